This design comes from an exercise in tuning for small area on the open sky130 flow, not from production work.
In this exercise RTL edits were held to simulation tests only and were not proved equivalent to the original.
Order is by start time. A run may have started before the one above it ended, and the first run may already hold edits.
Some runs may be left out. An edit can pass the tests and still lose a function that they never use.
The clock cells of runs 7 to 13 and 15 to 29 come from the design's own scripts or RTL, not from TritonCTS.
The clock input has no modelled driver; a real chip could not lean on it and would need a root buffer or a full tree.
No activity file was given, so power comes from the tool's default toggle rates.

==> flow/design.v <==
module	square_object	(	
					input		logic	clk,
					input		logic	resetN,
					input 	logic signed	[10:0] pixelX, 
					input 	logic signed	[10:0] pixelY,
					input 	logic signed	[10:0] topLeftX,  
					input 	logic	signed [10:0] topLeftY,    
					output 	logic	[10:0] offsetX, 
					output 	logic	[10:0] offsetY,
					output	logic	drawingRequest,  
					output	logic	[7:0]	 RGBout  
);
parameter  int OBJECT_WIDTH_X = 100;
parameter  int OBJECT_HEIGHT_Y = 100;
parameter  logic [7:0] OBJECT_COLOR = 8'h03 ; 
localparam logic [7:0] TRANSPARENT_ENCODING = 8'hFF ; 
int rightX ;  
int bottomY ;
logic insideBracket ; 
assign rightX	= (topLeftX + OBJECT_WIDTH_X);
assign bottomY	= (topLeftY + OBJECT_HEIGHT_Y);
assign	insideBracket  = 	 ( (pixelX  >= topLeftX) &&  (pixelX < rightX)  
						   && (pixelY  >= topLeftY) &&  (pixelY < bottomY) )  ;  
always_ff@(posedge clk or negedge resetN)
begin
	if(!resetN) begin
		RGBout			<=	8'b0;
		drawingRequest	<=	1'b0;
	end
	else begin 
	      RGBout <= TRANSPARENT_ENCODING ;  
			drawingRequest <= 1'b0 ; 
			offsetX	<= 0;  
			offsetY	<= 0;  
		if (insideBracket)  
		begin 
			RGBout  <= OBJECT_COLOR ;	 
			drawingRequest <= 1'b1 ;
			offsetX	<= (pixelX - topLeftX);  
			offsetY	<= (pixelY - topLeftY);
		end 
	end
end 
endmodule 
module	player_move	(	
					input	logic clk,
					input logic resetN,
					input	logic startOfFrame,       	 
					input	logic up_direction_key,   	 
					input	logic down_direction_key,   
					input	logic left_direction_key,   
					input	logic right_direction_key,  
					input logic column_collision,     
					input logic [1:0] speed_level,	 
					input logic [3:0] HitEdgeCode,
					input logic game_on,
					output logic signed [10:0] topLeftX,  
					output logic signed [10:0] topLeftY   
);
parameter int INITIAL_X = 15;
parameter int INITIAL_Y = 48;
parameter int Speed_default = 64;
localparam int	FIXED_POINT_MULTIPLIER = 64;  
localparam int   OBJECT_WIDTH_X = 32;
localparam int   OBJECT_HIGHT_Y = 32;
localparam int	x_FRAME_LEFT	=	15 * FIXED_POINT_MULTIPLIER; 
localparam int	x_FRAME_RIGHT	=	(623 - OBJECT_WIDTH_X)* FIXED_POINT_MULTIPLIER; 
localparam int	y_FRAME_TOP		=	48 * FIXED_POINT_MULTIPLIER;
localparam int	y_FRAME_BOTTOM	=	(464 - OBJECT_HIGHT_Y ) * FIXED_POINT_MULTIPLIER;  
localparam logic [3:0] TOP =		 4'b0100; 
localparam logic [3:0] RIGHT =   4'b0010; 
localparam logic [3:0] LEFT =	 4'b1000; 
localparam logic [3:0] BOTTOM =  4'b0001; 
enum  logic [2:0] {IDLE_ST,         	 
						 MOVE_ST, 				 
						 START_OF_FRAME_ST, 	 
						 POSITION_CHANGE_ST,  
						 POSITION_LIMITS_ST   
						}  SM_Motion ;
int Xmove;		  
int Ymove;
int Xposition ;  
int Yposition ;
logic [7:0] Speed;
logic [7:0] speed_level_value;        
always_comb
	case (speed_level)
		2'd0: speed_level_value = 8'd64;
		2'd1: speed_level_value = 8'd96;
		2'd2: speed_level_value = 8'd128;
		default: speed_level_value = 8'd64;    
	endcase
logic [3:0] hit_reg_1;
logic [3:0] hit_reg_2;
logic move_flag_up;
logic move_flag_down;
logic move_flag_left;
logic move_flag_right;
logic hit_flag_1;
logic hit_flag_2;
always_ff @(posedge clk or negedge resetN)
begin : fsm_sync_proc
	if (resetN == 1'b0) begin 
		SM_Motion <= IDLE_ST; 
		Xposition <= 0; 
		Yposition <= 0;
		Xmove <= 0;
		Ymove <= 0;
		hit_reg_1 <= 4'b0;
		hit_reg_2 <= 4'b0;
		move_flag_down <= 0;
		move_flag_up <= 0;
		move_flag_left <= 0;
		move_flag_right <= 0;
		hit_flag_1 <= 0;
		hit_flag_2 <= 0;
		Speed <= Speed_default;
	end 	
	else begin
		case(SM_Motion)
			IDLE_ST: begin
				Xposition <= INITIAL_X*FIXED_POINT_MULTIPLIER; 
				Yposition <= INITIAL_Y*FIXED_POINT_MULTIPLIER; 
				if (game_on) 
					SM_Motion <= MOVE_ST ;
			end
			MOVE_ST:  begin      
				if (up_direction_key && move_flag_up == 0) begin
					Ymove <= - Speed;
					move_flag_up <= 1;
					end
				if (down_direction_key && move_flag_down == 0) begin
					Ymove <= Speed;
					move_flag_down <= 1;
					end
				if (left_direction_key && move_flag_left == 0) begin
					Xmove <= - Speed;
					move_flag_left <= 1;
					end
				if (right_direction_key && move_flag_right == 0) begin
					Xmove <= Speed;
					move_flag_right <= 1;
					end
				if (column_collision && hit_flag_1 == 0) begin  
					hit_reg_1 <= HitEdgeCode;
					hit_flag_1 <= 1;
				end
				if (column_collision && hit_flag_1 && !hit_flag_2 && HitEdgeCode != hit_reg_1 && HitEdgeCode != 0) begin  
					hit_reg_2 <= HitEdgeCode;
					hit_flag_2 <= 1;
				end
				if (startOfFrame) begin
					move_flag_down <= 0;
					move_flag_up <= 0;
					move_flag_left <= 0;
					move_flag_right <= 0;
					SM_Motion <= START_OF_FRAME_ST ; 
				end
		end 
			START_OF_FRAME_ST:  begin       
				case (hit_reg_1[3:0])   
					TOP + LEFT: 	 
					begin
						Xposition[10:0] <= 11'b01111000000;
						Yposition[10:0] <= 11'b10000000000;
					end
					TOP + RIGHT:	 
					begin
						Xposition[10:0] <= 11'b01111000000;
						Yposition[10:0] <= 11'b10000000000;
					end
					BOTTOM + LEFT:  
					begin
						Xposition[10:0] <= 11'b01111000000;
						Yposition[10:0] <= 11'b10000000000;
					end
					BOTTOM + LEFT:  
					begin
						Xposition[10:0] <= 11'b01111000000;
						Yposition[10:0] <= 11'b10000000000;
					end
					TOP:  			 
					begin
						Yposition[10:0] <= 11'b10000000000;
					end
					BOTTOM: 			 
					begin
						Yposition[10:0] <= 11'b10000000000;
					end
					RIGHT:   		 
					begin
						Xposition[10:0] <= 11'b01111000000;
					end
					LEFT:				 
					begin
						Xposition[10:0] <= 11'b01111000000;
					end
					default: ; 
			  endcase
			  case (hit_reg_2[3:0])   
					TOP + LEFT: 	 
					begin
						Xposition[10:0] <= 11'b01111000000;
						Yposition[10:0] <= 11'b10000000000;
					end
					TOP + RIGHT:	 
					begin
						Xposition[10:0] <= 11'b01111000000;
						Yposition[10:0] <= 11'b10000000000;
					end
					BOTTOM + LEFT:  
					begin
						Xposition[10:0] <= 11'b01111000000;
						Yposition[10:0] <= 11'b10000000000;
					end
					BOTTOM + LEFT:  
					begin
						Xposition[10:0] <= 11'b01111000000;
						Yposition[10:0] <= 11'b10000000000;
					end
					TOP:  			 
					begin
						Yposition[10:0] <= 11'b10000000000;
					end
					BOTTOM: 			 
					begin
						Yposition[10:0] <= 11'b10000000000;
					end
					RIGHT:   		 
					begin
						Xposition[10:0] <= 11'b01111000000;
					end
					LEFT:				 
					begin
						Xposition[10:0] <= 11'b01111000000;
					end
					default: ; 
			  endcase
			hit_reg_1 <= 4'b0;
			hit_flag_1 <= 0;
			hit_reg_2 <= 4'b0;
			hit_flag_2 <= 0;
			SM_Motion <= POSITION_CHANGE_ST ; 
		end 
			POSITION_CHANGE_ST : begin   
				Xposition <= Xposition + Xmove; 
				Yposition <= Yposition + Ymove;
				Xmove <= 0;
				Ymove <= 0;
				Speed <= speed_level_value;
				SM_Motion <= POSITION_LIMITS_ST ; 
			end
			POSITION_LIMITS_ST : begin   
		if (Xposition < x_FRAME_LEFT) 
						Xposition <= x_FRAME_LEFT ; 
		if (Xposition > x_FRAME_RIGHT)
						Xposition <= x_FRAME_RIGHT ; 
		if (Yposition < y_FRAME_TOP) 
						Yposition <= y_FRAME_TOP ; 
		if (Yposition > y_FRAME_BOTTOM) 
						Yposition <= y_FRAME_BOTTOM ; 
					if (!game_on)
						SM_Motion <= IDLE_ST;
					else
						SM_Motion <= MOVE_ST; 
			end
		endcase   
	end 
end  
assign topLeftX = Xposition / FIXED_POINT_MULTIPLIER ;    
assign topLeftY = Yposition / FIXED_POINT_MULTIPLIER ; 
endmodule	
module	player_hit_SM	(	
			input	logic	clk,
			input	logic	resetN,
			input	logic	player_hit,
			input logic turbo_pulse,
			output logic player_invert,
			output logic player_invulnerable
);
enum  logic [1:0] {IDLE_ST,         	 
						 INVERTED_ST, 			 
						 REGULAR_ST 			 
						}  SM_Player_Hit ;
logic [4:0] count;
always_ff@(posedge clk or negedge resetN)
begin
	if(!resetN)
	begin 
	count <=5'b0;
	SM_Player_Hit <= IDLE_ST;
	player_invert <= 0;
	player_invulnerable <= 0;
	end 
	else begin 
		case(SM_Player_Hit)
			IDLE_ST: begin
				if (player_hit) begin
					SM_Player_Hit <= INVERTED_ST;
					player_invert <= 1;
					player_invulnerable <= 1;
					end
			end
			INVERTED_ST:  begin 
			if (turbo_pulse) begin
				SM_Player_Hit <= REGULAR_ST;
				player_invert <= 0;
				end	
			end 
			REGULAR_ST:  begin 
				if (count == 10) begin				 
					SM_Player_Hit <= IDLE_ST;
					player_invert <= 0;
					player_invulnerable <= 0;
					count <= 0;
					end
				else if (turbo_pulse) begin		 
					SM_Player_Hit <= INVERTED_ST;
					player_invert <= 1;
					count <= count + 1;
					end	
			end
		endcase
	end 
end
endmodule
module	playerBitMap	(	
					input	logic	clk,
					input	logic	resetN,
					input logic	[10:0] offsetX, 
					input logic	[10:0] offsetY,
					input	logic	InsideRectangle,  
					input logic left_key,
					input logic right_key,
					input logic up_key,
					output	logic	drawingRequest,  
					output	logic	[7:0] RGBout,   
				   output   logic	[3:0] HitEdgeCode 
 ) ;
localparam  int OBJECT_NUMBER_OF_Y_BITS = 5;   
localparam  int OBJECT_NUMBER_OF_X_BITS = 5;   
localparam logic [7:0] TRANSPARENT_ENCODING = 8'h00; 
logic [0:2] [0:31] [0:31] [7:0] object_colors;
assign object_colors = {
	{{8'h00,8'h00,8'h00,8'h00,8'h00,8'h00,8'h00,8'h00,8'h00,8'h00,8'h00,8'h00,8'h00,8'h00,8'h00,8'h00,8'h00,8'h00,8'h00,8'h00,8'h00,8'h00,8'h00,8'h00,8'h00,8'h00,8'h00,8'h00,8'h00,8'h00,8'h00,8'h00},
	{8'h00,8'h00,8'h00,8'h00,8'h00,8'h00,8'h00,8'h00,8'h00,8'h00,8'h00,8'h00,8'h00,8'h00,8'h00,8'h00,8'h00,8'h00,8'h00,8'h00,8'h00,8'h00,8'h00,8'h00,8'h00,8'h00,8'h00,8'h00,8'h00,8'h00,8'h00,8'h00},
	{8'h00,8'h00,8'h00,8'h00,8'h00,8'h00,8'h00,8'h00,8'h00,8'h00,8'h00,8'h65,8'h65,8'h65,8'h65,8'h65,8'h65,8'h65,8'h65,8'h65,8'h65,8'h00,8'h00,8'h00,8'h00,8'h00,8'h00,8'h00,8'h00,8'h00,8'h00,8'h00},
	{8'h00,8'h00,8'h00,8'h00,8'h00,8'h00,8'h00,8'h00,8'h00,8'h00,8'h00,8'h65,8'h65,8'h65,8'h65,8'h65,8'h65,8'h65,8'h65,8'h65,8'h65,8'h00,8'h00,8'h00,8'h00,8'h00,8'h00,8'h00,8'h00,8'h00,8'h00,8'h00},
	{8'h00,8'h00,8'h00,8'h00,8'h00,8'h00,8'h00,8'h00,8'h00,8'h65,8'h65,8'had,8'hd1,8'hd1,8'hd1,8'hd1,8'hd1,8'hd1,8'hd1,8'hd1,8'had,8'h65,8'h65,8'h00,8'h00,8'h00,8'h00,8'h00,8'h00,8'h00,8'h00,8'h00},
	{8'h00,8'h00,8'h00,8'h00,8'h00,8'h00,8'h00,8'h00,8'h00,8'h65,8'h65,8'had,8'hd1,8'hd1,8'hd1,8'hd1,8'hd1,8'hd1,8'hd1,8'hd1,8'had,8'h65,8'h65,8'h00,8'h00,8'h00,8'h00,8'h00,8'h00,8'h00,8'h00,8'h00},
	{8'h00,8'h00,8'h00,8'h00,8'h65,8'h65,8'h65,8'h65,8'h65,8'h65,8'h65,8'had,8'hd1,8'hd1,8'hd1,8'hd1,8'hd1,8'hd1,8'hd1,8'hd1,8'had,8'h65,8'h65,8'h65,8'h65,8'h65,8'h65,8'h65,8'h00,8'h00,8'h00,8'h00},
	{8'h00,8'h00,8'h65,8'h65,8'had,8'hd1,8'hd1,8'hd1,8'hd1,8'h46,8'h46,8'h6d,8'h6d,8'h6d,8'h6d,8'h6d,8'h6d,8'h6d,8'h6d,8'h6d,8'h6d,8'h46,8'h46,8'hd1,8'hd1,8'hd1,8'hd1,8'had,8'h65,8'h65,8'h00,8'h00},
	{8'h00,8'h00,8'h65,8'h65,8'had,8'hd1,8'hd1,8'hd1,8'hd1,8'h46,8'h46,8'h6d,8'h6d,8'h6d,8'h6d,8'h6d,8'h6d,8'h6d,8'h6d,8'h6d,8'h6d,8'h46,8'h46,8'hd1,8'hd1,8'hd1,8'hd1,8'had,8'h65,8'h65,8'h00,8'h00},
	{8'h00,8'h00,8'h65,8'h65,8'had,8'had,8'had,8'hd1,8'hd1,8'hd1,8'hd1,8'hd1,8'hd1,8'hd1,8'hd1,8'hd1,8'hd1,8'hd1,8'hd1,8'hd1,8'hd1,8'hd1,8'hd1,8'hd1,8'hd1,8'had,8'had,8'had,8'h65,8'h65,8'h00,8'h00},
	{8'h00,8'h00,8'h65,8'h65,8'had,8'had,8'had,8'hd1,8'hd1,8'hd1,8'hd1,8'hd1,8'hd1,8'hd1,8'hd1,8'hd1,8'hd1,8'hd1,8'hd1,8'hd1,8'hd1,8'hd1,8'hd1,8'hd1,8'hd1,8'had,8'had,8'had,8'h65,8'h65,8'h00,8'h00},
	{8'h00,8'h00,8'h65,8'h65,8'had,8'had,8'had,8'had,8'had,8'h65,8'h65,8'h65,8'h65,8'h65,8'h65,8'h65,8'h65,8'h65,8'h65,8'h65,8'h65,8'h65,8'h65,8'had,8'had,8'had,8'had,8'had,8'h65,8'h65,8'h00,8'h00},
	{8'h00,8'h00,8'h65,8'h65,8'had,8'had,8'had,8'had,8'had,8'h65,8'h65,8'h65,8'h65,8'h65,8'h65,8'h65,8'h65,8'h65,8'h65,8'h65,8'h65,8'h65,8'h65,8'had,8'had,8'had,8'had,8'had,8'h65,8'h65,8'h00,8'h00},
	{8'h00,8'h00,8'h00,8'h00,8'h65,8'had,8'had,8'h65,8'h65,8'hd6,8'hd6,8'hfa,8'hfa,8'hfa,8'hfa,8'hfa,8'hfa,8'hfa,8'hfa,8'hfa,8'hfa,8'hd6,8'hd6,8'h65,8'h65,8'had,8'had,8'h65,8'h00,8'h00,8'h00,8'h00},
	{8'h00,8'h00,8'h00,8'h00,8'h65,8'had,8'had,8'h65,8'h65,8'hd6,8'hd6,8'hfa,8'hfa,8'hfa,8'hfa,8'hfa,8'hfa,8'hfa,8'hfa,8'hfa,8'hfa,8'hd6,8'hd6,8'h65,8'h65,8'had,8'had,8'h65,8'h00,8'h00,8'h00,8'h00},
	{8'h00,8'h00,8'h00,8'h00,8'h00,8'h65,8'h65,8'h65,8'h65,8'hd6,8'hd6,8'hfa,8'h6d,8'h6d,8'hfa,8'hfa,8'hfa,8'hfa,8'h6d,8'h6d,8'hfa,8'hd6,8'hd6,8'h65,8'h65,8'h65,8'h65,8'h00,8'h00,8'h00,8'h00,8'h00},
	{8'h00,8'h00,8'h00,8'h00,8'h00,8'h65,8'h65,8'h65,8'h65,8'hd6,8'hd6,8'hfa,8'h6d,8'h6d,8'hfa,8'hfa,8'hfa,8'hfa,8'h6d,8'h6d,8'hfa,8'hd6,8'hd6,8'h65,8'h65,8'h65,8'h65,8'h00,8'h00,8'h00,8'h00,8'h00},
	{8'h00,8'h00,8'h00,8'h00,8'h00,8'h00,8'h00,8'h65,8'h65,8'hd6,8'hd6,8'hfa,8'h46,8'h46,8'hfa,8'hfa,8'hfa,8'hfa,8'h46,8'h46,8'hfa,8'hd6,8'hd6,8'h65,8'h65,8'h00,8'h00,8'h00,8'h00,8'h00,8'h00,8'h00},
	{8'h00,8'h00,8'h00,8'h00,8'h00,8'h00,8'h00,8'h65,8'h65,8'hd6,8'hd6,8'hfa,8'h46,8'h46,8'hfa,8'hfa,8'hfa,8'hfa,8'h46,8'h46,8'hfa,8'hd6,8'hd6,8'h65,8'h65,8'h00,8'h00,8'h00,8'h00,8'h00,8'h00,8'h00},
	{8'h00,8'h00,8'h00,8'h00,8'h00,8'h00,8'h00,8'h00,8'h00,8'h65,8'h65,8'hd6,8'hfa,8'hfa,8'hfa,8'hfa,8'hfa,8'hfa,8'hfa,8'hfa,8'hd6,8'h65,8'h65,8'h00,8'h00,8'h00,8'h00,8'h00,8'h00,8'h00,8'h00,8'h00},
	{8'h00,8'h00,8'h00,8'h00,8'h00,8'h00,8'h00,8'h00,8'h00,8'h65,8'h65,8'hd6,8'hfa,8'hfa,8'hfa,8'hfa,8'hfa,8'hfa,8'hfa,8'hfa,8'hd6,8'h65,8'h65,8'h00,8'h00,8'h00,8'h00,8'h00,8'h00,8'h00,8'h00,8'h00},
	{8'h00,8'h00,8'h00,8'h00,8'h00,8'h00,8'h00,8'h00,8'h00,8'h65,8'h65,8'had,8'had,8'had,8'had,8'had,8'had,8'had,8'had,8'had,8'had,8'h65,8'h65,8'h00,8'h00,8'h00,8'h00,8'h00,8'h00,8'h00,8'h00,8'h00},
	{8'h00,8'h00,8'h00,8'h00,8'h00,8'h00,8'h00,8'h00,8'h00,8'h65,8'h65,8'had,8'had,8'had,8'had,8'had,8'had,8'had,8'had,8'had,8'had,8'h65,8'h65,8'h00,8'h00,8'h00,8'h00,8'h00,8'h00,8'h00,8'h00,8'h00},
	{8'h00,8'h00,8'h00,8'h00,8'h00,8'h00,8'h00,8'h65,8'h65,8'hc5,8'hc5,8'hed,8'hc5,8'hc5,8'hed,8'hed,8'hed,8'hed,8'hc5,8'hc5,8'hed,8'hc5,8'hc5,8'h65,8'h65,8'h00,8'h00,8'h00,8'h00,8'h00,8'h00,8'h00},
	{8'h00,8'h00,8'h00,8'h00,8'h00,8'h00,8'h00,8'hfa,8'hfa,8'had,8'had,8'had,8'hd1,8'hd1,8'hd1,8'hd1,8'hd1,8'hd1,8'hd1,8'hd1,8'had,8'had,8'had,8'hfa,8'hfa,8'h00,8'h00,8'h00,8'h00,8'h00,8'h00,8'h00},
	{8'h00,8'h00,8'h00,8'h00,8'h00,8'h00,8'h00,8'hfa,8'hfa,8'had,8'had,8'had,8'hd1,8'hd1,8'hd1,8'hd1,8'hd1,8'hd1,8'hd1,8'hd1,8'had,8'had,8'had,8'hfa,8'hfa,8'h00,8'h00,8'h00,8'h00,8'h00,8'h00,8'h00},
	{8'h00,8'h00,8'h00,8'h00,8'h00,8'h00,8'h00,8'h00,8'h00,8'h65,8'h65,8'had,8'had,8'had,8'h65,8'h65,8'h65,8'h65,8'had,8'had,8'had,8'h65,8'h65,8'h00,8'h00,8'h00,8'h00,8'h00,8'h00,8'h00,8'h00,8'h00},
	{8'h00,8'h00,8'h00,8'h00,8'h00,8'h00,8'h00,8'h00,8'h00,8'h65,8'h65,8'had,8'had,8'had,8'h65,8'h65,8'h65,8'h65,8'had,8'had,8'had,8'h65,8'h65,8'h00,8'h00,8'h00,8'h00,8'h00,8'h00,8'h00,8'h00,8'h00},
	{8'h00,8'h00,8'h00,8'h00,8'h00,8'h00,8'h00,8'hb6,8'hb6,8'hb6,8'hb6,8'h65,8'h65,8'h65,8'hb6,8'hb6,8'hb6,8'hb6,8'h65,8'h65,8'h65,8'hb6,8'hb6,8'hb6,8'hb6,8'h00,8'h00,8'h00,8'h00,8'h00,8'h00,8'h00},
	{8'h00,8'h00,8'h00,8'h00,8'h00,8'h00,8'h00,8'hb6,8'hb6,8'hb6,8'hb6,8'h65,8'h65,8'h65,8'hb6,8'hb6,8'hb6,8'hb6,8'h65,8'h65,8'h65,8'hb6,8'hb6,8'hb6,8'hb6,8'h00,8'h00,8'h00,8'h00,8'h00,8'h00,8'h00},
	{8'h00,8'h00,8'h00,8'h00,8'h00,8'h00,8'h00,8'h00,8'h00,8'hb6,8'hb6,8'hb6,8'hb6,8'hb6,8'hb6,8'hb6,8'hb6,8'hb6,8'hb6,8'hb6,8'hb6,8'hb6,8'hb6,8'h00,8'h00,8'h00,8'h00,8'h00,8'h00,8'h00,8'h00,8'h00},
	{8'h00,8'h00,8'h00,8'h00,8'h00,8'h00,8'h00,8'h00,8'h00,8'hb6,8'hb6,8'hb6,8'hb6,8'hb6,8'hb6,8'hb6,8'hb6,8'hb6,8'hb6,8'hb6,8'hb6,8'hb6,8'hb6,8'h00,8'h00,8'h00,8'h00,8'h00,8'h00,8'h00,8'h00,8'h00}},
	{{8'h00,8'h00,8'h00,8'h00,8'h00,8'h00,8'h00,8'h00,8'h00,8'h00,8'h00,8'h00,8'h00,8'h00,8'h00,8'h00,8'h00,8'h00,8'h00,8'h00,8'h00,8'h00,8'h00,8'h00,8'h00,8'h00,8'h00,8'h00,8'h00,8'h00,8'h00,8'h00},
	{8'h00,8'h00,8'h00,8'h00,8'h00,8'h00,8'h00,8'h00,8'h00,8'h00,8'h65,8'h65,8'h65,8'h65,8'h65,8'h65,8'h65,8'h65,8'h65,8'h65,8'h65,8'h65,8'h00,8'h00,8'h00,8'h00,8'h00,8'h00,8'h00,8'h00,8'h00,8'h00},
	{8'h00,8'h00,8'h00,8'h00,8'h00,8'h00,8'h00,8'h00,8'h00,8'h00,8'h65,8'h65,8'h65,8'h65,8'h65,8'h65,8'h65,8'h65,8'h65,8'h65,8'h65,8'h65,8'h00,8'h00,8'h00,8'h00,8'h00,8'h00,8'h00,8'h00,8'h00,8'h00},
	{8'h00,8'h00,8'h00,8'h00,8'h00,8'h00,8'h00,8'h00,8'h00,8'h65,8'hd1,8'hd1,8'hd1,8'hd1,8'hd1,8'hd1,8'hd1,8'hd1,8'hd1,8'hd1,8'hd1,8'hd1,8'h65,8'h00,8'h00,8'h00,8'h00,8'h00,8'h00,8'h00,8'h00,8'h00},
	{8'h00,8'h00,8'h00,8'h00,8'h00,8'h00,8'h00,8'h00,8'h00,8'h65,8'hd1,8'hd1,8'hd1,8'hd1,8'hd1,8'hd1,8'hd1,8'hd1,8'hd1,8'hd1,8'hd1,8'hd1,8'h65,8'h00,8'h00,8'h00,8'h00,8'h00,8'h00,8'h00,8'h00,8'h00},
	{8'h00,8'h00,8'h00,8'h65,8'h65,8'h65,8'h65,8'h65,8'h65,8'h6d,8'hd1,8'hd1,8'hd1,8'hd1,8'hd1,8'hd1,8'hd1,8'hd1,8'hd1,8'hd1,8'hd1,8'hd1,8'h6d,8'h65,8'h65,8'h65,8'h65,8'h65,8'h65,8'h00,8'h00,8'h00},
	{8'h00,8'h00,8'h00,8'h65,8'h65,8'h65,8'h65,8'h65,8'h65,8'h6d,8'hd1,8'hd1,8'hd1,8'hd1,8'hd1,8'hd1,8'hd1,8'hd1,8'hd1,8'hd1,8'hd1,8'hd1,8'h6d,8'h65,8'h65,8'h65,8'h65,8'h65,8'h65,8'h00,8'h00,8'h00},
	{8'h00,8'h65,8'h65,8'had,8'had,8'hd1,8'hd1,8'hd1,8'hd1,8'hd1,8'h6d,8'h6d,8'h6d,8'h6d,8'h6d,8'h6d,8'h6d,8'h6d,8'h6d,8'h6d,8'h6d,8'h6d,8'hd1,8'hd1,8'hd1,8'hd1,8'hd1,8'had,8'had,8'h65,8'h65,8'h00},
	{8'h00,8'h65,8'h65,8'had,8'had,8'hd1,8'hd1,8'hd1,8'hd1,8'hd1,8'h6d,8'h6d,8'h6d,8'h6d,8'h6d,8'h6d,8'h6d,8'h6d,8'h6d,8'h6d,8'h6d,8'h6d,8'hd1,8'hd1,8'hd1,8'hd1,8'hd1,8'had,8'had,8'h65,8'h65,8'h00},
	{8'h00,8'h65,8'h65,8'had,8'had,8'had,8'had,8'had,8'had,8'hd1,8'hd1,8'hd1,8'hd1,8'hd1,8'hd1,8'hd1,8'hd1,8'hd1,8'hd1,8'hd1,8'hd1,8'hd1,8'hd1,8'had,8'had,8'had,8'had,8'had,8'had,8'h65,8'h65,8'h00},
	{8'h00,8'h65,8'h65,8'had,8'had,8'had,8'had,8'had,8'had,8'hd1,8'hd1,8'hd1,8'hd1,8'hd1,8'hd1,8'hd1,8'hd1,8'hd1,8'hd1,8'hd1,8'hd1,8'hd1,8'hd1,8'had,8'had,8'had,8'had,8'had,8'had,8'h65,8'h65,8'h00},
	{8'h00,8'h00,8'h00,8'h65,8'h65,8'h65,8'h65,8'h65,8'h65,8'h65,8'h65,8'h65,8'h65,8'h65,8'h65,8'h65,8'h65,8'h65,8'h65,8'h65,8'h65,8'h65,8'h65,8'h65,8'h65,8'h65,8'h65,8'h65,8'h65,8'h00,8'h00,8'h00},
	{8'h00,8'h00,8'h00,8'h65,8'h65,8'h65,8'h65,8'h65,8'h65,8'h65,8'h65,8'h65,8'h65,8'h65,8'h65,8'h65,8'h65,8'h65,8'h65,8'h65,8'h65,8'h65,8'h65,8'h65,8'h65,8'h65,8'h65,8'h65,8'h65,8'h00,8'h00,8'h00},
	{8'h00,8'h00,8'h00,8'h00,8'h00,8'h00,8'h00,8'h00,8'h00,8'h65,8'hfa,8'hfa,8'hfa,8'hfa,8'hfa,8'hfa,8'hfa,8'hfa,8'hd6,8'hd6,8'hd6,8'hd6,8'h65,8'h00,8'h00,8'h00,8'h00,8'h00,8'h00,8'h00,8'h00,8'h00},
	{8'h00,8'h00,8'h00,8'h00,8'h00,8'h00,8'h00,8'h00,8'h00,8'h65,8'hfa,8'hfa,8'hfa,8'hfa,8'hfa,8'hfa,8'hfa,8'hfa,8'hd6,8'hd6,8'hd6,8'hd6,8'h65,8'h00,8'h00,8'h00,8'h00,8'h00,8'h00,8'h00,8'h00,8'h00},
	{8'h00,8'h00,8'h00,8'h00,8'h00,8'h00,8'h00,8'h00,8'h00,8'h65,8'hfa,8'hfa,8'h6d,8'h6d,8'hfa,8'hfa,8'hfa,8'hfa,8'hd6,8'hd6,8'hd6,8'hd6,8'h65,8'h00,8'h00,8'h00,8'h00,8'h00,8'h00,8'h00,8'h00,8'h00},
	{8'h00,8'h00,8'h00,8'h00,8'h00,8'h00,8'h00,8'h00,8'h00,8'h65,8'hfa,8'hfa,8'h6d,8'h6d,8'hfa,8'hfa,8'hfa,8'hfa,8'hd6,8'hd6,8'hd6,8'hd6,8'h65,8'h00,8'h00,8'h00,8'h00,8'h00,8'h00,8'h00,8'h00,8'h00},
	{8'h00,8'h00,8'h00,8'h00,8'h00,8'h00,8'h00,8'h00,8'h00,8'h65,8'hfa,8'hfa,8'h6d,8'h6d,8'hfa,8'hfa,8'hfa,8'hfa,8'hd6,8'hd6,8'hd6,8'hd6,8'h65,8'h00,8'h00,8'h00,8'h00,8'h00,8'h00,8'h00,8'h00,8'h00},
	{8'h00,8'h00,8'h00,8'h00,8'h00,8'h00,8'h00,8'h00,8'h00,8'h65,8'hfa,8'hfa,8'hfa,8'hfa,8'hfa,8'hfa,8'hd6,8'hd6,8'hd6,8'hd6,8'h65,8'h65,8'h00,8'h00,8'h00,8'h00,8'h00,8'h00,8'h00,8'h00,8'h00,8'h00},
	{8'h00,8'h00,8'h00,8'h00,8'h00,8'h00,8'h00,8'h00,8'h00,8'h65,8'hfa,8'hfa,8'hfa,8'hfa,8'hfa,8'hfa,8'hd6,8'hd6,8'hd6,8'hd6,8'h65,8'h65,8'h00,8'h00,8'h00,8'h00,8'h00,8'h00,8'h00,8'h00,8'h00,8'h00},
	{8'h00,8'h00,8'h00,8'h00,8'h00,8'h00,8'h00,8'h00,8'h00,8'h00,8'h65,8'h65,8'had,8'had,8'had,8'had,8'had,8'had,8'had,8'had,8'h65,8'h65,8'h00,8'h00,8'h00,8'h00,8'h00,8'h00,8'h00,8'h00,8'h00,8'h00},
	{8'h00,8'h00,8'h00,8'h00,8'h00,8'h00,8'h00,8'h00,8'h00,8'h00,8'h65,8'h65,8'had,8'had,8'had,8'had,8'had,8'had,8'had,8'had,8'h65,8'h65,8'h00,8'h00,8'h00,8'h00,8'h00,8'h00,8'h00,8'h00,8'h00,8'h00},
	{8'h00,8'h00,8'h00,8'h00,8'h00,8'h00,8'h00,8'h00,8'h00,8'h65,8'hed,8'hed,8'hc5,8'hc5,8'hed,8'hed,8'hed,8'hed,8'hc5,8'hc5,8'hed,8'hed,8'h65,8'h00,8'h00,8'h00,8'h00,8'h00,8'h00,8'h00,8'h00,8'h00},
	{8'h00,8'h00,8'h00,8'h00,8'h00,8'h00,8'h00,8'h00,8'h00,8'h65,8'hed,8'hed,8'hc5,8'hc5,8'hed,8'hed,8'hed,8'hed,8'hc5,8'hc5,8'hed,8'hed,8'h65,8'h00,8'h00,8'h00,8'h00,8'h00,8'h00,8'h00,8'h00,8'h00},
	{8'h00,8'h00,8'h00,8'h00,8'h00,8'h00,8'h00,8'h00,8'h00,8'h65,8'had,8'had,8'had,8'had,8'hfa,8'hfa,8'had,8'had,8'had,8'had,8'had,8'had,8'h65,8'h00,8'h00,8'h00,8'h00,8'h00,8'h00,8'h00,8'h00,8'h00},
	{8'h00,8'h00,8'h00,8'h00,8'h00,8'h00,8'h00,8'h00,8'h00,8'h65,8'had,8'had,8'had,8'had,8'hfa,8'hfa,8'had,8'had,8'had,8'had,8'had,8'had,8'h65,8'h00,8'h00,8'h00,8'h00,8'h00,8'h00,8'h00,8'h00,8'h00},
	{8'h00,8'h00,8'h00,8'h00,8'h00,8'h00,8'h00,8'h00,8'h00,8'h00,8'h65,8'h65,8'had,8'had,8'had,8'had,8'had,8'had,8'had,8'had,8'h65,8'h65,8'h00,8'h00,8'h00,8'h00,8'h00,8'h00,8'h00,8'h00,8'h00,8'h00},
	{8'h00,8'h00,8'h00,8'h00,8'h00,8'h00,8'h00,8'h00,8'h00,8'h00,8'h65,8'h65,8'had,8'had,8'had,8'had,8'had,8'had,8'had,8'had,8'h65,8'h65,8'h00,8'h00,8'h00,8'h00,8'h00,8'h00,8'h00,8'h00,8'h00,8'h00},
	{8'h00,8'h00,8'h00,8'h00,8'h00,8'h00,8'h00,8'h00,8'h00,8'hb6,8'hb6,8'hb6,8'h65,8'h65,8'h65,8'h65,8'h65,8'h65,8'h65,8'h65,8'hb6,8'hb6,8'hb6,8'h00,8'h00,8'h00,8'h00,8'h00,8'h00,8'h00,8'h00,8'h00},
	{8'h00,8'h00,8'h00,8'h00,8'h00,8'h00,8'h00,8'h00,8'h00,8'hb6,8'hb6,8'hb6,8'h65,8'h65,8'h65,8'h65,8'h65,8'h65,8'h65,8'h65,8'hb6,8'hb6,8'hb6,8'h00,8'h00,8'h00,8'h00,8'h00,8'h00,8'h00,8'h00,8'h00},
	{8'h00,8'h00,8'h00,8'h00,8'h00,8'h00,8'h00,8'h00,8'h00,8'h00,8'hb6,8'hb6,8'hb6,8'hb6,8'hb6,8'hb6,8'hb6,8'hb6,8'hb6,8'hb6,8'hb6,8'hb6,8'h00,8'h00,8'h00,8'h00,8'h00,8'h00,8'h00,8'h00,8'h00,8'h00},
	{8'h00,8'h00,8'h00,8'h00,8'h00,8'h00,8'h00,8'h00,8'h00,8'h00,8'hb6,8'hb6,8'hb6,8'hb6,8'hb6,8'hb6,8'hb6,8'hb6,8'hb6,8'hb6,8'hb6,8'hb6,8'h00,8'h00,8'h00,8'h00,8'h00,8'h00,8'h00,8'h00,8'h00,8'h00}},
	{{8'h00,8'h00,8'h00,8'h00,8'h00,8'h00,8'h00,8'h00,8'h00,8'h00,8'h00,8'h00,8'h00,8'h00,8'h00,8'h00,8'h00,8'h00,8'h00,8'h00,8'h00,8'h00,8'h00,8'h00,8'h00,8'h00,8'h00,8'h00,8'h00,8'h00,8'h00,8'h00},
	{8'h00,8'h00,8'h00,8'h00,8'h00,8'h00,8'h00,8'h00,8'h00,8'h00,8'h00,8'h65,8'h65,8'h65,8'h65,8'h65,8'h65,8'h65,8'h65,8'h65,8'h65,8'h65,8'h00,8'h00,8'h00,8'h00,8'h00,8'h00,8'h00,8'h00,8'h00,8'h00},
	{8'h00,8'h00,8'h00,8'h00,8'h00,8'h00,8'h00,8'h00,8'h00,8'h00,8'h00,8'h65,8'h65,8'h65,8'h65,8'h65,8'h65,8'h65,8'h65,8'h65,8'h65,8'h65,8'h00,8'h00,8'h00,8'h00,8'h00,8'h00,8'h00,8'h00,8'h00,8'h00},
	{8'h00,8'h00,8'h00,8'h00,8'h00,8'h00,8'h00,8'h00,8'h00,8'h65,8'h65,8'had,8'had,8'hd1,8'hd1,8'hd1,8'hd1,8'hd1,8'hd1,8'hd1,8'had,8'had,8'h65,8'h65,8'h00,8'h00,8'h00,8'h00,8'h00,8'h00,8'h00,8'h00},
	{8'h00,8'h00,8'h00,8'h00,8'h00,8'h00,8'h00,8'h00,8'h00,8'h65,8'h65,8'had,8'had,8'hd1,8'hd1,8'hd1,8'hd1,8'hd1,8'hd1,8'hd1,8'had,8'had,8'h65,8'h65,8'h00,8'h00,8'h00,8'h00,8'h00,8'h00,8'h00,8'h00},
	{8'h00,8'h00,8'h00,8'h65,8'h65,8'h65,8'h65,8'h65,8'h65,8'h65,8'h65,8'had,8'had,8'hd1,8'hd1,8'hd1,8'hd1,8'hd1,8'hd1,8'hd1,8'had,8'had,8'h65,8'h65,8'h65,8'h65,8'h65,8'h65,8'h65,8'h65,8'h00,8'h00},
	{8'h00,8'h00,8'h00,8'h65,8'h65,8'h65,8'h65,8'h65,8'h65,8'h65,8'h65,8'had,8'had,8'hd1,8'hd1,8'hd1,8'hd1,8'hd1,8'hd1,8'hd1,8'had,8'had,8'h65,8'h65,8'h65,8'h65,8'h65,8'h65,8'h65,8'h65,8'h00,8'h00},
	{8'h00,8'h65,8'h65,8'had,8'had,8'hd1,8'hd1,8'hd1,8'hd1,8'h6d,8'h6d,8'had,8'had,8'hd1,8'hd1,8'hd1,8'hd1,8'hd1,8'hd1,8'hd1,8'had,8'had,8'h6d,8'h6d,8'hd1,8'hd1,8'hd1,8'hd1,8'had,8'had,8'h65,8'h65},
	{8'h00,8'h65,8'h65,8'had,8'had,8'hd1,8'hd1,8'hd1,8'hd1,8'h6d,8'h6d,8'had,8'had,8'hd1,8'hd1,8'hd1,8'hd1,8'hd1,8'hd1,8'hd1,8'had,8'had,8'h6d,8'h6d,8'hd1,8'hd1,8'hd1,8'hd1,8'had,8'had,8'h65,8'h65},
	{8'h00,8'h65,8'h65,8'had,8'had,8'had,8'had,8'hd1,8'hd1,8'hd1,8'hd1,8'h6d,8'h6d,8'h6d,8'h6d,8'h6d,8'h6d,8'h6d,8'h6d,8'h6d,8'h6d,8'h6d,8'hd1,8'hd1,8'hd1,8'hd1,8'had,8'had,8'had,8'had,8'h65,8'h65},
	{8'h00,8'h65,8'h65,8'had,8'had,8'had,8'had,8'hd1,8'hd1,8'hd1,8'hd1,8'h6d,8'h6d,8'h6d,8'h6d,8'h6d,8'h6d,8'h6d,8'h6d,8'h6d,8'h6d,8'h6d,8'hd1,8'hd1,8'hd1,8'hd1,8'had,8'had,8'had,8'had,8'h65,8'h65},
	{8'h00,8'h65,8'h65,8'had,8'had,8'had,8'had,8'had,8'had,8'hd1,8'hd1,8'hd1,8'hd1,8'hd1,8'hd1,8'hd1,8'hd1,8'hd1,8'hd1,8'hd1,8'hd1,8'hd1,8'hd1,8'hd1,8'had,8'had,8'had,8'had,8'had,8'had,8'h65,8'h65},
	{8'h00,8'h65,8'h65,8'had,8'had,8'had,8'had,8'had,8'had,8'hd1,8'hd1,8'hd1,8'hd1,8'hd1,8'hd1,8'hd1,8'hd1,8'hd1,8'hd1,8'hd1,8'hd1,8'hd1,8'hd1,8'hd1,8'had,8'had,8'had,8'had,8'had,8'had,8'h65,8'h65},
	{8'h00,8'h00,8'h00,8'h65,8'h65,8'had,8'had,8'had,8'had,8'had,8'had,8'had,8'had,8'had,8'had,8'had,8'had,8'had,8'had,8'had,8'had,8'had,8'had,8'had,8'had,8'had,8'had,8'had,8'h65,8'h65,8'h00,8'h00},
	{8'h00,8'h00,8'h00,8'h65,8'h65,8'had,8'had,8'had,8'had,8'had,8'had,8'had,8'had,8'had,8'had,8'had,8'had,8'had,8'had,8'had,8'had,8'had,8'had,8'had,8'had,8'had,8'had,8'had,8'h65,8'h65,8'h00,8'h00},
	{8'h00,8'h00,8'h00,8'h00,8'h00,8'h65,8'h65,8'h65,8'h65,8'had,8'had,8'had,8'had,8'had,8'had,8'had,8'had,8'had,8'had,8'had,8'had,8'had,8'had,8'had,8'h65,8'h65,8'h65,8'h65,8'h00,8'h00,8'h00,8'h00},
	{8'h00,8'h00,8'h00,8'h00,8'h00,8'h65,8'h65,8'h65,8'h65,8'had,8'had,8'had,8'had,8'had,8'had,8'had,8'had,8'had,8'had,8'had,8'had,8'had,8'had,8'had,8'h65,8'h65,8'h65,8'h65,8'h00,8'h00,8'h00,8'h00},
	{8'h00,8'h00,8'h00,8'h00,8'h00,8'h00,8'h00,8'h65,8'h65,8'h65,8'h65,8'h65,8'h65,8'h65,8'h65,8'h65,8'h65,8'h65,8'h65,8'h65,8'h65,8'h65,8'h65,8'h65,8'h65,8'h65,8'h00,8'h00,8'h00,8'h00,8'h00,8'h00},
	{8'h00,8'h00,8'h00,8'h00,8'h00,8'h00,8'h00,8'h65,8'h65,8'h65,8'h65,8'h65,8'h65,8'h65,8'h65,8'h65,8'h65,8'h65,8'h65,8'h65,8'h65,8'h65,8'h65,8'h65,8'h65,8'h65,8'h00,8'h00,8'h00,8'h00,8'h00,8'h00},
	{8'h00,8'h00,8'h00,8'h00,8'h00,8'h00,8'h00,8'h00,8'h00,8'h65,8'h65,8'hd6,8'hd6,8'hd6,8'hd6,8'hd6,8'hd6,8'hd6,8'hd6,8'hd6,8'hd6,8'hd6,8'h65,8'h65,8'h00,8'h00,8'h00,8'h00,8'h00,8'h00,8'h00,8'h00},
	{8'h00,8'h00,8'h00,8'h00,8'h00,8'h00,8'h00,8'h00,8'h00,8'h65,8'h65,8'hd6,8'hd6,8'hd6,8'hd6,8'hd6,8'hd6,8'hd6,8'hd6,8'hd6,8'hd6,8'hd6,8'h65,8'h65,8'h00,8'h00,8'h00,8'h00,8'h00,8'h00,8'h00,8'h00},
	{8'h00,8'h00,8'h00,8'h00,8'h00,8'h00,8'h00,8'h00,8'h00,8'h65,8'h65,8'had,8'had,8'had,8'had,8'had,8'had,8'had,8'had,8'had,8'had,8'had,8'h65,8'h65,8'h00,8'h00,8'h00,8'h00,8'h00,8'h00,8'h00,8'h00},
	{8'h00,8'h00,8'h00,8'h00,8'h00,8'h00,8'h00,8'h65,8'h65,8'hc5,8'hc5,8'hed,8'hed,8'hed,8'hed,8'hed,8'hed,8'hed,8'hed,8'hed,8'hed,8'hed,8'hc5,8'hc5,8'h65,8'h65,8'h00,8'h00,8'h00,8'h00,8'h00,8'h00},
	{8'h00,8'h00,8'h00,8'h00,8'h00,8'h00,8'h00,8'h65,8'h65,8'hc5,8'hc5,8'hed,8'hed,8'hed,8'hed,8'hed,8'hed,8'hed,8'hed,8'hed,8'hed,8'hed,8'hc5,8'hc5,8'h65,8'h65,8'h00,8'h00,8'h00,8'h00,8'h00,8'h00},
	{8'h00,8'h00,8'h00,8'h00,8'h00,8'h00,8'h00,8'hfa,8'hfa,8'had,8'had,8'had,8'had,8'had,8'had,8'had,8'had,8'had,8'had,8'had,8'had,8'had,8'had,8'had,8'hfa,8'hfa,8'h00,8'h00,8'h00,8'h00,8'h00,8'h00},
	{8'h00,8'h00,8'h00,8'h00,8'h00,8'h00,8'h00,8'hfa,8'hfa,8'had,8'had,8'had,8'had,8'had,8'had,8'had,8'had,8'had,8'had,8'had,8'had,8'had,8'had,8'had,8'hfa,8'hfa,8'h00,8'h00,8'h00,8'h00,8'h00,8'h00},
	{8'h00,8'h00,8'h00,8'h00,8'h00,8'h00,8'h00,8'hda,8'hda,8'h65,8'h65,8'had,8'had,8'had,8'h65,8'h65,8'h65,8'h65,8'h65,8'had,8'had,8'had,8'h65,8'h65,8'hda,8'hda,8'h00,8'h00,8'h00,8'h00,8'h00,8'h00},
	{8'h00,8'h00,8'h00,8'h00,8'h00,8'h00,8'h00,8'hda,8'hda,8'h65,8'h65,8'had,8'had,8'had,8'h65,8'h65,8'h65,8'h65,8'h65,8'had,8'had,8'had,8'h65,8'h65,8'hda,8'hda,8'h00,8'h00,8'h00,8'h00,8'h00,8'h00},
	{8'h00,8'h00,8'h00,8'h00,8'h00,8'h00,8'h00,8'hda,8'hda,8'hda,8'hda,8'h65,8'h65,8'h65,8'hda,8'hda,8'hda,8'hda,8'hda,8'h65,8'h65,8'h65,8'hda,8'hda,8'hda,8'hda,8'h00,8'h00,8'h00,8'h00,8'h00,8'h00},
	{8'h00,8'h00,8'h00,8'h00,8'h00,8'h00,8'h00,8'hda,8'hda,8'hda,8'hda,8'h65,8'h65,8'h65,8'hda,8'hda,8'hda,8'hda,8'hda,8'h65,8'h65,8'h65,8'hda,8'hda,8'hda,8'hda,8'h00,8'h00,8'h00,8'h00,8'h00,8'h00},
	{8'h00,8'h00,8'h00,8'h00,8'h00,8'h00,8'h00,8'h00,8'h00,8'hda,8'hda,8'hda,8'hda,8'hda,8'hda,8'hda,8'hda,8'hda,8'hda,8'hda,8'hda,8'hda,8'hda,8'hda,8'h00,8'h00,8'h00,8'h00,8'h00,8'h00,8'h00,8'h00},
	{8'h00,8'h00,8'h00,8'h00,8'h00,8'h00,8'h00,8'h00,8'h00,8'hda,8'hda,8'hda,8'hda,8'hda,8'hda,8'hda,8'hda,8'hda,8'hda,8'hda,8'hda,8'hda,8'hda,8'hda,8'h00,8'h00,8'h00,8'h00,8'h00,8'h00,8'h00,8'h00}}
	};
logic [0:7] [0:7] [3:0] hit_colors;
assign hit_colors =
			{32'hc4444446,
			 32'h8c444462,
			 32'h88c44622,
			 32'h888c6222,
			 32'h99993333,
			 32'h99911333,
			 32'h99111133,
			 32'h91111113};
logic [8191:0] sprite0, sprite1, sprite2;
logic [255:0]  hit_colors_flat;
logic [9:0]    pix_index;
logic [9:0]    pix_index_mirror;
logic [5:0]    hit_index;
assign sprite0 = object_colors[0];
assign sprite1 = object_colors[1];
assign sprite2 = object_colors[2];
assign hit_colors_flat  = hit_colors;
assign pix_index        = {offsetY[4:0], offsetX[4:0]};
assign pix_index_mirror = {offsetY[4:0], 5'd31 - offsetX[4:0]};
assign hit_index        = {offsetY[4:2], offsetX[4:2]};
always_ff@(posedge clk or negedge resetN)
begin
	if(!resetN) begin
		RGBout <=	8'h00;
		HitEdgeCode <= 3'h0;
	end
	else begin
		RGBout <= TRANSPARENT_ENCODING ;  
		HitEdgeCode <= 3'h0;
		if (InsideRectangle == 1'b1 ) 
		begin  
			if (left_key)
				RGBout <= sprite1[{~pix_index, 3'b000} +: 8];
			else if (right_key)
				RGBout <= sprite1[{~pix_index_mirror, 3'b000} +: 8];
			else if (up_key)
				RGBout <= sprite2[{~pix_index, 3'b000} +: 8];
			else
				RGBout <= sprite0[{~pix_index, 3'b000} +: 8];
			HitEdgeCode <= hit_colors_flat[{~hit_index, 2'b00} +: 4];	 
		end  	
	end
end
always_comb 
begin
	drawingRequest = (RGBout != TRANSPARENT_ENCODING ) ? 1'b1 : 1'b0 ;  
end   
endmodule
module	player_invert	(		
					input logic	[7:0] RGBin, 
					input logic invert_player,
					output logic	[7:0] RGBout   
 ) ;
parameter logic [7:0] TRANSPARENT_ENCODING = 8'h00; 
always_comb 
begin
	if (RGBin != TRANSPARENT_ENCODING && invert_player)    
		RGBout = 8'hff;
	else
		RGBout = RGBin;
end   
endmodule
module	color_changer	(	
					input logic	[7:0] RGBin, 
					input logic enable,
					output logic	[7:0] RGBout   
 ) ;
parameter logic [7:0] CHANGE_FROM1 = 8'h00; 
parameter logic [7:0] CHANGE_TO1 = 8'h00; 
parameter logic [7:0] CHANGE_FROM2 = 8'h00; 
parameter logic [7:0] CHANGE_TO2 = 8'h00; 
parameter logic [7:0] CHANGE_FROM3 = 8'h00; 
parameter logic [7:0] CHANGE_TO3 = 8'h00; 
always_comb 
begin
	if (enable && CHANGE_FROM1 == RGBin)
		RGBout = CHANGE_TO1;
	else if (enable && CHANGE_FROM2 == RGBin)
		RGBout = CHANGE_TO2;
	else if (enable && CHANGE_FROM3 == RGBin)
		RGBout = CHANGE_TO3;
	else
		RGBout = RGBin;
end   
endmodule
module Player_Block_T (
    input  logic        clk,
    input  logic        resetN,
    input  logic [10:0] pixelX,
    input  logic [10:0] pixelY,
    input  logic        startOfFrame,
    input  logic        up_key,
    input  logic        down_key,
    input  logic        left_key,
    input  logic        right_key,
    input  logic        column_collision,
    input  logic [1:0]  speed_level,
    input  logic        mode_sel,
    input  logic        game_on,
    input  logic        player_hit,
    input  logic        turbo_pulse,
    output logic [10:0] player_topLeftX,
    output logic [10:0] player_topLeftY,
    output logic        playerDR,
    output logic [7:0]  playerRGB,
    output logic        player_invulnerable
);
logic [10:0] offsetX;
logic [10:0] offsetY;
logic        playerRecDR;
logic [7:0]  square_RGB;
logic [3:0]  HitEdgeCode;
logic [7:0]  bitmap_RGB;
logic [7:0]  changed_RGB;
logic        invert_player;
player_move #(
    .INITIAL_X(15),
    .INITIAL_Y(48),
    .Speed_default(64)
) inst (
    .clk(clk),
    .resetN(resetN),
    .startOfFrame(startOfFrame),
    .up_direction_key(up_key),
    .down_direction_key(down_key),
    .left_direction_key(left_key),
    .right_direction_key(right_key),
    .column_collision(column_collision),
    .speed_level(speed_level),
    .HitEdgeCode(HitEdgeCode),
    .game_on(game_on),
    .topLeftX(player_topLeftX),
    .topLeftY(player_topLeftY)
);
square_object #(
    .OBJECT_WIDTH_X(32),
    .OBJECT_HEIGHT_Y(32),
    .OBJECT_COLOR(8'b00011100)
) inst6 (
    .clk(clk),
    .resetN(resetN),
    .pixelX(pixelX),
    .pixelY(pixelY),
    .topLeftX(player_topLeftX),
    .topLeftY(player_topLeftY),
    .offsetX(offsetX),
    .offsetY(offsetY),
    .drawingRequest(playerRecDR),
    .RGBout(square_RGB)
);
playerBitMap inst4 (
    .clk(clk),
    .resetN(resetN),
    .offsetX(offsetX),
    .offsetY(offsetY),
    .InsideRectangle(playerRecDR),
    .left_key(left_key),
    .right_key(right_key),
    .up_key(up_key),
    .drawingRequest(playerDR),
    .RGBout(bitmap_RGB),
    .HitEdgeCode(HitEdgeCode)
);
color_changer #(
    .CHANGE_FROM1(8'd101),
    .CHANGE_TO1(8'd196),
    .CHANGE_FROM2(8'd173),
    .CHANGE_TO2(8'd228),
    .CHANGE_FROM3(8'd209),
    .CHANGE_TO3(8'd202)
) inst1 (
    .RGBin(bitmap_RGB),
    .enable(mode_sel),
    .RGBout(changed_RGB)
);
player_invert #(
    .TRANSPARENT_ENCODING(8'h00)
) inst5 (
    .invert_player(invert_player),
    .RGBin(changed_RGB),
    .RGBout(playerRGB)
);
player_hit_SM inst2 (
    .clk(clk),
    .resetN(resetN),
    .player_hit(player_hit),
    .turbo_pulse(turbo_pulse),
    .player_invert(invert_player),
    .player_invulnerable(player_invulnerable)
);
endmodule
==> flow/run.sh <==
#!/bin/bash
# synth_recipe.tcl (not shown) runs the flow's synth.tcl, then flattens the netlist and writes it again
# the make line also repeats each setting of config.mk as NAME=value (left out here)
make -C /OpenROAD-flow-scripts/flow DESIGN_CONFIG=/design/flow/config.mk WORK_HOME=/design/flow/orfs CLKGATE_MAP_FILE= SYNTH_SCRIPT=/design/flow/synth_recipe.tcl finish
==> flow/config.mk <==
export PLATFORM = sky130hd
export DESIGN_NAME = Player_Block_T
export DESIGN_NICKNAME = Player_Block_T
export VERILOG_FILES = /design/flow/design.v
export SDC_FILE = /design/flow/constraint.sdc
export NUM_CORES = 8
export LEC_CHECK = 0
export CAP_MARGIN = 20
export CORE_MARGIN = 2
export CORE_UTILIZATION = 40
export SLEW_MARGIN = 20
==> flow/constraint.sdc <==
create_clock -name core_clock -period 10.0 [get_ports {clk}]
set_input_delay 2.0000 -clock core_clock [delete_from_list [all_inputs] [get_ports {clk}]]
set_output_delay 2.0000 -clock core_clock [all_outputs]
set_load 0.01 [all_outputs]
==> metrics.yaml, run 1 <==
timing:
  min_period_ns: 5.968
  clock-skew-final_ns: 0.01343
  finalSetupTns_ns: 0
  max_clock_freq_ghz: 0.1676
  layout_worst_path_cycle_share_pct: 59.68
  slack_of_the_critical_path_ns: 4.032
  max_slew.worst_pin.slew_ns: 1.212
  grt_setup_unrepaired: "no"
  report.final.hold_viol_count: 0
  max_slew_margin_pct: 19.00
  final_max_slew_viol_count: 0
  count_of_endpoints_failing_setup_in_the_final_report: 0
route:
  drt_pre_antenna_iters: 6
  route.detailed.wl_per_inst_um: 24.46
  aggregate_routed_wire_length_mm: 60.25
  detail-route-antenna-nets: 0
  drt-vias-per-instance: 6.578
  detailroute.via_count: 16200
  dr.first_iter.drc_count: 2278
  route.detailed.drc: 0
worst_setup_path:
  required_ns: 8.00
  cp-start-kind: "input pin"
  cp.arrival_ns: 3.97
  crit_slowest_cell: "sky130_fd_sc_hd__clkdlybuf4s50_1"
  crit_fanout: 7
  class_of_the_most_critical_setup_path: "in2out"
  setup.worst_path.end_class: "output port"
  worst_path_largest_cell_delay_ns: 0.48
  cp_cell_sequence: "clkdlybuf4s50_1, nand3_1, o21ai_0, nand3_1, nand2_1, nand2_1, or2_2, clkdlybuf4s50_1"
floorplan:
  initial_utilization_pct: 40.52
  io_pins: 68
  floorplan.core_area_um2: 36520
  die-width_um: 196.4
  die_area_um2: 38560
  die_height_um: 196.4
  fp-row-count: 70
yosys:
  postSynthRegisterBits: 115
  yosysMostFrequentCell: "sky130_fd_sc_hd__nand2_1"
  synth.yosys.seq_area_share_pct: 19.79
  synth_warnings: 6
  leading_register_cell_type_out_of_synthesis: "sky130_fd_sc_hd__dfrtp_1"
  synth_edf_count: 10
  synth_area_per_cell_um2: 7.378
  synth_area_leaders: "sky130_fd_sc_hd__dfrtp_1 18%, sky130_fd_sc_hd__ha_1 10%, sky130_fd_sc_hd__a21oi_1 6.7%"
  syn-cell-area_um2: 14800
  post_synth_most_frequent_cells: "206 x sky130_fd_sc_hd__nand2_1, 197 x sky130_fd_sc_hd__a21oi_1, 176 x sky130_fd_sc_hd__o21ai_0, 152 x sky130_fd_sc_hd__nor2_1, 119 x sky130_fd_sc_hd__ha_1"
  synth_cell_type_count: 106
  synth_top_area_share_pct: 17.58
  synthArstFlopShare_pct: 91.30
  synthDominantAreaCellType: "sky130_fd_sc_hd__dfrtp_1"
  synth_cells: 2006
grt:
  grt.overflow.total: 0
  grt_pass1_wl_mm: 93.94
  vias_in_the_first_global_route: 15680
  track_usage_pct: 31.37
  antenna_violations_before_repair: 0
  grt_start_max_net_pins: 85
clock_tree:
  clkLatencyLatePin_ns: 0.44
  post-cts-setup-buffer-count: 0
  cts_inserted_buffers: 17
  post_cts_resize_count: 0
  cts_tree: "done"
  max-clock-path-buffers: 2
  ctsRootBufferMaster: "sky130_fd_sc_hd__clkbuf_16"
  holdBufCountCts: 0
  numClockSinks: 115
  clk_pin_slew_worst_setup_hold_paths_ns: 0.06
  htree_num_levels: 4
place:
  dpl.hpwl_mm: 43.27
  detailedPlace.worstSlack_ns: 3.876
  numPortBuffers: 67
  place_congestion: 1.057
layout:
  n_fill_cell: 3751
  finish.net_count: 2141
  fraction_of_layout_cells_with_a_size_suffix_above_1_pct: 6.015
  area_delta_synth_final_pct: 8.953
  diode_count: 0
job:
  maxCapViolCount: 0
min_path:
  worst_hold_path_type: "reg2reg"
pwr:
  powerDensity_nw_per_um2: 238.6
  vdd.ir_drop.worst_mv: 0.1272
  total_leakage_power_nw: 6.857
  total_power_mw: 3.848
status:
  run_status: "timing/DRC/antenna clean"
-- sequential cells by signal, indices dropped and copies added (netlist names), 2 cells and up --
register and flops:
inst4.HitEdgeCode 4, inst.Xposition 27, inst4.RGBout 8, inst2.SM_Player_Hit 2, inst.Speed 3, inst2.count 5, inst.SM_Motion 3, inst6.offsetX 5
inst.Yposition 27, inst.Ymove 5, inst.hit_reg_2 4, inst.hit_reg_1 4, inst6.offsetY 5, inst.Xmove 5
-- layer usage --
metal | up-vias | global-route usage (%) | wire length, um
li1 | 7439 | - | -
met1 | 7631 | 40.45 | 24430
met5 | - | 0 | 0
met3 | 196 | 6.229 | 5349
met2 | 936 | 49.16 | 27170
met4 | 0 | 17.62 | 3307
-- where the power goes --
part,switching [mW],internal [mW],leakage [nW]
registers,0.198,0.599,1.46
clock network,0.242,0.348,0.259
logic,1.52,0.946,5.14
total,1.96,1.89,6.86
-- stage by stage --
stage               util [%]  hold WS (ns)  area [um^2]  std cells
floorplan                  -        0.4464        14800       2006
global placement       42.59        0.4638        15550       2431
detailed placement     42.63        0.4646        15570       2431
CTS                    44.15        0.4817        16130       2463
global route           44.15        0.5181        16130       2463
finish                 44.15        0.4813        16130       2463
-- cell families after synthesis --
group	after synthesis	share of synthesized area, %
compound gates	780	34.17
xor+xnor	86	5.140
fa+ha+maj	125	10.74
buf+inv	220	6.941
flops	115	19.79
mux	26	1.868
simple gates	654	21.35
-- worst paths after layout --
path                                          endpoint  cells past startpoint  slack, ns              from
min in group asynchronous       inst2.SM_Player_Hit[0]                      1       1.59            resetN
max in group asynchronous            inst.Xposition[9]                      2       6.98            resetN
worst max-delay path                      playerRGB[7]                      8       4.03          mode_sel
worst min-delay path                    inst2.count[4]                      1       0.48    inst2.count[4]
worst min register to register          inst2.count[4]                      1       0.48    inst2.count[4]
worst max register to register         inst4.RGBout[6]                     11       5.37  inst6.offsetX[1]
-- area by class of cell --
class / instances / area (um^2) / area share [%]
Inverter: 83 / 311.5 / 1.932
Clock buffer: 20 / 446.7 / 2.770
Sequential cell: 115 / 2929 / 18.16
Clock inverter: 12 / 108.9 / 0.6750
Multi-Input combinational cell: 1671 / 10870 / 67.43
Tap cell: 468 / 585.6 / 3.631
Timing Repair Buffer: 94 / 870.8 / 5.400
-- layout by cell type, fill, tap and decap left out, drive strengths merged, types with 30 or more instances in the layout --
cell	n
dfrtp	104
a21o	47
clkdlybuf4s50	66
nor2	156
a31oi	32
o31ai	35
o21ai	202
nand2	209
nor3	49
inv	83
nand3	65
ha	119
a21oi	199
xor2	41
xnor2	45
a211oi	30
o211ai	33
-- critical path: cells and delay by family --
kind                   cells  cell delay [ns]
AOI/OAI and AO/OA          1             0.23
buffers and inverters      2             0.96
and+or+nand+nor            5             0.78
==> run 2: changes to the inputs <==
==> flow/design.v (replaced) <==
module square_object (
    input  logic        clk,
    input  logic        resetN,
    input  logic [10:0] pixelX,      
    input  logic [10:0] pixelY,      
    input  logic [10:0] topLeftX,    
    input  logic [10:0] topLeftY,    
    input  logic        left_key,
    input  logic        right_key,
    input  logic        up_key,
    output logic [3:0]  col_idx,
    output logic [3:0]  hit_code
);
logic [10:0] dx;
logic [9:0]  dy;
assign dx = {1'b0, pixelX[9:0]} - {1'b0, topLeftX[9:0]};
assign dy = {1'b0, pixelY[8:0]} - {1'b0, topLeftY[8:0]};
logic       ins;
logic [4:0] ox, oy;
always_ff @(posedge clk or negedge resetN)
    if (!resetN) ins <= 1'b0;
    else         ins <= (dx[10:5] == 6'd0) && (dy[9:5] == 5'd0);
always_ff @(posedge clk) begin
    ox <= dx[4:0];
    oy <= dy[4:0];
end
logic [1:0] sel;
logic [4:0] col;
assign sel = (left_key | right_key) ? 2'd1 : up_key ? 2'd2 : 2'd0;
assign col = (right_key & ~left_key) ? ~ox : ox;
logic [3:0] idx;
playerBitMap rom (.sel(sel), .row(oy), .col(col), .idx(idx));
logic [3:0] hc;
hit_table ht (.row(oy[4:2]), .col(ox[4:2]), .code(hc));
always_ff @(posedge clk) begin
    col_idx  <= ins ? idx : 4'd0;
    hit_code <= ins ? hc  : 4'd0;
end
endmodule
module hit_table (
    input  logic [2:0] row,
    input  logic [2:0] col,
    output logic [3:0] code
);
always_comb
    case ({row, col})
        6'd0: code = 4'b1100;
        6'd1: code = 4'b0100;
        6'd2: code = 4'b0100;
        6'd3: code = 4'b0100;
        6'd4: code = 4'b0100;
        6'd5: code = 4'b0100;
        6'd6: code = 4'b0100;
        6'd7: code = 4'b1101;
        6'd8: code = 4'b1001;
        6'd9: code = 4'b1100;
        6'd10: code = 4'b0100;
        6'd11: code = 4'b0100;
        6'd12: code = 4'b0100;
        6'd13: code = 4'b0100;
        6'd14: code = 4'b1101;
        6'd15: code = 4'b1000;
        6'd16: code = 4'b1001;
        6'd17: code = 4'b1001;
        6'd18: code = 4'b1100;
        6'd19: code = 4'b0100;
        6'd20: code = 4'b0100;
        6'd21: code = 4'b1101;
        6'd22: code = 4'b1000;
        6'd23: code = 4'b1000;
        6'd24: code = 4'b1001;
        6'd25: code = 4'b1001;
        6'd26: code = 4'b1001;
        6'd27: code = 4'b1100;
        6'd28: code = 4'b1101;
        6'd29: code = 4'b1000;
        6'd30: code = 4'b1000;
        6'd31: code = 4'b1000;
        6'd32: code = 4'b1110;
        6'd33: code = 4'b1110;
        6'd34: code = 4'b1110;
        6'd35: code = 4'b1110;
        6'd36: code = 4'b0001;
        6'd37: code = 4'b0001;
        6'd38: code = 4'b0001;
        6'd39: code = 4'b0001;
        6'd40: code = 4'b1110;
        6'd41: code = 4'b1110;
        6'd42: code = 4'b1110;
        6'd43: code = 4'b0101;
        6'd44: code = 4'b0101;
        6'd45: code = 4'b0001;
        6'd46: code = 4'b0001;
        6'd47: code = 4'b0001;
        6'd48: code = 4'b1110;
        6'd49: code = 4'b1110;
        6'd50: code = 4'b0101;
        6'd51: code = 4'b0101;
        6'd52: code = 4'b0101;
        6'd53: code = 4'b0101;
        6'd54: code = 4'b0001;
        6'd55: code = 4'b0001;
        6'd56: code = 4'b1110;
        6'd57: code = 4'b0101;
        6'd58: code = 4'b0101;
        6'd59: code = 4'b0101;
        6'd60: code = 4'b0101;
        6'd61: code = 4'b0101;
        6'd62: code = 4'b0101;
        6'd63: code = 4'b0001;
        default: code = 4'b0000;
    endcase
endmodule
module player_move (
    input  logic        clk,
    input  logic        resetN,
    input  logic        startOfFrame,
    input  logic        up_key,
    input  logic        down_key,
    input  logic        left_key,
    input  logic        right_key,
    input  logic        column_collision,
    input  logic [1:0]  speed_level,
    input  logic [3:0]  hit_code,
    input  logic        game_on,
    output logic [10:0] topLeftX,
    output logic [10:0] topLeftY
);
localparam logic [2:0] IDLE_ST = 3'd0, MOVE_ST = 3'd1, SOF_ST = 3'd2, CHG_ST = 3'd3, LIM_ST = 3'd4;
localparam logic [3:0] HIT_EMPTY = 4'b0010;
logic [2:0]  st;
logic [10:0] x;        
logic [9:0]  y;        
logic [1:0]  spd;      
logic        f_up, f_dn, f_lf, f_rt;    
logic        ydir, xdir;                
logic [3:0]  hit;      
logic [2:0] amt;
assign amt = (spd == 2'd1) ? 3'd3 : (spd == 2'd2) ? 3'd4 : 3'd2;
logic [10:0] dxm;
logic [9:0]  dym;
assign dxm = (f_lf | f_rt) ? (xdir ? {8'd0, amt} : -{8'd0, amt}) : 11'd0;
assign dym = (f_up | f_dn) ? (ydir ? {7'd0, amt} : -{7'd0, amt}) : 10'd0;
wire in_move  = (st == MOVE_ST);
wire clr_keys = (st == IDLE_ST) || (st == CHG_ST);
wire hit_open = (hit[1:0] != 2'b11) && (hit != HIT_EMPTY);
always_ff @(posedge clk or negedge resetN)
    if (!resetN) begin
        st  <= IDLE_ST;
        spd <= 2'd0;
    end else begin
        case (st)
            IDLE_ST: if (game_on) st <= MOVE_ST;
            MOVE_ST: if (startOfFrame) st <= SOF_ST;
            SOF_ST:  st <= CHG_ST;
            CHG_ST:  begin st <= LIM_ST; spd <= speed_level; end
            default: st <= game_on ? MOVE_ST : IDLE_ST;
        endcase
    end
always_ff @(posedge clk or negedge resetN)
    if (!resetN) begin
        x <= 11'd0;
        y <= 10'd0;
    end else
    case (st)
        IDLE_ST: begin x <= 11'd30; y <= 10'd96; end
        SOF_ST: begin
            if (hit[3]) x[5:0] <= 6'd30;
            if (hit[2]) y[5:0] <= 6'd32;
        end
        CHG_ST: begin x <= x + dxm; y <= y + dym; end
        LIM_ST: begin
            if (x < 11'd30)   x <= 11'd30;
            if (x > 11'd1182) x <= 11'd1182;
            if (y < 10'd96)   y <= 10'd96;
            if (y > 10'd864)  y <= 10'd864;
        end
        default: ;
    endcase
always_ff @(posedge clk) begin
    if (clr_keys) begin
        f_up <= 1'b0; f_dn <= 1'b0; f_lf <= 1'b0; f_rt <= 1'b0;
    end else if (in_move) begin
        if (up_key)    f_up <= 1'b1;
        if (down_key)  f_dn <= 1'b1;
        if (left_key)  f_lf <= 1'b1;
        if (right_key) f_rt <= 1'b1;
        if (down_key && !f_dn)       ydir <= 1'b1;
        else if (up_key && !f_up)    ydir <= 1'b0;
        if (right_key && !f_rt)      xdir <= 1'b1;
        else if (left_key && !f_lf)  xdir <= 1'b0;
    end
    if (st == IDLE_ST || st == SOF_ST)
        hit <= HIT_EMPTY;
    else if (in_move && column_collision) begin
        if (hit == HIT_EMPTY)
            hit <= hit_code;
        else if (hit_open && hit_code != hit && hit_code != 4'b0000)
            hit <= {hit[3] | hit_code[3], hit[2] | hit_code[2], 2'b11};
    end
end
assign topLeftX = {1'b0, x[10:1]};
assign topLeftY = {2'b0, y[9:1]};
endmodule
module player_hit_SM (
    input  logic clk,
    input  logic resetN,
    input  logic player_hit,
    input  logic turbo_pulse,
    output logic player_invert,
    output logic player_invulnerable
);
logic [4:0] s;
always_ff @(posedge clk or negedge resetN)
    if (!resetN)                s <= 5'd0;
    else if (s == 5'd0)         begin if (player_hit) s <= 5'd1; end
    else if (s == 5'd22)        s <= 5'd0;
    else if (turbo_pulse)       s <= s + 5'd1;
assign player_invert       = s[0];
assign player_invulnerable = (s != 5'd0);
endmodule
module playerBitMap (
    input  logic [1:0] sel,    
    input  logic [4:0] row,
    input  logic [4:0] col,
    output logic [3:0] idx
);
always_comb
    case ({sel, row, col})
        12'd75: idx = 4'd2;
        12'd76: idx = 4'd2;
        12'd77: idx = 4'd2;
        12'd78: idx = 4'd2;
        12'd79: idx = 4'd2;
        12'd80: idx = 4'd2;
        12'd81: idx = 4'd2;
        12'd82: idx = 4'd2;
        12'd83: idx = 4'd2;
        12'd84: idx = 4'd2;
        12'd107: idx = 4'd2;
        12'd108: idx = 4'd2;
        12'd109: idx = 4'd2;
        12'd110: idx = 4'd2;
        12'd111: idx = 4'd2;
        12'd112: idx = 4'd2;
        12'd113: idx = 4'd2;
        12'd114: idx = 4'd2;
        12'd115: idx = 4'd2;
        12'd116: idx = 4'd2;
        12'd137: idx = 4'd2;
        12'd138: idx = 4'd2;
        12'd139: idx = 4'd4;
        12'd140: idx = 4'd7;
        12'd141: idx = 4'd7;
        12'd142: idx = 4'd7;
        12'd143: idx = 4'd7;
        12'd144: idx = 4'd7;
        12'd145: idx = 4'd7;
        12'd146: idx = 4'd7;
        12'd147: idx = 4'd7;
        12'd148: idx = 4'd4;
        12'd149: idx = 4'd2;
        12'd150: idx = 4'd2;
        12'd169: idx = 4'd2;
        12'd170: idx = 4'd2;
        12'd171: idx = 4'd4;
        12'd172: idx = 4'd7;
        12'd173: idx = 4'd7;
        12'd174: idx = 4'd7;
        12'd175: idx = 4'd7;
        12'd176: idx = 4'd7;
        12'd177: idx = 4'd7;
        12'd178: idx = 4'd7;
        12'd179: idx = 4'd7;
        12'd180: idx = 4'd4;
        12'd181: idx = 4'd2;
        12'd182: idx = 4'd2;
        12'd196: idx = 4'd2;
        12'd197: idx = 4'd2;
        12'd198: idx = 4'd2;
        12'd199: idx = 4'd2;
        12'd200: idx = 4'd2;
        12'd201: idx = 4'd2;
        12'd202: idx = 4'd2;
        12'd203: idx = 4'd4;
        12'd204: idx = 4'd7;
        12'd205: idx = 4'd7;
        12'd206: idx = 4'd7;
        12'd207: idx = 4'd7;
        12'd208: idx = 4'd7;
        12'd209: idx = 4'd7;
        12'd210: idx = 4'd7;
        12'd211: idx = 4'd7;
        12'd212: idx = 4'd4;
        12'd213: idx = 4'd2;
        12'd214: idx = 4'd2;
        12'd215: idx = 4'd2;
        12'd216: idx = 4'd2;
        12'd217: idx = 4'd2;
        12'd218: idx = 4'd2;
        12'd219: idx = 4'd2;
        12'd226: idx = 4'd2;
        12'd227: idx = 4'd2;
        12'd228: idx = 4'd4;
        12'd229: idx = 4'd7;
        12'd230: idx = 4'd7;
        12'd231: idx = 4'd7;
        12'd232: idx = 4'd7;
        12'd233: idx = 4'd1;
        12'd234: idx = 4'd1;
        12'd235: idx = 4'd3;
        12'd236: idx = 4'd3;
        12'd237: idx = 4'd3;
        12'd238: idx = 4'd3;
        12'd239: idx = 4'd3;
        12'd240: idx = 4'd3;
        12'd241: idx = 4'd3;
        12'd242: idx = 4'd3;
        12'd243: idx = 4'd3;
        12'd244: idx = 4'd3;
        12'd245: idx = 4'd1;
        12'd246: idx = 4'd1;
        12'd247: idx = 4'd7;
        12'd248: idx = 4'd7;
        12'd249: idx = 4'd7;
        12'd250: idx = 4'd7;
        12'd251: idx = 4'd4;
        12'd252: idx = 4'd2;
        12'd253: idx = 4'd2;
        12'd258: idx = 4'd2;
        12'd259: idx = 4'd2;
        12'd260: idx = 4'd4;
        12'd261: idx = 4'd7;
        12'd262: idx = 4'd7;
        12'd263: idx = 4'd7;
        12'd264: idx = 4'd7;
        12'd265: idx = 4'd1;
        12'd266: idx = 4'd1;
        12'd267: idx = 4'd3;
        12'd268: idx = 4'd3;
        12'd269: idx = 4'd3;
        12'd270: idx = 4'd3;
        12'd271: idx = 4'd3;
        12'd272: idx = 4'd3;
        12'd273: idx = 4'd3;
        12'd274: idx = 4'd3;
        12'd275: idx = 4'd3;
        12'd276: idx = 4'd3;
        12'd277: idx = 4'd1;
        12'd278: idx = 4'd1;
        12'd279: idx = 4'd7;
        12'd280: idx = 4'd7;
        12'd281: idx = 4'd7;
        12'd282: idx = 4'd7;
        12'd283: idx = 4'd4;
        12'd284: idx = 4'd2;
        12'd285: idx = 4'd2;
        12'd290: idx = 4'd2;
        12'd291: idx = 4'd2;
        12'd292: idx = 4'd4;
        12'd293: idx = 4'd4;
        12'd294: idx = 4'd4;
        12'd295: idx = 4'd7;
        12'd296: idx = 4'd7;
        12'd297: idx = 4'd7;
        12'd298: idx = 4'd7;
        12'd299: idx = 4'd7;
        12'd300: idx = 4'd7;
        12'd301: idx = 4'd7;
        12'd302: idx = 4'd7;
        12'd303: idx = 4'd7;
        12'd304: idx = 4'd7;
        12'd305: idx = 4'd7;
        12'd306: idx = 4'd7;
        12'd307: idx = 4'd7;
        12'd308: idx = 4'd7;
        12'd309: idx = 4'd7;
        12'd310: idx = 4'd7;
        12'd311: idx = 4'd7;
        12'd312: idx = 4'd7;
        12'd313: idx = 4'd4;
        12'd314: idx = 4'd4;
        12'd315: idx = 4'd4;
        12'd316: idx = 4'd2;
        12'd317: idx = 4'd2;
        12'd322: idx = 4'd2;
        12'd323: idx = 4'd2;
        12'd324: idx = 4'd4;
        12'd325: idx = 4'd4;
        12'd326: idx = 4'd4;
        12'd327: idx = 4'd7;
        12'd328: idx = 4'd7;
        12'd329: idx = 4'd7;
        12'd330: idx = 4'd7;
        12'd331: idx = 4'd7;
        12'd332: idx = 4'd7;
        12'd333: idx = 4'd7;
        12'd334: idx = 4'd7;
        12'd335: idx = 4'd7;
        12'd336: idx = 4'd7;
        12'd337: idx = 4'd7;
        12'd338: idx = 4'd7;
        12'd339: idx = 4'd7;
        12'd340: idx = 4'd7;
        12'd341: idx = 4'd7;
        12'd342: idx = 4'd7;
        12'd343: idx = 4'd7;
        12'd344: idx = 4'd7;
        12'd345: idx = 4'd4;
        12'd346: idx = 4'd4;
        12'd347: idx = 4'd4;
        12'd348: idx = 4'd2;
        12'd349: idx = 4'd2;
        12'd354: idx = 4'd2;
        12'd355: idx = 4'd2;
        12'd356: idx = 4'd4;
        12'd357: idx = 4'd4;
        12'd358: idx = 4'd4;
        12'd359: idx = 4'd4;
        12'd360: idx = 4'd4;
        12'd361: idx = 4'd2;
        12'd362: idx = 4'd2;
        12'd363: idx = 4'd2;
        12'd364: idx = 4'd2;
        12'd365: idx = 4'd2;
        12'd366: idx = 4'd2;
        12'd367: idx = 4'd2;
        12'd368: idx = 4'd2;
        12'd369: idx = 4'd2;
        12'd370: idx = 4'd2;
        12'd371: idx = 4'd2;
        12'd372: idx = 4'd2;
        12'd373: idx = 4'd2;
        12'd374: idx = 4'd2;
        12'd375: idx = 4'd4;
        12'd376: idx = 4'd4;
        12'd377: idx = 4'd4;
        12'd378: idx = 4'd4;
        12'd379: idx = 4'd4;
        12'd380: idx = 4'd2;
        12'd381: idx = 4'd2;
        12'd386: idx = 4'd2;
        12'd387: idx = 4'd2;
        12'd388: idx = 4'd4;
        12'd389: idx = 4'd4;
        12'd390: idx = 4'd4;
        12'd391: idx = 4'd4;
        12'd392: idx = 4'd4;
        12'd393: idx = 4'd2;
        12'd394: idx = 4'd2;
        12'd395: idx = 4'd2;
        12'd396: idx = 4'd2;
        12'd397: idx = 4'd2;
        12'd398: idx = 4'd2;
        12'd399: idx = 4'd2;
        12'd400: idx = 4'd2;
        12'd401: idx = 4'd2;
        12'd402: idx = 4'd2;
        12'd403: idx = 4'd2;
        12'd404: idx = 4'd2;
        12'd405: idx = 4'd2;
        12'd406: idx = 4'd2;
        12'd407: idx = 4'd4;
        12'd408: idx = 4'd4;
        12'd409: idx = 4'd4;
        12'd410: idx = 4'd4;
        12'd411: idx = 4'd4;
        12'd412: idx = 4'd2;
        12'd413: idx = 4'd2;
        12'd420: idx = 4'd2;
        12'd421: idx = 4'd4;
        12'd422: idx = 4'd4;
        12'd423: idx = 4'd2;
        12'd424: idx = 4'd2;
        12'd425: idx = 4'd8;
        12'd426: idx = 4'd8;
        12'd427: idx = 4'd11;
        12'd428: idx = 4'd11;
        12'd429: idx = 4'd11;
        12'd430: idx = 4'd11;
        12'd431: idx = 4'd11;
        12'd432: idx = 4'd11;
        12'd433: idx = 4'd11;
        12'd434: idx = 4'd11;
        12'd435: idx = 4'd11;
        12'd436: idx = 4'd11;
        12'd437: idx = 4'd8;
        12'd438: idx = 4'd8;
        12'd439: idx = 4'd2;
        12'd440: idx = 4'd2;
        12'd441: idx = 4'd4;
        12'd442: idx = 4'd4;
        12'd443: idx = 4'd2;
        12'd452: idx = 4'd2;
        12'd453: idx = 4'd4;
        12'd454: idx = 4'd4;
        12'd455: idx = 4'd2;
        12'd456: idx = 4'd2;
        12'd457: idx = 4'd8;
        12'd458: idx = 4'd8;
        12'd459: idx = 4'd11;
        12'd460: idx = 4'd11;
        12'd461: idx = 4'd11;
        12'd462: idx = 4'd11;
        12'd463: idx = 4'd11;
        12'd464: idx = 4'd11;
        12'd465: idx = 4'd11;
        12'd466: idx = 4'd11;
        12'd467: idx = 4'd11;
        12'd468: idx = 4'd11;
        12'd469: idx = 4'd8;
        12'd470: idx = 4'd8;
        12'd471: idx = 4'd2;
        12'd472: idx = 4'd2;
        12'd473: idx = 4'd4;
        12'd474: idx = 4'd4;
        12'd475: idx = 4'd2;
        12'd485: idx = 4'd2;
        12'd486: idx = 4'd2;
        12'd487: idx = 4'd2;
        12'd488: idx = 4'd2;
        12'd489: idx = 4'd8;
        12'd490: idx = 4'd8;
        12'd491: idx = 4'd11;
        12'd492: idx = 4'd3;
        12'd493: idx = 4'd3;
        12'd494: idx = 4'd11;
        12'd495: idx = 4'd11;
        12'd496: idx = 4'd11;
        12'd497: idx = 4'd11;
        12'd498: idx = 4'd3;
        12'd499: idx = 4'd3;
        12'd500: idx = 4'd11;
        12'd501: idx = 4'd8;
        12'd502: idx = 4'd8;
        12'd503: idx = 4'd2;
        12'd504: idx = 4'd2;
        12'd505: idx = 4'd2;
        12'd506: idx = 4'd2;
        12'd517: idx = 4'd2;
        12'd518: idx = 4'd2;
        12'd519: idx = 4'd2;
        12'd520: idx = 4'd2;
        12'd521: idx = 4'd8;
        12'd522: idx = 4'd8;
        12'd523: idx = 4'd11;
        12'd524: idx = 4'd3;
        12'd525: idx = 4'd3;
        12'd526: idx = 4'd11;
        12'd527: idx = 4'd11;
        12'd528: idx = 4'd11;
        12'd529: idx = 4'd11;
        12'd530: idx = 4'd3;
        12'd531: idx = 4'd3;
        12'd532: idx = 4'd11;
        12'd533: idx = 4'd8;
        12'd534: idx = 4'd8;
        12'd535: idx = 4'd2;
        12'd536: idx = 4'd2;
        12'd537: idx = 4'd2;
        12'd538: idx = 4'd2;
        12'd551: idx = 4'd2;
        12'd552: idx = 4'd2;
        12'd553: idx = 4'd8;
        12'd554: idx = 4'd8;
        12'd555: idx = 4'd11;
        12'd556: idx = 4'd1;
        12'd557: idx = 4'd1;
        12'd558: idx = 4'd11;
        12'd559: idx = 4'd11;
        12'd560: idx = 4'd11;
        12'd561: idx = 4'd11;
        12'd562: idx = 4'd1;
        12'd563: idx = 4'd1;
        12'd564: idx = 4'd11;
        12'd565: idx = 4'd8;
        12'd566: idx = 4'd8;
        12'd567: idx = 4'd2;
        12'd568: idx = 4'd2;
        12'd583: idx = 4'd2;
        12'd584: idx = 4'd2;
        12'd585: idx = 4'd8;
        12'd586: idx = 4'd8;
        12'd587: idx = 4'd11;
        12'd588: idx = 4'd1;
        12'd589: idx = 4'd1;
        12'd590: idx = 4'd11;
        12'd591: idx = 4'd11;
        12'd592: idx = 4'd11;
        12'd593: idx = 4'd11;
        12'd594: idx = 4'd1;
        12'd595: idx = 4'd1;
        12'd596: idx = 4'd11;
        12'd597: idx = 4'd8;
        12'd598: idx = 4'd8;
        12'd599: idx = 4'd2;
        12'd600: idx = 4'd2;
        12'd617: idx = 4'd2;
        12'd618: idx = 4'd2;
        12'd619: idx = 4'd8;
        12'd620: idx = 4'd11;
        12'd621: idx = 4'd11;
        12'd622: idx = 4'd11;
        12'd623: idx = 4'd11;
        12'd624: idx = 4'd11;
        12'd625: idx = 4'd11;
        12'd626: idx = 4'd11;
        12'd627: idx = 4'd11;
        12'd628: idx = 4'd8;
        12'd629: idx = 4'd2;
        12'd630: idx = 4'd2;
        12'd649: idx = 4'd2;
        12'd650: idx = 4'd2;
        12'd651: idx = 4'd8;
        12'd652: idx = 4'd11;
        12'd653: idx = 4'd11;
        12'd654: idx = 4'd11;
        12'd655: idx = 4'd11;
        12'd656: idx = 4'd11;
        12'd657: idx = 4'd11;
        12'd658: idx = 4'd11;
        12'd659: idx = 4'd11;
        12'd660: idx = 4'd8;
        12'd661: idx = 4'd2;
        12'd662: idx = 4'd2;
        12'd681: idx = 4'd2;
        12'd682: idx = 4'd2;
        12'd683: idx = 4'd4;
        12'd684: idx = 4'd4;
        12'd685: idx = 4'd4;
        12'd686: idx = 4'd4;
        12'd687: idx = 4'd4;
        12'd688: idx = 4'd4;
        12'd689: idx = 4'd4;
        12'd690: idx = 4'd4;
        12'd691: idx = 4'd4;
        12'd692: idx = 4'd4;
        12'd693: idx = 4'd2;
        12'd694: idx = 4'd2;
        12'd713: idx = 4'd2;
        12'd714: idx = 4'd2;
        12'd715: idx = 4'd4;
        12'd716: idx = 4'd4;
        12'd717: idx = 4'd4;
        12'd718: idx = 4'd4;
        12'd719: idx = 4'd4;
        12'd720: idx = 4'd4;
        12'd721: idx = 4'd4;
        12'd722: idx = 4'd4;
        12'd723: idx = 4'd4;
        12'd724: idx = 4'd4;
        12'd725: idx = 4'd2;
        12'd726: idx = 4'd2;
        12'd743: idx = 4'd2;
        12'd744: idx = 4'd2;
        12'd745: idx = 4'd6;
        12'd746: idx = 4'd6;
        12'd747: idx = 4'd10;
        12'd748: idx = 4'd6;
        12'd749: idx = 4'd6;
        12'd750: idx = 4'd10;
        12'd751: idx = 4'd10;
        12'd752: idx = 4'd10;
        12'd753: idx = 4'd10;
        12'd754: idx = 4'd6;
        12'd755: idx = 4'd6;
        12'd756: idx = 4'd10;
        12'd757: idx = 4'd6;
        12'd758: idx = 4'd6;
        12'd759: idx = 4'd2;
        12'd760: idx = 4'd2;
        12'd775: idx = 4'd11;
        12'd776: idx = 4'd11;
        12'd777: idx = 4'd4;
        12'd778: idx = 4'd4;
        12'd779: idx = 4'd4;
        12'd780: idx = 4'd7;
        12'd781: idx = 4'd7;
        12'd782: idx = 4'd7;
        12'd783: idx = 4'd7;
        12'd784: idx = 4'd7;
        12'd785: idx = 4'd7;
        12'd786: idx = 4'd7;
        12'd787: idx = 4'd7;
        12'd788: idx = 4'd4;
        12'd789: idx = 4'd4;
        12'd790: idx = 4'd4;
        12'd791: idx = 4'd11;
        12'd792: idx = 4'd11;
        12'd807: idx = 4'd11;
        12'd808: idx = 4'd11;
        12'd809: idx = 4'd4;
        12'd810: idx = 4'd4;
        12'd811: idx = 4'd4;
        12'd812: idx = 4'd7;
        12'd813: idx = 4'd7;
        12'd814: idx = 4'd7;
        12'd815: idx = 4'd7;
        12'd816: idx = 4'd7;
        12'd817: idx = 4'd7;
        12'd818: idx = 4'd7;
        12'd819: idx = 4'd7;
        12'd820: idx = 4'd4;
        12'd821: idx = 4'd4;
        12'd822: idx = 4'd4;
        12'd823: idx = 4'd11;
        12'd824: idx = 4'd11;
        12'd841: idx = 4'd2;
        12'd842: idx = 4'd2;
        12'd843: idx = 4'd4;
        12'd844: idx = 4'd4;
        12'd845: idx = 4'd4;
        12'd846: idx = 4'd2;
        12'd847: idx = 4'd2;
        12'd848: idx = 4'd2;
        12'd849: idx = 4'd2;
        12'd850: idx = 4'd4;
        12'd851: idx = 4'd4;
        12'd852: idx = 4'd4;
        12'd853: idx = 4'd2;
        12'd854: idx = 4'd2;
        12'd873: idx = 4'd2;
        12'd874: idx = 4'd2;
        12'd875: idx = 4'd4;
        12'd876: idx = 4'd4;
        12'd877: idx = 4'd4;
        12'd878: idx = 4'd2;
        12'd879: idx = 4'd2;
        12'd880: idx = 4'd2;
        12'd881: idx = 4'd2;
        12'd882: idx = 4'd4;
        12'd883: idx = 4'd4;
        12'd884: idx = 4'd4;
        12'd885: idx = 4'd2;
        12'd886: idx = 4'd2;
        12'd903: idx = 4'd5;
        12'd904: idx = 4'd5;
        12'd905: idx = 4'd5;
        12'd906: idx = 4'd5;
        12'd907: idx = 4'd2;
        12'd908: idx = 4'd2;
        12'd909: idx = 4'd2;
        12'd910: idx = 4'd5;
        12'd911: idx = 4'd5;
        12'd912: idx = 4'd5;
        12'd913: idx = 4'd5;
        12'd914: idx = 4'd2;
        12'd915: idx = 4'd2;
        12'd916: idx = 4'd2;
        12'd917: idx = 4'd5;
        12'd918: idx = 4'd5;
        12'd919: idx = 4'd5;
        12'd920: idx = 4'd5;
        12'd935: idx = 4'd5;
        12'd936: idx = 4'd5;
        12'd937: idx = 4'd5;
        12'd938: idx = 4'd5;
        12'd939: idx = 4'd2;
        12'd940: idx = 4'd2;
        12'd941: idx = 4'd2;
        12'd942: idx = 4'd5;
        12'd943: idx = 4'd5;
        12'd944: idx = 4'd5;
        12'd945: idx = 4'd5;
        12'd946: idx = 4'd2;
        12'd947: idx = 4'd2;
        12'd948: idx = 4'd2;
        12'd949: idx = 4'd5;
        12'd950: idx = 4'd5;
        12'd951: idx = 4'd5;
        12'd952: idx = 4'd5;
        12'd969: idx = 4'd5;
        12'd970: idx = 4'd5;
        12'd971: idx = 4'd5;
        12'd972: idx = 4'd5;
        12'd973: idx = 4'd5;
        12'd974: idx = 4'd5;
        12'd975: idx = 4'd5;
        12'd976: idx = 4'd5;
        12'd977: idx = 4'd5;
        12'd978: idx = 4'd5;
        12'd979: idx = 4'd5;
        12'd980: idx = 4'd5;
        12'd981: idx = 4'd5;
        12'd982: idx = 4'd5;
        12'd1001: idx = 4'd5;
        12'd1002: idx = 4'd5;
        12'd1003: idx = 4'd5;
        12'd1004: idx = 4'd5;
        12'd1005: idx = 4'd5;
        12'd1006: idx = 4'd5;
        12'd1007: idx = 4'd5;
        12'd1008: idx = 4'd5;
        12'd1009: idx = 4'd5;
        12'd1010: idx = 4'd5;
        12'd1011: idx = 4'd5;
        12'd1012: idx = 4'd5;
        12'd1013: idx = 4'd5;
        12'd1014: idx = 4'd5;
        12'd1066: idx = 4'd2;
        12'd1067: idx = 4'd2;
        12'd1068: idx = 4'd2;
        12'd1069: idx = 4'd2;
        12'd1070: idx = 4'd2;
        12'd1071: idx = 4'd2;
        12'd1072: idx = 4'd2;
        12'd1073: idx = 4'd2;
        12'd1074: idx = 4'd2;
        12'd1075: idx = 4'd2;
        12'd1076: idx = 4'd2;
        12'd1077: idx = 4'd2;
        12'd1098: idx = 4'd2;
        12'd1099: idx = 4'd2;
        12'd1100: idx = 4'd2;
        12'd1101: idx = 4'd2;
        12'd1102: idx = 4'd2;
        12'd1103: idx = 4'd2;
        12'd1104: idx = 4'd2;
        12'd1105: idx = 4'd2;
        12'd1106: idx = 4'd2;
        12'd1107: idx = 4'd2;
        12'd1108: idx = 4'd2;
        12'd1109: idx = 4'd2;
        12'd1129: idx = 4'd2;
        12'd1130: idx = 4'd7;
        12'd1131: idx = 4'd7;
        12'd1132: idx = 4'd7;
        12'd1133: idx = 4'd7;
        12'd1134: idx = 4'd7;
        12'd1135: idx = 4'd7;
        12'd1136: idx = 4'd7;
        12'd1137: idx = 4'd7;
        12'd1138: idx = 4'd7;
        12'd1139: idx = 4'd7;
        12'd1140: idx = 4'd7;
        12'd1141: idx = 4'd7;
        12'd1142: idx = 4'd2;
        12'd1161: idx = 4'd2;
        12'd1162: idx = 4'd7;
        12'd1163: idx = 4'd7;
        12'd1164: idx = 4'd7;
        12'd1165: idx = 4'd7;
        12'd1166: idx = 4'd7;
        12'd1167: idx = 4'd7;
        12'd1168: idx = 4'd7;
        12'd1169: idx = 4'd7;
        12'd1170: idx = 4'd7;
        12'd1171: idx = 4'd7;
        12'd1172: idx = 4'd7;
        12'd1173: idx = 4'd7;
        12'd1174: idx = 4'd2;
        12'd1187: idx = 4'd2;
        12'd1188: idx = 4'd2;
        12'd1189: idx = 4'd2;
        12'd1190: idx = 4'd2;
        12'd1191: idx = 4'd2;
        12'd1192: idx = 4'd2;
        12'd1193: idx = 4'd3;
        12'd1194: idx = 4'd7;
        12'd1195: idx = 4'd7;
        12'd1196: idx = 4'd7;
        12'd1197: idx = 4'd7;
        12'd1198: idx = 4'd7;
        12'd1199: idx = 4'd7;
        12'd1200: idx = 4'd7;
        12'd1201: idx = 4'd7;
        12'd1202: idx = 4'd7;
        12'd1203: idx = 4'd7;
        12'd1204: idx = 4'd7;
        12'd1205: idx = 4'd7;
        12'd1206: idx = 4'd3;
        12'd1207: idx = 4'd2;
        12'd1208: idx = 4'd2;
        12'd1209: idx = 4'd2;
        12'd1210: idx = 4'd2;
        12'd1211: idx = 4'd2;
        12'd1212: idx = 4'd2;
        12'd1219: idx = 4'd2;
        12'd1220: idx = 4'd2;
        12'd1221: idx = 4'd2;
        12'd1222: idx = 4'd2;
        12'd1223: idx = 4'd2;
        12'd1224: idx = 4'd2;
        12'd1225: idx = 4'd3;
        12'd1226: idx = 4'd7;
        12'd1227: idx = 4'd7;
        12'd1228: idx = 4'd7;
        12'd1229: idx = 4'd7;
        12'd1230: idx = 4'd7;
        12'd1231: idx = 4'd7;
        12'd1232: idx = 4'd7;
        12'd1233: idx = 4'd7;
        12'd1234: idx = 4'd7;
        12'd1235: idx = 4'd7;
        12'd1236: idx = 4'd7;
        12'd1237: idx = 4'd7;
        12'd1238: idx = 4'd3;
        12'd1239: idx = 4'd2;
        12'd1240: idx = 4'd2;
        12'd1241: idx = 4'd2;
        12'd1242: idx = 4'd2;
        12'd1243: idx = 4'd2;
        12'd1244: idx = 4'd2;
        12'd1249: idx = 4'd2;
        12'd1250: idx = 4'd2;
        12'd1251: idx = 4'd4;
        12'd1252: idx = 4'd4;
        12'd1253: idx = 4'd7;
        12'd1254: idx = 4'd7;
        12'd1255: idx = 4'd7;
        12'd1256: idx = 4'd7;
        12'd1257: idx = 4'd7;
        12'd1258: idx = 4'd3;
        12'd1259: idx = 4'd3;
        12'd1260: idx = 4'd3;
        12'd1261: idx = 4'd3;
        12'd1262: idx = 4'd3;
        12'd1263: idx = 4'd3;
        12'd1264: idx = 4'd3;
        12'd1265: idx = 4'd3;
        12'd1266: idx = 4'd3;
        12'd1267: idx = 4'd3;
        12'd1268: idx = 4'd3;
        12'd1269: idx = 4'd3;
        12'd1270: idx = 4'd7;
        12'd1271: idx = 4'd7;
        12'd1272: idx = 4'd7;
        12'd1273: idx = 4'd7;
        12'd1274: idx = 4'd7;
        12'd1275: idx = 4'd4;
        12'd1276: idx = 4'd4;
        12'd1277: idx = 4'd2;
        12'd1278: idx = 4'd2;
        12'd1281: idx = 4'd2;
        12'd1282: idx = 4'd2;
        12'd1283: idx = 4'd4;
        12'd1284: idx = 4'd4;
        12'd1285: idx = 4'd7;
        12'd1286: idx = 4'd7;
        12'd1287: idx = 4'd7;
        12'd1288: idx = 4'd7;
        12'd1289: idx = 4'd7;
        12'd1290: idx = 4'd3;
        12'd1291: idx = 4'd3;
        12'd1292: idx = 4'd3;
        12'd1293: idx = 4'd3;
        12'd1294: idx = 4'd3;
        12'd1295: idx = 4'd3;
        12'd1296: idx = 4'd3;
        12'd1297: idx = 4'd3;
        12'd1298: idx = 4'd3;
        12'd1299: idx = 4'd3;
        12'd1300: idx = 4'd3;
        12'd1301: idx = 4'd3;
        12'd1302: idx = 4'd7;
        12'd1303: idx = 4'd7;
        12'd1304: idx = 4'd7;
        12'd1305: idx = 4'd7;
        12'd1306: idx = 4'd7;
        12'd1307: idx = 4'd4;
        12'd1308: idx = 4'd4;
        12'd1309: idx = 4'd2;
        12'd1310: idx = 4'd2;
        12'd1313: idx = 4'd2;
        12'd1314: idx = 4'd2;
        12'd1315: idx = 4'd4;
        12'd1316: idx = 4'd4;
        12'd1317: idx = 4'd4;
        12'd1318: idx = 4'd4;
        12'd1319: idx = 4'd4;
        12'd1320: idx = 4'd4;
        12'd1321: idx = 4'd7;
        12'd1322: idx = 4'd7;
        12'd1323: idx = 4'd7;
        12'd1324: idx = 4'd7;
        12'd1325: idx = 4'd7;
        12'd1326: idx = 4'd7;
        12'd1327: idx = 4'd7;
        12'd1328: idx = 4'd7;
        12'd1329: idx = 4'd7;
        12'd1330: idx = 4'd7;
        12'd1331: idx = 4'd7;
        12'd1332: idx = 4'd7;
        12'd1333: idx = 4'd7;
        12'd1334: idx = 4'd7;
        12'd1335: idx = 4'd4;
        12'd1336: idx = 4'd4;
        12'd1337: idx = 4'd4;
        12'd1338: idx = 4'd4;
        12'd1339: idx = 4'd4;
        12'd1340: idx = 4'd4;
        12'd1341: idx = 4'd2;
        12'd1342: idx = 4'd2;
        12'd1345: idx = 4'd2;
        12'd1346: idx = 4'd2;
        12'd1347: idx = 4'd4;
        12'd1348: idx = 4'd4;
        12'd1349: idx = 4'd4;
        12'd1350: idx = 4'd4;
        12'd1351: idx = 4'd4;
        12'd1352: idx = 4'd4;
        12'd1353: idx = 4'd7;
        12'd1354: idx = 4'd7;
        12'd1355: idx = 4'd7;
        12'd1356: idx = 4'd7;
        12'd1357: idx = 4'd7;
        12'd1358: idx = 4'd7;
        12'd1359: idx = 4'd7;
        12'd1360: idx = 4'd7;
        12'd1361: idx = 4'd7;
        12'd1362: idx = 4'd7;
        12'd1363: idx = 4'd7;
        12'd1364: idx = 4'd7;
        12'd1365: idx = 4'd7;
        12'd1366: idx = 4'd7;
        12'd1367: idx = 4'd4;
        12'd1368: idx = 4'd4;
        12'd1369: idx = 4'd4;
        12'd1370: idx = 4'd4;
        12'd1371: idx = 4'd4;
        12'd1372: idx = 4'd4;
        12'd1373: idx = 4'd2;
        12'd1374: idx = 4'd2;
        12'd1379: idx = 4'd2;
        12'd1380: idx = 4'd2;
        12'd1381: idx = 4'd2;
        12'd1382: idx = 4'd2;
        12'd1383: idx = 4'd2;
        12'd1384: idx = 4'd2;
        12'd1385: idx = 4'd2;
        12'd1386: idx = 4'd2;
        12'd1387: idx = 4'd2;
        12'd1388: idx = 4'd2;
        12'd1389: idx = 4'd2;
        12'd1390: idx = 4'd2;
        12'd1391: idx = 4'd2;
        12'd1392: idx = 4'd2;
        12'd1393: idx = 4'd2;
        12'd1394: idx = 4'd2;
        12'd1395: idx = 4'd2;
        12'd1396: idx = 4'd2;
        12'd1397: idx = 4'd2;
        12'd1398: idx = 4'd2;
        12'd1399: idx = 4'd2;
        12'd1400: idx = 4'd2;
        12'd1401: idx = 4'd2;
        12'd1402: idx = 4'd2;
        12'd1403: idx = 4'd2;
        12'd1404: idx = 4'd2;
        12'd1411: idx = 4'd2;
        12'd1412: idx = 4'd2;
        12'd1413: idx = 4'd2;
        12'd1414: idx = 4'd2;
        12'd1415: idx = 4'd2;
        12'd1416: idx = 4'd2;
        12'd1417: idx = 4'd2;
        12'd1418: idx = 4'd2;
        12'd1419: idx = 4'd2;
        12'd1420: idx = 4'd2;
        12'd1421: idx = 4'd2;
        12'd1422: idx = 4'd2;
        12'd1423: idx = 4'd2;
        12'd1424: idx = 4'd2;
        12'd1425: idx = 4'd2;
        12'd1426: idx = 4'd2;
        12'd1427: idx = 4'd2;
        12'd1428: idx = 4'd2;
        12'd1429: idx = 4'd2;
        12'd1430: idx = 4'd2;
        12'd1431: idx = 4'd2;
        12'd1432: idx = 4'd2;
        12'd1433: idx = 4'd2;
        12'd1434: idx = 4'd2;
        12'd1435: idx = 4'd2;
        12'd1436: idx = 4'd2;
        12'd1449: idx = 4'd2;
        12'd1450: idx = 4'd11;
        12'd1451: idx = 4'd11;
        12'd1452: idx = 4'd11;
        12'd1453: idx = 4'd11;
        12'd1454: idx = 4'd11;
        12'd1455: idx = 4'd11;
        12'd1456: idx = 4'd11;
        12'd1457: idx = 4'd11;
        12'd1458: idx = 4'd8;
        12'd1459: idx = 4'd8;
        12'd1460: idx = 4'd8;
        12'd1461: idx = 4'd8;
        12'd1462: idx = 4'd2;
        12'd1481: idx = 4'd2;
        12'd1482: idx = 4'd11;
        12'd1483: idx = 4'd11;
        12'd1484: idx = 4'd11;
        12'd1485: idx = 4'd11;
        12'd1486: idx = 4'd11;
        12'd1487: idx = 4'd11;
        12'd1488: idx = 4'd11;
        12'd1489: idx = 4'd11;
        12'd1490: idx = 4'd8;
        12'd1491: idx = 4'd8;
        12'd1492: idx = 4'd8;
        12'd1493: idx = 4'd8;
        12'd1494: idx = 4'd2;
        12'd1513: idx = 4'd2;
        12'd1514: idx = 4'd11;
        12'd1515: idx = 4'd11;
        12'd1516: idx = 4'd3;
        12'd1517: idx = 4'd3;
        12'd1518: idx = 4'd11;
        12'd1519: idx = 4'd11;
        12'd1520: idx = 4'd11;
        12'd1521: idx = 4'd11;
        12'd1522: idx = 4'd8;
        12'd1523: idx = 4'd8;
        12'd1524: idx = 4'd8;
        12'd1525: idx = 4'd8;
        12'd1526: idx = 4'd2;
        12'd1545: idx = 4'd2;
        12'd1546: idx = 4'd11;
        12'd1547: idx = 4'd11;
        12'd1548: idx = 4'd3;
        12'd1549: idx = 4'd3;
        12'd1550: idx = 4'd11;
        12'd1551: idx = 4'd11;
        12'd1552: idx = 4'd11;
        12'd1553: idx = 4'd11;
        12'd1554: idx = 4'd8;
        12'd1555: idx = 4'd8;
        12'd1556: idx = 4'd8;
        12'd1557: idx = 4'd8;
        12'd1558: idx = 4'd2;
        12'd1577: idx = 4'd2;
        12'd1578: idx = 4'd11;
        12'd1579: idx = 4'd11;
        12'd1580: idx = 4'd3;
        12'd1581: idx = 4'd3;
        12'd1582: idx = 4'd11;
        12'd1583: idx = 4'd11;
        12'd1584: idx = 4'd11;
        12'd1585: idx = 4'd11;
        12'd1586: idx = 4'd8;
        12'd1587: idx = 4'd8;
        12'd1588: idx = 4'd8;
        12'd1589: idx = 4'd8;
        12'd1590: idx = 4'd2;
        12'd1609: idx = 4'd2;
        12'd1610: idx = 4'd11;
        12'd1611: idx = 4'd11;
        12'd1612: idx = 4'd11;
        12'd1613: idx = 4'd11;
        12'd1614: idx = 4'd11;
        12'd1615: idx = 4'd11;
        12'd1616: idx = 4'd8;
        12'd1617: idx = 4'd8;
        12'd1618: idx = 4'd8;
        12'd1619: idx = 4'd8;
        12'd1620: idx = 4'd2;
        12'd1621: idx = 4'd2;
        12'd1641: idx = 4'd2;
        12'd1642: idx = 4'd11;
        12'd1643: idx = 4'd11;
        12'd1644: idx = 4'd11;
        12'd1645: idx = 4'd11;
        12'd1646: idx = 4'd11;
        12'd1647: idx = 4'd11;
        12'd1648: idx = 4'd8;
        12'd1649: idx = 4'd8;
        12'd1650: idx = 4'd8;
        12'd1651: idx = 4'd8;
        12'd1652: idx = 4'd2;
        12'd1653: idx = 4'd2;
        12'd1674: idx = 4'd2;
        12'd1675: idx = 4'd2;
        12'd1676: idx = 4'd4;
        12'd1677: idx = 4'd4;
        12'd1678: idx = 4'd4;
        12'd1679: idx = 4'd4;
        12'd1680: idx = 4'd4;
        12'd1681: idx = 4'd4;
        12'd1682: idx = 4'd4;
        12'd1683: idx = 4'd4;
        12'd1684: idx = 4'd2;
        12'd1685: idx = 4'd2;
        12'd1706: idx = 4'd2;
        12'd1707: idx = 4'd2;
        12'd1708: idx = 4'd4;
        12'd1709: idx = 4'd4;
        12'd1710: idx = 4'd4;
        12'd1711: idx = 4'd4;
        12'd1712: idx = 4'd4;
        12'd1713: idx = 4'd4;
        12'd1714: idx = 4'd4;
        12'd1715: idx = 4'd4;
        12'd1716: idx = 4'd2;
        12'd1717: idx = 4'd2;
        12'd1737: idx = 4'd2;
        12'd1738: idx = 4'd10;
        12'd1739: idx = 4'd10;
        12'd1740: idx = 4'd6;
        12'd1741: idx = 4'd6;
        12'd1742: idx = 4'd10;
        12'd1743: idx = 4'd10;
        12'd1744: idx = 4'd10;
        12'd1745: idx = 4'd10;
        12'd1746: idx = 4'd6;
        12'd1747: idx = 4'd6;
        12'd1748: idx = 4'd10;
        12'd1749: idx = 4'd10;
        12'd1750: idx = 4'd2;
        12'd1769: idx = 4'd2;
        12'd1770: idx = 4'd10;
        12'd1771: idx = 4'd10;
        12'd1772: idx = 4'd6;
        12'd1773: idx = 4'd6;
        12'd1774: idx = 4'd10;
        12'd1775: idx = 4'd10;
        12'd1776: idx = 4'd10;
        12'd1777: idx = 4'd10;
        12'd1778: idx = 4'd6;
        12'd1779: idx = 4'd6;
        12'd1780: idx = 4'd10;
        12'd1781: idx = 4'd10;
        12'd1782: idx = 4'd2;
        12'd1801: idx = 4'd2;
        12'd1802: idx = 4'd4;
        12'd1803: idx = 4'd4;
        12'd1804: idx = 4'd4;
        12'd1805: idx = 4'd4;
        12'd1806: idx = 4'd11;
        12'd1807: idx = 4'd11;
        12'd1808: idx = 4'd4;
        12'd1809: idx = 4'd4;
        12'd1810: idx = 4'd4;
        12'd1811: idx = 4'd4;
        12'd1812: idx = 4'd4;
        12'd1813: idx = 4'd4;
        12'd1814: idx = 4'd2;
        12'd1833: idx = 4'd2;
        12'd1834: idx = 4'd4;
        12'd1835: idx = 4'd4;
        12'd1836: idx = 4'd4;
        12'd1837: idx = 4'd4;
        12'd1838: idx = 4'd11;
        12'd1839: idx = 4'd11;
        12'd1840: idx = 4'd4;
        12'd1841: idx = 4'd4;
        12'd1842: idx = 4'd4;
        12'd1843: idx = 4'd4;
        12'd1844: idx = 4'd4;
        12'd1845: idx = 4'd4;
        12'd1846: idx = 4'd2;
        12'd1866: idx = 4'd2;
        12'd1867: idx = 4'd2;
        12'd1868: idx = 4'd4;
        12'd1869: idx = 4'd4;
        12'd1870: idx = 4'd4;
        12'd1871: idx = 4'd4;
        12'd1872: idx = 4'd4;
        12'd1873: idx = 4'd4;
        12'd1874: idx = 4'd4;
        12'd1875: idx = 4'd4;
        12'd1876: idx = 4'd2;
        12'd1877: idx = 4'd2;
        12'd1898: idx = 4'd2;
        12'd1899: idx = 4'd2;
        12'd1900: idx = 4'd4;
        12'd1901: idx = 4'd4;
        12'd1902: idx = 4'd4;
        12'd1903: idx = 4'd4;
        12'd1904: idx = 4'd4;
        12'd1905: idx = 4'd4;
        12'd1906: idx = 4'd4;
        12'd1907: idx = 4'd4;
        12'd1908: idx = 4'd2;
        12'd1909: idx = 4'd2;
        12'd1929: idx = 4'd5;
        12'd1930: idx = 4'd5;
        12'd1931: idx = 4'd5;
        12'd1932: idx = 4'd2;
        12'd1933: idx = 4'd2;
        12'd1934: idx = 4'd2;
        12'd1935: idx = 4'd2;
        12'd1936: idx = 4'd2;
        12'd1937: idx = 4'd2;
        12'd1938: idx = 4'd2;
        12'd1939: idx = 4'd2;
        12'd1940: idx = 4'd5;
        12'd1941: idx = 4'd5;
        12'd1942: idx = 4'd5;
        12'd1961: idx = 4'd5;
        12'd1962: idx = 4'd5;
        12'd1963: idx = 4'd5;
        12'd1964: idx = 4'd2;
        12'd1965: idx = 4'd2;
        12'd1966: idx = 4'd2;
        12'd1967: idx = 4'd2;
        12'd1968: idx = 4'd2;
        12'd1969: idx = 4'd2;
        12'd1970: idx = 4'd2;
        12'd1971: idx = 4'd2;
        12'd1972: idx = 4'd5;
        12'd1973: idx = 4'd5;
        12'd1974: idx = 4'd5;
        12'd1994: idx = 4'd5;
        12'd1995: idx = 4'd5;
        12'd1996: idx = 4'd5;
        12'd1997: idx = 4'd5;
        12'd1998: idx = 4'd5;
        12'd1999: idx = 4'd5;
        12'd2000: idx = 4'd5;
        12'd2001: idx = 4'd5;
        12'd2002: idx = 4'd5;
        12'd2003: idx = 4'd5;
        12'd2004: idx = 4'd5;
        12'd2005: idx = 4'd5;
        12'd2026: idx = 4'd5;
        12'd2027: idx = 4'd5;
        12'd2028: idx = 4'd5;
        12'd2029: idx = 4'd5;
        12'd2030: idx = 4'd5;
        12'd2031: idx = 4'd5;
        12'd2032: idx = 4'd5;
        12'd2033: idx = 4'd5;
        12'd2034: idx = 4'd5;
        12'd2035: idx = 4'd5;
        12'd2036: idx = 4'd5;
        12'd2037: idx = 4'd5;
        12'd2091: idx = 4'd2;
        12'd2092: idx = 4'd2;
        12'd2093: idx = 4'd2;
        12'd2094: idx = 4'd2;
        12'd2095: idx = 4'd2;
        12'd2096: idx = 4'd2;
        12'd2097: idx = 4'd2;
        12'd2098: idx = 4'd2;
        12'd2099: idx = 4'd2;
        12'd2100: idx = 4'd2;
        12'd2101: idx = 4'd2;
        12'd2123: idx = 4'd2;
        12'd2124: idx = 4'd2;
        12'd2125: idx = 4'd2;
        12'd2126: idx = 4'd2;
        12'd2127: idx = 4'd2;
        12'd2128: idx = 4'd2;
        12'd2129: idx = 4'd2;
        12'd2130: idx = 4'd2;
        12'd2131: idx = 4'd2;
        12'd2132: idx = 4'd2;
        12'd2133: idx = 4'd2;
        12'd2153: idx = 4'd2;
        12'd2154: idx = 4'd2;
        12'd2155: idx = 4'd4;
        12'd2156: idx = 4'd4;
        12'd2157: idx = 4'd7;
        12'd2158: idx = 4'd7;
        12'd2159: idx = 4'd7;
        12'd2160: idx = 4'd7;
        12'd2161: idx = 4'd7;
        12'd2162: idx = 4'd7;
        12'd2163: idx = 4'd7;
        12'd2164: idx = 4'd4;
        12'd2165: idx = 4'd4;
        12'd2166: idx = 4'd2;
        12'd2167: idx = 4'd2;
        12'd2185: idx = 4'd2;
        12'd2186: idx = 4'd2;
        12'd2187: idx = 4'd4;
        12'd2188: idx = 4'd4;
        12'd2189: idx = 4'd7;
        12'd2190: idx = 4'd7;
        12'd2191: idx = 4'd7;
        12'd2192: idx = 4'd7;
        12'd2193: idx = 4'd7;
        12'd2194: idx = 4'd7;
        12'd2195: idx = 4'd7;
        12'd2196: idx = 4'd4;
        12'd2197: idx = 4'd4;
        12'd2198: idx = 4'd2;
        12'd2199: idx = 4'd2;
        12'd2211: idx = 4'd2;
        12'd2212: idx = 4'd2;
        12'd2213: idx = 4'd2;
        12'd2214: idx = 4'd2;
        12'd2215: idx = 4'd2;
        12'd2216: idx = 4'd2;
        12'd2217: idx = 4'd2;
        12'd2218: idx = 4'd2;
        12'd2219: idx = 4'd4;
        12'd2220: idx = 4'd4;
        12'd2221: idx = 4'd7;
        12'd2222: idx = 4'd7;
        12'd2223: idx = 4'd7;
        12'd2224: idx = 4'd7;
        12'd2225: idx = 4'd7;
        12'd2226: idx = 4'd7;
        12'd2227: idx = 4'd7;
        12'd2228: idx = 4'd4;
        12'd2229: idx = 4'd4;
        12'd2230: idx = 4'd2;
        12'd2231: idx = 4'd2;
        12'd2232: idx = 4'd2;
        12'd2233: idx = 4'd2;
        12'd2234: idx = 4'd2;
        12'd2235: idx = 4'd2;
        12'd2236: idx = 4'd2;
        12'd2237: idx = 4'd2;
        12'd2243: idx = 4'd2;
        12'd2244: idx = 4'd2;
        12'd2245: idx = 4'd2;
        12'd2246: idx = 4'd2;
        12'd2247: idx = 4'd2;
        12'd2248: idx = 4'd2;
        12'd2249: idx = 4'd2;
        12'd2250: idx = 4'd2;
        12'd2251: idx = 4'd4;
        12'd2252: idx = 4'd4;
        12'd2253: idx = 4'd7;
        12'd2254: idx = 4'd7;
        12'd2255: idx = 4'd7;
        12'd2256: idx = 4'd7;
        12'd2257: idx = 4'd7;
        12'd2258: idx = 4'd7;
        12'd2259: idx = 4'd7;
        12'd2260: idx = 4'd4;
        12'd2261: idx = 4'd4;
        12'd2262: idx = 4'd2;
        12'd2263: idx = 4'd2;
        12'd2264: idx = 4'd2;
        12'd2265: idx = 4'd2;
        12'd2266: idx = 4'd2;
        12'd2267: idx = 4'd2;
        12'd2268: idx = 4'd2;
        12'd2269: idx = 4'd2;
        12'd2273: idx = 4'd2;
        12'd2274: idx = 4'd2;
        12'd2275: idx = 4'd4;
        12'd2276: idx = 4'd4;
        12'd2277: idx = 4'd7;
        12'd2278: idx = 4'd7;
        12'd2279: idx = 4'd7;
        12'd2280: idx = 4'd7;
        12'd2281: idx = 4'd3;
        12'd2282: idx = 4'd3;
        12'd2283: idx = 4'd4;
        12'd2284: idx = 4'd4;
        12'd2285: idx = 4'd7;
        12'd2286: idx = 4'd7;
        12'd2287: idx = 4'd7;
        12'd2288: idx = 4'd7;
        12'd2289: idx = 4'd7;
        12'd2290: idx = 4'd7;
        12'd2291: idx = 4'd7;
        12'd2292: idx = 4'd4;
        12'd2293: idx = 4'd4;
        12'd2294: idx = 4'd3;
        12'd2295: idx = 4'd3;
        12'd2296: idx = 4'd7;
        12'd2297: idx = 4'd7;
        12'd2298: idx = 4'd7;
        12'd2299: idx = 4'd7;
        12'd2300: idx = 4'd4;
        12'd2301: idx = 4'd4;
        12'd2302: idx = 4'd2;
        12'd2303: idx = 4'd2;
        12'd2305: idx = 4'd2;
        12'd2306: idx = 4'd2;
        12'd2307: idx = 4'd4;
        12'd2308: idx = 4'd4;
        12'd2309: idx = 4'd7;
        12'd2310: idx = 4'd7;
        12'd2311: idx = 4'd7;
        12'd2312: idx = 4'd7;
        12'd2313: idx = 4'd3;
        12'd2314: idx = 4'd3;
        12'd2315: idx = 4'd4;
        12'd2316: idx = 4'd4;
        12'd2317: idx = 4'd7;
        12'd2318: idx = 4'd7;
        12'd2319: idx = 4'd7;
        12'd2320: idx = 4'd7;
        12'd2321: idx = 4'd7;
        12'd2322: idx = 4'd7;
        12'd2323: idx = 4'd7;
        12'd2324: idx = 4'd4;
        12'd2325: idx = 4'd4;
        12'd2326: idx = 4'd3;
        12'd2327: idx = 4'd3;
        12'd2328: idx = 4'd7;
        12'd2329: idx = 4'd7;
        12'd2330: idx = 4'd7;
        12'd2331: idx = 4'd7;
        12'd2332: idx = 4'd4;
        12'd2333: idx = 4'd4;
        12'd2334: idx = 4'd2;
        12'd2335: idx = 4'd2;
        12'd2337: idx = 4'd2;
        12'd2338: idx = 4'd2;
        12'd2339: idx = 4'd4;
        12'd2340: idx = 4'd4;
        12'd2341: idx = 4'd4;
        12'd2342: idx = 4'd4;
        12'd2343: idx = 4'd7;
        12'd2344: idx = 4'd7;
        12'd2345: idx = 4'd7;
        12'd2346: idx = 4'd7;
        12'd2347: idx = 4'd3;
        12'd2348: idx = 4'd3;
        12'd2349: idx = 4'd3;
        12'd2350: idx = 4'd3;
        12'd2351: idx = 4'd3;
        12'd2352: idx = 4'd3;
        12'd2353: idx = 4'd3;
        12'd2354: idx = 4'd3;
        12'd2355: idx = 4'd3;
        12'd2356: idx = 4'd3;
        12'd2357: idx = 4'd3;
        12'd2358: idx = 4'd7;
        12'd2359: idx = 4'd7;
        12'd2360: idx = 4'd7;
        12'd2361: idx = 4'd7;
        12'd2362: idx = 4'd4;
        12'd2363: idx = 4'd4;
        12'd2364: idx = 4'd4;
        12'd2365: idx = 4'd4;
        12'd2366: idx = 4'd2;
        12'd2367: idx = 4'd2;
        12'd2369: idx = 4'd2;
        12'd2370: idx = 4'd2;
        12'd2371: idx = 4'd4;
        12'd2372: idx = 4'd4;
        12'd2373: idx = 4'd4;
        12'd2374: idx = 4'd4;
        12'd2375: idx = 4'd7;
        12'd2376: idx = 4'd7;
        12'd2377: idx = 4'd7;
        12'd2378: idx = 4'd7;
        12'd2379: idx = 4'd3;
        12'd2380: idx = 4'd3;
        12'd2381: idx = 4'd3;
        12'd2382: idx = 4'd3;
        12'd2383: idx = 4'd3;
        12'd2384: idx = 4'd3;
        12'd2385: idx = 4'd3;
        12'd2386: idx = 4'd3;
        12'd2387: idx = 4'd3;
        12'd2388: idx = 4'd3;
        12'd2389: idx = 4'd3;
        12'd2390: idx = 4'd7;
        12'd2391: idx = 4'd7;
        12'd2392: idx = 4'd7;
        12'd2393: idx = 4'd7;
        12'd2394: idx = 4'd4;
        12'd2395: idx = 4'd4;
        12'd2396: idx = 4'd4;
        12'd2397: idx = 4'd4;
        12'd2398: idx = 4'd2;
        12'd2399: idx = 4'd2;
        12'd2401: idx = 4'd2;
        12'd2402: idx = 4'd2;
        12'd2403: idx = 4'd4;
        12'd2404: idx = 4'd4;
        12'd2405: idx = 4'd4;
        12'd2406: idx = 4'd4;
        12'd2407: idx = 4'd4;
        12'd2408: idx = 4'd4;
        12'd2409: idx = 4'd7;
        12'd2410: idx = 4'd7;
        12'd2411: idx = 4'd7;
        12'd2412: idx = 4'd7;
        12'd2413: idx = 4'd7;
        12'd2414: idx = 4'd7;
        12'd2415: idx = 4'd7;
        12'd2416: idx = 4'd7;
        12'd2417: idx = 4'd7;
        12'd2418: idx = 4'd7;
        12'd2419: idx = 4'd7;
        12'd2420: idx = 4'd7;
        12'd2421: idx = 4'd7;
        12'd2422: idx = 4'd7;
        12'd2423: idx = 4'd7;
        12'd2424: idx = 4'd4;
        12'd2425: idx = 4'd4;
        12'd2426: idx = 4'd4;
        12'd2427: idx = 4'd4;
        12'd2428: idx = 4'd4;
        12'd2429: idx = 4'd4;
        12'd2430: idx = 4'd2;
        12'd2431: idx = 4'd2;
        12'd2433: idx = 4'd2;
        12'd2434: idx = 4'd2;
        12'd2435: idx = 4'd4;
        12'd2436: idx = 4'd4;
        12'd2437: idx = 4'd4;
        12'd2438: idx = 4'd4;
        12'd2439: idx = 4'd4;
        12'd2440: idx = 4'd4;
        12'd2441: idx = 4'd7;
        12'd2442: idx = 4'd7;
        12'd2443: idx = 4'd7;
        12'd2444: idx = 4'd7;
        12'd2445: idx = 4'd7;
        12'd2446: idx = 4'd7;
        12'd2447: idx = 4'd7;
        12'd2448: idx = 4'd7;
        12'd2449: idx = 4'd7;
        12'd2450: idx = 4'd7;
        12'd2451: idx = 4'd7;
        12'd2452: idx = 4'd7;
        12'd2453: idx = 4'd7;
        12'd2454: idx = 4'd7;
        12'd2455: idx = 4'd7;
        12'd2456: idx = 4'd4;
        12'd2457: idx = 4'd4;
        12'd2458: idx = 4'd4;
        12'd2459: idx = 4'd4;
        12'd2460: idx = 4'd4;
        12'd2461: idx = 4'd4;
        12'd2462: idx = 4'd2;
        12'd2463: idx = 4'd2;
        12'd2467: idx = 4'd2;
        12'd2468: idx = 4'd2;
        12'd2469: idx = 4'd4;
        12'd2470: idx = 4'd4;
        12'd2471: idx = 4'd4;
        12'd2472: idx = 4'd4;
        12'd2473: idx = 4'd4;
        12'd2474: idx = 4'd4;
        12'd2475: idx = 4'd4;
        12'd2476: idx = 4'd4;
        12'd2477: idx = 4'd4;
        12'd2478: idx = 4'd4;
        12'd2479: idx = 4'd4;
        12'd2480: idx = 4'd4;
        12'd2481: idx = 4'd4;
        12'd2482: idx = 4'd4;
        12'd2483: idx = 4'd4;
        12'd2484: idx = 4'd4;
        12'd2485: idx = 4'd4;
        12'd2486: idx = 4'd4;
        12'd2487: idx = 4'd4;
        12'd2488: idx = 4'd4;
        12'd2489: idx = 4'd4;
        12'd2490: idx = 4'd4;
        12'd2491: idx = 4'd4;
        12'd2492: idx = 4'd2;
        12'd2493: idx = 4'd2;
        12'd2499: idx = 4'd2;
        12'd2500: idx = 4'd2;
        12'd2501: idx = 4'd4;
        12'd2502: idx = 4'd4;
        12'd2503: idx = 4'd4;
        12'd2504: idx = 4'd4;
        12'd2505: idx = 4'd4;
        12'd2506: idx = 4'd4;
        12'd2507: idx = 4'd4;
        12'd2508: idx = 4'd4;
        12'd2509: idx = 4'd4;
        12'd2510: idx = 4'd4;
        12'd2511: idx = 4'd4;
        12'd2512: idx = 4'd4;
        12'd2513: idx = 4'd4;
        12'd2514: idx = 4'd4;
        12'd2515: idx = 4'd4;
        12'd2516: idx = 4'd4;
        12'd2517: idx = 4'd4;
        12'd2518: idx = 4'd4;
        12'd2519: idx = 4'd4;
        12'd2520: idx = 4'd4;
        12'd2521: idx = 4'd4;
        12'd2522: idx = 4'd4;
        12'd2523: idx = 4'd4;
        12'd2524: idx = 4'd2;
        12'd2525: idx = 4'd2;
        12'd2533: idx = 4'd2;
        12'd2534: idx = 4'd2;
        12'd2535: idx = 4'd2;
        12'd2536: idx = 4'd2;
        12'd2537: idx = 4'd4;
        12'd2538: idx = 4'd4;
        12'd2539: idx = 4'd4;
        12'd2540: idx = 4'd4;
        12'd2541: idx = 4'd4;
        12'd2542: idx = 4'd4;
        12'd2543: idx = 4'd4;
        12'd2544: idx = 4'd4;
        12'd2545: idx = 4'd4;
        12'd2546: idx = 4'd4;
        12'd2547: idx = 4'd4;
        12'd2548: idx = 4'd4;
        12'd2549: idx = 4'd4;
        12'd2550: idx = 4'd4;
        12'd2551: idx = 4'd4;
        12'd2552: idx = 4'd2;
        12'd2553: idx = 4'd2;
        12'd2554: idx = 4'd2;
        12'd2555: idx = 4'd2;
        12'd2565: idx = 4'd2;
        12'd2566: idx = 4'd2;
        12'd2567: idx = 4'd2;
        12'd2568: idx = 4'd2;
        12'd2569: idx = 4'd4;
        12'd2570: idx = 4'd4;
        12'd2571: idx = 4'd4;
        12'd2572: idx = 4'd4;
        12'd2573: idx = 4'd4;
        12'd2574: idx = 4'd4;
        12'd2575: idx = 4'd4;
        12'd2576: idx = 4'd4;
        12'd2577: idx = 4'd4;
        12'd2578: idx = 4'd4;
        12'd2579: idx = 4'd4;
        12'd2580: idx = 4'd4;
        12'd2581: idx = 4'd4;
        12'd2582: idx = 4'd4;
        12'd2583: idx = 4'd4;
        12'd2584: idx = 4'd2;
        12'd2585: idx = 4'd2;
        12'd2586: idx = 4'd2;
        12'd2587: idx = 4'd2;
        12'd2599: idx = 4'd2;
        12'd2600: idx = 4'd2;
        12'd2601: idx = 4'd2;
        12'd2602: idx = 4'd2;
        12'd2603: idx = 4'd2;
        12'd2604: idx = 4'd2;
        12'd2605: idx = 4'd2;
        12'd2606: idx = 4'd2;
        12'd2607: idx = 4'd2;
        12'd2608: idx = 4'd2;
        12'd2609: idx = 4'd2;
        12'd2610: idx = 4'd2;
        12'd2611: idx = 4'd2;
        12'd2612: idx = 4'd2;
        12'd2613: idx = 4'd2;
        12'd2614: idx = 4'd2;
        12'd2615: idx = 4'd2;
        12'd2616: idx = 4'd2;
        12'd2617: idx = 4'd2;
        12'd2631: idx = 4'd2;
        12'd2632: idx = 4'd2;
        12'd2633: idx = 4'd2;
        12'd2634: idx = 4'd2;
        12'd2635: idx = 4'd2;
        12'd2636: idx = 4'd2;
        12'd2637: idx = 4'd2;
        12'd2638: idx = 4'd2;
        12'd2639: idx = 4'd2;
        12'd2640: idx = 4'd2;
        12'd2641: idx = 4'd2;
        12'd2642: idx = 4'd2;
        12'd2643: idx = 4'd2;
        12'd2644: idx = 4'd2;
        12'd2645: idx = 4'd2;
        12'd2646: idx = 4'd2;
        12'd2647: idx = 4'd2;
        12'd2648: idx = 4'd2;
        12'd2649: idx = 4'd2;
        12'd2665: idx = 4'd2;
        12'd2666: idx = 4'd2;
        12'd2667: idx = 4'd8;
        12'd2668: idx = 4'd8;
        12'd2669: idx = 4'd8;
        12'd2670: idx = 4'd8;
        12'd2671: idx = 4'd8;
        12'd2672: idx = 4'd8;
        12'd2673: idx = 4'd8;
        12'd2674: idx = 4'd8;
        12'd2675: idx = 4'd8;
        12'd2676: idx = 4'd8;
        12'd2677: idx = 4'd8;
        12'd2678: idx = 4'd2;
        12'd2679: idx = 4'd2;
        12'd2697: idx = 4'd2;
        12'd2698: idx = 4'd2;
        12'd2699: idx = 4'd8;
        12'd2700: idx = 4'd8;
        12'd2701: idx = 4'd8;
        12'd2702: idx = 4'd8;
        12'd2703: idx = 4'd8;
        12'd2704: idx = 4'd8;
        12'd2705: idx = 4'd8;
        12'd2706: idx = 4'd8;
        12'd2707: idx = 4'd8;
        12'd2708: idx = 4'd8;
        12'd2709: idx = 4'd8;
        12'd2710: idx = 4'd2;
        12'd2711: idx = 4'd2;
        12'd2729: idx = 4'd2;
        12'd2730: idx = 4'd2;
        12'd2731: idx = 4'd4;
        12'd2732: idx = 4'd4;
        12'd2733: idx = 4'd4;
        12'd2734: idx = 4'd4;
        12'd2735: idx = 4'd4;
        12'd2736: idx = 4'd4;
        12'd2737: idx = 4'd4;
        12'd2738: idx = 4'd4;
        12'd2739: idx = 4'd4;
        12'd2740: idx = 4'd4;
        12'd2741: idx = 4'd4;
        12'd2742: idx = 4'd2;
        12'd2743: idx = 4'd2;
        12'd2759: idx = 4'd2;
        12'd2760: idx = 4'd2;
        12'd2761: idx = 4'd6;
        12'd2762: idx = 4'd6;
        12'd2763: idx = 4'd10;
        12'd2764: idx = 4'd10;
        12'd2765: idx = 4'd10;
        12'd2766: idx = 4'd10;
        12'd2767: idx = 4'd10;
        12'd2768: idx = 4'd10;
        12'd2769: idx = 4'd10;
        12'd2770: idx = 4'd10;
        12'd2771: idx = 4'd10;
        12'd2772: idx = 4'd10;
        12'd2773: idx = 4'd10;
        12'd2774: idx = 4'd6;
        12'd2775: idx = 4'd6;
        12'd2776: idx = 4'd2;
        12'd2777: idx = 4'd2;
        12'd2791: idx = 4'd2;
        12'd2792: idx = 4'd2;
        12'd2793: idx = 4'd6;
        12'd2794: idx = 4'd6;
        12'd2795: idx = 4'd10;
        12'd2796: idx = 4'd10;
        12'd2797: idx = 4'd10;
        12'd2798: idx = 4'd10;
        12'd2799: idx = 4'd10;
        12'd2800: idx = 4'd10;
        12'd2801: idx = 4'd10;
        12'd2802: idx = 4'd10;
        12'd2803: idx = 4'd10;
        12'd2804: idx = 4'd10;
        12'd2805: idx = 4'd10;
        12'd2806: idx = 4'd6;
        12'd2807: idx = 4'd6;
        12'd2808: idx = 4'd2;
        12'd2809: idx = 4'd2;
        12'd2823: idx = 4'd11;
        12'd2824: idx = 4'd11;
        12'd2825: idx = 4'd4;
        12'd2826: idx = 4'd4;
        12'd2827: idx = 4'd4;
        12'd2828: idx = 4'd4;
        12'd2829: idx = 4'd4;
        12'd2830: idx = 4'd4;
        12'd2831: idx = 4'd4;
        12'd2832: idx = 4'd4;
        12'd2833: idx = 4'd4;
        12'd2834: idx = 4'd4;
        12'd2835: idx = 4'd4;
        12'd2836: idx = 4'd4;
        12'd2837: idx = 4'd4;
        12'd2838: idx = 4'd4;
        12'd2839: idx = 4'd4;
        12'd2840: idx = 4'd11;
        12'd2841: idx = 4'd11;
        12'd2855: idx = 4'd11;
        12'd2856: idx = 4'd11;
        12'd2857: idx = 4'd4;
        12'd2858: idx = 4'd4;
        12'd2859: idx = 4'd4;
        12'd2860: idx = 4'd4;
        12'd2861: idx = 4'd4;
        12'd2862: idx = 4'd4;
        12'd2863: idx = 4'd4;
        12'd2864: idx = 4'd4;
        12'd2865: idx = 4'd4;
        12'd2866: idx = 4'd4;
        12'd2867: idx = 4'd4;
        12'd2868: idx = 4'd4;
        12'd2869: idx = 4'd4;
        12'd2870: idx = 4'd4;
        12'd2871: idx = 4'd4;
        12'd2872: idx = 4'd11;
        12'd2873: idx = 4'd11;
        12'd2887: idx = 4'd9;
        12'd2888: idx = 4'd9;
        12'd2889: idx = 4'd2;
        12'd2890: idx = 4'd2;
        12'd2891: idx = 4'd4;
        12'd2892: idx = 4'd4;
        12'd2893: idx = 4'd4;
        12'd2894: idx = 4'd2;
        12'd2895: idx = 4'd2;
        12'd2896: idx = 4'd2;
        12'd2897: idx = 4'd2;
        12'd2898: idx = 4'd2;
        12'd2899: idx = 4'd4;
        12'd2900: idx = 4'd4;
        12'd2901: idx = 4'd4;
        12'd2902: idx = 4'd2;
        12'd2903: idx = 4'd2;
        12'd2904: idx = 4'd9;
        12'd2905: idx = 4'd9;
        12'd2919: idx = 4'd9;
        12'd2920: idx = 4'd9;
        12'd2921: idx = 4'd2;
        12'd2922: idx = 4'd2;
        12'd2923: idx = 4'd4;
        12'd2924: idx = 4'd4;
        12'd2925: idx = 4'd4;
        12'd2926: idx = 4'd2;
        12'd2927: idx = 4'd2;
        12'd2928: idx = 4'd2;
        12'd2929: idx = 4'd2;
        12'd2930: idx = 4'd2;
        12'd2931: idx = 4'd4;
        12'd2932: idx = 4'd4;
        12'd2933: idx = 4'd4;
        12'd2934: idx = 4'd2;
        12'd2935: idx = 4'd2;
        12'd2936: idx = 4'd9;
        12'd2937: idx = 4'd9;
        12'd2951: idx = 4'd9;
        12'd2952: idx = 4'd9;
        12'd2953: idx = 4'd9;
        12'd2954: idx = 4'd9;
        12'd2955: idx = 4'd2;
        12'd2956: idx = 4'd2;
        12'd2957: idx = 4'd2;
        12'd2958: idx = 4'd9;
        12'd2959: idx = 4'd9;
        12'd2960: idx = 4'd9;
        12'd2961: idx = 4'd9;
        12'd2962: idx = 4'd9;
        12'd2963: idx = 4'd2;
        12'd2964: idx = 4'd2;
        12'd2965: idx = 4'd2;
        12'd2966: idx = 4'd9;
        12'd2967: idx = 4'd9;
        12'd2968: idx = 4'd9;
        12'd2969: idx = 4'd9;
        12'd2983: idx = 4'd9;
        12'd2984: idx = 4'd9;
        12'd2985: idx = 4'd9;
        12'd2986: idx = 4'd9;
        12'd2987: idx = 4'd2;
        12'd2988: idx = 4'd2;
        12'd2989: idx = 4'd2;
        12'd2990: idx = 4'd9;
        12'd2991: idx = 4'd9;
        12'd2992: idx = 4'd9;
        12'd2993: idx = 4'd9;
        12'd2994: idx = 4'd9;
        12'd2995: idx = 4'd2;
        12'd2996: idx = 4'd2;
        12'd2997: idx = 4'd2;
        12'd2998: idx = 4'd9;
        12'd2999: idx = 4'd9;
        12'd3000: idx = 4'd9;
        12'd3001: idx = 4'd9;
        12'd3017: idx = 4'd9;
        12'd3018: idx = 4'd9;
        12'd3019: idx = 4'd9;
        12'd3020: idx = 4'd9;
        12'd3021: idx = 4'd9;
        12'd3022: idx = 4'd9;
        12'd3023: idx = 4'd9;
        12'd3024: idx = 4'd9;
        12'd3025: idx = 4'd9;
        12'd3026: idx = 4'd9;
        12'd3027: idx = 4'd9;
        12'd3028: idx = 4'd9;
        12'd3029: idx = 4'd9;
        12'd3030: idx = 4'd9;
        12'd3031: idx = 4'd9;
        12'd3049: idx = 4'd9;
        12'd3050: idx = 4'd9;
        12'd3051: idx = 4'd9;
        12'd3052: idx = 4'd9;
        12'd3053: idx = 4'd9;
        12'd3054: idx = 4'd9;
        12'd3055: idx = 4'd9;
        12'd3056: idx = 4'd9;
        12'd3057: idx = 4'd9;
        12'd3058: idx = 4'd9;
        12'd3059: idx = 4'd9;
        12'd3060: idx = 4'd9;
        12'd3061: idx = 4'd9;
        12'd3062: idx = 4'd9;
        12'd3063: idx = 4'd9;
        default: idx = 4'd0;
    endcase
endmodule
module color_changer (
    input  logic [3:0] idx,
    input  logic       mode_sel,
    input  logic       invert,
    output logic       drawingRequest,
    output logic [7:0] RGBout
);
logic [7:0] c;
always_comb
    case (idx)
        4'd1:  c = 8'h46;
        4'd2:  c = mode_sel ? 8'hc4 : 8'h65;
        4'd3:  c = 8'h6d;
        4'd4:  c = mode_sel ? 8'he4 : 8'had;
        4'd5:  c = 8'hb6;
        4'd6:  c = 8'hc5;
        4'd7:  c = mode_sel ? 8'hca : 8'hd1;
        4'd8:  c = 8'hd6;
        4'd9:  c = 8'hda;
        4'd10: c = 8'hed;
        4'd11: c = 8'hfa;
        default: c = 8'h00;
    endcase
assign drawingRequest = (idx != 4'd0);
assign RGBout = (invert && drawingRequest) ? 8'hff : c;
endmodule
module Player_Block_T (
    input  logic        clk,
    input  logic        resetN,
    input  logic [10:0] pixelX,
    input  logic [10:0] pixelY,
    input  logic        startOfFrame,
    input  logic        up_key,
    input  logic        down_key,
    input  logic        left_key,
    input  logic        right_key,
    input  logic        column_collision,
    input  logic [1:0]  speed_level,
    input  logic        mode_sel,
    input  logic        game_on,
    input  logic        player_hit,
    input  logic        turbo_pulse,
    output logic [10:0] player_topLeftX,
    output logic [10:0] player_topLeftY,
    output logic        playerDR,
    output logic [7:0]  playerRGB,
    output logic        player_invulnerable
);
logic [3:0] hit_code;      
logic [3:0] col_idx;       
logic       invert;
player_move mv (
    .clk(clk), .resetN(resetN), .startOfFrame(startOfFrame),
    .up_key(up_key), .down_key(down_key), .left_key(left_key), .right_key(right_key),
    .column_collision(column_collision), .speed_level(speed_level),
    .hit_code(hit_code), .game_on(game_on),
    .topLeftX(player_topLeftX), .topLeftY(player_topLeftY)
);
square_object sq (
    .clk(clk), .resetN(resetN), .pixelX(pixelX), .pixelY(pixelY),
    .topLeftX(player_topLeftX), .topLeftY(player_topLeftY),
    .left_key(left_key), .right_key(right_key), .up_key(up_key),
    .col_idx(col_idx), .hit_code(hit_code)
);
player_hit_SM hs (
    .clk(clk), .resetN(resetN), .player_hit(player_hit), .turbo_pulse(turbo_pulse),
    .player_invert(invert), .player_invulnerable(player_invulnerable)
);
color_changer cc (
    .idx(col_idx), .mode_sel(mode_sel), .invert(invert),
    .drawingRequest(playerDR), .RGBout(playerRGB)
);
endmodule
--- a/flow/config.mk
+++ b/flow/config.mk
@@ -5,7 +5,9 @@
 export SDC_FILE = /design/flow/constraint.sdc
 export NUM_CORES = 8
 export LEC_CHECK = 0
+export ABC_AREA = 1
 export CAP_MARGIN = 20
 export CORE_MARGIN = 2
 export CORE_UTILIZATION = 40
 export SLEW_MARGIN = 20
+export SYNTH_MEMORY_MAX_BITS = 65536
==> run 2 against run 1 <==
- critical path depth down 4
- still clean
- maximum frequency up 7.2%
- final area shrank 48%
- clock skew decreased by 0.0016 ns
- sequential share of layout area shrank 1.6 points
- sequential power shrank 42%
- combinational power down 13%
- clock power down 47%
- largest cell class unchanged
- routed wire length decreased by 60%
- clock-buffer cell count is 8 lower
- total power down 25%
==> metrics.yaml, run 2 <==
worst_setup_path:
  worst_path_largest_cell_delay_ns: 0.61  # +0.13 ns
  cp-start-kind: "input pin"
  class_of_the_most_critical_setup_path: "in2out"
  cp_cell_sequence: "clkdlybuf4s50_1, inv_1, o311ai_0, clkdlybuf4s50_1"
  crit_fanout: 4  # -3
  cp.arrival_ns: 3.57  # -0.40 ns
  timing.critical_path.mode_cell: "sky130_fd_sc_hd__clkdlybuf4s50_1"
  cp_num_buf_inv: 3  # +1
  crit_family: "buffers and inverters"
  required_ns: 8.00  # about the same
  setup.worst_path.end_class: "output port"
  crit_slowest_cell: "sky130_fd_sc_hd__clkdlybuf4s50_1"
yosys:
  synth_cells: 1239  # -38%
  synth.yosys.seq_area_share_pct: 18.51  # -1.3 points
  postSynthRegisterBits: 60  # -48%
  leading_register_cell_type_out_of_synthesis: "sky130_fd_sc_hd__dfrtp_1"
  synth_area_leaders: "sky130_fd_sc_hd__nand2_1 17%, sky130_fd_sc_hd__dfrtp_1 11%, sky130_fd_sc_hd__ha_1 9.4%"
  synth_top_area_share_pct: 16.85  # -0.73 points
  synth_edf_count: 2  # -8
  synthArstFlopShare_pct: 53.33  # -38 points
  syn-cell-area_um2: 7462  # -50%
  yosysMostFrequentCell: "sky130_fd_sc_hd__nand2_1"
  post_synth_most_frequent_cells: "335 x sky130_fd_sc_hd__nand2_1, 167 x sky130_fd_sc_hd__inv_1, 132 x sky130_fd_sc_hd__nand3_1, 108 x sky130_fd_sc_hd__nor2_1, 84 x sky130_fd_sc_hd__a21oi_1"
  synthDominantAreaCellType: "sky130_fd_sc_hd__nand2_1"
  synth_warnings: 6  # unchanged
  synth_cell_type_count: 54  # -49%
  synth_area_per_cell_um2: 6.023  # -18%
grt:
  grt_start_max_net_pins: 33  # -61%
  global_route.usage.met2_pct: 40.14  # -9.0 points
  groute.layer.met3.usage_pct: 3.906  # -2.3 points
  global_route.peak_usage_layer: "met2"
  grt_pass1_wl_mm: 39.34  # -58%
  antenna_violations_before_repair: 0  # unchanged
  vias_in_the_first_global_route: 7872  # -50%
  track_usage_pct: 24.59  # -6.8 points
  grt.overflow.total: 0  # unchanged
  use_met1_pct: 31.94  # -8.5 points
clock_tree:
  clk_pin_slew_worst_setup_hold_paths_ns: 0.05  # about the same
  numClockSinks: 60  # -48%
  clkLatencyLatePin_ns: 0.34  # -0.10 ns
  post_cts_resize_count: 0  # unchanged
  post-cts-setup-buffer-count: 0  # unchanged
  cts_tree: "done"
  cts_inserted_buffers: 9  # -8
  max-clock-path-buffers: 2  # unchanged
  ctsRootBufferMaster: "sky130_fd_sc_hd__clkbuf_16"
  htree_num_levels: 3  # -1
  holdBufCountCts: 0  # unchanged
place:
  numPortBuffers: 61  # -9.0%
  placedInstanceArea_um2: 8031  # -48%
  place_congestion: 0.9926  # -6.1%
  placed_cells_incl_taps: 1481  # -39%
  dpl.hpwl_mm: 18.55  # -57%
  detailedPlace.worstSlack_ns: 4.393  # +0.5169 ns
timing:
  clock-skew-final_ns: 0.01180  # -0.001629 ns
  grt_setup_unrepaired: "no"
  slack_of_the_critical_path_ns: 4.432  # +0.3993 ns
  max_clock_freq_ghz: 0.1796  # +7.2%
  final_max_slew_viol_count: 0  # unchanged
  max_slew_margin_pct: 43.35  # +24 points
  max_slew.worst_pin.slew_ns: 0.8489  # -0.3635 ns
  fin_hold_ws_ns: 0.4651  # -0.01622 ns
  finalSetupTns_ns: 0  # unchanged
  layout_worst_path_cycle_share_pct: 55.68  # -4.0 points
  count_of_endpoints_failing_setup_in_the_final_report: 0  # unchanged
  min_period_ns: 5.568  # -0.3993 ns
  report.final.hold_viol_count: 0  # unchanged
layout:
  mostFrequentLayoutCell: "sky130_fd_sc_hd__nand2_1"
  layout_common_cells: "335 x sky130_fd_sc_hd__nand2_1, 167 x sky130_fd_sc_hd__inv_1, 132 x sky130_fd_sc_hd__nand3_1"
  instances_no_fill: 1497  # -39%
  final_core_util_pct: 45.89  # +1.7 points
  area_delta_synth_final_pct: 11.60
  finish.net_count: 1359  # -37%
  fraction_of_layout_cells_with_a_size_suffix_above_1_pct: 4.259  # -1.8 points
  reg_top3: "mv.x (11), mv.y (10)"
  final_design_area_no_fill_um2: 8328  # -48%
  register_name_with_the_most_flops: "mv.x"
  diode_count: 0  # unchanged
  n_fill_cell: 1933  # -48%
  number_of_flip_flops_in_the_largest_register: 11
pwr:
  total_power_mw: 2.903  # -25%
  vdd.ir_drop.worst_mv: 0.1365  # +7.4%
  total_leakage_power_nw: 4.137  # -40%
  powerDensity_nw_per_um2: 348.5  # +46%
status:
  run_status: "timing/DRC/antenna clean"
route:
  drt-vias-per-instance: 5.605  # -15%
  detailroute.via_count: 8390  # -48%
  dr.first_iter.drc_count: 737  # -68%
  detail-route-antenna-nets: 0  # unchanged
  route.detailed.drc: 0  # unchanged
  route.detailed.wl_per_inst_um: 16.04  # -34%
  aggregate_routed_wire_length_mm: 24.02  # -60%
  drt_pre_antenna_iters: 9  # +3
floorplan:
  fp-row-count: 49  # -30%
  die-width_um: 140.6  # -28%
  die_area_um2: 19760  # -49%
  initial_utilization_pct: 41.12  # +0.60 points
  die_height_um: 140.6  # -28%
  floorplan.core_area_um2: 18150  # -50%
  io_pins: 68  # unchanged
job:
  maxCapViolCount: 0  # unchanged
min_path:
  worst_hold_path_type: "reg2reg"
[run 2: cell types whose count changed after synthesis, moves of 29 or more]
cell	delta
sky130_fd_sc_hd__a21o_1	-46
sky130_fd_sc_hd__a21oi_1	-113
sky130_fd_sc_hd__buf_2	-30
sky130_fd_sc_hd__clkbuf_1	-54
sky130_fd_sc_hd__dfrtp_1	-72
sky130_fd_sc_hd__ha_1	-63
sky130_fd_sc_hd__inv_1	+88
sky130_fd_sc_hd__nand2_1	+129
sky130_fd_sc_hd__nand3_1	+67
sky130_fd_sc_hd__nor2_1	-44
sky130_fd_sc_hd__nor3_1	-39
sky130_fd_sc_hd__o21ai_0	-118
sky130_fd_sc_hd__o31ai_1	-29
sky130_fd_sc_hd__xnor2_1	-38
[run 2: per-layer routing]
| layer | vias to the layer above | share of wire, % |
|---|---|---|
| met1 | 3783 | 43 |
| met4 | 0 | 4.5 |
| met3 | 85 | 7.5 |
| met5 | - | 0 |
| li1 | 4129 | - |
| met2 | 393 | 45 |
[run 2: final cells by class]
type                            instances  area, um^2  area share, %
Clock buffer                           12       246.5          2.960
Clock inverter                          4       50.05         0.6010
Inverter                              174       653.1          7.843
Multi-Input combinational cell        954        5082          61.03
Sequential cell                        60        1381          16.59
Tap cell                              229       286.5          3.441
Timing Repair Buffer                   64       628.1          7.542
[run 2: kinds of logic after synthesis]
| kind of cell | after synthesis | synth area share [%] |
|---|---|---|
| AOI/OAI and AO/OA | 235 | 18.49 |
| and+or+nand+nor | 635 | 36.54 |
| adders and majority gates | 60 | 10.46 |
| xor gates and xnor gates | 21 | 2.465 |
| other | 1 | 0.05025 |
| buffers and inverters | 227 | 13.48 |
| DFF | 60 | 18.51 |
[run 2: worst reg2reg max path: cells and delay by family, from the launching register on]
family	cells	cell delay (ns)
simple gates	9	2.15
compound gates	1	0.27
flops	1	0.50
buf+inv	2	0.79
[run 2: report_power, final]
group | internal [mW] | total, mW | leakage, nW | switching (mW)
logic | 0.682 | 2.13 | 3.36 | 1.45
clock network | 0.199 | 0.311 | 0.139 | 0.112
registers | 0.333 | 0.462 | 0.633 | 0.129
[run 2: final timing paths]
path / cells after the start / endpoint / startpoint / slack, ns
max in group asynchronous: 1 / mv.x[9] / resetN / 7.72
min in group asynchronous: 1 / hs.s[0] / resetN / 1.75
min: 2 / mv.f_lf / mv.f_lf / 0.47
max reg2reg: 12 / sq.col_idx[1] / sq.oy[1] / 6.19
max: 4 / playerRGB[7] / mode_sel / 4.43
min reg2reg: 2 / mv.f_lf / mv.f_lf / 0.47
==> run 3: changes to the inputs <==
==> flow/flow/run.sh (new file) <==
#!/bin/bash
cp standard.sh standard_sh_copy.log
cp config.mk config_mk_copy.log
export BUFFER_PORTS_ARGS="-buffer_cell sky130_fd_sc_hd__buf_1"
export CTS_ARGS="-sink_clustering_enable -repair_clock_nets -buf_list sky130_fd_sc_hd__clkbuf_4 -dont_use_dummy_load"
bash standard.sh > standard.log 2>&1
==> flow/standard.sh (new file) <==
#!/bin/bash
# synth_recipe.tcl (not shown) runs the flow's synth.tcl, then flattens the netlist and writes it again
# the make line also repeats each setting of config.mk as NAME=value (left out here)
make -C /OpenROAD-flow-scripts/flow DESIGN_CONFIG=/design/flow/config.mk WORK_HOME=/design/flow/orfs CLKGATE_MAP_FILE= SYNTH_SCRIPT=/design/flow/synth_recipe.tcl "${@:-finish}"
removed: flow/run.sh
==> run 3 against run 2 <==
- cell count fell by 0.33%
- sequential share of layout area rose by 1.3 points
- maximum frequency rose by 16%
- critical path type unchanged
- critical endpoint is now playerRGB[5]
- highest routed layer unchanged
==> metrics.yaml, run 3 <==
job:
  maxCapViolCount: 0  # unchanged
timing:
  clock-skew-final_ns: 0.03565  # +0.02385 ns
  max_clock_freq_ghz: 0.2075  # +16%
  count_of_endpoints_failing_setup_in_the_final_report: 0  # unchanged
  grt_setup_unrepaired: "no"
  report.final.hold_viol_count: 0  # unchanged
  final_max_slew_viol_count: 0  # unchanged
  finalSetupTns_ns: 0  # unchanged
  max_slew.worst_pin.slew_ns: 0.8966  # +0.04768 ns
  layout_worst_path_cycle_share_pct: 48.19  # -7.5 points
  min_period_ns: 4.819  # -0.7498 ns
  max_slew_margin_pct: 40.23  # -3.1 points
yosys:
  synthDominantAreaCellType: "sky130_fd_sc_hd__nand2_1"
  synthXorXnorAreaFrac_pct: 2.465  # unchanged
  yosysMostFrequentCell: "sky130_fd_sc_hd__nand2_1"
  synth_area_leaders: "sky130_fd_sc_hd__nand2_1 17%, sky130_fd_sc_hd__dfrtp_1 11%, sky130_fd_sc_hd__ha_1 9.4%"
  synthSimpleGateAreaFrac_pct: 36.54  # unchanged
  synth.mux.area_fraction_pct: 0  # unchanged
  synth_cell_type_count: 54  # unchanged
  synth_area_per_cell_um2: 6.023  # unchanged
  synth_cells: 1239  # unchanged
  post_synth_most_frequent_cells: "335 x sky130_fd_sc_hd__nand2_1, 167 x sky130_fd_sc_hd__inv_1, 132 x sky130_fd_sc_hd__nand3_1, 108 x sky130_fd_sc_hd__nor2_1, 84 x sky130_fd_sc_hd__a21oi_1"
  leading_register_cell_type_out_of_synthesis: "sky130_fd_sc_hd__dfrtp_1"
  synth_warnings: 6  # unchanged
  synth_fa_ha_area_share_pct: 10.46  # unchanged
  postSynthRegisterBits: 60  # unchanged
  synth_top_area_share_pct: 16.85  # unchanged
  syn-cell-area_um2: 7462  # unchanged
  synth.yosys.seq_area_share_pct: 18.51  # unchanged
  synthArstFlopShare_pct: 53.33  # unchanged
  synth_top_family_by_area: "simple AND/OR/NAND/NOR gates"
  fraction_of_the_mapped_netlist_area_in_compound_gates_pct: 18.49  # unchanged
  synth_edf_count: 2  # unchanged
layout:
  register_name_with_the_most_flops: "mv.x"
  fraction_of_layout_cells_with_a_size_suffix_above_1_pct: 3.962  # -0.30 points
  area_delta_synth_final_pct: 3.639
  reg_top3: "mv.x (11), mv.y (10)"
  number_of_flip_flops_in_the_largest_register: 11  # unchanged
  finish.net_count: 1360  # +0.074%
  mostFrequentLayoutCell: "sky130_fd_sc_hd__nand2_1"
  layout_common_cells: "335 x sky130_fd_sc_hd__nand2_1, 167 x sky130_fd_sc_hd__inv_1, 132 x sky130_fd_sc_hd__nand3_1"
  final_design_area_no_fill_um2: 7734  # -7.1%
grt:
  antenna_violations_before_repair: 1  # +1
  use_met1_pct: 32.88  # +0.95 points
  grt_start_max_net_pins: 33  # unchanged
  global_route.usage.met2_pct: 39.63  # -0.52 points
  vias_in_the_first_global_route: 7841  # -0.39%
  grt.overflow.total: 0  # unchanged
  groute.layer.met3.usage_pct: 2.955  # -0.95 points
  grt_pass1_wl_mm: 38.93  # -1.0%
  global_route.peak_usage_layer: "met2"
  track_usage_pct: 24.37  # -0.22 points
worst_setup_path:
  cp-start-kind: "input pin"
  cp.arrival_ns: 2.82  # -0.75 ns
  crit_fanout: 4  # unchanged
  setup.worst_path.end_class: "output port"
  required_ns: 8.00  # about the same
  class_of_the_most_critical_setup_path: "in2out"
clock_tree:
  htree_num_levels: 3  # unchanged
  clkLatencyLatePin_ns: 0.43  # +0.09 ns
  post-cts-setup-buffer-count: 0  # unchanged
  cts_tree: "done"
  post_cts_resize_count: 0  # unchanged
  numClockSinks: 60  # unchanged
  max-clock-path-buffers: 2  # unchanged
  ctsRootBufferMaster: "sky130_fd_sc_hd__clkbuf_4"
  holdBufCountCts: 0  # unchanged
  clk_pin_slew_worst_setup_hold_paths_ns: 0.09  # +0.04 ns
  cts_inserted_buffers: 9  # unchanged
route:
  route.detailed.wl_per_inst_um: 16.02  # -0.17%
  drt_pre_antenna_iters: 6  # -3
  drt-vias-per-instance: 5.567  # -0.67%
  route.detailed.drc: 0  # unchanged
  detail-route-antenna-nets: 0  # unchanged
  detailroute.via_count: 8306  # -1.0%
  dr.first_iter.drc_count: 839  # +14%
  aggregate_routed_wire_length_mm: 23.90  # -0.51%
floorplan:
  initial_utilization_pct: 41.12  # unchanged
  die_area_um2: 19760  # unchanged
  floorplan.core_area_um2: 18150  # unchanged
  die-width_um: 140.6  # unchanged
  fp-row-count: 49  # unchanged
  die_height_um: 140.6  # unchanged
  io_pins: 68  # unchanged
place:
  placedInstanceArea_um2: 7664  # -4.6%
  place_congestion: 0.9548  # -3.8%
  numPortBuffers: 61  # unchanged
  dpl.hpwl_mm: 18.70  # +0.82%
pwr:
  powerDensity_nw_per_um2: 342.7  # -1.7%
  total_leakage_power_nw: 3.888  # -6.0%
  vdd.ir_drop.worst_mv: 0.1281  # -6.1%
status:
  run_status: "timing/DRC/antenna clean"
min_path:
  worst_hold_path_type: "reg2reg"
==> run 3: per-layer routing <==
metal  vias up  routed length [um]
li1       4132                   -
met1      3727               10370
met2       373               10850
met3        74                1791
met4         0                 886
met5         -                   0
==> run 3: metrics by stage <==
| stage | cells | total power, mW | utilization [%] | hold slack, ns | worst slack, ns |
|---|---|---|---|---|---|
| 3_3_place_gp | 1482 | 2.491 | 42.23 | 0.4557 | 5.048 |
| 6_report | 1492 | 2.651 | 42.62 | 0.4692 | 5.181 |
| 4_1_cts | 1491 | 2.619 | 42.60 | 0.4687 | 5.179 |
| 5_1_grt | 1492 | 2.936 | 42.62 | 0.5033 | 5.076 |
| 3_5_place_dp | 1482 | 2.485 | 42.23 | 0.4557 | 5.082 |
| 2_1_floorplan | 1241 | 2.006 | - | 0.4404 | 5.418 |
==> run 3: where the power goes <==
part	internal, mW	switching (mW)
logic	0.635	1.43
clock network	0.0417	0.0816
registers	0.332	0.126
total	1.01	1.64
==> run 3: final timing paths <==
kind | slack [ns] | startpoint | cells after the start | endpoint
max in group asynchronous | 7.72 | resetN | 1 | mv.x[1]
worst max-delay path | 5.18 | mode_sel | 5 | playerRGB[5]
worst max register to register | 6.31 | sq.oy[1] | 12 | sq.col_idx[1]
worst min register to register | 0.47 | mv.f_lf | 2 | mv.f_lf
worst min-delay path | 0.47 | mv.f_lf | 2 | mv.f_lf
min in group asynchronous | 1.67 | resetN | 1 | hs.s[2]
==> run 3: kinds of logic (layout without fill, tap and decap cells) <==
logic type	count (synthesis)	in the layout
simple gates	635	635
buf+inv	227	248
other cells	1	4
flops	60	60
compound gates	235	235
fa+ha+maj	60	60
xor+xnor	21	21
==> run 3: layout make-up <==
class | count | area [um^2]
fillers | 2009 | 10410
repair buffers | 65 | 260.3
diodes | 1 | 2.502
clock buffers | 9 | 67.56
flip-flops and latches | 60 | 1381
inverters | 174 | 653.1
well taps | 229 | 286.5
multi-input cells | 954 | 5082
==> run 3: worst max-delay path, stage by stage <==
cell	delay, ns
sky130_fd_sc_hd__buf_1	0.11
sky130_fd_sc_hd__a211oi_1	0.33
sky130_fd_sc_hd__o21ai_0	0.12
sky130_fd_sc_hd__nand2_1	0.10
sky130_fd_sc_hd__buf_1	0.16
## Run 4: large edit since run 3, in outline
flow/design.v: 2060 -> 607 lines; modules unchanged: 0
  hit_table: edited, 74 -> 71 lines
  sprite_rom: new, 388 lines, shown in part
  palette: new, 21 lines
  Player_Block_T: edited, 47 -> 127 lines
  removed: square_object, player_move, player_hit_SM, playerBitMap, color_changer
==> module hit_table, changes in run 4 <==
@@ -1,10 +1,7 @@
-module hit_table (
-    input  logic [2:0] row,
-    input  logic [2:0] col,
-    output logic [3:0] code
-);
+module hit_table (input logic ins, input logic [2:0] row, input logic [2:0] col, output logic [3:0] code);
 always_comb
-    case ({row, col})
+    if (!ins) code = 4'b0000;
+    else case ({row, col})
         6'd0: code = 4'b1100;
         6'd1: code = 4'b0100;
         6'd2: code = 4'b0100;
==> module sprite_rom as of run 4, first 30 of 388 lines <==
module sprite_rom (
    input logic ins,
    input logic left,
    input logic right,
    input logic up,
    input logic [4:0] row,
    input logic [4:0] col,
    output logic [3:0] idx
);
wire new_n19, new_n20, new_n21, new_n22, new_n23, new_n24, new_n25,
    new_n26, new_n27, new_n28, new_n29, new_n30, new_n31, new_n32, new_n33,
    new_n34, new_n35, new_n36, new_n37, new_n38, new_n39, new_n40, new_n41,
    new_n42, new_n43, new_n44, new_n45, new_n46, new_n47, new_n48, new_n49,
    new_n50, new_n51, new_n52, new_n53, new_n54, new_n55, new_n56, new_n57,
    new_n58, new_n59, new_n60, new_n61, new_n62, new_n63, new_n64, new_n65,
    new_n66, new_n67, new_n68, new_n69, new_n70, new_n71, new_n72, new_n73,
    new_n74, new_n75, new_n76, new_n77, new_n78, new_n79, new_n80, new_n81,
    new_n82, new_n83, new_n84, new_n85, new_n86, new_n87, new_n88, new_n89,
    new_n90, new_n91, new_n92, new_n93, new_n94, new_n95, new_n96, new_n97,
    new_n98, new_n99, new_n100, new_n101, new_n102, new_n103, new_n104,
    new_n105, new_n106, new_n107, new_n108, new_n109, new_n110, new_n111,
    new_n112, new_n113, new_n114, new_n115, new_n116, new_n117, new_n118,
    new_n119, new_n120, new_n121, new_n122, new_n123, new_n124, new_n125,
    new_n126, new_n127, new_n128, new_n129, new_n130, new_n131, new_n132,
    new_n133, new_n134, new_n135, new_n136, new_n137, new_n138, new_n139,
    new_n140, new_n141, new_n142, new_n143, new_n144, new_n145, new_n146,
    new_n147, new_n148, new_n149, new_n150, new_n151, new_n152, new_n153,
    new_n154, new_n155, new_n156, new_n157, new_n158, new_n159, new_n160,
    new_n161, new_n162, new_n163, new_n164, new_n165, new_n166, new_n167,
    new_n168, new_n169, new_n170, new_n171, new_n172, new_n173, new_n175,
==> module palette as of run 4 <==
module palette (input logic [3:0] idx, input logic mode_sel, input logic invert,
                output logic dr, output logic [7:0] rgb);
logic [7:0] c;
always_comb
    case (idx)
        4'd13: c = 8'h46;
        4'd4: c = mode_sel ? 8'hc4 : 8'h65;
        4'd12: c = 8'h6d;
        4'd6: c = mode_sel ? 8'he4 : 8'had;
        4'd3: c = 8'hb6;
        4'd1: c = 8'hc5;
        4'd7: c = mode_sel ? 8'hca : 8'hd1;
        4'd11: c = 8'hd6;
        4'd14: c = 8'hda;
        4'd8: c = 8'hed;
        4'd2: c = 8'hfa;
        default: c = 8'h00;
    endcase
assign dr = (idx != 4'd0);
assign rgb = (invert && dr) ? 8'hff : c;
endmodule
==> module Player_Block_T as of run 4 <==
module Player_Block_T (
    input  logic        clk,
    input  logic        resetN,
    input  logic [10:0] pixelX,
    input  logic [10:0] pixelY,
    input  logic        startOfFrame,
    input  logic        up_key,
    input  logic        down_key,
    input  logic        left_key,
    input  logic        right_key,
    input  logic        column_collision,
    input  logic [1:0]  speed_level,
    input  logic        mode_sel,
    input  logic        game_on,
    input  logic        player_hit,
    input  logic        turbo_pulse,
    output logic [10:0] player_topLeftX,
    output logic [10:0] player_topLeftY,
    output logic        playerDR,
    output logic [7:0]  playerRGB,
    output logic        player_invulnerable
);
localparam logic [2:0] IDLE_ST = 3'd0, MOVE_ST = 3'd1, SOF_ST = 3'd2, CHG_ST = 3'd3, LIM_ST = 3'd4;
localparam logic [3:0] HIT_EMPTY = 4'b0010;
logic [2:0]  st;
logic [10:0] x;
logic [9:0]  y;
logic [1:0]  spd;                       
logic        f_up, f_dn, f_lf, f_rt;    
logic        ydir, xdir;                
logic [3:0]  hit;                       
logic [3:0]  hit_code;                  
logic [2:0] amt;                        
assign amt = (spd == 2'd1) ? 3'd3 : (spd == 2'd2) ? 3'd4 : 3'd2;
logic [10:0] dxm;
logic [9:0]  dym;
assign dxm = (f_lf | f_rt) ? (xdir ? {8'd0, amt} : -{8'd0, amt}) : 11'd0;
assign dym = (f_up | f_dn) ? (ydir ? {7'd0, amt} : -{7'd0, amt}) : 10'd0;
wire in_move  = (st == MOVE_ST);
wire hit_open = (hit[1:0] != 2'b11) && (hit != HIT_EMPTY);
always_ff @(posedge clk or negedge resetN)
    if (!resetN) begin
        st  <= IDLE_ST;
        spd <= 2'd0;
        x   <= 11'd0;
        y   <= 10'd0;
    end else begin
        case (st)
            IDLE_ST: begin
                x <= 11'd30; y <= 10'd96;
                if (game_on) st <= MOVE_ST;
            end
            MOVE_ST: if (startOfFrame) st <= SOF_ST;
            SOF_ST: begin
                if (hit[3]) x[5:0] <= 6'd30;
                if (hit[2]) y[5:0] <= 6'd32;
                st <= CHG_ST;
            end
            CHG_ST: begin
                x <= x + dxm; y <= y + dym;
                spd <= speed_level;
                st <= LIM_ST;
            end
            default: begin
                if (x < 11'd30)   x <= 11'd30;
                if (x > 11'd1182) x <= 11'd1182;
                if (y < 10'd96)   y <= 10'd96;
                if (y > 10'd864)  y <= 10'd864;
                st <= game_on ? MOVE_ST : IDLE_ST;
            end
        endcase
    end
always_ff @(posedge clk) begin
    if (st == IDLE_ST || st == CHG_ST) begin
        f_up <= 1'b0; f_dn <= 1'b0; f_lf <= 1'b0; f_rt <= 1'b0;
    end else if (in_move) begin
        if (up_key)    f_up <= 1'b1;
        if (down_key)  f_dn <= 1'b1;
        if (left_key)  f_lf <= 1'b1;
        if (right_key) f_rt <= 1'b1;
        if (down_key && !f_dn)       ydir <= 1'b1;
        else if (up_key && !f_up)    ydir <= 1'b0;
        if (right_key && !f_rt)      xdir <= 1'b1;
        else if (left_key && !f_lf)  xdir <= 1'b0;
    end
    if (st == IDLE_ST || st == SOF_ST)
        hit <= HIT_EMPTY;
    else if (in_move && column_collision) begin
        if (hit == HIT_EMPTY)
            hit <= hit_code;
        else if (hit_open && hit_code != hit && hit_code != 4'b0000)
            hit <= {hit[3] | hit_code[3], hit[2] | hit_code[2], 2'b11};
    end
end
assign player_topLeftX = {1'b0, x[10:1]};
assign player_topLeftY = {2'b0, y[9:1]};
logic [10:0] dx;
logic [9:0]  dy;
assign dx = {1'b0, pixelX[9:0]} - {1'b0, x[10:1]};
assign dy = {1'b0, pixelY[8:0]} - {1'b0, y[9:1]};
logic       ins;
logic [4:0] ox, oy;
always_ff @(posedge clk or negedge resetN)
    if (!resetN) ins <= 1'b0;
    else         ins <= (dx[10:5] == 6'd0) && (dy[9:5] == 5'd0);
always_ff @(posedge clk) begin
    ox <= dx[4:0];
    oy <= dy[4:0];
end
logic [3:0] idx_n, hc_n, col_idx;
sprite_rom rom (.ins(ins), .left(left_key), .right(right_key), .up(up_key),
                .row(oy), .col(ox), .idx(idx_n));
hit_table ht (.ins(ins), .row(oy[4:2]), .col(ox[4:2]), .code(hc_n));
always_ff @(posedge clk) begin
    col_idx  <= idx_n;
    hit_code <= hc_n;
end
logic [4:0] s;
always_ff @(posedge clk or negedge resetN)
    if (!resetN)          s <= 5'd0;
    else if (s == 5'd0)   begin if (player_hit) s <= 5'd1; end
    else if (s == 5'd22)  s <= 5'd0;
    else if (turbo_pulse) s <= s + 5'd1;
assign player_invulnerable = (s != 5'd0);
palette pal (.idx(col_idx), .mode_sel(mode_sel), .invert(s[0]),
             .dr(playerDR), .rgb(playerRGB));
endmodule
==> flow/flow/run.sh (replaced) <==
#!/bin/bash
# Layout flow: the standard synthesis; then an area-oriented re-mapping of the
# combinational logic only (every register instance is kept as synthesis made it);
# then the standard layout steps, with single-strength port buffers and a
# lighter clock tree. Each tool's output goes to a log_*.log file here.
set -euo pipefail
HERE=$(pwd)
R=$HERE/orfs/results/sky130hd/Player_Block_T/base
LIB=$FLOW_HOME/platforms/sky130hd/lib/sky130_fd_sc_hd__tt_025C_1v80.lib

# 1. standard synthesis, unchanged
bash standard.sh synth > log_1_standard_synth.log 2>&1
cp "$R/1_2_yosys.v" "$HERE/standard_1_2_yosys.v"

# 2. re-map the combinational logic for area (registers are black boxes here)
DU=$(grep -o 'cell *( *"\{0,1\}sky130_fd_sc_hd__\(lpflow\|probe\|fill\)[a-z0-9_]*' "$LIB" \
     | sed 's/.*sky130/sky130/' | sort -u | sed 's/^/-dont_use /' | tr '\n' ' ')
sed -e "s|@LIB@|$LIB|g" -e "s|@DU@|$DU|" -e "s|@IN@|$HERE/standard_1_2_yosys.v|" \
    -e "s|@OUT@|$HERE/remapped_1_2_yosys.v|" -e "s|@ABC@|$HERE/flow/remap.abc|" \
    flow/remap.ys > remap_run.ys
yosys -s remap_run.ys > log_2_remap_yosys.log 2>&1
cp "$HERE/remapped_1_2_yosys.v" "$R/1_2_yosys.v"
touch "$R/1_2_yosys.v"

# 3. the rest of the standard layout
export BUFFER_PORTS_ARGS="-buffer_cell sky130_fd_sc_hd__buf_1"
export CTS_ARGS="-sink_clustering_enable -repair_clock_nets -buf_list sky130_fd_sc_hd__clkbuf_4 -dont_use_dummy_load"
bash standard.sh > log_3_standard_layout.log 2>&1
==> flow/flow/remap.abc (new file) <==
strash
&get -n
&deepsyn -T 120
&put
dch -f
map -a
topo
dnsize
==> flow/flow/remap.ys (new file) <==
# Re-map the combinational cells of the standard synthesis netlist for area.
# Register cells (and tie cells) stay black boxes, so they keep names and types.
read_liberty -ignore_miss_func @LIB@
blackbox sky130_fd_sc_hd__df* sky130_fd_sc_hd__edf* sky130_fd_sc_hd__sdf* sky130_fd_sc_hd__dl* sky130_fd_sc_hd__conb_1
read_verilog @IN@
hierarchy -top Player_Block_T
flatten
opt_clean
stat
abc -liberty @LIB@ @DU@ -script @ABC@
opt_clean -purge
hilomap -singleton -hicell sky130_fd_sc_hd__conb_1 HI -locell sky130_fd_sc_hd__conb_1 LO
splitnets
opt_clean -purge
stat -liberty @LIB@

write_verilog -noattr -noexpr -nohex -nodec @OUT@
# sanity check of the written netlist with the cells as black boxes
design -reset
read_liberty -lib @LIB@
read_verilog @OUT@
hierarchy -top Player_Block_T
check -assert
--- a/flow/config.mk
+++ b/flow/config.mk
@@ -5,9 +5,7 @@
 export SDC_FILE = /design/flow/constraint.sdc
 export NUM_CORES = 8
 export LEC_CHECK = 0
-export ABC_AREA = 1
 export CAP_MARGIN = 20
 export CORE_MARGIN = 2
 export CORE_UTILIZATION = 40
 export SLEW_MARGIN = 20
-export SYNTH_MEMORY_MAX_BITS = 65536
==> run 4 against run 3 <==
- still clean on timing, DRC and antenna
- clock-buffer cell count unchanged
- final area down 36%
- total power down 44%
- critical path depth up 12
- cell count down 38%
- sequential power down 7.0%
- combinational power down 54%
- critical path type is now in2reg
==> metrics.yaml, run 4 <==
grt:
  grt_pass1_wl_mm: 21.64  # -44%
  track_usage_pct: 23.11  # -1.3 points
  grt_start_max_net_pins: 33  # unchanged
  antenna_violations_before_repair: 0  # -1
  grt.overflow.total: 0  # unchanged
  vias_in_the_first_global_route: 4586  # -42%
layout:
  mostFrequentLayoutCell: "sky130_fd_sc_hd__clkinv_1"
  multi_input_comb_area_um2: 2577  # -49%
  fraction_of_layout_cells_with_a_size_suffix_above_1_pct: 1.533  # -2.4 points
  register_area_um2: 1381  # unchanged
  area_delta_synth_final_pct: 10.82
  final_design_area_no_fill_um2: 4920  # -36%
  layout_common_cells: "130 x sky130_fd_sc_hd__clkinv_1, 129 x sky130_fd_sc_hd__nor2_1, 107 x sky130_fd_sc_hd__nand2_1"
  diode_count: 0  # -1
  number_of_flip_flops_in_the_largest_register: 11  # unchanged
  n_fill_cell: 1142  # -43%
  finish.net_count: 821  # -40%
  register_name_with_the_most_flops: "x"
  reg_top3: "x (11), y (10)"
worst_setup_path:
  cp.arrival_ns: 5.78  # +2.96 ns
  class_of_the_most_critical_setup_path: "in2reg"
  setup.worst_path.end_class: "register"
  cp-start-kind: "input pin"
  crit_slowest_cell: "sky130_fd_sc_hd__nor3_1"
  timing.critical_path.mode_cell: "sky130_fd_sc_hd__nor2_1"
  crit_cells: 17  # +12
  cp_cell_sequence: "buf_1, o21ai_0, o21ai_0, o31ai_1, o21ai_0, clkinv_1, nor3_1, nor2_1, clkinv_1, nor2_1, o21bai_1, nor2_1, nand2_1, o211ai_1, nor2_1, a2111oi_0, nor3_1"
  reg2regPathDepth: 18  # +6
  r2r_setup_slack_ns: 5.25  # -1.06 ns
  cp_num_buf_inv: 3  # +1
  worst_path_largest_cell_delay_ns: 0.60  # +0.27 ns
  crit_fanout: 12  # +8
  required_ns: 10.25  # +2.25 ns
  crit_family: "compound AO/OA/AOI/OAI gates"
min_path:
  hold_depth: 2  # unchanged
  worst_hold_path_type: "reg2reg"
route:
  route.detailed.wl_per_inst_um: 14.91  # -6.9%
  aggregate_routed_wire_length_mm: 13.77  # -42%
  route.detailed.drc: 0  # unchanged
  drt_pre_antenna_iters: 5  # -1
  detail-route-antenna-nets: 0  # unchanged
  detailroute.via_count: 5105  # -39%
  dr.first_iter.drc_count: 576  # -31%
  drt-vias-per-instance: 5.531  # -0.65%
timing:
  slack_of_the_critical_path_ns: 4.477  # -0.7048 ns
  finalSetupTns_ns: 0  # unchanged
  min_period_ns: 5.523  # +0.7048 ns
  grt_setup_unrepaired: "no"
  report.final.hold_viol_count: 0  # unchanged
  layout_worst_path_cycle_share_pct: 55.23  # +7.0 points
  final_max_slew_viol_count: 0  # unchanged
  clock-skew-final_ns: 0.02673  # -0.008922 ns
  max_slew_margin_pct: 37.62  # -2.6 points
  max_slew.worst_pin.slew_ns: 0.9259  # +0.02934 ns
  max_clock_freq_ghz: 0.1810  # -13%
  count_of_endpoints_failing_setup_in_the_final_report: 0  # unchanged
yosys:
  synth_cells: 711  # -43%
  syn-cell-area_um2: 4439  # -41%
  synth_warnings: 3  # -3
  synth_area_per_cell_um2: 6.244  # +3.7%
place:
  place_congestion: 1.025  # +7.4%
  dpl.hpwl_mm: 10.77  # -42%
  detailedPlace.worstSlack_ns: 4.347  # -0.7349 ns
  placedInstanceArea_um2: 4852  # -37%
  numPortBuffers: 61  # unchanged
clock_tree:
  post_cts_resize_count: 0  # unchanged
  numClockSinks: 60  # unchanged
  htree_num_levels: 3  # unchanged
  holdBufCountCts: 0  # unchanged
  post-cts-setup-buffer-count: 0  # unchanged
  clk_pin_slew_worst_setup_hold_paths_ns: 0.08  # about the same
  cts_inserted_buffers: 9  # unchanged
  cts_tree: "done"
  clkLatencyLatePin_ns: 0.39  # -0.04 ns
  ctsRootBufferMaster: "sky130_fd_sc_hd__clkbuf_4"
  max-clock-path-buffers: 2  # unchanged
floorplan:
  die_height_um: 109.3  # -22%
  die-width_um: 109.3  # -22%
  fp-row-count: 38  # -22%
  initial_utilization_pct: 40.95  # -0.17 points
  die_area_um2: 11960  # -40%
  io_pins: 68  # unchanged
  floorplan.core_area_um2: 10840  # -40%
pwr:
  total_leakage_power_nw: 1.871  # -52%
  vdd.ir_drop.worst_mv: 0.1374  # +7.2%
  powerDensity_nw_per_um2: 303.2  # -12%
job:
  maxCapViolCount: 0  # unchanged
status:
  run_status: "timing/DRC/antenna clean"
[run 4: area by class of cell]
type	count	area share, %
well taps	140	3.561
repair buffers	61	4.680
inverters	130	9.919
flip-flops and latches	60	28.08
clock buffers	9	1.373
multi-input cells	523	52.39
[run 4: worst paths after layout]
kind                       startpoint          to
max                            up_key  col_idx[2]
min                              f_dn        f_dn
max reg2reg                     ox[4]  col_idx[2]
min reg2reg                      f_dn        f_dn
max in group asynchronous      resetN        x[4]
min in group asynchronous      resetN        s[4]
[run 4: per-layer routing]
| layer | track usage (%) | up-vias | wire length, um |
|---|---|---|---|
| met5 | 0 | - | 0 |
| met4 | 9.313 | 0 | 367 |
| met3 | 5.157 | 39 | 1138 |
| met2 | 37.57 | 224 | 6305 |
| met1 | 29.75 | 2284 | 5954 |
| li1 | - | 2558 | - |
[run 4: report_power, final]
group | total (mW) | internal [mW] | switching, mW
logic | 0.950 | 0.279 | 0.671
registers | 0.426 | 0.316 | 0.109
clock network | 0.116 | 0.0418 | 0.0741
[run 4: metrics by stage]
| stage | hold WS (ns) | power, mW | util, % | std cells |
|---|---|---|---|---|
| 3_5_place_dp | 0.4664 | 1.342 | 44.76 | 914 |
| 2_1_floorplan | 0.4516 | 1.064 | - | 713 |
| 3_3_place_gp | 0.4604 | 1.359 | 44.76 | 914 |
| 6_report | 0.4795 | 1.492 | 45.38 | 923 |
| 5_1_grt | 0.5132 | 1.614 | 45.38 | 923 |
| 4_1_cts | 0.4796 | 1.465 | 45.38 | 923 |
[run 4: worst min-delay path, delay by kind of cell, from the launching register on]
kind / cells / cell delay [ns]
AO/OA/AOI/OAI: 1 / 0.06
buffers and inverters: 1 / 0.05
flip-flops: 1 / 0.32
==> run 5: changes to the inputs <==
--- a/flow/flow/run.sh
+++ b/flow/flow/run.sh
@@ -24,5 +24,5 @@
 
 # 3. the rest of the standard layout
 export BUFFER_PORTS_ARGS="-buffer_cell sky130_fd_sc_hd__buf_1"
-export CTS_ARGS="-sink_clustering_enable -repair_clock_nets -buf_list sky130_fd_sc_hd__clkbuf_4 -dont_use_dummy_load"
+export CTS_ARGS="-sink_clustering_enable -sink_clustering_size 30 -sink_clustering_max_diameter 300 -repair_clock_nets -buf_list sky130_fd_sc_hd__clkbuf_8 -dont_use_dummy_load"
 bash standard.sh > log_3_standard_layout.log 2>&1
==> flow/flow/remap.abc (replaced) <==
strash
&get -n
&deepsyn -T 120
&put
dch -f
amap
topo
dnsize
==> run 5 against run 4 <==
- still clean on timing, DRC and antenna
- maximum frequency down 0.29%
- die area is 2.8% lower
- clock power grew 38%
- sequential share of layout area grew 0.41 points
- synthesized area shrank 2.9%
==> metrics.yaml, run 5 <==
grt:
  grt_start_max_net_pins: 33  # unchanged
  grt_pass1_wl_mm: 21.76  # +0.57%
  antenna_violations_before_repair: 0  # unchanged
  vias_in_the_first_global_route: 4617  # +0.68%
  grt.overflow.total: 0  # unchanged
  track_usage_pct: 23.85  # +0.74 points
floorplan:
  fp-row-count: 37  # -2.6%
  floorplan.core_area_um2: 10370  # -4.3%
  die_height_um: 107.8  # -1.4%
  io_pins: 68  # unchanged
  die-width_um: 107.8  # -1.4%
  die_area_um2: 11620  # -2.8%
  initial_utilization_pct: 41.55  # +0.60 points
worst_setup_path:
  reg2regPathDepth: 20  # +2
  setup.worst_path.end_class: "register"
  cp.arrival_ns: 5.82  # +0.04 ns
  class_of_the_most_critical_setup_path: "in2reg"
  crit_fanout: 9  # -3
  cp-start-kind: "input pin"
  required_ns: 10.28  # +0.03 ns
layout:
  finish.net_count: 760  # -7.4%
  mostFrequentLayoutCell: "sky130_fd_sc_hd__nor2_1"
  register_name_with_the_most_flops: "x"
  diode_count: 0  # unchanged
  instances_no_fill: 858  # -7.0%
  layout_common_cells: "142 x sky130_fd_sc_hd__nor2_1, 106 x sky130_fd_sc_hd__clkinv_1, 69 x sky130_fd_sc_hd__o21ai_0"
  reg_top3: "x (11), y (10)"
  fraction_of_layout_cells_with_a_size_suffix_above_1_pct: 1.524  # -0.0090 points
  area_delta_synth_final_pct: 12.51
  number_of_flip_flops_in_the_largest_register: 11  # unchanged
clock_tree:
  clkLatencyLatePin_ns: 0.36  # -0.03 ns
  cts_tree: "done"
  post_cts_resize_count: 0  # unchanged
  numClockSinks: 60  # unchanged
  clk_pin_slew_worst_setup_hold_paths_ns: 0.06  # -0.02 ns
  htree_num_levels: 3  # unchanged
  ctsRootBufferMaster: "sky130_fd_sc_hd__clkbuf_8"
  cts_inserted_buffers: 9  # unchanged
  post-cts-setup-buffer-count: 0  # unchanged
  max-clock-path-buffers: 2  # unchanged
  holdBufCountCts: 0  # unchanged
route:
  drt_pre_antenna_iters: 7  # +2
  drt-vias-per-instance: 5.790  # +4.7%
  detail-route-antenna-nets: 0  # unchanged
  route.detailed.drc: 0  # unchanged
  aggregate_routed_wire_length_mm: 13.48  # -2.1%
  dr.first_iter.drc_count: 370  # -36%
  route.detailed.wl_per_inst_um: 15.71  # +5.3%
  detailroute.via_count: 4968  # -2.7%
pwr:
  p_sw_mw: 0.7402  # -13%
  total_power_mw: 1.385  # -7.1%
  powerDensity_nw_per_um2: 285.7  # -5.8%
  total_leakage_power_nw: 1.768  # -5.5%
  power.share.clock_pct: 11.6  # +3.8 points
  p_int_mw: 0.6451  # +1.3%
  vdd.ir_drop.worst_mv: 0.1140  # -17%
  p_sw_share_pct: 53.43  # -3.9 points
  power_frac_seq_pct: 29.4  # +0.9 points
  power.share.combinational_pct: 59.0  # -4.7 points
yosys:
  synth_area_per_cell_um2: 6.640  # +6.3%
  synth_cells: 649  # -8.7%
  syn-cell-area_um2: 4309  # -2.9%
  synth_warnings: 3  # unchanged
timing:
  grt_setup_unrepaired: "no"
  layout_worst_path_cycle_share_pct: 55.39  # +0.16 points
  final_max_slew_viol_count: 0  # unchanged
  count_of_endpoints_failing_setup_in_the_final_report: 0  # unchanged
  max_clock_freq_ghz: 0.1805  # -0.29%
  max_slew.worst_pin.slew_ns: 0.8862  # -0.03971 ns
  report.final.hold_viol_count: 0  # unchanged
  min_period_ns: 5.539  # +0.01607 ns
  finalSetupTns_ns: 0  # unchanged
  max_slew_margin_pct: 40.92  # +3.3 points
  clock-skew-final_ns: 0.03334  # +0.006606 ns
min_path:
  worst_hold_path_type: "reg2reg"
  hold_depth: 2  # unchanged
place:
  placed_cells_incl_taps: 849  # -7.1%
  numPortBuffers: 61  # unchanged
  place_congestion: 0.9857  # -3.8%
  dpl.hpwl_mm: 10.65  # -1.1%
job:
  maxCapViolCount: 0  # unchanged
status:
  run_status: "timing/DRC/antenna clean"
-- run 5: critical path, stage by stage --
cell	delay (ns)
sky130_fd_sc_hd__buf_1	0.42
sky130_fd_sc_hd__clkinv_1	0.44
sky130_fd_sc_hd__nor2_1	0.23
sky130_fd_sc_hd__o21ai_0	0.27
sky130_fd_sc_hd__nand2_1	0.17
sky130_fd_sc_hd__clkinv_1	0.13
sky130_fd_sc_hd__nor3_1	0.63
sky130_fd_sc_hd__a21oi_1	0.20
sky130_fd_sc_hd__clkinv_1	0.13
sky130_fd_sc_hd__o21ai_0	0.15
sky130_fd_sc_hd__o221ai_1	0.33
sky130_fd_sc_hd__a211oi_1	0.08
sky130_fd_sc_hd__nor4_1	0.44
sky130_fd_sc_hd__nor2_1	0.10
sky130_fd_sc_hd__nor2_1	0.10
-- run 5: layout make-up --
class	instances	area (um^2)
clock buffer	9	123.9
fill	1083	5522
inverter	106	397.9
multi-input combinational	485	2537
sequential	60	1381
tap	136	170.2
timing repair buffer	62	237.7
-- run 5: metrics by stage --
stage	utilization (%)	setup WS (ns)	hold WS [ns]	cell area (um^2)
4_1_cts	46.75	4.700	0.4771	4848
3_3_place_gp	45.56	4.239	0.4600	4725
5_1_grt	46.75	4.265	0.4967	4848
2_1_floorplan	-	5.205	0.4481	4317
6_report	46.75	4.461	0.4747	4848
3_5_place_dp	45.56	4.353	0.4709	4725
-- run 5: path summary, 6_finish.rpt --
kind	start	endpoint	slack, ns
worst max-delay path	up_key	col_idx[0]	4.46
max in group asynchronous	resetN	x[5]	7.67
worst min register to register	f_lf	f_lf	0.47
worst min-delay path	f_lf	f_lf	0.47
worst max register to register	ox[2]	col_idx[0]	4.85
min in group asynchronous	resetN	x[10]	1.73
-- run 5: power groups by stage --
stage / sequential [mW] / combinational (mW) / clock [mW]
global route: 0.421 / 0.904 / 0.178
detailed placement: 0.411 / 0.795 / 0
floorplan: 0.387 / 0.571 / 0
CTS: 0.407 / 0.799 / 0.167
finish: 0.408 / 0.817 / 0.160
global placement: 0.410 / 0.801 / 0
-- run 5: metal layers --
metal | vias up | global-route usage (%) | part of all wire [%]
met4 | 0 | 8.974 | 2.2
li1 | 2475 | - | -
met2 | 209 | 40.12 | 47
met1 | 2258 | 30.32 | 44
met5 | - | 0 | 0
met3 | 26 | 4.358 | 7.0
==> run 6: changes to the inputs <==
--- a/flow/config.mk
+++ b/flow/config.mk
@@ -7,5 +7,6 @@
 export LEC_CHECK = 0
 export CAP_MARGIN = 20
 export CORE_MARGIN = 2
-export CORE_UTILIZATION = 40
+export CORE_UTILIZATION = 65
+export PLACE_DENSITY = 0.75
 export SLEW_MARGIN = 20
==> run 6 against run 5 <==
- cell count is 6.9% lower
- clock-buffer cell count stayed put
- sequential share of layout area is 0.44 points higher
- largest cell class unchanged
- sequential power hardly changed
- via count is 7.5% higher
- worst hold slack better by 0.0069 ns
- critical path depth stayed put
- critical path type unchanged
- core utilization is 28 points higher
- combinational power is 2% higher
- die area is 37% lower
- clock power is 2% higher
==> metrics.yaml, run 6 <==
worst_setup_path:
  worstReg2RegStart: "ox[2]"
  required_ns: 10.27  # about the same
  setup.worst_path.end_class: "register"
  cp_cell_sequence: "buf_1, clkinv_1, nor2_1, o21ai_0, nand2_1, clkinv_1, nor3_1, a21oi_1, clkinv_1, o21ai_0, o221ai_1, a211oi_1, nor4_1, nor2_1, nor2_1"
  worst_path_largest_cell_delay_ns: 0.62  # about the same
  crit_family: "simple AND/OR/NAND/NOR gates"
  cp.arrival_ns: 5.58  # -0.24 ns
  startpoint: "up_key"
  class_of_the_most_critical_setup_path: "in2reg"
  crit_fanout: 9  # unchanged
  crit_slowest_cell: "sky130_fd_sc_hd__nor3_1"
  cp_num_buf_inv: 4  # unchanged
  cp-start-kind: "input pin"
yosys:
  synth_cells: 649  # unchanged
  synth_warnings: 3  # unchanged
  synth_area_per_cell_um2: 6.640  # unchanged
  syn-cell-area_um2: 4309  # unchanged
timing:
  max_slew_margin_pct: 39.73  # -1.2 points
  min_period_ns: 5.313  # -0.2265 ns
  report.final.hold_viol_count: 0  # unchanged
  max_slew.worst_pin.slew_ns: 0.9040  # +0.01781 ns
  layout_worst_path_cycle_share_pct: 53.13  # -2.3 points
  grt_setup_unrepaired: "no"
  finalSetupTns_ns: 0  # unchanged
  count_of_endpoints_failing_setup_in_the_final_report: 0  # unchanged
  fin_hold_ws_ns: 0.4816  # +0.006933 ns
  final_max_slew_viol_count: 0  # unchanged
  clock-skew-final_ns: 0.02669  # -0.006641 ns
  max_clock_freq_ghz: 0.1882  # +4.3%
place:
  dpl.hpwl_mm: 10.05  # -5.6%
  numPortBuffers: 61  # unchanged
  place_congestion: 1.088  # +10%
clock_tree:
  max-clock-path-buffers: 2  # unchanged
  post_cts_resize_count: 0  # unchanged
  post-cts-setup-buffer-count: 0  # unchanged
  cts_tree: "done"
  clk_pin_slew_worst_setup_hold_paths_ns: 0.06  # about the same
  cts_inserted_buffers: 9  # unchanged
  htree_num_levels: 3  # unchanged
  ctsRootBufferMaster: "sky130_fd_sc_hd__clkbuf_8"
  numClockSinks: 60  # unchanged
  holdBufCountCts: 0  # unchanged
  clkLatencyLatePin_ns: 0.34  # -0.02 ns
layout:
  final_core_util_pct: 74.76  # +28 points
  register_name_with_the_most_flops: "x"
  reg_top3: "x (11), y (10)"
  layout_common_cells: "142 x sky130_fd_sc_hd__nor2_1, 106 x sky130_fd_sc_hd__clkinv_1, 69 x sky130_fd_sc_hd__o21ai_0"
  mostFrequentLayoutCell: "sky130_fd_sc_hd__nor2_1"
  number_of_flip_flops_in_the_largest_register: 11  # unchanged
  area_delta_synth_final_pct: 10.80
  diode_count: 0  # unchanged
  fraction_of_layout_cells_with_a_size_suffix_above_1_pct: 1.524  # unchanged
  finish.net_count: 760  # unchanged
job:
  maxCapViolCount: 0  # unchanged
grt:
  grt.overflow.total: 0  # unchanged
  vias_in_the_first_global_route: 4887  # +5.8%
  grt_pass1_wl_mm: 22.46  # +3.2%
  track_usage_pct: 38.35  # +14 points
  grt_start_max_net_pins: 33  # unchanged
  antenna_violations_before_repair: 0  # unchanged
route:
  drt-vias-per-instance: 6.686  # +15%
  detailroute.via_count: 5342  # +7.5%
  route.detailed.wl_per_inst_um: 17.25  # +9.8%
  aggregate_routed_wire_length_mm: 13.78  # +2.2%
  dr.first_iter.drc_count: 720  # +95%
  drt_pre_antenna_iters: 6  # -1
  route.detailed.drc: 0  # unchanged
  detail-route-antenna-nets: 0  # unchanged
status:
  run_status: "timing/DRC/antenna clean"
floorplan:
  fp-row-count: 29  # -22%
  die_area_um2: 7297  # -37%
  floorplan.core_area_um2: 6386  # -38%
  die-width_um: 85.42  # -21%
  io_pins: 68  # unchanged
  die_height_um: 85.42  # -21%
  initial_utilization_pct: 67.48  # +26 points
pwr:
  vdd.ir_drop.worst_mv: 0.2042  # +79%
  total_leakage_power_nw: 1.768  # unchanged
  total_power_mw: 1.404  # +1.4%
  powerDensity_nw_per_um2: 294.1  # +2.9%
min_path:
  worst_hold_path_type: "reg2reg"
  hold_start: "f_lf"
==> run 6: power breakdown <==
group	switching (mW)	internal, mW
logic	0.576	0.255
clock network	0.0838	0.0799
registers	0.0989	0.310
total	0.759	0.645
==> run 6: path summary, 6_finish.rpt <==
kind,to,slack (ns),depth (start not counted)
hold reg to reg,f_lf,0.48,2
max in group asynchronous,ins,7.65,1
setup reg to reg,col_idx[0],4.98,20
hold / removal,f_lf,0.48,2
setup / recovery,col_idx[0],4.69,15
min in group asynchronous,s[4],1.77,1
==> run 6: through the flow <==
step           area (um^2)  std cells  setup slack, ns
2_1_floorplan         4317        651            5.205
3_3_place_gp          4651        790            4.434
3_5_place_dp          4651        790            4.590
4_1_cts               4775        799            4.864
5_1_grt               4775        799            4.445
6_report              4775        799            4.687
==> run 6: cell type report <==
cell class / count / area [um^2]
multi-input cells: 485 / 2537
flip-flops and latches: 60 / 1381
clock buffers: 9 / 123.9
well taps: 77 / 96.34
repair buffers: 62 / 237.7
inverters: 106 / 397.9
fillers: 476 / 1612
==> run 6: worst register-to-register path, stage by stage (launching register included) <==
cell and delay [ns]:
sky130_fd_sc_hd__dfxtp_1 0.55, sky130_fd_sc_hd__clkinv_1 0.28, sky130_fd_sc_hd__o22ai_1 0.75, sky130_fd_sc_hd__clkinv_1 0.37
sky130_fd_sc_hd__nor2_1 0.37, sky130_fd_sc_hd__clkinv_1 0.15, sky130_fd_sc_hd__nor2_1 0.19, sky130_fd_sc_hd__nor2_1 0.06
sky130_fd_sc_hd__nand3_1 0.15, sky130_fd_sc_hd__nand2_1 0.10, sky130_fd_sc_hd__clkinv_1 0.13, sky130_fd_sc_hd__nor3_1 0.13
sky130_fd_sc_hd__a21oi_1 0.35, sky130_fd_sc_hd__clkinv_1 0.19, sky130_fd_sc_hd__a21oi_1 0.16, sky130_fd_sc_hd__o21ai_0 0.17
sky130_fd_sc_hd__o221ai_1 0.27, sky130_fd_sc_hd__a211oi_1 0.08, sky130_fd_sc_hd__nor4_1 0.33, sky130_fd_sc_hd__nor2_1 0.09
sky130_fd_sc_hd__nor2_1 0.09
==> run 6: metal layers <==
metal  part of all wire [%]  GRT usage [%]  vias up
met2                     46          62.22      430
met1                     38          49.66     2371
li1                       -              -     2475
met5                      0              0        -
met4                    3.8          15.58        0
met3                     12          8.560       66
==> run 7: changes to the inputs <==
==> flow/flow/run.sh (replaced) <==
#!/bin/bash
# Layout flow: the standard synthesis; then an area-oriented re-mapping of the
# combinational logic only (every register instance is kept as synthesis made it);
# then the standard layout steps, with single-strength port buffers and a
# lighter clock tree (flow/cts_hook.tcl). Each tool's output goes to a log_*.log file here.
set -euo pipefail
HERE=$(pwd)
R=$HERE/orfs/results/sky130hd/Player_Block_T/base

# 1. standard synthesis, unchanged
bash standard.sh synth > log_1_standard_synth.log 2>&1
cp "$R/1_2_yosys.v" "$HERE/standard_1_2_yosys.v"

# 2. re-map the combinational logic for area (registers are black boxes here);
#    8 runs with different optimisation seeds, the smallest netlist is kept
bash flow/remap.sh "$HERE/standard_1_2_yosys.v" "$HERE/remapped_1_2_yosys.v" "$HERE/remap" 8 120 \
    > log_2_remap.log 2>&1
cp "$HERE/remapped_1_2_yosys.v" "$R/1_2_yosys.v"
touch "$R/1_2_yosys.v"

# 3. the rest of the standard layout
export BUFFER_PORTS_ARGS="-buffer_cell sky130_fd_sc_hd__buf_1"
export PRE_CTS_TCL="$HERE/flow/cts_hook.tcl"
export FLOW_CLK_K=4
export FLOW_CLK_SLEW_PS=105
bash standard.sh > log_3_standard_layout.log 2>&1
==> flow/flow/cts_hook.tcl (new file) <==
rename clock_tree_synthesis __orfs_clock_tree_synthesis
proc clock_tree_synthesis { args } {
  set block [ord::get_db_block]
  set port_net [[$block findBTerm clk] getNet]
  set master [[ord::get_db] findMaster sky130_fd_sc_hd__clkbuf_4]
  set k $::env(FLOW_CLK_K)
  set pins {}
  foreach it [$port_net getITerms] {
    set loc [[$it getInst] getLocation]
    lappend pins [list $it [lindex $loc 0] [lindex $loc 1]]
  }
  set n [llength $pins]
  # k-means, seeded with pins spread along x+y order
  set sorted [lsort -integer -index 1 $pins]
  set cx {}; set cy {}
  for {set c 0} {$c < $k} {incr c} {
    set p [lindex $sorted [expr {int(($c + 0.5) * $n / $k)}]]
    lappend cx [lindex $p 1]; lappend cy [lindex $p 2]
  }
  for {set iter 0} {$iter < 50} {incr iter} {
    set assign {}
    foreach p $pins {
      set best 0; set bd 1e30
      for {set c 0} {$c < $k} {incr c} {
        set dx [expr {[lindex $p 1] - [lindex $cx $c]}]; set dy [expr {[lindex $p 2] - [lindex $cy $c]}]
        set d [expr {abs($dx) + abs($dy)}]
        if {$d < $bd} { set bd $d; set best $c }
      }
      lappend assign $best
    }
    for {set c 0} {$c < $k} {incr c} { set sx($c) 0; set sy($c) 0; set sn($c) 0 }
    foreach p $pins a $assign {
      set sx($a) [expr {$sx($a) + [lindex $p 1]}]; set sy($a) [expr {$sy($a) + [lindex $p 2]}]; incr sn($a)
    }
    set ncx {}; set ncy {}
    for {set c 0} {$c < $k} {incr c} {
      if {$sn($c) > 0} { lappend ncx [expr {$sx($c) / $sn($c)}]; lappend ncy [expr {$sy($c) / $sn($c)}] } else { lappend ncx [lindex $cx $c]; lappend ncy [lindex $cy $c] }
    }
    set cx $ncx; set cy $ncy
  }
  for {set c 0} {$c < $k} {incr c} {
    if {$sn($c) == 0} continue
    set buf [odb::dbInst_create $block $master clkbuf_leaf_$c]
    set net [odb::dbNet_create $block clknet_leaf_$c]
    $net setSigType CLOCK
    [$buf findITerm A] connect $port_net
    [$buf findITerm X] connect $net
    $buf setLocation [lindex $cx $c] [lindex $cy $c]
    $buf setPlacementStatus PLACED
    set nets($c) $net
  }
  foreach p $pins a $assign {
    set it [lindex $p 0]
    $it disconnect
    $it connect $nets($a)
  }
  set_propagated_clock [all_clocks]
  foreach size {8 16 none} {
    estimate_parasitics -placement
    set upsized 0
    for {set c 0} {$c < $k} {incr c} {
      if {$sn($c) == 0} continue
      set worst 0
      foreach it [$nets($c) getITerms] {
        if {[$it isOutputSignal]} continue
        set pin [get_pins [[$it getInst] getName]/[[$it getMTerm] getName]]
        set sl [expr {[get_property $pin slew_max] * 1000.0}]
        if {$sl > $worst} { set worst $sl }
      }
      set bufinst [$block findInst clkbuf_leaf_$c]
      puts "clock buffer $c ([[$bufinst getMaster] getName]) drives $sn($c) clock pins, worst slew [format %.1f $worst] ps"
      if {$worst > $::env(FLOW_CLK_SLEW_PS) && $size ne "none"} {
        $bufinst swapMaster [[ord::get_db] findMaster sky130_fd_sc_hd__clkbuf_$size]
        set upsized 1
      }
    }
    if {!$upsized} break
  }
  unset_propagated_clock [all_clocks]
}
==> flow/flow/remap.abc (replaced) <==
strash
&get -n
&deepsyn -T @T@ -S @SEED@
&put
dch -f
amap
topo
dnsize
==> flow/flow/remap.sh (new file) <==
#!/bin/bash
# remap.sh IN.v OUT.v WORKDIR NSEEDS SECONDS
# Re-maps the combinational logic of IN.v for area NSEEDS times in parallel, each
# with its own seed for ABC's &deepsyn, and keeps the smallest result as OUT.v.
set -euo pipefail
IN=$1; OUT=$2; W=$3; NS=$4; T=$5
HERE=$(cd "$(dirname "$0")" && pwd)
LIB=$FLOW_HOME/platforms/sky130hd/lib/sky130_fd_sc_hd__tt_025C_1v80.lib
DU=$(grep -o 'cell *( *"\{0,1\}sky130_fd_sc_hd__\(lpflow\|probe\|fill\)[a-z0-9_]*' "$LIB" \
     | sed 's/.*sky130/sky130/' | sort -u | sed 's/^/-dont_use /' | tr '\n' ' ')
mkdir -p "$W"
for ((s = 0; s < NS; s++)); do
  sed -e "s|@SEED@|$s|g" -e "s|@T@|$T|g" "$HERE/remap.abc" > "$W/remap_$s.abc"
  sed -e "s|@LIB@|$LIB|g" -e "s|@DU@|$DU|" -e "s|@IN@|$IN|" \
      -e "s|@OUT@|$W/remapped_$s.v|" -e "s|@ABC@|$W/remap_$s.abc|" \
      "$HERE/remap.ys" > "$W/remap_$s.ys"
  (yosys -s "$W/remap_$s.ys" > "$W/log_remap_yosys_$s.log" 2>&1 || true) &
done
wait
best=""; best_area=""
for ((s = 0; s < NS; s++)); do
  a=$(grep 'Chip area' "$W/log_remap_yosys_$s.log" | tail -1 | grep -o '[0-9.]*$' || true)
  if [[ -n "$a" ]] && grep -q "Found and reported 0 problems" "$W/log_remap_yosys_$s.log"; then
    echo "seed $s: area $a"
    if [[ -z "$best" ]] || (( $(echo "$a < $best_area" | bc -l) )); then best=$s; best_area=$a; fi
  else
    echo "seed $s: failed"
  fi
done
[[ -n "$best" ]] || { echo "no re-mapping succeeded"; exit 1; }
echo "keeping seed $best (area $best_area)"
cp "$W/remapped_$best.v" "$OUT"
==> run 7 against run 6 <==
- first-iteration DRC count fell by 31%
- maximum frequency is 6.5% lower
- critical path depth rose by 3
- critical endpoint unchanged
- highest routed layer unchanged
==> metrics.yaml, run 7 <==
yosys:
  synth_area_per_cell_um2: 6.711  # +1.1%
  synth_warnings: 3  # unchanged
  synth_cells: 635  # -2.2%
  syn-cell-area_um2: 4262  # -1.1%
grt:
  grt_start_max_net_pins: 33  # unchanged
  grt.overflow.total: 0  # unchanged
  track_usage_pct: 36.44  # -1.9 points
  vias_in_the_first_global_route: 4837  # -1.0%
  antenna_violations_before_repair: 0  # unchanged
  grt_pass1_wl_mm: 22.08  # -1.7%
layout:
  final_design_area_no_fill_um2: 4684  # -1.9%
  final_core_util_pct: 73.77  # -0.99 points
  reg_top3: "x (11), y (10)"
  layout_common_cells: "122 x sky130_fd_sc_hd__nor2_1, 110 x sky130_fd_sc_hd__clkinv_1, 70 x sky130_fd_sc_hd__o21ai_0"
  finish.net_count: 743  # -2.2%
  area_delta_synth_final_pct: 9.924
  instances_no_fill: 782  # -2.1%
  fraction_of_layout_cells_with_a_size_suffix_above_1_pct: 1.135  # -0.39 points
  mostFrequentLayoutCell: "sky130_fd_sc_hd__nor2_1"
  number_of_flip_flops_in_the_largest_register: 11  # unchanged
  diode_count: 0  # unchanged
  register_name_with_the_most_flops: "x"
timing:
  clock-skew-final_ns: 0.02443  # -0.002268 ns
  min_period_ns: 5.680  # +0.3674 ns
  grt_setup_unrepaired: "no"
  max_clock_freq_ghz: 0.1760  # -6.5%
  max_slew.worst_pin.slew_ns: 0.8756  # -0.02841 ns
  finalSetupTns_ns: 0  # unchanged
  report.final.hold_viol_count: 0  # unchanged
  count_of_endpoints_failing_setup_in_the_final_report: 0  # unchanged
  max_slew_margin_pct: 41.63  # +1.9 points
  layout_worst_path_cycle_share_pct: 56.80  # +3.7 points
  final_max_slew_viol_count: 0  # unchanged
pwr:
  vdd.ir_drop.worst_mv: 0.2297  # +12%
  total_power_mw: 1.299  # -7.5%
  powerDensity_nw_per_um2: 277.2  # -5.8%
  total_leakage_power_nw: 1.677  # -5.1%
worst_setup_path:
  cp.arrival_ns: 5.77  # +0.19 ns
  setup.worst_path.end_class: "register"
  crit_fanout: 12  # +3
  cp-start-kind: "input pin"
  required_ns: 10.09  # -0.18 ns
  class_of_the_most_critical_setup_path: "in2reg"
place:
  dpl.hpwl_mm: 10.19  # +1.4%
  placedInstanceArea_um2: 4618  # -0.70%
  numPortBuffers: 61  # unchanged
  placed_cells_incl_taps: 778  # -1.5%
  place_congestion: 1.086  # -0.12%
route:
  m1WireLength_mm: 5.047  # -4.1%
  detailroute.wirelength.met3_mm: 1.229  # -27%
  drt-vias-per-instance: 6.595  # -1.4%
  dr.first_iter.drc_count: 496  # -31%
  aggregate_routed_wire_length_mm: 13.24  # -4.0%
  top_layer_used: "met4"
  route.detailed.drc: 0  # unchanged
  wl_met2_mm: 6.237  # -1.2%
  drt_pre_antenna_iters: 6  # unchanged
  route.detailed.wl_per_inst_um: 16.92  # -1.9%
  detailroute.via_count: 5157  # -3.5%
  detail-route-antenna-nets: 0  # unchanged
floorplan:
  initial_utilization_pct: 67.11  # -0.36 points
  floorplan.core_area_um2: 6350  # -0.57%
  die-width_um: 84.97  # -0.53%
  die_area_um2: 7220  # -1.1%
  fp-row-count: 29  # unchanged
  die_height_um: 84.97  # -0.53%
  io_pins: 68  # unchanged
job:
  maxCapViolCount: 0  # unchanged
clock_tree:
  holdBufCountCts: 0  # unchanged
  post-cts-setup-buffer-count: 0  # unchanged
  clk_pin_slew_worst_setup_hold_paths_ns: 0.10  # +0.04 ns
  clkLatencyLatePin_ns: 0.16  # -0.18 ns
  post_cts_resize_count: 0  # unchanged
status:
  run_status: "timing/DRC/antenna clean"
min_path:
  worst_hold_path_type: "reg2reg"
[run 7: final timing paths]
check,startpoint,to,cells after the start,slack (ns)
setup reg to reg,ox[4],col_idx[0],20,5.34
min in group asynchronous,resetN,s[0],1,1.93
setup / recovery,up_key,col_idx[0],18,4.32
hold / removal,f_rt,f_rt,2,0.48
hold reg to reg,f_rt,f_rt,2,0.48
max in group asynchronous,resetN,x[10],1,7.49
[run 7: critical path, cell delays in order]
cell	delay, ns
sky130_fd_sc_hd__buf_1	0.06
sky130_fd_sc_hd__buf_4	0.20
sky130_fd_sc_hd__clkinv_1	0.31
sky130_fd_sc_hd__o32ai_1	0.50
sky130_fd_sc_hd__clkinv_1	0.22
sky130_fd_sc_hd__nand3_1	0.25
sky130_fd_sc_hd__o21ai_0	0.20
sky130_fd_sc_hd__nand2_1	0.13
sky130_fd_sc_hd__clkinv_1	0.06
sky130_fd_sc_hd__o32ai_1	0.20
sky130_fd_sc_hd__o311a_1	0.23
sky130_fd_sc_hd__nor2_1	0.07
sky130_fd_sc_hd__o41ai_1	0.55
sky130_fd_sc_hd__o21a_1	0.21
sky130_fd_sc_hd__a31oi_1	0.04
sky130_fd_sc_hd__a311oi_1	0.33
sky130_fd_sc_hd__nor2_1	0.08
sky130_fd_sc_hd__nor3_1	0.13
[run 7: cell type report]
| type | instances | area [um^2] |
|---|---|---|
| multi-input combinational | 467 | 2475 |
| inverter | 110 | 412.9 |
| sequential | 60 | 1381 |
| fill | 508 | 1665 |
| buffer | 4 | 66.31 |
| tap | 77 | 96.34 |
| timing repair buffer | 64 | 252.7 |
[run 7: per-layer routing]
metal	up-vias	GRT usage [%]
met1	2296	46.57
met4	0	17.89
met5	-	0
met3	78	2.140
met2	347	62.78
li1	2436	-
[run 7: per-stage QoR]
stage	worst slack (ns)	hold WS [ns]
6_report	4.320	0.4772
5_1_grt	4.042	0.5133
4_1_cts	4.357	0.4680
3_5_place_dp	4.391	0.4691
3_3_place_gp	4.424	0.4578
2_1_floorplan	4.723	0.4481
[run 7: where the power goes]
group	switching, mW	internal (mW)
registers	0.0832	0.307
clock network	0.0614	0.0458
logic	0.549	0.252
==> run 8: changes to the inputs <==
==> flow/design.v (replaced) <==
module hit_table (input logic ins, input logic [2:0] row, input logic [2:0] col, output logic [3:0] code);
always_comb
    if (!ins) code = 4'b0000;
    else case ({row, col})
        6'd0: code = 4'b1100;
        6'd1: code = 4'b0101;
        6'd2: code = 4'b0101;
        6'd3: code = 4'b0101;
        6'd4: code = 4'b0101;
        6'd5: code = 4'b0101;
        6'd6: code = 4'b0101;
        6'd7: code = 4'b1110;
        6'd8: code = 4'b1000;
        6'd9: code = 4'b1100;
        6'd10: code = 4'b0101;
        6'd11: code = 4'b0101;
        6'd12: code = 4'b0101;
        6'd13: code = 4'b0101;
        6'd14: code = 4'b1110;
        6'd15: code = 4'b1010;
        6'd16: code = 4'b1000;
        6'd17: code = 4'b1000;
        6'd18: code = 4'b1100;
        6'd19: code = 4'b0101;
        6'd20: code = 4'b0101;
        6'd21: code = 4'b1110;
        6'd22: code = 4'b1010;
        6'd23: code = 4'b1010;
        6'd24: code = 4'b1000;
        6'd25: code = 4'b1000;
        6'd26: code = 4'b1000;
        6'd27: code = 4'b1100;
        6'd28: code = 4'b1110;
        6'd29: code = 4'b1010;
        6'd30: code = 4'b1010;
        6'd31: code = 4'b1010;
        6'd32: code = 4'b1101;
        6'd33: code = 4'b1101;
        6'd34: code = 4'b1101;
        6'd35: code = 4'b1101;
        6'd36: code = 4'b0001;
        6'd37: code = 4'b0001;
        6'd38: code = 4'b0001;
        6'd39: code = 4'b0001;
        6'd40: code = 4'b1101;
        6'd41: code = 4'b1101;
        6'd42: code = 4'b1101;
        6'd43: code = 4'b0110;
        6'd44: code = 4'b0110;
        6'd45: code = 4'b0001;
        6'd46: code = 4'b0001;
        6'd47: code = 4'b0001;
        6'd48: code = 4'b1101;
        6'd49: code = 4'b1101;
        6'd50: code = 4'b0110;
        6'd51: code = 4'b0110;
        6'd52: code = 4'b0110;
        6'd53: code = 4'b0110;
        6'd54: code = 4'b0001;
        6'd55: code = 4'b0001;
        6'd56: code = 4'b1101;
        6'd57: code = 4'b0110;
        6'd58: code = 4'b0110;
        6'd59: code = 4'b0110;
        6'd60: code = 4'b0110;
        6'd61: code = 4'b0110;
        6'd62: code = 4'b0110;
        6'd63: code = 4'b0001;
        default: code = 4'b0000;
    endcase
endmodule
module sprite_rom (
    input logic ins,
    input logic left,
    input logic right,
    input logic up,
    input logic [4:0] row,
    input logic [4:0] col,
    output logic [3:0] idx
);
wire new_n19, new_n20, new_n21, new_n22, new_n23, new_n24, new_n25,
    new_n26, new_n27, new_n28, new_n29, new_n30, new_n31, new_n32, new_n33,
    new_n34, new_n35, new_n36, new_n37, new_n38, new_n39, new_n40, new_n41,
    new_n42, new_n43, new_n44, new_n45, new_n46, new_n47, new_n48, new_n49,
    new_n50, new_n51, new_n52, new_n53, new_n54, new_n55, new_n56, new_n57,
    new_n58, new_n59, new_n60, new_n61, new_n62, new_n63, new_n64, new_n65,
    new_n66, new_n67, new_n68, new_n69, new_n70, new_n71, new_n72, new_n73,
    new_n74, new_n75, new_n76, new_n77, new_n78, new_n79, new_n80, new_n81,
    new_n82, new_n83, new_n84, new_n85, new_n86, new_n87, new_n88, new_n89,
    new_n90, new_n91, new_n92, new_n93, new_n94, new_n95, new_n96, new_n97,
    new_n98, new_n99, new_n100, new_n101, new_n102, new_n103, new_n104,
    new_n105, new_n106, new_n107, new_n108, new_n109, new_n110, new_n111,
    new_n112, new_n113, new_n114, new_n115, new_n116, new_n117, new_n118,
    new_n119, new_n120, new_n121, new_n122, new_n123, new_n124, new_n125,
    new_n126, new_n127, new_n128, new_n129, new_n130, new_n131, new_n132,
    new_n133, new_n134, new_n135, new_n136, new_n137, new_n138, new_n139,
    new_n140, new_n141, new_n142, new_n143, new_n144, new_n145, new_n146,
    new_n147, new_n148, new_n149, new_n150, new_n151, new_n152, new_n153,
    new_n154, new_n155, new_n156, new_n157, new_n158, new_n159, new_n160,
    new_n161, new_n162, new_n163, new_n164, new_n165, new_n166, new_n167,
    new_n168, new_n169, new_n170, new_n171, new_n172, new_n173, new_n174,
    new_n175, new_n176, new_n177, new_n178, new_n179, new_n180, new_n181,
    new_n182, new_n183, new_n184, new_n185, new_n186, new_n187, new_n188,
    new_n189, new_n190, new_n191, new_n192, new_n193, new_n194, new_n195,
    new_n196, new_n197, new_n198, new_n199, new_n200, new_n201, new_n202,
    new_n203, new_n204, new_n205, new_n206, new_n207, new_n208, new_n210,
    new_n211, new_n212, new_n213, new_n214, new_n215, new_n216, new_n217,
    new_n218, new_n219, new_n220, new_n221, new_n222, new_n223, new_n224,
    new_n225, new_n226, new_n227, new_n228, new_n229, new_n230, new_n231,
    new_n232, new_n233, new_n234, new_n235, new_n236, new_n237, new_n238,
    new_n239, new_n240, new_n241, new_n242, new_n243, new_n244, new_n245,
    new_n246, new_n247, new_n248, new_n249, new_n250, new_n251, new_n252,
    new_n253, new_n254, new_n255, new_n256, new_n257, new_n258, new_n259,
    new_n260, new_n261, new_n262, new_n263, new_n264, new_n265, new_n266,
    new_n267, new_n269, new_n270, new_n271, new_n272, new_n273, new_n274,
    new_n275, new_n276, new_n277, new_n278, new_n279, new_n280, new_n281,
    new_n282, new_n283, new_n284, new_n285, new_n286, new_n287, new_n288,
    new_n289, new_n290, new_n292, new_n293, new_n294, new_n295, new_n296,
    new_n297, new_n298, new_n299, new_n300, new_n301, new_n302, new_n303,
    new_n304, new_n305, new_n306, new_n307, new_n308, new_n309, new_n310,
    new_n311, new_n312, new_n313, new_n314, new_n315, new_n316, new_n317,
    new_n318, new_n319;
  assign new_n19 = ~row[2] & ~row[1];
  assign new_n20 = row[4] & row[3];
  assign new_n21 = col[3] & ~col[2];
  assign new_n22 = ~col[3] & col[2];
  assign new_n23 = ~new_n21 & ~new_n22;
  assign new_n24 = col[2] & ~col[1];
  assign new_n25 = ~col[2] & col[1];
  assign new_n26 = ~new_n24 & ~new_n25;
  assign new_n27 = ~new_n23 & new_n26;
  assign new_n28 = ~col[4] & col[3];
  assign new_n29 = col[4] & ~col[3];
  assign new_n30 = ~new_n28 & ~new_n29;
  assign new_n31 = ~new_n27 & ~new_n30;
  assign new_n32 = ~col[0] & ~new_n29;
  assign new_n33 = col[0] & ~new_n28;
  assign new_n34 = ~new_n32 & ~new_n33;
  assign new_n35 = ~new_n31 & ~new_n34;
  assign new_n36 = up & col[4];
  assign new_n37 = col[1] & new_n36;
  assign new_n38 = col[1] & ~col[0];
  assign new_n39 = ~col[1] & col[0];
  assign new_n40 = ~new_n38 & ~new_n39;
  assign new_n41 = ~new_n36 & ~new_n40;
  assign new_n42 = ~new_n37 & ~new_n41;
  assign new_n43 = new_n27 & new_n42;
  assign new_n44 = up & ~new_n30;
  assign new_n45 = ~new_n43 & new_n44;
  assign new_n46 = new_n35 & ~new_n45;
  assign new_n47 = ~row[1] & new_n43;
  assign new_n48 = new_n46 & ~new_n47;
  assign new_n49 = new_n20 & ~new_n48;
  assign new_n50 = ~row[2] & new_n20;
  assign new_n51 = ~up & ~col[3];
  assign new_n52 = new_n38 & ~new_n51;
  assign new_n53 = new_n39 & new_n51;
  assign new_n54 = ~new_n26 & ~new_n53;
  assign new_n55 = ~new_n52 & new_n54;
  assign new_n56 = row[1] & ~new_n55;
  assign new_n57 = new_n50 & ~new_n56;
  assign new_n58 = row[2] & row[1];
  assign new_n59 = row[2] & ~new_n55;
  assign new_n60 = ~new_n58 & ~new_n59;
  assign new_n61 = ~new_n57 & new_n60;
  assign new_n62 = new_n49 & ~new_n61;
  assign new_n63 = up & ~row[2];
  assign new_n64 = new_n20 & new_n63;
  assign new_n65 = new_n43 & new_n64;
  assign new_n66 = ~new_n62 & ~new_n65;
  assign new_n67 = ~row[1] & ~row[0];
  assign new_n68 = ~new_n46 & ~new_n67;
  assign new_n69 = row[4] & ~row[3];
  assign new_n70 = row[2] & new_n69;
  assign new_n71 = ~new_n26 & new_n42;
  assign new_n72 = ~new_n23 & ~new_n71;
  assign new_n73 = row[1] & row[0];
  assign new_n74 = up & row[1];
  assign new_n75 = ~new_n73 & ~new_n74;
  assign new_n76 = new_n72 & new_n75;
  assign new_n77 = new_n70 & ~new_n76;
  assign new_n78 = new_n68 & new_n77;
  assign new_n79 = new_n66 & ~new_n78;
  assign new_n80 = ~new_n19 & ~new_n79;
  assign new_n81 = new_n35 & ~new_n71;
  assign new_n82 = up & ~new_n81;
  assign new_n83 = ~new_n23 & new_n35;
  assign new_n84 = ~new_n82 & ~new_n83;
  assign new_n85 = ~new_n30 & ~new_n72;
  assign new_n86 = new_n84 & ~new_n85;
  assign new_n87 = ~up & new_n23;
  assign new_n88 = ~new_n46 & new_n75;
  assign new_n89 = up & row[0];
  assign new_n90 = ~row[2] & ~new_n89;
  assign new_n91 = new_n88 & new_n90;
  assign new_n92 = ~new_n23 & ~new_n40;
  assign new_n93 = col[3] & ~col[1];
  assign new_n94 = ~col[3] & col[1];
  assign new_n95 = ~new_n93 & ~new_n94;
  assign new_n96 = ~up & new_n95;
  assign new_n97 = ~new_n92 & new_n96;
  assign new_n98 = new_n91 & ~new_n97;
  assign new_n99 = new_n87 & new_n98;
  assign new_n100 = ~new_n87 & ~new_n91;
  assign new_n101 = new_n69 & ~new_n100;
  assign new_n102 = ~new_n99 & new_n101;
  assign new_n103 = ~row[4] & row[3];
  assign new_n104 = ~row[2] & new_n103;
  assign new_n105 = ~new_n73 & new_n104;
  assign new_n106 = ~row[4] & ~new_n67;
  assign new_n107 = row[2] & new_n106;
  assign new_n108 = ~row[3] & new_n107;
  assign new_n109 = new_n73 & new_n108;
  assign new_n110 = ~new_n105 & ~new_n109;
  assign new_n111 = ~new_n84 & new_n104;
  assign new_n112 = new_n110 & ~new_n111;
  assign new_n113 = new_n67 & ~new_n72;
  assign new_n114 = new_n45 & ~new_n113;
  assign new_n115 = ~new_n72 & new_n84;
  assign new_n116 = ~new_n114 & ~new_n115;
  assign new_n117 = ~new_n112 & new_n116;
  assign new_n118 = new_n43 & ~new_n73;
  assign new_n119 = ~new_n67 & ~new_n118;
  assign new_n120 = ~row[2] & new_n119;
  assign new_n121 = new_n117 & new_n120;
  assign new_n122 = ~new_n102 & ~new_n121;
  assign new_n123 = ~new_n86 & ~new_n122;
  assign new_n124 = ~new_n80 & ~new_n123;
  assign new_n125 = ~up & new_n73;
  assign new_n126 = ~row[2] & ~new_n73;
  assign new_n127 = ~row[4] & ~new_n126;
  assign new_n128 = ~row[3] & new_n127;
  assign new_n129 = ~new_n125 & new_n128;
  assign new_n130 = new_n85 & new_n129;
  assign new_n131 = ~new_n117 & ~new_n130;
  assign new_n132 = new_n71 & ~new_n131;
  assign new_n133 = new_n66 & ~new_n132;
  assign new_n134 = ~new_n87 & ~new_n133;
  assign new_n135 = ~left & ~right;
  assign new_n136 = ~new_n67 & new_n71;
  assign new_n137 = ~new_n84 & ~new_n136;
  assign new_n138 = ~new_n68 & ~new_n137;
  assign new_n139 = row[2] & new_n103;
  assign new_n140 = ~new_n138 & new_n139;
  assign new_n141 = new_n46 & new_n73;
  assign new_n142 = row[3] & new_n95;
  assign new_n143 = new_n73 & ~new_n142;
  assign new_n144 = ~up & ~new_n67;
  assign new_n145 = ~new_n92 & new_n144;
  assign new_n146 = ~new_n143 & new_n145;
  assign new_n147 = ~new_n141 & ~new_n146;
  assign new_n148 = ~new_n84 & new_n147;
  assign new_n149 = new_n84 & ~new_n147;
  assign new_n150 = ~new_n148 & ~new_n149;
  assign new_n151 = new_n140 & ~new_n150;
  assign new_n152 = ~new_n46 & new_n67;
  assign new_n153 = new_n151 & ~new_n152;
  assign new_n154 = new_n135 & ~new_n153;
  assign new_n155 = ~new_n134 & new_n154;
  assign new_n156 = new_n124 & new_n155;
  assign new_n157 = ~row[2] & new_n69;
  assign new_n158 = ~row[1] & new_n26;
  assign new_n159 = ~left & ~col[3];
  assign new_n160 = left & col[3];
  assign new_n161 = ~new_n159 & ~new_n160;
  assign new_n162 = ~new_n158 & new_n161;
  assign new_n163 = new_n157 & ~new_n162;
  assign new_n164 = ~row[1] & ~new_n95;
  assign new_n165 = new_n163 & ~new_n164;
  assign new_n166 = new_n143 & ~new_n161;
  assign new_n167 = row[3] & new_n107;
  assign new_n168 = ~new_n166 & new_n167;
  assign new_n169 = ~new_n165 & ~new_n168;
  assign new_n170 = new_n31 & ~new_n169;
  assign new_n171 = ~new_n135 & ~new_n170;
  assign new_n172 = ~new_n26 & new_n161;
  assign new_n173 = ~new_n35 & ~new_n172;
  assign new_n174 = new_n23 & new_n30;
  assign new_n175 = ~new_n26 & new_n40;
  assign new_n176 = new_n174 & ~new_n175;
  assign new_n177 = ~new_n107 & ~new_n176;
  assign new_n178 = ~new_n173 & ~new_n177;
  assign new_n179 = new_n103 & ~new_n178;
  assign new_n180 = ~new_n40 & ~new_n110;
  assign new_n181 = ~row[1] & new_n34;
  assign new_n182 = ~new_n31 & ~new_n181;
  assign new_n183 = new_n20 & ~new_n182;
  assign new_n184 = ~new_n135 & ~new_n183;
  assign new_n185 = ~new_n180 & new_n184;
  assign new_n186 = ~new_n179 & new_n185;
  assign new_n187 = ~new_n163 & new_n186;
  assign new_n188 = ~new_n171 & ~new_n187;
  assign new_n189 = row[4] & ~new_n58;
  assign new_n190 = ~new_n19 & new_n189;
  assign new_n191 = ~new_n23 & new_n190;
  assign new_n192 = new_n31 & ~new_n191;
  assign new_n193 = new_n70 & new_n192;
  assign new_n194 = ~new_n183 & ~new_n193;
  assign new_n195 = row[2] & ~new_n192;
  assign new_n196 = row[2] & ~row[1];
  assign new_n197 = new_n192 & ~new_n196;
  assign new_n198 = ~new_n70 & ~new_n197;
  assign new_n199 = ~new_n195 & new_n198;
  assign new_n200 = ~new_n194 & ~new_n199;
  assign new_n201 = row[3] & ~new_n67;
  assign new_n202 = ~new_n174 & new_n201;
  assign new_n203 = ~new_n175 & ~new_n202;
  assign new_n204 = new_n35 & ~new_n203;
  assign new_n205 = ~new_n110 & new_n204;
  assign new_n206 = ~new_n200 & ~new_n205;
  assign new_n207 = ~new_n188 & new_n206;
  assign new_n208 = ins & ~new_n207;
  assign idx[3] = ~new_n156 & new_n208;
  assign new_n210 = new_n73 & ~new_n87;
  assign new_n211 = ~new_n72 & new_n210;
  assign new_n212 = ~new_n98 & ~new_n211;
  assign new_n213 = new_n69 & ~new_n212;
  assign new_n214 = ~new_n140 & ~new_n213;
  assign new_n215 = new_n147 & ~new_n214;
  assign new_n216 = ~new_n87 & new_n215;
  assign new_n217 = new_n58 & ~new_n95;
  assign new_n218 = row[0] & new_n217;
  assign new_n219 = ~new_n63 & new_n69;
  assign new_n220 = ~new_n218 & new_n219;
  assign new_n221 = new_n85 & new_n220;
  assign new_n222 = ~new_n215 & new_n221;
  assign new_n223 = ~new_n71 & ~new_n119;
  assign new_n224 = new_n46 & ~new_n223;
  assign new_n225 = new_n157 & ~new_n211;
  assign new_n226 = ~new_n224 & new_n225;
  assign new_n227 = ~row[3] & row[2];
  assign new_n228 = ~row[1] & ~new_n89;
  assign new_n229 = ~new_n31 & new_n228;
  assign new_n230 = new_n227 & ~new_n229;
  assign new_n231 = new_n45 & new_n73;
  assign new_n232 = ~new_n230 & ~new_n231;
  assign new_n233 = ~col[1] & ~col[0];
  assign new_n234 = ~new_n96 & ~new_n233;
  assign new_n235 = new_n176 & ~new_n234;
  assign new_n236 = ~row[4] & ~new_n235;
  assign new_n237 = ~new_n232 & new_n236;
  assign new_n238 = ~new_n226 & ~new_n237;
  assign new_n239 = ~new_n72 & ~new_n84;
  assign new_n240 = ~new_n112 & ~new_n239;
  assign new_n241 = new_n238 & ~new_n240;
  assign new_n242 = new_n202 & ~new_n241;
  assign new_n243 = up & ~new_n60;
  assign new_n244 = new_n49 & ~new_n243;
  assign new_n245 = ~new_n60 & new_n244;
  assign new_n246 = ~new_n66 & ~new_n245;
  assign new_n247 = ~new_n130 & new_n135;
  assign new_n248 = ~new_n117 & new_n247;
  assign new_n249 = ~new_n151 & new_n248;
  assign new_n250 = ~new_n246 & new_n249;
  assign new_n251 = ~new_n242 & new_n250;
  assign new_n252 = ~new_n222 & new_n251;
  assign new_n253 = ~new_n216 & new_n252;
  assign new_n254 = ~new_n106 & new_n197;
  assign new_n255 = new_n31 & new_n128;
  assign new_n256 = ~new_n110 & ~new_n176;
  assign new_n257 = ~new_n255 & ~new_n256;
  assign new_n258 = new_n255 & new_n256;
  assign new_n259 = ~new_n257 & ~new_n258;
  assign new_n260 = ~new_n254 & new_n259;
  assign new_n261 = ~new_n50 & ~new_n69;
  assign new_n262 = ~new_n217 & ~new_n261;
  assign new_n263 = ~new_n163 & new_n262;
  assign new_n264 = new_n192 & new_n263;
  assign new_n265 = new_n171 & ~new_n264;
  assign new_n266 = ~new_n260 & new_n265;
  assign new_n267 = ins & ~new_n266;
  assign idx[2] = ~new_n253 & new_n267;
  assign new_n269 = new_n67 & new_n102;
  assign new_n270 = ~new_n57 & ~new_n77;
  assign new_n271 = ~new_n46 & ~new_n270;
  assign new_n272 = ~new_n269 & new_n271;
  assign new_n273 = new_n86 & ~new_n202;
  assign new_n274 = ~new_n112 & ~new_n273;
  assign new_n275 = ~new_n245 & new_n247;
  assign new_n276 = ~new_n274 & new_n275;
  assign new_n277 = ~new_n215 & new_n276;
  assign new_n278 = ~new_n272 & new_n277;
  assign new_n279 = ~new_n69 & ~new_n107;
  assign new_n280 = new_n192 & ~new_n279;
  assign new_n281 = ~new_n188 & new_n280;
  assign new_n282 = new_n95 & ~new_n161;
  assign new_n283 = new_n158 & new_n282;
  assign new_n284 = new_n200 & ~new_n283;
  assign new_n285 = ~new_n35 & new_n108;
  assign new_n286 = ~new_n135 & ~new_n285;
  assign new_n287 = ~new_n259 & new_n286;
  assign new_n288 = ~new_n284 & new_n287;
  assign new_n289 = ~new_n281 & new_n288;
  assign new_n290 = ins & ~new_n289;
  assign idx[1] = ~new_n278 & new_n290;
  assign new_n292 = new_n85 & new_n124;
  assign new_n293 = new_n43 & ~new_n75;
  assign new_n294 = ~new_n88 & ~new_n293;
  assign new_n295 = new_n227 & ~new_n294;
  assign new_n296 = ~new_n292 & new_n295;
  assign new_n297 = ~new_n86 & ~new_n211;
  assign new_n298 = ~new_n107 & ~new_n235;
  assign new_n299 = ~new_n297 & ~new_n298;
  assign new_n300 = new_n103 & ~new_n299;
  assign new_n301 = ~new_n73 & new_n86;
  assign new_n302 = ~new_n238 & ~new_n301;
  assign new_n303 = ~row[4] & ~new_n228;
  assign new_n304 = new_n85 & new_n303;
  assign new_n305 = new_n135 & ~new_n304;
  assign new_n306 = ~new_n244 & new_n305;
  assign new_n307 = ~new_n302 & new_n306;
  assign new_n308 = ~new_n300 & new_n307;
  assign new_n309 = ~new_n296 & new_n308;
  assign new_n310 = ~new_n31 & ~new_n58;
  assign new_n311 = ~new_n254 & ~new_n310;
  assign new_n312 = ~new_n127 & ~new_n163;
  assign new_n313 = ~new_n311 & new_n312;
  assign new_n314 = ~row[3] & ~new_n35;
  assign new_n315 = ~new_n313 & new_n314;
  assign new_n316 = new_n108 & ~new_n176;
  assign new_n317 = new_n186 & ~new_n316;
  assign new_n318 = ~new_n315 & new_n317;
  assign new_n319 = ins & ~new_n318;
  assign idx[0] = ~new_n309 & new_n319;
endmodule
module palette (
    input logic [3:0] idx,
    input logic mode_sel,
    input logic invert,
    output logic [7:0] rgb,
    output logic dr
);
wire new_n16, new_n17, new_n18, new_n19, new_n20, new_n22, new_n23,
    new_n24, new_n25, new_n26, new_n27, new_n29, new_n30, new_n31, new_n32,
    new_n33, new_n35, new_n36, new_n37, new_n38, new_n39, new_n40, new_n42,
    new_n43, new_n44, new_n45, new_n46, new_n47, new_n48, new_n50, new_n51,
    new_n52, new_n53, new_n55, new_n56, new_n57, new_n59, new_n61;
  assign new_n16 = ~idx[2] & ~idx[1];
  assign new_n17 = idx[3] & ~new_n16;
  assign new_n18 = idx[2] & idx[1];
  assign new_n19 = ~idx[0] & ~new_n18;
  assign new_n20 = ~idx[3] & ~new_n19;
  assign dr = new_n17 | new_n20;
  assign new_n22 = invert & dr;
  assign new_n23 = idx[0] & mode_sel;
  assign new_n24 = ~idx[3] & new_n23;
  assign new_n25 = new_n16 & new_n24;
  assign new_n26 = ~new_n17 & ~new_n18;
  assign new_n27 = ~new_n25 & new_n26;
  assign rgb[7] = new_n22 | ~new_n27;
  assign new_n29 = new_n18 & ~new_n23;
  assign new_n30 = idx[2] & ~new_n29;
  assign new_n31 = idx[0] & ~new_n30;
  assign new_n32 = idx[3] & ~invert;
  assign new_n33 = new_n31 & new_n32;
  assign rgb[6] = dr & ~new_n33;
  assign new_n35 = ~invert & new_n19;
  assign new_n36 = ~idx[1] & mode_sel;
  assign new_n37 = ~idx[2] & ~new_n36;
  assign new_n38 = ~invert & ~new_n37;
  assign new_n39 = rgb[6] & ~new_n38;
  assign new_n40 = ~new_n17 & ~new_n39;
  assign rgb[5] = ~new_n35 & ~new_n40;
  assign new_n42 = idx[3] & ~idx[1];
  assign new_n43 = ~invert & ~new_n42;
  assign new_n44 = dr & ~new_n43;
  assign new_n45 = ~idx[2] & idx[0];
  assign new_n46 = new_n17 & new_n45;
  assign new_n47 = ~new_n44 & ~new_n46;
  assign new_n48 = ~idx[3] & new_n29;
  assign rgb[4] = ~new_n47 | new_n48;
  assign new_n50 = ~idx[3] & idx[1];
  assign new_n51 = idx[0] & new_n50;
  assign new_n52 = ~new_n29 & ~new_n51;
  assign new_n53 = ~new_n48 & ~new_n52;
  assign rgb[3] = new_n44 | new_n53;
  assign new_n55 = idx[2] & new_n51;
  assign new_n56 = ~new_n42 & ~new_n55;
  assign new_n57 = dr & new_n56;
  assign rgb[2] = new_n22 | new_n57;
  assign new_n59 = new_n20 & ~new_n31;
  assign rgb[1] = ~new_n47 | new_n59;
  assign new_n61 = new_n29 & ~rgb[1];
  assign rgb[0] = new_n39 | new_n61;
endmodule
module Player_Block_T (
    input  logic        clk,
    input  logic        resetN,
    input  logic [10:0] pixelX,
    input  logic [10:0] pixelY,
    input  logic        startOfFrame,
    input  logic        up_key,
    input  logic        down_key,
    input  logic        left_key,
    input  logic        right_key,
    input  logic        column_collision,
    input  logic [1:0]  speed_level,
    input  logic        mode_sel,
    input  logic        game_on,
    input  logic        player_hit,
    input  logic        turbo_pulse,
    output logic [10:0] player_topLeftX,
    output logic [10:0] player_topLeftY,
    output logic        playerDR,
    output logic [7:0]  playerRGB,
    output logic        player_invulnerable
);
localparam logic [2:0] IDLE_ST = 3'd0, MOVE_ST = 3'd1, SOF_ST = 3'd2, CHG_ST = 3'd3, LIM_ST = 3'd4;
localparam logic [3:0] HIT_EMPTY = 4'b0010;
logic [2:0]  st;
logic [10:0] x;
logic [9:0]  y;
logic [10:1] x_hi;                      
logic [9:1]  y_hi;
logic        x_lo, y_lo;                
assign x = {x_hi, x_lo};
assign y = {y_hi, y_lo};
logic [1:0]  spd;                       
logic        f_up, f_dn, f_lf, f_rt;    
logic        ydir, xdir;                
logic [3:0]  hit;
logic [3:0]  hit_code;                  
logic [2:0] amt;                        
assign amt = (spd == 2'd1) ? 3'd3 : (spd == 2'd2) ? 3'd4 : 3'd2;
logic [10:0] dxm;
logic [9:0]  dym;
assign dxm = (f_lf | f_rt) ? (xdir ? {8'd0, amt} : -{8'd0, amt}) : 11'd0;
assign dym = (f_up | f_dn) ? (ydir ? {7'd0, amt} : -{7'd0, amt}) : 10'd0;
wire in_move  = (st == MOVE_ST);
wire hit_open = (hit[1:0] != 2'b11) && (hit != HIT_EMPTY);
logic [10:0] x_n;
logic [9:0]  y_n;
always_comb begin
    x_n = x;
    y_n = y;
    case (st)
        IDLE_ST: begin x_n = 11'd30; y_n = 10'd96; end
        SOF_ST: begin
            if (hit[3]) x_n = (x & ~11'h3f) | 11'd30;
            if (hit[2]) y_n = (y & ~10'h3f) | 10'd32;
        end
        CHG_ST: begin x_n = x + dxm; y_n = y + dym; end
        LIM_ST: begin
            if (x < 11'd30)   x_n = 11'd30;
            if (x > 11'd1182) x_n = 11'd1182;
            if (y < 10'd96)   y_n = 10'd96;
            if (y > 10'd864)  y_n = 10'd864;
        end
        default: ;
    endcase
end
always_ff @(posedge clk or negedge resetN)
    if (!resetN) begin
        st  <= IDLE_ST;
        spd <= 2'd0;
        x_hi <= 10'd0;
        y_hi <= 9'd0;
    end else begin
        x_hi <= x_n[10:1];
        y_hi <= y_n[9:1];
        case (st)
            IDLE_ST: if (game_on) st <= MOVE_ST;
            MOVE_ST: if (startOfFrame) st <= SOF_ST;
            SOF_ST:  st <= CHG_ST;
            CHG_ST:  begin spd <= speed_level; st <= LIM_ST; end
            default: st <= game_on ? MOVE_ST : IDLE_ST;
        endcase
    end
always_ff @(posedge clk) begin
    x_lo <= x_n[0];
    y_lo <= y_n[0];
end
always_ff @(posedge clk) begin
    if (st == IDLE_ST || st == CHG_ST) begin
        f_up <= 1'b0; f_dn <= 1'b0; f_lf <= 1'b0; f_rt <= 1'b0;
    end else if (in_move) begin
        if (up_key)    f_up <= 1'b1;
        if (down_key)  f_dn <= 1'b1;
        if (left_key)  f_lf <= 1'b1;
        if (right_key) f_rt <= 1'b1;
        if (down_key && !f_dn)       ydir <= 1'b1;
        else if (up_key && !f_up)    ydir <= 1'b0;
        if (right_key && !f_rt)      xdir <= 1'b1;
        else if (left_key && !f_lf)  xdir <= 1'b0;
    end
    if (st == IDLE_ST || st == SOF_ST)
        hit <= HIT_EMPTY;
    else if (in_move && column_collision) begin
        if (hit == HIT_EMPTY)
            hit <= hit_code;
        else if (hit_open && hit_code != hit && hit_code != 4'b0000)
            hit <= {hit[3] | hit_code[3], hit[2] | hit_code[2], 2'b11};
    end
end
assign player_topLeftX = {1'b0, x[10:1]};
assign player_topLeftY = {2'b0, y[9:1]};
logic [10:0] dx;
logic [9:0]  dy;
assign dx = {1'b0, pixelX[9:0]} - {1'b0, x[10:1]};
assign dy = {1'b0, pixelY[8:0]} - {1'b0, y[9:1]};
logic       ins;
logic [4:0] ox, oy;
always_ff @(posedge clk or negedge resetN)
    if (!resetN) ins <= 1'b0;
    else         ins <= (dx[10:5] == 6'd0) && (dy[9:5] == 5'd0);
always_ff @(posedge clk) begin
    ox <= dx[4:0];
    oy <= dy[4:0];
end
logic [3:0] idx_n, hc_n, col_idx;
sprite_rom rom (.ins(ins), .left(left_key), .right(right_key), .up(up_key),
                .row(oy), .col(ox), .idx(idx_n));
hit_table ht (.ins(ins), .row(oy[4:2]), .col(ox[4:2]), .code(hc_n));
always_ff @(posedge clk) begin
    col_idx  <= idx_n;
    hit_code <= hc_n;
end
logic [4:0] s;
always_ff @(posedge clk or negedge resetN)
    if (!resetN)          s <= 5'd0;
    else if (s == 5'd0)   begin if (player_hit) s <= 5'd1; end
    else if (s == 5'd22)  s <= 5'd0;
    else if (turbo_pulse) s <= s + 5'd1;
assign player_invulnerable = (s != 5'd0);
palette pal (.idx(col_idx), .mode_sel(mode_sel), .invert(s[0]),
             .dr(playerDR), .rgb(playerRGB));
endmodule
==> run 8 against run 7 <==
- sequential power is 11% higher
- register-to-register slack better by 0.36 ns
- clock power is 5% lower
- combinational power is 18% higher
- routed wire length is 7.5% lower
- final area is 2.1% lower
- synthesized cell count is 1.7% lower
- via count is 1.9% lower
- clock skew is 0.0046 ns higher
- maximum frequency is 0.57% higher
- critical path depth stayed put
- critical path type unchanged
- largest power group unchanged
- highest routed layer unchanged
==> metrics.yaml, run 8 <==
grt:
  track_usage_pct: 33.44  # -3.0 points
  grt_start_max_net_pins: 31  # -6.1%
  groute.layer.met3.usage_pct: 2.557  # +0.42 points
  grt.overflow.total: 0  # unchanged
  global_route.usage.met2_pct: 60.10  # -2.7 points
  grt_pass1_wl_mm: 20.24  # -8.3%
  use_met1_pct: 41.17  # -5.4 points
  vias_in_the_first_global_route: 4532  # -6.3%
  global_route.peak_usage_layer: "met2"
  antenna_violations_before_repair: 0  # unchanged
pwr:
  vdd.ir_drop.worst_mv: 0.2180  # -5.1%
  powerDensity_nw_per_um2: 323.4  # +17%
  total_power_mw: 1.482  # +14%
  total_leakage_power_nw: 1.636  # -2.5%
worst_setup_path:
  cp.arrival_ns: 5.69  # -0.08 ns
  cp_cell_sequence: "buf_1, clkinv_1, o21ai_0, a21oi_1, nand2_1, clkinv_1, nor2_1, clkinv_1, nor3_1, clkinv_1, nor2_1, nor2_1, nor2_1, nor2_1, nor2_1, o221ai_1, a211oi_1, nor3_1"
  worstReg2RegStart: "ox[3]"
  startpoint: "up_key"
  crit_family: "simple AND/OR/NAND/NOR gates"
  setup.worst_path.end_class: "register"
  crit_fanout: 9  # -3
  cp-start-kind: "input pin"
  class_of_the_most_critical_setup_path: "in2reg"
  crit_slowest_cell: "sky130_fd_sc_hd__nor2_1"
  timing.critical_path.mode_cell: "sky130_fd_sc_hd__nor2_1"
  cp_num_buf_inv: 5  # unchanged
  worst_path_largest_cell_delay_ns: 0.40  # -0.15 ns
  required_ns: 10.04  # -0.05 ns
clock_tree:
  post-cts-setup-buffer-count: 0  # unchanged
  holdBufCountCts: 0  # unchanged
  clk_pin_slew_worst_setup_hold_paths_ns: 0.09  # about the same
  clkLatencyLatePin_ns: 0.17  # about the same
  post_cts_resize_count: 0  # unchanged
floorplan:
  io_pins: 68  # unchanged
  die_height_um: 84.22  # -0.88%
  floorplan.core_area_um2: 6277  # -1.1%
  fp-row-count: 29  # unchanged
  die_area_um2: 7093  # -1.8%
  die-width_um: 84.22  # -0.88%
  initial_utilization_pct: 66.63  # -0.48 points
timing:
  layout_worst_path_cycle_share_pct: 56.48  # -0.32 points
  count_of_endpoints_failing_setup_in_the_final_report: 0  # unchanged
  clock-skew-final_ns: 0.02900  # +0.004577 ns
  max_slew.worst_pin.slew_ns: 0.7993  # -0.07630 ns
  max_slew_margin_pct: 46.71  # +5.1 points
  grt_setup_unrepaired: "no"
  max_clock_freq_ghz: 0.1771  # +0.57%
  final_max_slew_viol_count: 0  # unchanged
  report.final.hold_viol_count: 0  # unchanged
  min_period_ns: 5.648  # -0.03234 ns
  finalSetupTns_ns: 0  # unchanged
layout:
  area_delta_synth_final_pct: 9.602
  register_name_with_the_most_flops: "x_hi"
  finish.net_count: 730  # -1.7%
  mostFrequentLayoutCell: "sky130_fd_sc_hd__nor2_1"
  layout_common_cells: "139 x sky130_fd_sc_hd__nor2_1, 100 x sky130_fd_sc_hd__clkinv_1, 67 x sky130_fd_sc_hd__o21ai_0"
  number_of_flip_flops_in_the_largest_register: 10  # -1
  diode_count: 0  # unchanged
  n_fill_cell: 499  # -1.8%
  reg_top3: "x_hi (10), y_hi (9)"
  final_design_area_no_fill_um2: 4584  # -2.1%
  fraction_of_layout_cells_with_a_size_suffix_above_1_pct: 0.8671  # -0.27 points
place:
  numPortBuffers: 61  # unchanged
  placedInstanceArea_um2: 4524  # -2.0%
  place_congestion: 1.057  # -2.7%
  dpl.hpwl_mm: 9.346  # -8.3%
route:
  detailroute.via_count: 5057  # -1.9%
  aggregate_routed_wire_length_mm: 12.25  # -7.5%
  dr.first_iter.drc_count: 443  # -11%
  drt-vias-per-instance: 6.576  # -0.28%
  route.detailed.drc: 0  # unchanged
  drt_pre_antenna_iters: 7  # +1
  detail-route-antenna-nets: 0  # unchanged
  route.detailed.wl_per_inst_um: 15.92  # -5.9%
yosys:
  synth_cells: 624  # -1.7%
  synth_area_per_cell_um2: 6.703  # -0.12%
  syn-cell-area_um2: 4183  # -1.8%
  synth_warnings: 2  # -1
status:
  run_status: "timing/DRC/antenna clean"
min_path:
  hold_start: "hit[0]"
  worst_hold_path_type: "reg2reg"
job:
  maxCapViolCount: 0  # unchanged
## run 8: report_power, final
group	switching (mW)	total, mW	internal [mW]	leakage (nW)
clock	0.0605	0.102	0.0415	0.0313
sequential	0.110	0.434	0.324	0.622
combinational	0.644	0.946	0.302	0.983
## run 8: area by class of cell
type / count / area, um^2 / area share (%)
plain buffers: 4 / 60.06 / 1.310
well taps: 77 / 96.34 / 2.102
flip-flops and latches: 60 / 1391 / 30.35
repair buffers: 62 / 237.7 / 5.186
multi-input cells: 466 / 2424 / 52.87
inverters: 100 / 375.4 / 8.188
## run 8: worst paths after layout
path | slack [ns] | depth (start not counted) | to
max | 4.35 | 18 | col_idx[2]
min | 0.50 | 2 | hit[0]
max reg2reg | 5.70 | 18 | col_idx[0]
min reg2reg | 0.50 | 2 | hit[0]
max in group asynchronous | 7.56 | 1 | x_hi[2]
min in group asynchronous | 1.91 | 1 | x_hi[3]
## run 8: stage by stage
stage | util, % | instances | hold slack [ns] | setup slack [ns]
global placement | 72.07 | 765 | 0.4564 | 4.423
finish | 73.03 | 769 | 0.4995 | 4.352
global route | 73.03 | 769 | 0.5415 | 4.221
CTS | 73.03 | 769 | 0.4795 | 4.424
floorplan | - | 626 | 0.4461 | 4.860
detailed placement | 72.07 | 765 | 0.4680 | 4.446
## run 8: layer usage
metal,vias up,wire length [um]
met5,-,0
met4,0,620
met3,71,1001
met2,331,5862
met1,2274,4762
li1,2381,-
## run 8: tightest hold or removal path, delay by kind of cell (launching register included)
family           cells  cell delay (ns)
DFF                  1             0.35
and+or+nand+nor      2             0.12
==> run 9: changes to the inputs <==
--- a/flow/flow/run.sh
+++ b/flow/flow/run.sh
@@ -12,14 +12,18 @@
 cp "$R/1_2_yosys.v" "$HERE/standard_1_2_yosys.v"
 
 # 2. re-map the combinational logic for area (registers are black boxes here);
-#    8 runs with different optimisation seeds, the smallest netlist is kept
-bash flow/remap.sh "$HERE/standard_1_2_yosys.v" "$HERE/remapped_1_2_yosys.v" "$HERE/remap" 8 120 \
-    > log_2_remap.log 2>&1
+#    8 runs with different optimisation seeds, the smallest netlist is kept;
+bash flow/remap.sh "$HERE/standard_1_2_yosys.v" "$HERE/remapped_r1.v" "$HERE/remap_r1" 8 120 \
+    > log_2_remap_round1.log 2>&1
+#    a second round starts from the first round's best netlist
+bash flow/remap.sh "$HERE/remapped_r1.v" "$HERE/remapped_1_2_yosys.v" "$HERE/remap_r2" 8 60 \
+    > log_2_remap_round2.log 2>&1
 cp "$HERE/remapped_1_2_yosys.v" "$R/1_2_yosys.v"
 touch "$R/1_2_yosys.v"
 
 # 3. the rest of the standard layout
 export BUFFER_PORTS_ARGS="-buffer_cell sky130_fd_sc_hd__buf_1"
+export SKIP_REPAIR_TIE_FANOUT=1
 export PRE_CTS_TCL="$HERE/flow/cts_hook.tcl"
 export FLOW_CLK_K=4
 export FLOW_CLK_SLEW_PS=105
--- a/flow/config.mk
+++ b/flow/config.mk
@@ -5,8 +5,10 @@
 export SDC_FILE = /design/flow/constraint.sdc
 export NUM_CORES = 8
 export LEC_CHECK = 0
+export ABC_AREA = 1
 export CAP_MARGIN = 20
 export CORE_MARGIN = 2
 export CORE_UTILIZATION = 65
+export GPL_TIMING_DRIVEN = 0
 export PLACE_DENSITY = 0.75
 export SLEW_MARGIN = 20
==> run 9 against run 8 <==
- synthesized area is 0.96% lower
- highest routed layer unchanged
- worst hold slack got worse by 0.0025 ns
- clock skew decreased by 0.0096 ns
- sequential power is 2% lower
- combinational power shrank 13%
- register-to-register slack worse by 1.4 ns
- first-iteration DRC count fell by 1.6%
- final area fell by 0.76%
- maximum frequency down 9.3%
==> metrics.yaml, run 9 <==
timing:
  grt_setup_unrepaired: "no"
  report.final.hold_viol_count: 0  # unchanged
  fin_hold_ws_ns: 0.4970  # -0.002484 ns
  max_slew_margin_pct: 36.94  # -9.8 points
  max_slew.worst_pin.slew_ns: 0.9387  # +0.1394 ns
  final_max_slew_viol_count: 0  # unchanged
  clock-skew-final_ns: 0.01941  # -0.009597 ns
  min_period_ns: 6.226  # +0.5776 ns
  max_clock_freq_ghz: 0.1606  # -9.3%
  layout_worst_path_cycle_share_pct: 62.26  # +5.8 points
  count_of_endpoints_failing_setup_in_the_final_report: 0  # unchanged
  slack_of_the_critical_path_ns: 3.774  # -0.5776 ns
  finalSetupTns_ns: 0  # unchanged
floorplan:
  initial_utilization_pct: 66.38  # -0.25 points
  die-width_um: 83.84  # -0.46%
  fp-row-count: 29  # unchanged
  floorplan.core_area_um2: 6241  # -0.58%
  io_pins: 68  # unchanged
  die_height_um: 83.84  # -0.46%
  die_area_um2: 7028  # -0.91%
min_path:
  hold_start: "ox[4]"
  worst_hold_path_type: "reg2reg"
  hold_depth: 1  # -1
  timing.hold.worst_endpoint: "hit_code[2]"
clock_tree:
  holdBufCountCts: 0  # unchanged
  post_cts_resize_count: 0  # unchanged
  clkLatencyLatePin_ns: 0.16  # about the same
  post-cts-setup-buffer-count: 0  # unchanged
  clk_pin_slew_worst_setup_hold_paths_ns: 0.09  # about the same
grt:
  grt_pass1_wl_mm: 19.93  # -1.5%
  vias_in_the_first_global_route: 4502  # -0.66%
  antenna_violations_before_repair: 0  # unchanged
  track_usage_pct: 33.64  # +0.20 points
  grt_start_max_net_pins: 26  # -16%
  grt.overflow.total: 0  # unchanged
pwr:
  powerDensity_nw_per_um2: 295.8  # -8.5%
  vdd.ir_drop.worst_mv: 0.1965  # -9.9%
  total_leakage_power_nw: 1.603  # -2.0%
  total_power_mw: 1.346  # -9.2%
route:
  route.detailed.wl_per_inst_um: 16.29  # +2.3%
  detailroute.via_count: 4898  # -3.1%
  dr.first_iter.drc_count: 436  # -1.6%
  route.detailed.drc: 0  # unchanged
  detail-route-antenna-nets: 0  # unchanged
  aggregate_routed_wire_length_mm: 12.20  # -0.38%
  drt_pre_antenna_iters: 6  # -1
  drt-vias-per-instance: 6.539  # -0.56%
worst_setup_path:
  worst_path_largest_cell_delay_ns: 0.45  # +0.05 ns
  cp_cell_sequence: "buf_1, clkinv_1, o21ai_0, clkinv_1, o22ai_1, clkinv_1, nor2_1, clkinv_1, o41ai_1, o21ai_0, nand3_1, o21ai_0, a222oi_1, a221oi_1, o221a_1"
  worstReg2RegStart: "ox[3]"
  timing.critical_path.mode_cell: "sky130_fd_sc_hd__clkinv_1"
  cp_num_buf_inv: 5  # unchanged
  crit_slowest_cell: "sky130_fd_sc_hd__a222oi_1"
  r2r_setup_slack_ns: 4.32  # -1.38 ns
  cp.arrival_ns: 6.27  # +0.58 ns
  crit_fanout: 8  # -1
  reg2regPathDepth: 18  # unchanged
  required_ns: 10.05  # about the same
  cp-start-kind: "input pin"
  crit_family: "compound AO/OA/AOI/OAI gates"
  setup.worst_path.end_class: "register"
  r2r-end: "col_idx[0]"
  class_of_the_most_critical_setup_path: "in2reg"
layout:
  number_of_flip_flops_in_the_largest_register: 10  # unchanged
  register_area_um2: 1391  # unchanged
  finish.net_count: 710  # -2.7%
  n_fill_cell: 504  # +1.0%
  fraction_of_layout_cells_with_a_size_suffix_above_1_pct: 0.8929  # +0.026 points
  register_name_with_the_most_flops: "x_hi"
  area_delta_synth_final_pct: 9.816
  final_design_area_no_fill_um2: 4549  # -0.76%
  multi_input_comb_area_um2: 2406  # -0.72%
  diode_count: 0  # unchanged
  instances_no_fill: 749  # -2.6%
  reg_top3: "x_hi (10), y_hi (9)"
  layout_common_cells: "123 x sky130_fd_sc_hd__nor2_1, 92 x sky130_fd_sc_hd__clkinv_1, 65 x sky130_fd_sc_hd__o21ai_0"
  final_core_util_pct: 72.89  # -0.14 points
  mostFrequentLayoutCell: "sky130_fd_sc_hd__nor2_1"
yosys:
  syn-cell-area_um2: 4143  # -0.96%
  synth_cells: 606  # -2.9%
  synth_warnings: 2  # unchanged
  synth_area_per_cell_um2: 6.836  # +2.0%
place:
  placed_cells_incl_taps: 745  # -2.6%
  place_congestion: 1.017  # -3.8%
  dpl.hpwl_mm: 9.429  # +0.89%
  detailedPlace.worstSlack_ns: 3.843  # -0.6022 ns
  placedInstanceArea_um2: 4489  # -0.77%
  numPortBuffers: 61  # unchanged
job:
  maxCapViolCount: 0  # unchanged
status:
  run_status: "timing/DRC/antenna clean"
-- run 9: changes by cell type in the layout (fill, tap and decap cells not counted), sizes merged, moves of 3 or more --
cell and delta:
nor2b +3, clkinv -8, nor2 -16, o31ai +4
nand2 +3, o22ai -3, o21a +7, nand3 +3
a21oi -7
-- run 9: worst reg2reg max path, delay by kind of cell, from the launching register on --
family          cells  cell delay (ns)
buf+inv             4             1.24
simple gates        4             1.25
flops               1             0.39
compound gates     10             2.69
-- run 9: where the power goes --
part           switching (mW)  internal, mW
Combinational           0.564         0.255
Sequential              0.102         0.322
Clock                  0.0605        0.0415
-- run 9: worst max-delay path by stage --
| stage | from | end | slack [ns] | depth (start not counted) |
|---|---|---|---|---|
| 6_report | up_key | col_idx[0] | 3.77 | 15 |
| 5_1_grt | up_key | col_idx[0] | 3.57 | 15 |
| 4_1_cts | up_key | col_idx[0] | 3.81 | 15 |
| 3_5_place_dp | up_key | col_idx[0] | 3.84 | 15 |
| 3_3_place_gp | up_key | col_idx[0] | 3.65 | 15 |
| 2_1_floorplan | up_key | col_idx[0] | 5.27 | 14 |
-- run 9: final cells by class --
type,instances,area share (%)
plain buffers,4,1.320
inverters,92,7.591
flip-flops and latches,60,30.58
repair buffers,62,5.501
well taps,77,2.118
multi-input cells,454,52.89
-- run 9: metal layers --
| metal | GRT usage, % | part of all wire [%] |
|---|---|---|
| met1 | 40.08 | 38 |
| met2 | 61.67 | 49 |
| met3 | 3.165 | 8.6 |
| met4 | 14.08 | 4.4 |
| met5 | 0 | 0 |
==> run 10: changes to the inputs <==
--- a/flow/config.mk
+++ b/flow/config.mk
@@ -9,6 +9,5 @@
 export CAP_MARGIN = 20
 export CORE_MARGIN = 2
 export CORE_UTILIZATION = 65
-export GPL_TIMING_DRIVEN = 0
 export PLACE_DENSITY = 0.75
 export SLEW_MARGIN = 20
==> run 10 against run 9 <==
- still clean
- global-route usage is 2.2 points higher
- register-to-register slack better by 0.85 ns
- setup slack improved by 0.030 ns
- synthesized cell count up 2.0%
- final area is 0.44% higher
- cell count up 1.5%
- critical endpoint unchanged
- largest power group unchanged
==> metrics.yaml, run 10 <==
status:
  run_status: "timing/DRC/antenna clean"
floorplan:
  io_pins: 68  # unchanged
  initial_utilization_pct: 66.45  # +0.075 points
  die_height_um: 84.11  # +0.33%
  fp-row-count: 29  # unchanged
  die-width_um: 84.11  # +0.33%
  die_area_um2: 7074  # +0.66%
  floorplan.core_area_um2: 6277  # +0.58%
worst_setup_path:
  cp-start-kind: "input pin"
  class_of_the_most_critical_setup_path: "in2reg"
  crit_fanout: 10  # +2
  setup.worst_path.end_class: "register"
  required_ns: 10.06  # about the same
  cp.arrival_ns: 6.26  # about the same
timing:
  clock-skew-final_ns: 0.03057  # +0.01116 ns
  max_slew.worst_pin.slew_ns: 0.8453  # -0.09335 ns
  count_of_endpoints_failing_setup_in_the_final_report: 0  # unchanged
  max_clock_freq_ghz: 0.1614  # +0.48%
  slack_of_the_critical_path_ns: 3.804  # +0.02971 ns
  final_max_slew_viol_count: 0  # unchanged
  grt_setup_unrepaired: "no"
  min_period_ns: 6.196  # -0.02971 ns
  report.final.hold_viol_count: 0  # unchanged
  max_slew_margin_pct: 42.19  # +5.2 points
  layout_worst_path_cycle_share_pct: 61.96  # -0.30 points
  finalSetupTns_ns: 0  # unchanged
place:
  place_congestion: 1.024  # +0.73%
  detailedPlace.worstSlack_ns: 3.775  # -0.06896 ns
  numPortBuffers: 61  # unchanged
  placedInstanceArea_um2: 4498  # +0.19%
  dpl.hpwl_mm: 10.08  # +6.9%
pwr:
  total_leakage_power_nw: 1.618  # +0.90%
  powerDensity_nw_per_um2: 304.2  # +2.9%
  vdd.ir_drop.worst_mv: 0.2507  # +28%
  total_power_mw: 1.390  # +3.3%
layout:
  register_area_um2: 1391  # unchanged
  final_design_area_no_fill_um2: 4569  # +0.44%
  number_of_flip_flops_in_the_largest_register: 10  # unchanged
  register_name_with_the_most_flops: "x_hi"
  layout_common_cells: "135 x sky130_fd_sc_hd__nor2_1, 107 x sky130_fd_sc_hd__clkinv_1, 64 x sky130_fd_sc_hd__o21ai_0"
  reg_top3: "x_hi (10), y_hi (9)"
  fraction_of_layout_cells_with_a_size_suffix_above_1_pct: 0.7321  # -0.16 points
  mostFrequentLayoutCell: "sky130_fd_sc_hd__nor2_1"
  area_delta_synth_final_pct: 9.538
  diode_count: 0  # unchanged
  multi_input_comb_area_um2: 2379  # -1.1%
  finish.net_count: 721  # +1.5%
  n_fill_cell: 504  # unchanged
  final_core_util_pct: 72.79  # -0.10 points
grt:
  track_usage_pct: 35.86  # +2.2 points
  grt_start_max_net_pins: 31  # +19%
  grt.overflow.total: 0  # unchanged
  vias_in_the_first_global_route: 4750  # +5.5%
  antenna_violations_before_repair: 0  # unchanged
  grt_pass1_wl_mm: 21.33  # +7.0%
clock_tree:
  clk_pin_slew_worst_setup_hold_paths_ns: 0.11  # +0.02 ns
  post-cts-setup-buffer-count: 0  # unchanged
  holdBufCountCts: 0  # unchanged
  post_cts_resize_count: 0  # unchanged
  clkLatencyLatePin_ns: 0.16  # about the same
route:
  detailroute.wirelength.met3_mm: 1.076  # +2.2%
  detailroute.via_count: 5042  # +2.9%
  top_layer_used: "met4"
  drt_pre_antenna_iters: 5  # -1
  aggregate_routed_wire_length_mm: 12.97  # +6.4%
  wl_met2_mm: 6.282  # +5.0%
  dr.first_iter.drc_count: 605  # +39%
  route.detailed.drc: 0  # unchanged
  detail-route-antenna-nets: 0  # unchanged
  drt-vias-per-instance: 6.634  # +1.5%
  m1WireLength_mm: 4.910  # +6.3%
  route.detailed.wl_per_inst_um: 17.07  # +4.8%
yosys:
  synth_warnings: 2  # unchanged
  synth_area_per_cell_um2: 6.750  # -1.3%
  synth_cells: 618  # +2.0%
  syn-cell-area_um2: 4172  # +0.69%
min_path:
  worst_hold_path_type: "reg2reg"
job:
  maxCapViolCount: 0  # unchanged
## run 10: worst max-delay path: stages
cell and delay, ns:
sky130_fd_sc_hd__buf_1 0.34, sky130_fd_sc_hd__clkinv_1 0.38, sky130_fd_sc_hd__o21ai_0 0.40, sky130_fd_sc_hd__o21ai_0 0.18, sky130_fd_sc_hd__o22ai_1 0.39, sky130_fd_sc_hd__nor2_1 0.16, sky130_fd_sc_hd__nand2_1 0.13, sky130_fd_sc_hd__nor2_1 0.08
sky130_fd_sc_hd__a21oi_1 0.18, sky130_fd_sc_hd__nor2_1 0.05, sky130_fd_sc_hd__o21ai_0 0.40, sky130_fd_sc_hd__nor2_1 0.08, sky130_fd_sc_hd__a41oi_1 0.27, sky130_fd_sc_hd__nor2_1 0.09, sky130_fd_sc_hd__a2111oi_0 0.68, sky130_fd_sc_hd__a21oi_1 0.18
sky130_fd_sc_hd__o221a_1 0.26
## run 10: layer usage
metal	vias up	GRT usage, %
li1	2356	-
met1	2262	44.27
met2	340	63.78
met3	84	3.462
met4	0	15.25
met5	-	0
## run 10: final timing paths
check	startpoint	to	slack [ns]	cells past startpoint
setup / recovery	up_key	col_idx[0]	3.80	17
hold reg to reg	f_up	f_up	0.49	2
max in group asynchronous	resetN	x_hi[10]	7.51	1
min in group asynchronous	resetN	s[2]	1.92	1
setup reg to reg	ox[3]	col_idx[0]	5.17	18
hold / removal	f_up	f_up	0.49	2
## run 10: power by group
part           switching, mW  internal, mW
combinational          0.598         0.260
sequential             0.100         0.322
clock                 0.0606        0.0503
total                  0.759         0.631
## run 10: layout make-up
cell class	count	area share (%)
Timing Repair Buffer	61	5.038
Multi-Input combinational cell	451	52.05
Tap cell	77	2.108
Buffer	4	1.561
Sequential cell	60	30.45
Inverter	107	8.790
## run 10: stage by stage
stage / std cells / hold slack (ns)
floorplan: 618 / 0.4510
global placement: 756 / 0.4639
detailed placement: 756 / 0.4779
CTS: 760 / 0.4789
global route: 760 / 0.5103
finish: 760 / 0.4915
## Run 11: large edit since run 10, in outline
flow/design.v: 627 -> 625 lines; modules unchanged: 2
  sprite_rom: edited, 354 -> 347 lines, shown in part
  palette: edited, 60 -> 65 lines
==> module sprite_rom, changes in run 11, first 24 of 625 lines <==
@@ -32,323 +32,316 @@
     new_n182, new_n183, new_n184, new_n185, new_n186, new_n187, new_n188,
     new_n189, new_n190, new_n191, new_n192, new_n193, new_n194, new_n195,
     new_n196, new_n197, new_n198, new_n199, new_n200, new_n201, new_n202,
-    new_n203, new_n204, new_n205, new_n206, new_n207, new_n208, new_n210,
-    new_n211, new_n212, new_n213, new_n214, new_n215, new_n216, new_n217,
-    new_n218, new_n219, new_n220, new_n221, new_n222, new_n223, new_n224,
-    new_n225, new_n226, new_n227, new_n228, new_n229, new_n230, new_n231,
-    new_n232, new_n233, new_n234, new_n235, new_n236, new_n237, new_n238,
+    new_n203, new_n204, new_n205, new_n206, new_n207, new_n208, new_n209,
+    new_n210, new_n211, new_n212, new_n213, new_n214, new_n215, new_n216,
+    new_n217, new_n218, new_n219, new_n220, new_n221, new_n222, new_n223,
+    new_n224, new_n225, new_n226, new_n227, new_n228, new_n229, new_n230,
+    new_n231, new_n232, new_n233, new_n235, new_n236, new_n237, new_n238,
     new_n239, new_n240, new_n241, new_n242, new_n243, new_n244, new_n245,
     new_n246, new_n247, new_n248, new_n249, new_n250, new_n251, new_n252,
     new_n253, new_n254, new_n255, new_n256, new_n257, new_n258, new_n259,
     new_n260, new_n261, new_n262, new_n263, new_n264, new_n265, new_n266,
-    new_n267, new_n269, new_n270, new_n271, new_n272, new_n273, new_n274,
+    new_n267, new_n268, new_n270, new_n271, new_n272, new_n273, new_n274,
     new_n275, new_n276, new_n277, new_n278, new_n279, new_n280, new_n281,
     new_n282, new_n283, new_n284, new_n285, new_n286, new_n287, new_n288,
-    new_n289, new_n290, new_n292, new_n293, new_n294, new_n295, new_n296,
-    new_n297, new_n298, new_n299, new_n300, new_n301, new_n302, new_n303,
==> module palette as of run 11 <==
module palette (
    input logic [3:0] idx,
    input logic mode_sel,
    input logic invert,
    output logic [7:0] rgb,
    output logic dr
);
wire new_n16, new_n17, new_n18, new_n19, new_n20, new_n21, new_n22,
    new_n23, new_n24, new_n25, new_n26, new_n27, new_n28, new_n29, new_n32,
    new_n33, new_n34, new_n35, new_n36, new_n37, new_n38, new_n40, new_n41,
    new_n42, new_n43, new_n44, new_n46, new_n47, new_n48, new_n49, new_n51,
    new_n52, new_n53, new_n54, new_n56, new_n57, new_n58, new_n60, new_n61,
    new_n63, new_n64, new_n65;
  assign new_n16 = idx[3] & ~idx[1];
  assign new_n17 = idx[2] & new_n16;
  assign new_n18 = ~idx[3] & ~idx[0];
  assign new_n19 = invert & ~new_n16;
  assign new_n20 = ~new_n18 & new_n19;
  assign new_n21 = ~new_n17 & ~new_n20;
  assign new_n22 = ~idx[2] & ~idx[1];
  assign new_n23 = idx[2] & idx[1];
  assign new_n24 = ~idx[3] & ~new_n23;
  assign new_n25 = ~new_n22 & ~new_n24;
  assign new_n26 = ~idx[3] & idx[0];
  assign new_n27 = mode_sel & new_n22;
  assign new_n28 = new_n26 & new_n27;
  assign new_n29 = ~new_n25 & ~new_n28;
  assign rgb[7] = ~new_n21 | ~new_n29;
  assign dr = new_n25 | new_n26;
  assign new_n32 = idx[0] & mode_sel;
  assign new_n33 = new_n23 & ~new_n32;
  assign new_n34 = idx[2] & ~new_n33;
  assign new_n35 = ~new_n18 & ~new_n34;
  assign new_n36 = idx[3] & idx[0];
  assign new_n37 = ~invert & new_n36;
  assign new_n38 = new_n35 & new_n37;
  assign rgb[6] = dr & ~new_n38;
  assign new_n40 = ~idx[0] & ~new_n23;
  assign new_n41 = ~idx[3] & idx[2];
  assign new_n42 = ~new_n27 & ~new_n41;
  assign new_n43 = ~new_n40 & new_n42;
  assign new_n44 = ~invert & ~new_n43;
  assign rgb[5] = dr & ~new_n44;
  assign new_n46 = ~idx[2] & new_n36;
  assign new_n47 = idx[1] & new_n46;
  assign new_n48 = new_n21 & ~new_n47;
  assign new_n49 = ~idx[3] & new_n33;
  assign rgb[4] = ~new_n48 | new_n49;
  assign new_n51 = new_n33 & ~new_n44;
  assign new_n52 = idx[1] & new_n26;
  assign new_n53 = ~new_n33 & new_n52;
  assign new_n54 = new_n21 & ~new_n53;
  assign rgb[3] = new_n51 | ~new_n54;
  assign new_n56 = idx[1] & ~new_n26;
  assign new_n57 = ~invert & ~new_n56;
  assign new_n58 = new_n25 & new_n57;
  assign rgb[2] = dr & ~new_n58;
  assign new_n60 = ~idx[3] & ~new_n40;
  assign new_n61 = ~new_n35 & new_n60;
  assign rgb[1] = ~new_n48 | new_n61;
  assign new_n63 = ~new_n27 & ~new_n46;
  assign new_n64 = new_n35 & new_n63;
  assign new_n65 = ~invert & ~new_n64;
  assign rgb[0] = dr & ~new_n65;
endmodule
--- a/flow/flow/run.sh
+++ b/flow/flow/run.sh
@@ -13,10 +13,10 @@
 
 # 2. re-map the combinational logic for area (registers are black boxes here);
 #    8 runs with different optimisation seeds, the smallest netlist is kept;
-bash flow/remap.sh "$HERE/standard_1_2_yosys.v" "$HERE/remapped_r1.v" "$HERE/remap_r1" 8 120 \
+bash flow/remap.sh "$HERE/standard_1_2_yosys.v" "$HERE/remapped_r1.v" "$HERE/remap_r1" 8 "-J 1000" \
     > log_2_remap_round1.log 2>&1
 #    a second round starts from the first round's best netlist
-bash flow/remap.sh "$HERE/remapped_r1.v" "$HERE/remapped_1_2_yosys.v" "$HERE/remap_r2" 8 60 \
+bash flow/remap.sh "$HERE/remapped_r1.v" "$HERE/remapped_1_2_yosys.v" "$HERE/remap_r2" 8 "-J 300" \
     > log_2_remap_round2.log 2>&1
 cp "$HERE/remapped_1_2_yosys.v" "$R/1_2_yosys.v"
 touch "$R/1_2_yosys.v"
==> flow/flow/remap.abc (replaced) <==
strash
&get -n
&deepsyn @T@ -S @SEED@
&put
dch -f
amap
topo
dnsize
--- a/flow/flow/remap.sh
+++ b/flow/flow/remap.sh
@@ -1,5 +1,5 @@
 #!/bin/bash
-# remap.sh IN.v OUT.v WORKDIR NSEEDS SECONDS
+# remap.sh IN.v OUT.v WORKDIR NSEEDS "DEEPSYN-LIMIT-OPTIONS"
 # Re-maps the combinational logic of IN.v for area NSEEDS times in parallel, each
 # with its own seed for ABC's &deepsyn, and keeps the smallest result as OUT.v.
 set -euo pipefail
==> run 11 against run 10 <==
- flip-flop and latch count unchanged
- clock power up 4%
- final area down 0.66%
- synthesized cell count down 0.49%
- critical endpoint is now col_idx[3]
- combinational power down 2.5%
- core utilization down 0.058 points
- synthesized area down 0.87%
- largest cell class unchanged
- critical path type unchanged
- routed wire length down 9.3%
- global-route usage down 2.5 points
==> metrics.yaml, run 11 <==
timing:
  final_max_slew_viol_count: 0  # unchanged
  layout_worst_path_cycle_share_pct: 56.32  # -5.6 points
  clock-skew-final_ns: 0.006185  # -0.02438 ns
  max_slew_margin_pct: 33.90  # -8.3 points
  min_period_ns: 5.632  # -0.5635 ns
  count_of_endpoints_failing_setup_in_the_final_report: 0  # unchanged
  max_slew.worst_pin.slew_ns: 0.9666  # +0.1213 ns
  max_clock_freq_ghz: 0.1775  # +10%
  report.final.hold_viol_count: 0  # unchanged
  grt_setup_unrepaired: "no"
  finalSetupTns_ns: 0  # unchanged
layout:
  reg_top3: "x_hi (10), y_hi (9)"
  finish.net_count: 718  # -0.42%
  layout_common_cells: "139 x sky130_fd_sc_hd__nor2_1, 100 x sky130_fd_sc_hd__clkinv_1, 70 x sky130_fd_sc_hd__o21ai_0"
  diode_count: 0  # unchanged
  fraction_of_layout_cells_with_a_size_suffix_above_1_pct: 0.7353  # +0.0032 points
  register_name_with_the_most_flops: "x_hi"
  instances_no_fill: 757  # -0.39%
  mostFrequentLayoutCell: "sky130_fd_sc_hd__nor2_1"
  final_design_area_no_fill_um2: 4539  # -0.66%
  area_delta_synth_final_pct: 9.773
  number_of_flip_flops_in_the_largest_register: 10  # unchanged
clock_tree:
  post_cts_resize_count: 0  # unchanged
  post-cts-setup-buffer-count: 0  # unchanged
  clkLatencyLatePin_ns: 0.14  # -0.02 ns
  clk_pin_slew_worst_setup_hold_paths_ns: 0.08  # -0.03 ns
  holdBufCountCts: 0  # unchanged
place:
  place_congestion: 1.082  # +5.6%
  placedInstanceArea_um2: 4462  # -0.81%
  dpl.hpwl_mm: 9.175  # -9.0%
  placed_cells_incl_taps: 753  # -0.40%
  numPortBuffers: 61  # unchanged
grt:
  track_usage_pct: 33.39  # -2.5 points
  grt.overflow.total: 0  # unchanged
  vias_in_the_first_global_route: 4353  # -8.4%
  grt_pass1_wl_mm: 19.98  # -6.3%
  grt_start_max_net_pins: 31  # unchanged
  antenna_violations_before_repair: 0  # unchanged
worst_setup_path:
  worstReg2RegStart: "ox[2]"
  r2r_setup_slack_ns: 5.66  # +0.49 ns
  setup.worst_path.end_class: "register"
  class_of_the_most_critical_setup_path: "in2reg"
  cp.arrival_ns: 5.70  # -0.56 ns
  reg2regPathDepth: 15  # -3
  crit_fanout: 14  # +4
  cp-start-kind: "input pin"
  r2r-end: "col_idx[3]"
  required_ns: 10.07  # about the same
route:
  drt_pre_antenna_iters: 5  # unchanged
  route.detailed.wl_per_inst_um: 15.54  # -9.0%
  route.detailed.drc: 0  # unchanged
  detail-route-antenna-nets: 0  # unchanged
  detailroute.via_count: 4835  # -4.1%
  drt-vias-per-instance: 6.387  # -3.7%
  aggregate_routed_wire_length_mm: 11.76  # -9.3%
  dr.first_iter.drc_count: 395  # -35%
floorplan:
  io_pins: 68  # unchanged
  die_area_um2: 7016  # -0.83%
  initial_utilization_pct: 66.26  # -0.20 points
  die_height_um: 83.76  # -0.42%
  die-width_um: 83.76  # -0.42%
  fp-row-count: 29  # unchanged
  floorplan.core_area_um2: 6241  # -0.58%
yosys:
  synth_warnings: 2  # unchanged
  syn-cell-area_um2: 4135  # -0.87%
  synth_area_per_cell_um2: 6.724  # -0.39%
  synth_cells: 615  # -0.49%
min_path:
  hold_start: "f_up"
  timing.hold.worst_endpoint: "f_up"
  worst_hold_path_type: "reg2reg"
  hold_depth: 2  # unchanged
status:
  run_status: "timing/DRC/antenna clean"
job:
  maxCapViolCount: 0  # unchanged
pwr:
  total_power_mw: 1.363  # -2.0%
  total_leakage_power_nw: 1.645  # +1.7%
  vdd.ir_drop.worst_mv: 0.2388  # -4.8%
  powerDensity_nw_per_um2: 300.2  # -1.3%
run 11: metrics by stage:
step / setup WS, ns / util, % / hold slack, ns
2_1_floorplan: 5.193 / - / 0.4601
3_3_place_gp: 4.452 / 71.49 / 0.4780
3_5_place_dp: 4.438 / 71.49 / 0.4897
4_1_cts: 4.443 / 72.73 / 0.4916
5_1_grt: 4.137 / 72.73 / 0.5307
6_report: 4.368 / 72.73 / 0.5060
run 11: layer usage:
metal / share of wire [%] / vias to the layer above / track usage, %
met2: 47 / 278 / 58.11
met5: 0 / - / 0
li1: - / 2317 / -
met4: 3.2 / 0 / 9.824
met3: 8.1 / 36 / 3.066
met1: 41 / 2204 / 44.32
run 11: critical path, cell delays in order:
cell                        delay, ns
sky130_fd_sc_hd__buf_1           0.50
sky130_fd_sc_hd__nor3_1          0.09
sky130_fd_sc_hd__a2111oi_0       0.71
sky130_fd_sc_hd__a21oi_1         0.21
sky130_fd_sc_hd__clkinv_1        0.11
sky130_fd_sc_hd__nor2_1          0.09
sky130_fd_sc_hd__nor2_1          0.24
sky130_fd_sc_hd__clkinv_1        0.18
sky130_fd_sc_hd__a21oi_1         0.16
sky130_fd_sc_hd__o21ai_0         0.13
sky130_fd_sc_hd__a2111oi_0       0.79
sky130_fd_sc_hd__a21oi_1         0.18
sky130_fd_sc_hd__nor4bb_1        0.19
sky130_fd_sc_hd__nor3_1          0.11
run 11: report_power, final:
part	internal, mW	switching (mW)	total [mW]
Clock	0.0545	0.0604	0.115
Combinational	0.263	0.572	0.836
Sequential	0.321	0.0912	0.412
run 11: layout make-up:
class                           count  area, um^2
Multi-Input combinational cell    455        2369
Fill cell                         502        1702
Sequential cell                    60        1391
Inverter                          100       375.4
Timing Repair Buffer               61       230.2
Tap cell                           77       96.34
Buffer                              4       77.57
run 11: worst max-delay path by stage:
stage / start / end / depth (start not counted)
final: up_key / col_idx[3] / 14
after global routing: up_key / col_idx[3] / 14
after CTS: up_key / col_idx[3] / 14
after detailed placement: up_key / col_idx[3] / 14
after global placement: up_key / col_idx[1] / 13
after floorplan: mode_sel / playerRGB[4] / 6
==> run 12: changes to the inputs <==
--- a/flow/design.v
+++ b/flow/design.v
@@ -526,6 +526,10 @@
 assign dym = (f_up | f_dn) ? (ydir ? {7'd0, amt} : -{7'd0, amt}) : 10'd0;
 wire in_move  = (st == MOVE_ST);
 wire hit_open = (hit[1:0] != 2'b11) && (hit != HIT_EMPTY);
+wire x_below = (x[10:5] == 6'd0) & ~(x[2] & x[1]);                  
+wire x_above = x[10] & x[7] & (x[5] | (x[4:0] == 5'b11111));        
+wire y_below = (y[9:5] == 5'b00010);                                 
+wire y_above = y[9] & y[8] & y[6] & y[5] & (y[2:0] != 3'd0);        
 logic [10:0] x_n;
 logic [9:0]  y_n;
 always_comb begin
@@ -539,10 +543,10 @@
         end
         CHG_ST: begin x_n = x + dxm; y_n = y + dym; end
         LIM_ST: begin
-            if (x < 11'd30)   x_n = 11'd30;
-            if (x > 11'd1182) x_n = 11'd1182;
-            if (y < 10'd96)   y_n = 10'd96;
-            if (y > 10'd864)  y_n = 10'd864;
+            if (x_below) x_n = 11'd30;
+            if (x_above) x_n = 11'd1182;
+            if (y_below) y_n = 10'd96;
+            if (y_above) y_n = 10'd864;
         end
         default: ;
     endcase
--- a/flow/flow/run.sh
+++ b/flow/flow/run.sh
@@ -12,12 +12,9 @@
 cp "$R/1_2_yosys.v" "$HERE/standard_1_2_yosys.v"
 
 # 2. re-map the combinational logic for area (registers are black boxes here);
-#    8 runs with different optimisation seeds, the smallest netlist is kept;
-bash flow/remap.sh "$HERE/standard_1_2_yosys.v" "$HERE/remapped_r1.v" "$HERE/remap_r1" 8 "-J 1000" \
-    > log_2_remap_round1.log 2>&1
-#    a second round starts from the first round's best netlist
-bash flow/remap.sh "$HERE/remapped_r1.v" "$HERE/remapped_1_2_yosys.v" "$HERE/remap_r2" 8 "-J 300" \
-    > log_2_remap_round2.log 2>&1
+#    16 runs with different optimisation seeds, the smallest netlist is kept
+bash flow/remap.sh "$HERE/standard_1_2_yosys.v" "$HERE/remapped_1_2_yosys.v" "$HERE/remap" 16 "-J 1000" \
+    > log_2_remap.log 2>&1
 cp "$HERE/remapped_1_2_yosys.v" "$R/1_2_yosys.v"
 touch "$R/1_2_yosys.v"
 
@@ -26,5 +23,6 @@
 export SKIP_REPAIR_TIE_FANOUT=1
 export PRE_CTS_TCL="$HERE/flow/cts_hook.tcl"
 export FLOW_CLK_K=4
+export FLOW_CLK_MODE=bisect
 export FLOW_CLK_SLEW_PS=105
 bash standard.sh > log_3_standard_layout.log 2>&1
--- a/flow/flow/cts_hook.tcl
+++ b/flow/flow/cts_hook.tcl
@@ -10,6 +10,23 @@
     lappend pins [list $it [lindex $loc 0] [lindex $loc 1]]
   }
   set n [llength $pins]
+  if {[info exists ::env(FLOW_CLK_MODE)] && $::env(FLOW_CLK_MODE) eq "bisect"} {
+    # balanced: split by x into halves, then each half by y (k = 4)
+    set k 4
+    set byx [lsort -integer -index 1 $pins]
+    set h [expr {$n / 2}]
+    set groups [list [lrange $byx 0 [expr {$h - 1}]] [lrange $byx $h end]]
+    set pins {}; set assign {}
+    set c 0
+    foreach g $groups {
+      set byy [lsort -integer -index 2 $g]
+      set m [expr {[llength $byy] / 2}]
+      foreach p [lrange $byy 0 [expr {$m - 1}]] { lappend pins $p; lappend assign $c }
+      incr c
+      foreach p [lrange $byy $m end] { lappend pins $p; lappend assign $c }
+      incr c
+    }
+  } else {
   # k-means, seeded with pins spread along x+y order
   set sorted [lsort -integer -index 1 $pins]
   set cx {}; set cy {}
@@ -37,6 +54,15 @@
       if {$sn($c) > 0} { lappend ncx [expr {$sx($c) / $sn($c)}]; lappend ncy [expr {$sy($c) / $sn($c)}] } else { lappend ncx [lindex $cx $c]; lappend ncy [lindex $cy $c] }
     }
     set cx $ncx; set cy $ncy
+  }
+  }
+  for {set c 0} {$c < $k} {incr c} { set sx($c) 0; set sy($c) 0; set sn($c) 0 }
+  foreach p $pins a $assign {
+    set sx($a) [expr {$sx($a) + [lindex $p 1]}]; set sy($a) [expr {$sy($a) + [lindex $p 2]}]; incr sn($a)
+  }
+  set cx {}; set cy {}
+  for {set c 0} {$c < $k} {incr c} {
+    if {$sn($c) > 0} { lappend cx [expr {$sx($c) / $sn($c)}]; lappend cy [expr {$sy($c) / $sn($c)}] } else { lappend cx 0; lappend cy 0 }
   }
   for {set c 0} {$c < $k} {incr c} {
     if {$sn($c) == 0} continue
==> run 12 against run 11 <==
- critical path type unchanged
- maximum frequency fell by 9.6%
- global-route usage up 0.26 points
- still clean on timing, DRC and antenna
- synthesized area is 0.57% lower
==> metrics.yaml, run 12 <==
pwr:
  power_frac_seq_pct: 31.1  # +0.8 points
  power.share.clock_pct: 8.3  # about the same
  p_sw_mw: 0.6977  # -3.6%
  p_int_mw: 0.6168  # -3.4%
  power.share.combinational_pct: 60.6  # -0.7 points
  vdd.ir_drop.worst_mv: 0.1793  # -25%
  p_sw_share_pct: 53.07  # -0.054 points
  powerDensity_nw_per_um2: 292.0  # -2.7%
  total_leakage_power_nw: 1.584  # -3.7%
worst_setup_path:
  crit_slowest_cell: "sky130_fd_sc_hd__a2111oi_0"
  cp.arrival_ns: 6.24  # +0.54 ns
  class_of_the_most_critical_setup_path: "in2reg"
  cp_num_buf_inv: 3  # unchanged
  reg2regPathDepth: 19  # +4
  timing.critical_path.mode_cell: "sky130_fd_sc_hd__nor2_1"
  setup.worst_path.end_class: "register"
  crit_cells: 20  # +6
  crit_family: "compound AO/OA/AOI/OAI gates"
  cp_cell_sequence: "buf_1, clkinv_1, nor2_1, nor2_1, a22oi_1, nor2_1, nor2_1, clkinv_1, nand2_1, o311ai_0, nor2_1, nor2_1, a311oi_1, a311oi_1, nor3b_1, a21oi_1, o21ai_0, o32a_1, a2111oi_0, nor3_1"
  cp-start-kind: "input pin"
  required_ns: 10.01  # -0.06 ns
  worst_path_largest_cell_delay_ns: 0.53  # -0.26 ns
  crit_fanout: 9  # -5
  r2r_setup_slack_ns: 4.42  # -1.24 ns
layout:
  number_of_flip_flops_in_the_largest_register: 10  # unchanged
  register_area_um2: 1391  # unchanged
  finish.net_count: 703  # -2.1%
  mostFrequentLayoutCell: "sky130_fd_sc_hd__nor2_1"
  area_delta_synth_final_pct: 9.495
  layout_common_cells: "134 x sky130_fd_sc_hd__nor2_1, 105 x sky130_fd_sc_hd__clkinv_1, 60 x sky130_fd_sc_hd__o21ai_0, 60 x sky130_fd_sc_hd__buf_1, 38 x sky130_fd_sc_hd__a21oi_1"
  register_name_with_the_most_flops: "x_hi"
  n_fill_cell: 459  # -8.6%
  multi_input_comb_area_um2: 2326  # -1.8%
  fraction_of_layout_cells_with_a_size_suffix_above_1_pct: 0.7519  # +0.017 points
  diode_count: 0  # unchanged
  reg_top3: "x_hi (10), y_hi (9)"
  final_design_area_no_fill_um2: 4502  # -0.83%
clock_tree:
  clk_pin_slew_worst_setup_hold_paths_ns: 0.10  # +0.02 ns
  post_cts_resize_count: 0  # unchanged
  post-cts-setup-buffer-count: 0  # unchanged
  holdBufCountCts: 0  # unchanged
  clkLatencyLatePin_ns: 0.15  # about the same
timing:
  count_of_endpoints_failing_setup_in_the_final_report: 0  # unchanged
  max_slew.worst_pin.slew_ns: 1.016  # +0.04953 ns
  finalSetupTns_ns: 0  # unchanged
  layout_worst_path_cycle_share_pct: 62.30  # +6.0 points
  min_period_ns: 6.230  # +0.5977 ns
  clock-skew-final_ns: 0.01288  # +0.006697 ns
  max_clock_freq_ghz: 0.1605  # -9.6%
  report.final.hold_viol_count: 0  # unchanged
  max_slew_margin_pct: 30.51  # -3.4 points
  grt_setup_unrepaired: "no"
  fin_hold_ws_ns: 0.4951  # -0.01094 ns
  final_max_slew_viol_count: 0  # unchanged
yosys:
  synth_warnings: 2  # unchanged
  syn-cell-area_um2: 4111  # -0.57%
  synth_cells: 600  # -2.4%
  synth_area_per_cell_um2: 6.852  # +1.9%
floorplan:
  die-width_um: 83.53  # -0.27%
  die_area_um2: 6977  # -0.55%
  die_height_um: 83.53  # -0.27%
  fp-row-count: 28  # -3.4%
  floorplan.core_area_um2: 6026  # -3.4%
  initial_utilization_pct: 68.23  # +2.0 points
  io_pins: 68  # unchanged
min_path:
  hold_depth: 2  # unchanged
  worst_hold_path_type: "reg2reg"
route:
  detailroute.via_count: 4845  # +0.21%
  dr.first_iter.drc_count: 366  # -7.3%
  route.detailed.wl_per_inst_um: 16.41  # +5.6%
  route.detailed.drc: 0  # unchanged
  detail-route-antenna-nets: 0  # unchanged
  drt-vias-per-instance: 6.547  # +2.5%
  aggregate_routed_wire_length_mm: 12.14  # +3.2%
  drt_pre_antenna_iters: 6  # +1
grt:
  vias_in_the_first_global_route: 4456  # +2.4%
  antenna_violations_before_repair: 0  # unchanged
  grt_start_max_net_pins: 31  # unchanged
  grt_pass1_wl_mm: 19.84  # -0.66%
  grt.overflow.total: 0  # unchanged
  track_usage_pct: 33.65  # +0.26 points
status:
  run_status: "timing/DRC/antenna clean"
place:
  numPortBuffers: 61  # unchanged
  place_congestion: 0.9954  # -8.0%
  placedInstanceArea_um2: 4436  # -0.59%
  dpl.hpwl_mm: 9.386  # +2.3%
job:
  maxCapViolCount: 0  # unchanged
==> run 12: metal layers <==
layer	vias to the layer above	GRT usage, %	routed length (um)
met3	39	1.088	1025
met2	339	60.85	5905
met4	0	11.73	358
met5	-	0	0
li1	2289	-	-
met1	2178	43.32	4851
==> run 12: path summary, 6_finish.rpt <==
path | from | end
worst max-delay path | up_key | col_idx[1]
worst min-delay path | f_dn | f_dn
worst max register to register | ox[3] | col_idx[1]
worst min register to register | f_dn | f_dn
max in group asynchronous | resetN | s[1]
min in group asynchronous | resetN | spd[1]
==> run 12: power groups by stage <==
stage          Sequential [mW]  Combinational [mW]  Clock (mW)
2_1_floorplan            0.400               0.561           0
3_3_place_gp             0.407               0.746           0
3_5_place_dp             0.411               0.760           0
4_1_cts                  0.412               0.766      0.0813
5_1_grt                  0.419               0.871       0.117
6_report                 0.409               0.797       0.109
==> run 12: worst min-delay path, stage by stage, from the launching register on <==
cell	delay, ns
sky130_fd_sc_hd__dfxtp_1	0.34
sky130_fd_sc_hd__clkinv_1	0.05
sky130_fd_sc_hd__o22ai_1	0.06
==> run 12: layout make-up <==
class                      instances  area share, %
buffer                             4          1.473
inverter                         105          8.755
multi-input combinational        435          51.67
sequential                        60          30.91
tap                               75          2.084
timing repair buffer              61          5.114
==> run 12: metrics by stage <==
stage               util (%)  worst slack (ns)  instances  power [mW]
finish                 74.71             3.770        740       1.315
CTS                    74.71             3.883        740       1.260
floorplan                  -             5.008        600      0.9611
global route           74.71             3.388        740       1.407
global placement       73.61             3.803        736       1.153
detailed placement     73.61             3.884        736       1.172
==> run 13: changes to the inputs <==
--- a/flow/design.v
+++ b/flow/design.v
@@ -530,27 +530,24 @@
 wire x_above = x[10] & x[7] & (x[5] | (x[4:0] == 5'b11111));        
 wire y_below = (y[9:5] == 5'b00010);                                 
 wire y_above = y[9] & y[8] & y[6] & y[5] & (y[2:0] != 3'd0);        
+wire is_idle = (st == IDLE_ST);
+wire is_sof  = (st == SOF_ST);
+wire is_chg  = (st == CHG_ST);
+wire is_lim  = (st == LIM_ST);
+wire [10:0] xs = x + (is_chg ? dxm : 11'd0);
+wire [9:0]  ys = y + (is_chg ? dym : 10'd0);
+wire x_clamp = is_lim & (x_below | x_above);
+wire y_clamp = is_lim & (y_below | y_above);
+wire x_ld_lo = is_idle | (is_sof & hit[3]) | x_clamp;
+wire y_ld_lo = is_idle | (is_sof & hit[2]) | y_clamp;
+wire x_ld_hi = is_idle | x_clamp;
+wire y_ld_hi = is_idle | y_clamp;
 logic [10:0] x_n;
 logic [9:0]  y_n;
-always_comb begin
-    x_n = x;
-    y_n = y;
-    case (st)
-        IDLE_ST: begin x_n = 11'd30; y_n = 10'd96; end
-        SOF_ST: begin
-            if (hit[3]) x_n = (x & ~11'h3f) | 11'd30;
-            if (hit[2]) y_n = (y & ~10'h3f) | 10'd32;
-        end
-        CHG_ST: begin x_n = x + dxm; y_n = y + dym; end
-        LIM_ST: begin
-            if (x_below) x_n = 11'd30;
-            if (x_above) x_n = 11'd1182;
-            if (y_below) y_n = 10'd96;
-            if (y_above) y_n = 10'd864;
-        end
-        default: ;
-    endcase
-end
+assign x_n[5:0]  = x_ld_lo ? 6'b011110 : xs[5:0];
+assign x_n[10:6] = x_ld_hi ? ((is_lim & x_above) ? 5'b10010 : 5'b00000) : xs[10:6];
+assign y_n[5:0]  = y_ld_lo ? 6'b100000 : ys[5:0];
+assign y_n[9:6]  = y_ld_hi ? ((is_lim & y_above) ? 4'b1101 : 4'b0001) : ys[9:6];
 always_ff @(posedge clk or negedge resetN)
     if (!resetN) begin
         st  <= IDLE_ST;
@@ -573,6 +570,10 @@
     y_lo <= y_n[0];
 end
 always_ff @(posedge clk) begin
+    ydir <= (in_move & down_key & ~f_dn) | (ydir & ~(in_move & up_key & ~f_up));
+    xdir <= (in_move & right_key & ~f_rt) | (xdir & ~(in_move & left_key & ~f_lf));
+end
+always_ff @(posedge clk) begin
     if (st == IDLE_ST || st == CHG_ST) begin
         f_up <= 1'b0; f_dn <= 1'b0; f_lf <= 1'b0; f_rt <= 1'b0;
     end else if (in_move) begin
@@ -580,10 +581,6 @@
         if (down_key)  f_dn <= 1'b1;
         if (left_key)  f_lf <= 1'b1;
         if (right_key) f_rt <= 1'b1;
-        if (down_key && !f_dn)       ydir <= 1'b1;
-        else if (up_key && !f_up)    ydir <= 1'b0;
-        if (right_key && !f_rt)      xdir <= 1'b1;
-        else if (left_key && !f_lf)  xdir <= 1'b0;
     end
     if (st == IDLE_ST || st == SOF_ST)
         hit <= HIT_EMPTY;
==> run 13 against run 12 <==
- combinational power rose by 8.5%
- critical path depth did not move
- first-iteration DRC count rose by 57%
==> metrics.yaml, run 13 <==
layout:
  diode_count: 0  # unchanged
  number_of_flip_flops_in_the_largest_register: 10  # unchanged
  reg_top3: "x_hi (10), y_hi (9)"
  area_delta_synth_final_pct: 9.639
  fraction_of_layout_cells_with_a_size_suffix_above_1_pct: 1.032  # +0.28 points
  n_fill_cell: 453  # -1.3%
  register_name_with_the_most_flops: "x_hi"
  multi_input_comb_area_um2: 2407  # +3.5%
  layout_common_cells: "136 x sky130_fd_sc_hd__nor2_1, 88 x sky130_fd_sc_hd__clkinv_1, 60 x sky130_fd_sc_hd__buf_1"
  finish.net_count: 716  # +1.8%
  mostFrequentLayoutCell: "sky130_fd_sc_hd__nor2_1"
  final_design_area_no_fill_um2: 4483  # -0.42%
  register_area_um2: 1351  # -2.9%
yosys:
  synth_warnings: 2  # unchanged
  syn-cell-area_um2: 4089  # -0.55%
  synth_cells: 611  # +1.8%
  synth_area_per_cell_um2: 6.692  # -2.3%
route:
  detail-route-antenna-nets: 0  # unchanged
  dr.first_iter.drc_count: 575  # +57%
  aggregate_routed_wire_length_mm: 11.79  # -2.9%
  drt-vias-per-instance: 6.584  # +0.57%
  detailroute.via_count: 4958  # +2.3%
  drt_pre_antenna_iters: 5  # -1
  route.detailed.drc: 0  # unchanged
  route.detailed.wl_per_inst_um: 15.65  # -4.6%
floorplan:
  die-width_um: 83.32  # -0.26%
  die_area_um2: 6941  # -0.51%
  die_height_um: 83.32  # -0.26%
  io_pins: 68  # unchanged
  floorplan.core_area_um2: 5991  # -0.58%
  initial_utilization_pct: 68.25  # about the same
  fp-row-count: 28  # unchanged
grt:
  vias_in_the_first_global_route: 4443  # -0.29%
  grt.overflow.total: 0  # unchanged
  grt_pass1_wl_mm: 19.69  # -0.77%
  antenna_violations_before_repair: 0  # unchanged
  grt_start_max_net_pins: 31  # unchanged
  track_usage_pct: 32.76  # -0.89 points
place:
  dpl.hpwl_mm: 8.968  # -4.5%
  place_congestion: 1.016  # +2.0%
  detailedPlace.worstSlack_ns: 4.119  # +0.2354 ns
  placedInstanceArea_um2: 4428  # -0.17%
  numPortBuffers: 61  # unchanged
pwr:
  total_leakage_power_nw: 1.619  # +2.2%
  total_power_mw: 1.391  # +5.8%
  powerDensity_nw_per_um2: 310.2  # +6.2%
  vdd.ir_drop.worst_mv: 0.2061  # +15%
worst_setup_path:
  setup.worst_path.end_class: "register"
  crit_family: "compound AO/OA/AOI/OAI gates"
  crit_slowest_cell: "sky130_fd_sc_hd__nor2_1"
  class_of_the_most_critical_setup_path: "in2reg"
  cp-start-kind: "input pin"
  required_ns: 10.05  # +0.04 ns
  worst_path_largest_cell_delay_ns: 0.45  # -0.08 ns
  crit_fanout: 12  # +3
  cp_num_buf_inv: 4  # +1
  timing.critical_path.mode_cell: "sky130_fd_sc_hd__nor2_1"
  cp_cell_sequence: "buf_1, clkinv_1, a211oi_1, nor3_1, o21ai_0, nor2_1, nor2_1, o21ai_0, nor2_1, clkinv_1, nor2_1, a221oi_1, o31ai_1, clkinv_1, o22ai_1, nor2_1, a21oi_1, nor3_1, nor3_1, nor3_1"
  cp.arrival_ns: 5.97  # -0.27 ns
timing:
  report.final.hold_viol_count: 0  # unchanged
  slack_of_the_critical_path_ns: 4.078  # +0.3086 ns
  max_slew_margin_pct: 42.90  # +12 points
  clock-skew-final_ns: 0.007204  # -0.005678 ns
  min_period_ns: 5.922  # -0.3086 ns
  count_of_endpoints_failing_setup_in_the_final_report: 0  # unchanged
  finalSetupTns_ns: 0  # unchanged
  grt_setup_unrepaired: "no"
  fin_hold_ws_ns: 0.4849  # -0.01017 ns
  max_clock_freq_ghz: 0.1689  # +5.2%
  max_slew.worst_pin.slew_ns: 0.8454  # -0.1707 ns
  layout_worst_path_cycle_share_pct: 59.22  # -3.1 points
  final_max_slew_viol_count: 0  # unchanged
min_path:
  worst_hold_path_type: "reg2reg"
clock_tree:
  clk_pin_slew_worst_setup_hold_paths_ns: 0.10  # about the same
  post-cts-setup-buffer-count: 0  # unchanged
  clkLatencyLatePin_ns: 0.16  # about the same
  post_cts_resize_count: 0  # unchanged
  holdBufCountCts: 0  # unchanged
status:
  run_status: "timing/DRC/antenna clean"
job:
  maxCapViolCount: 0  # unchanged
run 13: cell type report:
type | count | share of cell area, %
multi-input cells | 463 | 53.70
flip-flops and latches | 60 | 30.14
inverters | 88 | 7.368
repair buffers | 63 | 5.470
well taps | 75 | 2.093
plain buffers | 4 | 1.228
run 13: path summary, 6_finish.rpt:
| check | start | end | slack, ns | depth (start not counted) |
|---|---|---|---|---|
| max | up_key | col_idx[3] | 4.08 | 20 |
| min | f_up | f_up | 0.48 | 2 |
| max reg2reg | ox[2] | col_idx[3] | 5.75 | 18 |
| min reg2reg | f_up | f_up | 0.48 | 2 |
| max in group asynchronous | resetN | y_hi[3] | 7.57 | 1 |
| min in group asynchronous | resetN | s[0] | 1.91 | 1 |
run 13: layer usage:
metal	vias to the layer above	GRT usage [%]	wire length [um]
li1	2330	-	-
met1	2244	42.86	4695
met2	321	55.79	5532
met3	63	3.877	1140
met4	0	11.77	419
met5	-	0	0
run 13: power breakdown:
part	leakage (nW)	total, mW	internal, mW	switching (mW)
registers	0.613	0.426	0.317	0.109
clock network	0.0288	0.0999	0.0371	0.0628
logic	0.977	0.865	0.279	0.585
run 13: through the flow:
step                      cells  utilization, %
after floorplan             611               -
after global placement      749           73.91
after detailed placement    749           73.91
after CTS                   753           74.83
after global routing        753           74.83
final                       753           74.83
run 13: worst reg2reg max path, cell delays in order, from the launching register on:
cell                       delay, ns
sky130_fd_sc_hd__dfxtp_1        0.43
sky130_fd_sc_hd__clkinv_1       0.21
sky130_fd_sc_hd__o22ai_1        0.33
sky130_fd_sc_hd__clkinv_1       0.22
sky130_fd_sc_hd__nor3_1         0.47
sky130_fd_sc_hd__o21ai_0        0.28
sky130_fd_sc_hd__nor2_1         0.25
sky130_fd_sc_hd__nor2_1         0.05
sky130_fd_sc_hd__o21ai_0        0.16
sky130_fd_sc_hd__nor2_1         0.23
sky130_fd_sc_hd__nor3_1         0.36
sky130_fd_sc_hd__clkinv_1       0.21
sky130_fd_sc_hd__nor4_1         0.28
sky130_fd_sc_hd__o22ai_1        0.14
sky130_fd_sc_hd__nor2_1         0.12
sky130_fd_sc_hd__a21oi_1        0.05
sky130_fd_sc_hd__nor3_1         0.18
sky130_fd_sc_hd__nor3_1         0.08
sky130_fd_sc_hd__nor3_1         0.12
==> run 14: changes to the inputs <==
--- a/flow/config.mk
+++ b/flow/config.mk
@@ -8,6 +8,6 @@
 export ABC_AREA = 1
 export CAP_MARGIN = 20
 export CORE_MARGIN = 2
-export CORE_UTILIZATION = 65
-export PLACE_DENSITY = 0.75
+export CORE_UTILIZATION = 78
+export PLACE_DENSITY = 0.88
 export SLEW_MARGIN = 20
==> run 14 against run 13 <==
- the flow now stops in global placement
- synthesized cell count unchanged
- synthesized area unchanged
==> metrics.yaml, run 14 <==
yosys:
  synth_area_per_cell_um2: 6.692  # unchanged
  synth_warnings: 2  # unchanged
  syn-cell-area_um2: 4089  # unchanged
  synth_cells: 611  # unchanged
floorplan:
  die_height_um: 76.41  # -8.3%
  io_pins: 68  # unchanged
  die-width_um: 76.41  # -8.3%
  initial_utilization_pct: 80.57  # +12 points
  fp-row-count: 26  # -7.1%
place:
  numPortBuffers: 61  # unchanged
status:
  tool.error: "[ERROR GPL-0301] Utilization 101.309 % exceeds 100%."
  run_status: "did not finish"
  stop_stage: "global placement"
==> run 15: changes to the inputs <==
--- a/flow/design.v
+++ b/flow/design.v
@@ -503,7 +503,6 @@
     output logic [7:0]  playerRGB,
     output logic        player_invulnerable
 );
-localparam logic [2:0] IDLE_ST = 3'd0, MOVE_ST = 3'd1, SOF_ST = 3'd2, CHG_ST = 3'd3, LIM_ST = 3'd4;
 localparam logic [3:0] HIT_EMPTY = 4'b0010;
 logic [2:0]  st;
 logic [10:0] x;
@@ -524,16 +523,16 @@
 logic [9:0]  dym;
 assign dxm = (f_lf | f_rt) ? (xdir ? {8'd0, amt} : -{8'd0, amt}) : 11'd0;
 assign dym = (f_up | f_dn) ? (ydir ? {7'd0, amt} : -{7'd0, amt}) : 10'd0;
-wire in_move  = (st == MOVE_ST);
+wire in_move = ~st[1] & st[0];                  
 wire hit_open = (hit[1:0] != 2'b11) && (hit != HIT_EMPTY);
 wire x_below = (x[10:5] == 6'd0) & ~(x[2] & x[1]);                  
 wire x_above = x[10] & x[7] & (x[5] | (x[4:0] == 5'b11111));        
 wire y_below = (y[9:5] == 5'b00010);                                 
 wire y_above = y[9] & y[8] & y[6] & y[5] & (y[2:0] != 3'd0);        
-wire is_idle = (st == IDLE_ST);
-wire is_sof  = (st == SOF_ST);
-wire is_chg  = (st == CHG_ST);
-wire is_lim  = (st == LIM_ST);
+wire is_idle = ~(st[2] | st[1] | st[0]);        
+wire is_sof  = st[1] & st[0];                    
+wire is_chg  = st[1] & ~st[0];                   
+wire is_lim  = st[2];                            
 wire [10:0] xs = x + (is_chg ? dxm : 11'd0);
 wire [9:0]  ys = y + (is_chg ? dym : 10'd0);
 wire x_clamp = is_lim & (x_below | x_above);
@@ -550,20 +549,15 @@
 assign y_n[9:6]  = y_ld_hi ? ((is_lim & y_above) ? 4'b1101 : 4'b0001) : ys[9:6];
 always_ff @(posedge clk or negedge resetN)
     if (!resetN) begin
-        st  <= IDLE_ST;
+        st  <= 3'b000;
         spd <= 2'd0;
         x_hi <= 10'd0;
         y_hi <= 9'd0;
     end else begin
         x_hi <= x_n[10:1];
         y_hi <= y_n[9:1];
-        case (st)
-            IDLE_ST: if (game_on) st <= MOVE_ST;
-            MOVE_ST: if (startOfFrame) st <= SOF_ST;
-            SOF_ST:  st <= CHG_ST;
-            CHG_ST:  begin spd <= speed_level; st <= LIM_ST; end
-            default: st <= game_on ? MOVE_ST : IDLE_ST;
-        endcase
+        st  <= {is_chg, st[0] & (st[1] | startOfFrame), ~st[1] & (st[0] | game_on)};
+        if (is_chg) spd <= speed_level;
     end
 always_ff @(posedge clk) begin
     x_lo <= x_n[0];
@@ -574,7 +568,7 @@
     xdir <= (in_move & right_key & ~f_rt) | (xdir & ~(in_move & left_key & ~f_lf));
 end
 always_ff @(posedge clk) begin
-    if (st == IDLE_ST || st == CHG_ST) begin
+    if (is_idle || is_chg) begin
         f_up <= 1'b0; f_dn <= 1'b0; f_lf <= 1'b0; f_rt <= 1'b0;
     end else if (in_move) begin
         if (up_key)    f_up <= 1'b1;
@@ -582,7 +576,7 @@
         if (left_key)  f_lf <= 1'b1;
         if (right_key) f_rt <= 1'b1;
     end
-    if (st == IDLE_ST || st == SOF_ST)
+    if (is_idle || is_sof)
         hit <= HIT_EMPTY;
     else if (in_move && column_collision) begin
         if (hit == HIT_EMPTY)
--- a/flow/config.mk
+++ b/flow/config.mk
@@ -8,6 +8,6 @@
 export ABC_AREA = 1
 export CAP_MARGIN = 20
 export CORE_MARGIN = 2
-export CORE_UTILIZATION = 78
-export PLACE_DENSITY = 0.88
+export CORE_UTILIZATION = 65
+export PLACE_DENSITY = 0.75
 export SLEW_MARGIN = 20
==> run 15 against run 14 <==
- now clean on timing, DRC and antenna
- synthesized area shrank 0.98%
- synthesized cell count down 3.3%
==> metrics.yaml, run 15 <==
status:
  run_status: "timing/DRC/antenna clean"
job:
  maxCapViolCount: 0
grt:
  antenna_violations_before_repair: 0
  grt_start_max_net_pins: 31
  track_usage_pct: 33.34
  vias_in_the_first_global_route: 4474
  grt.overflow.total: 0
  grt_pass1_wl_mm: 19.84
pwr:
  p_sw_share_pct: 54.39
  p_sw_mw: 0.6971
  vdd.ir_drop.worst_mv: 0.2232
  p_int_mw: 0.5847
  power.share.clock_pct: 7.6
  total_leakage_power_nw: 1.566
  powerDensity_nw_per_um2: 289.5
  power.share.combinational_pct: 59.8
  power_frac_seq_pct: 32.6
place:
  placed_cells_incl_taps: 727
  place_congestion: 0.9972
  dpl.hpwl_mm: 9.273
  numPortBuffers: 61  # unchanged
worst_setup_path:
  timing.critical_path.mode_cell: "sky130_fd_sc_hd__nor2_1"
  cp.arrival_ns: 5.69
  crit_fanout: 10
  cp_cell_sequence: "buf_1, clkinv_1, nor2_1, nor2_1, nor2_1, clkinv_1, a21oi_1, nor2b_1, o21ai_0, nor2_1, nor2_1, o311ai_0, o21ai_0, nor3_1, nor3_1, o211a_1, nor3_1"
  required_ns: 10.08
  cp-start-kind: "input pin"
  cp_num_buf_inv: 3
  crit_slowest_cell: "sky130_fd_sc_hd__o311ai_0"
  crit_family: "simple AND/OR/NAND/NOR gates"
  worst_path_largest_cell_delay_ns: 0.58
  class_of_the_most_critical_setup_path: "in2reg"
  setup.worst_path.end_class: "register"
timing:
  min_period_ns: 5.609
  finalSetupTns_ns: 0
  max_slew.worst_pin.slew_ns: 0.8921
  count_of_endpoints_failing_setup_in_the_final_report: 0
  max_slew_margin_pct: 40.53
  clock-skew-final_ns: 0.006807
  final_max_slew_viol_count: 0
  grt_setup_unrepaired: "no"
  layout_worst_path_cycle_share_pct: 56.09
  max_clock_freq_ghz: 0.1783
  report.final.hold_viol_count: 0
floorplan:
  die_height_um: 82.93  # +8.5%
  die-width_um: 82.93  # +8.5%
  fp-row-count: 28  # +7.7%
  initial_utilization_pct: 67.98  # -13 points
  floorplan.core_area_um2: 5956
  io_pins: 68  # unchanged
  die_area_um2: 6877
yosys:
  synth_cells: 591  # -3.3%
  synth_area_per_cell_um2: 6.851  # +2.4%
  syn-cell-area_um2: 4049  # -0.98%
  synth_warnings: 2  # unchanged
route:
  route.detailed.drc: 0
  drt_pre_antenna_iters: 6
  route.detailed.wl_per_inst_um: 16.56
  detail-route-antenna-nets: 0
  dr.first_iter.drc_count: 665
  drt-vias-per-instance: 6.616
  detailroute.via_count: 4836
  aggregate_routed_wire_length_mm: 12.11
layout:
  reg_top3: "x_hi (10), y_hi (9)"
  register_name_with_the_most_flops: "x_hi"
  finish.net_count: 694
  number_of_flip_flops_in_the_largest_register: 10
  instances_no_fill: 731
  layout_common_cells: "103 x sky130_fd_sc_hd__clkinv_1, 103 x sky130_fd_sc_hd__nor2_1, 61 x sky130_fd_sc_hd__o21ai_0"
  diode_count: 0
  fraction_of_layout_cells_with_a_size_suffix_above_1_pct: 0.7622
  area_delta_synth_final_pct: 9.363
clock_tree:
  clk_pin_slew_worst_setup_hold_paths_ns: 0.10
  clkLatencyLatePin_ns: 0.15
  holdBufCountCts: 0
  post-cts-setup-buffer-count: 0
  post_cts_resize_count: 0
min_path:
  worst_hold_path_type: "reg2reg"
==> run 15: power by group through the flow <==
| stage | clock [mW] | sequential, mW | combinational [mW] |
|---|---|---|---|
| floorplan | 0 | 0.398 | 0.537 |
| global placement | 0 | 0.415 | 0.718 |
| detailed placement | 0 | 0.419 | 0.730 |
| CTS | 0.0727 | 0.420 | 0.734 |
| global route | 0.107 | 0.428 | 0.841 |
| finish | 0.0977 | 0.418 | 0.766 |
==> run 15: cell type report <==
| type | count | area (um^2) |
|---|---|---|
| inverters | 103 | 386.6 |
| well taps | 75 | 93.84 |
| flip-flops and latches | 60 | 1351 |
| repair buffers | 61 | 230.2 |
| fillers | 466 | 1528 |
| multi-input cells | 428 | 2311 |
| plain buffers | 4 | 55.05 |
==> run 15: layer usage <==
layer	global-route usage (%)	part of all wire [%]
met3	2.584	8.5
met1	42.53	41
met5	0	0
met2	58.50	47
met4	13.41	3.8
==> run 15: final timing paths <==
kind / from / endpoint / slack (ns) / cells after the start
worst max register to register: ox[2] / col_idx[1] / 5.26 / 19
worst max-delay path: up_key / col_idx[3] / 4.39 / 17
worst min register to register: f_rt / xdir / 0.49 / 1
max in group asynchronous: resetN / st[0] / 7.49 / 1
worst min-delay path: f_rt / xdir / 0.49 / 1
min in group asynchronous: resetN / s[1] / 1.96 / 1
==> run 15: worst register-to-register path, stage by stage, from the launching register on <==
cell	delay, ns
sky130_fd_sc_hd__dfxtp_1	0.39
sky130_fd_sc_hd__clkinv_1	0.12
sky130_fd_sc_hd__o22ai_1	0.50
sky130_fd_sc_hd__clkinv_1	0.32
sky130_fd_sc_hd__nor2_1	0.27
sky130_fd_sc_hd__clkinv_1	0.16
sky130_fd_sc_hd__o21ai_0	0.38
sky130_fd_sc_hd__nand2_1	0.21
sky130_fd_sc_hd__clkinv_1	0.14
sky130_fd_sc_hd__o21ai_0	0.15
sky130_fd_sc_hd__nor2_1	0.30
sky130_fd_sc_hd__clkinv_1	0.14
sky130_fd_sc_hd__nor2_1	0.14
sky130_fd_sc_hd__a311oi_1	0.07
sky130_fd_sc_hd__o2111ai_1	0.13
sky130_fd_sc_hd__clkinv_1	0.10
sky130_fd_sc_hd__a221oi_1	0.38
sky130_fd_sc_hd__a31oi_1	0.12
sky130_fd_sc_hd__or4_1	0.44
sky130_fd_sc_hd__o311a_1	0.14
==> run 15: per-stage QoR <==
| step | power, mW | utilization [%] | instance area, um^2 | hold slack [ns] | setup WS [ns] |
|---|---|---|---|---|---|
| after global routing | 1.376 | 74.35 | 4428 | 0.5146 | 4.018 |
| after detailed placement | 1.149 | 73.42 | 4373 | 0.4593 | 4.405 |
| after CTS | 1.227 | 74.35 | 4428 | 0.4726 | 4.329 |
| after floorplan | 0.9353 | - | 4049 | 0.4377 | 5.287 |
| after global placement | 1.133 | 73.42 | 4373 | 0.4561 | 4.416 |
| final | 1.282 | 74.35 | 4428 | 0.4873 | 4.391 |
==> run 16: changes to the inputs <==
--- a/flow/design.v
+++ b/flow/design.v
@@ -568,7 +568,7 @@
     xdir <= (in_move & right_key & ~f_rt) | (xdir & ~(in_move & left_key & ~f_lf));
 end
 always_ff @(posedge clk) begin
-    if (is_idle || is_chg) begin
+    if (~st[2] & ~st[0]) begin                   
         f_up <= 1'b0; f_dn <= 1'b0; f_lf <= 1'b0; f_rt <= 1'b0;
     end else if (in_move) begin
         if (up_key)    f_up <= 1'b1;
@@ -612,7 +612,7 @@
 always_ff @(posedge clk or negedge resetN)
     if (!resetN)          s <= 5'd0;
     else if (s == 5'd0)   begin if (player_hit) s <= 5'd1; end
-    else if (s == 5'd22)  s <= 5'd0;
+    else if (s[4] & s[2] & s[1]) s <= 5'd0;       
     else if (turbo_pulse) s <= s + 5'd1;
 assign player_invulnerable = (s != 5'd0);
 palette pal (.idx(col_idx), .mode_sel(mode_sel), .invert(s[0]),
==> run 16 against run 15 <==
- still clean on timing, DRC and antenna
- core utilization fell by 0.080 points
- sequential power hardly changed
- critical path depth grew 2
- total power is 4.7% higher
==> metrics.yaml, run 16 <==
pwr:
  power.share.combinational_pct: 61.5  # +1.7 points
  power.share.clock_pct: 7.4  # -0.2 points
  vdd.ir_drop.worst_mv: 0.2166  # -2.9%
  total_leakage_power_nw: 1.611  # +2.9%
  power_frac_seq_pct: 31.1  # -1.5 points
  p_sw_share_pct: 53.47  # -0.91 points
  powerDensity_nw_per_um2: 301.7  # +4.2%
  p_int_mw: 0.6244  # +6.8%
  p_sw_mw: 0.7177  # +3.0%
yosys:
  synth_warnings: 2  # unchanged
  synth_cells: 600  # +1.5%
  syn-cell-area_um2: 4063  # +0.34%
  synth_area_per_cell_um2: 6.771  # -1.2%
floorplan:
  die_height_um: 83.06  # +0.16%
  io_pins: 68  # unchanged
  initial_utilization_pct: 67.82  # -0.17 points
  fp-row-count: 28  # unchanged
  die-width_um: 83.06  # +0.16%
  floorplan.core_area_um2: 5991  # +0.59%
  die_area_um2: 6899  # +0.33%
min_path:
  hold_depth: 1  # unchanged
  worst_hold_path_type: "reg2reg"
  timing.hold.worst_endpoint: "xdir"
  hold_start: "f_rt"
timing:
  layout_worst_path_cycle_share_pct: 53.88  # -2.2 points
  final_max_slew_viol_count: 0  # unchanged
  slack_of_the_critical_path_ns: 4.612  # +0.2218 ns
  count_of_endpoints_failing_setup_in_the_final_report: 0  # unchanged
  finalSetupTns_ns: 0  # unchanged
  clock-skew-final_ns: 0.007916  # +0.001109 ns
  min_period_ns: 5.388  # -0.2218 ns
  max_slew.worst_pin.slew_ns: 0.8634  # -0.02872 ns
  fin_hold_ws_ns: 0.4820  # -0.005305 ns
  report.final.hold_viol_count: 0  # unchanged
  grt_setup_unrepaired: "no"
  max_clock_freq_ghz: 0.1856  # +4.1%
  max_slew_margin_pct: 42.44  # +1.9 points
worst_setup_path:
  worst_path_largest_cell_delay_ns: 0.42  # -0.16 ns
  cp.arrival_ns: 5.47  # -0.22 ns
  setup.worst_path.end_class: "register"
  cp-start-kind: "input pin"
  required_ns: 10.08  # about the same
  timing.critical_path.mode_cell: "sky130_fd_sc_hd__nor2_1"
  worstReg2RegStart: "ox[3]"
  crit_fanout: 12  # +2
  r2r_setup_slack_ns: 5.62  # +0.36 ns
  r2r-end: "col_idx[3]"
  crit_slowest_cell: "sky130_fd_sc_hd__buf_1"
  reg2regPathDepth: 20  # +1
  class_of_the_most_critical_setup_path: "in2reg"
  cp_cell_sequence: "buf_1, o22ai_1, nor2_1, nor2_1, nor2_1, clkinv_1, nor2_1, nor3_1, clkinv_1, nor2_1, nor2_1, o21ai_0, nor3_1, o21a_1, o22ai_1, a21oi_1, o21ai_0, o2111a_1, nor3_1"
status:
  run_status: "timing/DRC/antenna clean"
route:
  aggregate_routed_wire_length_mm: 11.59  # -4.3%
  detail-route-antenna-nets: 0  # unchanged
  drt_pre_antenna_iters: 8  # +2
  dr.first_iter.drc_count: 570  # -14%
  route.detailed.wl_per_inst_um: 15.63  # -5.6%
  detailroute.via_count: 4867  # +0.64%
  route.detailed.drc: 0  # unchanged
  drt-vias-per-instance: 6.568  # -0.72%
grt:
  vias_in_the_first_global_route: 4391  # -1.9%
  track_usage_pct: 32.38  # -0.96 points
  grt_pass1_wl_mm: 19.40  # -2.3%
  antenna_violations_before_repair: 0  # unchanged
  grt.overflow.total: 0  # unchanged
  grt_start_max_net_pins: 31  # unchanged
clock_tree:
  clk_pin_slew_worst_setup_hold_paths_ns: 0.10  # about the same
  clkLatencyLatePin_ns: 0.15  # about the same
  post-cts-setup-buffer-count: 0  # unchanged
  holdBufCountCts: 0  # unchanged
  post_cts_resize_count: 0  # unchanged
place:
  dpl.hpwl_mm: 8.790  # -5.2%
  detailedPlace.worstSlack_ns: 4.585  # +0.1802 ns
  place_congestion: 0.9918  # -0.54%
  placed_cells_incl_taps: 737  # +1.4%
  numPortBuffers: 61  # unchanged
layout:
  reg_top3: "x_hi (10), y_hi (9)"
  fraction_of_layout_cells_with_a_size_suffix_above_1_pct: 0.9009  # +0.14 points
  layout_common_cells: "127 x sky130_fd_sc_hd__nor2_1, 94 x sky130_fd_sc_hd__clkinv_1, 60 x sky130_fd_sc_hd__buf_1"
  number_of_flip_flops_in_the_largest_register: 10  # unchanged
  register_area_um2: 1351  # unchanged
  mostFrequentLayoutCell: "sky130_fd_sc_hd__nor2_1"
  instances_no_fill: 741  # +1.4%
  area_delta_synth_final_pct: 9.517
  multi_input_comb_area_um2: 2359  # +2.1%
  register_name_with_the_most_flops: "x_hi"
  finish.net_count: 704  # +1.4%
  n_fill_cell: 470  # +0.86%
  diode_count: 0  # unchanged
job:
  maxCapViolCount: 0  # unchanged
## run 16: critical path: cells and delay by family
family	cells	cell delay, ns
AND/OR/NAND/NOR	9	1.62
AO/OA/AOI/OAI	7	1.16
buffers and inverters	3	0.66
## run 16: metal layers
layer	routed length, um	share of wire [%]	track usage, %	vias up
met4	357	3.1	10.88	0
met5	0	0	0	-
met2	5385	46	55.21	337
met3	1069	9.2	3.181	50
met1	4774	41	43.18	2186
li1	-	-	-	2294
## run 16: layout make-up
| cell class | instances | share of cell area (%) |
|---|---|---|
| multi-input cells | 446 | 53.01 |
| plain buffers | 4 | 1.237 |
| well taps | 75 | 2.109 |
| repair buffers | 62 | 5.343 |
| inverters | 94 | 7.930 |
| flip-flops and latches | 60 | 30.37 |
## run 16: how the worst max path moves through the flow
| stage | startpoint | to | slack, ns |
|---|---|---|---|
| floorplan | mode_sel | playerRGB[1] | 5.16 |
| global placement | up_key | col_idx[3] | 4.56 |
| detailed placement | up_key | col_idx[3] | 4.58 |
| CTS | up_key | col_idx[3] | 4.56 |
| global route | up_key | col_idx[3] | 4.26 |
| finish | up_key | col_idx[3] | 4.61 |
## run 16: power by group through the flow
stage | Combinational (mW) | Sequential (mW) | Clock, mW
2_1_floorplan | 0.589 | 0.401 | 0
3_3_place_gp | 0.778 | 0.412 | 0
3_5_place_dp | 0.789 | 0.418 | 0
4_1_cts | 0.793 | 0.420 | 0.0727
5_1_grt | 0.908 | 0.430 | 0.109
6_report | 0.826 | 0.418 | 0.0989
## run 16: per-stage QoR
| stage | instance area (um^2) | power (mW) | util, % |
|---|---|---|---|
| floorplan | 4063 | 0.9895 | - |
| global placement | 4394 | 1.190 | 73.35 |
| detailed placement | 4394 | 1.207 | 73.35 |
| CTS | 4449 | 1.285 | 74.27 |
| global route | 4449 | 1.446 | 74.27 |
| finish | 4449 | 1.342 | 74.27 |
==> run 17: changes to the inputs <==
--- a/flow/design.v
+++ b/flow/design.v
@@ -568,7 +568,7 @@
     xdir <= (in_move & right_key & ~f_rt) | (xdir & ~(in_move & left_key & ~f_lf));
 end
 always_ff @(posedge clk) begin
-    if (~st[2] & ~st[0]) begin                   
+    if (is_idle || is_chg) begin
         f_up <= 1'b0; f_dn <= 1'b0; f_lf <= 1'b0; f_rt <= 1'b0;
     end else if (in_move) begin
         if (up_key)    f_up <= 1'b1;
@@ -612,7 +612,7 @@
 always_ff @(posedge clk or negedge resetN)
     if (!resetN)          s <= 5'd0;
     else if (s == 5'd0)   begin if (player_hit) s <= 5'd1; end
-    else if (s[4] & s[2] & s[1]) s <= 5'd0;       
+    else if (s == 5'd22)  s <= 5'd0;
     else if (turbo_pulse) s <= s + 5'd1;
 assign player_invulnerable = (s != 5'd0);
 palette pal (.idx(col_idx), .mode_sel(mode_sel), .invert(s[0]),
--- a/flow/flow/run.sh
+++ b/flow/flow/run.sh
@@ -12,9 +12,17 @@
 cp "$R/1_2_yosys.v" "$HERE/standard_1_2_yosys.v"
 
 # 2. re-map the combinational logic for area (registers are black boxes here);
-#    16 runs with different optimisation seeds, the smallest netlist is kept
-bash flow/remap.sh "$HERE/standard_1_2_yosys.v" "$HERE/remapped_1_2_yosys.v" "$HERE/remap" 16 "-J 1000" \
-    > log_2_remap.log 2>&1
+#    16 runs with different optimisation seeds from the netlist as it is, and 16 from
+#    it after one ABC dc2 pass; the smallest netlist is kept
+bash flow/remap.sh "$HERE/standard_1_2_yosys.v" "$HERE/remapped_a.v" "$HERE/remap_a" 16 "-J 1000" \
+    > log_2_remap_a.log 2>&1
+bash flow/remap.sh "$HERE/standard_1_2_yosys.v" "$HERE/remapped_b.v" "$HERE/remap_b" 16 "-J 1000" "dc2" \
+    > log_2_remap_b.log 2>&1
+area_a=$(sed -n 's/^keeping seed .* (area \(.*\))$/\1/p' log_2_remap_a.log)
+area_b=$(sed -n 's/^keeping seed .* (area \(.*\))$/\1/p' log_2_remap_b.log)
+if (( $(echo "$area_b < $area_a" | bc -l) )); then best=b; else best=a; fi
+echo "a: $area_a b: $area_b, keeping $best" > log_2_remap.log
+cp "$HERE/remapped_$best.v" "$HERE/remapped_1_2_yosys.v"
 cp "$HERE/remapped_1_2_yosys.v" "$R/1_2_yosys.v"
 touch "$R/1_2_yosys.v"
 
==> flow/flow/remap.abc (replaced) <==
strash
@PRE@
&get -n
&deepsyn @T@ -S @SEED@
&put
dch -f
amap
topo
dnsize
--- a/flow/flow/remap.sh
+++ b/flow/flow/remap.sh
@@ -1,16 +1,16 @@
 #!/bin/bash
-# remap.sh IN.v OUT.v WORKDIR NSEEDS "DEEPSYN-LIMIT-OPTIONS"
+# remap.sh IN.v OUT.v WORKDIR NSEEDS "DEEPSYN-LIMIT-OPTIONS" ["ABC-PRE-COMMANDS"]
 # Re-maps the combinational logic of IN.v for area NSEEDS times in parallel, each
 # with its own seed for ABC's &deepsyn, and keeps the smallest result as OUT.v.
 set -euo pipefail
-IN=$1; OUT=$2; W=$3; NS=$4; T=$5
+IN=$1; OUT=$2; W=$3; NS=$4; T=$5; PRE=${6:-strash}
 HERE=$(cd "$(dirname "$0")" && pwd)
 LIB=$FLOW_HOME/platforms/sky130hd/lib/sky130_fd_sc_hd__tt_025C_1v80.lib
 DU=$(grep -o 'cell *( *"\{0,1\}sky130_fd_sc_hd__\(lpflow\|probe\|fill\)[a-z0-9_]*' "$LIB" \
      | sed 's/.*sky130/sky130/' | sort -u | sed 's/^/-dont_use /' | tr '\n' ' ')
 mkdir -p "$W"
 for ((s = 0; s < NS; s++)); do
-  sed -e "s|@SEED@|$s|g" -e "s|@T@|$T|g" "$HERE/remap.abc" > "$W/remap_$s.abc"
+  sed -e "s|@SEED@|$s|g" -e "s|@T@|$T|g" -e "s|@PRE@|$PRE|" "$HERE/remap.abc" > "$W/remap_$s.abc"
   sed -e "s|@LIB@|$LIB|g" -e "s|@DU@|$DU|" -e "s|@IN@|$IN|" \
       -e "s|@OUT@|$W/remapped_$s.v|" -e "s|@ABC@|$W/remap_$s.abc|" \
       "$HERE/remap.ys" > "$W/remap_$s.ys"
==> run 17 against run 16 <==
- still clean on timing, DRC and antenna
- sequential share of layout area rose by 0.14 points
- combinational power rose by 0.7%
- flip-flop and latch count did not move
- sequential power rose by 2%
- worst hold slack barely moved
- via count fell by 0.33%
- die area fell by 0.47%
- first-iteration DRC count rose by 29%
- clock power rose by 4%
- global-route usage rose by 0.79 points
- critical path type unchanged
- largest cell class unchanged
==> metrics.yaml, run 17 <==
status:
  run_status: "timing/DRC/antenna clean"
worst_setup_path:
  crit_fanout: 8  # -4
  cp-start-kind: "input pin"
  class_of_the_most_critical_setup_path: "in2reg"
  setup.worst_path.end_class: "register"
  cp.arrival_ns: 6.39  # +0.92 ns
  crit_family: "compound AO/OA/AOI/OAI gates"
  worst_path_largest_cell_delay_ns: 0.52  # +0.10 ns
  required_ns: 10.09  # about the same
  cp_num_buf_inv: 4  # +1
  timing.critical_path.mode_cell: "sky130_fd_sc_hd__nor2_1"
  crit_slowest_cell: "sky130_fd_sc_hd__a221oi_1"
  cp_cell_sequence: "buf_1, nor2_1, clkinv_1, o21ai_0, nor2_1, nor2_1, nor2_1, nor2_1, clkinv_1, nor2_1, a221oi_1, nand2_1, nor2_1, nor2_1, o21ai_0, clkinv_1, o311ai_0, o21ai_0, o311ai_0, a31oi_1, nor3_1"
grt:
  grt_start_max_net_pins: 31  # unchanged
  antenna_violations_before_repair: 0  # unchanged
  grt_pass1_wl_mm: 19.95  # +2.9%
  grt.overflow.total: 0  # unchanged
  track_usage_pct: 33.17  # +0.79 points
  vias_in_the_first_global_route: 4540  # +3.4%
layout:
  n_fill_cell: 453  # -3.6%
  fraction_of_layout_cells_with_a_size_suffix_above_1_pct: 0.8996  # -0.0014 points
  area_delta_synth_final_pct: 9.564  # about the same
  number_of_flip_flops_in_the_largest_register: 10  # unchanged
  final_design_area_no_fill_um2: 4429  # -0.45%
  layout_common_cells: "124 x sky130_fd_sc_hd__nor2_1, 93 x sky130_fd_sc_hd__clkinv_1, 60 x sky130_fd_sc_hd__buf_1"
  diode_count: 0  # unchanged
  finish.net_count: 705  # +0.14%
  register_name_with_the_most_flops: "x_hi"
  mostFrequentLayoutCell: "sky130_fd_sc_hd__nor2_1"
  reg_top3: "x_hi (10), y_hi (9)"
clock_tree:
  post_cts_resize_count: 0  # unchanged
  clkLatencyLatePin_ns: 0.16  # about the same
  clk_pin_slew_worst_setup_hold_paths_ns: 0.10  # about the same
  post-cts-setup-buffer-count: 0  # unchanged
  holdBufCountCts: 0  # unchanged
yosys:
  syn-cell-area_um2: 4043  # -0.49%
  synth_cells: 601  # +0.17%
  synth_warnings: 2  # unchanged
  synth_area_per_cell_um2: 6.727  # -0.66%
route:
  route.detailed.drc: 0  # unchanged
  drt_pre_antenna_iters: 7  # -1
  detail-route-antenna-nets: 0  # unchanged
  dr.first_iter.drc_count: 734  # +29%
  route.detailed.wl_per_inst_um: 15.95  # +2.0%
  aggregate_routed_wire_length_mm: 11.83  # +2.1%
  drt-vias-per-instance: 6.538  # -0.46%
  detailroute.via_count: 4851  # -0.33%
timing:
  count_of_endpoints_failing_setup_in_the_final_report: 0  # unchanged
  max_slew_margin_pct: 44.02  # +1.6 points
  final_max_slew_viol_count: 0  # unchanged
  finalSetupTns_ns: 0  # unchanged
  clock-skew-final_ns: 0.009487  # +0.001571 ns
  max_clock_freq_ghz: 0.1587  # -14%
  grt_setup_unrepaired: "no"
  layout_worst_path_cycle_share_pct: 63.01  # +9.1 points
  max_slew.worst_pin.slew_ns: 0.8397  # -0.02374 ns
  min_period_ns: 6.301  # +0.9133 ns
  report.final.hold_viol_count: 0  # unchanged
floorplan:
  die-width_um: 82.87  # -0.23%
  fp-row-count: 28  # unchanged
  io_pins: 68  # unchanged
  floorplan.core_area_um2: 5956  # -0.58%
  die_area_um2: 6867  # -0.47%
  initial_utilization_pct: 67.88  # about the same
  die_height_um: 82.87  # -0.23%
place:
  place_congestion: 1.047  # +5.5%
  numPortBuffers: 61  # unchanged
  placedInstanceArea_um2: 4374  # -0.46%
  dpl.hpwl_mm: 8.911  # +1.4%
min_path:
  worst_hold_path_type: "reg2reg"
job:
  maxCapViolCount: 0  # unchanged
pwr:
  total_leakage_power_nw: 1.579  # -2.0%
  vdd.ir_drop.worst_mv: 0.2092  # -3.4%
  powerDensity_nw_per_um2: 307.0  # +1.8%
[run 17: metrics by stage]
step	setup WS, ns	std cells	hold slack, ns	power [mW]	util (%)
2_1_floorplan	4.918	601	0.4457	0.9944	-
3_3_place_gp	3.787	738	0.4592	1.199	73.45
3_5_place_dp	3.817	738	0.4676	1.213	73.45
4_1_cts	3.789	742	0.4692	1.292	74.37
5_1_grt	3.360	742	0.5115	1.454	74.37
6_report	3.699	742	0.4824	1.360	74.37
[run 17: layout make-up]
cell class                      instances  area (um^2)  share of cell area [%]
Sequential cell                        60         1351                   30.51
Buffer                                  4        55.05                   1.243
Inverter                               93        349.1                   7.881
Tap cell                               75        93.84                   2.119
Multi-Input combinational cell        448         2342                   52.88
Timing Repair Buffer                   62        237.7                   5.367
[run 17: worst reg2reg max path, stage by stage, from the launching register on]
cell                        delay, ns
sky130_fd_sc_hd__dfxtp_1         0.45
sky130_fd_sc_hd__clkinv_1        0.23
sky130_fd_sc_hd__o22ai_1         0.59
sky130_fd_sc_hd__clkinv_1        0.31
sky130_fd_sc_hd__nor2_1          0.23
sky130_fd_sc_hd__clkinv_1        0.15
sky130_fd_sc_hd__o21ai_0         0.13
sky130_fd_sc_hd__nor2_1          0.12
sky130_fd_sc_hd__nor2_1          0.21
sky130_fd_sc_hd__nor2_1          0.08
sky130_fd_sc_hd__nor2_1          0.16
sky130_fd_sc_hd__clkinv_1        0.14
sky130_fd_sc_hd__nor2_1          0.21
sky130_fd_sc_hd__a221oi_1        0.14
sky130_fd_sc_hd__nand2_1         0.17
sky130_fd_sc_hd__clkinv_1        0.09
sky130_fd_sc_hd__nor2_1          0.32
sky130_fd_sc_hd__nor3_1          0.09
sky130_fd_sc_hd__a2111oi_0       0.32
sky130_fd_sc_hd__buf_4           0.20
sky130_fd_sc_hd__clkinv_1        0.08
sky130_fd_sc_hd__o31ai_1         0.50
sky130_fd_sc_hd__nand2_1         0.13
sky130_fd_sc_hd__a31oi_1         0.26
sky130_fd_sc_hd__nor3_1          0.07
[run 17: worst paths after layout]
path | cells past startpoint | slack, ns | to | startpoint
setup / recovery | 21 | 3.70 | col_idx[3] | up_key
hold / removal | 2 | 0.48 | f_lf | f_lf
setup reg to reg | 24 | 4.52 | col_idx[3] | ox[3]
hold reg to reg | 2 | 0.48 | f_lf | f_lf
max in group asynchronous | 1 | 7.55 | x_hi[4] | resetN
min in group asynchronous | 1 | 1.93 | s[0] | resetN
[run 17: per-layer routing]
layer,track usage (%),vias up,wire length (um)
met3,3.479,68,1207
met4,11.62,0,444
li1,-,2302,-
met5,0,-,0
met1,41.00,2146,4620
met2,59.90,335,5560
[run 17: power breakdown]
group | switching [mW] | internal (mW) | total, mW
Sequential | 0.108 | 0.317 | 0.425
Combinational | 0.570 | 0.262 | 0.832
Clock | 0.0657 | 0.0372 | 0.103
Total | 0.744 | 0.616 | 1.36
==> run 18: changes to the inputs <==
==> flow/design.v (replaced) <==
module hit_table (input logic ins, input logic [2:0] row, input logic [2:0] col, output logic [3:0] code);
always_comb
    if (!ins) code = 4'b0000;
    else case ({row, col})
        6'd0: code = 4'b1100;
        6'd1: code = 4'b0101;
        6'd2: code = 4'b0101;
        6'd3: code = 4'b0101;
        6'd4: code = 4'b0101;
        6'd5: code = 4'b0101;
        6'd6: code = 4'b0101;
        6'd7: code = 4'b1110;
        6'd8: code = 4'b1000;
        6'd9: code = 4'b1100;
        6'd10: code = 4'b0101;
        6'd11: code = 4'b0101;
        6'd12: code = 4'b0101;
        6'd13: code = 4'b0101;
        6'd14: code = 4'b1110;
        6'd15: code = 4'b1010;
        6'd16: code = 4'b1000;
        6'd17: code = 4'b1000;
        6'd18: code = 4'b1100;
        6'd19: code = 4'b0101;
        6'd20: code = 4'b0101;
        6'd21: code = 4'b1110;
        6'd22: code = 4'b1010;
        6'd23: code = 4'b1010;
        6'd24: code = 4'b1000;
        6'd25: code = 4'b1000;
        6'd26: code = 4'b1000;
        6'd27: code = 4'b1100;
        6'd28: code = 4'b1110;
        6'd29: code = 4'b1010;
        6'd30: code = 4'b1010;
        6'd31: code = 4'b1010;
        6'd32: code = 4'b1101;
        6'd33: code = 4'b1101;
        6'd34: code = 4'b1101;
        6'd35: code = 4'b1101;
        6'd36: code = 4'b0001;
        6'd37: code = 4'b0001;
        6'd38: code = 4'b0001;
        6'd39: code = 4'b0001;
        6'd40: code = 4'b1101;
        6'd41: code = 4'b1101;
        6'd42: code = 4'b1101;
        6'd43: code = 4'b0110;
        6'd44: code = 4'b0110;
        6'd45: code = 4'b0001;
        6'd46: code = 4'b0001;
        6'd47: code = 4'b0001;
        6'd48: code = 4'b1101;
        6'd49: code = 4'b1101;
        6'd50: code = 4'b0110;
        6'd51: code = 4'b0110;
        6'd52: code = 4'b0110;
        6'd53: code = 4'b0110;
        6'd54: code = 4'b0001;
        6'd55: code = 4'b0001;
        6'd56: code = 4'b1101;
        6'd57: code = 4'b0110;
        6'd58: code = 4'b0110;
        6'd59: code = 4'b0110;
        6'd60: code = 4'b0110;
        6'd61: code = 4'b0110;
        6'd62: code = 4'b0110;
        6'd63: code = 4'b0001;
        default: code = 4'b0000;
    endcase
endmodule
module sprite_rom (
    input logic ins,
    input logic left,
    input logic right,
    input logic up,
    input logic [4:0] row,
    input logic [4:0] col,
    output logic [3:0] idx
);
wire new_n19, new_n20, new_n21, new_n22, new_n23, new_n24, new_n25,
    new_n26, new_n27, new_n28, new_n29, new_n30, new_n31, new_n32, new_n33,
    new_n34, new_n35, new_n36, new_n37, new_n38, new_n39, new_n40, new_n41,
    new_n42, new_n43, new_n44, new_n45, new_n46, new_n47, new_n48, new_n49,
    new_n50, new_n51, new_n52, new_n53, new_n54, new_n55, new_n56, new_n57,
    new_n58, new_n59, new_n60, new_n61, new_n62, new_n63, new_n64, new_n65,
    new_n66, new_n67, new_n68, new_n69, new_n70, new_n71, new_n72, new_n73,
    new_n74, new_n75, new_n76, new_n77, new_n78, new_n79, new_n80, new_n81,
    new_n82, new_n83, new_n84, new_n85, new_n86, new_n87, new_n88, new_n89,
    new_n90, new_n91, new_n92, new_n93, new_n94, new_n95, new_n96, new_n97,
    new_n98, new_n99, new_n100, new_n101, new_n102, new_n103, new_n104,
    new_n105, new_n106, new_n107, new_n108, new_n109, new_n110, new_n111,
    new_n112, new_n113, new_n114, new_n115, new_n116, new_n117, new_n118,
    new_n119, new_n120, new_n121, new_n122, new_n123, new_n124, new_n125,
    new_n126, new_n127, new_n128, new_n129, new_n130, new_n131, new_n132,
    new_n133, new_n134, new_n135, new_n136, new_n137, new_n138, new_n139,
    new_n140, new_n141, new_n142, new_n143, new_n144, new_n145, new_n146,
    new_n147, new_n148, new_n149, new_n150, new_n151, new_n152, new_n153,
    new_n154, new_n155, new_n156, new_n157, new_n158, new_n159, new_n160,
    new_n161, new_n162, new_n163, new_n164, new_n165, new_n166, new_n167,
    new_n168, new_n169, new_n170, new_n171, new_n172, new_n173, new_n174,
    new_n175, new_n176, new_n177, new_n178, new_n179, new_n180, new_n181,
    new_n182, new_n183, new_n184, new_n185, new_n186, new_n187, new_n188,
    new_n189, new_n190, new_n191, new_n192, new_n194, new_n195, new_n196,
    new_n197, new_n198, new_n199, new_n200, new_n201, new_n202, new_n203,
    new_n204, new_n205, new_n206, new_n207, new_n208, new_n209, new_n210,
    new_n211, new_n212, new_n213, new_n214, new_n215, new_n216, new_n217,
    new_n218, new_n219, new_n220, new_n221, new_n222, new_n223, new_n224,
    new_n225, new_n226, new_n227, new_n228, new_n229, new_n231, new_n232,
    new_n233, new_n234, new_n235, new_n236, new_n237, new_n238, new_n239,
    new_n240, new_n241, new_n242, new_n243, new_n244, new_n245, new_n246,
    new_n247, new_n248, new_n249, new_n250, new_n251, new_n252, new_n253,
    new_n254, new_n255, new_n256, new_n257, new_n258, new_n259, new_n260,
    new_n261, new_n263, new_n264, new_n265, new_n266, new_n267, new_n268,
    new_n269, new_n270, new_n271, new_n272, new_n273, new_n274, new_n275,
    new_n276, new_n277, new_n278, new_n279, new_n280, new_n281, new_n282,
    new_n283, new_n284, new_n285, new_n286, new_n287, new_n288, new_n289,
    new_n290, new_n291, new_n292, new_n293, new_n294, new_n295, new_n296,
    new_n297, new_n298, new_n299, new_n300, new_n301, new_n302, new_n303;
  assign new_n19 = row[1] & row[0];
  assign new_n20 = ~row[1] & ~row[0];
  assign new_n21 = ~new_n19 & ~new_n20;
  assign new_n22 = ~row[4] & row[3];
  assign new_n23 = new_n21 & new_n22;
  assign new_n24 = col[3] & ~col[1];
  assign new_n25 = ~col[3] & col[1];
  assign new_n26 = ~new_n24 & ~new_n25;
  assign new_n27 = ~up & ~new_n26;
  assign new_n28 = row[2] & ~new_n20;
  assign new_n29 = ~row[2] & ~new_n19;
  assign new_n30 = ~new_n28 & ~new_n29;
  assign new_n31 = ~row[3] & ~new_n19;
  assign new_n32 = ~new_n30 & ~new_n31;
  assign new_n33 = row[3] & new_n28;
  assign new_n34 = ~row[3] & new_n20;
  assign new_n35 = ~row[4] & ~new_n34;
  assign new_n36 = ~new_n33 & new_n35;
  assign new_n37 = new_n32 & new_n36;
  assign new_n38 = row[3] & ~new_n37;
  assign new_n39 = row[4] & ~row[3];
  assign new_n40 = ~new_n23 & ~new_n39;
  assign new_n41 = ~new_n38 & new_n40;
  assign new_n42 = ~col[4] & ~col[3];
  assign new_n43 = col[4] & col[3];
  assign new_n44 = ~new_n42 & ~new_n43;
  assign new_n45 = col[3] & col[2];
  assign new_n46 = ~col[3] & ~col[2];
  assign new_n47 = ~new_n45 & ~new_n46;
  assign new_n48 = ~col[1] & ~col[0];
  assign new_n49 = col[2] & new_n48;
  assign new_n50 = new_n47 & ~new_n49;
  assign new_n51 = up & ~new_n48;
  assign new_n52 = col[1] & col[0];
  assign new_n53 = ~col[4] & new_n52;
  assign new_n54 = ~new_n51 & ~new_n53;
  assign new_n55 = new_n44 & ~new_n54;
  assign new_n56 = new_n50 & ~new_n55;
  assign new_n57 = ~new_n48 & ~new_n52;
  assign new_n58 = up & ~col[1];
  assign new_n59 = new_n57 & ~new_n58;
  assign new_n60 = ~new_n26 & ~new_n59;
  assign new_n61 = new_n56 & new_n60;
  assign new_n62 = new_n44 & ~new_n61;
  assign new_n63 = ~up & ~row[0];
  assign new_n64 = row[1] & ~new_n63;
  assign new_n65 = ~row[3] & ~row[2];
  assign new_n66 = up & row[0];
  assign new_n67 = new_n65 & ~new_n66;
  assign new_n68 = ~new_n64 & new_n67;
  assign new_n69 = row[4] & ~new_n68;
  assign new_n70 = new_n62 & ~new_n69;
  assign new_n71 = ~new_n41 & new_n70;
  assign new_n72 = ~new_n27 & new_n71;
  assign new_n73 = ~new_n23 & ~new_n72;
  assign new_n74 = ~new_n44 & ~new_n60;
  assign new_n75 = row[3] & ~new_n28;
  assign new_n76 = ~new_n74 & new_n75;
  assign new_n77 = new_n47 & new_n57;
  assign new_n78 = ~new_n62 & new_n77;
  assign new_n79 = ~col[2] & ~col[1];
  assign new_n80 = col[2] & col[1];
  assign new_n81 = ~new_n79 & ~new_n80;
  assign new_n82 = ~new_n27 & new_n59;
  assign new_n83 = new_n81 & ~new_n82;
  assign new_n84 = new_n47 & ~new_n83;
  assign new_n85 = new_n44 & ~new_n84;
  assign new_n86 = up & new_n50;
  assign new_n87 = ~new_n85 & ~new_n86;
  assign new_n88 = ~new_n78 & new_n87;
  assign new_n89 = ~new_n76 & ~new_n88;
  assign new_n90 = ~new_n73 & new_n89;
  assign new_n91 = ~up & ~new_n47;
  assign new_n92 = new_n83 & ~new_n91;
  assign new_n93 = new_n37 & new_n92;
  assign new_n94 = new_n88 & new_n93;
  assign new_n95 = ~new_n90 & ~new_n94;
  assign new_n96 = ~row[2] & ~row[1];
  assign new_n97 = new_n91 & new_n96;
  assign new_n98 = row[4] & row[3];
  assign new_n99 = ~row[1] & new_n61;
  assign new_n100 = ~new_n62 & ~new_n99;
  assign new_n101 = new_n98 & ~new_n100;
  assign new_n102 = ~row[2] & row[1];
  assign new_n103 = ~new_n83 & new_n102;
  assign new_n104 = row[2] & ~row[1];
  assign new_n105 = new_n83 & new_n104;
  assign new_n106 = ~new_n103 & ~new_n105;
  assign new_n107 = new_n101 & new_n106;
  assign new_n108 = ~row[2] & new_n61;
  assign new_n109 = up & new_n98;
  assign new_n110 = new_n108 & new_n109;
  assign new_n111 = ~new_n107 & ~new_n110;
  assign new_n112 = row[2] & row[1];
  assign new_n113 = row[4] & ~new_n112;
  assign new_n114 = ~up & ~new_n113;
  assign new_n115 = ~new_n29 & ~new_n98;
  assign new_n116 = ~new_n114 & new_n115;
  assign new_n117 = new_n85 & new_n116;
  assign new_n118 = new_n91 & new_n117;
  assign new_n119 = ~new_n64 & new_n84;
  assign new_n120 = new_n28 & new_n39;
  assign new_n121 = new_n62 & new_n120;
  assign new_n122 = ~new_n119 & new_n121;
  assign new_n123 = ~new_n118 & ~new_n122;
  assign new_n124 = new_n111 & new_n123;
  assign new_n125 = ~new_n97 & ~new_n124;
  assign new_n126 = ~row[2] & new_n31;
  assign new_n127 = new_n41 & ~new_n126;
  assign new_n128 = ~up & ~new_n31;
  assign new_n129 = new_n85 & ~new_n128;
  assign new_n130 = new_n127 & new_n129;
  assign new_n131 = ~new_n47 & ~new_n92;
  assign new_n132 = col[0] & ~new_n47;
  assign new_n133 = ~new_n131 & ~new_n132;
  assign new_n134 = new_n130 & new_n133;
  assign new_n135 = ~left & ~right;
  assign new_n136 = new_n22 & new_n30;
  assign new_n137 = ~new_n62 & new_n136;
  assign new_n138 = ~new_n131 & new_n137;
  assign new_n139 = new_n135 & ~new_n138;
  assign new_n140 = ~new_n134 & new_n139;
  assign new_n141 = ~new_n125 & new_n140;
  assign new_n142 = new_n95 & new_n141;
  assign new_n143 = ~row[3] & ~new_n32;
  assign new_n144 = ~new_n21 & ~new_n143;
  assign new_n145 = ~new_n126 & ~new_n144;
  assign new_n146 = ~new_n26 & new_n47;
  assign new_n147 = new_n44 & ~new_n146;
  assign new_n148 = ~row[4] & new_n147;
  assign new_n149 = ~new_n145 & new_n148;
  assign new_n150 = row[1] & new_n47;
  assign new_n151 = ~row[2] & ~new_n150;
  assign new_n152 = new_n98 & ~new_n151;
  assign new_n153 = new_n147 & ~new_n152;
  assign new_n154 = ~new_n57 & new_n81;
  assign new_n155 = ~new_n47 & ~new_n154;
  assign new_n156 = ~new_n65 & ~new_n155;
  assign new_n157 = ~new_n147 & ~new_n156;
  assign new_n158 = new_n37 & ~new_n157;
  assign new_n159 = ~new_n153 & ~new_n158;
  assign new_n160 = ~new_n149 & ~new_n159;
  assign new_n161 = ~new_n26 & new_n96;
  assign new_n162 = ~row[1] & ~new_n81;
  assign new_n163 = ~left & ~col[3];
  assign new_n164 = left & col[3];
  assign new_n165 = ~new_n163 & ~new_n164;
  assign new_n166 = ~row[2] & new_n165;
  assign new_n167 = ~new_n162 & new_n166;
  assign new_n168 = new_n47 & new_n104;
  assign new_n169 = new_n39 & ~new_n168;
  assign new_n170 = ~new_n167 & new_n169;
  assign new_n171 = ~new_n161 & new_n170;
  assign new_n172 = ~new_n57 & new_n146;
  assign new_n173 = new_n44 & ~new_n172;
  assign new_n174 = ~new_n21 & ~new_n154;
  assign new_n175 = ~new_n173 & ~new_n174;
  assign new_n176 = ~new_n171 & ~new_n175;
  assign new_n177 = new_n160 & ~new_n176;
  assign new_n178 = ~new_n104 & ~new_n146;
  assign new_n179 = ~new_n168 & ~new_n178;
  assign new_n180 = ~row[2] & new_n150;
  assign new_n181 = new_n98 & ~new_n180;
  assign new_n182 = new_n173 & new_n181;
  assign new_n183 = ~new_n179 & new_n182;
  assign new_n184 = ~new_n135 & ~new_n183;
  assign new_n185 = new_n33 & new_n148;
  assign new_n186 = ~new_n21 & ~new_n26;
  assign new_n187 = new_n81 & new_n165;
  assign new_n188 = ~new_n186 & ~new_n187;
  assign new_n189 = new_n185 & new_n188;
  assign new_n190 = new_n184 & ~new_n189;
  assign new_n191 = ~new_n177 & new_n190;
  assign new_n192 = ins & ~new_n191;
  assign idx[3] = ~new_n142 & new_n192;
  assign new_n194 = ~new_n160 & ~new_n185;
  assign new_n195 = ~new_n26 & new_n112;
  assign new_n196 = ~row[3] & ~new_n171;
  assign new_n197 = ~new_n195 & ~new_n196;
  assign new_n198 = row[4] & row[1];
  assign new_n199 = row[3] & ~new_n198;
  assign new_n200 = ~new_n127 & ~new_n199;
  assign new_n201 = new_n187 & new_n199;
  assign new_n202 = ~new_n200 & ~new_n201;
  assign new_n203 = ~new_n160 & new_n202;
  assign new_n204 = new_n65 & ~new_n150;
  assign new_n205 = row[4] & ~new_n146;
  assign new_n206 = ~new_n204 & new_n205;
  assign new_n207 = ~new_n170 & ~new_n206;
  assign new_n208 = ~new_n203 & new_n207;
  assign new_n209 = ~new_n197 & ~new_n208;
  assign new_n210 = ~new_n194 & ~new_n209;
  assign new_n211 = ~new_n135 & ~new_n210;
  assign new_n212 = ~up & ~new_n186;
  assign new_n213 = new_n85 & new_n212;
  assign new_n214 = ~new_n40 & new_n213;
  assign new_n215 = new_n37 & new_n56;
  assign new_n216 = ~new_n117 & ~new_n215;
  assign new_n217 = ~new_n214 & new_n216;
  assign new_n218 = new_n95 & new_n217;
  assign new_n219 = ~up & row[2];
  assign new_n220 = ~new_n111 & ~new_n219;
  assign new_n221 = ~up & new_n30;
  assign new_n222 = new_n71 & ~new_n221;
  assign new_n223 = ~new_n138 & ~new_n222;
  assign new_n224 = ~new_n85 & ~new_n223;
  assign new_n225 = ~new_n130 & new_n135;
  assign new_n226 = ~new_n224 & new_n225;
  assign new_n227 = ~new_n220 & new_n226;
  assign new_n228 = new_n218 & new_n227;
  assign new_n229 = ins & ~new_n228;
  assign idx[2] = ~new_n211 & new_n229;
  assign new_n231 = ~new_n213 & ~new_n223;
  assign new_n232 = new_n37 & ~new_n88;
  assign new_n233 = ~new_n122 & new_n225;
  assign new_n234 = ~new_n232 & new_n233;
  assign new_n235 = ~new_n231 & new_n234;
  assign new_n236 = up & row[2];
  assign new_n237 = new_n101 & ~new_n236;
  assign new_n238 = ~new_n108 & new_n237;
  assign new_n239 = new_n235 & ~new_n238;
  assign new_n240 = new_n218 & new_n239;
  assign new_n241 = ~new_n91 & new_n117;
  assign new_n242 = new_n62 & ~new_n241;
  assign new_n243 = new_n235 & new_n242;
  assign new_n244 = ~new_n107 & new_n243;
  assign new_n245 = ~row[2] & ~new_n161;
  assign new_n246 = ~new_n168 & ~new_n245;
  assign new_n247 = ~new_n207 & ~new_n246;
  assign new_n248 = ~new_n189 & ~new_n247;
  assign new_n249 = ~new_n194 & new_n248;
  assign new_n250 = left & new_n45;
  assign new_n251 = right & ~col[2];
  assign new_n252 = new_n163 & new_n251;
  assign new_n253 = ~new_n250 & ~new_n252;
  assign new_n254 = ~row[1] & ~new_n253;
  assign new_n255 = ~new_n184 & ~new_n254;
  assign new_n256 = ~new_n30 & new_n173;
  assign new_n257 = new_n127 & new_n256;
  assign new_n258 = ~new_n255 & ~new_n257;
  assign new_n259 = ~new_n249 & new_n258;
  assign new_n260 = ins & ~new_n259;
  assign new_n261 = ~new_n244 & new_n260;
  assign idx[1] = ~new_n240 & new_n261;
  assign new_n263 = ~new_n61 & new_n88;
  assign new_n264 = ~new_n30 & ~new_n263;
  assign new_n265 = new_n244 & ~new_n264;
  assign new_n266 = ~row[1] & ~new_n66;
  assign new_n267 = row[2] & ~new_n131;
  assign new_n268 = ~new_n85 & ~new_n267;
  assign new_n269 = ~new_n266 & ~new_n268;
  assign new_n270 = new_n143 & ~new_n269;
  assign new_n271 = ~new_n265 & new_n270;
  assign new_n272 = row[4] & ~new_n244;
  assign new_n273 = ~new_n48 & ~new_n91;
  assign new_n274 = ~new_n81 & ~new_n273;
  assign new_n275 = ~new_n33 & ~new_n65;
  assign new_n276 = ~new_n274 & new_n275;
  assign new_n277 = ~new_n19 & new_n92;
  assign new_n278 = ~new_n276 & ~new_n277;
  assign new_n279 = new_n263 & new_n278;
  assign new_n280 = ~new_n272 & ~new_n279;
  assign new_n281 = ~new_n271 & new_n280;
  assign new_n282 = ~new_n243 & ~new_n264;
  assign new_n283 = new_n61 & new_n64;
  assign new_n284 = ~new_n61 & ~new_n64;
  assign new_n285 = row[2] & ~new_n284;
  assign new_n286 = ~new_n283 & new_n285;
  assign new_n287 = ~new_n20 & new_n74;
  assign new_n288 = new_n39 & ~new_n287;
  assign new_n289 = ~new_n286 & new_n288;
  assign new_n290 = ~new_n282 & new_n289;
  assign new_n291 = new_n225 & ~new_n237;
  assign new_n292 = ~new_n290 & new_n291;
  assign new_n293 = ~new_n281 & new_n292;
  assign new_n294 = row[1] & new_n249;
  assign new_n295 = ~new_n207 & ~new_n294;
  assign new_n296 = ~new_n202 & ~new_n295;
  assign new_n297 = new_n173 & ~new_n296;
  assign new_n298 = new_n32 & new_n57;
  assign new_n299 = new_n157 & ~new_n298;
  assign new_n300 = new_n36 & ~new_n299;
  assign new_n301 = ~new_n225 & ~new_n300;
  assign new_n302 = ~new_n297 & new_n301;
  assign new_n303 = ins & ~new_n302;
  assign idx[0] = ~new_n293 & new_n303;
endmodule
module palette (
    input logic [3:0] idx,
    input logic mode_sel,
    input logic invert,
    output logic [7:0] rgb,
    output logic dr
);
wire new_n16, new_n17, new_n18, new_n19, new_n20, new_n22, new_n23,
    new_n24, new_n25, new_n27, new_n28, new_n29, new_n30, new_n31, new_n32,
    new_n34, new_n35, new_n36, new_n37, new_n38, new_n40, new_n41, new_n42,
    new_n43, new_n44, new_n45, new_n46, new_n47, new_n49, new_n50, new_n51,
    new_n52, new_n54, new_n55, new_n56, new_n58, new_n59, new_n60, new_n62;
  assign new_n16 = idx[2] & idx[1];
  assign new_n17 = ~idx[2] & ~idx[1];
  assign new_n18 = idx[3] & ~new_n17;
  assign new_n19 = ~idx[3] & idx[0];
  assign new_n20 = ~new_n18 & ~new_n19;
  assign dr = new_n16 | ~new_n20;
  assign new_n22 = mode_sel & new_n17;
  assign new_n23 = ~invert & ~new_n16;
  assign new_n24 = ~new_n18 & new_n23;
  assign new_n25 = ~new_n22 & new_n24;
  assign rgb[7] = dr & ~new_n25;
  assign new_n27 = idx[3] & idx[0];
  assign new_n28 = ~invert & new_n27;
  assign new_n29 = dr & ~new_n28;
  assign new_n30 = idx[1] & ~mode_sel;
  assign new_n31 = idx[2] & idx[0];
  assign new_n32 = ~new_n30 & new_n31;
  assign rgb[6] = new_n29 | new_n32;
  assign new_n34 = ~idx[2] & ~new_n22;
  assign new_n35 = ~invert & ~new_n34;
  assign new_n36 = new_n29 & ~new_n35;
  assign new_n37 = ~new_n18 & ~new_n36;
  assign new_n38 = ~idx[0] & new_n23;
  assign rgb[5] = ~new_n37 & ~new_n38;
  assign new_n40 = idx[3] & ~idx[1];
  assign new_n41 = ~invert & ~new_n40;
  assign new_n42 = ~new_n20 & ~new_n41;
  assign new_n43 = ~idx[2] & idx[1];
  assign new_n44 = new_n27 & new_n43;
  assign new_n45 = ~new_n42 & ~new_n44;
  assign new_n46 = new_n16 & ~new_n32;
  assign new_n47 = ~idx[3] & new_n46;
  assign rgb[4] = ~new_n45 | new_n47;
  assign new_n49 = ~new_n37 & new_n46;
  assign new_n50 = idx[1] & new_n19;
  assign new_n51 = ~new_n46 & new_n50;
  assign new_n52 = ~new_n42 & ~new_n51;
  assign rgb[3] = new_n49 | ~new_n52;
  assign new_n54 = new_n16 & new_n19;
  assign new_n55 = ~new_n40 & ~new_n54;
  assign new_n56 = ~invert & ~new_n55;
  assign rgb[2] = dr & ~new_n56;
  assign new_n58 = ~idx[0] & new_n16;
  assign new_n59 = ~new_n32 & ~new_n58;
  assign new_n60 = ~idx[3] & ~new_n59;
  assign rgb[1] = ~new_n45 | new_n60;
  assign new_n62 = new_n46 & ~new_n60;
  assign rgb[0] = new_n36 | new_n62;
endmodule
module Player_Block_T (
    input  logic        clk,
    input  logic        resetN,
    input  logic [10:0] pixelX,
    input  logic [10:0] pixelY,
    input  logic        startOfFrame,
    input  logic        up_key,
    input  logic        down_key,
    input  logic        left_key,
    input  logic        right_key,
    input  logic        column_collision,
    input  logic [1:0]  speed_level,
    input  logic        mode_sel,
    input  logic        game_on,
    input  logic        player_hit,
    input  logic        turbo_pulse,
    output logic [10:0] player_topLeftX,
    output logic [10:0] player_topLeftY,
    output logic        playerDR,
    output logic [7:0]  playerRGB,
    output logic        player_invulnerable
);
localparam logic [3:0] HIT_EMPTY = 4'b0010;
logic [2:0]  st;
logic [10:0] x;
logic [9:0]  y;
logic [10:1] x_hi;                      
logic [9:1]  y_hi;
logic        x_lo, y_lo;                
assign x = {x_hi, x_lo};
assign y = {y_hi, y_lo};
logic [1:0]  spd;                       
logic        f_up, f_dn, f_lf, f_rt;    
logic        ydir, xdir;                
logic [3:0]  hit;
logic [3:0]  hit_code;                  
logic [2:0] amt;                        
assign amt = (spd == 2'd1) ? 3'd3 : (spd == 2'd2) ? 3'd4 : 3'd2;
logic [10:0] dxm;
logic [9:0]  dym;
assign dxm = (f_lf | f_rt) ? (xdir ? {8'd0, amt} : -{8'd0, amt}) : 11'd0;
assign dym = (f_up | f_dn) ? (ydir ? {7'd0, amt} : -{7'd0, amt}) : 10'd0;
wire in_move = ~st[1] & st[0];                  
wire hit_open = (hit[1:0] != 2'b11) && (hit != HIT_EMPTY);
wire x_below = (x[10:5] == 6'd0) & ~(x[2] & x[1]);                  
wire x_above = x[10] & x[7] & (x[5] | (x[4:0] == 5'b11111));        
wire y_below = (y[9:5] == 5'b00010);                                 
wire y_above = y[9] & y[8] & y[6] & y[5] & (y[2:0] != 3'd0);        
wire is_idle = ~(st[2] | st[1] | st[0]);        
wire is_sof  = st[1] & st[0];                    
wire is_chg  = st[1] & ~st[0];                   
wire is_lim  = st[2];                            
wire [10:0] xs = x + (is_chg ? dxm : 11'd0);
wire [9:0]  ys = y + (is_chg ? dym : 10'd0);
wire x_clamp = is_lim & (x_below | x_above);
wire y_clamp = is_lim & (y_below | y_above);
wire x_ld_lo = is_idle | (is_sof & hit[3]) | x_clamp;
wire y_ld_lo = is_idle | (is_sof & hit[2]) | y_clamp;
wire x_ld_hi = is_idle | x_clamp;
wire y_ld_hi = is_idle | y_clamp;
logic [10:0] x_n;
logic [9:0]  y_n;
assign x_n[5:0]  = x_ld_lo ? 6'b011110 : xs[5:0];
assign x_n[10:6] = x_ld_hi ? ((is_lim & x_above) ? 5'b10010 : 5'b00000) : xs[10:6];
assign y_n[5:0]  = y_ld_lo ? 6'b100000 : ys[5:0];
assign y_n[9:6]  = y_ld_hi ? ((is_lim & y_above) ? 4'b1101 : 4'b0001) : ys[9:6];
always_ff @(posedge clk or negedge resetN)
    if (!resetN) begin
        st  <= 3'b000;
        spd <= 2'd0;
        x_hi <= 10'd0;
        y_hi <= 9'd0;
    end else begin
        x_hi <= x_n[10:1];
        y_hi <= y_n[9:1];
        st  <= {is_chg, st[0] & (st[1] | startOfFrame), ~st[1] & (st[0] | game_on)};
        if (is_chg) spd <= speed_level;
    end
always_ff @(posedge clk) begin
    x_lo <= x_n[0];
    y_lo <= y_n[0];
end
always_ff @(posedge clk) begin
    ydir <= (in_move & down_key & ~f_dn) | (ydir & ~(in_move & up_key & ~f_up));
    xdir <= (in_move & right_key & ~f_rt) | (xdir & ~(in_move & left_key & ~f_lf));
end
always_ff @(posedge clk) begin
    if (is_idle || is_chg) begin
        f_up <= 1'b0; f_dn <= 1'b0; f_lf <= 1'b0; f_rt <= 1'b0;
    end else if (in_move) begin
        if (up_key)    f_up <= 1'b1;
        if (down_key)  f_dn <= 1'b1;
        if (left_key)  f_lf <= 1'b1;
        if (right_key) f_rt <= 1'b1;
    end
    if (is_idle || is_sof)
        hit <= HIT_EMPTY;
    else if (in_move && column_collision) begin
        if (hit == HIT_EMPTY)
            hit <= hit_code;
        else if (hit_open && hit_code != hit && hit_code != 4'b0000)
            hit <= {hit[3] | hit_code[3], hit[2] | hit_code[2], 2'b11};
    end
end
assign player_topLeftX = {1'b0, x[10:1]};
assign player_topLeftY = {2'b0, y[9:1]};
logic [10:0] dx;
logic [9:0]  dy;
assign dx = {1'b0, pixelX[9:0]} - {1'b0, x[10:1]};
assign dy = {1'b0, pixelY[8:0]} - {1'b0, y[9:1]};
logic       ins;
logic [4:0] ox, oy;
always_ff @(posedge clk or negedge resetN)
    if (!resetN) ins <= 1'b0;
    else         ins <= (dx[10:5] == 6'd0) && (dy[9:5] == 5'd0);
always_ff @(posedge clk) begin
    ox <= dx[4:0];
    oy <= dy[4:0];
end
logic [3:0] idx_n, hc_n, col_idx;
sprite_rom rom (.ins(ins), .left(left_key), .right(right_key), .up(up_key),
                .row(oy), .col(ox), .idx(idx_n));
hit_table ht (.ins(ins), .row(oy[4:2]), .col(ox[4:2]), .code(hc_n));
always_ff @(posedge clk) begin
    col_idx  <= idx_n;
    hit_code <= hc_n;
end
logic [4:0] s;
always_ff @(posedge clk or negedge resetN)
    if (!resetN)          s <= 5'd0;
    else if (s == 5'd0)   begin if (player_hit) s <= 5'd1; end
    else if (s == 5'd22)  s <= 5'd0;
    else if (turbo_pulse) s <= s + 5'd1;
assign player_invulnerable = (s != 5'd0);
palette pal (.idx(col_idx), .mode_sel(mode_sel), .invert(s[0]),
             .dr(playerDR), .rgb(playerRGB));
endmodule
==> run 18 against run 17 <==
- first-iteration DRC count fell by 34%
- global-route usage fell by 0.29 points
- die area barely moved
- final area fell by 0.14%
- core utilization fell by 0.11 points
- flip-flop and latch count did not move
- sequential power fell by 4%
- routed wire length barely moved
- clock power barely moved
- via count fell by 0.21%
- setup slack improved by 0.40 ns
==> metrics.yaml, run 18 <==
status:
  run_status: "timing/DRC/antenna clean"
layout:
  area_delta_synth_final_pct: 9.375
  reg_top3: "x_hi (10), y_hi (9)"
  mostFrequentLayoutCell: "sky130_fd_sc_hd__nor2_1"
  finish.net_count: 699  # -0.85%
  diode_count: 0  # unchanged
  final_core_util_pct: 74.26  # -0.11 points
  final_design_area_no_fill_um2: 4423  # -0.14%
  register_name_with_the_most_flops: "x_hi"
  fraction_of_layout_cells_with_a_size_suffix_above_1_pct: 0.7564  # -0.14 points
  layout_common_cells: "113 x sky130_fd_sc_hd__nor2_1, 97 x sky130_fd_sc_hd__clkinv_1, 61 x sky130_fd_sc_hd__o21ai_0"
  number_of_flip_flops_in_the_largest_register: 10  # unchanged
route:
  detailroute.via_count: 4841  # -0.21%
  route.detailed.drc: 0  # unchanged
  detail-route-antenna-nets: 0  # unchanged
  dr.first_iter.drc_count: 484  # -34%
  route.detailed.wl_per_inst_um: 16.07  # +0.76%
  drt_pre_antenna_iters: 6  # -1
  drt-vias-per-instance: 6.577  # +0.61%
  aggregate_routed_wire_length_mm: 11.83  # about the same
grt:
  antenna_violations_before_repair: 0  # unchanged
  track_usage_pct: 32.88  # -0.29 points
  grt_start_max_net_pins: 31  # unchanged
  grt_pass1_wl_mm: 19.38  # -2.9%
  grt.overflow.total: 0  # unchanged
  vias_in_the_first_global_route: 4340  # -4.4%
floorplan:
  io_pins: 68  # unchanged
  die_area_um2: 6868  # about the same
  fp-row-count: 28  # unchanged
  die-width_um: 82.88  # about the same
  initial_utilization_pct: 67.90  # about the same
  die_height_um: 82.88  # about the same
  floorplan.core_area_um2: 5956  # unchanged
timing:
  min_period_ns: 5.902  # -0.3991 ns
  max_slew_margin_pct: 41.95  # -2.1 points
  finalSetupTns_ns: 0  # unchanged
  fin_hold_ws_ns: 0.4875  # +0.005134 ns
  final_max_slew_viol_count: 0  # unchanged
  max_clock_freq_ghz: 0.1694  # +6.8%
  clock-skew-final_ns: 0.005833  # -0.003654 ns
  max_slew.worst_pin.slew_ns: 0.8488  # +0.009176 ns
  grt_setup_unrepaired: "no"
  count_of_endpoints_failing_setup_in_the_final_report: 0  # unchanged
  report.final.hold_viol_count: 0  # unchanged
  layout_worst_path_cycle_share_pct: 59.02  # -4.0 points
min_path:
  hold_start: "f_dn"
  worst_hold_path_type: "reg2reg"
clock_tree:
  holdBufCountCts: 0  # unchanged
  post-cts-setup-buffer-count: 0  # unchanged
  post_cts_resize_count: 0  # unchanged
  clk_pin_slew_worst_setup_hold_paths_ns: 0.10  # about the same
  clkLatencyLatePin_ns: 0.16  # about the same
yosys:
  synth_warnings: 2  # unchanged
  syn-cell-area_um2: 4044  # about the same
  synth_area_per_cell_um2: 6.785  # +0.87%
  synth_cells: 596  # -0.83%
worst_setup_path:
  required_ns: 10.05  # -0.04 ns
  worstReg2RegStart: "ox[1]"
  crit_fanout: 12  # +4
  cp.arrival_ns: 5.95  # -0.44 ns
  cp-start-kind: "input pin"
  class_of_the_most_critical_setup_path: "in2reg"
  setup.worst_path.end_class: "register"
  startpoint: "up_key"
pwr:
  p_sw_share_pct: 53.25  # -1.5 points
  power.share.clock_pct: 8.1  # +0.5 points
  powerDensity_nw_per_um2: 281.3  # -8.4%
  p_int_mw: 0.5817  # -5.6%
  power.share.combinational_pct: 59.2  # -2.0 points
  power_frac_seq_pct: 32.7  # +1.4 points
  total_leakage_power_nw: 1.581  # +0.11%
  vdd.ir_drop.worst_mv: 0.1993  # -4.8%
  p_sw_mw: 0.6626  # -11%
place:
  placedInstanceArea_um2: 4368  # -0.14%
  dpl.hpwl_mm: 8.966  # +0.62%
  numPortBuffers: 61  # unchanged
  place_congestion: 1.110  # +6.0%
job:
  maxCapViolCount: 0  # unchanged
## run 18: final timing paths
check                              to  slack (ns)  cells past startpoint
hold / removal                   f_dn        0.49                      2
min in group asynchronous         ins        1.95                      1
setup reg to reg           col_idx[1]        5.34                     20
hold reg to reg                  f_dn        0.49                      2
setup / recovery           col_idx[1]        4.10                     19
max in group asynchronous     y_hi[4]        7.52                      1
## run 18: critical path, cell delays in order
cell	delay (ns)
sky130_fd_sc_hd__buf_1	0.43
sky130_fd_sc_hd__nor2_1	0.14
sky130_fd_sc_hd__clkinv_1	0.09
sky130_fd_sc_hd__a31oi_1	0.16
sky130_fd_sc_hd__nand2_1	0.19
sky130_fd_sc_hd__clkinv_1	0.10
sky130_fd_sc_hd__nor2_1	0.17
sky130_fd_sc_hd__nor2_1	0.13
sky130_fd_sc_hd__o22ai_1	0.35
sky130_fd_sc_hd__nor3b_1	0.13
sky130_fd_sc_hd__nor2_1	0.41
sky130_fd_sc_hd__clkinv_1	0.26
sky130_fd_sc_hd__o21ai_0	0.17
sky130_fd_sc_hd__o21ai_0	0.11
sky130_fd_sc_hd__o311a_1	0.12
sky130_fd_sc_hd__a31oi_1	0.25
sky130_fd_sc_hd__or4b_1	0.52
sky130_fd_sc_hd__a31oi_1	0.17
sky130_fd_sc_hd__nor3_1	0.07
## run 18: routing by layer
layer	global-route usage, %	routed length [um]
met5	0	0
met2	56.52	5563
met3	3.280	1135
met4	13.71	503
met1	42.33	4624
## run 18: cell type report
type / instances / area, um^2
Buffer: 4 / 55.05
Fill cell: 459 / 1533
Sequential cell: 60 / 1351
Multi-Input combinational cell: 439 / 2328
Tap cell: 75 / 93.84
Timing Repair Buffer: 61 / 230.2
Inverter: 97 / 364.1
## run 18: power groups by stage
| stage | clock network [mW] | logic, mW | registers (mW) |
|---|---|---|---|
| 6_report | 0.100 | 0.737 | 0.407 |
| 4_1_cts | 0.0727 | 0.708 | 0.409 |
| 2_1_floorplan | 0 | 0.520 | 0.392 |
| 3_5_place_dp | 0 | 0.702 | 0.408 |
| 5_1_grt | 0.108 | 0.810 | 0.418 |
| 3_3_place_gp | 0 | 0.690 | 0.404 |
## run 18: metrics by stage
step	setup WS, ns	cells	power, mW
5_1_grt	3.863	736	1.337
3_3_place_gp	4.161	732	1.094
4_1_cts	4.166	736	1.190
3_5_place_dp	4.176	732	1.110
2_1_floorplan	5.236	596	0.9118
6_report	4.098	736	1.244
==> run 19: changes to the inputs <==
--- a/flow/design.v
+++ b/flow/design.v
@@ -571,18 +571,21 @@
 end
 assign player_topLeftX = {1'b0, x[10:1]};
 assign player_topLeftY = {2'b0, y[9:1]};
-logic [10:0] dx;
-logic [9:0]  dy;
-assign dx = {1'b0, pixelX[9:0]} - {1'b0, x[10:1]};
-assign dy = {1'b0, pixelY[8:0]} - {1'b0, y[9:1]};
+logic [5:0] dxl, dyl;                   
+logic [4:0] dxh;
+logic [3:0] dyh;
+assign dxl = {1'b0, pixelX[4:0]} - {1'b0, x[5:1]};
+assign dyl = {1'b0, pixelY[4:0]} - {1'b0, y[5:1]};
+assign dxh = pixelX[9:5] - x[10:6] - {4'd0, dxl[5]};
+assign dyh = pixelY[8:5] - y[9:6] - {3'd0, dyl[5]};
 logic       ins;
 logic [4:0] ox, oy;
 always_ff @(posedge clk or negedge resetN)
     if (!resetN) ins <= 1'b0;
-    else         ins <= (dx[10:5] == 6'd0) && (dy[9:5] == 5'd0);
+    else         ins <= (dxh == 5'd0) && (dyh == 4'd0);
 always_ff @(posedge clk) begin
-    ox <= dx[4:0];
-    oy <= dy[4:0];
+    ox <= dxl[4:0];
+    oy <= dyl[4:0];
 end
 logic [3:0] idx_n, hc_n, col_idx;
 sprite_rom rom (.ins(ins), .left(left_key), .right(right_key), .up(up_key),
==> run 19 against run 18 <==
- synthesized area is essentially flat
- flip-flop and latch count is the same
- global-route usage shrank 1.3 points
- setup slack lost 0.57 ns
- register-to-register slack lost 0.36 ns
==> metrics.yaml, run 19 <==
layout:
  register_name_with_the_most_flops: "x_hi"
  finish.net_count: 705  # +0.86%
  multi_input_comb_area_um2: 2340  # +0.48%
  fraction_of_layout_cells_with_a_size_suffix_above_1_pct: 0.7496  # -0.0068 points
  number_of_flip_flops_in_the_largest_register: 10  # unchanged
  register_area_um2: 1351  # unchanged
  reg_top3: "x_hi (10), y_hi (9)"
  layout_common_cells: "154 x sky130_fd_sc_hd__nor2_1, 93 x sky130_fd_sc_hd__clkinv_1, 60 x sky130_fd_sc_hd__buf_1"
  area_delta_synth_final_pct: 9.384  # about the same
  diode_count: 0  # unchanged
  n_fill_cell: 469  # +2.2%
  mostFrequentLayoutCell: "sky130_fd_sc_hd__nor2_1"
  final_core_util_pct: 74.20  # about the same
route:
  route.detailed.wl_per_inst_um: 15.26  # -5.0%
  detail-route-antenna-nets: 0  # unchanged
  dr.first_iter.drc_count: 491  # +1.4%
  drt-vias-per-instance: 6.416  # -2.4%
  route.detailed.drc: 0  # unchanged
  detailroute.via_count: 4761  # -1.7%
  aggregate_routed_wire_length_mm: 11.32  # -4.3%
  drt_pre_antenna_iters: 5  # -1
timing:
  report.final.hold_viol_count: 0  # unchanged
  final_max_slew_viol_count: 0  # unchanged
  finalSetupTns_ns: 0  # unchanged
  max_clock_freq_ghz: 0.1544  # -8.9%
  max_slew.worst_pin.slew_ns: 0.8283  # -0.02057 ns
  max_slew_margin_pct: 44.78  # +2.8 points
  count_of_endpoints_failing_setup_in_the_final_report: 0  # unchanged
  grt_setup_unrepaired: "no"
  layout_worst_path_cycle_share_pct: 64.76  # +5.7 points
  min_period_ns: 6.476  # +0.5742 ns
  slack_of_the_critical_path_ns: 3.524  # -0.5742 ns
  clock-skew-final_ns: 0.003752  # -0.002082 ns
  fin_hold_ws_ns: 0.4876  # +0.00006500 ns
worst_setup_path:
  reg2regPathDepth: 21  # +5.0%
  crit_fanout: 8  # -4
  r2r-end: "col_idx[2]"
  cp.arrival_ns: 6.53  # +0.58 ns
  r2r_setup_slack_ns: 4.98  # -0.36 ns
  setup.worst_path.end_class: "register"
  worstReg2RegStart: "ox[3]"
  class_of_the_most_critical_setup_path: "in2reg"
  cp-start-kind: "input pin"
  required_ns: 10.05  # about the same
yosys:
  syn-cell-area_um2: 4040  # about the same
  synth_cells: 602  # +1.0%
  synth_area_per_cell_um2: 6.711  # -1.1%
  synth_warnings: 2  # unchanged
min_path:
  worst_hold_path_type: "reg2reg"
  timing.hold.worst_endpoint: "f_lf"
  hold_depth: 2  # unchanged
  hold_start: "f_lf"
place:
  place_congestion: 1.170  # +5.5%
  dpl.hpwl_mm: 8.782  # -2.1%
  numPortBuffers: 61  # unchanged
  detailedPlace.worstSlack_ns: 3.625  # -0.5506 ns
clock_tree:
  post-cts-setup-buffer-count: 0  # unchanged
  clkLatencyLatePin_ns: 0.15  # about the same
  post_cts_resize_count: 0  # unchanged
  clk_pin_slew_worst_setup_hold_paths_ns: 0.09  # about the same
  holdBufCountCts: 0  # unchanged
job:
  maxCapViolCount: 0  # unchanged
pwr:
  vdd.ir_drop.worst_mv: 0.1740  # -13%
  total_leakage_power_nw: 1.581  # about the same
  powerDensity_nw_per_um2: 278.8  # -0.91%
  total_power_mw: 1.232  # -0.99%
grt:
  grt_start_max_net_pins: 31  # unchanged
  grt.overflow.total: 0  # unchanged
  track_usage_pct: 31.62  # -1.3 points
  antenna_violations_before_repair: 0  # unchanged
  vias_in_the_first_global_route: 4442  # +2.4%
  grt_pass1_wl_mm: 18.79  # -3.1%
floorplan:
  floorplan.core_area_um2: 5956  # unchanged
  die-width_um: 82.84  # about the same
  io_pins: 68  # unchanged
  initial_utilization_pct: 67.84  # about the same
  fp-row-count: 28  # unchanged
  die_area_um2: 6862  # about the same
  die_height_um: 82.84  # about the same
status:
  run_status: "timing/DRC/antenna clean"
-- run 19: worst max-delay path by stage --
stage                      start  cells past startpoint    endpoint
after detailed placement  up_key                     22  col_idx[1]
after global placement    up_key                     22  col_idx[1]
after CTS                 up_key                     22  col_idx[1]
after global routing      up_key                     22  col_idx[1]
after floorplan           up_key                     21  col_idx[1]
final                     up_key                     22  col_idx[1]
-- run 19: layer usage --
metal | GRT usage [%] | routed length [um] | up-vias | share of wire, %
li1 | - | - | 2305 | -
met1 | 39.67 | 4628 | 2105 | 41
met2 | 54.40 | 5145 | 290 | 45
met3 | 4.771 | 1010 | 61 | 8.9
met4 | 13.11 | 538 | 0 | 4.8
met5 | 0 | 0 | - | 0
-- run 19: cell type report --
| cell class | count | share of cell area [%] |
|---|---|---|
| inverters | 93 | 7.899 |
| flip-flops and latches | 60 | 30.58 |
| multi-input cells | 449 | 52.94 |
| well taps | 75 | 2.123 |
| repair buffers | 61 | 5.210 |
| plain buffers | 4 | 1.246 |
-- run 19: stage by stage --
stage,std cells,cell area [um^2]
2_1_floorplan,602,4040
5_1_grt,742,4419
6_report,742,4419
3_5_place_dp,738,4364
3_3_place_gp,738,4364
4_1_cts,742,4419
-- run 19: power breakdown --
| group | total [mW] | internal [mW] | leakage (nW) | switching, mW |
|---|---|---|---|---|
| logic | 0.731 | 0.230 | 0.938 | 0.501 |
| clock network | 0.0972 | 0.0370 | 0.0288 | 0.0602 |
| registers | 0.404 | 0.311 | 0.614 | 0.0924 |
-- run 19: critical path: stages --
cell and delay (ns):
sky130_fd_sc_hd__buf_1 0.30, sky130_fd_sc_hd__clkinv_1 0.37, sky130_fd_sc_hd__o21ai_0 0.34, sky130_fd_sc_hd__o21ai_0 0.27, sky130_fd_sc_hd__nor2_1 0.24, sky130_fd_sc_hd__clkinv_1 0.14, sky130_fd_sc_hd__nor2_1 0.14, sky130_fd_sc_hd__o32ai_1 0.15
sky130_fd_sc_hd__a31oi_1 0.29, sky130_fd_sc_hd__clkinv_1 0.18, sky130_fd_sc_hd__nor2_1 0.15, sky130_fd_sc_hd__nand2_1 0.13, sky130_fd_sc_hd__clkinv_1 0.12, sky130_fd_sc_hd__or2_0 0.13, sky130_fd_sc_hd__a31oi_1 0.13, sky130_fd_sc_hd__o2111ai_1 0.32
sky130_fd_sc_hd__o21ai_0 0.18, sky130_fd_sc_hd__nor2_1 0.19, sky130_fd_sc_hd__nor2_1 0.06, sky130_fd_sc_hd__o2111ai_1 0.25, sky130_fd_sc_hd__o21ai_0 0.13, sky130_fd_sc_hd__a311oi_1 0.33
==> run 20: changes to the inputs <==
--- a/flow/flow/run.sh
+++ b/flow/flow/run.sh
@@ -13,13 +13,14 @@
 
 # 2. re-map the combinational logic for area (registers are black boxes here);
 #    16 runs with different optimisation seeds from the netlist as it is, and 16 from
-#    it after one ABC dc2 pass; the smallest netlist is kept
+#    it after one ABC dc2 pass, each also mapped with other amap settings; the
+#    smallest netlist is kept
 bash flow/remap.sh "$HERE/standard_1_2_yosys.v" "$HERE/remapped_a.v" "$HERE/remap_a" 16 "-J 1000" \
     > log_2_remap_a.log 2>&1
 bash flow/remap.sh "$HERE/standard_1_2_yosys.v" "$HERE/remapped_b.v" "$HERE/remap_b" 16 "-J 1000" "dc2" \
     > log_2_remap_b.log 2>&1
-area_a=$(sed -n 's/^keeping seed .* (area \(.*\))$/\1/p' log_2_remap_a.log)
-area_b=$(sed -n 's/^keeping seed .* (area \(.*\))$/\1/p' log_2_remap_b.log)
+area_a=$(sed -n 's/^keeping run .* (area \(.*\))$/\1/p' log_2_remap_a.log)
+area_b=$(sed -n 's/^keeping run .* (area \(.*\))$/\1/p' log_2_remap_b.log)
 if (( $(echo "$area_b < $area_a" | bc -l) )); then best=b; else best=a; fi
 echo "a: $area_a b: $area_b, keeping $best" > log_2_remap.log
 cp "$HERE/remapped_$best.v" "$HERE/remapped_1_2_yosys.v"
==> flow/flow/remap.abc (replaced) <==
strash
@PRE@
&get -n
&deepsyn @T@ -S @SEED@
&put
write_blif @DEEP@
dch -f
amap
topo
dnsize
==> flow/flow/remap.sh (replaced) <==
#!/bin/bash
# remap.sh IN.v OUT.v WORKDIR NSEEDS "DEEPSYN-LIMIT-OPTIONS" ["ABC-PRE-COMMANDS"]
# Re-maps the combinational logic of IN.v for area NSEEDS times in parallel, each
# with its own seed for ABC's &deepsyn (then mapped with amap). Each optimised logic
# network is then also mapped with a few other amap settings (after ABC's cec proves
# it equal to IN.v's logic), and the smallest netlist of all is kept as OUT.v.
set -euo pipefail
IN=$1; OUT=$2; W=$3; NS=$4; T=$5; PRE=${6:-strash}
HERE=$(cd "$(dirname "$0")" && pwd)
LIB=$FLOW_HOME/platforms/sky130hd/lib/sky130_fd_sc_hd__tt_025C_1v80.lib
DU=$(grep -o 'cell *( *"\{0,1\}sky130_fd_sc_hd__\(lpflow\|probe\|fill\)[a-z0-9_]*' "$LIB" \
     | sed 's/.*sky130/sky130/' | sort -u | sed 's/^/-dont_use /' | tr '\n' ' ')
MAPS=("amap -F 2" "amap -F 3" "amap -A 8 -F 2" "amap -m")
mkdir -p "$W"
ys() {  # ys NAME ABCSCRIPT : one yosys re-mapping run
  sed -e "s|@LIB@|$LIB|g" -e "s|@DU@|$DU|" -e "s|@IN@|$IN|" \
      -e "s|@OUT@|$W/remapped_$1.v|" -e "s|@ABC@|$2|" "$HERE/remap.ys" > "$W/remap_$1.ys"
  yosys -s "$W/remap_$1.ys" > "$W/log_remap_yosys_$1.log" 2>&1 || true
}
for ((s = 0; s < NS; s++)); do
  sed -e "s|@SEED@|$s|g" -e "s|@T@|$T|g" -e "s|@PRE@|$PRE|" -e "s|@DEEP@|$W/deep_$s.blif|" \
      "$HERE/remap.abc" > "$W/remap_$s.abc"
  ys "$s" "$W/remap_$s.abc" &
done
wait
names=()
for ((s = 0; s < NS; s++)); do
  names+=("$s")
  [[ -f "$W/deep_$s.blif" ]] || continue
  for ((m = 0; m < ${#MAPS[@]}; m++)); do
    sed -e "s|@DEEP@|$W/deep_$s.blif|g" -e "s|@MAP@|${MAPS[$m]}|" "$HERE/remap_map.abc" > "$W/remap_${s}m$m.abc"
    ys "${s}m$m" "$W/remap_${s}m$m.abc" &
    names+=("${s}m$m")
  done
  while (( $(jobs -r | wc -l) >= 16 )); do sleep 1; done
done
wait
best=""; best_area=""
for n in "${names[@]}"; do
  L="$W/log_remap_yosys_$n.log"
  a=$(grep 'Chip area' "$L" 2>/dev/null | tail -1 | grep -o '[0-9.]*$' || true)
  ok=1
  grep -q "Found and reported 0 problems" "$L" 2>/dev/null || ok=0
  if [[ "$n" == *m* ]] && ! grep -q "Networks are equivalent" "$L"; then ok=0; fi
  if [[ -n "$a" && $ok == 1 ]]; then
    echo "run $n: area $a"
    if [[ -z "$best" ]] || (( $(echo "$a < $best_area" | bc -l) )); then best=$n; best_area=$a; fi
  else
    echo "run $n: failed"
  fi
done
[[ -n "$best" ]] || { echo "no re-mapping succeeded"; exit 1; }
echo "keeping run $best (area $best_area)"
cp "$W/remapped_$best.v" "$OUT"
==> flow/flow/remap_map.abc (new file) <==
strash
cec @DEEP@
read_blif @DEEP@
strash
dch -f
@MAP@
topo
dnsize
==> run 20 against run 19 <==
- still clean
- die area fell by 0.36%
- setup slack worse by 0.088 ns
- clock power rose by 4%
- first-iteration DRC count grew 9.4%
- total power increased by 5.0%
- flip-flop and latch count unchanged
- final area shrank 0.17%
- critical endpoint unchanged
- largest cell class unchanged
==> metrics.yaml, run 20 <==
route:
  detailroute.via_count: 4740  # -0.44%
  dr.first_iter.drc_count: 537  # +9.4%
  route.detailed.drc: 0  # unchanged
  aggregate_routed_wire_length_mm: 11.53  # +1.8%
  drt-vias-per-instance: 6.467  # +0.78%
  route.detailed.wl_per_inst_um: 15.73  # +3.1%
  detail-route-antenna-nets: 0  # unchanged
  drt_pre_antenna_iters: 6  # +1
clock_tree:
  post-cts-setup-buffer-count: 0  # unchanged
  holdBufCountCts: 0  # unchanged
  clk_pin_slew_worst_setup_hold_paths_ns: 0.10  # about the same
  clkLatencyLatePin_ns: 0.16  # about the same
  post_cts_resize_count: 0  # unchanged
worst_setup_path:
  cp_cell_sequence: "buf_1, clkinv_1, o21ai_0, o21ai_0, or3_1, a31oi_1, o31ai_1, nor2_1, nand2_1, clkinv_1, o21ai_0, o221ai_1, clkinv_1, o2111ai_1, o21ai_0, nor3_1, nor2_1, o211ai_1, o21a_1, o311a_1"
  required_ns: 10.11  # +0.06 ns
  worst_path_largest_cell_delay_ns: 0.46  # +0.09 ns
  cp.arrival_ns: 6.67  # +0.14 ns
  crit_fanout: 9  # +1
  worstReg2RegStart: "ox[3]"
  crit_family: "compound AO/OA/AOI/OAI gates"
  class_of_the_most_critical_setup_path: "in2reg"
  r2r-end: "col_idx[1]"
  r2r_setup_slack_ns: 5.03  # +0.05 ns
  cp-start-kind: "input pin"
  crit_cells: 20  # -9.1%
  setup.worst_path.end_class: "register"
  cp_num_buf_inv: 4  # -1
  reg2regPathDepth: 21  # unchanged
  crit_slowest_cell: "sky130_fd_sc_hd__or3_1"
  timing.critical_path.mode_cell: "sky130_fd_sc_hd__o21ai_0"
  startpoint: "up_key"
timing:
  grt_setup_unrepaired: "no"
  layout_worst_path_cycle_share_pct: 65.64  # +0.88 points
  clock-skew-final_ns: 0.008129  # +0.004377 ns
  max_slew.worst_pin.slew_ns: 0.8864  # +0.05814 ns
  max_clock_freq_ghz: 0.1524  # -1.3%
  report.final.hold_viol_count: 0  # unchanged
  count_of_endpoints_failing_setup_in_the_final_report: 0  # unchanged
  finalSetupTns_ns: 0  # unchanged
  final_max_slew_viol_count: 0  # unchanged
  min_period_ns: 6.564  # +0.08776 ns
  max_slew_margin_pct: 40.91  # -3.9 points
place:
  place_congestion: 1.044  # -11%
  placedInstanceArea_um2: 4357  # -0.17%
  numPortBuffers: 61  # unchanged
  dpl.hpwl_mm: 8.808  # +0.30%
floorplan:
  die_area_um2: 6838  # -0.36%
  die-width_um: 82.69  # -0.18%
  io_pins: 68  # unchanged
  floorplan.core_area_um2: 5956  # unchanged
  initial_utilization_pct: 67.58  # -0.25 points
  die_height_um: 82.69  # -0.18%
  fp-row-count: 28  # unchanged
layout:
  finish.net_count: 696  # -1.3%
  n_fill_cell: 463  # -1.3%
  layout_common_cells: "120 x sky130_fd_sc_hd__nor2_1, 97 x sky130_fd_sc_hd__clkinv_1, 70 x sky130_fd_sc_hd__o21ai_0"
  number_of_flip_flops_in_the_largest_register: 10  # unchanged
  reg_top3: "x_hi (10), y_hi (9)"
  area_delta_synth_final_pct: 9.605
  multi_input_comb_area_um2: 2310  # -1.3%
  fraction_of_layout_cells_with_a_size_suffix_above_1_pct: 0.9119  # +0.16 points
  register_area_um2: 1351  # unchanged
  diode_count: 0  # unchanged
  final_design_area_no_fill_um2: 4412  # -0.17%
  register_name_with_the_most_flops: "x_hi"
  mostFrequentLayoutCell: "sky130_fd_sc_hd__nor2_1"
status:
  run_status: "timing/DRC/antenna clean"
min_path:
  hold_depth: 2  # unchanged
  worst_hold_path_type: "reg2reg"
  timing.hold.worst_endpoint: "f_lf"
  hold_start: "f_lf"
pwr:
  power_frac_seq_pct: 32.8  # about the same
  p_sw_share_pct: 53.37  # +0.30 points
  p_int_mw: 0.6034  # +4.4%
  powerDensity_nw_per_um2: 293.3  # +5.2%
  power.share.combinational_pct: 59.4  # about the same
  p_sw_mw: 0.6905  # +5.6%
  total_leakage_power_nw: 1.598  # +1.1%
  power.share.clock_pct: 7.8  # about the same
  vdd.ir_drop.worst_mv: 0.2052  # +18%
grt:
  grt_start_max_net_pins: 31  # unchanged
  grt.overflow.total: 0  # unchanged
  vias_in_the_first_global_route: 4335  # -2.4%
  grt_pass1_wl_mm: 19.02  # +1.3%
  track_usage_pct: 34.61  # +3.0 points
  antenna_violations_before_repair: 0  # unchanged
yosys:
  synth_cells: 592  # -1.7%
  syn-cell-area_um2: 4025  # -0.37%
  synth_area_per_cell_um2: 6.799  # +1.3%
  synth_warnings: 2  # unchanged
job:
  maxCapViolCount: 0  # unchanged
-- run 20: cell types whose count changed in the layout (fill, tap and decap cells not counted), sizes merged, moves of 4 or more --
| cell | previous run | this run |
|---|---|---|
| a21oi | 37 | 45 |
| clkinv | 93 | 97 |
| nor2 | 154 | 120 |
| nor3 | 21 | 29 |
| nor4 | 15 | 8 |
| o211ai | 7 | 2 |
| o21ai | 59 | 70 |
-- run 20: final cells by class --
type	instances	area share [%]
Sequential cell	60	30.63
Inverter	97	8.253
Multi-Input combinational cell	435	52.35
Timing Repair Buffer	62	5.389
Buffer	4	1.248
Tap cell	75	2.127
-- run 20: metrics by stage --
stage / utilization (%) / instances / power (mW) / setup slack, ns / hold WS (ns)
2_1_floorplan: - / 592 / 0.9529 / 4.759 / 0.4430
3_3_place_gp: 73.15 / 729 / 1.151 / 3.563 / 0.4559
3_5_place_dp: 73.15 / 729 / 1.162 / 3.533 / 0.4611
4_1_cts: 74.08 / 733 / 1.241 / 3.522 / 0.4699
5_1_grt: 74.08 / 733 / 1.396 / 3.177 / 0.5099
6_report: 74.08 / 733 / 1.294 / 3.436 / 0.4823
-- run 20: worst max-delay path by stage --
stage / end / slack, ns
3_5_place_dp: col_idx[1] / 3.53
2_1_floorplan: col_idx[1] / 4.76
4_1_cts: col_idx[1] / 3.52
5_1_grt: col_idx[1] / 3.18
3_3_place_gp: col_idx[1] / 3.56
6_report: col_idx[1] / 3.44
-- run 20: layer usage --
layer	vias to the layer above	GRT usage, %	routed length, um
met3	64	5.217	911
met4	0	15.41	475
met2	294	60.81	5541
li1	2275	-	-
met5	-	0	0
met1	2107	41.77	4600
-- run 20: worst register-to-register path: stages, from the launching register on --
cell	delay (ns)
sky130_fd_sc_hd__dfxtp_1	0.42
sky130_fd_sc_hd__clkinv_1	0.16
sky130_fd_sc_hd__o22ai_1	0.46
sky130_fd_sc_hd__nor2_1	0.12
sky130_fd_sc_hd__o21ai_0	0.43
sky130_fd_sc_hd__or3_1	0.22
sky130_fd_sc_hd__a31oi_1	0.18
sky130_fd_sc_hd__o31ai_1	0.54
sky130_fd_sc_hd__nor2_1	0.13
sky130_fd_sc_hd__nand2_1	0.14
sky130_fd_sc_hd__clkinv_1	0.17
sky130_fd_sc_hd__nand2_1	0.09
sky130_fd_sc_hd__o21ai_0	0.08
sky130_fd_sc_hd__o221ai_1	0.24
sky130_fd_sc_hd__clkinv_1	0.15
sky130_fd_sc_hd__o2111ai_1	0.30
sky130_fd_sc_hd__o21ai_0	0.18
sky130_fd_sc_hd__nor3_1	0.27
sky130_fd_sc_hd__nor2_1	0.07
sky130_fd_sc_hd__o211ai_1	0.25
sky130_fd_sc_hd__o21a_1	0.20
sky130_fd_sc_hd__o311a_1	0.15
-- run 20: power groups by stage --
stage          sequential (mW)  combinational, mW  clock (mW)
6_report                 0.425              0.768       0.101
5_1_grt                  0.438              0.851       0.108
4_1_cts                  0.428              0.740      0.0727
3_5_place_dp             0.427              0.736           0
3_3_place_gp             0.422              0.728           0
2_1_floorplan            0.405              0.547           0
==> run 21: changes to the inputs <==
--- a/flow/design.v
+++ b/flow/design.v
@@ -552,7 +552,7 @@
     xdir <= (in_move & right_key & ~f_rt) | (xdir & ~(in_move & left_key & ~f_lf));
 end
 always_ff @(posedge clk) begin
-    if (is_idle || is_chg) begin
+    if (~st[2] & ~st[0]) begin                   
         f_up <= 1'b0; f_dn <= 1'b0; f_lf <= 1'b0; f_rt <= 1'b0;
     end else if (in_move) begin
         if (up_key)    f_up <= 1'b1;
@@ -599,7 +599,7 @@
 always_ff @(posedge clk or negedge resetN)
     if (!resetN)          s <= 5'd0;
     else if (s == 5'd0)   begin if (player_hit) s <= 5'd1; end
-    else if (s == 5'd22)  s <= 5'd0;
+    else if (s[4] & s[2] & s[1]) s <= 5'd0;       
     else if (turbo_pulse) s <= s + 5'd1;
 assign player_invulnerable = (s != 5'd0);
 palette pal (.idx(col_idx), .mode_sel(mode_sel), .invert(s[0]),
==> run 21 against run 20 <==
- still clean on timing, DRC and antenna
- routed wire length grew 0.27%
- global-route usage shrank 0.22 points
- via count shrank 0.19%
- flip-flop and latch count is the same
- final area shrank 0.65%
- synthesized cell count shrank 0.17%
- combinational power shrank 2%
- register-to-register slack gained 0.88 ns
- clock skew grew 0.0049 ns
- cell count shrank 0.27%
- sequential power shrank 3%
==> metrics.yaml, run 21 <==
status:
  run_status: "timing/DRC/antenna clean"
min_path:
  hold_depth: 1  # -1
  timing.hold.worst_endpoint: "xdir"
  hold_start: "f_rt"
  worst_hold_path_type: "reg2reg"
worst_setup_path:
  cp-start-kind: "input pin"
  cp.arrival_ns: 3.75  # -2.92 ns
  required_ns: 8.00  # -2.11 ns
  setup.worst_path.end_class: "output port"
  r2r-end: "col_idx[0]"
  worstReg2RegStart: "ox[3]"
  reg2regPathDepth: 20  # -4.8%
  class_of_the_most_critical_setup_path: "in2out"
  r2r_setup_slack_ns: 5.91  # +0.88 ns
  crit_fanout: 2  # -7
clock_tree:
  clkLatencyLatePin_ns: 0.16  # about the same
  holdBufCountCts: 0  # unchanged
  post_cts_resize_count: 0  # unchanged
  post-cts-setup-buffer-count: 0  # unchanged
  clk_pin_slew_worst_setup_hold_paths_ns: 0.08  # -0.02 ns
floorplan:
  die_area_um2: 6804  # -0.50%
  floorplan.core_area_um2: 5921  # -0.59%
  die-width_um: 82.49  # -0.25%
  initial_utilization_pct: 67.62  # about the same
  fp-row-count: 28  # unchanged
  io_pins: 68  # unchanged
  die_height_um: 82.49  # -0.25%
timing:
  max_clock_freq_ghz: 0.1738  # +14%
  layout_worst_path_cycle_share_pct: 57.54  # -8.1 points
  min_period_ns: 5.754  # -0.8099 ns
  grt_setup_unrepaired: "no"
  final_max_slew_viol_count: 0  # unchanged
  max_slew_margin_pct: 45.95  # +5.0 points
  clock-skew-final_ns: 0.01308  # +0.004948 ns
  fin_hold_ws_ns: 0.4875  # +0.005127 ns
  count_of_endpoints_failing_setup_in_the_final_report: 0  # unchanged
  finalSetupTns_ns: 0  # unchanged
  max_slew.worst_pin.slew_ns: 0.7903  # -0.09606 ns
  report.final.hold_viol_count: 0  # unchanged
route:
  route.detailed.wl_per_inst_um: 15.81  # +0.54%
  drt_pre_antenna_iters: 6  # unchanged
  aggregate_routed_wire_length_mm: 11.56  # +0.27%
  detailroute.via_count: 4731  # -0.19%
  detail-route-antenna-nets: 0  # unchanged
  route.detailed.drc: 0  # unchanged
  dr.first_iter.drc_count: 507  # -5.6%
  drt-vias-per-instance: 6.472  # about the same
grt:
  grt.overflow.total: 0  # unchanged
  vias_in_the_first_global_route: 4082  # -5.8%
  grt_start_max_net_pins: 31  # unchanged
  track_usage_pct: 34.40  # -0.22 points
  antenna_violations_before_repair: 0  # unchanged
  grt_pass1_wl_mm: 18.77  # -1.3%
pwr:
  vdd.ir_drop.worst_mv: 0.2275  # +11%
  p_int_mw: 0.5867  # -2.8%
  power.share.combinational_pct: 59.7  # +0.3 points
  power.share.clock_pct: 7.7  # about the same
  p_sw_mw: 0.6800  # -1.5%
  total_power_mw: 1.267  # -2.1%
  powerDensity_nw_per_um2: 289.0  # -1.5%
  total_leakage_power_nw: 1.571  # -1.7%
  power_frac_seq_pct: 32.7  # about the same
  p_sw_share_pct: 53.68  # +0.32 points
layout:
  multi_input_comb_area_um2: 2333  # +1.0%
  fraction_of_layout_cells_with_a_size_suffix_above_1_pct: 0.7622  # -0.15 points
  layout_common_cells: "128 x sky130_fd_sc_hd__nor2_1, 85 x sky130_fd_sc_hd__clkinv_1, 60 x sky130_fd_sc_hd__buf_1"
  instances_no_fill: 731  # -0.27%
  finish.net_count: 694  # -0.29%
  n_fill_cell: 459  # -0.86%
  area_delta_synth_final_pct: 9.469
  register_name_with_the_most_flops: "x_hi"
  number_of_flip_flops_in_the_largest_register: 10  # unchanged
  reg_top3: "x_hi (10), y_hi (9)"
  mostFrequentLayoutCell: "sky130_fd_sc_hd__nor2_1"
  diode_count: 0  # unchanged
  register_area_um2: 1351  # unchanged
place:
  place_congestion: 1.041  # -0.23%
  dpl.hpwl_mm: 8.928  # +1.4%
  placed_cells_incl_taps: 727  # -0.27%
  numPortBuffers: 61  # unchanged
yosys:
  synth_warnings: 2  # unchanged
  synth_cells: 591  # -0.17%
  syn-cell-area_um2: 4004  # -0.53%
  synth_area_per_cell_um2: 6.775  # -0.36%
job:
  maxCapViolCount: 0  # unchanged
[run 21: stage by stage]
stage	instance area, um^2	utilization (%)	setup WS (ns)
4_1_cts	4383	74.03	4.364
3_5_place_dp	4328	73.10	4.369
3_3_place_gp	4328	73.10	4.385
2_1_floorplan	4004	-	4.610
5_1_grt	4383	74.03	4.030
6_report	4383	74.03	4.246
[run 21: worst max path at each step]
stage             start           end  depth (start not counted)
2_1_floorplan  mode_sel  playerRGB[4]                          8
6_report       mode_sel  playerRGB[3]                         11
5_1_grt          up_key    col_idx[0]                         18
4_1_cts        mode_sel  playerRGB[4]                         10
3_5_place_dp   mode_sel  playerRGB[4]                         10
3_3_place_gp     up_key    col_idx[0]                         18
[run 21: final cells by class]
| cell class | instances | share of cell area [%] |
|---|---|---|
| flip-flops and latches | 60 | 30.83 |
| inverters | 85 | 7.279 |
| plain buffers | 4 | 1.256 |
| multi-input cells | 446 | 53.24 |
| repair buffers | 61 | 5.253 |
| well taps | 75 | 2.141 |
[run 21: worst max-delay path, stage by stage]
cell                       delay (ns)
sky130_fd_sc_hd__buf_1           0.11
sky130_fd_sc_hd__o21a_1          0.15
sky130_fd_sc_hd__a211oi_1        0.10
sky130_fd_sc_hd__nor2_1          0.17
sky130_fd_sc_hd__o21ai_0         0.16
sky130_fd_sc_hd__o211ai_1        0.17
sky130_fd_sc_hd__clkinv_1        0.16
sky130_fd_sc_hd__nor4_1          0.36
sky130_fd_sc_hd__nor2_1          0.10
sky130_fd_sc_hd__o31ai_1         0.08
sky130_fd_sc_hd__buf_1           0.17
[run 21: power groups by stage]
stage               Clock (mW)  Combinational (mW)  Sequential [mW]
floorplan                    0               0.535            0.397
global placement             0               0.711            0.411
detailed placement           0               0.721            0.416
CTS                     0.0727               0.725            0.417
global route             0.105               0.834            0.427
finish                  0.0971               0.756            0.414
[run 21: metal layers]
metal  global-route usage [%]  part of all wire [%]
met1                    46.54                    42
met2                    57.90                    46
met3                    4.239                   9.3
met4                    9.667                   2.8
met5                        0                     0
==> run 22: changes to the inputs <==
--- a/flow/design.v
+++ b/flow/design.v
@@ -516,11 +516,10 @@
 wire is_idle = ~(st[2] | st[1] | st[0]);        
 wire is_sof  = st[1] & st[0];                    
 wire is_chg  = st[1] & ~st[0];                   
-wire is_lim  = st[2];                            
-wire [10:0] xs = x + (is_chg ? dxm : 11'd0);
-wire [9:0]  ys = y + (is_chg ? dym : 10'd0);
-wire x_clamp = is_lim & (x_below | x_above);
-wire y_clamp = is_lim & (y_below | y_above);
+wire [10:0] xs = x + (st[0] ? 11'd0 : dxm);
+wire [9:0]  ys = y + (st[0] ? 10'd0 : dym);
+wire x_clamp = x_below | x_above;
+wire y_clamp = y_below | y_above;
 wire x_ld_lo = is_idle | (is_sof & hit[3]) | x_clamp;
 wire y_ld_lo = is_idle | (is_sof & hit[2]) | y_clamp;
 wire x_ld_hi = is_idle | x_clamp;
@@ -528,9 +527,9 @@
 logic [10:0] x_n;
 logic [9:0]  y_n;
 assign x_n[5:0]  = x_ld_lo ? 6'b011110 : xs[5:0];
-assign x_n[10:6] = x_ld_hi ? ((is_lim & x_above) ? 5'b10010 : 5'b00000) : xs[10:6];
+assign x_n[10:6] = x_ld_hi ? (x_above ? 5'b10010 : 5'b00000) : xs[10:6];
 assign y_n[5:0]  = y_ld_lo ? 6'b100000 : ys[5:0];
-assign y_n[9:6]  = y_ld_hi ? ((is_lim & y_above) ? 4'b1101 : 4'b0001) : ys[9:6];
+assign y_n[9:6]  = y_ld_hi ? (y_above ? 4'b1101 : 4'b0001) : ys[9:6];
 always_ff @(posedge clk or negedge resetN)
     if (!resetN) begin
         st  <= 3'b000;
@@ -565,7 +564,7 @@
     else if (in_move && column_collision) begin
         if (hit == HIT_EMPTY)
             hit <= hit_code;
-        else if (hit_open && hit_code != hit && hit_code != 4'b0000)
+        else if (hit_open && hit_code != hit && (hit_code[3] | hit_code[2] | hit_code[0]))   
             hit <= {hit[3] | hit_code[3], hit[2] | hit_code[2], 2'b11};
     end
 end
==> run 22 against run 21 <==
- still clean on timing, DRC and antenna
- cell count rose by 0.55%
- clock skew fell by 0.0065 ns
- global-route usage rose by 0.44 points
- first-iteration DRC count rose by 7.1%
- via count rose by 1.7%
- critical path depth rose by 9
- flip-flop and latch count did not move
- sequential share of layout area fell by 0.11 points
- critical path type is now in2reg
- critical endpoint is now col_idx[0]
==> metrics.yaml, run 22 <==
min_path:
  worst_hold_path_type: "reg2reg"
place:
  place_congestion: 0.9737  # -6.5%
  dpl.hpwl_mm: 9.304  # +4.2%
  numPortBuffers: 61  # unchanged
  placed_cells_incl_taps: 731  # +0.55%
  detailedPlace.worstSlack_ns: 4.373  # +0.004240 ns
timing:
  min_period_ns: 5.708  # -0.04586 ns
  grt_setup_unrepaired: "no"
  max_slew.worst_pin.slew_ns: 0.9016  # +0.1112 ns
  layout_worst_path_cycle_share_pct: 57.08  # -0.46 points
  max_slew_margin_pct: 38.34  # -7.6 points
  final_max_slew_viol_count: 0  # unchanged
  fin_hold_ws_ns: 0.4752  # -0.01230 ns
  report.final.hold_viol_count: 0  # unchanged
  clock-skew-final_ns: 0.006549  # -0.006528 ns
  count_of_endpoints_failing_setup_in_the_final_report: 0  # unchanged
  slack_of_the_critical_path_ns: 4.292  # +0.04586 ns
  finalSetupTns_ns: 0  # unchanged
  max_clock_freq_ghz: 0.1752  # +0.80%
layout:
  instances_no_fill: 735  # +0.55%
  finish.net_count: 698  # +0.58%
  number_of_flip_flops_in_the_largest_register: 10  # unchanged
  layout_common_cells: "130 x sky130_fd_sc_hd__nor2_1, 93 x sky130_fd_sc_hd__clkinv_1, 65 x sky130_fd_sc_hd__o21ai_0"
  n_fill_cell: 480  # +4.6%
  area_delta_synth_final_pct: 9.638
  reg_top3: "x_hi (10), y_hi (9)"
  multi_input_comb_area_um2: 2311  # -0.97%
  register_area_um2: 1351  # unchanged
  register_name_with_the_most_flops: "x_hi"
  mostFrequentLayoutCell: "sky130_fd_sc_hd__nor2_1"
  diode_count: 0  # unchanged
  fraction_of_layout_cells_with_a_size_suffix_above_1_pct: 0.9091  # +0.15 points
yosys:
  synth_warnings: 2  # unchanged
  synth_cells: 594  # +0.51%
  syn-cell-area_um2: 4011  # +0.19%
  synth_area_per_cell_um2: 6.753  # -0.32%
route:
  drt-vias-per-instance: 6.548  # +1.2%
  detailroute.via_count: 4813  # +1.7%
  aggregate_routed_wire_length_mm: 11.98  # +3.6%
  detail-route-antenna-nets: 0  # unchanged
  drt_pre_antenna_iters: 6  # unchanged
  route.detailed.drc: 0  # unchanged
  dr.first_iter.drc_count: 543  # +7.1%
  route.detailed.wl_per_inst_um: 16.29  # +3.0%
clock_tree:
  post-cts-setup-buffer-count: 0  # unchanged
  clk_pin_slew_worst_setup_hold_paths_ns: 0.10  # +0.02 ns
  clkLatencyLatePin_ns: 0.16  # about the same
  post_cts_resize_count: 0  # unchanged
  holdBufCountCts: 0  # unchanged
worst_setup_path:
  crit_fanout: 9  # +7
  cp-start-kind: "input pin"
  required_ns: 10.05  # +2.05 ns
  cp.arrival_ns: 5.76  # +2.01 ns
  setup.worst_path.end_class: "register"
  class_of_the_most_critical_setup_path: "in2reg"
pwr:
  total_leakage_power_nw: 1.598  # +1.7%
  powerDensity_nw_per_um2: 290.1  # +0.37%
  vdd.ir_drop.worst_mv: 0.2376  # +4.4%
floorplan:
  die_area_um2: 6815  # +0.17%
  floorplan.core_area_um2: 5956  # +0.59%
  io_pins: 68  # unchanged
  die-width_um: 82.56  # about the same
  fp-row-count: 28  # unchanged
  initial_utilization_pct: 67.35  # -0.27 points
  die_height_um: 82.56  # about the same
grt:
  antenna_violations_before_repair: 0  # unchanged
  track_usage_pct: 34.84  # +0.44 points
  grt_pass1_wl_mm: 19.10  # +1.8%
  grt.overflow.total: 0  # unchanged
  grt_start_max_net_pins: 31  # unchanged
  vias_in_the_first_global_route: 4293  # +5.2%
job:
  maxCapViolCount: 0  # unchanged
status:
  run_status: "timing/DRC/antenna clean"
-- run 22: worst paths after layout --
| check | slack, ns | end | start | cells past startpoint |
|---|---|---|---|---|
| worst max-delay path | 4.29 | col_idx[0] | up_key | 20 |
| worst min-delay path | 0.48 | ydir | f_dn | 1 |
| worst max register to register | 5.81 | col_idx[0] | oy[2] | 19 |
| worst min register to register | 0.48 | ydir | f_dn | 1 |
| max in group asynchronous | 7.56 | x_hi[2] | resetN | 1 |
| min in group asynchronous | 1.92 | s[1] | resetN | 1 |
-- run 22: power by group --
part	total, mW	switching (mW)	internal [mW]	leakage, nW
registers	0.402	0.0892	0.313	0.614
logic	0.777	0.526	0.251	0.955
clock network	0.0972	0.0603	0.0370	0.0288
total	1.28	0.675	0.601	1.60
-- run 22: area by class of cell --
type,instances,area share [%]
repair buffers,62,5.405
flip-flops and latches,60,30.73
well taps,75,2.134
inverters,93,7.937
plain buffers,4,1.252
multi-input cells,441,52.55
-- run 22: per-stage QoR --
step,power (mW),utilization (%),cell area [um^2]
2_1_floorplan,0.9392,-,4011
3_3_place_gp,1.123,72.92,4343
3_5_place_dp,1.145,72.92,4343
4_1_cts,1.225,73.84,4398
5_1_grt,1.368,73.84,4398
6_report,1.276,73.84,4398
-- run 22: layer usage --
metal / part of all wire (%) / GRT usage [%]
met3: 7.8 / 4.674
met2: 49 / 60.97
met1: 39 / 42.46
met5: 0 / 0
met4: 4.3 / 15.90
-- run 22: critical path, cell delays in order --
cell and delay (ns):
sky130_fd_sc_hd__buf_1 0.37, sky130_fd_sc_hd__clkinv_1 0.39, sky130_fd_sc_hd__nor2_1 0.23, sky130_fd_sc_hd__nor3_1 0.09
sky130_fd_sc_hd__a21oi_1 0.27, sky130_fd_sc_hd__nor2_1 0.12, sky130_fd_sc_hd__nor2_1 0.21, sky130_fd_sc_hd__clkinv_1 0.12
sky130_fd_sc_hd__nor3_1 0.31, sky130_fd_sc_hd__o21ai_0 0.16, sky130_fd_sc_hd__o21ai_0 0.09, sky130_fd_sc_hd__o21ai_0 0.15
sky130_fd_sc_hd__o21ai_0 0.16, sky130_fd_sc_hd__clkinv_1 0.12, sky130_fd_sc_hd__o221ai_1 0.25, sky130_fd_sc_hd__a211oi_1 0.11
sky130_fd_sc_hd__nor2b_1 0.16, sky130_fd_sc_hd__o21a_1 0.20, sky130_fd_sc_hd__nor3_1 0.14, sky130_fd_sc_hd__nor3_1 0.08
==> run 23: changes to the inputs <==
--- a/flow/flow/run.sh
+++ b/flow/flow/run.sh
@@ -12,17 +12,23 @@
 cp "$R/1_2_yosys.v" "$HERE/standard_1_2_yosys.v"
 
 # 2. re-map the combinational logic for area (registers are black boxes here);
-#    16 runs with different optimisation seeds from the netlist as it is, and 16 from
-#    it after one ABC dc2 pass, each also mapped with other amap settings; the
-#    smallest netlist is kept
+#    16 runs with different optimisation seeds from the netlist as it is, 16 from it
+#    after one ABC dc2 pass and 16 after an ABC resyn2-style pass, each also mapped
+#    with other amap settings; the smallest netlist is kept
 bash flow/remap.sh "$HERE/standard_1_2_yosys.v" "$HERE/remapped_a.v" "$HERE/remap_a" 16 "-J 1000" \
     > log_2_remap_a.log 2>&1
 bash flow/remap.sh "$HERE/standard_1_2_yosys.v" "$HERE/remapped_b.v" "$HERE/remap_b" 16 "-J 1000" "dc2" \
     > log_2_remap_b.log 2>&1
-area_a=$(sed -n 's/^keeping run .* (area \(.*\))$/\1/p' log_2_remap_a.log)
-area_b=$(sed -n 's/^keeping run .* (area \(.*\))$/\1/p' log_2_remap_b.log)
-if (( $(echo "$area_b < $area_a" | bc -l) )); then best=b; else best=a; fi
-echo "a: $area_a b: $area_b, keeping $best" > log_2_remap.log
+bash flow/remap.sh "$HERE/standard_1_2_yosys.v" "$HERE/remapped_c.v" "$HERE/remap_c" 16 "-J 1000" \
+    "balance; rewrite; refactor; balance; rewrite; rewrite -z; balance; refactor -z; rewrite -z; balance" \
+    > log_2_remap_c.log 2>&1
+best=""; best_area=""
+for v in a b c; do
+  a=$(sed -n 's/^keeping run .* (area \(.*\))$/\1/p' log_2_remap_$v.log)
+  echo "$v: $a" >> log_2_remap.log
+  if [[ -z "$best" ]] || (( $(echo "$a < $best_area" | bc -l) )); then best=$v; best_area=$a; fi
+done
+echo "keeping $best" >> log_2_remap.log
 cp "$HERE/remapped_$best.v" "$HERE/remapped_1_2_yosys.v"
 cp "$HERE/remapped_1_2_yosys.v" "$R/1_2_yosys.v"
 touch "$R/1_2_yosys.v"
==> run 23 against run 22 <==
- worst hold slack improved by 0.0060 ns
- first-iteration DRC count decreased by 12%
- critical path depth decreased by 3
- total power increased by 0.81%
- sequential power increased by 4%
- register-to-register slack got worse by 0.56 ns
==> metrics.yaml, run 23 <==
status:
  run_status: "timing/DRC/antenna clean"
yosys:
  synth_cells: 586  # -1.3%
  syn-cell-area_um2: 4000  # -0.28%
  synth_area_per_cell_um2: 6.826  # +1.1%
  synth_warnings: 2  # unchanged
pwr:
  power_frac_seq_pct: 32.4  # +0.9 points
  power.share.clock_pct: 7.7  # about the same
  p_int_mw: 0.5929  # -1.3%
  total_leakage_power_nw: 1.599  # +0.10%
  power.share.combinational_pct: 59.9  # -1.0 points
  powerDensity_nw_per_um2: 293.7  # +1.2%
  vdd.ir_drop.worst_mv: 0.2400  # +1.0%
  p_sw_mw: 0.6932  # +2.7%
  p_sw_share_pct: 53.90  # +0.99 points
layout:
  final_core_util_pct: 73.96  # +0.12 points
  reg_top3: "x_hi (10), y_hi (9)"
  area_delta_synth_final_pct: 9.478
  n_fill_cell: 479  # -0.21%
  multi_input_comb_area_um2: 2300  # -0.49%
  final_design_area_no_fill_um2: 4379  # -0.43%
  fraction_of_layout_cells_with_a_size_suffix_above_1_pct: 0.7680  # -0.14 points
  register_name_with_the_most_flops: "x_hi"
  number_of_flip_flops_in_the_largest_register: 10  # unchanged
  mostFrequentLayoutCell: "sky130_fd_sc_hd__nor2_1"
  diode_count: 0  # unchanged
  finish.net_count: 689  # -1.3%
  layout_common_cells: "119 x sky130_fd_sc_hd__nor2_1, 93 x sky130_fd_sc_hd__clkinv_1, 73 x sky130_fd_sc_hd__o21ai_0"
  register_area_um2: 1351  # unchanged
min_path:
  timing.hold.worst_endpoint: "ydir"
  hold_depth: 1  # unchanged
  hold_start: "f_dn"
  worst_hold_path_type: "reg2reg"
worst_setup_path:
  crit_fanout: 9  # unchanged
  r2r_setup_slack_ns: 5.25  # -0.56 ns
  cp_cell_sequence: "buf_1, clkinv_1, o21ai_0, o21ai_0, a21oi_1, clkinv_1, nor2_1, a21oi_1, a21oi_1, nor2_1, clkinv_1, o21ai_0, o311ai_0, clkinv_1, o21a_1, or4b_1, o311a_1"
  crit_slowest_cell: "sky130_fd_sc_hd__o311ai_0"
  r2r-end: "col_idx[0]"
  class_of_the_most_critical_setup_path: "in2reg"
  cp-start-kind: "input pin"
  crit_family: "compound AO/OA/AOI/OAI gates"
  setup.worst_path.end_class: "register"
  worst_path_largest_cell_delay_ns: 0.53  # +0.14 ns
  cp_num_buf_inv: 5  # +1
  required_ns: 10.05  # about the same
  reg2regPathDepth: 16  # -3
  worstReg2RegStart: "ox[3]"
  timing.critical_path.mode_cell: "sky130_fd_sc_hd__clkinv_1"
  cp.arrival_ns: 6.10  # +0.34 ns
grt:
  groute.layer.met3.usage_pct: 3.370  # -1.3 points
  track_usage_pct: 35.55  # +0.71 points
  grt_pass1_wl_mm: 19.18  # +0.40%
  grt.overflow.total: 0  # unchanged
  global_route.usage.met2_pct: 64.68  # +3.7 points
  antenna_violations_before_repair: 0  # unchanged
  use_met1_pct: 42.87  # +0.40 points
  vias_in_the_first_global_route: 4373  # +1.9%
  global_route.peak_usage_layer: "met2"
  grt_start_max_net_pins: 31  # unchanged
timing:
  grt_setup_unrepaired: "no"
  final_max_slew_viol_count: 0  # unchanged
  min_period_ns: 6.050  # +0.3418 ns
  slack_of_the_critical_path_ns: 3.950  # -0.3418 ns
  layout_worst_path_cycle_share_pct: 60.50  # +3.4 points
  report.final.hold_viol_count: 0  # unchanged
  max_clock_freq_ghz: 0.1653  # -5.6%
  finalSetupTns_ns: 0  # unchanged
  clock-skew-final_ns: 0.006818  # +0.0002689 ns
  max_slew_margin_pct: 35.33  # -3.0 points
  max_slew.worst_pin.slew_ns: 0.9456  # +0.04404 ns
  count_of_endpoints_failing_setup_in_the_final_report: 0  # unchanged
clock_tree:
  post-cts-setup-buffer-count: 0  # unchanged
  clk_pin_slew_worst_setup_hold_paths_ns: 0.10  # about the same
  holdBufCountCts: 0  # unchanged
  clkLatencyLatePin_ns: 0.16  # about the same
  post_cts_resize_count: 0  # unchanged
floorplan:
  initial_utilization_pct: 67.56  # +0.21 points
  die-width_um: 82.45  # -0.13%
  die_height_um: 82.45  # -0.13%
  floorplan.core_area_um2: 5921  # -0.59%
  die_area_um2: 6797  # -0.27%
  io_pins: 68  # unchanged
  fp-row-count: 28  # unchanged
route:
  detail-route-antenna-nets: 0  # unchanged
  dr.first_iter.drc_count: 480  # -12%
  route.detailed.wl_per_inst_um: 16.55  # +1.6%
  drt-vias-per-instance: 6.576  # +0.42%
  drt_pre_antenna_iters: 6  # unchanged
  route.detailed.drc: 0  # unchanged
  aggregate_routed_wire_length_mm: 12.01  # +0.32%
  detailroute.via_count: 4774  # -0.81%
place:
  dpl.hpwl_mm: 9.177  # -1.4%
  place_congestion: 1.016  # +4.4%
  placedInstanceArea_um2: 4324  # -0.43%
  detailedPlace.worstSlack_ns: 4.033  # -0.3403 ns
  numPortBuffers: 61  # unchanged
job:
  maxCapViolCount: 0  # unchanged
[run 23: power by group through the flow]
stage | clock (mW) | combinational (mW) | sequential, mW
2_1_floorplan | 0 | 0.540 | 0.400
3_3_place_gp | 0 | 0.716 | 0.414
3_5_place_dp | 0 | 0.734 | 0.418
4_1_cts | 0.0727 | 0.739 | 0.419
5_1_grt | 0.106 | 0.845 | 0.428
6_report | 0.0996 | 0.770 | 0.417
[run 23: metal layers]
layer	wire [um]	part of all wire (%)	vias to the layer above
met3	980	8.2	68
met1	4723	39	2125
li1	-	-	2257
met4	513	4.3	0
met5	0	0	-
met2	5795	48	324
[run 23: area by class of cell]
cell class / count / share of cell area (%)
plain buffers: 4 / 1.257
inverters: 93 / 7.971
multi-input cells: 433 / 52.51
flip-flops and latches: 60 / 30.86
well taps: 75 / 2.143
repair buffers: 61 / 5.257
[run 23: how the worst max path moves through the flow]
stage / start / to / depth (start not counted)
6_report: up_key / col_idx[0] / 17
5_1_grt: up_key / col_idx[0] / 17
4_1_cts: up_key / col_idx[0] / 17
3_5_place_dp: up_key / col_idx[0] / 17
3_3_place_gp: up_key / col_idx[0] / 17
2_1_floorplan: up_key / col_idx[0] / 16
[run 23: through the flow]
| step | std cells | power (mW) | hold WS, ns |
|---|---|---|---|
| after floorplan | 586 | 0.9404 | 0.4430 |
| final | 726 | 1.286 | 0.4811 |
| after global routing | 726 | 1.378 | 0.4976 |
| after CTS | 726 | 1.231 | 0.4658 |
| after detailed placement | 722 | 1.152 | 0.4658 |
| after global placement | 722 | 1.131 | 0.4571 |
==> run 24: changes to the inputs <==
--- a/flow/design.v
+++ b/flow/design.v
@@ -516,10 +516,11 @@
 wire is_idle = ~(st[2] | st[1] | st[0]);        
 wire is_sof  = st[1] & st[0];                    
 wire is_chg  = st[1] & ~st[0];                   
-wire [10:0] xs = x + (st[0] ? 11'd0 : dxm);
-wire [9:0]  ys = y + (st[0] ? 10'd0 : dym);
-wire x_clamp = x_below | x_above;
-wire y_clamp = y_below | y_above;
+wire is_lim  = st[2];                            
+wire [10:0] xs = x + (is_chg ? dxm : 11'd0);
+wire [9:0]  ys = y + (is_chg ? dym : 10'd0);
+wire x_clamp = is_lim & (x_below | x_above);
+wire y_clamp = is_lim & (y_below | y_above);
 wire x_ld_lo = is_idle | (is_sof & hit[3]) | x_clamp;
 wire y_ld_lo = is_idle | (is_sof & hit[2]) | y_clamp;
 wire x_ld_hi = is_idle | x_clamp;
@@ -527,9 +528,9 @@
 logic [10:0] x_n;
 logic [9:0]  y_n;
 assign x_n[5:0]  = x_ld_lo ? 6'b011110 : xs[5:0];
-assign x_n[10:6] = x_ld_hi ? (x_above ? 5'b10010 : 5'b00000) : xs[10:6];
+assign x_n[10:6] = x_ld_hi ? ((is_lim & x_above) ? 5'b10010 : 5'b00000) : xs[10:6];
 assign y_n[5:0]  = y_ld_lo ? 6'b100000 : ys[5:0];
-assign y_n[9:6]  = y_ld_hi ? (y_above ? 4'b1101 : 4'b0001) : ys[9:6];
+assign y_n[9:6]  = y_ld_hi ? ((is_lim & y_above) ? 4'b1101 : 4'b0001) : ys[9:6];
 always_ff @(posedge clk or negedge resetN)
     if (!resetN) begin
         st  <= 3'b000;
@@ -564,7 +565,7 @@
     else if (in_move && column_collision) begin
         if (hit == HIT_EMPTY)
             hit <= hit_code;
-        else if (hit_open && hit_code != hit && (hit_code[3] | hit_code[2] | hit_code[0]))   
+        else if (hit_open && hit_code != hit && hit_code != 4'b0000)
             hit <= {hit[3] | hit_code[3], hit[2] | hit_code[2], 2'b11};
     end
 end
==> run 24 against run 23 <==
- still clean
- setup slack better by 0.30 ns
- total power down 1.5%
- final area about the same
- sequential power about the same
- clock power down 2.5%
- critical path type is now in2out
- largest cell class unchanged
==> metrics.yaml, run 24 <==
timing:
  grt_setup_unrepaired: "no"
  fin_hold_ws_ns: 0.4875  # +0.006308 ns
  count_of_endpoints_failing_setup_in_the_final_report: 0  # unchanged
  layout_worst_path_cycle_share_pct: 57.54  # -3.0 points
  report.final.hold_viol_count: 0  # unchanged
  max_clock_freq_ghz: 0.1738  # +5.1%
  finalSetupTns_ns: 0  # unchanged
  min_period_ns: 5.754  # -0.2959 ns
  max_slew_margin_pct: 45.95  # +11 points
  final_max_slew_viol_count: 0  # unchanged
  clock-skew-final_ns: 0.01308  # +0.006259 ns
  max_slew.worst_pin.slew_ns: 0.7903  # -0.1553 ns
grt:
  use_met1_pct: 46.54  # +3.7 points
  global_route.peak_usage_layer: "met2"
  grt_pass1_wl_mm: 18.77  # -2.1%
  grt_start_max_net_pins: 31  # unchanged
  vias_in_the_first_global_route: 4082  # -6.7%
  grt.overflow.total: 0  # unchanged
  antenna_violations_before_repair: 0  # unchanged
  track_usage_pct: 34.40  # -1.1 points
  groute.layer.met3.usage_pct: 4.239  # +0.87 points
  global_route.usage.met2_pct: 57.90  # -6.8 points
yosys:
  synth_area_per_cell_um2: 6.775  # -0.75%
  syn-cell-area_um2: 4004  # about the same
  synth_warnings: 2  # unchanged
  synth_cells: 591  # +0.85%
route:
  drt_pre_antenna_iters: 6  # unchanged
  dr.first_iter.drc_count: 507  # +5.6%
  route.detailed.drc: 0  # unchanged
  detailroute.via_count: 4731  # -0.90%
  drt-vias-per-instance: 6.472  # -1.6%
  detail-route-antenna-nets: 0  # unchanged
  aggregate_routed_wire_length_mm: 11.56  # -3.8%
  route.detailed.wl_per_inst_um: 15.81  # -4.4%
place:
  placed_cells_incl_taps: 727  # +0.69%
  dpl.hpwl_mm: 8.928  # -2.7%
  place_congestion: 1.041  # +2.5%
  numPortBuffers: 61  # unchanged
floorplan:
  die-width_um: 82.49  # about the same
  floorplan.core_area_um2: 5921  # unchanged
  die_height_um: 82.49  # about the same
  initial_utilization_pct: 67.62  # about the same
  fp-row-count: 28  # unchanged
  io_pins: 68  # unchanged
  die_area_um2: 6804  # about the same
worst_setup_path:
  cp-start-kind: "input pin"
  cp_cell_sequence: "buf_1, o21a_1, a211oi_1, nor2_1, o21ai_0, o211ai_1, clkinv_1, nor4_1, nor2_1, o31ai_1, buf_1"
  crit_slowest_cell: "sky130_fd_sc_hd__nor4_1"
  cp_num_buf_inv: 3  # -2
  crit_family: "compound AO/OA/AOI/OAI gates"
  class_of_the_most_critical_setup_path: "in2out"
  crit_fanout: 2  # -7
  setup.worst_path.end_class: "output port"
  worst_path_largest_cell_delay_ns: 0.36  # -0.17 ns
  required_ns: 8.00  # -2.05 ns
  cp.arrival_ns: 3.75  # -2.35 ns
pwr:
  powerDensity_nw_per_um2: 289.0  # -1.6%
  total_leakage_power_nw: 1.571  # -1.8%
  vdd.ir_drop.worst_mv: 0.2275  # -5.2%
clock_tree:
  clkLatencyLatePin_ns: 0.16  # about the same
  post_cts_resize_count: 0  # unchanged
  post-cts-setup-buffer-count: 0  # unchanged
  holdBufCountCts: 0  # unchanged
  clk_pin_slew_worst_setup_hold_paths_ns: 0.08  # -0.02 ns
layout:
  register_name_with_the_most_flops: "x_hi"
  reg_top3: "x_hi (10), y_hi (9)"
  fraction_of_layout_cells_with_a_size_suffix_above_1_pct: 0.7622  # -0.0059 points
  finish.net_count: 694  # +0.73%
  instances_no_fill: 731  # +0.69%
  area_delta_synth_final_pct: 9.469  # about the same
  diode_count: 0  # unchanged
  layout_common_cells: "128 x sky130_fd_sc_hd__nor2_1, 85 x sky130_fd_sc_hd__clkinv_1, 60 x sky130_fd_sc_hd__buf_1"
  mostFrequentLayoutCell: "sky130_fd_sc_hd__nor2_1"
  n_fill_cell: 459  # -4.2%
  number_of_flip_flops_in_the_largest_register: 10  # unchanged
job:
  maxCapViolCount: 0  # unchanged
min_path:
  worst_hold_path_type: "reg2reg"
status:
  run_status: "timing/DRC/antenna clean"
[run 24: final cells by class]
| cell class | instances | area, um^2 | area share [%] |
|---|---|---|---|
| buffer | 4 | 55.05 | 1.256 |
| inverter | 85 | 319.1 | 7.279 |
| multi-input combinational | 446 | 2333 | 53.24 |
| sequential | 60 | 1351 | 30.83 |
| tap | 75 | 93.84 | 2.141 |
| timing repair buffer | 61 | 230.2 | 5.253 |
[run 24: report_power, final]
| group | internal [mW] | switching, mW | leakage, nW |
|---|---|---|---|
| clock network | 0.0370 | 0.0601 | 0.0288 |
| logic | 0.235 | 0.521 | 0.927 |
| registers | 0.315 | 0.0988 | 0.615 |
| total | 0.587 | 0.680 | 1.57 |
[run 24: routing by layer]
metal | up-vias | routed length, um
li1 | 2256 | -
met1 | 2122 | 4849
met2 | 305 | 5311
met3 | 48 | 1073
met4 | 0 | 324
met5 | - | 0
[run 24: stage by stage]
stage | cell area (um^2) | power (mW) | utilization (%) | worst slack, ns
2_1_floorplan | 4004 | 0.9322 | - | 4.610
3_3_place_gp | 4328 | 1.122 | 73.10 | 4.385
3_5_place_dp | 4328 | 1.137 | 73.10 | 4.369
4_1_cts | 4383 | 1.215 | 74.03 | 4.364
5_1_grt | 4383 | 1.366 | 74.03 | 4.030
6_report | 4383 | 1.267 | 74.03 | 4.246
[run 24: worst paths after layout]
kind                       startpoint      endpoint  slack (ns)  cells past startpoint
max                          mode_sel  playerRGB[3]        4.25                     11
min                              f_rt          xdir        0.49                      1
min in group asynchronous      resetN          s[3]        1.90                      1
max reg2reg                     ox[3]    col_idx[0]        5.91                     20
max in group asynchronous      resetN           ins        7.61                      1
min reg2reg                      f_rt          xdir        0.49                      1
==> run 25: changes to the inputs <==
--- a/flow/design.v
+++ b/flow/design.v
@@ -516,11 +516,10 @@
 wire is_idle = ~(st[2] | st[1] | st[0]);        
 wire is_sof  = st[1] & st[0];                    
 wire is_chg  = st[1] & ~st[0];                   
-wire is_lim  = st[2];                            
-wire [10:0] xs = x + (is_chg ? dxm : 11'd0);
-wire [9:0]  ys = y + (is_chg ? dym : 10'd0);
-wire x_clamp = is_lim & (x_below | x_above);
-wire y_clamp = is_lim & (y_below | y_above);
+wire [10:0] xs = x + (st[0] ? 11'd0 : dxm);
+wire [9:0]  ys = y + (st[0] ? 10'd0 : dym);
+wire x_clamp = x_below | x_above;
+wire y_clamp = y_below | y_above;
 wire x_ld_lo = is_idle | (is_sof & hit[3]) | x_clamp;
 wire y_ld_lo = is_idle | (is_sof & hit[2]) | y_clamp;
 wire x_ld_hi = is_idle | x_clamp;
@@ -528,9 +527,9 @@
 logic [10:0] x_n;
 logic [9:0]  y_n;
 assign x_n[5:0]  = x_ld_lo ? 6'b011110 : xs[5:0];
-assign x_n[10:6] = x_ld_hi ? ((is_lim & x_above) ? 5'b10010 : 5'b00000) : xs[10:6];
+assign x_n[10:6] = x_ld_hi ? (x_above ? 5'b10010 : 5'b00000) : xs[10:6];
 assign y_n[5:0]  = y_ld_lo ? 6'b100000 : ys[5:0];
-assign y_n[9:6]  = y_ld_hi ? ((is_lim & y_above) ? 4'b1101 : 4'b0001) : ys[9:6];
+assign y_n[9:6]  = y_ld_hi ? (y_above ? 4'b1101 : 4'b0001) : ys[9:6];
 always_ff @(posedge clk or negedge resetN)
     if (!resetN) begin
         st  <= 3'b000;
@@ -565,7 +564,7 @@
     else if (in_move && column_collision) begin
         if (hit == HIT_EMPTY)
             hit <= hit_code;
-        else if (hit_open && hit_code != hit && hit_code != 4'b0000)
+        else if (hit_open && hit_code != hit && (hit_code[3] | hit_code[2] | hit_code[0]))   
             hit <= {hit[3] | hit_code[3], hit[2] | hit_code[2], 2'b11};
     end
 end
--- a/flow/flow/run.sh
+++ b/flow/flow/run.sh
@@ -12,14 +12,14 @@
 cp "$R/1_2_yosys.v" "$HERE/standard_1_2_yosys.v"
 
 # 2. re-map the combinational logic for area (registers are black boxes here);
-#    16 runs with different optimisation seeds from the netlist as it is, 16 from it
-#    after one ABC dc2 pass and 16 after an ABC resyn2-style pass, each also mapped
+#    24 runs with different optimisation seeds from the netlist as it is, 24 from it
+#    after one ABC dc2 pass and 24 after an ABC resyn2-style pass, each also mapped
 #    with other amap settings; the smallest netlist is kept
-bash flow/remap.sh "$HERE/standard_1_2_yosys.v" "$HERE/remapped_a.v" "$HERE/remap_a" 16 "-J 1000" \
+bash flow/remap.sh "$HERE/standard_1_2_yosys.v" "$HERE/remapped_a.v" "$HERE/remap_a" 24 "-J 1000" \
     > log_2_remap_a.log 2>&1
-bash flow/remap.sh "$HERE/standard_1_2_yosys.v" "$HERE/remapped_b.v" "$HERE/remap_b" 16 "-J 1000" "dc2" \
+bash flow/remap.sh "$HERE/standard_1_2_yosys.v" "$HERE/remapped_b.v" "$HERE/remap_b" 24 "-J 1000" "dc2" \
     > log_2_remap_b.log 2>&1
-bash flow/remap.sh "$HERE/standard_1_2_yosys.v" "$HERE/remapped_c.v" "$HERE/remap_c" 16 "-J 1000" \
+bash flow/remap.sh "$HERE/standard_1_2_yosys.v" "$HERE/remapped_c.v" "$HERE/remap_c" 24 "-J 1000" \
     "balance; rewrite; refactor; balance; rewrite; rewrite -z; balance; refactor -z; rewrite -z; balance" \
     > log_2_remap_c.log 2>&1
 best=""; best_area=""
==> run 25 against run 24 <==
- first-iteration DRC count shrank 5.3%
- total power grew 1.5%
- critical path depth up 6
- clock skew fell by 0.0063 ns
- clock power up 2.6%
- routed wire length increased by 3.9%
- synthesized cell count shrank 0.85%
- final area barely moved
- sequential share of layout area is essentially flat
- die area is essentially flat
- largest cell class unchanged
- core utilization shrank 0.063 points
- maximum frequency down 4.9%
==> metrics.yaml, run 25 <==
status:
  run_status: "timing/DRC/antenna clean"
worst_setup_path:
  crit_fanout: 9  # +7
  worstReg2RegStart: "ox[3]"
  r2r-end: "col_idx[0]"
  setup.worst_path.end_class: "register"
  reg2regPathDepth: 16  # -20%
  r2r_setup_slack_ns: 5.25  # -0.66 ns
  cp.arrival_ns: 6.10  # +2.35 ns
  class_of_the_most_critical_setup_path: "in2reg"
  required_ns: 10.05  # +2.05 ns
  cp-start-kind: "input pin"
clock_tree:
  holdBufCountCts: 0  # unchanged
  post_cts_resize_count: 0  # unchanged
  clkLatencyLatePin_ns: 0.16  # about the same
  clk_pin_slew_worst_setup_hold_paths_ns: 0.10  # +0.02 ns
  post-cts-setup-buffer-count: 0  # unchanged
layout:
  mostFrequentLayoutCell: "sky130_fd_sc_hd__nor2_1"
  n_fill_cell: 479  # +4.4%
  number_of_flip_flops_in_the_largest_register: 10  # unchanged
  fraction_of_layout_cells_with_a_size_suffix_above_1_pct: 0.7680  # +0.0059 points
  area_delta_synth_final_pct: 9.478  # about the same
  finish.net_count: 689  # -0.72%
  layout_common_cells: "119 x sky130_fd_sc_hd__nor2_1, 93 x sky130_fd_sc_hd__clkinv_1, 73 x sky130_fd_sc_hd__o21ai_0"
  diode_count: 0  # unchanged
  register_name_with_the_most_flops: "x_hi"
  final_core_util_pct: 73.96  # about the same
  register_area_um2: 1351  # unchanged
  reg_top3: "x_hi (10), y_hi (9)"
  multi_input_comb_area_um2: 2300  # -1.4%
yosys:
  synth_warnings: 2  # unchanged
  synth_area_per_cell_um2: 6.826  # +0.76%
  synth_cells: 586  # -0.85%
  syn-cell-area_um2: 4000  # about the same
min_path:
  hold_start: "f_dn"
  hold_depth: 1  # unchanged
  worst_hold_path_type: "reg2reg"
  timing.hold.worst_endpoint: "ydir"
route:
  detailroute.via_count: 4774  # +0.91%
  drt-vias-per-instance: 6.576  # +1.6%
  drt_pre_antenna_iters: 6  # unchanged
  detail-route-antenna-nets: 0  # unchanged
  route.detailed.wl_per_inst_um: 16.55  # +4.6%
  aggregate_routed_wire_length_mm: 12.01  # +3.9%
  dr.first_iter.drc_count: 480  # -5.3%
  route.detailed.drc: 0  # unchanged
timing:
  max_slew_margin_pct: 35.33  # -11 points
  grt_setup_unrepaired: "no"
  count_of_endpoints_failing_setup_in_the_final_report: 0  # unchanged
  final_max_slew_viol_count: 0  # unchanged
  report.final.hold_viol_count: 0  # unchanged
  clock-skew-final_ns: 0.006818  # -0.006259 ns
  max_clock_freq_ghz: 0.1653  # -4.9%
  layout_worst_path_cycle_share_pct: 60.50  # +3.0 points
  max_slew.worst_pin.slew_ns: 0.9456  # +0.1553 ns
  finalSetupTns_ns: 0  # unchanged
  min_period_ns: 6.050  # +0.2959 ns
floorplan:
  io_pins: 68  # unchanged
  initial_utilization_pct: 67.56  # about the same
  die_area_um2: 6797  # about the same
  die_height_um: 82.45  # about the same
  fp-row-count: 28  # unchanged
  floorplan.core_area_um2: 5921  # unchanged
  die-width_um: 82.45  # about the same
pwr:
  powerDensity_nw_per_um2: 293.7  # +1.6%
  total_leakage_power_nw: 1.599  # +1.8%
  vdd.ir_drop.worst_mv: 0.2400  # +5.5%
grt:
  grt_pass1_wl_mm: 19.18  # +2.2%
  antenna_violations_before_repair: 0  # unchanged
  grt.overflow.total: 0  # unchanged
  track_usage_pct: 35.55  # +1.1 points
  vias_in_the_first_global_route: 4373  # +7.1%
  grt_start_max_net_pins: 31  # unchanged
place:
  dpl.hpwl_mm: 9.177  # +2.8%
  numPortBuffers: 61  # unchanged
  place_congestion: 1.016  # -2.4%
job:
  maxCapViolCount: 0  # unchanged
==> run 25: final cells by class <==
class	count	area share [%]
flip-flops and latches	60	30.86
repair buffers	61	5.257
plain buffers	4	1.257
inverters	93	7.971
well taps	75	2.143
multi-input cells	433	52.51
==> run 25: worst max-delay path by stage <==
stage	to	from	depth (start not counted)
2_1_floorplan	col_idx[0]	up_key	16
3_3_place_gp	col_idx[0]	up_key	17
3_5_place_dp	col_idx[0]	up_key	17
4_1_cts	col_idx[0]	up_key	17
5_1_grt	col_idx[0]	up_key	17
6_report	col_idx[0]	up_key	17
==> run 25: per-stage QoR <==
| step | setup slack (ns) | power, mW | hold WS [ns] | std cells | instance area [um^2] |
|---|---|---|---|---|---|
| 2_1_floorplan | 5.066 | 0.9404 | 0.4430 | 586 | 4000 |
| 3_3_place_gp | 3.976 | 1.131 | 0.4571 | 722 | 4324 |
| 3_5_place_dp | 4.033 | 1.152 | 0.4658 | 722 | 4324 |
| 4_1_cts | 4.003 | 1.231 | 0.4658 | 726 | 4379 |
| 5_1_grt | 3.703 | 1.378 | 0.4976 | 726 | 4379 |
| 6_report | 3.950 | 1.286 | 0.4811 | 726 | 4379 |
==> run 25: layer usage <==
metal | part of all wire [%] | vias to the layer above | GRT usage (%)
met5 | 0 | - | 0
met4 | 4.3 | 0 | 14.17
met3 | 8.2 | 68 | 3.370
met2 | 48 | 324 | 64.68
met1 | 39 | 2125 | 42.87
li1 | - | 2257 | -
==> run 25: power by group <==
group	total, mW	switching (mW)	internal (mW)
logic	0.770	0.530	0.240
clock network	0.0996	0.0626	0.0371
registers	0.417	0.100	0.316
total	1.29	0.693	0.593
==> run 25: critical path, cell delays in order <==
cell,delay (ns)
sky130_fd_sc_hd__buf_1,0.35
sky130_fd_sc_hd__clkinv_1,0.42
sky130_fd_sc_hd__o21ai_0,0.37
sky130_fd_sc_hd__o21ai_0,0.30
sky130_fd_sc_hd__a21oi_1,0.32
sky130_fd_sc_hd__clkinv_1,0.17
sky130_fd_sc_hd__nor2_1,0.17
sky130_fd_sc_hd__a21oi_1,0.06
sky130_fd_sc_hd__a21oi_1,0.18
sky130_fd_sc_hd__nor2_1,0.10
sky130_fd_sc_hd__clkinv_1,0.06
sky130_fd_sc_hd__o21ai_0,0.11
sky130_fd_sc_hd__o311ai_0,0.53
sky130_fd_sc_hd__clkinv_1,0.13
sky130_fd_sc_hd__o21a_1,0.20
sky130_fd_sc_hd__or4b_1,0.50
sky130_fd_sc_hd__o311a_1,0.12
==> run 26: changes to the inputs <==
--- a/flow/design.v
+++ b/flow/design.v
@@ -497,16 +497,16 @@
 assign x = {x_hi, x_lo};
 assign y = {y_hi, y_lo};
 logic [1:0]  spd;                       
-logic        f_up, f_dn, f_lf, f_rt;    
-logic        ydir, xdir;                
+logic        m_y, b_y, ydir;
+logic        m_x, b_x, xdir;
 logic [3:0]  hit;
 logic [3:0]  hit_code;                  
 logic [2:0] amt;                        
 assign amt = (spd == 2'd1) ? 3'd3 : (spd == 2'd2) ? 3'd4 : 3'd2;
 logic [10:0] dxm;
 logic [9:0]  dym;
-assign dxm = (f_lf | f_rt) ? (xdir ? {8'd0, amt} : -{8'd0, amt}) : 11'd0;
-assign dym = (f_up | f_dn) ? (ydir ? {7'd0, amt} : -{7'd0, amt}) : 10'd0;
+assign dxm = m_x ? (xdir ? {8'd0, amt} : -{8'd0, amt}) : 11'd0;
+assign dym = m_y ? (ydir ? {7'd0, amt} : -{7'd0, amt}) : 10'd0;
 wire in_move = ~st[1] & st[0];                  
 wire hit_open = (hit[1:0] != 2'b11) && (hit != HIT_EMPTY);
 wire x_below = (x[10:5] == 6'd0) & ~(x[2] & x[1]);                  
@@ -546,19 +546,20 @@
     x_lo <= x_n[0];
     y_lo <= y_n[0];
 end
+wire clr_keys = ~st[2] & ~st[0];                
+wire e_y = in_move & ~b_y;
+wire e_x = in_move & ~b_x;
 always_ff @(posedge clk) begin
-    ydir <= (in_move & down_key & ~f_dn) | (ydir & ~(in_move & up_key & ~f_up));
-    xdir <= (in_move & right_key & ~f_rt) | (xdir & ~(in_move & left_key & ~f_lf));
+    ydir <= ydir ? ~(e_y & ((m_y & up_key) | (~m_y & ~down_key))) : (e_y & down_key);
+    xdir <= xdir ? ~(e_x & ((m_x & left_key) | (~m_x & ~right_key))) : (e_x & right_key);
+end
+always_ff @(posedge clk) begin
+    m_y <= ~clr_keys & (m_y | (in_move & (up_key | down_key)));
+    m_x <= ~clr_keys & (m_x | (in_move & (left_key | right_key)));
+    b_y <= ~clr_keys & (b_y | (in_move & (m_y ? (ydir ? up_key : down_key) : (up_key & down_key))));
+    b_x <= ~clr_keys & (b_x | (in_move & (m_x ? (xdir ? left_key : right_key) : (left_key & right_key))));
 end
 always_ff @(posedge clk) begin
-    if (~st[2] & ~st[0]) begin                   
-        f_up <= 1'b0; f_dn <= 1'b0; f_lf <= 1'b0; f_rt <= 1'b0;
-    end else if (in_move) begin
-        if (up_key)    f_up <= 1'b1;
-        if (down_key)  f_dn <= 1'b1;
-        if (left_key)  f_lf <= 1'b1;
-        if (right_key) f_rt <= 1'b1;
-    end
     if (is_idle || is_sof)
         hit <= HIT_EMPTY;
     else if (in_move && column_collision) begin
--- a/flow/flow/run.sh
+++ b/flow/flow/run.sh
@@ -12,14 +12,14 @@
 cp "$R/1_2_yosys.v" "$HERE/standard_1_2_yosys.v"
 
 # 2. re-map the combinational logic for area (registers are black boxes here);
-#    24 runs with different optimisation seeds from the netlist as it is, 24 from it
-#    after one ABC dc2 pass and 24 after an ABC resyn2-style pass, each also mapped
+#    16 runs with different optimisation seeds from the netlist as it is, 16 from it
+#    after one ABC dc2 pass and 16 after an ABC resyn2-style pass, each also mapped
 #    with other amap settings; the smallest netlist is kept
-bash flow/remap.sh "$HERE/standard_1_2_yosys.v" "$HERE/remapped_a.v" "$HERE/remap_a" 24 "-J 1000" \
+bash flow/remap.sh "$HERE/standard_1_2_yosys.v" "$HERE/remapped_a.v" "$HERE/remap_a" 16 "-J 1000" \
     > log_2_remap_a.log 2>&1
-bash flow/remap.sh "$HERE/standard_1_2_yosys.v" "$HERE/remapped_b.v" "$HERE/remap_b" 24 "-J 1000" "dc2" \
+bash flow/remap.sh "$HERE/standard_1_2_yosys.v" "$HERE/remapped_b.v" "$HERE/remap_b" 16 "-J 1000" "dc2" \
     > log_2_remap_b.log 2>&1
-bash flow/remap.sh "$HERE/standard_1_2_yosys.v" "$HERE/remapped_c.v" "$HERE/remap_c" 24 "-J 1000" \
+bash flow/remap.sh "$HERE/standard_1_2_yosys.v" "$HERE/remapped_c.v" "$HERE/remap_c" 16 "-J 1000" \
     "balance; rewrite; refactor; balance; rewrite; rewrite -z; balance; refactor -z; rewrite -z; balance" \
     > log_2_remap_c.log 2>&1
 best=""; best_area=""
==> run 26 against run 25 <==
- maximum frequency down 1.2%
- total power increased by 3.4%
- cell count rose by 2.3%
- still clean on timing, DRC and antenna
- clock power fell by 1%
- global-route usage shrank 3.1 points
- largest power group unchanged
- sequential share of layout area down 0.37 points
- register-to-register slack better by 0.59 ns
- first-iteration DRC count down 21%
- synthesized cell count up 2.7%
- via count fell by 1.9%
==> metrics.yaml, run 26 <==
status:
  run_status: "timing/DRC/antenna clean"
place:
  dpl.hpwl_mm: 9.101  # -0.83%
  place_congestion: 1.025  # +0.86%
  numPortBuffers: 61  # unchanged
  detailedPlace.worstSlack_ns: 3.983  # -0.05016 ns
  placedInstanceArea_um2: 4377  # +1.2%
layout:
  finish.net_count: 706  # +2.5%
  diode_count: 0  # unchanged
  layout_common_cells: "133 x sky130_fd_sc_hd__nor2_1, 97 x sky130_fd_sc_hd__clkinv_1, 67 x sky130_fd_sc_hd__o21ai_0"
  final_design_area_no_fill_um2: 4432  # +1.2%
  mostFrequentLayoutCell: "sky130_fd_sc_hd__nor2_1"
  n_fill_cell: 481  # +0.42%
  area_delta_synth_final_pct: 9.558  # about the same
  register_area_um2: 1351  # unchanged
  reg_top3: "x_hi (10), y_hi (9)"
  multi_input_comb_area_um2: 2330  # +1.3%
  number_of_flip_flops_in_the_largest_register: 10  # unchanged
  register_name_with_the_most_flops: "x_hi"
  final_core_util_pct: 74.41  # +0.45 points
  fraction_of_layout_cells_with_a_size_suffix_above_1_pct: 0.8982  # +0.13 points
clock_tree:
  clk_pin_slew_worst_setup_hold_paths_ns: 0.10  # about the same
  clkLatencyLatePin_ns: 0.15  # about the same
  post_cts_resize_count: 0  # unchanged
  post-cts-setup-buffer-count: 0  # unchanged
  holdBufCountCts: 0  # unchanged
timing:
  max_clock_freq_ghz: 0.1634  # -1.2%
  grt_setup_unrepaired: "no"
  max_slew_margin_pct: 39.51  # +4.2 points
  fin_hold_ws_ns: 0.4739  # -0.007204 ns
  count_of_endpoints_failing_setup_in_the_final_report: 0  # unchanged
  max_slew.worst_pin.slew_ns: 0.8844  # -0.06118 ns
  final_max_slew_viol_count: 0  # unchanged
  clock-skew-final_ns: 0.005996  # -0.0008223 ns
  min_period_ns: 6.120  # +0.07070 ns
  finalSetupTns_ns: 0  # unchanged
  report.final.hold_viol_count: 0  # unchanged
  layout_worst_path_cycle_share_pct: 61.20  # +0.71 points
  slack_of_the_critical_path_ns: 3.880  # -0.07070 ns
floorplan:
  die-width_um: 82.89  # +0.53%
  fp-row-count: 28  # unchanged
  die_area_um2: 6870  # +1.1%
  initial_utilization_pct: 67.92  # +0.36 points
  io_pins: 68  # unchanged
  floorplan.core_area_um2: 5956  # +0.59%
  die_height_um: 82.89  # +0.53%
pwr:
  vdd.ir_drop.worst_mv: 0.2417  # +0.72%
  powerDensity_nw_per_um2: 300.0  # +2.2%
  total_leakage_power_nw: 1.619  # +1.3%
grt:
  antenna_violations_before_repair: 0  # unchanged
  grt.overflow.total: 0  # unchanged
  track_usage_pct: 32.41  # -3.1 points
  grt_start_max_net_pins: 31  # unchanged
  vias_in_the_first_global_route: 4342  # -0.71%
  grt_pass1_wl_mm: 19.27  # +0.50%
yosys:
  synth_cells: 602  # +2.7%
  syn-cell-area_um2: 4045  # +1.1%
  synth_area_per_cell_um2: 6.719  # -1.6%
  synth_warnings: 2  # unchanged
worst_setup_path:
  crit_fanout: 4  # -5
  cp.arrival_ns: 4.12  # -1.98 ns
  setup.worst_path.end_class: "output port"
  cp-start-kind: "input pin"
  required_ns: 8.00  # -2.05 ns
  class_of_the_most_critical_setup_path: "in2out"
route:
  route.detailed.drc: 0  # unchanged
  aggregate_routed_wire_length_mm: 11.61  # -3.3%
  drt_pre_antenna_iters: 9  # +3
  route.detailed.wl_per_inst_um: 15.63  # -5.5%
  detail-route-antenna-nets: 0  # unchanged
  drt-vias-per-instance: 6.300  # -4.2%
  dr.first_iter.drc_count: 378  # -21%
  detailroute.via_count: 4681  # -1.9%
job:
  maxCapViolCount: 0  # unchanged
min_path:
  worst_hold_path_type: "reg2reg"
run 26: cell count changes in the layout (fill, tap and decap cells not counted), moves of 5 or more:
cell	before	now
sky130_fd_sc_hd__a21oi_1	51	37
sky130_fd_sc_hd__nor2_1	119	133
sky130_fd_sc_hd__nand2_1	39	48
sky130_fd_sc_hd__o21ai_0	73	67
sky130_fd_sc_hd__o31ai_1	1	6
run 26: through the flow:
step / power (mW) / std cells
finish: 1.330 / 743
global route: 1.437 / 743
CTS: 1.279 / 743
detailed placement: 1.200 / 739
global placement: 1.181 / 739
floorplan: 0.9748 / 602
run 26: power breakdown:
| part | switching, mW | internal (mW) |
|---|---|---|
| clock network | 0.0615 | 0.0370 |
| logic | 0.568 | 0.263 |
| registers | 0.0888 | 0.311 |
| total | 0.718 | 0.611 |
run 26: final cells by class:
cell class	count	share of cell area, %
multi-input cells	445	52.57
repair buffers	62	5.364
plain buffers	4	1.242
flip-flops and latches	60	30.49
inverters	97	8.216
well taps	75	2.117
run 26: path summary, 6_finish.rpt:
kind,start,endpoint,slack (ns),cells past startpoint
setup / recovery,mode_sel,playerRGB[3],3.88,12
hold / removal,b_y,b_y,0.47,2
setup reg to reg,ox[2],col_idx[1],5.84,12
hold reg to reg,b_y,b_y,0.47,2
max in group asynchronous,resetN,x_hi[5],7.60,1
min in group asynchronous,resetN,s[1],1.90,1
run 26: per-layer routing:
metal  track usage, %  up-vias  wire length, um
li1                 -     2281                -
met1            41.18     2108             4764
met2            57.70      256             5562
met3            2.386       36              859
met4            11.77        0              427
met5                0        -                0
run 26: worst max-delay path, stage by stage:
cell and delay [ns]:
sky130_fd_sc_hd__buf_1 0.12, sky130_fd_sc_hd__or2_0 0.18, sky130_fd_sc_hd__o21ai_0 0.12, sky130_fd_sc_hd__o21ai_0 0.25, sky130_fd_sc_hd__clkinv_1 0.12, sky130_fd_sc_hd__a21oi_1 0.29
sky130_fd_sc_hd__nor2_1 0.08, sky130_fd_sc_hd__nor4_1 0.28, sky130_fd_sc_hd__o21ai_0 0.16, sky130_fd_sc_hd__o21ai_0 0.17, sky130_fd_sc_hd__a21boi_0 0.19, sky130_fd_sc_hd__buf_1 0.17
==> run 27: changes to the inputs <==
--- a/flow/design.v
+++ b/flow/design.v
@@ -2,69 +2,69 @@
 always_comb
     if (!ins) code = 4'b0000;
     else case ({row, col})
-        6'd0: code = 4'b1100;
-        6'd1: code = 4'b0101;
-        6'd2: code = 4'b0101;
-        6'd3: code = 4'b0101;
-        6'd4: code = 4'b0101;
-        6'd5: code = 4'b0101;
-        6'd6: code = 4'b0101;
+        6'd0: code = 4'b1101;
+        6'd1: code = 4'b0110;
+        6'd2: code = 4'b0110;
+        6'd3: code = 4'b0110;
+        6'd4: code = 4'b0110;
+        6'd5: code = 4'b0110;
+        6'd6: code = 4'b0110;
         6'd7: code = 4'b1110;
         6'd8: code = 4'b1000;
-        6'd9: code = 4'b1100;
-        6'd10: code = 4'b0101;
-        6'd11: code = 4'b0101;
-        6'd12: code = 4'b0101;
-        6'd13: code = 4'b0101;
+        6'd9: code = 4'b1101;
+        6'd10: code = 4'b0110;
+        6'd11: code = 4'b0110;
+        6'd12: code = 4'b0110;
+        6'd13: code = 4'b0110;
         6'd14: code = 4'b1110;
-        6'd15: code = 4'b1010;
+        6'd15: code = 4'b1001;
         6'd16: code = 4'b1000;
         6'd17: code = 4'b1000;
-        6'd18: code = 4'b1100;
-        6'd19: code = 4'b0101;
-        6'd20: code = 4'b0101;
+        6'd18: code = 4'b1101;
+        6'd19: code = 4'b0110;
+        6'd20: code = 4'b0110;
         6'd21: code = 4'b1110;
-        6'd22: code = 4'b1010;
-        6'd23: code = 4'b1010;
+        6'd22: code = 4'b1001;
+        6'd23: code = 4'b1001;
         6'd24: code = 4'b1000;
         6'd25: code = 4'b1000;
         6'd26: code = 4'b1000;
-        6'd27: code = 4'b1100;
+        6'd27: code = 4'b1101;
         6'd28: code = 4'b1110;
-        6'd29: code = 4'b1010;
-        6'd30: code = 4'b1010;
-        6'd31: code = 4'b1010;
-        6'd32: code = 4'b1101;
-        6'd33: code = 4'b1101;
-        6'd34: code = 4'b1101;
-        6'd35: code = 4'b1101;
+        6'd29: code = 4'b1001;
+        6'd30: code = 4'b1001;
+        6'd31: code = 4'b1001;
+        6'd32: code = 4'b1100;
+        6'd33: code = 4'b1100;
+        6'd34: code = 4'b1100;
+        6'd35: code = 4'b1100;
         6'd36: code = 4'b0001;
         6'd37: code = 4'b0001;
         6'd38: code = 4'b0001;
         6'd39: code = 4'b0001;
-        6'd40: code = 4'b1101;
-        6'd41: code = 4'b1101;
-        6'd42: code = 4'b1101;
-        6'd43: code = 4'b0110;
-        6'd44: code = 4'b0110;
+        6'd40: code = 4'b1100;
+        6'd41: code = 4'b1100;
+        6'd42: code = 4'b1100;
+        6'd43: code = 4'b0100;
+        6'd44: code = 4'b0100;
         6'd45: code = 4'b0001;
         6'd46: code = 4'b0001;
         6'd47: code = 4'b0001;
-        6'd48: code = 4'b1101;
-        6'd49: code = 4'b1101;
-        6'd50: code = 4'b0110;
-        6'd51: code = 4'b0110;
-        6'd52: code = 4'b0110;
-        6'd53: code = 4'b0110;
+        6'd48: code = 4'b1100;
+        6'd49: code = 4'b1100;
+        6'd50: code = 4'b0100;
+        6'd51: code = 4'b0100;
+        6'd52: code = 4'b0100;
+        6'd53: code = 4'b0100;
         6'd54: code = 4'b0001;
         6'd55: code = 4'b0001;
-        6'd56: code = 4'b1101;
-        6'd57: code = 4'b0110;
-        6'd58: code = 4'b0110;
-        6'd59: code = 4'b0110;
-        6'd60: code = 4'b0110;
-        6'd61: code = 4'b0110;
-        6'd62: code = 4'b0110;
+        6'd56: code = 4'b1100;
+        6'd57: code = 4'b0100;
+        6'd58: code = 4'b0100;
+        6'd59: code = 4'b0100;
+        6'd60: code = 4'b0100;
+        6'd61: code = 4'b0100;
+        6'd62: code = 4'b0100;
         6'd63: code = 4'b0001;
         default: code = 4'b0000;
     endcase
@@ -497,16 +497,16 @@
 assign x = {x_hi, x_lo};
 assign y = {y_hi, y_lo};
 logic [1:0]  spd;                       
-logic        m_y, b_y, ydir;
-logic        m_x, b_x, xdir;
+logic        f_up, f_dn, f_lf, f_rt;    
+logic        ydir, xdir;                
 logic [3:0]  hit;
 logic [3:0]  hit_code;                  
 logic [2:0] amt;                        
 assign amt = (spd == 2'd1) ? 3'd3 : (spd == 2'd2) ? 3'd4 : 3'd2;
 logic [10:0] dxm;
 logic [9:0]  dym;
-assign dxm = m_x ? (xdir ? {8'd0, amt} : -{8'd0, amt}) : 11'd0;
-assign dym = m_y ? (ydir ? {7'd0, amt} : -{7'd0, amt}) : 10'd0;
+assign dxm = (f_lf | f_rt) ? (xdir ? {8'd0, amt} : -{8'd0, amt}) : 11'd0;
+assign dym = (f_up | f_dn) ? (ydir ? {7'd0, amt} : -{7'd0, amt}) : 10'd0;
 wire in_move = ~st[1] & st[0];                  
 wire hit_open = (hit[1:0] != 2'b11) && (hit != HIT_EMPTY);
 wire x_below = (x[10:5] == 6'd0) & ~(x[2] & x[1]);                  
@@ -546,20 +546,19 @@
     x_lo <= x_n[0];
     y_lo <= y_n[0];
 end
-wire clr_keys = ~st[2] & ~st[0];                
-wire e_y = in_move & ~b_y;
-wire e_x = in_move & ~b_x;
 always_ff @(posedge clk) begin
-    ydir <= ydir ? ~(e_y & ((m_y & up_key) | (~m_y & ~down_key))) : (e_y & down_key);
-    xdir <= xdir ? ~(e_x & ((m_x & left_key) | (~m_x & ~right_key))) : (e_x & right_key);
-end
-always_ff @(posedge clk) begin
-    m_y <= ~clr_keys & (m_y | (in_move & (up_key | down_key)));
-    m_x <= ~clr_keys & (m_x | (in_move & (left_key | right_key)));
-    b_y <= ~clr_keys & (b_y | (in_move & (m_y ? (ydir ? up_key : down_key) : (up_key & down_key))));
-    b_x <= ~clr_keys & (b_x | (in_move & (m_x ? (xdir ? left_key : right_key) : (left_key & right_key))));
+    ydir <= (in_move & down_key & ~f_dn) | (ydir & ~(in_move & up_key & ~f_up));
+    xdir <= (in_move & right_key & ~f_rt) | (xdir & ~(in_move & left_key & ~f_lf));
 end
 always_ff @(posedge clk) begin
+    if (~st[2] & ~st[0]) begin                   
+        f_up <= 1'b0; f_dn <= 1'b0; f_lf <= 1'b0; f_rt <= 1'b0;
+    end else if (in_move) begin
+        if (up_key)    f_up <= 1'b1;
+        if (down_key)  f_dn <= 1'b1;
+        if (left_key)  f_lf <= 1'b1;
+        if (right_key) f_rt <= 1'b1;
+    end
     if (is_idle || is_sof)
         hit <= HIT_EMPTY;
     else if (in_move && column_collision) begin
==> run 27 against run 26 <==
- still clean on timing, DRC and antenna
- sequential share of layout area increased by 0.16 points
- maximum frequency increased by 16%
- register-to-register slack improved by 0.31 ns
- via count increased by 0.77%
- setup slack improved by 0.85 ns
- clock skew increased by 0.0024 ns
- largest power group unchanged
==> metrics.yaml, run 27 <==
worst_setup_path:
  crit_end: "col_idx[0]"
  startpoint: "up_key"
  cp.arrival_ns: 5.34  # +1.22 ns
  r2r-end: "col_idx[0]"
  cp-start-kind: "input pin"
  r2r_setup_slack_ns: 6.15  # +0.31 ns
  crit_fanout: 11  # +7
  class_of_the_most_critical_setup_path: "in2reg"
  setup.worst_path.end_class: "register"
  required_ns: 10.07  # +2.07 ns
  worstReg2RegStart: "oy[2]"
  reg2regPathDepth: 13  # +1
grt:
  vias_in_the_first_global_route: 4207  # -3.1%
  track_usage_pct: 34.20  # +1.8 points
  grt_pass1_wl_mm: 18.63  # -3.3%
  use_met1_pct: 43.00  # +1.8 points
  global_route.usage.met2_pct: 60.48  # +2.8 points
  grt_start_max_net_pins: 31  # unchanged
  grt.overflow.total: 0  # unchanged
  global_route.peak_usage_layer: "met2"
  antenna_violations_before_repair: 0  # unchanged
  groute.layer.met3.usage_pct: 4.022  # +1.6 points
place:
  place_congestion: 1.008  # -1.6%
  placedInstanceArea_um2: 4353  # -0.54%
  numPortBuffers: 61  # unchanged
  placed_cells_incl_taps: 726  # -1.8%
  detailedPlace.worstSlack_ns: 4.774  # +0.7913 ns
  dpl.hpwl_mm: 8.933  # -1.8%
route:
  detail-route-antenna-nets: 0  # unchanged
  aggregate_routed_wire_length_mm: 11.66  # +0.43%
  route.detailed.wl_per_inst_um: 15.98  # +2.2%
  detailroute.via_count: 4717  # +0.77%
  drt_pre_antenna_iters: 6  # -3
  drt-vias-per-instance: 6.462  # +2.6%
  dr.first_iter.drc_count: 586  # +55%
  route.detailed.drc: 0  # unchanged
timing:
  layout_worst_path_cycle_share_pct: 52.69  # -8.5 points
  max_clock_freq_ghz: 0.1898  # +16%
  max_slew_margin_pct: 43.33  # +3.8 points
  clock-skew-final_ns: 0.008379  # +0.002383 ns
  finalSetupTns_ns: 0  # unchanged
  fin_hold_ws_ns: 0.4866  # +0.01265 ns
  max_slew.worst_pin.slew_ns: 0.8501  # -0.03438 ns
  report.final.hold_viol_count: 0  # unchanged
  min_period_ns: 5.269  # -0.8513 ns
  grt_setup_unrepaired: "no"
  slack_of_the_critical_path_ns: 4.731  # +0.8513 ns
  final_max_slew_viol_count: 0  # unchanged
  count_of_endpoints_failing_setup_in_the_final_report: 0  # unchanged
pwr:
  p_sw_mw: 0.7029  # -2.1%
  p_sw_share_pct: 53.18  # -0.84 points
  total_power_mw: 1.322  # -0.59%
  power.share.clock_pct: 7.5  # about the same
  p_int_mw: 0.6189  # +1.2%
  powerDensity_nw_per_um2: 299.9  # about the same
  total_leakage_power_nw: 1.572  # -2.9%
  vdd.ir_drop.worst_mv: 0.2343  # -3.1%
  power_frac_seq_pct: 31.5  # +1.4 points
  power.share.combinational_pct: 61.0  # -1.5 points
floorplan:
  io_pins: 68  # unchanged
  die_height_um: 82.66  # -0.28%
  floorplan.core_area_um2: 5956  # unchanged
  fp-row-count: 28  # unchanged
  die_area_um2: 6832  # -0.55%
  die-width_um: 82.66  # -0.28%
  initial_utilization_pct: 67.52  # -0.40 points
clock_tree:
  clk_pin_slew_worst_setup_hold_paths_ns: 0.10  # about the same
  post_cts_resize_count: 0  # unchanged
  clkLatencyLatePin_ns: 0.16  # about the same
  post-cts-setup-buffer-count: 0  # unchanged
  holdBufCountCts: 0  # unchanged
layout:
  diode_count: 0  # unchanged
  mostFrequentLayoutCell: "sky130_fd_sc_hd__nor2_1"
  fraction_of_layout_cells_with_a_size_suffix_above_1_pct: 0.9160  # +0.018 points
  area_delta_synth_final_pct: 9.614  # about the same
  final_core_util_pct: 74.01  # -0.40 points
  final_design_area_no_fill_um2: 4408  # -0.54%
  reg_top3: "x_hi (10), y_hi (9)"
  layout_common_cells: "125 x sky130_fd_sc_hd__nor2_1, 99 x sky130_fd_sc_hd__clkinv_1, 60 x sky130_fd_sc_hd__buf_1"
  finish.net_count: 693  # -1.8%
  register_name_with_the_most_flops: "x_hi"
  instances_no_fill: 730  # -1.7%
  number_of_flip_flops_in_the_largest_register: 10  # unchanged
yosys:
  syn-cell-area_um2: 4021  # -0.59%
  synth_warnings: 2  # unchanged
  synth_cells: 589  # -2.2%
  synth_area_per_cell_um2: 6.827  # +1.6%
status:
  run_status: "timing/DRC/antenna clean"
min_path:
  worst_hold_path_type: "reg2reg"
job:
  maxCapViolCount: 0  # unchanged
run 27: cell types whose count changed in the layout (fill, tap and decap cells not counted), moves of 3 or more:
cell	delta
sky130_fd_sc_hd__nand2_1	-15
sky130_fd_sc_hd__a21oi_1	+10
sky130_fd_sc_hd__o21ai_0	-10
sky130_fd_sc_hd__nor2_1	-8
sky130_fd_sc_hd__o22ai_1	+7
sky130_fd_sc_hd__o211ai_1	+5
sky130_fd_sc_hd__a311oi_1	+4
sky130_fd_sc_hd__nand3_1	+4
sky130_fd_sc_hd__o21a_1	+4
sky130_fd_sc_hd__o31ai_1	-4
sky130_fd_sc_hd__a221oi_1	+3
sky130_fd_sc_hd__o2111a_1	-3
run 27: power by group through the flow:
stage                     clock network [mW]  registers (mW)  logic (mW)
after floorplan                            0           0.399       0.576
after global placement                     0           0.413       0.756
after detailed placement                   0           0.418       0.770
after CTS                             0.0727           0.419       0.776
after global routing                   0.108           0.428       0.883
final                                 0.0991           0.416       0.807
run 27: how the worst min path moves through the flow:
stage / from / end / slack, ns / cells after the start
after detailed placement: f_lf / f_lf / 0.47 / 2
final: f_lf / f_lf / 0.49 / 2
after floorplan: f_rt / xdir / 0.44 / 1
after global routing: f_dn / ydir / 0.51 / 1
after global placement: f_lf / f_lf / 0.46 / 2
after CTS: f_dn / ydir / 0.47 / 1
run 27: final cells by class:
cell class,instances,area [um^2]
plain buffers,4,55.05
inverters,99,371.6
multi-input cells,430,2298
repair buffers,62,237.7
flip-flops and latches,60,1351
fillers,460,1548
well taps,75,93.84
run 27: per-layer routing:
metal | share of wire (%) | wire [um]
met2 | 48 | 5653
met5 | 0 | 0
met1 | 39 | 4585
met3 | 8.9 | 1040
met4 | 3.3 | 383
run 27: critical path, stage by stage:
cell                        delay [ns]
sky130_fd_sc_hd__buf_1            0.41
sky130_fd_sc_hd__clkinv_1         0.37
sky130_fd_sc_hd__o21ai_0          0.28
sky130_fd_sc_hd__o21ai_0          0.22
sky130_fd_sc_hd__nor2_1           0.35
sky130_fd_sc_hd__nor2_1           0.13
sky130_fd_sc_hd__nor4_1           0.33
sky130_fd_sc_hd__nor2_1           0.09
sky130_fd_sc_hd__nor2_1           0.10
sky130_fd_sc_hd__o21a_1           0.14
sky130_fd_sc_hd__nor3b_1          0.27
sky130_fd_sc_hd__o2111ai_1        0.21
sky130_fd_sc_hd__a21oi_1          0.15
sky130_fd_sc_hd__a2111oi_0        0.08
sky130_fd_sc_hd__a311oi_1         0.22
==> run 28: changes to the inputs <==
==> flow/design.v: back to that of run 22 <==
--- a/flow/flow/run.sh
+++ b/flow/flow/run.sh
@@ -13,8 +13,9 @@
 
 # 2. re-map the combinational logic for area (registers are black boxes here);
 #    16 runs with different optimisation seeds from the netlist as it is, 16 from it
-#    after one ABC dc2 pass and 16 after an ABC resyn2-style pass, each also mapped
-#    with other amap settings; the smallest netlist is kept
+#    after one ABC dc2 pass, 16 after an ABC resyn2-style pass and 16 with &deepsyn's
+#    two-input-LUT option, each also mapped with other amap settings; the smallest
+#    netlist is kept
 bash flow/remap.sh "$HERE/standard_1_2_yosys.v" "$HERE/remapped_a.v" "$HERE/remap_a" 16 "-J 1000" \
     > log_2_remap_a.log 2>&1
 bash flow/remap.sh "$HERE/standard_1_2_yosys.v" "$HERE/remapped_b.v" "$HERE/remap_b" 16 "-J 1000" "dc2" \
@@ -22,8 +23,10 @@
 bash flow/remap.sh "$HERE/standard_1_2_yosys.v" "$HERE/remapped_c.v" "$HERE/remap_c" 16 "-J 1000" \
     "balance; rewrite; refactor; balance; rewrite; rewrite -z; balance; refactor -z; rewrite -z; balance" \
     > log_2_remap_c.log 2>&1
+bash flow/remap.sh "$HERE/standard_1_2_yosys.v" "$HERE/remapped_d.v" "$HERE/remap_d" 16 "-J 1000 -t" \
+    > log_2_remap_d.log 2>&1
 best=""; best_area=""
-for v in a b c; do
+for v in a b c d; do
   a=$(sed -n 's/^keeping run .* (area \(.*\))$/\1/p' log_2_remap_$v.log)
   echo "$v: $a" >> log_2_remap.log
   if [[ -z "$best" ]] || (( $(echo "$a < $best_area" | bc -l) )); then best=$v; best_area=$a; fi
==> run 28 against run 27 <==
- synthesized cell count down 0.51%
- flip-flop and latch count is the same
- sequential share of layout area is 0.23 points higher
- cell count is 0.55% lower
- final area is 0.74% lower
- register-to-register slack got worse by 0.99 ns
- first-iteration DRC count decreased by 14%
- die area decreased by 0.59%
- synthesized area decreased by 0.62%
- still clean
- total power is 1.8% higher
==> metrics.yaml, run 28 <==
status:
  run_status: "timing/DRC/antenna clean"
pwr:
  p_sw_share_pct: 54.92  # +1.7 points
  power.share.clock_pct: 7.3  # -0.2 points
  power.share.combinational_pct: 62.3  # +1.3 points
  p_int_mw: 0.6067  # -2.0%
  power_frac_seq_pct: 30.4  # -1.1 points
  p_sw_mw: 0.7391  # +5.2%
  powerDensity_nw_per_um2: 307.6  # +2.6%
  total_leakage_power_nw: 1.572  # about the same
  vdd.ir_drop.worst_mv: 0.2112  # -9.8%
route:
  drt_pre_antenna_iters: 7  # +1
  drt-vias-per-instance: 6.607  # +2.3%
  detailroute.via_count: 4797  # +1.7%
  detail-route-antenna-nets: 0  # unchanged
  route.detailed.drc: 0  # unchanged
  aggregate_routed_wire_length_mm: 11.93  # +2.3%
  route.detailed.wl_per_inst_um: 16.43  # +2.8%
  dr.first_iter.drc_count: 504  # -14%
floorplan:
  die_height_um: 82.41  # -0.30%
  die_area_um2: 6791  # -0.59%
  floorplan.core_area_um2: 5921  # -0.59%
  fp-row-count: 28  # unchanged
  initial_utilization_pct: 67.50  # about the same
  io_pins: 68  # unchanged
  die-width_um: 82.41  # -0.30%
timing:
  min_period_ns: 5.108  # -0.1606 ns
  max_clock_freq_ghz: 0.1958  # +3.1%
  slack_of_the_critical_path_ns: 4.892  # +0.1606 ns
  count_of_endpoints_failing_setup_in_the_final_report: 0  # unchanged
  clock-skew-final_ns: 0.008148  # -0.0002309 ns
  max_slew_margin_pct: 42.80  # -0.53 points
  max_slew.worst_pin.slew_ns: 0.8364  # -0.01367 ns
  final_max_slew_viol_count: 0  # unchanged
  report.final.hold_viol_count: 0  # unchanged
  finalSetupTns_ns: 0  # unchanged
  grt_setup_unrepaired: "no"
  layout_worst_path_cycle_share_pct: 51.08  # -1.6 points
layout:
  layout_common_cells: "121 x sky130_fd_sc_hd__nor2_1, 99 x sky130_fd_sc_hd__clkinv_1, 60 x sky130_fd_sc_hd__o21ai_0, 60 x sky130_fd_sc_hd__buf_1"
  multi_input_comb_area_um2: 2273  # -1.1%
  reg_top3: "x_hi (10), y_hi (9)"
  area_delta_synth_final_pct: 9.487
  n_fill_cell: 444  # -3.5%
  fraction_of_layout_cells_with_a_size_suffix_above_1_pct: 0.7680  # -0.15 points
  diode_count: 0  # unchanged
  number_of_flip_flops_in_the_largest_register: 10  # unchanged
  register_name_with_the_most_flops: "x_hi"
  register_area_um2: 1351  # unchanged
  final_core_util_pct: 73.90  # -0.11 points
  finish.net_count: 689  # -0.58%
  mostFrequentLayoutCell: "sky130_fd_sc_hd__nor2_1"
grt:
  track_usage_pct: 35.13  # +0.93 points
  grt_pass1_wl_mm: 19.00  # +2.0%
  vias_in_the_first_global_route: 4296  # +2.1%
  antenna_violations_before_repair: 0  # unchanged
  grt_start_max_net_pins: 31  # unchanged
  grt.overflow.total: 0  # unchanged
clock_tree:
  post-cts-setup-buffer-count: 0  # unchanged
  clkLatencyLatePin_ns: 0.16  # about the same
  holdBufCountCts: 0  # unchanged
  post_cts_resize_count: 0  # unchanged
  clk_pin_slew_worst_setup_hold_paths_ns: 0.10  # about the same
job:
  maxCapViolCount: 0  # unchanged
worst_setup_path:
  setup.worst_path.end_class: "register"
  required_ns: 10.03  # -0.04 ns
  class_of_the_most_critical_setup_path: "in2reg"
  crit_fanout: 11  # unchanged
  cp.arrival_ns: 5.14  # -0.20 ns
  cp-start-kind: "input pin"
place:
  numPortBuffers: 61  # unchanged
  detailedPlace.worstSlack_ns: 4.846  # +0.07202 ns
  dpl.hpwl_mm: 9.195  # +2.9%
  place_congestion: 0.9876  # -2.0%
min_path:
  worst_hold_path_type: "reg2reg"
yosys:
  synth_cells: 586  # -0.51%
  synth_warnings: 2  # unchanged
  synth_area_per_cell_um2: 6.820  # -0.11%
  syn-cell-area_um2: 3996  # -0.62%
## run 28: cell count changes in the layout (fill, tap and decap cells not counted), sizes merged, moves of 4 or more
cell	delta
a2111oi	+5
nor3	+6
nor2	-4
a21oi	-6
nand2	+8
nor2b	-5
## run 28: power groups by stage
stage          Clock (mW)  Sequential, mW  Combinational, mW
6_report           0.0989           0.409              0.838
5_1_grt             0.106           0.421              0.912
4_1_cts            0.0727           0.412              0.797
3_5_place_dp            0           0.411              0.791
3_3_place_gp            0           0.407              0.780
2_1_floorplan           0           0.392              0.588
## run 28: path summary, 6_finish.rpt
check / startpoint / to / slack (ns) / cells after the start
setup / recovery: up_key / col_idx[0] / 4.89 / 14
hold / removal: f_up / f_up / 0.49 / 2
setup reg to reg: ox[3] / col_idx[0] / 5.16 / 15
hold reg to reg: f_up / f_up / 0.49 / 2
max in group asynchronous: resetN / x_hi[1] / 7.59 / 1
min in group asynchronous: resetN / s[3] / 1.90 / 1
## run 28: area by class of cell
type                       instances  share of cell area, %
buffer                             4                  1.258
inverter                          99                  8.493
multi-input combinational        427                  51.96
sequential                        60                  30.88
tap                               75                  2.145
timing repair buffer              61                  5.262
## run 28: metrics by stage
step | instance area [um^2] | power (mW) | hold slack, ns | std cells
2_1_floorplan | 3996 | 0.9797 | 0.4430 | 586
3_3_place_gp | 4320 | 1.187 | 0.4580 | 722
3_5_place_dp | 4320 | 1.202 | 0.4645 | 722
4_1_cts | 4375 | 1.281 | 0.4718 | 726
6_report | 4375 | 1.346 | 0.4858 | 726
5_1_grt | 4375 | 1.439 | 0.5110 | 726
## run 28: routing by layer
layer | wire length, um | up-vias | global-route usage (%)
met5 | 0 | - | 0
li1 | - | 2261 | -
met1 | 4600 | 2132 | 42.61
met3 | 1038 | 87 | 5.435
met4 | 670 | 0 | 17.67
met2 | 5619 | 317 | 60.32
## run 28: worst max-delay path: stages
cell                       delay [ns]
sky130_fd_sc_hd__buf_1           0.38
sky130_fd_sc_hd__clkinv_1        0.40
sky130_fd_sc_hd__o21ai_0         0.33
sky130_fd_sc_hd__o21ai_0         0.16
sky130_fd_sc_hd__clkinv_1        0.12
sky130_fd_sc_hd__nor2_1          0.06
sky130_fd_sc_hd__nor2_1          0.19
sky130_fd_sc_hd__clkinv_1        0.15
sky130_fd_sc_hd__nor4_1          0.39
sky130_fd_sc_hd__a211o_1         0.24
sky130_fd_sc_hd__nor3_1          0.07
sky130_fd_sc_hd__o32ai_1         0.34
sky130_fd_sc_hd__o311a_1         0.24
sky130_fd_sc_hd__nor3_1          0.06
==> run 29: changes to the inputs <==
--- a/flow/design.v
+++ b/flow/design.v
@@ -516,10 +516,11 @@
 wire is_idle = ~(st[2] | st[1] | st[0]);        
 wire is_sof  = st[1] & st[0];                    
 wire is_chg  = st[1] & ~st[0];                   
-wire [10:0] xs = x + (st[0] ? 11'd0 : dxm);
-wire [9:0]  ys = y + (st[0] ? 10'd0 : dym);
-wire x_clamp = x_below | x_above;
-wire y_clamp = y_below | y_above;
+wire is_lim  = st[2];                            
+wire [10:0] xs = x + (is_chg ? dxm : 11'd0);
+wire [9:0]  ys = y + (is_chg ? dym : 10'd0);
+wire x_clamp = is_lim & (x_below | x_above);
+wire y_clamp = is_lim & (y_below | y_above);
 wire x_ld_lo = is_idle | (is_sof & hit[3]) | x_clamp;
 wire y_ld_lo = is_idle | (is_sof & hit[2]) | y_clamp;
 wire x_ld_hi = is_idle | x_clamp;
@@ -527,9 +528,9 @@
 logic [10:0] x_n;
 logic [9:0]  y_n;
 assign x_n[5:0]  = x_ld_lo ? 6'b011110 : xs[5:0];
-assign x_n[10:6] = x_ld_hi ? (x_above ? 5'b10010 : 5'b00000) : xs[10:6];
+assign x_n[10:6] = x_ld_hi ? ((is_lim & x_above) ? 5'b10010 : 5'b00000) : xs[10:6];
 assign y_n[5:0]  = y_ld_lo ? 6'b100000 : ys[5:0];
-assign y_n[9:6]  = y_ld_hi ? (y_above ? 4'b1101 : 4'b0001) : ys[9:6];
+assign y_n[9:6]  = y_ld_hi ? ((is_lim & y_above) ? 4'b1101 : 4'b0001) : ys[9:6];
 always_ff @(posedge clk or negedge resetN)
     if (!resetN) begin
         st  <= 3'b000;
@@ -564,7 +565,7 @@
     else if (in_move && column_collision) begin
         if (hit == HIT_EMPTY)
             hit <= hit_code;
-        else if (hit_open && hit_code != hit && (hit_code[3] | hit_code[2] | hit_code[0]))   
+        else if (hit_open && hit_code != hit && hit_code != 4'b0000)
             hit <= {hit[3] | hit_code[3], hit[2] | hit_code[2], 2'b11};
     end
 end
==> run 29 against run 28 <==
- highest routed layer unchanged
- clock skew increased by 0.0049 ns
- critical path depth decreased by 3
- still clean
- largest power group unchanged
- synthesized area increased by 0.19%
- total power decreased by 5.9%
- setup slack got worse by 0.65 ns
- maximum frequency decreased by 11%
- synthesized cell count increased by 0.85%
- routed wire length decreased by 3.1%
- combinational power decreased by 9.8%
==> metrics.yaml, run 29 <==
layout:
  finish.net_count: 694  # +0.73%
  layout_common_cells: "128 x sky130_fd_sc_hd__nor2_1, 85 x sky130_fd_sc_hd__clkinv_1, 60 x sky130_fd_sc_hd__buf_1"
  n_fill_cell: 459  # +3.4%
  final_core_util_pct: 74.03  # +0.13 points
  register_area_um2: 1351  # unchanged
  reg_top3: "x_hi (10), y_hi (9)"
  diode_count: 0  # unchanged
  multi_input_comb_area_um2: 2333  # +2.6%
  number_of_flip_flops_in_the_largest_register: 10  # unchanged
  fraction_of_layout_cells_with_a_size_suffix_above_1_pct: 0.7622  # -0.0059 points
  area_delta_synth_final_pct: 9.469  # about the same
  register_name_with_the_most_flops: "x_hi"
  mostFrequentLayoutCell: "sky130_fd_sc_hd__nor2_1"
pwr:
  vdd.ir_drop.worst_mv: 0.2275  # +7.7%
  total_leakage_power_nw: 1.571  # -0.11%
  power.share.combinational_pct: 59.7  # -2.6 points
  total_power_mw: 1.267  # -5.9%
  p_sw_share_pct: 53.68  # -1.2 points
  powerDensity_nw_per_um2: 289.0  # -6.0%
  p_int_mw: 0.5867  # -3.3%
  p_sw_mw: 0.6800  # -8.0%
  power_frac_seq_pct: 32.7  # +2.3 points
  power.share.clock_pct: 7.7  # +0.4 points
timing:
  finalSetupTns_ns: 0  # unchanged
  grt_setup_unrepaired: "no"
  final_max_slew_viol_count: 0  # unchanged
  count_of_endpoints_failing_setup_in_the_final_report: 0  # unchanged
  report.final.hold_viol_count: 0  # unchanged
  max_slew.worst_pin.slew_ns: 0.7903  # -0.04604 ns
  min_period_ns: 5.754  # +0.6453 ns
  max_slew_margin_pct: 45.95  # +3.1 points
  max_clock_freq_ghz: 0.1738  # -11%
  layout_worst_path_cycle_share_pct: 57.54  # +6.5 points
  clock-skew-final_ns: 0.01308  # +0.004929 ns
status:
  run_status: "timing/DRC/antenna clean"
yosys:
  syn-cell-area_um2: 4004  # +0.19%
  synth_cells: 591  # +0.85%
  synth_area_per_cell_um2: 6.775  # -0.66%
  synth_warnings: 2  # unchanged
worst_setup_path:
  cp-start-kind: "input pin"
  crit_family: "compound AO/OA/AOI/OAI gates"
  startpoint: "mode_sel"
  cp_num_buf_inv: 3  # -1
  crit_fanout: 2  # -9
  crit_slowest_cell: "sky130_fd_sc_hd__nor4_1"
  class_of_the_most_critical_setup_path: "in2out"
  r2r-end: "col_idx[0]"
  cp_cell_sequence: "buf_1, o21a_1, a211oi_1, nor2_1, o21ai_0, o211ai_1, clkinv_1, nor4_1, nor2_1, o31ai_1, buf_1"
  r2r_setup_slack_ns: 5.91  # +0.75 ns
  worstReg2RegStart: "ox[3]"
  required_ns: 8.00  # -2.03 ns
  worst_path_largest_cell_delay_ns: 0.36  # -0.04 ns
  crit_cells: 11  # -3
  cp.arrival_ns: 3.75  # -1.39 ns
  setup.worst_path.end_class: "output port"
  reg2regPathDepth: 20  # +5
  crit_end: "playerRGB[3]"
place:
  place_congestion: 1.041  # +5.4%
  numPortBuffers: 61  # unchanged
  dpl.hpwl_mm: 8.928  # -2.9%
floorplan:
  io_pins: 68  # unchanged
  die-width_um: 82.49  # about the same
  die_area_um2: 6804  # +0.18%
  die_height_um: 82.49  # about the same
  initial_utilization_pct: 67.62  # +0.13 points
  floorplan.core_area_um2: 5921  # unchanged
  fp-row-count: 28  # unchanged
grt:
  antenna_violations_before_repair: 0  # unchanged
  track_usage_pct: 34.40  # -0.73 points
  vias_in_the_first_global_route: 4082  # -5.0%
  grt.overflow.total: 0  # unchanged
  grt_pass1_wl_mm: 18.77  # -1.2%
  grt_start_max_net_pins: 31  # unchanged
clock_tree:
  clk_pin_slew_worst_setup_hold_paths_ns: 0.08  # -0.02 ns
  post-cts-setup-buffer-count: 0  # unchanged
  clkLatencyLatePin_ns: 0.16  # about the same
  holdBufCountCts: 0  # unchanged
  post_cts_resize_count: 0  # unchanged
route:
  drt-vias-per-instance: 6.472  # -2.1%
  detail-route-antenna-nets: 0  # unchanged
  aggregate_routed_wire_length_mm: 11.56  # -3.1%
  detailroute.via_count: 4731  # -1.4%
  dr.first_iter.drc_count: 507  # +0.60%
  drt_pre_antenna_iters: 6  # -1
  route.detailed.drc: 0  # unchanged
  route.detailed.wl_per_inst_um: 15.81  # -3.8%
job:
  maxCapViolCount: 0  # unchanged
min_path:
  worst_hold_path_type: "reg2reg"
-- run 29: area by class of cell --
type,instances,area share (%)
sequential,60,30.83
tap,75,2.141
inverter,85,7.279
timing repair buffer,61,5.253
buffer,4,1.256
multi-input combinational,446,53.24
-- run 29: worst min path at each step --
stage / from / slack [ns] / end / depth (start not counted)
CTS: f_rt / 0.47 / xdir / 1
global placement: f_dn / 0.46 / ydir / 1
global route: f_rt / 0.51 / xdir / 1
floorplan: f_rt / 0.44 / xdir / 1
detailed placement: f_rt / 0.46 / xdir / 1
finish: f_rt / 0.49 / xdir / 1
-- run 29: worst reg2reg max path, cell delays in order, from the launching register on --
cell	delay [ns]
sky130_fd_sc_hd__dfxtp_1	0.42
sky130_fd_sc_hd__clkinv_1	0.18
sky130_fd_sc_hd__o22ai_1	0.63
sky130_fd_sc_hd__nor2_1	0.15
sky130_fd_sc_hd__clkinv_1	0.12
sky130_fd_sc_hd__nor2_1	0.07
sky130_fd_sc_hd__nor2_1	0.32
sky130_fd_sc_hd__a31oi_1	0.20
sky130_fd_sc_hd__o21ai_0	0.22
sky130_fd_sc_hd__nor3_1	0.08
sky130_fd_sc_hd__a21oi_1	0.13
sky130_fd_sc_hd__nor2_1	0.07
sky130_fd_sc_hd__o31ai_1	0.13
sky130_fd_sc_hd__a21oi_1	0.08
sky130_fd_sc_hd__nor2_1	0.19
sky130_fd_sc_hd__o221a_1	0.23
sky130_fd_sc_hd__nand4_1	0.14
sky130_fd_sc_hd__a21boi_0	0.16
sky130_fd_sc_hd__a311oi_1	0.22
sky130_fd_sc_hd__nor3_1	0.07
sky130_fd_sc_hd__a311oi_1	0.21
-- run 29: power by group through the flow --
stage / logic, mW / clock network [mW] / registers, mW
after global routing: 0.834 / 0.105 / 0.427
final: 0.756 / 0.0971 / 0.414
after CTS: 0.725 / 0.0727 / 0.417
after detailed placement: 0.721 / 0 / 0.416
after floorplan: 0.535 / 0 / 0.397
after global placement: 0.711 / 0 / 0.411
-- run 29: layer usage --
| metal | up-vias | share of wire (%) | track usage, % | routed length [um] |
|---|---|---|---|---|
| met5 | - | 0 | 0 | 0 |
| met4 | 0 | 2.8 | 9.667 | 324 |
| met3 | 48 | 9.3 | 4.239 | 1073 |
| met2 | 305 | 46 | 57.90 | 5311 |
| met1 | 2122 | 42 | 46.54 | 4849 |
| li1 | 2256 | - | - | - |
-- run 29: metrics by stage --
stage          hold WS, ns  std cells  cell area, um^2  worst slack [ns]
3_3_place_gp        0.4589        727             4328             4.385
6_report            0.4875        731             4383             4.246
4_1_cts             0.4734        731             4383             4.364
5_1_grt             0.5078        731             4383             4.030
3_5_place_dp        0.4611        727             4328             4.369
2_1_floorplan       0.4430        591             4004             4.610

## separate check: timing with driven ports
The flow's constraints put no driver on any port. The routed layouts listed below were extracted and timed again, unchanged, in two steps. Step 1 (the two cells are an assumption about what drives the block):
set clk [get_ports {clk}]
set_driving_cell -lib_cell sky130_fd_sc_hd__clkbuf_16 $clk
set_driving_cell -lib_cell sky130_fd_sc_hd__buf_2 [delete_from_list [all_inputs] $clk]
Step 2 also shifts input and output timing later by t, the mid clock arrival at the registers, as if the neighbouring blocks saw the same clock. a / b / c = ideal ports / drivers / drivers and shift; a / b = the first two.
run | shift t [ns] | setup slack, ns | latest minus earliest clock arrival (ns) | worst data-port slew with drivers (ns)
run 1 | 0.488 | 4.032 / 4.005 / 3.754 | 0.013 / 0.013 | 0.05
run 2 | 0.373 | 4.432 / 4.400 / 4.400 | 0.012 / 0.012 | 0.04
run 3 | 0.443 | 5.181 / 5.158 / 5.009 | 0.035 / 0.035 | 0.04
run 4 | 0.408 | 4.477 / 4.482 / 4.074 | 0.027 / 0.027 | 0.04
run 5 | 0.373 | 4.461 / 4.470 / 4.097 | 0.033 / 0.033 | 0.04
run 6 | 0.359 | 4.687 / 4.692 / 4.333 | 0.027 / 0.027 | 0.05
run 7 | 0.212 | 4.320 / 4.360 / 4.148 | 0.025 / 0.024 | 0.05
run 8 | 0.217 | 4.352 / 4.389 / 4.172 | 0.029 / 0.029 | 0.04
run 9 | 0.216 | 3.774 / 3.815 / 3.599 | 0.020 / 0.020 | 0.04
run 10 | 0.216 | 3.804 / 3.847 / 3.631 | 0.031 / 0.030 | 0.05
run 11 | 0.211 | 4.368 / 4.412 / 4.201 | 0.006 / 0.006 | 0.04
run 12 | 0.213 | 3.770 / 3.813 / 3.600 | 0.014 / 0.014 | 0.04
run 13 | 0.217 | 4.078 / 4.117 / 3.900 | 0.007 / 0.008 | 0.05
run 15 | 0.207 | 4.391 / 4.426 / 4.219 | 0.007 / 0.007 | 0.04
run 16 | 0.212 | 4.612 / 4.646 / 4.434 | 0.008 / 0.008 | 0.04
run 17 | 0.215 | 3.699 / 3.734 / 3.519 | 0.010 / 0.009 | 0.03
run 18 | 0.214 | 4.098 / 4.131 / 3.917 | 0.007 / 0.007 | 0.05
run 19 | 0.206 | 3.524 / 3.558 / 3.352 | 0.004 / 0.004 | 0.04
run 20 | 0.215 | 3.436 / 3.477 / 3.262 | 0.008 / 0.008 | 0.04
run 21 | 0.202 | 4.246 / 4.224 / 4.224 | 0.015 / 0.014 | 0.04
run 22 | 0.210 | 4.292 / 4.328 / 4.117 | 0.007 / 0.007 | 0.05
run 23 | 0.210 | 3.950 / 3.986 / 3.776 | 0.007 / 0.007 | 0.05
run 24 | 0.202 | 4.246 / 4.224 / 4.224 | 0.015 / 0.014 | 0.04
run 25 | 0.210 | 3.950 / 3.986 / 3.776 | 0.007 / 0.007 | 0.05
run 26 | 0.212 | 3.880 / 3.849 / 3.849 | 0.006 / 0.006 | 0.04
run 27 | 0.212 | 4.731 / 4.765 / 4.552 | 0.009 / 0.009 | 0.03
run 28 | 0.212 | 4.892 / 4.927 / 4.714 | 0.008 / 0.009 | 0.04
run 29 | 0.202 | 4.246 / 4.224 / 4.224 | 0.015 / 0.014 | 0.04
After both steps every run listed still meets setup and hold. The setup slack of run 4, which loses most, moves by +0.005 ns with the drivers and by -0.403 ns with both steps.
